This is an optimization exercise on Yosys and OpenROAD, whose aim is small area, not a production implementation. RTL that was checked went through simulation tests only; none was proved equivalent to the original. The runs stand in the order in which they began. Some may have run side by side, so a run need not build on the results above it, and the first need not be the original design. Not every run is shown, and edits may drop behaviour that the tests do not exercise. The RTL of runs 5 to 9 was laid out without a check of its function. Power and IR drop assume default switching activity.

`design/flow/run.sh`:
```
#!/bin/bash
# synth_recipe.tcl (not shown) runs the flow's synth.tcl, then flattens the netlist and writes it again
# the make line also repeats each setting of config.mk as NAME=value (left out here)
make -C /OpenROAD-flow-scripts/flow DESIGN_CONFIG=/design/flow/config.mk WORK_HOME=/design/flow/orfs CLKGATE_MAP_FILE= SYNTH_SCRIPT=/design/flow/synth_recipe.tcl finish
```
`design/flow/config.mk`:
```
export PLATFORM = sky130hd
export DESIGN_NAME = pim_system
export DESIGN_NICKNAME = pim_system
export VERILOG_FILES = /design/flow/design.v
export SDC_FILE = /design/flow/constraint.sdc
export NUM_CORES = 4
export LEC_CHECK = 0
export CAP_MARGIN = 20
export CORE_MARGIN = 2
export CORE_UTILIZATION = 40
export SLEW_MARGIN = 20
```
`design/flow/constraint.sdc`:
```
create_clock -name core_clock -period 5.0 [get_ports {clk}]
set_input_delay 1.0000 -clock core_clock [delete_from_list [all_inputs] [get_ports {clk}]]
set_output_delay 1.0000 -clock core_clock [all_outputs]
set_load 0.01 [all_outputs]
```
`design/flow/design.v`:
```
localparam logic [7:0] OPC_NOP           = 8'h00;
localparam logic [7:0] OPC_FETCH_INPUT   = 8'h01;
localparam logic [7:0] OPC_FETCH_WEIGHTS = 8'h02;
localparam logic [7:0] OPC_COMPUTE       = 8'h03;
localparam logic [7:0] OPC_STORE_OUTPUT  = 8'h04;
localparam logic [7:0] OPC_HALT          = 8'hFF;  
typedef struct packed {
    logic [7:0]  opcode;
    logic [7:0]  flags;
    logic [31:0] addr;
    logic [15:0] mac_count;
} pim_cmd_t;
`timescale 1ns / 1ps
module priority_arbiter #(
    parameter int MASTERS = 2
) (
    input  logic [MASTERS-1:0] req,
    output logic [MASTERS-1:0] gnt
);
    always_comb begin
        gnt = '0;
        for (int i = 0; i < MASTERS; i++) begin
            if (req[i]) begin
                gnt = '0;
                gnt[i] = 1'b1;
            end
        end
    end
endmodule
`timescale 1ns / 1ps
module memory_model #(
    parameter int MEM_DEPTH_WORDS = 1024,  
    parameter int BUS_WIDTH_BITS     = 64,
    parameter int ADDR_WIDTH_BITS    = 64,
    parameter int READ_LATENCY   = 2
)(
    input  logic clk,
    input  logic rst_n,
    input  logic [ADDR_WIDTH_BITS-1:0] addr,
    input  logic [BUS_WIDTH_BITS-1:0]  wdata,
    input  logic                     wen,
    output logic [BUS_WIDTH_BITS-1:0] rdata,
    output logic                     rvalid
);
    logic rvalid_reg;
    assign rdata = '0;
    assign rvalid = rvalid_reg;
    always_ff @(posedge clk or negedge rst_n) begin
        if (!rst_n) begin
            rvalid_reg <= 1'b0;
        end else begin
            rvalid_reg <= !wen;
        end
    end
endmodule
`timescale 1ns / 1ps
module bus_interface #(
    parameter int BUS_WIDTH_BITS       = 64,
    parameter int CMD_SIZE_BITS        = 64,
    parameter int ADDR_WIDTH_BITS      = 64
)(
    input  logic clk,
    input  logic rst_n,
    input  logic              req_valid,
    output logic              req_ready,
    input  logic [1:0]        req_type,
    input  logic [ADDR_WIDTH_BITS-1:0] req_addr,
    input  logic [CMD_SIZE_BITS-1:0] req_data,
    input  logic [7:0]        req_len,
    output logic              bus_req,
    input  logic              bus_grant,
    output logic [ADDR_WIDTH_BITS-1:0] bus_addr,
    output logic [BUS_WIDTH_BITS-1:0] bus_write_data,
    output logic              bus_write_en,
    input  logic [BUS_WIDTH_BITS-1:0] bus_read_data,
    input  logic              bus_read_valid,
    output logic              bus_op_done
);
    typedef enum logic [1:0] { IDLE, ARBITRATING, TRANSFERRING } bus_state_e;
    bus_state_e bus_state_q, bus_state_d;
    logic [7:0] transfer_count_q, transfer_count_d;
    logic [7:0] current_req_len_q, current_req_len_d;
    logic [1:0] current_req_type_q, current_req_type_d;
    logic [ADDR_WIDTH_BITS-1:0] current_req_addr_q, current_req_addr_d;
    logic [CMD_SIZE_BITS-1:0] current_req_data_q, current_req_data_d;
    logic bus_op_done_r;
    localparam int CYCLES_PER_CMD_TRANSFER = (CMD_SIZE_BITS + BUS_WIDTH_BITS - 1) / BUS_WIDTH_BITS;
    assign req_ready      = (bus_state_q == IDLE);
    assign bus_req        = (bus_state_q == ARBITRATING);
    assign bus_write_en   = (bus_state_q == TRANSFERRING) && bus_grant && ((current_req_type_q == 2'b00) || (current_req_type_q == 2'b10));
    assign bus_write_data = current_req_data_q[BUS_WIDTH_BITS-1:0];
    assign bus_addr       = current_req_addr_q + (transfer_count_q * (BUS_WIDTH_BITS/8));
    assign bus_op_done    = bus_op_done_r;
    always_ff @(posedge clk or negedge rst_n) begin
        if (!rst_n) begin
            bus_state_q <= IDLE;
            transfer_count_q <= '0;
            current_req_len_q <= '0;
            bus_op_done_r <= 1'b0;
        end else begin
            bus_state_q <= bus_state_d;
            transfer_count_q <= transfer_count_d;
            current_req_len_q <= current_req_len_d;
            if (req_valid && req_ready) begin
                current_req_type_q <= req_type;
                current_req_addr_q <= req_addr;
                current_req_data_q <= req_data;
            end
            bus_op_done_r <= (bus_state_q == TRANSFERRING) && (bus_state_d == IDLE);
        end
    end
    always_comb begin
        bus_state_d = bus_state_q;
        transfer_count_d = transfer_count_q;
        current_req_len_d = current_req_len_q;
        case (bus_state_q)
            IDLE: begin
                if (req_valid) begin
                    bus_state_d = ARBITRATING;
                    current_req_len_d = (req_type == 2'b00) ? CYCLES_PER_CMD_TRANSFER : req_len;
                    transfer_count_d = '0;
                end
            end
            ARBITRATING: begin
                if (bus_grant) begin
                    bus_state_d = TRANSFERRING;
                end
            end
            TRANSFERRING: begin
                if (bus_grant) begin
                    if ((current_req_type_q == 2'b01) && !bus_read_valid) begin
                    end else begin
                        if (transfer_count_q == current_req_len_q - 1) begin
                            bus_state_d = IDLE;
                        end else begin
                            transfer_count_d = transfer_count_q + 1;
                        end
                    end
                end
            end
            default: bus_state_d = IDLE;
        endcase
    end
endmodule
`timescale 1ns / 1ps
module sequencer_fifo #(
    parameter int FIFO_DEPTH = 4,
    parameter int MICROPROG_LEN_WORDS = 4,
    parameter int CMD_SIZE_BITS = 64
) (
    input  logic clk,
    input  logic rst_n,
    input  logic write_en,    
    input  logic [CMD_SIZE_BITS*MICROPROG_LEN_WORDS-1:0] write_data,
    output logic write_ack,   
    input  logic read_en,     
    output logic [CMD_SIZE_BITS*MICROPROG_LEN_WORDS-1:0] read_data,  
    output logic empty,
    output logic full,
    output logic [$clog2(FIFO_DEPTH+1)-1:0] current_depth
);
    localparam int ENTRY_BITS = CMD_SIZE_BITS * MICROPROG_LEN_WORDS;
    localparam int PTR_W = (FIFO_DEPTH > 1) ? $clog2(FIFO_DEPTH) : 1;
    localparam int DEPTH_W = $clog2(FIFO_DEPTH + 1);  
    logic [ENTRY_BITS-1:0] mem [0:FIFO_DEPTH-1];
    logic [PTR_W-1:0] wr_ptr_q, wr_ptr_d;
    logic [PTR_W-1:0] rd_ptr_q, rd_ptr_d;
    logic [DEPTH_W-1:0] depth_count_q, depth_count_d;
    logic [ENTRY_BITS-1:0] read_data_r;
    logic do_write;
    logic do_read;
    assign read_data = read_data_r;
    assign empty = (depth_count_q == 0);
    assign full  = (depth_count_q == FIFO_DEPTH);
    assign current_depth = depth_count_q;
    always_ff @(posedge clk or negedge rst_n) begin
        if (!rst_n) begin
            wr_ptr_q     <= '0;
            rd_ptr_q     <= '0;
            depth_count_q<= '0;
            read_data_r  <= '0;  
            write_ack    <= 1'b0;  
        end else begin
            wr_ptr_q     <= wr_ptr_d;
            rd_ptr_q     <= rd_ptr_d;
            depth_count_q<= depth_count_d;
            write_ack    <= 1'b0;
            read_data_r  <= read_data_r;  
            if (do_write) begin  
                mem[wr_ptr_q] <= write_data;
                write_ack <= 1'b1;  
            end
            if (do_read) begin  
                read_data_r <= mem[rd_ptr_q];  
            end
        end
    end
    always_comb begin
        wr_ptr_d      = wr_ptr_q;
        rd_ptr_d      = rd_ptr_q;
        depth_count_d = depth_count_q;
        do_write = write_en && !full;
        do_read  = read_en  && !empty;
        if (do_write) begin
            wr_ptr_d = wr_ptr_q + 1;
        end
        if (do_read) begin
            rd_ptr_d = rd_ptr_q + 1;
        end
        if (do_write && !do_read) begin
            depth_count_d = depth_count_q + 1;
        end else if (!do_write && do_read) begin
            depth_count_d = depth_count_q - 1;
        end
    end
endmodule
`timescale 1ns / 1ps
module sequencer_fsm #(
    parameter int MICROPROG_LEN_WORDS      = 4,
    parameter int CMD_SIZE_BITS            = 64,
    parameter int SEQUENCER_EXECUTE_OVERHEAD = 8,
    parameter int SEQUENCER_PER_MICRO_CYCLES = 1
) (
    input  logic clk,
    input  logic rst_n,
    input  logic [CMD_SIZE_BITS*MICROPROG_LEN_WORDS-1:0] fifo_read_data,
    input  logic fifo_empty,
    output logic fifo_read_en,
    output logic cmd_to_pim_valid,
    output logic [CMD_SIZE_BITS-1:0] cmd_to_pim_data,
    input  logic cmd_to_pim_ready,
    input  logic pim_op_done,
    output logic sequencer_busy,
    output logic sequencer_done
);
    localparam int OP_IDX_W = (MICROPROG_LEN_WORDS > 1) ? $clog2(MICROPROG_LEN_WORDS) : 1;
    typedef enum logic [2:0] {
        S_IDLE, S_START_OVERHEAD, S_READ_FIFO_REQ, S_READ_FIFO_WAIT,
        S_ISSUE_MICRO_OP, S_WAIT_PIM_OP, S_CLEANUP
    } seq_state_e;
    seq_state_e state_q, state_d;
    logic [CMD_SIZE_BITS*MICROPROG_LEN_WORDS-1:0] microprog_q;
    logic [OP_IDX_W-1:0] micro_op_idx_q, micro_op_idx_d;
    logic [7:0] overhead_timer_q, overhead_timer_d;  
    logic sequencer_done_r;
    function automatic logic [CMD_SIZE_BITS-1:0] get_micro_op (
        input logic [CMD_SIZE_BITS*MICROPROG_LEN_WORDS-1:0] mp,
        input int index
    );
        get_micro_op = mp[(index*CMD_SIZE_BITS) +: CMD_SIZE_BITS];
    endfunction
    assign cmd_to_pim_data = get_micro_op(microprog_q, micro_op_idx_q);
    assign sequencer_busy = (state_q != S_IDLE);
    assign sequencer_done = sequencer_done_r;
    always_ff @(posedge clk or negedge rst_n) begin
        if (!rst_n) begin
            state_q <= S_IDLE;
            microprog_q <= '0;
            micro_op_idx_q <= '0;
            overhead_timer_q <= '0;
            sequencer_done_r <= 1'b0;
        end else begin
            state_q <= state_d;
            micro_op_idx_q <= micro_op_idx_d;
            overhead_timer_q <= overhead_timer_d;
            if (state_q == S_READ_FIFO_WAIT) begin
                microprog_q <= fifo_read_data;
            end else if (state_d == S_IDLE) begin
                microprog_q <= '0;  
            end
            sequencer_done_r <= (state_q == S_CLEANUP);  
        end
    end
    always_comb begin
        state_d = state_q;
        micro_op_idx_d = micro_op_idx_q;
        overhead_timer_d = overhead_timer_q;
        fifo_read_en = 1'b0;
        cmd_to_pim_valid = 1'b0;
        case (state_q)
            S_IDLE: begin
                if (!fifo_empty) begin
                    state_d = S_START_OVERHEAD;
                    overhead_timer_d = SEQUENCER_EXECUTE_OVERHEAD;
                end
            end
            S_START_OVERHEAD: begin
                if (overhead_timer_q <= 1) state_d = S_READ_FIFO_REQ;
                else overhead_timer_d = overhead_timer_q - 1;
            end
            S_READ_FIFO_REQ: begin
                fifo_read_en = 1'b1;
                state_d = S_READ_FIFO_WAIT;
            end
            S_READ_FIFO_WAIT: begin
                state_d = S_ISSUE_MICRO_OP;
                micro_op_idx_d = '0;
            end
            S_ISSUE_MICRO_OP: begin
                cmd_to_pim_valid = 1'b1;
                if (cmd_to_pim_ready) begin
                    state_d = S_WAIT_PIM_OP;
                    overhead_timer_d = SEQUENCER_PER_MICRO_CYCLES;
                end
            end
            S_WAIT_PIM_OP: begin
                if (overhead_timer_q > 1) overhead_timer_d = overhead_timer_q - 1;
                else overhead_timer_d = '0;
                if (pim_op_done) begin
                    if (micro_op_idx_q == MICROPROG_LEN_WORDS - 1) begin
                        state_d = S_CLEANUP;
                    end else begin
                        micro_op_idx_d = micro_op_idx_q + 1;
                        state_d = S_ISSUE_MICRO_OP;
                    end
                end
            end
            S_CLEANUP: begin
                state_d = S_IDLE;
            end
            default: state_d = S_IDLE;
        endcase
    end
endmodule
`timescale 1ns / 1ps
module pim_controller #(
    parameter int CMD_SIZE_BITS         = 64,
    parameter int MACS_PER_CYCLE        = 16,
    parameter int PIM_BASE_LATENCY_CYCLES = 20,
    parameter int FETCH_CYCLES          = 5,
    parameter int STORE_CYCLES          = 5,
    parameter int FETCH_BUS_TRANSFERS   = 128,  
    parameter int CONTROLLER_DECODE_CYCLES = 5,
    parameter int ADDR_WIDTH_BITS       = 64
)(
    input  logic                   clk,
    input  logic                   rst_n,
    input  logic                   cmd_valid,
    input  logic [CMD_SIZE_BITS-1:0] cmd_data,
    output logic                   cmd_ready,
    output logic                   bus_req_valid,
    output logic [1:0]             bus_req_type,
    output logic [ADDR_WIDTH_BITS-1:0] bus_req_addr,
    output logic [7:0]             bus_req_len,
    output logic [CMD_SIZE_BITS-1:0] bus_req_data,  
    input  logic                   bus_req_ready,
    input  logic                   bus_op_done,
    output logic                   pim_busy,
    output logic                   pim_op_done
);
    typedef enum logic [2:0] {
        S_IDLE, S_DECODE, S_ISSUE_BUS_REQ,
        S_WAIT_BUS_COMPLETE, S_LOCAL_MEM, S_PERFORM_COMPUTE
    } state_e;
    state_e state_q, state_d;
    pim_cmd_t current_cmd_q, current_cmd_d;
    logic [$clog2(CONTROLLER_DECODE_CYCLES+1):0] decode_timer_q, decode_timer_d;
    logic [15:0] op_timer_q, op_timer_d;
    logic [15:0] mac_ops_q, mac_ops_d;
    logic pim_op_done_r;
    assign cmd_ready = (state_q == S_IDLE);
    assign pim_busy = (state_q != S_IDLE);
    assign bus_req_type = (current_cmd_q.opcode == OPC_STORE_OUTPUT) ? 2'b10 : 2'b01;
    assign bus_req_addr = {{(ADDR_WIDTH_BITS-32){1'b0}}, current_cmd_q.addr};
    assign bus_req_len  = FETCH_BUS_TRANSFERS[7:0];
    assign bus_req_data = '0;  
    assign pim_op_done = pim_op_done_r;
    always_ff @(posedge clk or negedge rst_n) begin
        if (!rst_n) begin
            state_q <= S_IDLE;
            current_cmd_q <= '0;
            decode_timer_q <= '0;
            op_timer_q <= '0;
            mac_ops_q <= '0;
            pim_op_done_r <= 1'b0;
        end else begin
            state_q <= state_d;
            current_cmd_q <= current_cmd_d;
            decode_timer_q <= decode_timer_d;
            op_timer_q <= op_timer_d;
            mac_ops_q <= mac_ops_d;
            pim_op_done_r <= (state_q != S_IDLE) && (state_d == S_IDLE);
        end
    end
    always_comb begin
        state_d = state_q;
        current_cmd_d = current_cmd_q;
        decode_timer_d = decode_timer_q;
        op_timer_d = op_timer_q;
        mac_ops_d = mac_ops_q;
        bus_req_valid = 1'b0;
        case (state_q)
            S_IDLE: begin
                if (cmd_valid) begin
                    current_cmd_d = pim_cmd_t'(cmd_data);
                    mac_ops_d = current_cmd_d.mac_count;
                    decode_timer_d = CONTROLLER_DECODE_CYCLES;
                    state_d = S_DECODE;
                end
            end
            S_DECODE: begin
                if (decode_timer_q <= 1) begin
                    decode_timer_d = '0;
                    if ((current_cmd_q.opcode == OPC_FETCH_INPUT) ||
                        (current_cmd_q.opcode == OPC_FETCH_WEIGHTS) ||
                        (current_cmd_q.opcode == OPC_STORE_OUTPUT)) begin
                        state_d = S_ISSUE_BUS_REQ;
                    end else if (current_cmd_q.opcode == OPC_COMPUTE) begin
                        op_timer_d = PIM_BASE_LATENCY_CYCLES + ((mac_ops_q + MACS_PER_CYCLE - 1) / MACS_PER_CYCLE);
                        state_d = S_PERFORM_COMPUTE;
                    end else begin
                        state_d = S_IDLE;
                    end
                end else begin
                    decode_timer_d = decode_timer_q - 1;
                end
            end
            S_ISSUE_BUS_REQ: begin
                bus_req_valid = 1'b1;
                if (bus_req_ready) begin
                    state_d = S_WAIT_BUS_COMPLETE;
                end
            end
            S_WAIT_BUS_COMPLETE: begin
                if (bus_op_done) begin
                    op_timer_d = (current_cmd_q.opcode == OPC_STORE_OUTPUT) ? STORE_CYCLES : FETCH_CYCLES;
                    state_d = S_LOCAL_MEM;
                end
            end
            S_LOCAL_MEM: begin
                if (op_timer_q <= 1) begin
                    state_d = S_IDLE;
                end else begin
                    op_timer_d = op_timer_q - 1;
                end
            end
            S_PERFORM_COMPUTE: begin
                if (op_timer_q <= 1) begin
                    state_d = S_IDLE;
                end else begin
                    op_timer_d = op_timer_q - 1;
                end
            end
            default: begin
                state_d = S_IDLE;
            end
        endcase
    end
endmodule
`timescale 1ns / 1ps
module pim_system #(
    parameter int BUS_WIDTH_BITS           = 64,
    parameter int CMD_SIZE_BITS            = 64,
    parameter int FETCH_BUS_TRANSFERS      = 128,
    parameter int MACS_PER_CYCLE           = 16,
    parameter int PIM_BASE_LATENCY_CYCLES  = 20,
    parameter int FETCH_CYCLES             = 5,
    parameter int STORE_CYCLES             = 5,
    parameter int SEQUENCER_FIFO_DEPTH     = 4,
    parameter int MICROPROG_LEN_WORDS      = 4,
    parameter int ADDR_WIDTH_BITS          = 64,
    parameter int MEM_DEPTH_WORDS          = 1024
)(
    input  logic clk,
    input  logic rst_n,
    input  logic cpu_cmd_valid,
    input  logic [CMD_SIZE_BITS-1:0]  cpu_cmd_data,
    output logic cpu_cmd_ready,
    input  logic cpu_microprog_valid,
    input  logic [CMD_SIZE_BITS*MICROPROG_LEN_WORDS-1:0] cpu_microprog_data,
    output logic cpu_microprog_ack,
    input  logic cpu_execute_seq_valid,
    output logic cpu_execute_seq_ready,
    output logic pim_system_idle,
    output logic sequencer_busy_out
);
    logic       seq_cmd_valid, seq_cmd_ready;
    logic [CMD_SIZE_BITS-1:0] seq_cmd_data;
    logic [1:0] cmd_arb_req, cmd_arb_gnt;
    logic       seq_cmd_gnt, cpu_cmd_gnt;
    logic       pim_ctrl_cmd_valid;
    logic [CMD_SIZE_BITS-1:0] pim_ctrl_cmd_data;
    logic       pim_ctrl_cmd_ready, pim_ctrl_pim_busy, pim_ctrl_pim_op_done;
    logic       pim_bus_req_valid, pim_bus_req_ready;
    logic [1:0] pim_bus_req_type;
    logic [ADDR_WIDTH_BITS-1:0] pim_bus_req_addr;
    logic [7:0] pim_bus_req_len;
    logic [CMD_SIZE_BITS-1:0] pim_bus_req_data;
    logic       bus_if_op_done;
    logic       bus_grant;
    assign bus_grant = 1'b1;
    logic       fifo_empty, fifo_full, fifo_read_en;
    logic [CMD_SIZE_BITS*MICROPROG_LEN_WORDS-1:0] fifo_read_data;
    logic [ADDR_WIDTH_BITS-1:0]  mem_bus_addr;
    logic [BUS_WIDTH_BITS-1:0]   mem_bus_wdata;
    logic                        mem_bus_wen;
    logic [BUS_WIDTH_BITS-1:0]   mem_bus_rdata;
    logic                        mem_bus_rvalid;
    logic       bus_req_sink, sequencer_done_sink;
    priority_arbiter #(.MASTERS(2)) i_cmd_arb (  
        .req({seq_cmd_valid, cpu_cmd_valid}),
        .gnt({seq_cmd_gnt, cpu_cmd_gnt})
    );
    assign pim_ctrl_cmd_valid = (seq_cmd_gnt && seq_cmd_valid) || (cpu_cmd_gnt && cpu_cmd_valid);
    assign pim_ctrl_cmd_data  = seq_cmd_gnt ? seq_cmd_data : cpu_cmd_data;
    assign seq_cmd_ready = seq_cmd_gnt && pim_ctrl_cmd_ready;
    assign cpu_cmd_ready = cpu_cmd_gnt && pim_ctrl_cmd_ready;
    bus_interface #( .ADDR_WIDTH_BITS(ADDR_WIDTH_BITS) ) i_bus_if (
        .clk(clk), .rst_n(rst_n),
        .req_valid(pim_bus_req_valid), .req_ready(pim_bus_req_ready),
        .req_type(pim_bus_req_type), .req_addr(pim_bus_req_addr),
        .req_len(pim_bus_req_len), .req_data(pim_bus_req_data),
        .bus_grant(bus_grant),
        .bus_req(bus_req_sink),
        .bus_addr(mem_bus_addr), .bus_write_en(mem_bus_wen), .bus_write_data(mem_bus_wdata),
        .bus_read_data(mem_bus_rdata), .bus_read_valid(mem_bus_rvalid),
        .bus_op_done(bus_if_op_done)
    );
    sequencer_fifo #(.FIFO_DEPTH(SEQUENCER_FIFO_DEPTH)) i_fifo (
        .clk(clk), .rst_n(rst_n),
        .write_en(cpu_microprog_valid), .write_data(cpu_microprog_data),
        .write_ack(cpu_microprog_ack),
        .read_en(fifo_read_en), .read_data(fifo_read_data),
        .empty(fifo_empty), .full(fifo_full), .current_depth()
    );
    sequencer_fsm i_seq_fsm (
        .clk(clk), .rst_n(rst_n),
        .fifo_read_data(fifo_read_data), .fifo_empty(fifo_empty),
        .fifo_read_en(fifo_read_en),
        .cmd_to_pim_valid(seq_cmd_valid), .cmd_to_pim_data(seq_cmd_data),
        .cmd_to_pim_ready(seq_cmd_ready),
        .pim_op_done(pim_ctrl_pim_op_done),
        .sequencer_busy(sequencer_busy_out),
        .sequencer_done(sequencer_done_sink)
    );
    pim_controller #( .ADDR_WIDTH_BITS(ADDR_WIDTH_BITS) ) i_pim_ctrl (
        .clk(clk), .rst_n(rst_n),
        .cmd_valid(pim_ctrl_cmd_valid), .cmd_data(pim_ctrl_cmd_data),
        .cmd_ready(pim_ctrl_cmd_ready),
        .bus_req_valid(pim_bus_req_valid), .bus_req_ready(pim_bus_req_ready),
        .bus_req_type(pim_bus_req_type), .bus_req_addr(pim_bus_req_addr),
        .bus_req_len(pim_bus_req_len), .bus_req_data(pim_bus_req_data),
        .bus_op_done(bus_if_op_done),
        .pim_busy(pim_ctrl_pim_busy),
        .pim_op_done(pim_ctrl_pim_op_done)
    );
    memory_model #( .MEM_DEPTH_WORDS(MEM_DEPTH_WORDS), .ADDR_WIDTH_BITS(ADDR_WIDTH_BITS) ) i_mem (  
        .clk(clk), .rst_n(rst_n),
        .addr(mem_bus_addr), .wen(mem_bus_wen), .wdata(mem_bus_wdata),
        .rdata(mem_bus_rdata), .rvalid(mem_bus_rvalid)
    );
    assign pim_system_idle = !pim_ctrl_pim_busy && !sequencer_busy_out && fifo_empty;
    assign cpu_execute_seq_ready = !fifo_empty && !sequencer_busy_out;
endmodule
```
==> reports/metrics.cfg, run 1 <==
[run_status]
outcome = finished clean

[logic_synthesis]
ys_types = 70
synth_common_cells = edfxtp_1 (386), dfrtp_1 (274), nand2_1 (171), o21ai_0 (165), nor2_1 (140)
synthArstFlopShare_pct = 41.5
synth_edf_count = 386
synthFlopType = edfxtp_1
yosysTopAreaCell = edfxtp_1
ys_seq_elements = 660
synth.avg_cell_area_um2 = 13.8
syn_area_mm2 = 0.0262
yosysMostFrequentCell = edfxtp_1
synthesis.nets = 2249
syn_inst = 1903
ys_seq_area_share_pct = 70.3
synthTopCellsByArea = edfxtp_1 (44%), dfrtp_1 (26%), a222oi_1 (3.7%)
netlist.area_leader.share_pct = 44.2
yosys_warnings = 7

[die]
die_w_um = 260
ios = 330
die_y_um = 260
row_count = 93
core-area_mm2 = 0.0646
die-area_mm2 = 0.0676
start_util_pct = 40.6

[worst_setup_path]
cp-start-kind = flop
cp.arrival_ns = 2.62
crit_required_ns = 4.00
r2r_slack_ns = 1.48
crit_fanout = 27
path_class = reg -> out
crit_path_end_kind = output port

[clocking]
clk_root_buffer_cell = clkbuf_16
cts.path.max_buffers = 3
post_cts_buffers = 0
path_clk_slew_ns = 0.06
clock-sinks = 660
cts_hold_buf = 0
tritoncts = done
cts_resized = 0
cts_htree_levels = 3
clk_latency_ns = 0.60
cts-buffers-inserted = 71

[finish]
largest_reg_flops = 384
nets = 2348
largest_register = i_fifo.mem
fin_area_mm2 = 0.0308
fillers = 5597
postLayoutCoreUtil_pct = 47.6
drive_gt1_share_pct = 9.18
area_delta_synth_final_pct = 17.3
largestRegisters = i_fifo.mem (384), i_fifo.read_data_r (96), i_seq_fsm.microprog_q (96)
fin_cells = 2914
antenna_cells = 0

[power]
power.total_mw = 17.5
vdd_drop_max_mv = 0.361
powerDensity_mw_per_mm2 = 568
leakagePower_nw = 11.3

[placed_design]
port_buffers = 128
place.gp.congestion = 0.779
place_hpwl_mm = 39.0
pre_cts_slack_ns = 1.37
placed_area_mm2 = 0.0285
place_inst = 2784

[sta]
drv_slew = 0
fin_setup_tns_ns = 0
final_hold_viol_count = 0
layout_setup_ws_ns = 1.38
finalCritPeriodShare_pct = 72.3
setup_violations = 0
relSlewSlack_pct = 31.0
min_period_ns = 3.62
rsz0062_at_grt = false
fmax_ghz = 0.277
whs_ns = 0.342
tightest_slew_ns = 1.04
worst_clock_skew_ns = 0.0301

[global_route]
grt_max_degree = 182
grt_pass1_wl_mm = 96.0
grtUsageTotal_pct = 18.6
antenna_found_initial = 2
grt-ovfl-total = 0
first_global_vias = 15900

[worst_hold_path]
hold_path.class = in -> async

[routing]
drc = 0
routed_wl_mm = 62.4
wire_per_inst_um = 21.4
drtPass1Iterations = 8
dr_total_vias = 16100
viasPerCell = 5.54
ant_nets = 0
drt-initial-drc-count = 1829

[job]
cap_violations = 0

==> final cells by class <==
cell class | instances | area, um2 | share of cell area [%]
sequential | 660 | 18400 | 59.9
multi-input combinational | 1092 | 7290 | 23.7
clock buffer | 103 | 2030 | 6.60
timing repair buffer | 158 | 1590 | 5.16
tap | 855 | 1070 | 3.48
clock inverter | 27 | 277 | 0.899
inverter | 19 | 71.3 | 0.232
==> layer usage <==
layer	routed length (um)	GRT usage, %
met2	30000	29.7
met4	1400	5.06
met5	13	0
met3	3520	3.45
met1	27500	26.2
==> final timing paths <==
path | endpoint | start | depth (start not counted)
setup / recovery | cpu_cmd_ready | i_seq_fsm.state_q[2] | 6
hold reg to reg | i_bus_if.current_req_len_q[7] | i_bus_if.current_req_len_q[7] | 1
hold / removal | i_bus_if.transfer_count_q[4] | rst_n | 1
setup reg to reg | i_pim_ctrl.op_timer_q[13] | i_pim_ctrl.mac_ops_q[4] | 9
min in group core_clock | i_bus_if.current_req_len_q[7] | i_bus_if.current_req_len_q[7] | 1
max in group asynchronous | i_fifo.read_data_r[128] | rst_n | 2
==> power by group <==
part / switching [mW] / internal (mW) / total (mW)
registers: 0.877 / 6.96 / 7.84
clock network: 2.13 / 3.00 / 5.13
logic: 2.75 / 1.76 / 4.51
==> critical path, cell delays in order (launching register included) <==
cell and delay, ns:
dfrtp_1 0.49, inv_1 0.16, nor3_2 0.05, buf_4 0.28
nand2b_1 0.24, nor4_1 0.20, clkdlybuf4s50_1 0.59
==> cells by family (layout without fill, tap and decap cells) <==
logic type,count (synthesis),count (layout),share of synthesized area [%]
adder cells (fa/ha/maj),21,21,1.03
AO/OA/AOI/OAI,528,528,13.9
buffers and inverters,151,307,2.24
multiplexers,52,52,3.19
AND/OR/NAND/NOR,448,448,7.82
XOR/XNOR,43,43,1.46
flip-flops,660,660,70.3
==> cell usage in the layout, fill, tap and decap left out, types with 4 or more instances in the layout <==
| cell | count |
|---|---|
| o31ai_1 | 6 |
| clkbuf_16 | 73 |
| a21oi_1 | 119 |
| nor2b_1 | 6 |
| or4_1 | 4 |
| mux2i_1 | 25 |
| a222oi_1 | 96 |
| nor2_1 | 140 |
| or3_1 | 9 |
| buf_4 | 24 |
| ha_1 | 16 |
| xor2_1 | 16 |
| buf_12 | 6 |
| nand2_1 | 171 |
| mux4_2 | 24 |
| nor3_1 | 19 |
| and3_4 | 4 |
| clkbuf_1 | 21 |
| nor4_1 | 14 |
| nand2b_1 | 10 |
| o21ai_0 | 164 |
| nand3_1 | 26 |
| and2_1 | 6 |
| ha_4 | 4 |
| dfrtp_1 | 274 |
| inv_1 | 19 |
| clkdlybuf4s50_1 | 127 |
| edfxtp_1 | 386 |
| clkbuf_8 | 9 |
| xnor2_1 | 26 |
| or2_2 | 4 |
| clkinv_1 | 5 |
| a22o_1 | 101 |
| nand4_1 | 9 |
| clkinv_2 | 9 |
==> run 2: changes to the inputs <==
==> design/flow/design.v (replaced) <==
`timescale 1ns / 1ps
module pim_system #(
    parameter int BUS_WIDTH_BITS           = 64,
    parameter int CMD_SIZE_BITS            = 64,
    parameter int FETCH_BUS_TRANSFERS      = 128,
    parameter int MACS_PER_CYCLE           = 16,
    parameter int PIM_BASE_LATENCY_CYCLES  = 20,
    parameter int FETCH_CYCLES             = 5,
    parameter int STORE_CYCLES             = 5,
    parameter int SEQUENCER_FIFO_DEPTH     = 4,
    parameter int MICROPROG_LEN_WORDS      = 4,
    parameter int ADDR_WIDTH_BITS          = 64,
    parameter int MEM_DEPTH_WORDS          = 1024
)(
    input  logic clk,
    input  logic rst_n,
    input  logic cpu_cmd_valid,
    input  logic [CMD_SIZE_BITS-1:0]  cpu_cmd_data,
    output logic cpu_cmd_ready,
    input  logic cpu_microprog_valid,
    input  logic [CMD_SIZE_BITS*MICROPROG_LEN_WORDS-1:0] cpu_microprog_data,
    output logic cpu_microprog_ack,
    input  logic cpu_execute_seq_valid,
    output logic cpu_execute_seq_ready,
    output logic pim_system_idle,
    output logic sequencer_busy_out
);
    localparam int CW = 14;    
    localparam int EW = 4*CW;  
    function automatic logic [CW-1:0] encode(input logic [63:0] w);
        logic c, b;
        c = (w[63:56] == 8'h03);
        b = (w[63:56] == 8'h01) || (w[63:56] == 8'h02) || (w[63:56] == 8'h04);
        encode = {c, w[15:4], c ? (|w[3:0]) : b};
    endfunction
    logic [EW-1:0] mem [0:3];
    logic [1:0] wr_ptr_q, rd_ptr_q;
    logic [2:0] count_q;
    logic       ack_q;
    logic       empty, full, do_write, do_read;
    logic [EW-1:0] wdata;
    assign wdata = {encode(cpu_microprog_data[255:192]), encode(cpu_microprog_data[191:128]),
                    encode(cpu_microprog_data[127:64]),  encode(cpu_microprog_data[63:0])};
    assign empty    = (count_q == 3'd0);
    assign full     = count_q[2];
    assign do_write = cpu_microprog_valid && !full;
    always_ff @(posedge clk) begin
        if (do_write) mem[wr_ptr_q] <= wdata;
    end
    always_ff @(posedge clk or negedge rst_n) begin
        if (!rst_n) begin
            wr_ptr_q <= '0;
            rd_ptr_q <= '0;
            count_q  <= '0;
            ack_q    <= 1'b0;
        end else begin
            ack_q <= do_write;
            if (do_write) wr_ptr_q <= wr_ptr_q + 2'd1;
            if (do_read)  rd_ptr_q <= rd_ptr_q + 2'd1;
            if (do_write && !do_read)      count_q <= count_q + 3'd1;
            else if (!do_write && do_read) count_q <= count_q - 3'd1;
        end
    end
    logic       seq_busy_q, seq_pre_q;
    logic [3:0] seq_cnt_q;
    logic [EW-1:0] prog_q;
    logic       seq_issue, seq_wait, seq_cleanup;
    logic       ctrl_busy, accept;
    assign seq_issue   = seq_busy_q && !seq_pre_q && !seq_cnt_q[3] && !seq_cnt_q[2];
    assign seq_wait    = seq_busy_q && !seq_pre_q && seq_cnt_q[2];
    assign seq_cleanup = seq_busy_q && !seq_pre_q && seq_cnt_q[3];
    assign do_read     = seq_busy_q && seq_pre_q && (seq_cnt_q == 4'd8);
    always_ff @(posedge clk) begin
        if (do_read) prog_q <= mem[rd_ptr_q];
    end
    always_ff @(posedge clk or negedge rst_n) begin
        if (!rst_n) begin
            seq_busy_q <= 1'b0;
            seq_pre_q  <= 1'b0;
            seq_cnt_q  <= '0;
        end else if (!seq_busy_q) begin
            if (!empty) begin
                seq_busy_q <= 1'b1;
                seq_pre_q  <= 1'b1;
                seq_cnt_q  <= '0;
            end
        end else if (seq_pre_q) begin
            if (seq_cnt_q == 4'd9) begin
                seq_pre_q <= 1'b0;
                seq_cnt_q <= '0;
            end else begin
                seq_cnt_q <= seq_cnt_q + 4'd1;
            end
        end else if (seq_cleanup) begin
            seq_busy_q <= 1'b0;
            seq_cnt_q  <= '0;
        end else if (seq_issue) begin
            if (!ctrl_busy) seq_cnt_q[2] <= 1'b1;
        end else begin  
            if (!ctrl_busy) begin
                seq_cnt_q[2] <= 1'b0;
                if (seq_cnt_q[1:0] == 2'd3) seq_cnt_q[3] <= 1'b1;
                else seq_cnt_q[1:0] <= seq_cnt_q[1:0] + 2'd1;
            end
        end
    end
    logic [12:0] ctr_q;
    logic        rnd_q;
    logic [CW-1:0] code;
    logic [12:0]   start;
    assign code = seq_issue ? prog_q[seq_cnt_q[1:0]*CW +: CW] : encode(cpu_cmd_data);
    assign start = code[CW-1] ? {1'b1, ~code[CW-2:1]} :
                   code[0]    ? 13'd8075 : 13'd19;
    assign ctrl_busy = (ctr_q != {8'd0, 4'b1100, rnd_q});
    assign accept    = !ctrl_busy && (seq_issue || cpu_cmd_valid);
    always_ff @(posedge clk or negedge rst_n) begin
        if (!rst_n) begin
            ctr_q <= 13'd24;
            rnd_q <= 1'b0;
        end else if (accept) begin
            ctr_q <= start;
            rnd_q <= code[CW-1] & code[0];
        end else if (ctrl_busy) begin
            ctr_q <= ctr_q + 13'd1;
        end
    end
    assign cpu_cmd_ready         = cpu_cmd_valid && !seq_issue && !ctrl_busy;
    assign cpu_microprog_ack     = ack_q;
    assign cpu_execute_seq_ready = !empty && !seq_busy_q;
    assign pim_system_idle       = !ctrl_busy && !seq_busy_q && empty;
    assign sequencer_busy_out    = seq_busy_q;
endmodule
==> run 2 against run 1 <==
Net effect: still clean; synthesized area shrank 54%; total power fell by 58%; sequential power down 55%; worst hold slack improved by 0.18 ns; core utilization up 2.6 points; first-iteration DRC count decreased by 79%; routed wire length down 62%; clock skew down 0.022 ns; clock power shrank 55%; via count decreased by 62%; sequential share of layout area grew 1.1 points; critical path type unchanged; largest cell class unchanged; largest power group unchanged.
==> reports/metrics.cfg, run 2 <==
[clocking]
post_cts_buffers = 0  ; unchanged
cts_htree_levels = 1  ; -2
cts-buffers-inserted = 30  ; -58%
cts_hold_buf = 0  ; unchanged
clock-sinks = 308  ; -53%
path_clk_slew_ns = 0.06  ; about the same
clk_latency_ns = 0.54  ; -0.06 ns
tritoncts = done
cts_resized = 0  ; unchanged
cts.path.max_buffers = 3  ; unchanged
clk_root_buffer_cell = clkbuf_16

[worst_setup_path]
cp-start-kind = flop
crit_fanout = 14  ; -48%
rr_worst_depth = 5  ; -4
path_class = reg -> out
cp.arrival_ns = 2.90  ; +0.28 ns
crit_required_ns = 4.00  ; about the same
crit_path_end_kind = output port

[finish]
fin_area_mm2 = 0.0149  ; -51%
nets = 1095  ; -53%
final_common_cell = edfxtp_1
area_delta_synth_final_pct = 23.2
drive_gt1_share_pct = 17.3  ; +8.2 points
largest_reg_flops = 224  ; -42%
layout_common_cells = edfxtp_1 (280), clkdlybuf4s50_1 (128), mux4_2 (66)
largest_register = mem
largestRegisters = mem (224), prog_q (56), ctr_q (13)

[sta]
rsz0062_at_grt = false
final_hold_viol_count = 0  ; unchanged
fmax_ghz = 0.256  ; -7.3%
finalCritPeriodShare_pct = 78.0  ; +5.7 points
min_period_ns = 3.90  ; +0.285 ns
worst_clock_skew_ns = 0.00819  ; -0.0219 ns
setup_violations = 0  ; unchanged
tightest_slew_ns = 0.812  ; -0.223 ns
relSlewSlack_pct = 45.9  ; +15 points
layout_setup_ws_ns = 1.10  ; -0.285 ns
fin_setup_tns_ns = 0  ; unchanged
drv_slew = 0  ; unchanged

[logic_synthesis]
synth_common_cells = edfxtp_1 (280), mux4_2 (66), nand2_1 (37), dfrtp_1 (26), nor2_1 (23)
ys_seq_elements = 308  ; -53%
yosysMostFrequentCell = edfxtp_1
synth.avg_cell_area_um2 = 19.8  ; +44%
ys_types = 49  ; -30%
synthFlopType = edfxtp_1
syn_inst = 612  ; -68%
syn_area_mm2 = 0.0121  ; -54%
synth_edf_count = 280  ; -27%
netlist.area_leader.share_pct = 69.4  ; +25 points
synthArstFlopShare_pct = 9.09  ; -32 points
synthesis.nets = 947  ; -58%
yosys_warnings = 1  ; -6
ys_seq_area_share_pct = 75.2  ; +4.9 points
yosysTopAreaCell = edfxtp_1
synthTopCellsByArea = edfxtp_1 (69%), mux4_2 (12%), dfrtp_1 (5.4%)

[routing]
drc = 0  ; unchanged
ant_nets = 0  ; unchanged
routed_wl_mm = 23.6  ; -62%
dr_total_vias = 6182  ; -62%
wire_per_inst_um = 20.1  ; -6.3%
viasPerCell = 5.26  ; -5.1%
drtPass1Iterations = 5  ; -3
drt-initial-drc-count = 385  ; -79%

[job]
cap_violations = 0  ; unchanged

[placed_design]
port_buffers = 128  ; unchanged
pre_cts_slack_ns = 1.50  ; +0.133 ns
place_hpwl_mm = 14.6  ; -63%
placed_area_mm2 = 0.0139  ; -51%
place.gp.congestion = 0.839  ; +7.7%

[die]
die_w_um = 178  ; -32%
core-area_mm2 = 0.0297  ; -54%
die_y_um = 178  ; -32%
row_count = 63  ; -32%
ios = 330  ; unchanged
start_util_pct = 40.8  ; +0.15 points
die-area_mm2 = 0.0317  ; -53%

[worst_hold_path]
hold_path_depth = 2
hold_path.class = reg -> reg

[run_status]
outcome = finished clean

[power]
leakagePower_nw = 4.85  ; -57%
powerDensity_mw_per_mm2 = 494  ; -13%
vdd_drop_max_mv = 0.314  ; -13%

[global_route]
grt_pass1_wl_mm = 36.4  ; -62%
grtUsageTotal_pct = 15.2  ; -3.4 points
grt-ovfl-total = 0  ; unchanged
grt_max_degree = 59  ; -68%
first_global_vias = 6585  ; -59%
antenna_found_initial = 5  ; +3

==> run 2: final cells by class <==
type,count,area [um2]
diodes,2,5.00
clock buffers,35,791
clock inverters,21,228
fillers,2392,14800
inverters,10,37.5
multi-input cells,271,2870
flip-flops and latches,308,9120
well taps,390,488
repair buffers,139,1390
==> run 2: path summary, 6_finish.rpt <==
path / startpoint / to / slack [ns]
max: ctr_q[9] / pim_system_idle / 1.10
min in group asynchronous: rst_n / ack_q / 0.84
max in group asynchronous: rst_n / ctr_q[3] / 3.84
max reg2reg: ctr_q[9] / ctr_q[3] / 2.52
min: rnd_q / rnd_q / 0.52
min reg2reg: rnd_q / rnd_q / 0.52
==> run 2: power breakdown <==
part	switching [mW]	total, mW	internal, mW
clock	0.911	2.29	1.38
combinational	0.776	1.56	0.788
sequential	0.241	3.51	3.27
==> run 2: critical path, cell delays in order, from the launching register on <==
cell and delay (ns):
dfrtp_1 0.42, nor4_1 0.45, nand4_1 0.63, nor2_1 0.28, clkdlybuf4s50_1 0.57
==> run 2: cells by family (layout without fill, tap and decap cells) <==
logic type / after synthesis / in the layout / synth area share, %
buffers and inverters: 33 / 205 / 1.17
xor gates and xnor gates: 21 / 21 / 1.52
other: 0 / 2 / 0
muxes: 76 / 76 / 13.7
DFF: 308 / 308 / 75.2
AOI/OAI and AO/OA: 49 / 49 / 2.45
and+or+nand+nor: 115 / 115 / 4.82
adders and majority gates: 10 / 10 / 1.10
==> run 2: through the flow <==
stage	total power, mW	utilization [%]	hold slack [ns]	std cells
3_5_place_dp	5.18	46.8	0.506	1118
2_1_floorplan	4.61	-	0.483	612
4_1_cts	7.47	50.2	0.520	1174
6_report	7.37	50.2	0.518	1176
3_3_place_gp	5.09	46.8	0.499	1118
5_1_grt	7.72	50.2	0.545	1174
==> run 2: layer usage <==
layer	share of wire [%]	vias up	track usage [%]
met5	0.12	-	0
met4	1.4	4	3.35
met3	7.2	29	3.47
met2	50	193	26.0
met1	42	3176	19.9
li1	-	2780	-
==> run 3: changes to the inputs <==
==> design/flow/flow/run.sh (new file) <==
#!/bin/bash
# Standard layout, with two changes: the port buffers are the smallest
# buffer (buf_1), and clock tree synthesis uses smaller clock buffers and
# no dummy loads.
set -euo pipefail
export BUFFER_PORTS_ARGS="-buffer_cell sky130_fd_sc_hd__buf_1"
export CTS_ARGS="-sink_clustering_enable -repair_clock_nets -dont_use_dummy_load -buf_list {sky130_fd_sc_hd__clkbuf_4} -sink_clustering_size 12 -sink_clustering_max_diameter 50"
bash standard.sh > standard.log 2>&1
==> design/flow/standard.sh (new file) <==
#!/bin/bash
# synth_recipe.tcl (not shown) runs the flow's synth.tcl, then flattens the netlist and writes it again
# the make line also repeats each setting of config.mk as NAME=value (left out here)
make -C /OpenROAD-flow-scripts/flow DESIGN_CONFIG=/design/flow/config.mk WORK_HOME=/design/flow/orfs CLKGATE_MAP_FILE= SYNTH_SCRIPT=/design/flow/synth_recipe.tcl "${@:-finish}"
removed: design/flow/run.sh
==> run 3 against run 2 <==
Net effect: register-to-register slack worse by 0.31 ns; highest routed layer unchanged; setup slack better by 0.33 ns; via count is 0.27% lower; largest power group unchanged.
==> reports/metrics.cfg, run 3 <==
[sta]
relSlewSlack_pct = 37.1  ; -8.7 points
drv_slew = 0  ; unchanged
tightest_slew_ns = 0.943  ; +0.131 ns
min_period_ns = 3.57  ; -0.329 ns
fmax_ghz = 0.280  ; +9.2%
setup_violations = 0  ; unchanged
worst_clock_skew_ns = 0.0700  ; +0.0618 ns
fin_setup_tns_ns = 0  ; unchanged
final_hold_viol_count = 0  ; unchanged
finalCritPeriodShare_pct = 71.4  ; -6.6 points
rsz0062_at_grt = false

[finish]
nets = 1099  ; +0.37%
layout_common_cells = edfxtp_1 (280), buf_1 (128), mux4_2 (66)
largest_register = mem
final_common_cell = edfxtp_1
area_delta_synth_final_pct = 10.2
largestRegisters = mem (224), prog_q (56), ctr_q (13)
largest_reg_flops = 224  ; unchanged
drive_gt1_share_pct = 16.5  ; -0.81 points

[clocking]
clk_latency_ns = 0.66  ; +0.12 ns
cts_hold_buf = 0  ; unchanged
tritoncts = done
cts_resized = 0  ; unchanged
cts_htree_levels = 2  ; +1
clock-sinks = 308  ; unchanged
path_clk_slew_ns = 0.11  ; +0.05 ns
clk_root_buffer_cell = clkbuf_4
post_cts_buffers = 0  ; unchanged
cts-buffers-inserted = 34  ; +13%
cts.path.max_buffers = 3  ; unchanged

[global_route]
antenna_found_initial = 4  ; -1
grtUsageTotal_pct = 15.2  ; about the same
first_global_vias = 6529  ; -0.85%
grt-ovfl-total = 0  ; unchanged
grt_pass1_wl_mm = 36.1  ; -1.0%
grt_max_degree = 59  ; unchanged

[job]
cap_violations = 0  ; unchanged

[worst_setup_path]
crit_fanout = 14  ; unchanged
worstReg2RegStart = seq_cnt_q[0]
rr_endpoint = count_q[2]
r2r_slack_ns = 2.21  ; -0.31 ns
cp.arrival_ns = 2.57  ; -0.33 ns
crit_required_ns = 4.00  ; about the same
rr_worst_depth = 12  ; +7
cp-start-kind = flop
crit_path_end_kind = output port
path_class = reg -> out

[die]
die_w_um = 178  ; unchanged
ios = 330  ; unchanged
row_count = 63  ; unchanged
core-area_mm2 = 0.0297  ; unchanged
die-area_mm2 = 0.0317  ; unchanged
start_util_pct = 40.8  ; unchanged
die_y_um = 178  ; unchanged

[logic_synthesis]
ys_seq_area_share_pct = 75.2  ; unchanged
synthTopCellsByArea = edfxtp_1 (69%), mux4_2 (12%), dfrtp_1 (5.4%)
ys_seq_elements = 308  ; unchanged
synth_common_cells = edfxtp_1 (280), mux4_2 (66), nand2_1 (37), dfrtp_1 (26), nor2_1 (23)
yosys_warnings = 1  ; unchanged
ys_types = 49  ; unchanged
syn_area_mm2 = 0.0121  ; unchanged
synthArstFlopShare_pct = 9.09  ; unchanged
syn_inst = 612  ; unchanged
synth_edf_count = 280  ; unchanged
synthesis.nets = 947  ; unchanged
netlist.area_leader.share_pct = 69.4  ; unchanged
yosysMostFrequentCell = edfxtp_1
synthFlopType = edfxtp_1
synth.avg_cell_area_um2 = 19.8  ; unchanged
yosysTopAreaCell = edfxtp_1

[run_status]
outcome = finished clean

[routing]
routed_wl_mm = 23.4  ; -0.75%
dr_total_vias = 6165  ; -0.27%
wire_per_inst_um = 20.3  ; +1.1%
viasPerCell = 5.34  ; +1.5%
drtPass1Iterations = 5  ; unchanged
drt-initial-drc-count = 470  ; +22%
drc = 0  ; unchanged
ant_nets = 0  ; unchanged

[power]
leakagePower_nw = 4.16  ; -14%
powerDensity_mw_per_mm2 = 452  ; -8.5%
vdd_drop_max_mv = 0.184  ; -41%
power.total_mw = 6.02  ; -18%

[placed_design]
place.gp.congestion = 0.861  ; +2.6%
place_hpwl_mm = 14.8  ; +1.0%
port_buffers = 128  ; unchanged

[worst_hold_path]
hold_path.class = in -> async

-- run 3: how the worst max path moves through the flow --
stage                         from         endpoint
3_3_place_gp   cpu_microprog_valid       mem[3][10]
6_report                  ctr_q[3]  pim_system_idle
5_1_grt                   ctr_q[3]  pim_system_idle
3_5_place_dp   cpu_microprog_valid       mem[3][10]
2_1_floorplan         seq_cnt_q[0]       count_q[1]
4_1_cts                   ctr_q[3]  pim_system_idle
-- run 3: metal layers --
layer,up-vias,part of all wire [%],GRT usage (%)
li1,2771,-,-
met1,3138,43,20.5
met2,207,48,24.9
met3,47,6.4,3.22
met4,2,2.1,4.61
met5,-,0.056,0
-- run 3: stage by stage --
| step | std cells | area, um2 | hold slack, ns | setup slack, ns | util [%] |
|---|---|---|---|---|---|
| floorplan | 612 | 12100 | 0.483 | 0.160 | - |
| global placement | 1118 | 13100 | 0.499 | 1.79 | 44.0 |
| detailed placement | 1118 | 13100 | 0.505 | 1.71 | 44.0 |
| CTS | 1152 | 13300 | 0.348 | 1.47 | 44.9 |
| global route | 1153 | 13300 | 0.353 | 1.19 | 44.9 |
| finish | 1155 | 13300 | 0.379 | 1.43 | 44.9 |
-- run 3: final cells by class --
cell class	count	area [um2]
antenna	3	7.51
clock buffer	34	255
fill	2561	16400
inverter	10	37.5
multi-input combinational	271	2870
sequential	308	9120
tap	390	488
timing repair buffer	139	563
-- run 3: cells by family after synthesis --
logic type | synth area share, %
AO/OA/AOI/OAI | 2.45
XOR/XNOR | 1.52
adder cells (fa/ha/maj) | 1.10
buffers and inverters | 1.17
flip-flops | 75.2
multiplexers | 13.7
AND/OR/NAND/NOR | 4.82
-- run 3: report_power, final --
group / leakage [nW] / total, mW / internal [mW] / switching, mW
clock network: 0.156 / 1.04 / 0.316 / 0.719
logic: 1.15 / 1.43 / 0.710 / 0.724
registers: 2.86 / 3.55 / 3.27 / 0.289
total: 4.16 / 6.02 / 4.29 / 1.73
-- run 3: worst max-delay path: stages (launching register included) --
cell	delay, ns
dfstp_2	0.59
nor4bb_1	0.31
nand4_1	0.63
nor2_1	0.28
buf_1	0.18
==> run 4: changes to the inputs <==
==> design/flow/flow/run.sh (replaced) <==
#!/bin/bash
# Standard layout, with two changes: the port buffers are the smallest
# buffer (buf_1), and clock tree synthesis uses smaller clock buffers and
# no dummy loads.
set -euo pipefail
export BUFFER_PORTS_ARGS="-buffer_cell sky130_fd_sc_hd__buf_1"
export CTS_ARGS="-sink_clustering_enable -repair_clock_nets -dont_use_dummy_load -buf_list {sky130_fd_sc_hd__clkbuf_4 sky130_fd_sc_hd__clkbuf_8}"
bash standard.sh > standard.log 2>&1
==> run 4 against run 3 <==
Net effect: critical path type unchanged; largest cell class unchanged; combinational power about the same; sequential share of layout area decreased by 2.1 points; non-clock buffer count unchanged; synthesized area unchanged; largest power group unchanged; still clean; clock-buffer cell count increased by 16; total power increased by 11%.
==> reports/metrics.cfg, run 4 <==
[power]
p_int_mw = 4.86  ; +13%
pwr-share-seq_pct = 53.2  ; -5.8 points
clkPwrFrac_pct = 25.4  ; +8.2 points
vdd_drop_max_mv = 0.177  ; -4.3%
switchingPower_mw = 1.83  ; +5.7%
powerDensity_mw_per_mm2 = 486  ; +7.6%
pwr-share-comb_pct = 21.4  ; -2.4 points
p_sw_share_pct = 27.3  ; -1.4 points
leakagePower_nw = 4.37  ; +4.9%

[worst_setup_path]
cp.arrival_ns = 2.44  ; -0.13 ns
cp.buffers_inverters = 1  ; unchanged
crit_path_end_kind = output port
path_class = reg -> out
crit_fanout = 14  ; unchanged
rr_worst_depth = 12  ; unchanged
cp.depth = 4  ; unchanged
cp-start-kind = flop
slowest_delay_ns = 0.58  ; -0.05 ns
crit_chain = nor4bb_1, nand4_1, nor2_1, buf_1
crit_required_ns = 4.00  ; about the same
crit_family = simple AND/OR/NAND/NOR gates
cp_slowest_cell = dfstp_2

[job]
cap_violations = 0  ; unchanged

[clocking]
cts.path.max_buffers = 3  ; unchanged
path_clk_slew_ns = 0.06  ; -0.05 ns
cts_hold_buf = 0  ; unchanged
clk_latency_ns = 0.56  ; -0.10 ns
cts-buffers-inserted = 50  ; +47%
cts_htree_levels = 2  ; unchanged
clk_root_buffer_cell = clkbuf_8
tritoncts = done
post_cts_buffers = 0  ; unchanged
clock-sinks = 308  ; unchanged
cts_resized = 0  ; unchanged

[finish]
layout_common_cells = edfxtp_1 (280), buf_1 (128), mux4_2 (66)
largestRegisters = mem (224), prog_q (56), ctr_q (13)
nets = 1115  ; +1.5%
largest_reg_flops = 224  ; unchanged
fillers = 2510  ; -2.0%
ff_latch_area_mm2 = 0.00912  ; unchanged
largest_register = mem
final_common_cell = edfxtp_1
area_delta_synth_final_pct = 13.7
postLayoutCoreUtil_pct = 46.3  ; +1.4 points
multiInputGateArea_mm2 = 0.00287  ; unchanged
drive_gt1_share_pct = 18.3  ; +1.7 points

[run_status]
outcome = finished clean

[logic_synthesis]
yosysMostFrequentCell = edfxtp_1
synthesis.nets = 947  ; unchanged
synth_compound_area_share_pct = 2.45  ; unchanged
yosysTopAreaCell = edfxtp_1
netlist.area_leader.share_pct = 69.4  ; unchanged
ys_types = 49  ; unchanged
synthArstFlopShare_pct = 9.09  ; unchanged
synth_top_family_by_area = multiplexers
syn_area_mm2 = 0.0121  ; unchanged
ys_seq_elements = 308  ; unchanged
yosys.area_share.xor_xnor_pct = 1.52  ; unchanged
synth-simple-area-share_pct = 4.82  ; unchanged
synth_edf_count = 280  ; unchanged
synthFlopType = edfxtp_1
synth.avg_cell_area_um2 = 19.8  ; unchanged
yosys_warnings = 1  ; unchanged
synth_common_cells = edfxtp_1 (280), mux4_2 (66), nand2_1 (37), dfrtp_1 (26), nor2_1 (23)
synth.area.mux_share_pct = 13.7  ; unchanged
syn_inst = 612  ; unchanged
synth_adder_area_share_pct = 1.10  ; unchanged
ys_seq_area_share_pct = 75.2  ; unchanged
synthTopCellsByArea = edfxtp_1 (69%), mux4_2 (12%), dfrtp_1 (5.4%)

[sta]
final_hold_viol_count = 0  ; unchanged
fmax_ghz = 0.291  ; +4.0%
drv_slew = 0  ; unchanged
setup_violations = 0  ; unchanged
fin_setup_tns_ns = 0  ; unchanged
min_period_ns = 3.44  ; -0.137 ns
relSlewSlack_pct = 38.0  ; +0.83 points
tightest_slew_ns = 0.931  ; -0.0124 ns
worst_clock_skew_ns = 0.0509  ; -0.0191 ns
rsz0062_at_grt = false
finalCritPeriodShare_pct = 68.7  ; -2.7 points

[routing]
drt-initial-drc-count = 577  ; +23%
routed_wl_mm = 23.6  ; +0.60%
drtPass1Iterations = 5  ; unchanged
wire_per_inst_um = 20.1  ; -0.69%
dr_total_vias = 6195  ; +0.49%
ant_nets = 0  ; unchanged
drc = 0  ; unchanged
viasPerCell = 5.29  ; -0.80%

[die]
die-area_mm2 = 0.0317  ; unchanged
start_util_pct = 40.8  ; unchanged
die_y_um = 178  ; unchanged
die_w_um = 178  ; unchanged
row_count = 63  ; unchanged
ios = 330  ; unchanged
core-area_mm2 = 0.0297  ; unchanged

[global_route]
antenna_found_initial = 3  ; -1
grtUsageTotal_pct = 15.3  ; +0.15 points
grt_max_degree = 59  ; unchanged
grt_pass1_wl_mm = 36.5  ; +1.1%
first_global_vias = 6662  ; +2.0%
grt-ovfl-total = 0  ; unchanged

[worst_hold_path]
hold_path.class = in -> async

[placed_design]
place_hpwl_mm = 14.8  ; unchanged
port_buffers = 128  ; unchanged
place.gp.congestion = 0.861  ; unchanged

==> run 4: worst paths after layout <==
check                             start             to  slack (ns)
max in group asynchronous         rst_n       ctr_q[4]        4.21
min reg2reg                   ctr_q[12]      ctr_q[12]        0.52
max reg2reg                seq_cnt_q[0]     count_q[2]        2.21
max                            ctr_q[3]  cpu_cmd_ready        1.56
min                               rst_n   seq_cnt_q[0]        0.46
min in group core_clock       ctr_q[12]      ctr_q[12]        0.52
==> run 4: per-stage QoR <==
step	instance area (um2)	hold slack (ns)	setup WS, ns	power (mW)	std cells
after CTS	13800	0.442	1.55	6.80	1168
after floorplan	12100	0.483	0.160	4.61	612
after global routing	13800	0.460	1.26	7.05	1168
final	13800	0.459	1.56	6.69	1170
after detailed placement	13100	0.505	1.71	5.09	1118
after global placement	13100	0.499	1.79	5.02	1118
==> run 4: power groups by stage <==
| stage | Clock, mW | Sequential, mW | Combinational (mW) |
|---|---|---|---|
| after CTS | 1.75 | 3.58 | 1.47 |
| after global routing | 1.86 | 3.61 | 1.57 |
| final | 1.70 | 3.56 | 1.43 |
| after global placement | 0 | 3.60 | 1.42 |
| after floorplan | 0 | 3.43 | 1.19 |
| after detailed placement | 0 | 3.63 | 1.46 |
==> run 4: logic make-up after synthesis <==
logic type / Yosys count
fa+ha+maj: 10
mux: 76
compound gates: 49
simple gates: 115
xor+xnor: 21
flops: 308
buf+inv: 33
==> run 4: worst register-to-register path: stages, from the launching register on <==
cell     delay [ns]
dfrtp_1        0.70
buf_4          0.38
inv_1          0.13
ha_1           0.21
nand4_1        0.13
nor2_4         0.04
inv_1          0.06
ha_1           0.17
inv_1          0.06
fa_1           0.37
xor2_1         0.17
nor2_1         0.12
xor2_1         0.15
==> run 4: routing by layer <==
layer	track usage, %	vias to the layer above	wire length (um)
met5	0	-	13
met4	4.44	2	499
met3	4.01	47	1780
met2	25.0	234	11300
met1	20.4	3126	9950
li1	-	2786	-
==> run 4: cell type report <==
| cell class | instances | area share [%] |
|---|---|---|
| flip-flops and latches | 308 | 66.2 |
| multi-input cells | 271 | 20.9 |
| clock buffers | 50 | 5.00 |
| repair buffers | 139 | 4.09 |
| well taps | 390 | 3.54 |
| inverters | 10 | 0.273 |
| diodes | 2 | 0.0363 |
==> run 5: changes to the inputs <==
--- a/design/flow/design.v
+++ b/design/flow/design.v
@@ -27,9 +27,13 @@
 );
-    localparam int CW = 14;    
+    localparam int CW = 13;    
     localparam int EW = 4*CW;  
     function automatic logic [CW-1:0] encode(input logic [63:0] w);
-        logic c, b;
+        logic c, b, z, r;
         c = (w[63:56] == 8'h03);
         b = (w[63:56] == 8'h01) || (w[63:56] == 8'h02) || (w[63:56] == 8'h04);
-        encode = {c, w[15:4], c ? (|w[3:0]) : b};
+        z = (w[15:4] == 12'd0);
+        r = |w[3:0];
+        if (c) encode = (z && r) ? {1'b0, 12'd1} : {r, w[15:4]};
+        else if (b) encode = {1'b0, 12'd116};
+        else encode = {1'b1, 12'd0};
     endfunction
@@ -37,3 +41,3 @@
     logic [1:0] wr_ptr_q, rd_ptr_q;
-    logic [2:0] count_q;
+    logic       full_q;    
     logic       ack_q;
@@ -43,4 +47,4 @@
                     encode(cpu_microprog_data[127:64]),  encode(cpu_microprog_data[63:0])};
-    assign empty    = (count_q == 3'd0);
-    assign full     = count_q[2];
+    assign empty    = (wr_ptr_q == rd_ptr_q) && !full_q;
+    assign full     = full_q;
     assign do_write = cpu_microprog_valid && !full;
@@ -53,3 +57,3 @@
             rd_ptr_q <= '0;
-            count_q  <= '0;
+            full_q   <= 1'b0;
             ack_q    <= 1'b0;
@@ -59,4 +63,4 @@
             if (do_read)  rd_ptr_q <= rd_ptr_q + 2'd1;
-            if (do_write && !do_read)      count_q <= count_q + 3'd1;
-            else if (!do_write && do_read) count_q <= count_q - 3'd1;
+            if (do_read)       full_q <= 1'b0;
+            else if (do_write) full_q <= (wr_ptr_q + 2'd1 == rd_ptr_q);
         end
@@ -72,4 +76,10 @@
     assign do_read     = seq_busy_q && seq_pre_q && (seq_cnt_q == 4'd8);
+    logic [EW-1:0] head;
+    always_comb begin
+        head = '0;
+        for (int k = 0; k < 4; k++)
+            head = head | (mem[k] & {EW{rd_ptr_q == 2'(k)}});
+    end
     always_ff @(posedge clk) begin
-        if (do_read) prog_q <= mem[rd_ptr_q];
+        if (do_read) prog_q <= head;
     end
@@ -110,5 +120,10 @@
     logic [12:0]   start;
-    assign code = seq_issue ? prog_q[seq_cnt_q[1:0]*CW +: CW] : encode(cpu_cmd_data);
-    assign start = code[CW-1] ? {1'b1, ~code[CW-2:1]} :
-                   code[0]    ? 13'd8075 : 13'd19;
+    always_comb begin
+        code = encode(cpu_cmd_data) & {CW{!seq_issue}};
+        for (int k = 0; k < 4; k++)
+            code = code | (prog_q[k*CW +: CW] & {CW{seq_issue && seq_cnt_q[1:0] == 2'(k)}});
+    end
+    logic other;
+    assign other = code[12] && (code[11:0] == 12'd0);
+    assign start = other ? 13'd19 : {1'b1, ~code[11:0]};
     assign ctrl_busy = (ctr_q != {8'd0, 4'b1100, rnd_q});
@@ -121,3 +136,3 @@
             ctr_q <= start;
-            rnd_q <= code[CW-1] & code[0];
+            rnd_q <= code[12] && !other;
         end else if (ctrl_busy) begin
==> design/flow/flow/run.sh (replaced) <==
#!/bin/bash
# Standard layout, with two changes: the port buffers are the smallest
# buffer (buf_1), and clock tree synthesis uses smaller clock buffers and
# no dummy loads.
set -euo pipefail
export BUFFER_PORTS_ARGS="-buffer_cell sky130_fd_sc_hd__buf_1"
export CTS_ARGS="-sink_clustering_enable -repair_clock_nets -dont_use_dummy_load -buf_list {sky130_fd_sc_hd__clkbuf_4} -sink_clustering_size 12 -sink_clustering_max_diameter 40"
bash standard.sh > standard.log 2>&1
--- a/design/flow/config.mk
+++ b/design/flow/config.mk
@@ -9,3 +9,4 @@
 export CORE_MARGIN = 2
-export CORE_UTILIZATION = 40
+export CORE_UTILIZATION = 70
+export PLACE_DENSITY = 0.8
 export SLEW_MARGIN = 20
==> run 5 against run 4 <==
Net effect: clock-buffer cell count shrank 14; largest cell class unchanged; total power shrank 14%; first-iteration DRC count grew 12%; critical endpoint is now pim_system_idle; combinational power grew 12%; clock skew grew 0.0080 ns; core utilization grew 30 points; fmax shrank 16%; global-route usage grew 14 points; still clean; sequential share of layout area grew 0.90 points; register-to-register slack lost 0.26 ns; synthesized area shrank 4.0%.
==> reports/metrics.cfg, run 5 <==
[logic_synthesis]
synth.avg_cell_area_um2 = 14.6  ; -26%
synthFlopType = edfxtp_1
synthesis.nets = 1136  ; +20%
yosysMostFrequentCell = edfxtp_1
netlist.area_leader.share_pct = 67.2  ; -2.3 points
yosysTopAreaCell = edfxtp_1
ys_types = 46  ; -6.1%
synthTopCellsByArea = edfxtp_1 (67%), a22oi_1 (6.9%), dfrtp_1 (5.2%)
ys_seq_area_share_pct = 72.8  ; -2.5 points
syn_area_mm2 = 0.0116  ; -4.0%
synth_edf_count = 260  ; -7.1%
synth_common_cells = edfxtp_1 (260), a22oi_1 (107), nand2_1 (88), clkbuf_1 (36), and2_1 (32)
ys_seq_elements = 286  ; -7.1%
synthArstFlopShare_pct = 9.09  ; unchanged
yosys_warnings = 1  ; unchanged
syn_inst = 798  ; +30%

[global_route]
grtUsageTotal_pct = 29.2  ; +14 points
antenna_found_initial = 1  ; -2
grt-ovfl-total = 0  ; unchanged
grt_max_degree = 57  ; -3.4%
grt_pass1_wl_mm = 39.4  ; +8.1%
first_global_vias = 7554  ; +13%

[die]
die_w_um = 133  ; -25%
die_y_um = 133  ; -25%
core-area_mm2 = 0.0164  ; -45%
start_util_pct = 70.9  ; +30 points
die-area_mm2 = 0.0177  ; -44%
row_count = 47  ; -25%
ios = 330  ; unchanged

[routing]
met2_length_mm = 12.7  ; +13%
drc = 0  ; unchanged
drtPass1Iterations = 5  ; unchanged
drt-initial-drc-count = 644  ; +12%
top_layer_used = met4
wl_met3_mm = 2.22  ; +25%
ant_nets = 0  ; unchanged
routed_wl_mm = 25.4  ; +7.9%
dr_total_vias = 7556  ; +22%
met1_length_mm = 9.90  ; -0.47%
wire_per_inst_um = 22.0  ; +9.2%
viasPerCell = 6.54  ; +23%

[sta]
drv_slew = 0  ; unchanged
fmax_ghz = 0.244  ; -16%
setup_violations = 0  ; unchanged
worst_clock_skew_ns = 0.0589  ; +0.00799 ns
tightest_slew_ns = 0.815  ; -0.115 ns
finalCritPeriodShare_pct = 81.8  ; +13 points
min_period_ns = 4.09  ; +0.657 ns
relSlewSlack_pct = 45.6  ; +7.7 points
whs_ns = 0.373  ; -0.0857 ns
final_hold_viol_count = 0  ; unchanged
rsz0062_at_grt = false
fin_setup_tns_ns = 0  ; unchanged

[clocking]
post_cts_buffers = 0  ; unchanged
tritoncts = done
cts_htree_levels = 2  ; unchanged
cts-buffers-inserted = 36  ; -28%
cts_resized = 0  ; unchanged
clock-sinks = 286  ; -7.1%
clk_latency_ns = 0.63  ; +0.07 ns
clk_root_buffer_cell = clkbuf_4
path_clk_slew_ns = 0.09  ; +0.03 ns
cts.path.max_buffers = 3  ; unchanged
cts_hold_buf = 0  ; unchanged

[finish]
final_common_cell = edfxtp_1
largest_reg_flops = 208  ; -7.1%
largest_register = mem
largestRegisters = mem (208), prog_q (52), ctr_q (13)
area_delta_synth_final_pct = 8.44
layout_common_cells = edfxtp_1 (260), buf_1 (128), a22oi_1 (107)
drive_gt1_share_pct = 6.31  ; -12 points
nets = 1275  ; +14%

[power]
vdd_drop_max_mv = 0.358  ; +100%
clkPwrFrac_pct = 17.5  ; -7.9 points
p_sw_share_pct = 33.6  ; +6.3 points
leakagePower_nw = 4.46  ; +2.0%
pwr-share-seq_pct = 54.6  ; +1.4 points
switchingPower_mw = 1.94  ; +5.8%
powerDensity_mw_per_mm2 = 457  ; -6.0%
pwr-share-comb_pct = 27.9  ; +6.5 points
p_int_mw = 3.82  ; -21%

[worst_setup_path]
worstReg2RegStart = ctr_q[8]
cp.arrival_ns = 3.09  ; +0.65 ns
crit_fanout = 12  ; -2
worstSetupStartpoint = ctr_q[8]
path_class = reg -> out
r2r_slack_ns = 1.95  ; -0.26 ns
crit_required_ns = 4.00  ; about the same
cp-start-kind = flop
rr_endpoint = ctr_q[7]
rr_worst_depth = 6  ; -6
crit_path_end_kind = output port
cp-endpoint = pim_system_idle

[placed_design]
place_hpwl_mm = 15.9  ; +7.6%
place.gp.congestion = 0.893  ; +3.8%
port_buffers = 128  ; unchanged

[job]
cap_violations = 0  ; unchanged

[run_status]
outcome = finished clean

[worst_hold_path]
hold_path.class = in -> async

run 5: changes by cell type in the layout (fill, tap and decap cells not counted), sizes merged, moves of 14 or more:
cell | previous run | this run
nor4 | 10 | 24
a21o | 1 | 18
mux4 | 70 | 0
clkbuf | 50 | 36
nand2 | 37 | 88
edfxtp | 280 | 260
and2 | 5 | 32
a22oi | 0 | 107
run 5: power by group through the flow:
stage	sequential [mW]	combinational, mW	clock (mW)
floorplan	3.14	1.12	0
global placement	3.17	1.55	0
detailed placement	3.19	1.59	0
CTS	3.14	1.59	1.03
global route	3.17	1.76	1.11
finish	3.14	1.60	1.01
run 5: per-layer routing:
layer  GRT usage, %  vias up
met5              0        -
met4           9.32        0
met3           5.06       50
met2           48.5      424
met1           40.2     3666
li1               -     3416
run 5: area by class of cell:
type | instances | area (um2)
Antenna cell | 1 | 2.50
Clock buffer | 36 | 270
Fill cell | 956 | 3800
Inverter | 7 | 26.3
Multi-Input combinational cell | 463 | 2980
Sequential cell | 286 | 8460
Tap cell | 220 | 275
Timing Repair Buffer | 143 | 593
run 5: through the flow:
stage          power (mW)  worst slack [ns]  util [%]  instance area (um2)  cells
2_1_floorplan        4.25              1.32         -                11600    798
6_report             5.76             0.908      76.8                12600   1156
3_3_place_gp         4.72              1.50      75.2                12300   1119
4_1_cts              5.76             0.824      76.8                12600   1155
3_5_place_dp         4.78              1.53      75.2                12300   1119
5_1_grt              6.05             0.647      76.8                12600   1156
run 5: critical path: stages (launching register included):
cell and delay, ns:
dfrtp_1 0.44, or4_1 0.57, nor4_1 0.48, nand3_1 0.50
nor3_1 0.32, buf_1 0.18
run 5: how the worst min path moves through the flow:
| stage | startpoint | end | slack (ns) |
|---|---|---|---|
| finish | rst_n | rnd_q | 0.37 |
| global route | rst_n | rnd_q | 0.37 |
| CTS | rst_n | rnd_q | 0.34 |
| detailed placement | ctr_q[12] | ctr_q[12] | 0.50 |
| global placement | ctr_q[12] | ctr_q[12] | 0.49 |
| floorplan | ctr_q[12] | ctr_q[12] | 0.47 |
run 5: cells by family after synthesis:
group / Yosys count / synth area share (%)
xor gates and xnor gates: 21 / 1.58
adders and majority gates: 13 / 1.40
and+or+nand+nor: 217 / 9.27
AOI/OAI and AO/OA: 212 / 13.2
DFF: 286 / 72.8
buffers and inverters: 49 / 1.74
==> run 6: changes to the inputs <==
==> design/flow/flow/run.sh (replaced) <==
#!/bin/bash
# Standard layout, with two changes: the port buffers are the smallest
# buffer (buf_1), and clock tree synthesis uses smaller clock buffers and
# no dummy loads.
set -euo pipefail
export BUFFER_PORTS_ARGS="-buffer_cell sky130_fd_sc_hd__buf_1"
export CTS_ARGS="-sink_clustering_enable -repair_clock_nets -dont_use_dummy_load -buf_list {sky130_fd_sc_hd__clkbuf_16} -sink_clustering_size 40 -sink_clustering_max_diameter 60"
bash standard.sh > standard.log 2>&1
==> run 6 against run 5 <==
Net effect: critical path depth stayed put; fmax grew 4.6%; still clean on timing, DRC and antenna; largest cell class unchanged; largest power group unchanged; worst hold slack gained 0.13 ns.
==> reports/metrics.cfg, run 6 <==
[logic_synthesis]
yosys_warnings = 1  ; unchanged
ys_types = 46  ; unchanged
synthFlopType = edfxtp_1
synthTopCellsByArea = edfxtp_1 (67%), a22oi_1 (6.9%), dfrtp_1 (5.2%)
synth_common_cells = edfxtp_1 (260), a22oi_1 (107), nand2_1 (88), clkbuf_1 (36), and2_1 (32)
yosysTopAreaCell = edfxtp_1
synth.avg_cell_area_um2 = 14.6  ; unchanged
ys_seq_elements = 286  ; unchanged
netlist.area_leader.share_pct = 67.2  ; unchanged
ys_seq_area_share_pct = 72.8  ; unchanged
syn_inst = 798  ; unchanged
synthesis.nets = 1136  ; unchanged
syn_area_mm2 = 0.0116  ; unchanged
synthArstFlopShare_pct = 9.09  ; unchanged
synth_edf_count = 260  ; unchanged
yosysMostFrequentCell = edfxtp_1

[worst_setup_path]
crit_required_ns = 4.00  ; about the same
crit_path_end_kind = output port
crit_chain = or4_1, nor4_1, nand3_1, nor3_1, buf_1
cp-start-kind = flop
cp_slowest_cell = or4_1
path_class = reg -> out
crit_fanout = 12  ; unchanged
slowest_delay_ns = 0.57  ; about the same
cp.buffers_inverters = 1  ; unchanged
crit_family = simple AND/OR/NAND/NOR gates
cp.arrival_ns = 2.91  ; -0.18 ns

[sta]
finalCritPeriodShare_pct = 78.2  ; -3.6 points
min_period_ns = 3.91  ; -0.180 ns
layout_setup_ws_ns = 1.09  ; +0.180 ns
relSlewSlack_pct = 45.5  ; -0.19 points
fmax_ghz = 0.256  ; +4.6%
fin_setup_tns_ns = 0  ; unchanged
final_hold_viol_count = 0  ; unchanged
setup_violations = 0  ; unchanged
drv_slew = 0  ; unchanged
tightest_slew_ns = 0.818  ; +0.00285 ns
worst_clock_skew_ns = 0.0933  ; +0.0344 ns
rsz0062_at_grt = false

[finish]
nets = 1255  ; -1.6%
layout_common_cells = edfxtp_1 (260), buf_1 (128), a22oi_1 (107)
antenna_cells = 0  ; -1
fillers = 916  ; -4.2%
final_common_cell = edfxtp_1
largest_reg_flops = 208  ; unchanged
largestRegisters = mem (208), prog_q (52), ctr_q (13)
drive_gt1_share_pct = 4.26  ; -2.0 points
largest_register = mem
area_delta_synth_final_pct = 9.53

[routing]
drt-initial-drc-count = 661  ; +2.6%
drtPass1Iterations = 5  ; unchanged
ant_nets = 0  ; unchanged
viasPerCell = 6.64  ; +1.5%
wire_per_inst_um = 22.4  ; +1.9%
dr_total_vias = 7532  ; -0.32%
drc = 0  ; unchanged
routed_wl_mm = 25.4  ; about the same

[power]
leakagePower_nw = 4.49  ; +0.71%
pwr-share-seq_pct = 52.5  ; -2.1 points
pwr-share-comb_pct = 26.7  ; -1.2 points
p_int_mw = 4.06  ; +6.3%
clkPwrFrac_pct = 20.8  ; +3.3 points
switchingPower_mw = 1.93  ; -0.22%
vdd_drop_max_mv = 0.358  ; about the same
powerDensity_mw_per_mm2 = 471  ; +3.1%
p_sw_share_pct = 32.2  ; -1.4 points

[clocking]
cts.path.max_buffers = 3  ; unchanged
cts_resized = 0  ; unchanged
cts-buffers-inserted = 16  ; -56%
tritoncts = done
clk_latency_ns = 0.53  ; -0.10 ns
cts_htree_levels = 1  ; -1
post_cts_buffers = 0  ; unchanged
clk_root_buffer_cell = clkbuf_16
clock-sinks = 286  ; unchanged
path_clk_slew_ns = 0.11  ; +0.02 ns
cts_hold_buf = 0  ; unchanged

[die]
core-area_mm2 = 0.0164  ; unchanged
die-area_mm2 = 0.0177  ; unchanged
die_w_um = 133  ; unchanged
die_y_um = 133  ; unchanged
row_count = 47  ; unchanged
ios = 330  ; unchanged
start_util_pct = 70.9  ; unchanged

[placed_design]
place_hpwl_mm = 15.9  ; unchanged
pre_cts_slack_ns = 1.53  ; unchanged
place.gp.congestion = 0.893  ; unchanged
port_buffers = 128  ; unchanged

[global_route]
grt-ovfl-total = 0  ; unchanged
grt_max_degree = 57  ; unchanged
grtUsageTotal_pct = 29.1  ; -0.092 points
first_global_vias = 7450  ; -1.4%
grt_pass1_wl_mm = 39.6  ; +0.47%
antenna_found_initial = 0  ; -1

[job]
cap_violations = 0  ; unchanged

[run_status]
outcome = finished clean

[worst_hold_path]
hold_path.class = in -> async

## run 6: cell counts after synthesis
Identical to the previous run, type by type.
## run 6: worst paths after layout
| kind | startpoint | depth (start not counted) | endpoint | slack, ns |
|---|---|---|---|---|
| hold reg to reg | mem[2][13] | 2 | prog_q[13] | 0.51 |
| hold / removal | rst_n | 2 | ctr_q[5] | 0.50 |
| min in group core_clock | mem[2][13] | 2 | prog_q[13] | 0.51 |
| max in group asynchronous | rst_n | 2 | ctr_q[4] | 4.14 |
| setup reg to reg | ctr_q[8] | 6 | ctr_q[7] | 1.98 |
| setup / recovery | ctr_q[8] | 5 | pim_system_idle | 1.09 |
## run 6: kinds of logic (layout without fill, tap and decap cells)
kind of cell | count (synthesis) | in the layout | synth area share [%]
adder cells (fa/ha/maj) | 13 | 13 | 1.40
buffers and inverters | 49 | 166 | 1.74
AND/OR/NAND/NOR | 217 | 217 | 9.27
XOR/XNOR | 21 | 21 | 1.58
AO/OA/AOI/OAI | 212 | 212 | 13.2
flip-flops | 286 | 286 | 72.8
## run 6: final cells by class
class / count / area, um2 / area share (%)
Sequential cell: 286 / 8460 / 66.4
Clock buffer: 16 / 400 / 3.14
Inverter: 7 / 26.3 / 0.206
Tap cell: 220 / 275 / 2.16
Multi-Input combinational cell: 463 / 2980 / 23.4
Timing Repair Buffer: 143 / 593 / 4.66
## run 6: power groups by stage
stage               clock (mW)  combinational [mW]  sequential, mW
finish                    1.25                1.60            3.15
global route              1.33                1.77            3.17
CTS                       1.26                1.60            3.14
detailed placement           0                1.59            3.19
floorplan                    0                1.12            3.14
global placement             0                1.55            3.17
## run 6: metrics by stage
stage	util, %	cells	power (mW)	hold slack [ns]	cell area [um2]
after global placement	75.2	1119	4.72	0.492	12300
after floorplan	-	798	4.25	0.474	11600
after detailed placement	75.2	1119	4.78	0.505	12300
after CTS	77.6	1135	6.00	0.508	12700
final	77.6	1135	5.99	0.503	12700
after global routing	77.6	1135	6.27	0.525	12700
## run 6: per-layer routing
metal,up-vias,track usage (%),wire [um]
met5,-,0,0
met4,0,8.66,622
met3,43,3.68,2160
met2,432,48.8,12800
met1,3687,40.9,9900
li1,3370,-,-
## run 6: worst reg2reg max path: cells and delay by family (launching register included)
family             cells  cell delay (ns)
DFF                    1             0.42
AOI/OAI and AO/OA      2             0.42
and+or+nand+nor        4             2.10
==> run 7: changes to the inputs <==
==> design/flow/flow/run.sh (replaced) <==
#!/bin/bash
# Standard layout, with two changes: the port buffers are the smallest
# buffer (buf_1), and clock tree synthesis uses smaller clock buffers and
# no dummy loads.
set -euo pipefail
export BUFFER_PORTS_ARGS="-buffer_cell sky130_fd_sc_hd__buf_1"
export CTS_ARGS="-sink_clustering_enable -repair_clock_nets -dont_use_dummy_load -buf_list {sky130_fd_sc_hd__clkbuf_8} -sink_clustering_size 20 -sink_clustering_max_diameter 50"
bash standard.sh > standard.log 2>&1
==> run 7 against run 6 <==
Net effect: synthesized cell count unchanged; register-to-register slack about the same; critical path depth unchanged; still clean; critical endpoint unchanged.
==> reports/metrics.cfg, run 7 <==
[clocking]
post_cts_buffers = 0  ; unchanged
tritoncts = done
clock-sinks = 286  ; unchanged
path_clk_slew_ns = 0.07  ; -0.04 ns
cts.path.max_buffers = 3  ; unchanged
cts-buffers-inserted = 23  ; +7
cts_resized = 0  ; unchanged
cts_hold_buf = 0  ; unchanged
clk_latency_ns = 0.56  ; +0.03 ns
cts_htree_levels = 1  ; unchanged
clk_root_buffer_cell = clkbuf_8

[logic_synthesis]
yosysMostFrequentCell = edfxtp_1
synthesis.nets = 1136  ; unchanged
synthArstFlopShare_pct = 9.09  ; unchanged
ys_seq_elements = 286  ; unchanged
yosysTopAreaCell = edfxtp_1
yosys_warnings = 1  ; unchanged
synthTopCellsByArea = edfxtp_1 (67%), a22oi_1 (6.9%), dfrtp_1 (5.2%)
ys_seq_area_share_pct = 72.8  ; unchanged
synth_common_cells = edfxtp_1 (260), a22oi_1 (107), nand2_1 (88), clkbuf_1 (36), and2_1 (32)
syn_area_mm2 = 0.0116  ; unchanged
synth.avg_cell_area_um2 = 14.6  ; unchanged
ys_types = 46  ; unchanged
synth_edf_count = 260  ; unchanged
synthFlopType = edfxtp_1
syn_inst = 798  ; unchanged
netlist.area_leader.share_pct = 67.2  ; unchanged

[power]
switchingPower_mw = 1.92  ; -0.88%
pwr-share-comb_pct = 27.5  ; +0.8 points
p_int_mw = 3.90  ; -4.0%
p_sw_share_pct = 32.9  ; +0.70 points
leakagePower_nw = 4.46  ; -0.71%
clkPwrFrac_pct = 18.5  ; -2.3 points
vdd_drop_max_mv = 0.388  ; +8.5%
pwr-share-seq_pct = 54.0  ; +1.5 points
powerDensity_mw_per_mm2 = 460  ; -2.3%

[global_route]
grt-ovfl-total = 0  ; unchanged
antenna_found_initial = 0  ; unchanged
grt_pass1_wl_mm = 39.0  ; -1.6%
grtUsageTotal_pct = 28.5  ; -0.58 points
grt_max_degree = 57  ; unchanged
first_global_vias = 7471  ; +0.28%

[worst_setup_path]
crit_path_end_kind = output port
r2r_slack_ns = 1.98  ; about the same
cp.arrival_ns = 3.00  ; +0.09 ns
crit_required_ns = 4.00  ; about the same
crit_fanout = 12  ; unchanged
rr_worst_depth = 6  ; unchanged
cp-start-kind = flop
path_class = reg -> out

[sta]
worst_clock_skew_ns = 0.0705  ; -0.0228 ns
fin_setup_tns_ns = 0  ; unchanged
drv_slew = 0  ; unchanged
min_period_ns = 4.00  ; +0.0904 ns
tightest_slew_ns = 0.835  ; +0.0166 ns
final_hold_viol_count = 0  ; unchanged
relSlewSlack_pct = 44.3  ; -1.1 points
fmax_ghz = 0.250  ; -2.3%
finalCritPeriodShare_pct = 80.0  ; +1.8 points
rsz0062_at_grt = false
setup_violations = 0  ; unchanged

[finish]
area_delta_synth_final_pct = 8.81
final_common_cell = edfxtp_1
fillers = 941  ; +2.7%
largestRegisters = mem (208), prog_q (52), ctr_q (13)
nets = 1262  ; +0.56%
layout_common_cells = edfxtp_1 (260), buf_1 (128), a22oi_1 (107)
largest_register = mem
fin_area_mm2 = 0.0127  ; -0.66%
largest_reg_flops = 208  ; unchanged
drive_gt1_share_pct = 4.99  ; +0.73 points
antenna_cells = 0  ; unchanged

[die]
start_util_pct = 70.9  ; unchanged
die-area_mm2 = 0.0177  ; unchanged
die_w_um = 133  ; unchanged
row_count = 47  ; unchanged
core-area_mm2 = 0.0164  ; unchanged
die_y_um = 133  ; unchanged
ios = 330  ; unchanged

[placed_design]
port_buffers = 128  ; unchanged
place.gp.congestion = 0.893  ; unchanged
placed_area_mm2 = 0.0123  ; unchanged
place_hpwl_mm = 15.9  ; unchanged

[routing]
drc = 0  ; unchanged
viasPerCell = 6.57  ; -0.93%
ant_nets = 0  ; unchanged
drtPass1Iterations = 5  ; unchanged
routed_wl_mm = 25.1  ; -1.4%
drt-initial-drc-count = 729  ; +10%
wire_per_inst_um = 22.0  ; -2.0%
dr_total_vias = 7508  ; -0.32%

[job]
cap_violations = 0  ; unchanged

[worst_hold_path]
hold_path.class = in -> async

[run_status]
outcome = finished clean

run 7: layer usage:
| metal | GRT usage [%] | vias up | share of wire, % |
|---|---|---|---|
| met1 | 39.9 | 3689 | 39 |
| met3 | 2.95 | 44 | 8.4 |
| met5 | 0 | - | 0 |
| li1 | - | 3381 | - |
| met2 | 48.2 | 394 | 50 |
| met4 | 9.08 | 0 | 2.4 |
run 7: worst max-delay path, stage by stage, from the launching register on:
cell     delay, ns
dfrtp_1       0.43
or4_1         0.57
nor4_1        0.48
nand3_1       0.50
nor3_1        0.31
buf_1         0.18
run 7: cell type report:
cell class / instances / area [um2] / share of cell area (%)
Multi-Input combinational cell: 463 / 2980 / 23.5
Inverter: 7 / 26.3 / 0.208
Clock buffer: 23 / 317 / 2.50
Timing Repair Buffer: 143 / 593 / 4.69
Tap cell: 220 / 275 / 2.18
Sequential cell: 286 / 8460 / 66.9
run 7: power by group through the flow:
stage	Combinational [mW]	Clock [mW]	Sequential, mW
after global placement	1.55	0	3.17
after detailed placement	1.59	0	3.19
final	1.60	1.07	3.14
after CTS	1.60	1.08	3.14
after global routing	1.76	1.16	3.17
after floorplan	1.12	0	3.14
run 7: path summary, 6_finish.rpt:
kind / start / endpoint
max: ctr_q[8] / pim_system_idle
min: rst_n / ctr_q[5]
max reg2reg: ctr_q[8] / ctr_q[3]
min reg2reg: mem[1][37] / prog_q[37]
max in group asynchronous: rst_n / ctr_q[4]
min in group core_clock: mem[1][37] / prog_q[37]
run 7: logic make-up (layout without fill, tap and decap cells):
kind of cell | count (synthesis) | in the layout | synth area share, %
fa+ha+maj | 13 | 13 | 1.40
xor+xnor | 21 | 21 | 1.58
buf+inv | 49 | 173 | 1.74
flops | 286 | 286 | 72.8
simple gates | 217 | 217 | 9.27
compound gates | 212 | 212 | 13.2
run 7: per-stage QoR:
step	utilization, %	total power, mW	hold slack (ns)	setup WS [ns]	cells
2_1_floorplan	-	4.25	0.474	1.32	798
3_3_place_gp	75.2	4.72	0.492	1.50	1119
3_5_place_dp	75.2	4.78	0.505	1.53	1119
4_1_cts	77.1	5.82	0.452	0.933	1142
5_1_grt	77.1	6.09	0.479	0.755	1142
6_report	77.1	5.82	0.467	0.998	1142
==> run 8: changes to the inputs <==
--- a/design/flow/design.v
+++ b/design/flow/design.v
@@ -30,10 +30,7 @@
     function automatic logic [CW-1:0] encode(input logic [63:0] w);
-        logic c, b, z, r;
+        logic c, b, r;
         c = (w[63:56] == 8'h03);
         b = (w[63:56] == 8'h01) || (w[63:56] == 8'h02) || (w[63:56] == 8'h04);
-        z = (w[15:4] == 12'd0);
         r = |w[3:0];
-        if (c) encode = (z && r) ? {1'b0, 12'd1} : {r, w[15:4]};
-        else if (b) encode = {1'b0, 12'd116};
-        else encode = {1'b1, 12'd0};
+        encode = {!c || (w[4] && r), w[15:6], c ? w[5] : b, c && (w[4] || r)};
     endfunction
@@ -67,11 +64,9 @@
     end
-    logic       seq_busy_q, seq_pre_q;
-    logic [3:0] seq_cnt_q;
+    logic [4:0] seq_q;
     logic [EW-1:0] prog_q;
-    logic       seq_issue, seq_wait, seq_cleanup;
+    logic       seq_busy, seq_issue;
     logic       ctrl_busy, accept;
-    assign seq_issue   = seq_busy_q && !seq_pre_q && !seq_cnt_q[3] && !seq_cnt_q[2];
-    assign seq_wait    = seq_busy_q && !seq_pre_q && seq_cnt_q[2];
-    assign seq_cleanup = seq_busy_q && !seq_pre_q && seq_cnt_q[3];
-    assign do_read     = seq_busy_q && seq_pre_q && (seq_cnt_q == 4'd8);
+    assign seq_busy  = (seq_q != 5'd0);
+    assign seq_issue = seq_q[4] && !seq_q[3] && !seq_q[0];
+    assign do_read   = (seq_q == 5'd14);
     logic [EW-1:0] head;
@@ -86,31 +81,10 @@
     always_ff @(posedge clk or negedge rst_n) begin
-        if (!rst_n) begin
-            seq_busy_q <= 1'b0;
-            seq_pre_q  <= 1'b0;
-            seq_cnt_q  <= '0;
-        end else if (!seq_busy_q) begin
-            if (!empty) begin
-                seq_busy_q <= 1'b1;
-                seq_pre_q  <= 1'b1;
-                seq_cnt_q  <= '0;
-            end
-        end else if (seq_pre_q) begin
-            if (seq_cnt_q == 4'd9) begin
-                seq_pre_q <= 1'b0;
-                seq_cnt_q <= '0;
-            end else begin
-                seq_cnt_q <= seq_cnt_q + 4'd1;
-            end
-        end else if (seq_cleanup) begin
-            seq_busy_q <= 1'b0;
-            seq_cnt_q  <= '0;
-        end else if (seq_issue) begin
-            if (!ctrl_busy) seq_cnt_q[2] <= 1'b1;
-        end else begin  
-            if (!ctrl_busy) begin
-                seq_cnt_q[2] <= 1'b0;
-                if (seq_cnt_q[1:0] == 2'd3) seq_cnt_q[3] <= 1'b1;
-                else seq_cnt_q[1:0] <= seq_cnt_q[1:0] + 2'd1;
-            end
-        end
+        if (!rst_n)
+            seq_q <= 5'd0;
+        else if (!seq_busy)
+            seq_q <= empty ? 5'd0 : 5'd6;
+        else if (seq_q[4] && seq_q[3])
+            seq_q <= 5'd0;
+        else if (!seq_q[4] || !ctrl_busy)
+            seq_q <= seq_q + 5'd1;
     end
@@ -123,7 +97,7 @@
         for (int k = 0; k < 4; k++)
-            code = code | (prog_q[k*CW +: CW] & {CW{seq_issue && seq_cnt_q[1:0] == 2'(k)}});
+            code = code | (prog_q[k*CW +: CW] & {CW{seq_issue && seq_q[2:1] == 2'(k)}});
     end
-    logic other;
-    assign other = code[12] && (code[11:0] == 12'd0);
-    assign start = other ? 13'd19 : {1'b1, ~code[11:0]};
+    logic special;
+    assign special = code[12] && !code[0];
+    assign start = !special ? {1'b1, ~code[11:0]} : code[1] ? 13'd8075 : 13'd19;
     assign ctrl_busy = (ctr_q != {8'd0, 4'b1100, rnd_q});
@@ -136,3 +110,3 @@
             ctr_q <= start;
-            rnd_q <= code[12] && !other;
+            rnd_q <= code[12] && code[0];
         end else if (ctrl_busy) begin
@@ -143,5 +117,5 @@
     assign cpu_microprog_ack     = ack_q;
-    assign cpu_execute_seq_ready = !empty && !seq_busy_q;
-    assign pim_system_idle       = !ctrl_busy && !seq_busy_q && empty;
-    assign sequencer_busy_out    = seq_busy_q;
+    assign cpu_execute_seq_ready = !empty && !seq_busy;
+    assign pim_system_idle       = !ctrl_busy && !seq_busy && empty;
+    assign sequencer_busy_out    = seq_busy;
 endmodule
==> design/flow/flow/run.sh (replaced) <==
#!/bin/bash
# Standard layout, with two changes: the port buffers are the smallest
# buffer (buf_1), and clock tree synthesis uses smaller clock buffers and
# no dummy loads.
set -euo pipefail
export BUFFER_PORTS_ARGS="-buffer_cell sky130_fd_sc_hd__buf_1"
export CTS_ARGS="-sink_clustering_enable -repair_clock_nets -dont_use_dummy_load -buf_list {sky130_fd_sc_hd__clkbuf_2} -sink_clustering_size 6 -sink_clustering_max_diameter 30"
bash standard.sh > standard.log 2>&1
==> run 8 against run 7 <==
Net effect: global-route usage increased by 0.24 points; via count decreased by 8.6%; register-to-register slack improved by 0.48 ns; clock skew increased by 0.032 ns; setup slack improved by 0.27 ns; first-iteration DRC count decreased by 4.9%; cell area decreased by 3.4%; largest cell class unchanged; largest power group unchanged; highest routed layer unchanged.
==> reports/metrics.cfg, run 8 <==
[sta]
tightest_slew_ns = 1.02  ; +0.188 ns
worst_clock_skew_ns = 0.103  ; +0.0324 ns
fmax_ghz = 0.268  ; +7.3%
fin_setup_tns_ns = 0  ; unchanged
final_hold_viol_count = 0  ; unchanged
drv_slew = 0  ; unchanged
layout_setup_ws_ns = 1.27  ; +0.273 ns
relSlewSlack_pct = 31.8  ; -13 points
rsz0062_at_grt = false
min_period_ns = 3.73  ; -0.273 ns
finalCritPeriodShare_pct = 74.6  ; -5.5 points
setup_violations = 0  ; unchanged

[clocking]
cts_resized = 0  ; unchanged
cts-buffers-inserted = 56  ; +140%
clk_latency_ns = 0.81  ; +0.25 ns
cts.path.max_buffers = 3  ; unchanged
cts_htree_levels = 2  ; +1
post_cts_buffers = 0  ; unchanged
clock-sinks = 285  ; -0.35%
clk_root_buffer_cell = clkbuf_2
path_clk_slew_ns = 0.12  ; +0.05 ns
cts_hold_buf = 0  ; unchanged
tritoncts = done

[global_route]
antenna_found_initial = 4  ; +4
grt_pass1_wl_mm = 35.7  ; -8.4%
grt_max_degree = 53  ; -7.0%
first_global_vias = 6830  ; -8.6%
grtUsageTotal_pct = 28.8  ; +0.24 points
grt-ovfl-total = 0  ; unchanged

[worst_setup_path]
crit_fanout = 18  ; +6
cp_common_cell = inv_1
cp.buffers_inverters = 4  ; +3
crit_chain = buf_4, inv_1, ha_1, nor4b_1, inv_1, nor2_1, buf_1
cp_slowest_cell = nor4b_1
cp.arrival_ns = 2.73  ; -0.27 ns
slowest_delay_ns = 0.50  ; -0.07 ns
crit_required_ns = 4.00  ; about the same
crit_family = simple AND/OR/NAND/NOR gates
crit_path_end_kind = output port
cp-start-kind = flop
path_class = reg -> out

[logic_synthesis]
synth_edf_count = 260  ; unchanged
synth_adder_area_share_pct = 1.34  ; -0.058 points
ys_seq_area_share_pct = 75.3  ; +2.6 points
ys_seq_elements = 285  ; -0.35%
synth_top_family_by_area = compound AO/OA/AOI/OAI gates
synth-simple-area-share_pct = 7.09  ; -2.2 points
netlist.area_leader.share_pct = 69.7  ; +2.6 points
syn_inst = 691  ; -13%
yosys.area_share.xor_xnor_pct = 1.33  ; -0.25 points
synth_compound_area_share_pct = 10.0  ; -3.2 points
synthesis.nets = 1028  ; -9.5%
synth.area.mux_share_pct = 3.41  ; +3.4 points
synthTopCellsByArea = edfxtp_1 (70%), a22oi_1 (7.0%), dfrtp_1 (5.1%)
synth.avg_cell_area_um2 = 16.2  ; +11%
synthArstFlopShare_pct = 8.77  ; -0.32 points
syn_area_mm2 = 0.0112  ; -3.7%
ys_types = 52  ; +13%
yosys_warnings = 1  ; unchanged
yosysMostFrequentCell = edfxtp_1
synth_common_cells = edfxtp_1 (260), a22oi_1 (104), nand2_1 (85), clkbuf_1 (27), dfrtp_1 (23)
yosysTopAreaCell = edfxtp_1
synthFlopType = edfxtp_1

[finish]
final_common_cell = edfxtp_1
area_delta_synth_final_pct = 9.19
layout_common_cells = edfxtp_1 (260), buf_1 (128), a22oi_1 (104)
largestRegisters = mem (208), prog_q (52), ctr_q (13)
largest_register = mem
nets = 1195  ; -5.3%
fillers = 957  ; +1.7%
drive_gt1_share_pct = 12.7  ; +7.7 points
largest_reg_flops = 208  ; unchanged

[placed_design]
place_hpwl_mm = 14.6  ; -7.8%
pre_cts_slack_ns = 1.72  ; +0.194 ns
place.gp.congestion = 0.840  ; -6.0%
port_buffers = 128  ; unchanged

[die]
core-area_mm2 = 0.0158  ; -3.9%
row_count = 46  ; -2.1%
die_w_um = 130  ; -1.8%
die-area_mm2 = 0.0170  ; -3.6%
ios = 330  ; unchanged
start_util_pct = 71.0  ; +0.13 points
die_y_um = 130  ; -1.8%

[routing]
dr_total_vias = 6861  ; -8.6%
drc = 0  ; unchanged
wire_per_inst_um = 22.4  ; +2.2%
routed_wl_mm = 24.1  ; -3.7%
viasPerCell = 6.38  ; -3.0%
drtPass1Iterations = 7  ; +2
ant_nets = 0  ; unchanged
drt-initial-drc-count = 693  ; -4.9%

[worst_hold_path]
hold_path.class = in -> async

[power]
vdd_drop_max_mv = 0.369  ; -5.0%
power.total_mw = 5.69  ; -2.2%
powerDensity_mw_per_mm2 = 465  ; +1.2%
leakagePower_nw = 4.06  ; -8.9%

[job]
cap_violations = 0  ; unchanged

[run_status]
outcome = finished clean

-- run 8: worst register-to-register path, cell delays in order (launching register included) --
cell	delay (ns)
dfrtp_1	0.41
nor2b_1	0.40
and2_2	0.91
buf_4	0.49
-- run 8: kinds of logic after synthesis --
group / Yosys count
and+or+nand+nor: 160
adders and majority gates: 12
DFF: 285
AOI/OAI and AO/OA: 153
muxes: 21
buffers and inverters: 43
xor gates and xnor gates: 17
-- run 8: routing by layer --
layer,global-route usage [%],routed length (um)
met1,37.0,9160
met2,47.3,12100
met3,8.14,2330
met4,11.8,578
met5,0,0
-- run 8: final cells by class --
type                    count  area (um2)  share of cell area (%)
multi-input cells         363        2610                    21.3
repair buffers            141         578                    4.73
inverters                  11        41.3                   0.338
well taps                 216         270                    2.21
flip-flops and latches    285        8440                    69.0
clock buffers              56         280                    2.29
diodes                      4        10.0                  0.0819
-- run 8: worst paths after layout --
check                                             from                     to  slack, ns  cells after the start
worst max-delay path                          seq_q[1]  cpu_execute_seq_ready       1.27                      7
worst min-delay path                             rst_n               ctr_q[5]       0.16                      2
worst max register to register                  full_q             mem[1][46]       2.46                      3
worst min register to register              mem[1][44]             prog_q[44]       0.49                      2
max in group asynchronous                        rst_n              ctr_q[11]       4.48                      2
min in group core_clock         cpu_microprog_data[78]             mem[2][23]       0.43                      1
-- run 8: stage by stage --
step | instance area, um2 | hold slack (ns) | utilization (%) | std cells
floorplan | 11200 | 0.476 | - | 691
global placement | 11900 | 0.502 | 75.7 | 1016
detailed placement | 11900 | 0.506 | 75.7 | 1016
CTS | 12200 | 0.120 | 77.5 | 1072
global route | 12200 | 0.0997 | 77.5 | 1075
finish | 12200 | 0.157 | 77.5 | 1076
-- run 8: power by group --
part	total (mW)	internal (mW)	switching [mW]
registers	3.09	2.94	0.147
clock network	1.02	0.290	0.731
logic	1.58	0.580	1.00
==> run 9: changes to the inputs <==
==> design/flow/flow/run.sh (replaced) <==
#!/bin/bash
# Standard layout, with two changes: the port buffers are the smallest
# buffer (buf_1), and clock tree synthesis uses smaller clock buffers and
# no dummy loads.
set -euo pipefail
export BUFFER_PORTS_ARGS="-buffer_cell sky130_fd_sc_hd__buf_1"
export CTS_ARGS="-sink_clustering_enable -repair_clock_nets -dont_use_dummy_load -buf_list {sky130_fd_sc_hd__clkbuf_4} -sink_clustering_size 10 -sink_clustering_max_diameter 35"
bash standard.sh > standard.log 2>&1
==> run 9 against run 8 <==
Net effect: global-route usage down 0.23 points; flip-flop and latch count is the same; routed wire length decreased by 2.1%; fmax increased by 4.3%; clock power is essentially flat; highest routed layer unchanged; clock-buffer cell count decreased by 16; via count shrank 1.4%; setup slack improved by 0.15 ns; largest power group unchanged; non-clock buffer count unchanged; critical path depth is the same; synthesized cell count did not move.
==> reports/metrics.cfg, run 9 <==
[worst_setup_path]
cp-start-kind = flop
path_class = reg -> out
rr_endpoint = mem[1][24]
worstReg2RegStart = full_q
crit_path_end_kind = output port
cp-endpoint = cpu_execute_seq_ready
crit_fanout = 18  ; unchanged
cp.arrival_ns = 2.58  ; -0.15 ns
rr_worst_depth = 3  ; unchanged
r2r_slack_ns = 2.48  ; +0.02 ns
crit_required_ns = 4.00  ; about the same
worstSetupStartpoint = seq_q[1]

[logic_synthesis]
synth_adder_area_share_pct = 1.34  ; unchanged
ys_types = 52  ; unchanged
yosysTopAreaCell = edfxtp_1
synthFlopType = edfxtp_1
synthesis.nets = 1028  ; unchanged
ys_seq_elements = 285  ; unchanged
yosys.area_share.xor_xnor_pct = 1.33  ; unchanged
syn_area_mm2 = 0.0112  ; unchanged
yosys_warnings = 1  ; unchanged
yosysMostFrequentCell = edfxtp_1
synth.avg_cell_area_um2 = 16.2  ; unchanged
ys_seq_area_share_pct = 75.3  ; unchanged
synth_compound_area_share_pct = 10.0  ; unchanged
synth_common_cells = edfxtp_1 (260), a22oi_1 (104), nand2_1 (85), clkbuf_1 (27), dfrtp_1 (23)
synth-simple-area-share_pct = 7.09  ; unchanged
synth_edf_count = 260  ; unchanged
syn_inst = 691  ; unchanged
synthTopCellsByArea = edfxtp_1 (70%), a22oi_1 (7.0%), dfrtp_1 (5.1%)
netlist.area_leader.share_pct = 69.7  ; unchanged
synth_top_family_by_area = compound AO/OA/AOI/OAI gates
synthArstFlopShare_pct = 8.77  ; unchanged
synth.area.mux_share_pct = 3.41  ; unchanged

[sta]
relSlewSlack_pct = 32.9  ; +1.1 points
drv_slew = 0  ; unchanged
tightest_slew_ns = 1.01  ; -0.0168 ns
fin_setup_tns_ns = 0  ; unchanged
finalCritPeriodShare_pct = 71.5  ; -3.1 points
whs_ns = 0.373  ; +0.216 ns
final_hold_viol_count = 0  ; unchanged
setup_violations = 0  ; unchanged
rsz0062_at_grt = false
min_period_ns = 3.58  ; -0.155 ns
fmax_ghz = 0.280  ; +4.3%
worst_clock_skew_ns = 0.0630  ; -0.0399 ns

[clocking]
clk_root_buffer_cell = clkbuf_4
cts_hold_buf = 0  ; unchanged
cts_resized = 0  ; unchanged
clk_latency_ns = 0.64  ; -0.17 ns
cts_htree_levels = 2  ; unchanged
clock-sinks = 285  ; unchanged
path_clk_slew_ns = 0.08  ; -0.04 ns
tritoncts = done
cts-buffers-inserted = 40  ; -29%
cts.path.max_buffers = 3  ; unchanged
post_cts_buffers = 0  ; unchanged

[run_status]
outcome = finished clean

[finish]
final_common_cell = edfxtp_1
layout_common_cells = edfxtp_1 (260), buf_1 (128), a22oi_1 (104)
largest_reg_flops = 208  ; unchanged
fillers = 969  ; +1.3%
drive_gt1_share_pct = 11.1  ; -1.7 points
largestRegisters = mem (208), prog_q (52), ctr_q (13)
area_delta_synth_final_pct = 9.34
largest_register = mem
nets = 1179  ; -1.3%

[routing]
drc = 0  ; unchanged
wire_per_inst_um = 22.3  ; -0.49%
viasPerCell = 6.39  ; +0.23%
dr_total_vias = 6768  ; -1.4%
ant_nets = 0  ; unchanged
drtPass1Iterations = 5  ; -2
routed_wl_mm = 23.6  ; -2.1%
drt-initial-drc-count = 611  ; -12%

[placed_design]
port_buffers = 128  ; unchanged
place_hpwl_mm = 14.6  ; unchanged
place.gp.congestion = 0.840  ; unchanged

[global_route]
grt_pass1_wl_mm = 35.4  ; -0.95%
grt-ovfl-total = 0  ; unchanged
grtUsageTotal_pct = 28.5  ; -0.23 points
grt_max_degree = 53  ; unchanged
antenna_found_initial = 4  ; unchanged
first_global_vias = 6758  ; -1.1%

[die]
die_y_um = 130  ; unchanged
die_w_um = 130  ; unchanged
core-area_mm2 = 0.0158  ; unchanged
die-area_mm2 = 0.0170  ; unchanged
row_count = 46  ; unchanged
start_util_pct = 71.0  ; unchanged
ios = 330  ; unchanged

[worst_hold_path]
hold_path.class = in -> async

[job]
cap_violations = 0  ; unchanged

[power]
vdd_drop_max_mv = 0.281  ; -24%
power.total_mw = 5.70  ; +0.23%
leakagePower_nw = 4.01  ; -1.2%
powerDensity_mw_per_mm2 = 466  ; about the same

## run 9: cell counts after synthesis
No cell type changed its count.
## run 9: worst min path at each step
stage	to	slack [ns]
5_1_grt	ctr_q[7]	0.34
4_1_cts	ctr_q[5]	0.34
3_3_place_gp	rnd_q	0.50
6_report	ctr_q[7]	0.37
3_5_place_dp	ctr_q[12]	0.51
2_1_floorplan	ctr_q[12]	0.48
## run 9: cell families (layout without fill, tap and decap cells)
group,after synthesis,count (layout)
DFF,285,285
and+or+nand+nor,160,160
AOI/OAI and AO/OA,153,153
buffers and inverters,43,192
muxes,21,21
xor gates and xnor gates,17,17
adders and majority gates,12,12
other,0,3
## run 9: worst max-delay path, cell delays in order, from the launching register on
cell and delay [ns]:
dfrtp_1 0.35, buf_4 0.25, inv_1 0.10, ha_1 0.13
nor4b_1 0.50, inv_1 0.13, nor2_1 0.29, buf_1 0.23
## run 9: metrics by stage
stage / area, um2 / std cells / worst slack [ns] / util (%)
5_1_grt: 12200 / 1058 / 1.27 / 77.6
6_report: 12200 / 1059 / 1.42 / 77.6
2_1_floorplan: 11200 / 691 / 1.98 / -
4_1_cts: 12200 / 1056 / 1.37 / 77.6
3_3_place_gp: 11900 / 1016 / 1.84 / 75.7
3_5_place_dp: 11900 / 1016 / 1.72 / 75.7
## run 9: routing by layer
| layer | share of wire, % | track usage, % | vias up |
|---|---|---|---|
| met1 | 38 | 36.4 | 3341 |
| met2 | 50 | 46.9 | 352 |
| li1 | - | - | 3032 |
| met5 | 0 | 0 | - |
| met4 | 2.6 | 12.1 | 0 |
| met3 | 9.4 | 8.22 | 43 |
## run 9: final cells by class
cell class                 count  area [um2]  area share, %
clock buffer                  40         300           2.45
sequential                   285        8440           68.9
inverter                      11        41.3          0.337
multi-input combinational    363        2610           21.3
antenna                        3        7.51         0.0613
tap                          216         270           2.21
timing repair buffer         141         578           4.72
## run 9: power by group
group / switching [mW] / total (mW) / internal (mW) / leakage, nW
clock network: 0.679 / 1.05 / 0.368 / 0.184
logic: 0.988 / 1.57 / 0.579 / 1.21
registers: 0.145 / 3.08 / 2.94 / 2.62
total: 1.81 / 5.70 / 3.89 / 4.01
==> run 10: changes to the inputs <==
--- a/design/flow/design.v
+++ b/design/flow/design.v
@@ -79,2 +79,3 @@
         if (do_read) prog_q <= head;
+        else if (seq_issue && !ctrl_busy) prog_q[EW-CW-1:0] <= prog_q[EW-1:CW];
     end
@@ -96,4 +97,3 @@
         code = encode(cpu_cmd_data) & {CW{!seq_issue}};
-        for (int k = 0; k < 4; k++)
-            code = code | (prog_q[k*CW +: CW] & {CW{seq_issue && seq_q[2:1] == 2'(k)}});
+        code = code | (prog_q[CW-1:0] & {CW{seq_issue}});
     end
==> run 10 against run 9 <==
Net effect: synthesized cell count grew 5.8%; via count grew 2.0%; critical path depth shrank 1; largest cell class unchanged; register-to-register slack lost 0.04 ns; critical endpoint unchanged; non-clock buffer count shrank 2; cell count grew 3.2%; routed wire length shrank 1.8%; highest routed layer unchanged.
==> reports/metrics.cfg, run 10 <==
[clocking]
cts-buffers-inserted = 41  ; +2.5%
cts.path.max_buffers = 3  ; unchanged
path_clk_slew_ns = 0.10  ; +0.02 ns
clock-sinks = 285  ; unchanged
tritoncts = done
cts_htree_levels = 2  ; unchanged
clk_root_buffer_cell = clkbuf_4
cts_resized = 0  ; unchanged
cts_hold_buf = 0  ; unchanged
post_cts_buffers = 0  ; unchanged
clk_latency_ns = 0.65  ; about the same

[worst_setup_path]
cp.arrival_ns = 2.48  ; -0.10 ns
path_class = reg -> out
crit_path_end_kind = output port
cp-start-kind = flop
crit_fanout = 5  ; -13
crit_required_ns = 4.00  ; about the same

[logic_synthesis]
synth_common_cells = edfxtp_1 (260), nand2_1 (86), o21ai_0 (58), a22o_1 (45), a221oi_1 (39)
yosysTopAreaCell = edfxtp_1
synth-simple-area-share_pct = 7.28  ; +0.20 points
yosysMostFrequentCell = edfxtp_1
ys_seq_elements = 285  ; unchanged
synth_compound_area_share_pct = 12.8  ; +2.8 points
synth.area.mux_share_pct = 0  ; -3.4 points
yosys_warnings = 1  ; unchanged
synth_edf_count = 260  ; unchanged
netlist.area_leader.share_pct = 69.9  ; +0.16 points
yosys.area_share.xor_xnor_pct = 1.41  ; +0.081 points
synthArstFlopShare_pct = 8.77  ; unchanged
syn_inst = 731  ; +5.8%
synth_adder_area_share_pct = 1.34  ; +0.0030 points
ys_seq_area_share_pct = 75.5  ; +0.17 points
synthesis.nets = 1068  ; +3.9%
synthFlopType = edfxtp_1
synthTopCellsByArea = edfxtp_1 (70%), dfrtp_1 (5.2%), a22o_1 (3.5%)
synth.avg_cell_area_um2 = 15.3  ; -5.7%
syn_area_mm2 = 0.0112  ; -0.22%
synth_top_family_by_area = compound AO/OA/AOI/OAI gates
ys_types = 42  ; -19%

[finish]
drive_gt1_share_pct = 8.24  ; -2.8 points
final_common_cell = edfxtp_1
fillers = 935  ; -3.5%
area_delta_synth_final_pct = 9.22
largest_reg_flops = 208  ; unchanged
nets = 1213  ; +2.9%
layout_common_cells = edfxtp_1 (260), buf_1 (128), nand2_1 (85)
largestRegisters = mem (208), prog_q (52), ctr_q (13)
fin_area_mm2 = 0.0122  ; -0.34%
largest_register = mem

[sta]
drv_slew = 0  ; unchanged
rsz0062_at_grt = false
finalCritPeriodShare_pct = 69.6  ; -1.9 points
whs_ns = 0.343  ; -0.0297 ns
setup_violations = 0  ; unchanged
layout_setup_ws_ns = 1.52  ; +0.0935 ns
relSlewSlack_pct = 39.6  ; +6.6 points
min_period_ns = 3.48  ; -0.0935 ns
tightest_slew_ns = 0.906  ; -0.0996 ns
fin_setup_tns_ns = 0  ; unchanged
worst_clock_skew_ns = 0.0943  ; +0.0313 ns
final_hold_viol_count = 0  ; unchanged
fmax_ghz = 0.287  ; +2.7%

[placed_design]
place_hpwl_mm = 14.5  ; -0.84%
place.gp.congestion = 0.854  ; +1.6%
port_buffers = 128  ; unchanged
placed_area_mm2 = 0.0119  ; -0.41%
pre_cts_slack_ns = 1.86  ; +0.136 ns

[routing]
ant_nets = 0  ; unchanged
wire_per_inst_um = 21.3  ; -4.8%
routed_wl_mm = 23.2  ; -1.8%
dr_total_vias = 6902  ; +2.0%
viasPerCell = 6.31  ; -1.2%
drc = 0  ; unchanged
drtPass1Iterations = 5  ; unchanged
drt-initial-drc-count = 703  ; +15%

[power]
vdd_drop_max_mv = 0.351  ; +25%
powerDensity_mw_per_mm2 = 451  ; -3.2%
power.total_mw = 5.50  ; -3.5%
leakagePower_nw = 4.03  ; +0.44%

[die]
core-area_mm2 = 0.0157  ; -0.36%
die_w_um = 130  ; -0.11%
start_util_pct = 71.1  ; +0.10 points
row_count = 46  ; unchanged
die_y_um = 130  ; -0.11%
ios = 330  ; unchanged
die-area_mm2 = 0.0170  ; -0.21%

[job]
cap_violations = 0  ; unchanged

[worst_hold_path]
hold_path.class = in -> async

[global_route]
grt-ovfl-total = 0  ; unchanged
grt_max_degree = 74  ; +40%
antenna_found_initial = 2  ; -2
first_global_vias = 7014  ; +3.8%
grtUsageTotal_pct = 28.3  ; -0.19 points
grt_pass1_wl_mm = 35.8  ; +1.2%

[run_status]
outcome = finished clean

-- run 10: cell families after synthesis --
kind of cell,after synthesis
AOI/OAI and AO/OA,195
xor gates and xnor gates,18
adders and majority gates,12
buffers and inverters,48
DFF,285
and+or+nand+nor,173
-- run 10: through the flow --
step                instances  utilization (%)
detailed placement       1049             75.6
floorplan                 731                -
global route             1092             77.6
finish                   1093             77.6
global placement         1049             75.6
CTS                      1090             77.6
-- run 10: path summary, 6_finish.rpt --
path | depth (start not counted) | start | end | slack [ns]
worst max-delay path | 6 | seq_q[0] | cpu_execute_seq_ready | 1.52
worst min-delay path | 2 | rst_n | ctr_q[12] | 0.34
worst max register to register | 5 | ctr_q[3] | prog_q[25] | 2.44
worst min register to register | 2 | mem[1][40] | prog_q[40] | 0.52
max in group asynchronous | 2 | rst_n | ctr_q[4] | 4.29
min in group core_clock | 2 | mem[1][40] | prog_q[40] | 0.52
-- run 10: cell type report --
type	instances	area, um2	area share [%]
clock buffers	41	308	2.52
well taps	216	270	2.22
multi-input cells	398	2570	21.1
flip-flops and latches	285	8440	69.1
repair buffers	139	563	4.61
diodes	3	7.51	0.0615
inverters	11	41.3	0.338
-- run 10: critical path, cell delays in order, from the launching register on --
cell and delay [ns]:
dfrtp_1 0.43, inv_1 0.19, ha_1 0.17, nor4b_1 0.50, inv_1 0.14, nor2_1 0.25, buf_1 0.19
-- run 10: per-layer routing --
layer | global-route usage [%] | share of wire [%] | wire [um]
met1 | 37.1 | 39 | 8950
met2 | 46.0 | 50 | 11600
met3 | 5.99 | 8.1 | 1880
met4 | 14.1 | 3.3 | 777
met5 | 0 | 0 | 0
-- run 10: power by group --
part	leakage (nW)	total, mW	internal [mW]	switching, mW
Combinational	1.22	1.41	0.527	0.883
Sequential	2.62	3.04	2.89	0.148
Clock	0.189	1.05	0.377	0.672
Total	4.03	5.50	3.80	1.70
==> run 11: changes to the inputs <==
--- a/design/flow/config.mk
+++ b/design/flow/config.mk
@@ -7,6 +7,7 @@
 export LEC_CHECK = 0
-export CAP_MARGIN = 20
+export CAP_MARGIN = 0
 export CORE_MARGIN = 2
 export CORE_UTILIZATION = 70
+export GPL_TIMING_DRIVEN = 0
 export PLACE_DENSITY = 0.8
-export SLEW_MARGIN = 20
+export SLEW_MARGIN = 0
==> run 11 against run 10 <==
Net effect: clock skew is 0.012 ns higher; highest routed layer unchanged; sequential share of layout area fell by 0.42 points; setup slack lost 0.031 ns; clock power about the same; largest power group unchanged; flip-flop and latch count is the same; first-iteration DRC count decreased by 13%; fmax is 0.87% lower; total power grew 2.0%; core utilization rose by 0.47 points; synthesized cell count is the same; global-route usage barely moved.
==> reports/metrics.cfg, run 11 <==
[run_status]
outcome = finished clean

[sta]
relSlewSlack_pct = 42.3  ; +2.7 points
worst_clock_skew_ns = 0.107  ; +0.0125 ns
drv_slew = 0  ; unchanged
tightest_slew_ns = 0.865  ; -0.0410 ns
finalCritPeriodShare_pct = 70.2  ; +0.61 points
final_hold_viol_count = 0  ; unchanged
layout_setup_ws_ns = 1.49  ; -0.0307 ns
setup_violations = 0  ; unchanged
whs_ns = 0.365  ; +0.0214 ns
rsz0062_at_grt = false
fmax_ghz = 0.285  ; -0.87%
min_period_ns = 3.51  ; +0.0307 ns

[die]
row_count = 46  ; unchanged
ios = 330  ; unchanged
start_util_pct = 71.1  ; unchanged
die_w_um = 130  ; unchanged
die_y_um = 130  ; unchanged
die-area_mm2 = 0.0170  ; unchanged
core-area_mm2 = 0.0157  ; unchanged

[clocking]
cts.path.max_buffers = 3  ; unchanged
path_clk_slew_ns = 0.10  ; about the same
cts-buffers-inserted = 41  ; unchanged
clock-sinks = 285  ; unchanged
cts_hold_buf = 0  ; unchanged
post_cts_buffers = 0  ; unchanged
tritoncts = done
cts_resized = 0  ; unchanged
clk_root_buffer_cell = clkbuf_4
clk_latency_ns = 0.66  ; about the same
cts_htree_levels = 2  ; unchanged

[finish]
drive_gt1_share_pct = 6.66  ; -1.6 points
final_common_cell = edfxtp_1
area_delta_synth_final_pct = 9.88
ff_latch_area_mm2 = 0.00844  ; unchanged
largest_reg_flops = 208  ; unchanged
layout_common_cells = edfxtp_1 (260), buf_1 (127), nand2_1 (86)
nets = 1240  ; +2.2%
fin_area_mm2 = 0.0123  ; +0.60%
multiInputGateArea_mm2 = 0.00257  ; -0.29%
largest_register = mem
largestRegisters = mem (208), prog_q (52), ctr_q (13)
fillers = 981  ; +4.9%

[power]
power.total_mw = 5.61  ; +2.0%
leakagePower_nw = 4.04  ; +0.36%
vdd_drop_max_mv = 0.314  ; -10%
powerDensity_mw_per_mm2 = 457  ; +1.4%

[logic_synthesis]
synthArstFlopShare_pct = 8.77  ; unchanged
syn_inst = 731  ; unchanged
ys_seq_area_share_pct = 75.5  ; unchanged
synthFlopType = edfxtp_1
synth_edf_count = 260  ; unchanged
yosys_warnings = 1  ; unchanged
synthesis.nets = 1068  ; unchanged
yosysTopAreaCell = edfxtp_1
netlist.area_leader.share_pct = 69.9  ; unchanged
syn_area_mm2 = 0.0112  ; unchanged
ys_seq_elements = 285  ; unchanged
yosysMostFrequentCell = edfxtp_1
synth_common_cells = edfxtp_1 (260), nand2_1 (86), o21ai_0 (58), a22o_1 (45), a221oi_1 (39)
ys_types = 42  ; unchanged
synth.avg_cell_area_um2 = 15.3  ; unchanged
synthTopCellsByArea = edfxtp_1 (70%), dfrtp_1 (5.2%), a22o_1 (3.5%)

[placed_design]
pre_cts_slack_ns = 2.13  ; +0.276 ns
port_buffers = 128  ; unchanged
place.gp.congestion = 0.917  ; +7.4%
placed_area_mm2 = 0.0120  ; +0.65%
place_hpwl_mm = 15.8  ; +8.9%

[routing]
drc = 0  ; unchanged
dr_total_vias = 7062  ; +2.3%
wire_per_inst_um = 21.4  ; +0.63%
routed_wl_mm = 23.9  ; +2.9%
ant_nets = 0  ; unchanged
drt-initial-drc-count = 610  ; -13%
viasPerCell = 6.32  ; about the same
drtPass1Iterations = 6  ; +1

[global_route]
grtUsageTotal_pct = 28.4  ; +0.029 points
grt-ovfl-total = 0  ; unchanged
busiest_layer = met2
use_met2_pct = 47.7  ; +1.8 points
grt.met3_usage_pct = 5.58  ; -0.41 points
grt_use_met1_pct = 36.5  ; -0.66 points
grt_max_degree = 53  ; -28%
first_global_vias = 6745  ; -3.8%
antenna_found_initial = 1  ; -1
grt_pass1_wl_mm = 35.3  ; -1.3%

[worst_setup_path]
slowest_delay_ns = 0.57  ; +0.07 ns
path_class = reg -> out
crit_path_end_kind = output port
crit_fanout = 10  ; +5
crit_chain = nand2_1, nor3_1, nand4_1, clkbuf_1, nor2_1, buf_1
cp.arrival_ns = 2.51  ; +0.03 ns
cp-start-kind = flop
crit_required_ns = 4.00  ; about the same
crit_family = simple AND/OR/NAND/NOR gates
cp_slowest_cell = dfstp_2
cp.buffers_inverters = 2  ; -1

[worst_hold_path]
hold_path.class = in -> async

[job]
cap_violations = 0  ; unchanged

## run 11: path summary, 6_finish.rpt
| kind | start | end | slack, ns | cells after the start |
|---|---|---|---|---|
| setup / recovery | ctr_q[3] | pim_system_idle | 1.49 | 6 |
| setup reg to reg | rd_ptr_q[0] | prog_q[1] | 2.33 | 7 |
| hold reg to reg | prog_q[43] | prog_q[30] | 0.51 | 2 |
| min in group core_clock | prog_q[43] | prog_q[30] | 0.51 | 2 |
| max in group asynchronous | rst_n | ctr_q[8] | 4.12 | 1 |
| hold / removal | rst_n | rd_ptr_q[1] | 0.36 | 1 |
## run 11: layout make-up
class | instances | area share, %
Antenna cell | 1 | 0.0204
Tap cell | 216 | 2.20
Sequential cell | 285 | 68.7
Clock buffer | 41 | 2.51
Buffer | 37 | 1.20
Inverter | 11 | 0.336
Timing Repair Buffer | 129 | 4.09
Multi-Input combinational cell | 398 | 20.9
## run 11: kinds of logic after synthesis
logic type | synth area share [%]
AO/OA/AOI/OAI | 12.8
XOR/XNOR | 1.41
adder cells (fa/ha/maj) | 1.34
flip-flops | 75.5
AND/OR/NAND/NOR | 7.28
buffers and inverters | 1.69
## run 11: metrics by stage
step	utilization, %	cells	TNS, ns
after detailed placement	76.1	1076	0
after floorplan	-	731	0
final	78.1	1118	0
after global routing	78.1	1118	0
after CTS	78.1	1117	0
after global placement	75.9	1075	-37.58
## run 11: per-layer routing
metal / routed length [um] / share of wire, %
met1: 9170 / 38
met3: 1980 / 8.3
met2: 11900 / 50
met5: 0 / 0
met4: 837 / 3.5
## run 11: worst register-to-register path: stages, from the launching register on
cell and delay, ns:
dfrtp_1 0.46, inv_1 0.12, ha_1 0.22, clkbuf_1 0.23, clkbuf_1 0.40, a22o_1 0.34
a221oi_1 0.43, o21ai_0 0.15
## run 11: power by group
| part | internal [mW] | total (mW) | switching, mW |
|---|---|---|---|
| registers | 2.89 | 3.04 | 0.152 |
| clock network | 0.378 | 1.06 | 0.685 |
| logic | 0.546 | 1.50 | 0.955 |
==> run 12: changes to the inputs <==
--- a/design/flow/design.v
+++ b/design/flow/design.v
@@ -37,4 +37,4 @@
     logic [EW-1:0] mem [0:3];
-    logic [1:0] wr_ptr_q, rd_ptr_q;
-    logic       full_q;    
+    logic [3:0] valid_q;
+    logic [3:0] move;
     logic       ack_q;
@@ -44,7 +44,13 @@
                     encode(cpu_microprog_data[127:64]),  encode(cpu_microprog_data[63:0])};
-    assign empty    = (wr_ptr_q == rd_ptr_q) && !full_q;
-    assign full     = full_q;
+    assign empty    = (valid_q == 4'b0000);
+    assign full     = (valid_q == 4'b1111);
     assign do_write = cpu_microprog_valid && !full;
+    assign move[3] = do_read;
+    assign move[2] = valid_q[2] && (!valid_q[3] || move[3]);
+    assign move[1] = valid_q[1] && (!valid_q[2] || move[2]);
+    assign move[0] = valid_q[0] && (!valid_q[1] || move[1]);
     always_ff @(posedge clk) begin
-        if (do_write) mem[wr_ptr_q] <= wdata;
+        if (do_write) mem[0] <= wdata;
+        for (int k = 1; k < 4; k++)
+            if (move[k-1]) mem[k] <= mem[k-1];
     end
@@ -52,12 +58,9 @@
         if (!rst_n) begin
-            wr_ptr_q <= '0;
-            rd_ptr_q <= '0;
-            full_q   <= 1'b0;
-            ack_q    <= 1'b0;
+            valid_q <= '0;
+            ack_q   <= 1'b0;
         end else begin
             ack_q <= do_write;
-            if (do_write) wr_ptr_q <= wr_ptr_q + 2'd1;
-            if (do_read)  rd_ptr_q <= rd_ptr_q + 2'd1;
-            if (do_read)       full_q <= 1'b0;
-            else if (do_write) full_q <= (wr_ptr_q + 2'd1 == rd_ptr_q);
+            valid_q[0] <= do_write || (valid_q[0] && !move[0]);
+            for (int k = 1; k < 4; k++)
+                valid_q[k] <= move[k-1] || (valid_q[k] && !move[k]);
         end
@@ -71,11 +74,4 @@
     assign do_read   = (seq_q == 5'd14);
-    logic [EW-1:0] head;
-    always_comb begin
-        head = '0;
-        for (int k = 0; k < 4; k++)
-            head = head | (mem[k] & {EW{rd_ptr_q == 2'(k)}});
-    end
     always_ff @(posedge clk) begin
-        if (do_read) prog_q <= head;
-        else if (seq_issue && !ctrl_busy) prog_q[EW-CW-1:0] <= prog_q[EW-1:CW];
+        if (do_read) prog_q <= mem[3];
     end
@@ -97,3 +93,4 @@
         code = encode(cpu_cmd_data) & {CW{!seq_issue}};
-        code = code | (prog_q[CW-1:0] & {CW{seq_issue}});
+        for (int k = 0; k < 4; k++)
+            code = code | (prog_q[k*CW +: CW] & {CW{seq_issue && seq_q[2:1] == 2'(k)}});
     end
--- a/design/flow/config.mk
+++ b/design/flow/config.mk
@@ -7,7 +7,6 @@
 export LEC_CHECK = 0
-export CAP_MARGIN = 0
+export CAP_MARGIN = 20
 export CORE_MARGIN = 2
 export CORE_UTILIZATION = 70
-export GPL_TIMING_DRIVEN = 0
 export PLACE_DENSITY = 0.8
-export SLEW_MARGIN = 0
+export SLEW_MARGIN = 20
==> run 12 against run 11 <==
Net effect: fmax increased by 2.4%; cell area decreased by 11%; highest routed layer unchanged; sequential share of layout area increased by 8.0 points; first-iteration DRC count decreased by 43%; largest power group unchanged; still clean; clock power decreased by 7%; sequential power decreased by 9.5%; critical endpoint unchanged; flip-flop and latch count decreased by 1; via count decreased by 31%.
==> reports/metrics.cfg, run 12 <==
[run_status]
outcome = finished clean

[die]
row_count = 43  ; -6.5%
ios = 330  ; unchanged
die-area_mm2 = 0.0152  ; -10%
start_util_pct = 71.8  ; +0.75 points
die_y_um = 123  ; -5.3%
die_w_um = 123  ; -5.3%
core-area_mm2 = 0.0139  ; -12%

[placed_design]
pre_cts_slack_ns = 1.86  ; -0.269 ns
port_buffers = 128  ; unchanged
place.gp.congestion = 0.861  ; -6.2%
place_inst = 814  ; -24%
place_hpwl_mm = 9.92  ; -37%

[finish]
fillers = 730  ; -26%
antenna_cells = 0  ; -1
area_delta_synth_final_pct = 9.94  ; about the same
fin_cells = 853  ; -24%
postLayoutCoreUtil_pct = 79.0  ; +0.86 points
largestRegisters = mem (208), prog_q (52), ctr_q (13)
final_common_cell = edfxtp_1
nets = 1004  ; -19%
multiInputGateArea_mm2 = 0.00149  ; -42%
largest_reg_flops = 208  ; unchanged
drive_gt1_share_pct = 10.7  ; +4.0 points
ff_latch_area_mm2 = 0.00841  ; -0.30%
largest_register = mem
layout_common_cells = edfxtp_1 (260), buf_1 (128), nand2_1 (40)

[routing]
drc = 0  ; unchanged
routed_wl_mm = 14.6  ; -39%
dr_total_vias = 4907  ; -31%
wire_per_inst_um = 17.1  ; -20%
drt-initial-drc-count = 345  ; -43%
ant_nets = 0  ; unchanged
drtPass1Iterations = 5  ; -1
viasPerCell = 5.75  ; -8.9%

[worst_setup_path]
crit_required_ns = 4.00  ; about the same
cp.arrival_ns = 2.43  ; -0.08 ns
cp_slowest_cell = dfrtp_1
worstReg2RegStart = seq_q[2]
crit_fanout = 17  ; +7
crit_family = simple AND/OR/NAND/NOR gates
worstSetupStartpoint = seq_q[2]
path_class = reg -> out
crit_path_end_kind = output port
cp.depth = 4  ; -2
r2r_slack_ns = 2.50  ; +0.17 ns
crit_chain = nor3_1, inv_1, nor3b_1, buf_1
rr_endpoint = mem[1][18]
slowest_delay_ns = 0.71  ; +0.14 ns
cp-endpoint = pim_system_idle
cp.buffers_inverters = 2  ; unchanged
rr_worst_depth = 4  ; -3
cp-start-kind = flop

[logic_synthesis]
synth_common_cells = edfxtp_1 (260), nand2_1 (40), dfrtp_1 (22), nor2_1 (16), mux4_2 (13)
yosysMostFrequentCell = edfxtp_1
synthArstFlopShare_pct = 8.45  ; -0.32 points
synthTopCellsByArea = edfxtp_1 (78%), dfrtp_1 (5.5%), mux4_2 (2.9%)
netlist.area_leader.share_pct = 78.3  ; +8.4 points
syn_inst = 513  ; -30%
syn_area_mm2 = 0.00997  ; -11%
yosys_warnings = 2  ; +1
ys_types = 47  ; +12%
synthesis.nets = 842  ; -21%
ys_seq_elements = 284  ; -0.35%
synth.avg_cell_area_um2 = 19.4  ; +27%
yosysTopAreaCell = edfxtp_1
ys_seq_area_share_pct = 84.3  ; +8.8 points
synthFlopType = edfxtp_1
synth_edf_count = 260  ; unchanged

[clocking]
clock-sinks = 284  ; -0.35%
clk_latency_ns = 0.62  ; -0.04 ns
cts-buffers-inserted = 39  ; -4.9%
clk_root_buffer_cell = clkbuf_4
cts_htree_levels = 2  ; unchanged
path_clk_slew_ns = 0.09  ; about the same
post_cts_buffers = 0  ; unchanged
cts_resized = 0  ; unchanged
tritoncts = done
cts.path.max_buffers = 3  ; unchanged
cts_hold_buf = 0  ; unchanged

[global_route]
grt-ovfl-total = 0  ; unchanged
antenna_found_initial = 0  ; -1
first_global_vias = 4874  ; -28%
grt_max_degree = 54  ; +1.9%
grtUsageTotal_pct = 20.3  ; -8.1 points
grt_pass1_wl_mm = 22.6  ; -36%

[power]
p_sw_share_pct = 20.7  ; -11 points
p_int_mw = 3.14  ; -18%
clkPwrFrac_pct = 24.8  ; +5.8 points
switchingPower_mw = 0.818  ; -54%
vdd_drop_max_mv = 0.227  ; -28%
powerDensity_mw_per_mm2 = 361  ; -21%
leakagePower_nw = 3.48  ; -14%
pwr-share-comb_pct = 5.6  ; -21 points
pwr-share-seq_pct = 69.5  ; +15 points

[sta]
setup_violations = 0  ; unchanged
rsz0062_at_grt = false
drv_slew = 0  ; unchanged
layout_setup_ws_ns = 1.57  ; +0.0809 ns
final_hold_viol_count = 0  ; unchanged
tightest_slew_ns = 0.872  ; +0.00670 ns
worst_clock_skew_ns = 0.0696  ; -0.0372 ns
min_period_ns = 3.43  ; -0.0809 ns
relSlewSlack_pct = 41.9  ; -0.38 points
fin_setup_tns_ns = 0  ; unchanged
fmax_ghz = 0.291  ; +2.4%
finalCritPeriodShare_pct = 68.6  ; -1.6 points

[worst_hold_path]
hold_path.class = reg -> reg
hold_path_depth = 0

[job]
cap_violations = 0  ; unchanged

run 12: cell types whose count changed in the layout (fill, tap and decap cells not counted), sizes merged, moves of 7 or more:
cell	before	now
ha	12	4
a22oi	26	0
a22o	45	2
nand4	4	11
a221oi	39	2
o21ai	58	12
nand2	86	40
nor2	23	16
mux4	0	13
clkbuf	78	39
run 12: logic make-up after synthesis:
kind of cell             synth area share [%]
buffers and inverters                   0.853
adder cells (fa/ha/maj)                 0.502
XOR/XNOR                                 1.14
AO/OA/AOI/OAI                            2.67
AND/OR/NAND/NOR                          7.04
flip-flops                               84.3
multiplexers                             3.45
run 12: final cells by class:
class                           instances  share of cell area [%]
Sequential cell                       284                    76.7
Clock buffer                           39                    2.67
Tap cell                              180                    2.05
Timing Repair Buffer                  133                    4.72
Inverter                                8                   0.285
Multi-Input combinational cell        209                    13.5
run 12: power groups by stage:
stage	clock, mW	sequential [mW]	combinational, mW
2_1_floorplan	0	2.78	0.142
3_3_place_gp	0	2.80	0.206
3_5_place_dp	0	2.80	0.221
4_1_cts	1.03	2.75	0.223
5_1_grt	1.11	2.76	0.249
6_report	0.983	2.75	0.223
run 12: routing by layer:
layer	global-route usage (%)	share of wire [%]
met5	0	0
met4	9.38	2.6
met1	24.0	38
met3	5.03	7.7
met2	35.3	52
run 12: through the flow:
| stage | power (mW) | instance area [um2] | hold slack [ns] |
|---|---|---|---|
| final | 3.96 | 11000 | 0.394 |
| after global routing | 4.12 | 11000 | 0.402 |
| after CTS | 4.00 | 11000 | 0.395 |
| after detailed placement | 3.03 | 10700 | 0.405 |
| after global placement | 3.00 | 10700 | 0.402 |
| after floorplan | 2.93 | 9970 | 0.400 |
run 12: worst min-delay path by stage:
| stage | startpoint | end | slack, ns |
|---|---|---|---|
| after global routing | mem[3][21] | prog_q[21] | 0.40 |
| after CTS | mem[3][19] | prog_q[19] | 0.39 |
| after global placement | mem[2][5] | mem[3][5] | 0.40 |
| after detailed placement | mem[0][17] | mem[1][17] | 0.40 |
| final | mem[3][23] | prog_q[23] | 0.39 |
| after floorplan | mem[0][0] | mem[1][0] | 0.40 |
==> run 13: changes to the inputs <==
==> design/flow/flow/run.sh (replaced) <==
#!/bin/bash
# Standard layout, with two changes: the port buffers are the smallest
# buffer (buf_1), and clock tree synthesis uses smaller clock buffers and
# no dummy loads.
set -euo pipefail
export BUFFER_PORTS_ARGS="-buffer_cell sky130_fd_sc_hd__buf_1"
export CTS_ARGS="-sink_clustering_enable -repair_clock_nets -dont_use_dummy_load -buf_list {sky130_fd_sc_hd__clkbuf_4} -sink_clustering_size 12 -sink_clustering_max_diameter 40"
bash standard.sh > standard.log 2>&1
==> run 13 against run 12 <==
Net effect: still clean on timing, DRC and antenna; combinational power hardly changed; first-iteration DRC count is 7.8% higher; synthesized area stayed put; via count is 1.4% lower; sequential share of layout area is 0.51 points higher; worst hold slack worse by 0.044 ns; clock skew is 0.0035 ns lower; total power is 3.1% lower; cell area is 0.66% lower; flip-flop and latch count stayed put; sequential power hardly changed; critical path type unchanged; critical endpoint is now cpu_execute_seq_ready; largest cell class unchanged; largest power group unchanged.
==> reports/metrics.cfg, run 13 <==
[run_status]
outcome = finished clean

[worst_setup_path]
cp.buffers_inverters = 2  ; unchanged
worstReg2RegStart = seq_q[2]
crit_chain = nor3_1, inv_1, nor2_1, buf_1
rr_worst_depth = 4  ; unchanged
crit_path_end_kind = output port
r2r_slack_ns = 2.45  ; -0.05 ns
crit_fanout = 17  ; unchanged
cp.arrival_ns = 2.49  ; +0.06 ns
cp-start-kind = flop
path_class = reg -> out
crit_family = simple AND/OR/NAND/NOR gates
slowest_delay_ns = 0.72  ; about the same
rr_endpoint = mem[1][23]
crit_required_ns = 4.00  ; about the same
cp_slowest_cell = dfrtp_1

[clocking]
cts_htree_levels = 1  ; -1
cts_hold_buf = 0  ; unchanged
clk_root_buffer_cell = clkbuf_4
clk_latency_ns = 0.64  ; +0.02 ns
cts_resized = 0  ; unchanged
tritoncts = done
path_clk_slew_ns = 0.12  ; +0.03 ns
cts.path.max_buffers = 3  ; unchanged
post_cts_buffers = 0  ; unchanged
clock-sinks = 284  ; unchanged
cts-buffers-inserted = 29  ; -26%

[sta]
finalCritPeriodShare_pct = 69.8  ; +1.1 points
relSlewSlack_pct = 43.3  ; +1.5 points
drv_slew = 0  ; unchanged
tightest_slew_ns = 0.850  ; -0.0220 ns
setup_violations = 0  ; unchanged
rsz0062_at_grt = false
fin_setup_tns_ns = 0  ; unchanged
final_hold_viol_count = 0  ; unchanged
worst_clock_skew_ns = 0.0661  ; -0.00353 ns
min_period_ns = 3.49  ; +0.0572 ns
fmax_ghz = 0.287  ; -1.6%

[finish]
multiInputGateArea_mm2 = 0.00149  ; unchanged
final_common_cell = edfxtp_1
fin_cells = 844  ; -1.1%
ff_latch_area_mm2 = 0.00841  ; unchanged
layout_common_cells = edfxtp_1 (260), buf_1 (128), nand2_1 (40)
drive_gt1_share_pct = 9.35  ; -1.3 points
fillers = 745  ; +2.1%
largest_register = mem
postLayoutCoreUtil_pct = 78.5  ; -0.52 points
fin_area_mm2 = 0.0109  ; -0.66%
nets = 994  ; -1.0%
largest_reg_flops = 208  ; unchanged
area_delta_synth_final_pct = 9.21
largestRegisters = mem (208), prog_q (52), ctr_q (13)

[routing]
drc = 0  ; unchanged
routed_wl_mm = 14.5  ; -0.62%
ant_nets = 0  ; unchanged
viasPerCell = 5.73  ; -0.38%
drt-initial-drc-count = 372  ; +7.8%
drtPass1Iterations = 5  ; unchanged
wire_per_inst_um = 17.2  ; +0.44%
dr_total_vias = 4837  ; -1.4%

[placed_design]
placed_area_mm2 = 0.0107  ; unchanged
place.gp.congestion = 0.861  ; unchanged
place_hpwl_mm = 9.92  ; unchanged
place_inst = 814  ; unchanged
port_buffers = 128  ; unchanged

[logic_synthesis]
synth_common_cells = edfxtp_1 (260), nand2_1 (40), dfrtp_1 (22), nor2_1 (16), mux4_2 (13)
synthFlopType = edfxtp_1
synthTopCellsByArea = edfxtp_1 (78%), dfrtp_1 (5.5%), mux4_2 (2.9%)
ys_seq_area_share_pct = 84.3  ; unchanged
yosysMostFrequentCell = edfxtp_1
synth_edf_count = 260  ; unchanged
synthArstFlopShare_pct = 8.45  ; unchanged
netlist.area_leader.share_pct = 78.3  ; unchanged
ys_types = 47  ; unchanged
yosys_warnings = 2  ; unchanged
synth.avg_cell_area_um2 = 19.4  ; unchanged
ys_seq_elements = 284  ; unchanged
synthesis.nets = 842  ; unchanged
syn_area_mm2 = 0.00997  ; unchanged
syn_inst = 513  ; unchanged
yosysTopAreaCell = edfxtp_1

[global_route]
grt_max_degree = 54  ; unchanged
grt-ovfl-total = 0  ; unchanged
grt_pass1_wl_mm = 22.4  ; -0.91%
antenna_found_initial = 1  ; +1
grtUsageTotal_pct = 19.9  ; -0.45 points
first_global_vias = 4798  ; -1.6%

[die]
row_count = 43  ; unchanged
die_y_um = 123  ; unchanged
die_w_um = 123  ; unchanged
ios = 330  ; unchanged
start_util_pct = 71.8  ; unchanged
die-area_mm2 = 0.0152  ; unchanged
core-area_mm2 = 0.0139  ; unchanged

[power]
pwr-share-comb_pct = 5.8  ; +0.2 points
power.total_mw = 3.84  ; -3.1%
vdd_drop_max_mv = 0.229  ; +0.80%
leakagePower_nw = 3.43  ; -1.3%
clkPwrFrac_pct = 22.4  ; -2.4 points
p_sw_share_pct = 20.6  ; -0.097 points
p_int_mw = 3.05  ; -3.0%
powerDensity_mw_per_mm2 = 352  ; -2.5%
switchingPower_mw = 0.789  ; -3.6%
pwr-share-seq_pct = 71.8  ; +2.3 points

[job]
cap_violations = 0  ; unchanged

[worst_hold_path]
hold_path.class = in -> async

[run 13: cell counts after synthesis]
No cell type changed its count.
[run 13: area by class of cell]
class,instances,area share (%)
timing repair buffer,133,4.76
multi-input combinational,209,13.6
clock buffer,29,2.00
inverter,8,0.287
tap,180,2.07
antenna,1,0.0230
sequential,284,77.2
[run 13: per-layer routing]
layer	vias up	share of wire (%)	routed length (um)	track usage (%)
li1	2315	-	-	-
met1	2271	39	5590	24.4
met2	225	52	7560	35.2
met3	26	7.4	1070	3.55
met4	0	1.9	281	7.95
met5	-	0	0	0
[run 13: how the worst max path moves through the flow]
stage                           startpoint                    end  slack, ns  depth (start not counted)
after floorplan                   seq_q[1]        pim_system_idle       2.21                          8
after CTS                         seq_q[2]        pim_system_idle       1.42                          4
after global placement    cpu_cmd_data[60]               ctr_q[4]       1.89                          6
final                             seq_q[2]  cpu_execute_seq_ready       1.51                          4
after detailed placement  cpu_cmd_data[60]               ctr_q[4]       1.86                          6
after global routing              seq_q[2]        pim_system_idle       1.35                          4
[run 13: cell families (layout without fill, tap and decap cells)]
logic type                 count (synthesis)  in the layout  synth area share (%)
buffers and inverters                     20            170                 0.853
and+or+nand+nor                          133            133                  7.04
other                                      0              1                     0
AOI/OAI and AO/OA                         41             41                  2.67
xor gates and xnor gates                  13             13                  1.14
adders and majority gates                  4              4                 0.502
muxes                                     18             18                  3.45
DFF                                      284            284                  84.3
[run 13: power groups by stage]
stage | clock network (mW) | logic, mW | registers, mW
floorplan | 0 | 0.142 | 2.78
CTS | 0.898 | 0.223 | 2.75
global route | 0.986 | 0.249 | 2.76
finish | 0.859 | 0.223 | 2.75
global placement | 0 | 0.206 | 2.80
detailed placement | 0 | 0.221 | 2.80
[run 13: per-stage QoR]
stage | hold slack (ns) | worst slack (ns)
2_1_floorplan | 0.400 | 2.21
3_3_place_gp | 0.402 | 1.89
3_5_place_dp | 0.405 | 1.86
4_1_cts | 0.315 | 1.42
5_1_grt | 0.331 | 1.35
6_report | 0.350 | 1.51
==> run 14: changes to the inputs <==
==> design/flow/flow/run.sh (replaced) <==
#!/bin/bash
# Standard layout, with two changes: the port buffers are the smallest
# buffer (buf_1), and clock tree synthesis uses smaller clock buffers and
# no dummy loads.
set -euo pipefail
export BUFFER_PORTS_ARGS="-buffer_cell sky130_fd_sc_hd__buf_1"
export CTS_ARGS="-sink_clustering_enable -repair_clock_nets -dont_use_dummy_load -buf_list {sky130_fd_sc_hd__clkbuf_4 sky130_fd_sc_hd__clkbuf_8} -root_buf sky130_fd_sc_hd__clkbuf_8 -tree_buf sky130_fd_sc_hd__clkbuf_8 -sink_clustering_buffer sky130_fd_sc_hd__clkbuf_4 -sink_clustering_size 11 -sink_clustering_max_diameter 35"
bash standard.sh > standard.log 2>&1
==> run 14 against run 13 <==
Net effect: setup slack improved by 0.13 ns; die area unchanged; critical path type unchanged; clock power grew 16%; critical path depth is the same; clock-buffer cell count increased by 7; register-to-register slack about the same; synthesized area stayed put; largest power group unchanged.
==> reports/metrics.cfg, run 14 <==
[routing]
wire_per_inst_um = 17.1  ; -0.44%
drtPass1Iterations = 4  ; -1
drt-initial-drc-count = 320  ; -14%
drc = 0  ; unchanged
ant_nets = 0  ; unchanged
viasPerCell = 5.73  ; about the same
dr_total_vias = 4869  ; +0.66%
routed_wl_mm = 14.5  ; +0.27%

[worst_setup_path]
cp.arrival_ns = 2.36  ; -0.13 ns
crit_required_ns = 4.00  ; about the same
rr_endpoint = mem[1][5]
crit_fanout = 17  ; unchanged
r2r_slack_ns = 2.45  ; about the same
cp-start-kind = flop
crit_path_end_kind = output port
worstReg2RegStart = seq_q[2]
rr_worst_depth = 4  ; unchanged
path_class = reg -> out

[clocking]
clock-sinks = 284  ; unchanged
cts_resized = 0  ; unchanged
clk_latency_ns = 0.51  ; -0.13 ns
tritoncts = done
cts-buffers-inserted = 36  ; +24%
cts_htree_levels = 2  ; +1
clk_root_buffer_cell = clkbuf_8
post_cts_buffers = 0  ; unchanged
cts_hold_buf = 0  ; unchanged
cts.path.max_buffers = 3  ; unchanged
path_clk_slew_ns = 0.11  ; about the same

[sta]
min_period_ns = 3.36  ; -0.127 ns
fmax_ghz = 0.297  ; +3.8%
rsz0062_at_grt = false
worst_clock_skew_ns = 0.0585  ; -0.00755 ns
whs_ns = 0.374  ; +0.0232 ns
tightest_slew_ns = 0.853  ; +0.00342 ns
fin_setup_tns_ns = 0  ; unchanged
finalCritPeriodShare_pct = 67.2  ; -2.5 points
final_hold_viol_count = 0  ; unchanged
drv_slew = 0  ; unchanged
setup_violations = 0  ; unchanged
relSlewSlack_pct = 43.1  ; -0.23 points

[die]
start_util_pct = 71.8  ; unchanged
die_y_um = 123  ; unchanged
die-area_mm2 = 0.0152  ; unchanged
die_w_um = 123  ; unchanged
row_count = 43  ; unchanged
core-area_mm2 = 0.0139  ; unchanged
ios = 330  ; unchanged

[worst_hold_path]
holdPathEnd = mem[2][19]
hold_path.class = reg -> reg
hp-start = mem[1][19]
hold_path_depth = 0

[finish]
final_common_cell = edfxtp_1
fin_cells = 850  ; +0.71%
largest_reg_flops = 208  ; unchanged
largestRegisters = mem (208), prog_q (52), ctr_q (13)
antenna_cells = 0  ; -1
largest_register = mem
fin_area_mm2 = 0.0110  ; +0.75%
area_delta_synth_final_pct = 10.0
layout_common_cells = edfxtp_1 (260), buf_1 (128), nand2_1 (40)
nets = 1001  ; +0.70%
drive_gt1_share_pct = 10.3  ; +0.95 points

[logic_synthesis]
synthesis.nets = 842  ; unchanged
yosys_warnings = 2  ; unchanged
netlist.area_leader.share_pct = 78.3  ; unchanged
ys_seq_elements = 284  ; unchanged
syn_area_mm2 = 0.00997  ; unchanged
synth.avg_cell_area_um2 = 19.4  ; unchanged
syn_inst = 513  ; unchanged
ys_types = 47  ; unchanged
yosysTopAreaCell = edfxtp_1
yosysMostFrequentCell = edfxtp_1
synthArstFlopShare_pct = 8.45  ; unchanged
synth_edf_count = 260  ; unchanged
synthFlopType = edfxtp_1
synthTopCellsByArea = edfxtp_1 (78%), dfrtp_1 (5.5%), mux4_2 (2.9%)
ys_seq_area_share_pct = 84.3  ; unchanged
synth_common_cells = edfxtp_1 (260), nand2_1 (40), dfrtp_1 (22), nor2_1 (16), mux4_2 (13)

[placed_design]
place_inst = 814  ; unchanged
place_hpwl_mm = 9.92  ; unchanged
placed_area_mm2 = 0.0107  ; unchanged
port_buffers = 128  ; unchanged
place.gp.congestion = 0.861  ; unchanged

[job]
cap_violations = 0  ; unchanged

[global_route]
antenna_found_initial = 0  ; -1
first_global_vias = 4858  ; +1.3%
grtUsageTotal_pct = 20.3  ; +0.48 points
grt-ovfl-total = 0  ; unchanged
grt_max_degree = 54  ; unchanged
grt_pass1_wl_mm = 22.6  ; +0.77%

[power]
powerDensity_mw_per_mm2 = 362  ; +2.8%
vdd_drop_max_mv = 0.220  ; -4.0%
leakagePower_nw = 3.48  ; +1.3%

[run_status]
outcome = finished clean

run 14: cell counts after synthesis:
No cell type changed its count.
run 14: stage by stage:
step / total power, mW / worst slack [ns] / util [%]
after floorplan: 2.93 / 2.21 / -
after global placement: 3.00 / 1.89 / 76.8
after detailed placement: 3.03 / 1.86 / 76.8
after CTS: 4.01 / 1.59 / 79.0
after global routing: 4.14 / 1.52 / 79.0
final: 3.98 / 1.64 / 79.0
run 14: where the power goes:
group / internal, mW / switching, mW / total (mW)
clock network: 0.379 / 0.619 / 0.998
registers: 2.68 / 0.0733 / 2.75
logic: 0.100 / 0.122 / 0.223
total: 3.16 / 0.814 / 3.98
run 14: routing by layer:
| layer | vias up | GRT usage (%) | share of wire, % |
|---|---|---|---|
| met4 | 0 | 10.2 | 2.4 |
| met1 | 2274 | 24.4 | 38 |
| met3 | 32 | 4.11 | 8.2 |
| li1 | 2324 | - | - |
| met2 | 239 | 35.4 | 52 |
| met5 | - | 0 | 0 |
run 14: worst max-delay path by stage:
stage / cells after the start / end / slack, ns / from
after floorplan: 8 / pim_system_idle / 2.21 / seq_q[1]
after global placement: 6 / ctr_q[4] / 1.89 / cpu_cmd_data[60]
after detailed placement: 6 / ctr_q[4] / 1.86 / cpu_cmd_data[60]
after CTS: 4 / pim_system_idle / 1.59 / seq_q[2]
after global routing: 4 / pim_system_idle / 1.52 / seq_q[2]
final: 4 / pim_system_idle / 1.64 / seq_q[2]
run 14: worst max-delay path, stage by stage (launching register included):
cell and delay (ns):
dfrtp_1 0.72, nor3_1 0.48, inv_1 0.17, nor3b_1 0.29, buf_1 0.19
run 14: final cells by class:
class	instances	area, um2
Multi-Input combinational cell	209	1490
Sequential cell	284	8410
Timing Repair Buffer	133	518
Tap cell	180	225
Clock buffer	36	302
Fill cell	724	2910
Inverter	8	31.3
run 14: kinds of logic (layout without fill, tap and decap cells):
| group | count (synthesis) | count (layout) | synth area share (%) |
|---|---|---|---|
| compound gates | 41 | 41 | 2.67 |
| xor+xnor | 13 | 13 | 1.14 |
| fa+ha+maj | 4 | 4 | 0.502 |
| buf+inv | 20 | 177 | 0.853 |
| flops | 284 | 284 | 84.3 |
| mux | 18 | 18 | 3.45 |
| simple gates | 133 | 133 | 7.04 |
==> run 15: changes to the inputs <==
==> design/flow/flow/run.sh (replaced) <==
#!/bin/bash
# Standard layout, with two changes: the port buffers are the smallest
# buffer (buf_1), and clock tree synthesis uses smaller clock buffers and
# no dummy loads.
set -euo pipefail
export BUFFER_PORTS_ARGS="-buffer_cell sky130_fd_sc_hd__buf_1"
export CTS_ARGS="-sink_clustering_enable -repair_clock_nets -dont_use_dummy_load -buf_list {sky130_fd_sc_hd__clkbuf_4 sky130_fd_sc_hd__clkbuf_8} -root_buf sky130_fd_sc_hd__clkbuf_8 -tree_buf sky130_fd_sc_hd__clkbuf_8 -sink_clustering_buffer sky130_fd_sc_hd__clkbuf_4 -sink_clustering_size 12 -sink_clustering_max_diameter 40"
bash standard.sh > standard.log 2>&1
==> run 15 against run 14 <==
Net effect: still clean on timing, DRC and antenna; clock skew decreased by 0.0027 ns; total power decreased by 2.6%; synthesized cell count unchanged; core utilization decreased by 0.47 points; combinational power about the same; clock power decreased by about 10%; fmax decreased by 1.0%; cell count decreased by 0.82%; critical endpoint unchanged; largest cell class unchanged; largest power group unchanged; highest routed layer unchanged.
==> reports/metrics.cfg, run 15 <==
[run_status]
outcome = finished clean

[logic_synthesis]
synthArstFlopShare_pct = 8.45  ; unchanged
synth.avg_cell_area_um2 = 19.4  ; unchanged
ys_seq_elements = 284  ; unchanged
synth_common_cells = edfxtp_1 (260), nand2_1 (40), dfrtp_1 (22), nor2_1 (16), mux4_2 (13)
synth_edf_count = 260  ; unchanged
synthFlopType = edfxtp_1
ys_seq_area_share_pct = 84.3  ; unchanged
syn_area_mm2 = 0.00997  ; unchanged
yosysMostFrequentCell = edfxtp_1
yosysTopAreaCell = edfxtp_1
netlist.area_leader.share_pct = 78.3  ; unchanged
ys_types = 47  ; unchanged
synthTopCellsByArea = edfxtp_1 (78%), dfrtp_1 (5.5%), mux4_2 (2.9%)
synthesis.nets = 842  ; unchanged
yosys_warnings = 2  ; unchanged
syn_inst = 513  ; unchanged

[routing]
dr_total_vias = 4805  ; -1.3%
drtPass1Iterations = 5  ; +1
wire_per_inst_um = 17.2  ; +0.21%
routed_wl_mm = 14.5  ; -0.61%
drt-initial-drc-count = 432  ; +35%
ant_nets = 0  ; unchanged
viasPerCell = 5.70  ; -0.49%
drc = 0  ; unchanged

[clocking]
cts_resized = 0  ; unchanged
post_cts_buffers = 0  ; unchanged
clk_root_buffer_cell = clkbuf_8
cts_hold_buf = 0  ; unchanged
clk_latency_ns = 0.54  ; +0.03 ns
cts_htree_levels = 1  ; -1
clock-sinks = 284  ; unchanged
tritoncts = done
path_clk_slew_ns = 0.12  ; about the same
cts-buffers-inserted = 29  ; -19%
cts.path.max_buffers = 3  ; unchanged

[sta]
whs_ns = 0.393  ; +0.0193 ns
relSlewSlack_pct = 43.4  ; +0.28 points
rsz0062_at_grt = false
fmax_ghz = 0.294  ; -1.0%
min_period_ns = 3.40  ; +0.0349 ns
worst_clock_skew_ns = 0.0558  ; -0.00272 ns
setup_violations = 0  ; unchanged
final_hold_viol_count = 0  ; unchanged
fin_setup_tns_ns = 0  ; unchanged
finalCritPeriodShare_pct = 67.9  ; +0.70 points
tightest_slew_ns = 0.848  ; -0.00516 ns
drv_slew = 0  ; unchanged

[worst_hold_path]
hold_path.class = reg -> reg

[placed_design]
place.gp.congestion = 0.861  ; unchanged
placed_area_mm2 = 0.0107  ; unchanged
port_buffers = 128  ; unchanged
place_hpwl_mm = 9.92  ; unchanged

[global_route]
busiest_layer = met2
grt-ovfl-total = 0  ; unchanged
grt.met3_usage_pct = 3.60  ; -0.51 points
grtUsageTotal_pct = 19.9  ; -0.45 points
antenna_found_initial = 0  ; unchanged
use_met2_pct = 35.2  ; -0.17 points
first_global_vias = 4806  ; -1.1%
grt_max_degree = 54  ; unchanged
grt_use_met1_pct = 24.4  ; +0.043 points
grt_pass1_wl_mm = 22.4  ; -0.70%

[finish]
largestRegisters = mem (208), prog_q (52), ctr_q (13)
fin_area_mm2 = 0.0109  ; -0.59%
largest_register = mem
drive_gt1_share_pct = 9.35  ; -0.95 points
nets = 994  ; -0.70%
layout_common_cells = edfxtp_1 (260), buf_1 (128), nand2_1 (40)
area_delta_synth_final_pct = 9.37
antenna_cells = 0  ; unchanged
largest_reg_flops = 208  ; unchanged
final_common_cell = edfxtp_1

[worst_setup_path]
cp.buffers_inverters = 2  ; unchanged
crit_family = simple AND/OR/NAND/NOR gates
crit_fanout = 17  ; unchanged
path_class = reg -> out
crit_path_end_kind = output port
slowest_delay_ns = 0.72  ; about the same
cp_slowest_cell = dfrtp_1
crit_chain = nor3_1, inv_1, nor3b_1, buf_1
crit_required_ns = 4.00  ; about the same
cp-start-kind = flop
cp.arrival_ns = 2.40  ; +0.04 ns

[die]
core-area_mm2 = 0.0139  ; unchanged
die-area_mm2 = 0.0152  ; unchanged
row_count = 43  ; unchanged
die_w_um = 123  ; unchanged
ios = 330  ; unchanged
start_util_pct = 71.8  ; unchanged
die_y_um = 123  ; unchanged

[power]
power.total_mw = 3.87  ; -2.6%
leakagePower_nw = 3.44  ; -1.1%
vdd_drop_max_mv = 0.231  ; +4.8%
powerDensity_mw_per_mm2 = 355  ; -2.1%

[job]
cap_violations = 0  ; unchanged

[run 15: cells by family after synthesis]
group                      Yosys count  share of synthesized area (%)
AOI/OAI and AO/OA                   41                           2.67
and+or+nand+nor                    133                           7.04
adders and majority gates            4                          0.502
DFF                                284                           84.3
buffers and inverters               20                          0.853
muxes                               18                           3.45
xor gates and xnor gates            13                           1.14
[run 15: cell type report]
| type | count | area [um2] |
|---|---|---|
| Multi-Input combinational cell | 209 | 1490 |
| Inverter | 8 | 31.3 |
| Timing Repair Buffer | 133 | 518 |
| Clock buffer | 29 | 236 |
| Sequential cell | 284 | 8410 |
| Tap cell | 180 | 225 |
| Fill cell | 739 | 2970 |
[run 15: worst reg2reg max path, cell delays in order, from the launching register on]
cell and delay, ns:
dfrtp_1 0.92, and3_1 0.29, nand2_1 0.13, nand4_1 0.14, and2_4 0.58
[run 15: through the flow]
step	utilization [%]	cells	setup slack, ns
6_report	78.6	843	1.60
5_1_grt	78.6	843	1.47
4_1_cts	78.5	843	1.55
3_5_place_dp	76.8	814	1.86
3_3_place_gp	76.8	814	1.89
2_1_floorplan	-	513	2.21
[run 15: per-layer routing]
layer | up-vias | part of all wire, %
li1 | 2310 | -
met1 | 2253 | 38
met4 | 0 | 1.9
met5 | - | 0
met2 | 217 | 52
met3 | 25 | 7.6
[run 15: path summary, 6_finish.rpt]
kind / startpoint / to / slack, ns / cells after the start
setup / recovery: seq_q[2] / pim_system_idle / 1.60 / 4
max in group asynchronous: rst_n / ctr_q[4] / 4.21 / 2
setup reg to reg: seq_q[2] / mem[1][23] / 2.47 / 4
hold / removal: mem[0][36] / mem[1][36] / 0.39 / 0
hold reg to reg: mem[0][36] / mem[1][36] / 0.39 / 0
min in group asynchronous: rst_n / seq_q[2] / 0.46 / 2
[run 15: where the power goes]
part           switching [mW]  internal, mW
Combinational           0.124         0.100
Clock                   0.597         0.297
Sequential             0.0718          2.68
==> run 16: changes to the inputs <==
==> design/flow/flow/run.sh (replaced) <==
#!/bin/bash
# Standard layout, with two changes: the port buffers are the smallest
# buffer (buf_1), and clock tree synthesis uses smaller clock buffers and
# no dummy loads.
set -euo pipefail
export BUFFER_PORTS_ARGS="-buffer_cell sky130_fd_sc_hd__buf_1"
export CTS_ARGS="-sink_clustering_enable -repair_clock_nets -dont_use_dummy_load -buf_list {sky130_fd_sc_hd__clkbuf_4 sky130_fd_sc_hd__clkbuf_8} -root_buf sky130_fd_sc_hd__clkbuf_8 -tree_buf sky130_fd_sc_hd__clkbuf_8 -sink_clustering_buffer sky130_fd_sc_hd__clkbuf_4 -sink_clustering_size 11 -sink_clustering_max_diameter 40"
bash standard.sh > standard.log 2>&1
==> run 16 against run 15 <==
Net effect: via count hardly changed; cell count is 0.12% higher; critical path type unchanged; fmax is 0.20% higher; setup slack better by 0.0068 ns; still clean on timing, DRC and antenna; clock power is 1% higher; die area stayed put; critical path depth stayed put; critical endpoint unchanged; global-route usage hardly changed; synthesized cell count stayed put; sequential share of layout area is 0.053 points lower; total power is 0.22% higher.
==> reports/metrics.cfg, run 16 <==
[routing]
routed_wl_mm = 14.5  ; about the same
dr_total_vias = 4804  ; -0.021%
ant_nets = 0  ; unchanged
drc = 0  ; unchanged
viasPerCell = 5.69  ; -0.14%
wire_per_inst_um = 17.1  ; about the same
drt-initial-drc-count = 349  ; -19%
drtPass1Iterations = 4  ; -1

[power]
switchingPower_mw = 0.792  ; about the same
p_int_mw = 3.09  ; +0.29%
pwr-share-seq_pct = 71.0  ; about the same
clkPwrFrac_pct = 23.3  ; +0.2 points
leakagePower_nw = 3.45  ; +0.13%
vdd_drop_max_mv = 0.225  ; -2.5%
pwr-share-comb_pct = 5.7  ; about the same
powerDensity_mw_per_mm2 = 355  ; +0.15%
p_sw_share_pct = 20.4  ; -0.056 points

[logic_synthesis]
yosysTopAreaCell = edfxtp_1
synthesis.nets = 842  ; unchanged
ys_seq_elements = 284  ; unchanged
ys_types = 47  ; unchanged
yosysMostFrequentCell = edfxtp_1
synthArstFlopShare_pct = 8.45  ; unchanged
synthTopCellsByArea = edfxtp_1 (78%), dfrtp_1 (5.5%), mux4_2 (2.9%)
synth_edf_count = 260  ; unchanged
synth.avg_cell_area_um2 = 19.4  ; unchanged
syn_area_mm2 = 0.00997  ; unchanged
syn_inst = 513  ; unchanged
yosys_warnings = 2  ; unchanged
synth_common_cells = edfxtp_1 (260), nand2_1 (40), dfrtp_1 (22), nor2_1 (16), mux4_2 (13)
synthFlopType = edfxtp_1
netlist.area_leader.share_pct = 78.3  ; unchanged
ys_seq_area_share_pct = 84.3  ; unchanged

[sta]
final_hold_viol_count = 0  ; unchanged
fmax_ghz = 0.295  ; +0.20%
worst_clock_skew_ns = 0.0424  ; -0.0134 ns
finalCritPeriodShare_pct = 67.8  ; -0.14 points
tightest_slew_ns = 0.841  ; -0.00704 ns
setup_violations = 0  ; unchanged
drv_slew = 0  ; unchanged
fin_setup_tns_ns = 0  ; unchanged
min_period_ns = 3.39  ; -0.00680 ns
layout_setup_ws_ns = 1.61  ; +0.00680 ns
rsz0062_at_grt = false
relSlewSlack_pct = 43.9  ; +0.53 points

[global_route]
grt-ovfl-total = 0  ; unchanged
first_global_vias = 4784  ; -0.46%
antenna_found_initial = 0  ; unchanged
grt_max_degree = 54  ; unchanged
grtUsageTotal_pct = 19.9  ; +0.039 points
grt_pass1_wl_mm = 22.5  ; about the same

[job]
cap_violations = 0  ; unchanged

[die]
die-area_mm2 = 0.0152  ; unchanged
core-area_mm2 = 0.0139  ; unchanged
ios = 330  ; unchanged
start_util_pct = 71.8  ; unchanged
die_y_um = 123  ; unchanged
die_w_um = 123  ; unchanged
row_count = 43  ; unchanged

[finish]
largestRegisters = mem (208), prog_q (52), ctr_q (13)
final_common_cell = edfxtp_1
postLayoutCoreUtil_pct = 78.6  ; about the same
layout_common_cells = edfxtp_1 (260), buf_1 (128), nand2_1 (40)
largest_register = mem
area_delta_synth_final_pct = 9.45  ; about the same
largest_reg_flops = 208  ; unchanged
antenna_cells = 0  ; unchanged
drive_gt1_share_pct = 9.49  ; +0.14 points
nets = 995  ; +0.10%

[clocking]
tritoncts = done
cts_hold_buf = 0  ; unchanged
cts.path.max_buffers = 3  ; unchanged
cts_resized = 0  ; unchanged
clk_latency_ns = 0.54  ; about the same
cts-buffers-inserted = 30  ; +3.4%
cts_htree_levels = 1  ; unchanged
post_cts_buffers = 0  ; unchanged
clk_root_buffer_cell = clkbuf_8
path_clk_slew_ns = 0.11  ; about the same
clock-sinks = 284  ; unchanged

[placed_design]
place.gp.congestion = 0.861  ; unchanged
place_hpwl_mm = 9.92  ; unchanged
pre_cts_slack_ns = 1.86  ; unchanged
port_buffers = 128  ; unchanged

[worst_setup_path]
path_class = reg -> out
cp-start-kind = flop
crit_fanout = 17  ; unchanged
cp.arrival_ns = 2.39  ; about the same
crit_required_ns = 4.00  ; about the same
crit_path_end_kind = output port

[run_status]
outcome = finished clean

[worst_hold_path]
hold_path.class = reg -> reg

## run 16: changes by cell type in the layout (fill, tap and decap cells not counted), sizes merged
cell and change:
clkbuf +1
## run 16: path summary, 6_finish.rpt
check	from	endpoint	slack, ns	cells past startpoint
min in group asynchronous	rst_n	seq_q[2]	0.46	2
max in group asynchronous	rst_n	ctr_q[3]	4.22	2
setup reg to reg	seq_q[2]	mem[1][6]	2.49	4
hold / removal	mem[0][17]	mem[1][17]	0.41	0
hold reg to reg	mem[0][17]	mem[1][17]	0.41	0
setup / recovery	seq_q[2]	pim_system_idle	1.61	4
## run 16: critical path, stage by stage, from the launching register on
cell	delay (ns)
dfrtp_1	0.72
nor3_1	0.48
inv_1	0.17
nor3b_1	0.29
buf_1	0.19
## run 16: cell type report
cell class | instances | area [um2]
repair buffers | 133 | 518
inverters | 8 | 31.3
well taps | 180 | 225
clock buffers | 30 | 244
multi-input cells | 209 | 1490
flip-flops and latches | 284 | 8410
fillers | 740 | 2970
## run 16: kinds of logic after synthesis
| group | Yosys count | synth area share [%] |
|---|---|---|
| AOI/OAI and AO/OA | 41 | 2.67 |
| xor gates and xnor gates | 13 | 1.14 |
| adders and majority gates | 4 | 0.502 |
| buffers and inverters | 20 | 0.853 |
| DFF | 284 | 84.3 |
| muxes | 18 | 3.45 |
| and+or+nand+nor | 133 | 7.04 |
## run 16: per-stage QoR
stage / power (mW) / area, um2 / hold slack (ns) / cells
global placement: 3.00 / 10700 / 0.402 / 814
CTS: 3.91 / 10900 / 0.411 / 844
floorplan: 2.93 / 9970 / 0.400 / 513
detailed placement: 3.03 / 10700 / 0.405 / 814
finish: 3.88 / 10900 / 0.408 / 844
global route: 4.04 / 10900 / 0.419 / 844
## run 16: layer usage
| metal | global-route usage, % | part of all wire [%] | vias up |
|---|---|---|---|
| met5 | 0 | 0 | - |
| met4 | 8.10 | 2.1 | 0 |
| met3 | 3.69 | 7.0 | 32 |
| met2 | 35.0 | 52 | 199 |
| met1 | 24.7 | 39 | 2258 |
| li1 | - | - | 2315 |
## run 16: power by group through the flow
stage | logic [mW] | clock network [mW] | registers, mW
floorplan | 0.142 | 0 | 2.78
global placement | 0.206 | 0 | 2.80
detailed placement | 0.221 | 0 | 2.80
CTS | 0.223 | 0.940 | 2.75
global route | 0.249 | 1.03 | 2.76
finish | 0.223 | 0.903 | 2.75
==> run 17: changes to the inputs <==
==> design/flow/flow/run.sh (replaced) <==
#!/bin/bash
# Standard layout, with two changes: the port buffers are the smallest
# buffer (buf_1), and clock tree synthesis uses smaller clock buffers and
# no dummy loads.
set -euo pipefail
export BUFFER_PORTS_ARGS="-buffer_cell sky130_fd_sc_hd__buf_1"
export CTS_ARGS="-sink_clustering_enable -repair_clock_nets -dont_use_dummy_load -buf_list {sky130_fd_sc_hd__clkbuf_4} -sink_clustering_size 11 -sink_clustering_max_diameter 38"
bash standard.sh > standard.log 2>&1
==> run 17 against run 16 <==
Net effect: sequential power hardly changed; setup slack worse by 0.060 ns; core utilization is 0.15 points higher; total power is 0.87% higher; routed wire length is 1.0% higher; combinational power hardly changed; register-to-register slack worse by 0.03 ns; clock skew is 0.015 ns higher; cell count is 0.71% higher; flip-flop and latch count stayed put; worst hold slack worse by 0.021 ns; clock-buffer cell count is 5 higher; critical endpoint unchanged; largest cell class unchanged.
==> reports/metrics.cfg, run 17 <==
[run_status]
outcome = finished clean

[sta]
min_period_ns = 3.45  ; +0.0601 ns
worst_clock_skew_ns = 0.0570  ; +0.0146 ns
finalCritPeriodShare_pct = 69.0  ; +1.2 points
drv_slew = 0  ; unchanged
setup_violations = 0  ; unchanged
layout_setup_ws_ns = 1.55  ; -0.0601 ns
final_hold_viol_count = 0  ; unchanged
tightest_slew_ns = 0.865  ; +0.0237 ns
fin_setup_tns_ns = 0  ; unchanged
rsz0062_at_grt = false
relSlewSlack_pct = 42.3  ; -1.6 points
fmax_ghz = 0.290  ; -1.7%

[power]
leakagePower_nw = 3.46  ; +0.44%
power.total_mw = 3.91  ; +0.87%
powerDensity_mw_per_mm2 = 358  ; +0.68%
vdd_drop_max_mv = 0.220  ; -2.1%

[logic_synthesis]
yosysMostFrequentCell = edfxtp_1
synth_edf_count = 260  ; unchanged
synthArstFlopShare_pct = 8.45  ; unchanged
synthFlopType = edfxtp_1
netlist.area_leader.share_pct = 78.3  ; unchanged
syn_inst = 513  ; unchanged
yosys_warnings = 2  ; unchanged
ys_types = 47  ; unchanged
ys_seq_area_share_pct = 84.3  ; unchanged
synth.avg_cell_area_um2 = 19.4  ; unchanged
syn_area_mm2 = 0.00997  ; unchanged
synth_common_cells = edfxtp_1 (260), nand2_1 (40), dfrtp_1 (22), nor2_1 (16), mux4_2 (13)
synthesis.nets = 842  ; unchanged
ys_seq_elements = 284  ; unchanged
yosysTopAreaCell = edfxtp_1
synthTopCellsByArea = edfxtp_1 (78%), dfrtp_1 (5.5%), mux4_2 (2.9%)

[finish]
fillers = 736  ; -0.54%
ff_latch_area_mm2 = 0.00841  ; unchanged
area_delta_synth_final_pct = 9.66
largest_reg_flops = 208  ; unchanged
multiInputGateArea_mm2 = 0.00149  ; unchanged
drive_gt1_share_pct = 10.2  ; +0.68 points
layout_common_cells = edfxtp_1 (260), buf_1 (128), nand2_1 (40)
nets = 1000  ; +0.50%
final_common_cell = edfxtp_1
largestRegisters = mem (208), prog_q (52), ctr_q (13)
largest_register = mem

[worst_setup_path]
slowest_delay_ns = 0.73  ; about the same
rr_worst_depth = 4  ; unchanged
cp.depth = 4  ; unchanged
cp.arrival_ns = 2.45  ; +0.06 ns
worstSetupStartpoint = seq_q[2]
cp.buffers_inverters = 2  ; unchanged
r2r_slack_ns = 2.46  ; -0.03 ns
crit_required_ns = 4.00  ; about the same
crit_chain = nor3_1, inv_1, nor3b_1, buf_1
rr_endpoint = mem[1][23]
crit_fanout = 17  ; unchanged
crit_path_end_kind = output port
cp-start-kind = flop
crit_family = simple AND/OR/NAND/NOR gates
worstReg2RegStart = seq_q[2]
path_class = reg -> out
cp_slowest_cell = dfrtp_1

[clocking]
clock-sinks = 284  ; unchanged
clk_latency_ns = 0.61  ; +0.07 ns
cts_resized = 0  ; unchanged
cts.path.max_buffers = 3  ; unchanged
cts_hold_buf = 0  ; unchanged
cts-buffers-inserted = 35  ; +17%
path_clk_slew_ns = 0.11  ; about the same
tritoncts = done
cts_htree_levels = 2  ; +1
clk_root_buffer_cell = clkbuf_4
post_cts_buffers = 0  ; unchanged

[routing]
drtPass1Iterations = 5  ; +1
wire_per_inst_um = 17.2  ; +0.32%
viasPerCell = 5.73  ; +0.66%
routed_wl_mm = 14.6  ; +1.0%
ant_nets = 0  ; unchanged
drc = 0  ; unchanged
dr_total_vias = 4870  ; +1.4%
drt-initial-drc-count = 351  ; +0.57%

[job]
cap_violations = 0  ; unchanged

[worst_hold_path]
hp-start = mem[1][23]
holdPathEnd = mem[2][23]
hold_path_depth = 0  ; unchanged
hold_path.class = reg -> reg

[placed_design]
pre_cts_slack_ns = 1.86  ; unchanged
place.gp.congestion = 0.861  ; unchanged
place_hpwl_mm = 9.92  ; unchanged
port_buffers = 128  ; unchanged

[global_route]
grt_max_degree = 54  ; unchanged
grt-ovfl-total = 0  ; unchanged
antenna_found_initial = 1  ; +1
grt_pass1_wl_mm = 22.6  ; +0.80%
first_global_vias = 4819  ; +0.73%
grtUsageTotal_pct = 20.4  ; +0.47 points

[die]
die-area_mm2 = 0.0152  ; unchanged
die_y_um = 123  ; unchanged
die_w_um = 123  ; unchanged
start_util_pct = 71.8  ; unchanged
ios = 330  ; unchanged
row_count = 43  ; unchanged
core-area_mm2 = 0.0139  ; unchanged

==> run 17: cell counts after synthesis <==
No cell type changed its count.
==> run 17: worst max-delay path by stage <==
stage / end / slack (ns)
after floorplan: pim_system_idle / 2.21
after global placement: ctr_q[4] / 1.89
after detailed placement: ctr_q[4] / 1.86
after CTS: pim_system_idle / 1.48
after global routing: pim_system_idle / 1.41
final: pim_system_idle / 1.55
==> run 17: final cells by class <==
cell class | instances | share of cell area, %
Clock buffer | 35 | 2.40
Timing Repair Buffer | 133 | 4.74
Tap cell | 180 | 2.06
Sequential cell | 284 | 76.9
Inverter | 8 | 0.286
Antenna cell | 1 | 0.0229
Multi-Input combinational cell | 209 | 13.6
==> run 17: power by group <==
part / leakage (nW) / total, mW / internal [mW] / switching, mW
logic: 0.704 / 0.223 / 0.100 / 0.123
clock network: 0.161 / 0.936 / 0.325 / 0.612
registers: 2.60 / 2.75 / 2.68 / 0.0718
total: 3.46 / 3.91 / 3.11 / 0.806
==> run 17: logic make-up (layout without fill, tap and decap cells) <==
kind of cell	count (synthesis)	after routing	synth area share, %
fa+ha+maj	4	4	0.502
flops	284	284	84.3
mux	18	18	3.45
compound gates	41	41	2.67
simple gates	133	133	7.04
xor+xnor	13	13	1.14
buf+inv	20	176	0.853
other cells	0	1	0
==> run 17: layer usage <==
layer / vias up / wire (um) / track usage (%)
met2: 221 / 7560 / 35.2
met3: 34 / 1100 / 5.26
li1: 2322 / - / -
met5: - / 0 / 0
met4: 0 / 319 / 8.52
met1: 2293 / 5640 / 24.6
==> run 17: metrics by stage <==
step | util (%) | instances | hold WS [ns] | area, um2
2_1_floorplan | - | 513 | 0.400 | 9970
3_3_place_gp | 76.8 | 814 | 0.402 | 10700
3_5_place_dp | 76.8 | 814 | 0.405 | 10700
4_1_cts | 78.7 | 849 | 0.377 | 10900
5_1_grt | 78.8 | 850 | 0.386 | 10900
6_report | 78.8 | 850 | 0.387 | 10900
==> run 18: changes to the inputs <==
==> design/flow/flow/run.sh (replaced) <==
#!/bin/bash
# The standard layout (standard.sh: standard synthesis, floorplan,
# placement, CTS, routing), with two changes passed through the ORFS
# variables it reads:
#  - port buffers are the smallest buffer, buf_1 (every port still gets one);
#  - clock tree synthesis builds its tree from clkbuf_8 and its leaves from
#    clkbuf_4 in clusters of at most 11 sinks, without dummy loads.
# The whole make run's output goes to standard.log; ORFS keeps each
# tool's own log under orfs/logs/.
set -euo pipefail
export BUFFER_PORTS_ARGS="-buffer_cell sky130_fd_sc_hd__buf_1"
export CTS_ARGS="-sink_clustering_enable -repair_clock_nets -dont_use_dummy_load -buf_list {sky130_fd_sc_hd__clkbuf_4 sky130_fd_sc_hd__clkbuf_8} -root_buf sky130_fd_sc_hd__clkbuf_8 -tree_buf sky130_fd_sc_hd__clkbuf_8 -sink_clustering_buffer sky130_fd_sc_hd__clkbuf_4 -sink_clustering_size 11 -sink_clustering_max_diameter 40"
bash standard.sh > standard.log 2>&1
==> run 18 against run 17 <==
Net effect: still clean; clock-buffer cell count is 5 lower; via count is 1.4% lower; synthesized area stayed put; fmax is 1.8% higher; first-iteration DRC count is 0.57% lower.
==> reports/metrics.cfg, run 18 <==
[run_status]
outcome = finished clean

[routing]
ant_nets = 0  ; unchanged
routed_wl_mm = 14.5  ; -1.0%
wire_per_inst_um = 17.1  ; -0.32%
drt-initial-drc-count = 349  ; -0.57%
viasPerCell = 5.69  ; -0.65%
drc = 0  ; unchanged
dr_total_vias = 4804  ; -1.4%
drtPass1Iterations = 4  ; -1

[sta]
min_period_ns = 3.39  ; -0.0601 ns
relSlewSlack_pct = 43.9  ; +1.6 points
fin_setup_tns_ns = 0  ; unchanged
final_hold_viol_count = 0  ; unchanged
fmax_ghz = 0.295  ; +1.8%
rsz0062_at_grt = false
worst_clock_skew_ns = 0.0424  ; -0.0146 ns
tightest_slew_ns = 0.841  ; -0.0237 ns
setup_violations = 0  ; unchanged
finalCritPeriodShare_pct = 67.8  ; -1.2 points
drv_slew = 0  ; unchanged

[clocking]
clk_latency_ns = 0.54  ; -0.07 ns
cts_hold_buf = 0  ; unchanged
tritoncts = done
cts_htree_levels = 1  ; -1
clk_root_buffer_cell = clkbuf_8
cts-buffers-inserted = 30  ; -14%
cts.path.max_buffers = 3  ; unchanged
clock-sinks = 284  ; unchanged
path_clk_slew_ns = 0.11  ; about the same
cts_resized = 0  ; unchanged
post_cts_buffers = 0  ; unchanged

[logic_synthesis]
synth_edf_count = 260  ; unchanged
yosys_warnings = 2  ; unchanged
ys_seq_area_share_pct = 84.3  ; unchanged
syn_inst = 513  ; unchanged
ys_seq_elements = 284  ; unchanged
syn_area_mm2 = 0.00997  ; unchanged
yosysTopAreaCell = edfxtp_1
synthesis.nets = 842  ; unchanged
yosysMostFrequentCell = edfxtp_1
synth.avg_cell_area_um2 = 19.4  ; unchanged
ys_types = 47  ; unchanged
synthFlopType = edfxtp_1
synthTopCellsByArea = edfxtp_1 (78%), dfrtp_1 (5.5%), mux4_2 (2.9%)
synth_common_cells = edfxtp_1 (260), nand2_1 (40), dfrtp_1 (22), nor2_1 (16), mux4_2 (13)
synthArstFlopShare_pct = 8.45  ; unchanged
netlist.area_leader.share_pct = 78.3  ; unchanged

[power]
vdd_drop_max_mv = 0.225  ; +2.1%
pwr-share-comb_pct = 5.7  ; about the same
p_int_mw = 3.09  ; -0.64%
switchingPower_mw = 0.792  ; -1.7%
p_sw_share_pct = 20.4  ; -0.18 points
powerDensity_mw_per_mm2 = 355  ; -0.67%
leakagePower_nw = 3.45  ; -0.44%
pwr-share-seq_pct = 71.0  ; +0.6 points
clkPwrFrac_pct = 23.3  ; -0.6 points

[worst_hold_path]
hold_path.class = reg -> reg
hp-start = mem[0][17]
holdPathEnd = mem[1][17]
hold_path_depth = 0  ; unchanged

[global_route]
antenna_found_initial = 0  ; -1
grt_max_degree = 54  ; unchanged
grtUsageTotal_pct = 19.9  ; -0.47 points
grt-ovfl-total = 0  ; unchanged
first_global_vias = 4784  ; -0.73%
grt_pass1_wl_mm = 22.5  ; -0.79%

[worst_setup_path]
rr_endpoint = mem[1][6]
path_class = reg -> out
cp.arrival_ns = 2.39  ; -0.06 ns
crit_chain = nor3_1, inv_1, nor3b_1, buf_1
worstReg2RegStart = seq_q[2]
cp-start-kind = flop
crit_fanout = 17  ; unchanged
slowest_delay_ns = 0.72  ; about the same
crit_required_ns = 4.00  ; about the same
cp_slowest_cell = dfrtp_1
rr_worst_depth = 4  ; unchanged
r2r_slack_ns = 2.49  ; +0.03 ns
crit_path_end_kind = output port

[finish]
largest_register = mem
nets = 995  ; -0.50%
largestRegisters = mem (208), prog_q (52), ctr_q (13)
multiInputGateArea_mm2 = 0.00149  ; unchanged
largest_reg_flops = 208  ; unchanged
area_delta_synth_final_pct = 9.45
antenna_cells = 0  ; -1
final_common_cell = edfxtp_1
fin_area_mm2 = 0.0109  ; -0.19%
layout_common_cells = edfxtp_1 (260), buf_1 (128), nand2_1 (40)
fillers = 740  ; +0.54%
ff_latch_area_mm2 = 0.00841  ; unchanged
postLayoutCoreUtil_pct = 78.6  ; -0.15 points
drive_gt1_share_pct = 9.49  ; -0.68 points

[placed_design]
placed_area_mm2 = 0.0107  ; unchanged
port_buffers = 128  ; unchanged
place.gp.congestion = 0.861  ; unchanged
place_hpwl_mm = 9.92  ; unchanged

[die]
row_count = 43  ; unchanged
die-area_mm2 = 0.0152  ; unchanged
die_y_um = 123  ; unchanged
ios = 330  ; unchanged
core-area_mm2 = 0.0139  ; unchanged
die_w_um = 123  ; unchanged
start_util_pct = 71.8  ; unchanged

[job]
cap_violations = 0  ; unchanged

-- run 18: cell counts after synthesis --
No cell type changed its count.
-- run 18: kinds of logic after synthesis --
group,after synthesis,share of synthesized area (%)
flops,284,84.3
simple gates,133,7.04
compound gates,41,2.67
buf+inv,20,0.853
mux,18,3.45
xor+xnor,13,1.14
fa+ha+maj,4,0.502
-- run 18: power groups by stage --
| stage | Clock (mW) | Sequential [mW] | Combinational (mW) |
|---|---|---|---|
| floorplan | 0 | 2.78 | 0.142 |
| global placement | 0 | 2.80 | 0.206 |
| detailed placement | 0 | 2.80 | 0.221 |
| CTS | 0.940 | 2.75 | 0.223 |
| global route | 1.03 | 2.76 | 0.249 |
| finish | 0.903 | 2.75 | 0.223 |
-- run 18: layout make-up --
type	count	area share (%)
well taps	180	2.06
repair buffers	133	4.75
inverters	8	0.287
multi-input cells	209	13.6
flip-flops and latches	284	77.1
clock buffers	30	2.24
-- run 18: per-layer routing --
layer | share of wire (%) | global-route usage, % | up-vias
li1 | - | - | 2315
met1 | 39 | 24.7 | 2258
met2 | 52 | 35.0 | 199
met3 | 7.0 | 3.69 | 32
met4 | 2.1 | 8.10 | 0
met5 | 0 | 0 | -
-- run 18: through the flow --
stage	cells	hold WS (ns)	setup WS (ns)	total power, mW
floorplan	513	0.400	2.21	2.93
global placement	814	0.402	1.89	3.00
detailed placement	814	0.405	1.86	3.03
CTS	844	0.411	1.55	3.91
global route	844	0.419	1.47	4.04
finish	844	0.408	1.61	3.88
-- run 18: how the worst max path moves through the flow --
| stage | slack, ns | from | endpoint |
|---|---|---|---|
| final | 1.61 | seq_q[2] | pim_system_idle |
| after floorplan | 2.21 | seq_q[1] | pim_system_idle |
| after CTS | 1.55 | seq_q[2] | pim_system_idle |
| after detailed placement | 1.86 | cpu_cmd_data[60] | ctr_q[4] |
| after global routing | 1.47 | seq_q[2] | pim_system_idle |
| after global placement | 1.89 | cpu_cmd_data[60] | ctr_q[4] |
-- run 18: worst max-delay path, delay by kind of cell (launching register included) --
family	cells	cell delay [ns]
buffers and inverters	2	0.36
DFF	1	0.72
and+or+nand+nor	2	0.77
==> run 19: changes to the inputs <==
==> design/flow/flow/run.sh (replaced) <==
#!/bin/bash
# Standard layout, with two changes: the port buffers are the smallest
# buffer (buf_1), and clock tree synthesis uses smaller clock buffers and
# no dummy loads.
set -euo pipefail
export BUFFER_PORTS_ARGS="-buffer_cell sky130_fd_sc_hd__buf_1"
export CTS_ARGS="-sink_clustering_enable -repair_clock_nets -dont_use_dummy_load -buf_list {sky130_fd_sc_hd__clkbuf_2 sky130_fd_sc_hd__clkbuf_8} -root_buf sky130_fd_sc_hd__clkbuf_8 -tree_buf sky130_fd_sc_hd__clkbuf_8 -sink_clustering_buffer sky130_fd_sc_hd__clkbuf_2 -sink_clustering_size 7 -sink_clustering_max_diameter 30"
bash standard.sh > standard.log 2>&1
==> run 19 against run 18 <==
Net effect: cell area up 0.50%; still clean; highest routed layer unchanged; via count increased by 3.9%; clock-buffer cell count is 21 higher; flip-flop and latch count did not move; synthesized cell count unchanged.
==> reports/metrics.cfg, run 19 <==
[finish]
largestRegisters = mem (208), prog_q (52), ctr_q (13)
final_common_cell = edfxtp_1
drive_gt1_share_pct = 12.3  ; +2.8 points
fin_area_mm2 = 0.0110  ; +0.50%
largest_register = mem
area_delta_synth_final_pct = 10.0
nets = 1016  ; +2.1%
layout_common_cells = edfxtp_1 (260), buf_1 (128), clkbuf_2 (46)
fillers = 743  ; +0.41%
ff_latch_area_mm2 = 0.00841  ; unchanged
multiInputGateArea_mm2 = 0.00149  ; unchanged
largest_reg_flops = 208  ; unchanged
antenna_cells = 0  ; unchanged

[clocking]
clk_latency_ns = 0.53  ; about the same
cts.path.max_buffers = 3  ; unchanged
cts_htree_levels = 2  ; +1
cts_hold_buf = 0  ; unchanged
post_cts_buffers = 0  ; unchanged
cts_resized = 0  ; unchanged
path_clk_slew_ns = 0.10  ; about the same
cts-buffers-inserted = 51  ; +70%
clk_root_buffer_cell = clkbuf_8
tritoncts = done
clock-sinks = 284  ; unchanged

[global_route]
grt-ovfl-total = 0  ; unchanged
grtUsageTotal_pct = 20.5  ; +0.61 points
grt_max_degree = 54  ; unchanged
antenna_found_initial = 0  ; unchanged
first_global_vias = 4953  ; +3.5%
grt_pass1_wl_mm = 22.8  ; +1.7%

[placed_design]
port_buffers = 128  ; unchanged
pre_cts_slack_ns = 1.86  ; unchanged
place.gp.congestion = 0.861  ; unchanged
place_hpwl_mm = 9.92  ; unchanged
placed_area_mm2 = 0.0107  ; unchanged

[routing]
drtPass1Iterations = 7  ; +3
viasPerCell = 5.77  ; +1.4%
dr_total_vias = 4990  ; +3.9%
drc = 0  ; unchanged
wire_per_inst_um = 17.1  ; -0.11%
ant_nets = 0  ; unchanged
routed_wl_mm = 14.8  ; +2.4%
drt-initial-drc-count = 367  ; +5.2%

[logic_synthesis]
synth_top_family_by_area = simple AND/OR/NAND/NOR gates
synthFlopType = edfxtp_1
synth.avg_cell_area_um2 = 19.4  ; unchanged
synthArstFlopShare_pct = 8.45  ; unchanged
ys_seq_area_share_pct = 84.3  ; unchanged
synthTopCellsByArea = edfxtp_1 (78%), dfrtp_1 (5.5%), mux4_2 (2.9%)
netlist.area_leader.share_pct = 78.3  ; unchanged
synth_compound_area_share_pct = 2.67  ; unchanged
ys_seq_elements = 284  ; unchanged
yosys_warnings = 2  ; unchanged
syn_area_mm2 = 0.00997  ; unchanged
synthesis.nets = 842  ; unchanged
yosysMostFrequentCell = edfxtp_1
ys_types = 47  ; unchanged
synth_adder_area_share_pct = 0.502  ; unchanged
synth-simple-area-share_pct = 7.04  ; unchanged
yosys.area_share.xor_xnor_pct = 1.14  ; unchanged
syn_inst = 513  ; unchanged
synth.area.mux_share_pct = 3.45  ; unchanged
yosysTopAreaCell = edfxtp_1
synth_edf_count = 260  ; unchanged
synth_common_cells = edfxtp_1 (260), nand2_1 (40), dfrtp_1 (22), nor2_1 (16), mux4_2 (13)

[worst_setup_path]
crit_fanout = 17  ; unchanged
crit_path_end_kind = output port
path_class = reg -> out
cp-start-kind = flop
crit_required_ns = 4.00  ; about the same
cp.arrival_ns = 2.32  ; -0.07 ns

[die]
ios = 330  ; unchanged
die-area_mm2 = 0.0152  ; unchanged
die_w_um = 123  ; unchanged
row_count = 43  ; unchanged
start_util_pct = 71.8  ; unchanged
die_y_um = 123  ; unchanged
core-area_mm2 = 0.0139  ; unchanged

[worst_hold_path]
hold_path.class = reg -> reg

[power]
leakagePower_nw = 3.53  ; +2.4%
powerDensity_mw_per_mm2 = 362  ; +2.0%
vdd_drop_max_mv = 0.209  ; -6.8%

[job]
cap_violations = 0  ; unchanged

[sta]
whs_ns = 0.392  ; -0.0157 ns
worst_clock_skew_ns = 0.0595  ; +0.0171 ns
tightest_slew_ns = 0.860  ; +0.0191 ns
layout_setup_ws_ns = 1.68  ; +0.0675 ns
fin_setup_tns_ns = 0  ; unchanged
finalCritPeriodShare_pct = 66.4  ; -1.4 points
setup_violations = 0  ; unchanged
relSlewSlack_pct = 42.6  ; -1.3 points
final_hold_viol_count = 0  ; unchanged
fmax_ghz = 0.301  ; +2.0%
rsz0062_at_grt = false
drv_slew = 0  ; unchanged
min_period_ns = 3.32  ; -0.0675 ns

[run_status]
outcome = finished clean

-- run 19: area by class of cell --
type,count,share of cell area [%]
repair buffers,133,4.72
flip-flops and latches,284,76.7
well taps,180,2.05
multi-input cells,209,13.5
clock buffers,51,2.73
inverters,8,0.285
-- run 19: report_power, final --
group / total [mW] / switching (mW) / internal, mW
clock: 0.999 / 0.664 / 0.336
sequential: 2.75 / 0.0723 / 2.68
combinational: 0.223 / 0.123 / 0.100
-- run 19: metal layers --
layer	share of wire, %	track usage [%]	vias up
met2	52	35.9	267
li1	-	-	2353
met1	38	24.2	2331
met3	8.2	5.35	39
met5	0	0	-
met4	2.3	8.81	0
-- run 19: path summary, 6_finish.rpt --
kind	startpoint	endpoint	slack, ns	depth (start not counted)
worst max register to register	ctr_q[4]	ctr_q[4]	2.52	6
worst min-delay path	mem[2][13]	mem[3][13]	0.39	0
min in group asynchronous	rst_n	seq_q[1]	0.44	2
worst min register to register	mem[2][13]	mem[3][13]	0.39	0
max in group asynchronous	rst_n	ctr_q[4]	4.21	2
worst max-delay path	seq_q[2]	pim_system_idle	1.68	4
-- run 19: critical path, cell delays in order (launching register included) --
cell,delay [ns]
dfrtp_1,0.71
nor3_1,0.49
inv_1,0.17
nor3b_1,0.28
buf_1,0.19
-- run 19: cells by family after synthesis --
kind of cell / count (synthesis)
XOR/XNOR: 13
adder cells (fa/ha/maj): 4
AO/OA/AOI/OAI: 41
flip-flops: 284
AND/OR/NAND/NOR: 133
multiplexers: 18
buffers and inverters: 20
-- run 19: stage by stage --
stage	utilization [%]	total power, mW	std cells
finish	79.0	3.98	865
global route	79.0	4.14	865
CTS	79.0	4.02	865
detailed placement	76.8	3.03	814
global placement	76.8	3.00	814
floorplan	-	2.93	513
==> run 20: changes to the inputs <==
--- a/design/flow/design.v
+++ b/design/flow/design.v
@@ -84,4 +84,4 @@
             seq_q <= 5'd0;
-        else if (!seq_q[4] || !ctrl_busy)
-            seq_q <= seq_q + 5'd1;
+        else
+            seq_q <= seq_q + {4'd0, !seq_q[4] || !ctrl_busy};
     end
@@ -105,7 +105,5 @@
             rnd_q <= 1'b0;
-        end else if (accept) begin
-            ctr_q <= start;
-            rnd_q <= code[12] && code[0];
-        end else if (ctrl_busy) begin
-            ctr_q <= ctr_q + 13'd1;
+        end else begin
+            ctr_q <= accept ? start : ctr_q + {12'd0, ctrl_busy};
+            if (accept) rnd_q <= code[12] && code[0];
         end
==> design/flow/flow/run.sh (replaced) <==
#!/bin/bash
# The standard layout (standard.sh: standard synthesis, floorplan,
# placement, CTS, routing), with two changes passed through the ORFS
# variables it reads:
#  - port buffers are the smallest buffer, buf_1 (every port still gets one);
#  - clock tree synthesis builds its tree from clkbuf_8 and its leaves from
#    clkbuf_4 in clusters of at most 11 sinks, without dummy loads.
# The whole make run's output goes to standard.log; ORFS keeps each
# tool's own log under orfs/logs/.
set -euo pipefail
export BUFFER_PORTS_ARGS="-buffer_cell sky130_fd_sc_hd__buf_1"
export CTS_ARGS="-sink_clustering_enable -repair_clock_nets -dont_use_dummy_load -buf_list {sky130_fd_sc_hd__clkbuf_4 sky130_fd_sc_hd__clkbuf_8} -root_buf sky130_fd_sc_hd__clkbuf_8 -tree_buf sky130_fd_sc_hd__clkbuf_8 -sink_clustering_buffer sky130_fd_sc_hd__clkbuf_4 -sink_clustering_size 11 -sink_clustering_max_diameter 40"
bash standard.sh > standard.log 2>&1
==> run 20 against run 19 <==
Net effect: first-iteration DRC count is 6.0% higher; sequential share of layout area hardly changed; cell area hardly changed; critical path depth stayed put; global-route usage is 1.4 points higher; clock-buffer cell count is 16 lower; critical endpoint unchanged; highest routed layer unchanged.
==> reports/metrics.cfg, run 20 <==
[worst_setup_path]
crit_fanout = 5  ; -12
r2r_slack_ns = 2.24  ; -0.28 ns
cp.arrival_ns = 2.26  ; -0.06 ns
crit_path_end_kind = output port
path_class = reg -> out
cp-start-kind = flop
crit_required_ns = 4.00  ; about the same

[worst_hold_path]
hold_path.class = reg -> reg

[routing]
dr_total_vias = 4877  ; -2.3%
wire_per_inst_um = 18.2  ; +6.4%
viasPerCell = 5.74  ; -0.54%
routed_wl_mm = 15.5  ; +4.6%
drc = 0  ; unchanged
drt-initial-drc-count = 389  ; +6.0%
ant_nets = 0  ; unchanged
drtPass1Iterations = 5  ; -2

[die]
die_y_um = 123  ; -0.24%
ios = 330  ; unchanged
start_util_pct = 71.5  ; -0.36 points
row_count = 43  ; unchanged
die-area_mm2 = 0.0151  ; -0.49%
core-area_mm2 = 0.0139  ; unchanged
die_w_um = 123  ; -0.24%

[power]
pwr-share-seq_pct = 69.8  ; +0.6 points
leakagePower_nw = 3.50  ; -0.90%
p_sw_share_pct = 20.6  ; -1.0 points
switchingPower_mw = 0.815  ; -5.1%
p_int_mw = 3.15  ; +0.92%
pwr-share-comb_pct = 5.0  ; -0.6 points
vdd_drop_max_mv = 0.325  ; +55%
clkPwrFrac_pct = 25.2  ; about the same
powerDensity_mw_per_mm2 = 361  ; -0.35%

[global_route]
grt_pass1_wl_mm = 24.0  ; +5.2%
grtUsageTotal_pct = 21.9  ; +1.4 points
first_global_vias = 4859  ; -1.9%
antenna_found_initial = 2  ; +2
grt_max_degree = 55  ; +1.9%
grt-ovfl-total = 0  ; unchanged

[finish]
largest_reg_flops = 208  ; unchanged
postLayoutCoreUtil_pct = 79.0  ; about the same
largest_register = mem
drive_gt1_share_pct = 10.2  ; -2.1 points
layout_common_cells = edfxtp_1 (260), buf_1 (128), nand2_1 (43)
final_common_cell = edfxtp_1
largestRegisters = mem (208), prog_q (52), ctr_q (13)
fillers = 735  ; -1.1%
area_delta_synth_final_pct = 10.5
nets = 999  ; -1.7%
fin_cells = 850  ; -1.7%

[logic_synthesis]
yosysMostFrequentCell = edfxtp_1
ys_seq_area_share_pct = 84.8  ; +0.43 points
yosys.area_share.xor_xnor_pct = 1.15  ; +0.0058 points
yosysTopAreaCell = edfxtp_1
netlist.area_leader.share_pct = 78.7  ; +0.39 points
synth_adder_area_share_pct = 0.504  ; +0.0025 points
synth_edf_count = 260  ; unchanged
synth.avg_cell_area_um2 = 19.6  ; +0.87%
synth_common_cells = edfxtp_1 (260), nand2_1 (43), nor2_1 (28), dfrtp_1 (22), mux4_2 (13)
synth.area.mux_share_pct = 3.05  ; -0.40 points
synth_compound_area_share_pct = 2.62  ; -0.050 points
synthesis.nets = 835  ; -0.83%
yosys_warnings = 2  ; unchanged
ys_seq_elements = 284  ; unchanged
synth_top_family_by_area = simple AND/OR/NAND/NOR gates
synth-simple-area-share_pct = 7.47  ; +0.43 points
ys_types = 46  ; -2.1%
synthArstFlopShare_pct = 8.45  ; unchanged
syn_inst = 506  ; -1.4%
syn_area_mm2 = 0.00992  ; -0.50%
synthTopCellsByArea = edfxtp_1 (79%), dfrtp_1 (5.5%), mux4_2 (3.0%)
synthFlopType = edfxtp_1

[sta]
fmax_ghz = 0.307  ; +1.9%
finalCritPeriodShare_pct = 65.2  ; -1.2 points
whs_ns = 0.400  ; +0.00824 ns
min_period_ns = 3.26  ; -0.0606 ns
setup_violations = 0  ; unchanged
drv_slew = 0  ; unchanged
relSlewSlack_pct = 27.7  ; -15 points
tightest_slew_ns = 1.07  ; +0.210 ns
fin_setup_tns_ns = 0  ; unchanged
rsz0062_at_grt = false
final_hold_viol_count = 0  ; unchanged
worst_clock_skew_ns = 0.0457  ; -0.0138 ns
layout_setup_ws_ns = 1.74  ; +0.0606 ns

[placed_design]
pre_cts_slack_ns = 1.97  ; +0.103 ns
place_inst = 812  ; -0.25%
place.gp.congestion = 0.904  ; +5.0%
place_hpwl_mm = 10.8  ; +8.4%
port_buffers = 128  ; unchanged

[clocking]
clk_latency_ns = 0.51  ; -0.02 ns
path_clk_slew_ns = 0.10  ; about the same
cts_hold_buf = 0  ; unchanged
post_cts_buffers = 0  ; unchanged
clock-sinks = 284  ; unchanged
cts_resized = 0  ; unchanged
clk_root_buffer_cell = clkbuf_8
cts.path.max_buffers = 3  ; unchanged
cts-buffers-inserted = 35  ; -31%
cts_htree_levels = 2  ; unchanged
tritoncts = done

[job]
cap_violations = 0  ; unchanged

[run_status]
outcome = finished clean

## run 20: critical path: stages, from the launching register on
cell	delay [ns]
dfstp_2	0.58
nor4bb_1	0.34
nand4_1	0.32
nor3_1	0.35
buf_1	0.19
## run 20: final cells by class
type	instances	area [um2]	share of cell area, %
repair buffers	135	546	4.97
flip-flops and latches	284	8410	76.7
inverters	3	11.3	0.103
diodes	2	5.00	0.0456
multi-input cells	211	1480	13.5
well taps	180	225	2.05
clock buffers	35	294	2.68
## run 20: path summary, 6_finish.rpt
| check | startpoint | to | cells after the start |
|---|---|---|---|
| max | ctr_q[4] | pim_system_idle | 4 |
| min | mem[1][1] | mem[2][1] | 0 |
| max reg2reg | seq_q[1] | mem[3][27] | 6 |
| min reg2reg | mem[1][1] | mem[2][1] | 0 |
| max in group asynchronous | rst_n | ctr_q[3] | 2 |
| min in group asynchronous | rst_n | seq_q[1] | 2 |
## run 20: routing by layer
layer	routed length (um)	part of all wire [%]	GRT usage (%)
met1	5890	38	27.7
met2	8000	52	36.5
met5	0	0	0
met4	361	2.3	10.9
met3	1240	8.0	4.94
## run 20: cell families after synthesis
family / after synthesis
flip-flops: 284
AND/OR/NAND/NOR: 143
AO/OA/AOI/OAI: 37
multiplexers: 14
XOR/XNOR: 13
buffers and inverters: 11
adder cells (fa/ha/maj): 4
## run 20: per-stage QoR
stage / total power [mW] / area, um2
6_report: 3.96 / 11000
5_1_grt: 4.13 / 11000
4_1_cts: 4.00 / 10900
3_5_place_dp: 3.01 / 10600
3_3_place_gp: 2.98 / 10600
2_1_floorplan: 2.92 / 9920
## run 20: power groups by stage
stage               Clock, mW  Sequential [mW]  Combinational (mW)
finish                  0.997             2.76               0.199
global route             1.13             2.77               0.223
CTS                      1.04             2.76               0.199
detailed placement          0             2.81               0.198
global placement            0             2.80               0.183
floorplan                   0             2.79               0.130
==> run 21: changes to the inputs <==
--- a/design/flow/design.v
+++ b/design/flow/design.v
@@ -84,4 +84,4 @@
             seq_q <= 5'd0;
-        else
-            seq_q <= seq_q + {4'd0, !seq_q[4] || !ctrl_busy};
+        else if (!seq_q[4] || !ctrl_busy)
+            seq_q <= seq_q + 5'd1;
     end
@@ -105,5 +105,7 @@
             rnd_q <= 1'b0;
-        end else begin
-            ctr_q <= accept ? start : ctr_q + {12'd0, ctrl_busy};
-            if (accept) rnd_q <= code[12] && code[0];
+        end else if (accept) begin
+            ctr_q <= start;
+            rnd_q <= code[12] && code[0];
+        end else if (ctrl_busy) begin
+            ctr_q <= ctr_q + 13'd1;
         end
==> design/flow/run.sh (new file) <==
#!/bin/bash
# synth_recipe.tcl (not shown) runs the flow's synth.tcl, then flattens the netlist and writes it again
# the make line also repeats each setting of config.mk as NAME=value (left out here)
make -C /OpenROAD-flow-scripts/flow DESIGN_CONFIG=/design/flow/config.mk WORK_HOME=/design/flow/orfs CLKGATE_MAP_FILE= SYNTH_SCRIPT=/design/flow/synth_recipe.tcl finish
--- a/design/flow/config.mk
+++ b/design/flow/config.mk
@@ -10,2 +10,5 @@
 export CORE_UTILIZATION = 70
+export CTS_BUF_LIST = sky130_fd_sc_hd__clkbuf_4 sky130_fd_sc_hd__clkbuf_8
+export CTS_CLUSTER_DIAMETER = 40
+export CTS_CLUSTER_SIZE = 11
 export PLACE_DENSITY = 0.8
removed: design/flow/flow/run.sh
removed: design/flow/standard.sh
==> run 21 against run 20 <==
Net effect: critical path type unchanged; flip-flop and latch count is the same; cell count up 2.2%; global-route usage up 3.3 points; cell area up 10%; still clean on timing, DRC and antenna; synthesized area rose by 0.50%; critical endpoint unchanged; via count grew 6.3%; largest cell class unchanged.
==> reports/metrics.cfg, run 21 <==
[finish]
layout_common_cells = edfxtp_1 (260), clkdlybuf4s50_1 (127), nand2_1 (40)
nets = 994  ; -0.50%
final_common_cell = edfxtp_1
largest_register = mem
drive_gt1_share_pct = 12.9  ; +2.7 points
antenna_cells = 0  ; -2
postLayoutCoreUtil_pct = 87.2  ; +8.2 points
fin_area_mm2 = 0.0121  ; +10%
largest_reg_flops = 208  ; unchanged
fillers = 524  ; -29%
area_delta_synth_final_pct = 21.4
largestRegisters = mem (208), prog_q (52), ctr_q (13)

[die]
die-area_mm2 = 0.0152  ; +0.49%
die_y_um = 123  ; +0.24%
row_count = 43  ; unchanged
start_util_pct = 71.8  ; +0.36 points
core-area_mm2 = 0.0139  ; unchanged
die_w_um = 123  ; +0.24%
ios = 330  ; unchanged

[clocking]
clk_latency_ns = 0.55  ; +0.04 ns
path_clk_slew_ns = 0.08  ; -0.02 ns
cts_htree_levels = 1  ; -1
clock-sinks = 284  ; unchanged
clk_root_buffer_cell = clkbuf_8
post_cts_buffers = 0  ; unchanged
cts_resized = 0  ; unchanged
cts-buffers-inserted = 30  ; -14%
cts_hold_buf = 0  ; unchanged
cts.path.max_buffers = 3  ; unchanged
tritoncts = done

[logic_synthesis]
synth_edf_count = 260  ; unchanged
yosysTopAreaCell = edfxtp_1
syn_area_mm2 = 0.00997  ; +0.50%
ys_types = 47  ; +2.2%
synthTopCellsByArea = edfxtp_1 (78%), dfrtp_1 (5.5%), mux4_2 (2.9%)
ys_seq_area_share_pct = 84.3  ; -0.43 points
ys_seq_elements = 284  ; unchanged
synth.avg_cell_area_um2 = 19.4  ; -0.87%
yosysMostFrequentCell = edfxtp_1
synthFlopType = edfxtp_1
synth_common_cells = edfxtp_1 (260), nand2_1 (40), dfrtp_1 (22), nor2_1 (16), mux4_2 (13)
synthesis.nets = 842  ; +0.84%
syn_inst = 513  ; +1.4%
yosys_warnings = 2  ; unchanged
synthArstFlopShare_pct = 8.45  ; unchanged
netlist.area_leader.share_pct = 78.3  ; -0.39 points

[routing]
drc = 0  ; unchanged
wire_per_inst_um = 21.2  ; +17%
drt-initial-drc-count = 459  ; +18%
ant_nets = 0  ; unchanged
routed_wl_mm = 18.5  ; +19%
dr_total_vias = 5182  ; +6.3%
viasPerCell = 5.96  ; +3.9%
drtPass1Iterations = 5  ; unchanged

[worst_setup_path]
rr_worst_depth = 5  ; -1
path_class = reg -> out
cp.arrival_ns = 2.99  ; +0.73 ns
cp_slowest_cell = clkdlybuf4s50_1
crit_family = buffers and inverters
crit_path_end_kind = output port
slowest_delay_ns = 0.60  ; +0.02 ns
cp.buffers_inverters = 3  ; +2
crit_chain = inv_1, ha_1, nand2b_1, nor3_1, inv_1, nor3b_1, clkdlybuf4s50_1
r2r_slack_ns = 2.29  ; +0.05 ns
crit_required_ns = 4.00  ; about the same
cp-start-kind = flop
cp_common_cell = inv_1
crit_fanout = 8  ; +3
cp.depth = 7  ; +3

[power]
clkPwrFrac_pct = 33.2  ; +8.0 points
leakagePower_nw = 4.00  ; +14%
pwr-share-seq_pct = 60.2  ; -9.6 points
p_int_mw = 3.65  ; +16%
pwr-share-comb_pct = 6.5  ; +1.5 points
p_sw_share_pct = 20.4  ; -0.18 points
switchingPower_mw = 0.936  ; +15%
powerDensity_mw_per_mm2 = 379  ; +4.9%
vdd_drop_max_mv = 0.287  ; -12%

[global_route]
grt_use_met1_pct = 31.3  ; +3.6 points
use_met2_pct = 44.9  ; +8.4 points
antenna_found_initial = 0  ; -2
grt.met3_usage_pct = 4.98  ; +0.046 points
grt_max_degree = 54  ; -1.8%
busiest_layer = met2
first_global_vias = 5487  ; +13%
grt-ovfl-total = 0  ; unchanged
grt_pass1_wl_mm = 28.2  ; +17%
grtUsageTotal_pct = 25.2  ; +3.3 points

[sta]
rsz0062_at_grt = false
tightest_slew_ns = 0.903  ; -0.168 ns
fmax_ghz = 0.251  ; -18%
final_hold_viol_count = 0  ; unchanged
relSlewSlack_pct = 39.8  ; +12 points
drv_slew = 0  ; unchanged
finalCritPeriodShare_pct = 79.8  ; +15 points
setup_violations = 0  ; unchanged
worst_clock_skew_ns = 0.0113  ; -0.0344 ns
fin_setup_tns_ns = 0  ; unchanged
min_period_ns = 3.99  ; +0.727 ns
layout_setup_ws_ns = 1.01  ; -0.727 ns

[job]
cap_violations = 0  ; unchanged

[run_status]
outcome = finished clean

[worst_hold_path]
hold_path.class = reg -> reg
hold_path_depth = 0  ; unchanged

[placed_design]
placed_area_mm2 = 0.0115  ; +7.7%
pre_cts_slack_ns = 1.47  ; -0.499 ns
place_hpwl_mm = 11.5  ; +7.1%
place.gp.congestion = 0.866  ; -4.2%
port_buffers = 128  ; unchanged

-- run 21: cells by family (layout without fill, tap and decap cells) --
kind of cell	count (synthesis)	after routing	share of synthesized area [%]
DFF	284	284	84.3
and+or+nand+nor	133	133	7.04
AOI/OAI and AO/OA	41	41	2.67
buffers and inverters	20	196	0.853
muxes	18	18	3.45
xor gates and xnor gates	13	13	1.14
adders and majority gates	4	4	0.502
-- run 21: path summary, 6_finish.rpt --
path / start / to
max: seq_q[0] / pim_system_idle
min: mem[1][5] / mem[2][5]
max reg2reg: seq_q[4] / ctr_q[4]
min reg2reg: mem[1][5] / mem[2][5]
max in group asynchronous: rst_n / seq_q[1]
min in group asynchronous: rst_n / seq_q[0]
-- run 21: power by group through the flow --
stage | logic, mW | clock network, mW | registers [mW]
after global routing | 0.322 | 1.65 | 2.77
after detailed placement | 0.290 | 0 | 2.81
final | 0.299 | 1.53 | 2.76
after floorplan | 0.142 | 0 | 2.78
after global placement | 0.271 | 0 | 2.79
after CTS | 0.299 | 1.56 | 2.76
-- run 21: layout make-up --
type	instances	area (um2)	area share (%)
inverter	8	31.3	0.258
sequential	284	8410	69.5
clock inverter	2	35.0	0.289
clock buffer	54	606	5.00
timing repair buffer	132	1310	10.8
tap	180	225	1.86
multi-input combinational	209	1490	12.3
-- run 21: per-stage QoR --
stage	cells	hold slack [ns]	total power [mW]
after floorplan	513	0.400	2.93
after global placement	813	0.401	3.06
after detailed placement	813	0.405	3.10
after CTS	869	0.418	4.62
after global routing	869	0.425	4.74
final	869	0.415	4.59
-- run 21: per-layer routing --
layer  vias up  part of all wire [%]
li1       2325                     -
met1      2523                    36
met2       293                    53
met3        41                   7.9
met4         0                   2.5
met5         -                     0
==> run 22: changes to the inputs <==
==> design/flow/flow/run.sh (new file) <==
#!/bin/bash
# The standard layout (standard.sh: standard synthesis, floorplan,
# placement, CTS, routing), with two changes passed through the ORFS
# variables it reads:
#  - port buffers are the smallest buffer, buf_1 (every port still gets one);
#  - clock tree synthesis builds its tree from clkbuf_8 and its leaves from
#    clkbuf_4 in clusters of at most 11 sinks, without dummy loads.
# The whole make run's output goes to standard.log; ORFS keeps each
# tool's own log under orfs/logs/.
set -euo pipefail
export BUFFER_PORTS_ARGS="-buffer_cell sky130_fd_sc_hd__buf_1"
export CTS_ARGS="-sink_clustering_enable -repair_clock_nets -dont_use_dummy_load -buf_list {sky130_fd_sc_hd__clkbuf_4 sky130_fd_sc_hd__clkbuf_8} -root_buf sky130_fd_sc_hd__clkbuf_8 -tree_buf sky130_fd_sc_hd__clkbuf_8 -sink_clustering_buffer sky130_fd_sc_hd__clkbuf_4 -sink_clustering_size 11 -sink_clustering_max_diameter 40"
bash standard.sh > standard.log 2>&1
==> design/flow/standard.sh (new file) <==
#!/bin/bash
# synth_recipe.tcl (not shown) runs the flow's synth.tcl, then flattens the netlist and writes it again
# the make line also repeats each setting of config.mk as NAME=value (left out here)
make -C /OpenROAD-flow-scripts/flow DESIGN_CONFIG=/design/flow/config.mk WORK_HOME=/design/flow/orfs CLKGATE_MAP_FILE= SYNTH_SCRIPT=/design/flow/synth_recipe.tcl "${@:-finish}"
==> design/flow/config.mk (replaced) <==
export PLATFORM = sky130hd
export DESIGN_NAME = pim_system
export DESIGN_NICKNAME = pim_system
export VERILOG_FILES = /design/flow/design.v
export SDC_FILE = /design/flow/constraint.sdc
export NUM_CORES = 4
export LEC_CHECK = 0
export CAP_MARGIN = 20
export CORE_MARGIN = 2
export CORE_UTILIZATION = 60
export PLACE_DENSITY = 0.7
export SLEW_MARGIN = 20
removed: design/flow/run.sh
==> run 22 against run 21 <==
Net effect: still clean; total power decreased by 14%; first-iteration DRC count decreased by 25%; flip-flop and latch count unchanged; fmax increased by 16%; largest power group unchanged; highest routed layer unchanged; cell area decreased by 9.1%; clock-buffer cell count decreased by 20; sequential power about the same; critical path type unchanged.
==> reports/metrics.cfg, run 22 <==
[die]
row_count = 47  ; +9.3%
die-area_mm2 = 0.0177  ; +16%
core-area_mm2 = 0.0164  ; +18%
die_w_um = 133  ; +7.8%
start_util_pct = 60.8  ; -11 points
ios = 330  ; unchanged
die_y_um = 133  ; +7.8%

[finish]
fillers = 1105  ; +110%
final_common_cell = edfxtp_1
largest_reg_flops = 208  ; unchanged
antenna_cells = 0  ; unchanged
nets = 999  ; +0.50%
largest_register = mem
drive_gt1_share_pct = 10.2  ; -2.7 points
postLayoutCoreUtil_pct = 67.1  ; -20 points
fin_cells = 888  ; +2.2%
largestRegisters = mem (208), prog_q (52), ctr_q (13)
fin_area_mm2 = 0.0110  ; -9.1%
area_delta_synth_final_pct = 10.4
layout_common_cells = edfxtp_1 (260), buf_1 (128), nand2_1 (40)

[logic_synthesis]
synth.avg_cell_area_um2 = 19.4  ; unchanged
synthTopCellsByArea = edfxtp_1 (78%), dfrtp_1 (5.5%), mux4_2 (2.9%)
synthFlopType = edfxtp_1
netlist.area_leader.share_pct = 78.3  ; unchanged
synthArstFlopShare_pct = 8.45  ; unchanged
yosys_warnings = 2  ; unchanged
synth_common_cells = edfxtp_1 (260), nand2_1 (40), dfrtp_1 (22), nor2_1 (16), mux4_2 (13)
yosysMostFrequentCell = edfxtp_1
ys_seq_area_share_pct = 84.3  ; unchanged
ys_types = 47  ; unchanged
yosysTopAreaCell = edfxtp_1
synthesis.nets = 842  ; unchanged
synth_edf_count = 260  ; unchanged
syn_inst = 513  ; unchanged
syn_area_mm2 = 0.00997  ; unchanged
ys_seq_elements = 284  ; unchanged

[clocking]
cts_htree_levels = 2  ; +1
post_cts_buffers = 0  ; unchanged
clk_latency_ns = 0.51  ; -0.04 ns
cts-buffers-inserted = 34  ; +13%
cts.path.max_buffers = 3  ; unchanged
clock-sinks = 284  ; unchanged
path_clk_slew_ns = 0.10  ; +0.02 ns
tritoncts = done
cts_resized = 0  ; unchanged
clk_root_buffer_cell = clkbuf_8
cts_hold_buf = 0  ; unchanged

[sta]
drv_slew = 0  ; unchanged
finalCritPeriodShare_pct = 69.0  ; -11 points
rsz0062_at_grt = false
setup_violations = 0  ; unchanged
worst_clock_skew_ns = 0.0567  ; +0.0454 ns
min_period_ns = 3.45  ; -0.538 ns
tightest_slew_ns = 0.839  ; -0.0636 ns
whs_ns = 0.372  ; -0.0432 ns
final_hold_viol_count = 0  ; unchanged
fmax_ghz = 0.290  ; +16%
relSlewSlack_pct = 44.0  ; +4.2 points
fin_setup_tns_ns = 0  ; unchanged
layout_setup_ws_ns = 1.55  ; +0.538 ns

[worst_setup_path]
crit_required_ns = 4.00  ; about the same
r2r_slack_ns = 2.18  ; -0.11 ns
worstReg2RegStart = seq_q[2]
cp-start-kind = flop
crit_fanout = 17  ; +9
path_class = reg -> out
rr_worst_depth = 5  ; unchanged
crit_path_end_kind = output port
rr_endpoint = mem[1][39]
cp.arrival_ns = 2.45  ; -0.54 ns

[routing]
ant_nets = 0  ; unchanged
viasPerCell = 5.42  ; -9.1%
drc = 0  ; unchanged
drt-initial-drc-count = 342  ; -25%
dr_total_vias = 4815  ; -7.1%
drtPass1Iterations = 4  ; -1
wire_per_inst_um = 16.1  ; -24%
routed_wl_mm = 14.3  ; -23%

[worst_hold_path]
hp-start = mem[2][18]
hold_path_depth = 0  ; unchanged
hold_path.class = reg -> reg
holdPathEnd = mem[3][18]

[global_route]
grt_pass1_wl_mm = 23.1  ; -18%
grt_max_degree = 55  ; +1.9%
grt-ovfl-total = 0  ; unchanged
grtUsageTotal_pct = 16.9  ; -8.3 points
first_global_vias = 4798  ; -13%
antenna_found_initial = 0  ; unchanged

[power]
power.total_mw = 3.97  ; -14%
powerDensity_mw_per_mm2 = 360  ; -4.9%
vdd_drop_max_mv = 0.214  ; -25%
leakagePower_nw = 3.47  ; -13%

[placed_design]
placed_area_mm2 = 0.0107  ; -6.5%
pre_cts_slack_ns = 1.76  ; +0.292 ns
place_inst = 854  ; +5.0%
port_buffers = 128  ; unchanged
place.gp.congestion = 0.924  ; +6.7%
place_hpwl_mm = 9.34  ; -19%

[run_status]
outcome = finished clean

[job]
cap_violations = 0  ; unchanged

-- run 22: worst max path at each step --
stage / cells past startpoint / end / slack, ns / from
6_report: 7 / pim_system_idle / 1.55 / seq_q[1]
5_1_grt: 7 / pim_system_idle / 1.32 / seq_q[1]
4_1_cts: 7 / pim_system_idle / 1.21 / seq_q[1]
3_5_place_dp: 7 / pim_system_idle / 1.76 / seq_q[1]
3_3_place_gp: 6 / ctr_q[4] / 1.86 / cpu_cmd_data[60]
2_1_floorplan: 8 / pim_system_idle / 2.21 / seq_q[1]
-- run 22: cell families after synthesis --
logic type | share of synthesized area [%]
AO/OA/AOI/OAI | 2.67
XOR/XNOR | 1.14
adder cells (fa/ha/maj) | 0.502
buffers and inverters | 0.853
flip-flops | 84.3
multiplexers | 3.45
AND/OR/NAND/NOR | 7.04
-- run 22: layout make-up --
cell class	count	area, um2	area share (%)
flip-flops and latches	284	8410	76.4
repair buffers	133	518	4.71
well taps	220	275	2.50
multi-input cells	209	1480	13.5
inverters	8	31.3	0.284
clock buffers	34	287	2.60
-- run 22: worst max-delay path, stage by stage (launching register included) --
cell and delay, ns:
dfrtp_2 0.62, inv_1 0.18, ha_1 0.17, nand2b_1 0.09
nor3_1 0.28, inv_1 0.16, nor3b_1 0.28, buf_1 0.18
-- run 22: routing by layer --
layer  track usage, %  vias to the layer above  part of all wire (%)
li1                 -                     2315                     -
met5                0                        -                     0
met1             21.1                     2285                    40
met2             28.2                      186                    51
met3             4.37                       29                   6.7
met4             7.77                        0                   2.2
-- run 22: power breakdown --
| group | internal, mW | total [mW] | switching (mW) |
|---|---|---|---|
| Combinational | 0.101 | 0.223 | 0.122 |
| Sequential | 2.68 | 2.75 | 0.0718 |
| Clock | 0.361 | 0.990 | 0.628 |
==> run 23: changes to the inputs <==
--- a/design/flow/config.mk
+++ b/design/flow/config.mk
@@ -9,4 +9,4 @@
 export CORE_MARGIN = 2
-export CORE_UTILIZATION = 60
-export PLACE_DENSITY = 0.7
+export CORE_UTILIZATION = 75
+export PLACE_DENSITY = 0.85
 export SLEW_MARGIN = 20
==> run 23 against run 22 <==
Net effect: synthesized area stayed put; routed wire length grew 22%; global-route usage rose by 9.1 points; clock skew decreased by 0.0098 ns; register-to-register slack got worse by 0.26 ns; core utilization rose by 16 points; largest cell class unchanged; worst hold slack gained 0.031 ns; sequential share of layout area rose by 0.43 points; clock-buffer cell count stayed put; cell area decreased by 0.57%; cell count fell by 5.1%; first-iteration DRC count is 73% higher.
==> reports/metrics.cfg, run 23 <==
[routing]
dr_total_vias = 5127  ; +6.5%
drc = 0  ; unchanged
routed_wl_mm = 17.5  ; +22%
drt-initial-drc-count = 592  ; +73%
ant_nets = 0  ; unchanged
viasPerCell = 6.08  ; +12%
drtPass1Iterations = 5  ; +1
wire_per_inst_um = 20.7  ; +29%

[clocking]
clk_root_buffer_cell = clkbuf_8
path_clk_slew_ns = 0.10  ; about the same
clock-sinks = 284  ; unchanged
cts_hold_buf = 0  ; unchanged
cts_htree_levels = 2  ; unchanged
cts.path.max_buffers = 3  ; unchanged
cts-buffers-inserted = 34  ; unchanged
cts_resized = 0  ; unchanged
post_cts_buffers = 0  ; unchanged
clk_latency_ns = 0.52  ; about the same
tritoncts = done

[sta]
fin_setup_tns_ns = 0  ; unchanged
relSlewSlack_pct = 40.6  ; -3.4 points
worst_clock_skew_ns = 0.0469  ; -0.00981 ns
finalCritPeriodShare_pct = 72.3  ; +3.3 points
tightest_slew_ns = 0.888  ; +0.0489 ns
rsz0062_at_grt = false
fmax_ghz = 0.277  ; -4.6%
final_hold_viol_count = 0  ; unchanged
setup_violations = 0  ; unchanged
drv_slew = 0  ; unchanged
min_period_ns = 3.61  ; +0.165 ns

[worst_setup_path]
cp-start-kind = flop
cp_slowest_cell = nand4_1
cp.arrival_ns = 2.61  ; +0.16 ns
crit_path_end_kind = output port
crit_required_ns = 4.00  ; about the same
cp.buffers_inverters = 1  ; -2
path_class = reg -> out
crit_fanout = 15  ; -2
slowest_delay_ns = 0.62  ; about the same
crit_family = simple AND/OR/NAND/NOR gates
crit_chain = nor4bb_1, nand4_1, nor3b_1, buf_1

[global_route]
first_global_vias = 5262  ; +9.7%
grt_pass1_wl_mm = 27.1  ; +17%
antenna_found_initial = 0  ; unchanged
grt-ovfl-total = 0  ; unchanged
grtUsageTotal_pct = 26.0  ; +9.1 points
grt_max_degree = 54  ; -1.8%

[logic_synthesis]
syn_inst = 513  ; unchanged
ys_seq_area_share_pct = 84.3  ; unchanged
ys_seq_elements = 284  ; unchanged
syn_area_mm2 = 0.00997  ; unchanged
synth_common_cells = edfxtp_1 (260), nand2_1 (40), dfrtp_1 (22), nor2_1 (16), mux4_2 (13)
synth_edf_count = 260  ; unchanged
ys_types = 47  ; unchanged
synthArstFlopShare_pct = 8.45  ; unchanged
netlist.area_leader.share_pct = 78.3  ; unchanged
synth.avg_cell_area_um2 = 19.4  ; unchanged
yosysTopAreaCell = edfxtp_1
synthFlopType = edfxtp_1
synthesis.nets = 842  ; unchanged
synthTopCellsByArea = edfxtp_1 (78%), dfrtp_1 (5.5%), mux4_2 (2.9%)
yosysMostFrequentCell = edfxtp_1
yosys_warnings = 2  ; unchanged

[finish]
final_common_cell = edfxtp_1
layout_common_cells = edfxtp_1 (260), buf_1 (128), nand2_1 (40)
largest_register = mem
nets = 998  ; -0.10%
largest_reg_flops = 208  ; unchanged
largestRegisters = mem (208), prog_q (52), ctr_q (13)
antenna_cells = 0  ; unchanged
postLayoutCoreUtil_pct = 83.3  ; +16 points
fin_area_mm2 = 0.0109  ; -0.57%
drive_gt1_share_pct = 9.90  ; -0.28 points
area_delta_synth_final_pct = 9.75

[power]
vdd_drop_max_mv = 0.301  ; +41%
powerDensity_mw_per_mm2 = 363  ; +0.83%
leakagePower_nw = 3.47  ; about the same

[die]
core-area_mm2 = 0.0131  ; -20%
die_w_um = 119  ; -10%
die-area_mm2 = 0.0142  ; -19%
row_count = 42  ; -11%
start_util_pct = 75.9  ; +15 points
die_y_um = 119  ; -10%
ios = 330  ; unchanged

[worst_hold_path]
hold_path.class = reg -> reg

[job]
cap_violations = 0  ; unchanged

[run_status]
outcome = finished clean

[placed_design]
placed_area_mm2 = 0.0107  ; -0.58%
place.gp.congestion = 0.820  ; -11%
port_buffers = 128  ; unchanged
place_hpwl_mm = 12.2  ; +31%

==> run 23: cell count changes in the layout (fill, tap and decap cells not counted) <==
cell     delta
buf_4       -1
and2_2      -1
and2_4      +1
dfrtp_1     +1
dfrtp_2     -1
==> run 23: worst paths after layout <==
| path | slack, ns | start | endpoint | cells after the start |
|---|---|---|---|---|
| min in group asynchronous | 0.48 | rst_n | valid_q[0] | 2 |
| max in group asynchronous | 4.18 | rst_n | ctr_q[4] | 2 |
| worst min register to register | 0.40 | mem[0][3] | mem[1][3] | 0 |
| worst max register to register | 1.92 | ctr_q[4] | ctr_q[4] | 5 |
| worst max-delay path | 1.39 | ctr_q[4] | pim_system_idle | 4 |
| worst min-delay path | 0.40 | mem[0][3] | mem[1][3] | 0 |
==> run 23: cells by family after synthesis <==
family | count (synthesis) | synth area share [%]
flops | 284 | 84.3
simple gates | 133 | 7.04
compound gates | 41 | 2.67
buf+inv | 20 | 0.853
mux | 18 | 3.45
xor+xnor | 13 | 1.14
fa+ha+maj | 4 | 0.502
==> run 23: power breakdown <==
part | total (mW) | switching (mW) | internal (mW) | leakage [nW]
Combinational | 0.229 | 0.129 | 0.100 | 0.700
Clock | 0.991 | 0.629 | 0.362 | 0.169
Sequential | 2.76 | 0.0742 | 2.68 | 2.60
Total | 3.98 | 0.832 | 3.14 | 3.47
==> run 23: per-stage QoR <==
stage / cells / hold WS [ns] / power, mW / setup WS (ns)
finish: 843 / 0.403 / 3.98 / 1.39
global route: 843 / 0.410 / 4.14 / 1.18
CTS: 843 / 0.394 / 4.01 / 1.35
detailed placement: 809 / 0.405 / 3.04 / 1.78
global placement: 809 / 0.401 / 3.01 / 1.78
floorplan: 513 / 0.400 / 2.93 / 2.21
==> run 23: cell type report <==
| type | instances | area (um2) |
|---|---|---|
| sequential | 284 | 8410 |
| fill | 589 | 2190 |
| multi-input combinational | 209 | 1490 |
| timing repair buffer | 132 | 510 |
| clock buffer | 34 | 287 |
| tap | 176 | 220 |
| inverter | 8 | 31.3 |
==> run 23: layer usage <==
| layer | global-route usage (%) | vias to the layer above | wire, um |
|---|---|---|---|
| met5 | 0 | - | 0 |
| met4 | 9.85 | 0 | 578 |
| met3 | 5.80 | 63 | 1400 |
| met2 | 43.1 | 313 | 8860 |
| met1 | 34.6 | 2439 | 6620 |
| li1 | - | 2312 | - |
==> run 24: changes to the inputs <==
--- a/design/flow/design.v
+++ b/design/flow/design.v
@@ -84,4 +84,4 @@
             seq_q <= 5'd0;
-        else if (!seq_q[4] || !ctrl_busy)
-            seq_q <= seq_q + 5'd1;
+        else
+            seq_q <= seq_q + {4'd0, !seq_q[4] || !ctrl_busy};
     end
@@ -105,7 +105,5 @@
             rnd_q <= 1'b0;
-        end else if (accept) begin
-            ctr_q <= start;
-            rnd_q <= code[12] && code[0];
-        end else if (ctrl_busy) begin
-            ctr_q <= ctr_q + 13'd1;
+        end else begin
+            ctr_q <= accept ? start : ctr_q + {12'd0, ctrl_busy};
+            if (accept) rnd_q <= code[12] && code[0];
         end
==> design/flow/flow/run.sh (replaced) <==
#!/bin/bash
# The standard layout (standard.sh) with three changes:
#  - synthesis is the standard flow's synthesis script (synth_recipe.tcl, ORFS synth.tcl)
#    with only the ABC mapping script replaced by flow/abc_area.script
#    (area-oriented mapping plus don't-care optimisation, mfs2); the Yosys
#    passes, and so the registers and their names, are unchanged;
#  - port buffers are the smallest buffer, buf_1 (every port still gets one);
#  - clock tree synthesis builds its tree from clkbuf_8 and its leaves from
#    clkbuf_4 in clusters of at most 11 sinks, without dummy loads.
# The make run's output goes to standard.log; ORFS keeps each tool's own
# log under orfs/logs/.
set -euo pipefail
here=$(pwd)
sed "s#^source \$::env(SCRIPTS_DIR)/synth_preamble.tcl\$#&\nset abc_args [lreplace \$abc_args 1 1 $here/flow/abc_area.script]\nputs \"ABC script: [lindex \$abc_args 1]\"#" \
  "$FLOW_HOME/scripts/synth.tcl" > synth_abc.tcl
grep -q "flow/abc_area.script" synth_abc.tcl
sed "s#^source \$::env(SCRIPTS_DIR)/synth.tcl\$#source $here/synth_abc.tcl#" synth_recipe.tcl > own_synth.tcl
grep -q "source $here/synth_abc.tcl" own_synth.tcl
export BUFFER_PORTS_ARGS="-buffer_cell sky130_fd_sc_hd__buf_1"
export CTS_ARGS="-sink_clustering_enable -repair_clock_nets -dont_use_dummy_load -buf_list {sky130_fd_sc_hd__clkbuf_4 sky130_fd_sc_hd__clkbuf_8} -root_buf sky130_fd_sc_hd__clkbuf_8 -tree_buf sky130_fd_sc_hd__clkbuf_8 -sink_clustering_buffer sky130_fd_sc_hd__clkbuf_4 -sink_clustering_size 11 -sink_clustering_max_diameter 40"
bash standard.sh SYNTH_SCRIPT="$here/own_synth.tcl" finish > standard.log 2>&1
==> design/flow/flow/abc_area.script (new file) <==
&get -n
&st
&dch -f
&nf -R 1000 -p
&put
mfs2 -W 10
&get -n
&st
&dch -f
&nf -R 1000 -p
&put
mfs2 -W 10
&get -n
&st
&dch -f
&nf -R 1000 -p
&put
mfs2 -W 10
strash
&get -n
&st
&dch -f
&nf -R 1000 -p
&put
buffer -c
topo
stime -c
upsize -c
dnsize -c
--- a/design/flow/config.mk
+++ b/design/flow/config.mk
@@ -9,4 +9,4 @@
 export CORE_MARGIN = 2
-export CORE_UTILIZATION = 75
-export PLACE_DENSITY = 0.85
+export CORE_UTILIZATION = 70
+export PLACE_DENSITY = 0.8
 export SLEW_MARGIN = 20
==> run 24 against run 23 <==
Net effect: combinational power increased to 2.5 times the previous value; clock skew increased by 0.011 ns; synthesized cell count decreased by 4.1%; total power increased by 19%; synthesized area decreased by 2.5%; clock power decreased by 2%; largest cell class unchanged; largest power group unchanged.
==> reports/metrics.cfg, run 24 <==
[routing]
routed_wl_mm = 15.7  ; -10%
dr_total_vias = 4871  ; -5.0%
ant_nets = 0  ; unchanged
drc = 0  ; unchanged
wire_per_inst_um = 18.7  ; -9.7%
drtPass1Iterations = 5  ; unchanged
viasPerCell = 5.82  ; -4.3%
drt-initial-drc-count = 436  ; -26%

[logic_synthesis]
ys_seq_elements = 284  ; unchanged
synthFlopType = edfxtp_1
synth.avg_cell_area_um2 = 19.8  ; +1.7%
syn_inst = 492  ; -4.1%
synth_edf_count = 260  ; unchanged
ys_seq_area_share_pct = 86.5  ; +2.2 points
synthArstFlopShare_pct = 8.45  ; unchanged
synthTopCellsByArea = edfxtp_1 (80%), dfrtp_1 (5.7%), a222oi_1 (1.1%)
yosysTopAreaCell = edfxtp_1
syn_area_mm2 = 0.00972  ; -2.5%
synthesis.nets = 821  ; -2.5%
synth_common_cells = edfxtp_1 (260), nor2_1 (25), dfrtp_1 (22), nand2_1 (21), a21oi_1 (17)
ys_types = 46  ; -2.1%
yosys_warnings = 2  ; unchanged
yosysMostFrequentCell = edfxtp_1
netlist.area_leader.share_pct = 80.3  ; +2.0 points

[worst_setup_path]
crit_required_ns = 4.00  ; about the same
crit_fanout = 5  ; -10
cp-start-kind = flop
cp.arrival_ns = 2.28  ; -0.33 ns
crit_path_end_kind = output port
path_class = reg -> out

[die]
ios = 330  ; unchanged
die_y_um = 122  ; +2.1%
die-area_mm2 = 0.0148  ; +4.3%
die_w_um = 122  ; +2.1%
start_util_pct = 70.9  ; -5.0 points
core-area_mm2 = 0.0137  ; +4.4%
row_count = 43  ; +2.4%

[global_route]
grt-ovfl-total = 0  ; unchanged
grt_pass1_wl_mm = 24.0  ; -11%
antenna_found_initial = 0  ; unchanged
grtUsageTotal_pct = 21.9  ; -4.1 points
first_global_vias = 4875  ; -7.4%
grt_max_degree = 53  ; -1.9%

[power]
powerDensity_mw_per_mm2 = 437  ; +20%
leakagePower_nw = 3.44  ; -0.66%
power.total_mw = 4.73  ; +19%
vdd_drop_max_mv = 0.310  ; +3.0%

[finish]
final_common_cell = edfxtp_1
fin_cells = 837  ; -0.71%
largest_register = mem
largest_reg_flops = 208  ; unchanged
layout_common_cells = edfxtp_1 (260), buf_1 (128), clkbuf_4 (29)
postLayoutCoreUtil_pct = 78.9  ; -4.4 points
largestRegisters = mem (208), prog_q (52), ctr_q (13)
fin_area_mm2 = 0.0108  ; -1.1%
antenna_cells = 0  ; unchanged
area_delta_synth_final_pct = 11.4
nets = 988  ; -1.0%
drive_gt1_share_pct = 9.44  ; -0.46 points

[placed_design]
place_hpwl_mm = 10.7  ; -13%
place.gp.congestion = 0.867  ; +5.7%
place_inst = 802  ; -0.87%
placed_area_mm2 = 0.0105  ; -1.3%
pre_cts_slack_ns = 1.63  ; -0.154 ns
port_buffers = 128  ; unchanged

[sta]
worst_clock_skew_ns = 0.0583  ; +0.0114 ns
rsz0062_at_grt = false
setup_violations = 0  ; unchanged
tightest_slew_ns = 0.919  ; +0.0307 ns
finalCritPeriodShare_pct = 65.7  ; -6.6 points
fmax_ghz = 0.305  ; +10%
layout_setup_ws_ns = 1.72  ; +0.331 ns
whs_ns = 0.378  ; -0.0252 ns
fin_setup_tns_ns = 0  ; unchanged
relSlewSlack_pct = 38.6  ; -2.0 points
final_hold_viol_count = 0  ; unchanged
drv_slew = 0  ; unchanged
min_period_ns = 3.28  ; -0.331 ns

[run_status]
outcome = finished clean

[worst_hold_path]
hold_path.class = reg -> reg

[clocking]
post_cts_buffers = 0  ; unchanged
cts-buffers-inserted = 34  ; unchanged
cts.path.max_buffers = 3  ; unchanged
cts_htree_levels = 2  ; unchanged
cts_hold_buf = 0  ; unchanged
path_clk_slew_ns = 0.10  ; about the same
clk_latency_ns = 0.50  ; -0.02 ns
cts_resized = 0  ; unchanged
clock-sinks = 284  ; unchanged
clk_root_buffer_cell = clkbuf_8
tritoncts = done

[job]
cap_violations = 0  ; unchanged

## run 24: cell families (layout without fill, tap and decap cells)
family	count (synthesis)	after routing	share of synthesized area (%)
buffers and inverters	14	179	0.644
adder cells (fa/ha/maj)	4	4	0.515
AO/OA/AOI/OAI	75	75	5.41
XOR/XNOR	14	14	1.26
flip-flops	284	284	86.5
multiplexers	1	1	0.116
AND/OR/NAND/NOR	100	100	5.55
## run 24: layout make-up
| cell class | count | area (um2) |
|---|---|---|
| sequential | 284 | 8410 |
| multi-input combinational | 194 | 1300 |
| timing repair buffer | 138 | 576 |
| inverter | 7 | 28.8 |
| fill | 742 | 2890 |
| clock buffer | 34 | 287 |
| tap | 180 | 225 |
## run 24: routing by layer
layer / up-vias / GRT usage, % / wire, um / share of wire [%]
li1: 2290 / - / - / -
met1: 2323 / 26.3 / 5720 / 37
met2: 216 / 38.0 / 8280 / 53
met3: 42 / 4.07 / 1010 / 6.4
met4: 0 / 11.9 / 642 / 4.1
met5: - / 0 / 0 / 0
## run 24: final timing paths
kind,startpoint,end,slack [ns],cells past startpoint
worst max register to register,seq_q[3],ctr_q[12],1.80,11
max in group asynchronous,rst_n,ctr_q[3],4.22,2
min in group asynchronous,rst_n,ctr_q[10],0.48,2
worst min-delay path,mem[2][12],mem[3][12],0.38,0
worst max-delay path,ctr_q[3],pim_system_idle,1.72,4
worst min register to register,mem[2][12],mem[3][12],0.38,0
## run 24: critical path, stage by stage, from the launching register on
cell and delay (ns):
dfstp_2 0.56, nor4b_1 0.31, nand4_1 0.32, nor3b_1 0.42
buf_1 0.20
## run 24: power breakdown
group,switching [mW],leakage (nW),internal [mW]
Clock,0.613,0.169,0.361
Sequential,0.168,2.61,3.00
Combinational,0.382,0.667,0.201
Total,1.16,3.44,3.57
==> run 25: changes to the inputs <==
--- a/design/flow/flow/abc_area.script
+++ b/design/flow/flow/abc_area.script
@@ -24,6 +24,2 @@
 &put
-buffer -c
 topo
-stime -c
-upsize -c
-dnsize -c
==> run 25 against run 24 <==
Net effect: still clean on timing, DRC and antenna; via count rose by 2.3%; clock power is 3.4% lower; register-to-register slack got worse by 0.09 ns; clock-buffer cell count decreased by 3.
==> reports/metrics.cfg, run 25 <==
[clocking]
post_cts_buffers = 0  ; unchanged
clock-sinks = 284  ; unchanged
clk_latency_ns = 0.53  ; +0.03 ns
cts.path.max_buffers = 3  ; unchanged
tritoncts = done
cts_hold_buf = 0  ; unchanged
path_clk_slew_ns = 0.11  ; about the same
cts_htree_levels = 1  ; -1
cts_resized = 0  ; unchanged
cts-buffers-inserted = 31  ; -8.8%
clk_root_buffer_cell = clkbuf_8

[power]
switchingPower_mw = 1.17  ; +1.0%
leakagePower_nw = 3.38  ; -1.7%
pwr-share-comb_pct = 12.2  ; about the same
clkPwrFrac_pct = 20.1  ; -0.5 points
vdd_drop_max_mv = 0.373  ; +20%
p_sw_share_pct = 25.1  ; +0.48 points
powerDensity_mw_per_mm2 = 437  ; about the same
p_int_mw = 3.51  ; -1.5%
pwr-share-seq_pct = 67.8  ; +0.7 points

[logic_synthesis]
synth_edf_count = 260  ; unchanged
syn_area_mm2 = 0.00966  ; -0.67%
ys_types = 36  ; -22%
synthArstFlopShare_pct = 8.45  ; unchanged
synthTopCellsByArea = edfxtp_1 (81%), dfrtp_1 (5.7%), a222oi_1 (1.1%)
ys_seq_area_share_pct = 87.1  ; +0.58 points
synth.avg_cell_area_um2 = 19.9  ; +0.76%
synthesis.nets = 814  ; -0.85%
yosys_warnings = 2  ; unchanged
yosysMostFrequentCell = edfxtp_1
netlist.area_leader.share_pct = 80.8  ; +0.54 points
yosysTopAreaCell = edfxtp_1
syn_inst = 485  ; -1.4%
ys_seq_elements = 284  ; unchanged
synth_common_cells = edfxtp_1 (260), nor2_1 (26), dfrtp_1 (22), nand2_1 (21), a21oi_1 (17)
synthFlopType = edfxtp_1

[finish]
largest_reg_flops = 208  ; unchanged
area_delta_synth_final_pct = 11.2
multiInputGateArea_mm2 = 0.00127  ; -2.2%
largestRegisters = mem (208), prog_q (52), ctr_q (13)
nets = 985  ; -0.30%
ff_latch_area_mm2 = 0.00841  ; unchanged
antenna_cells = 0  ; unchanged
fin_area_mm2 = 0.0107  ; -0.84%
largest_register = mem
layout_common_cells = edfxtp_1 (260), buf_1 (128), clkbuf_4 (28)
fillers = 707  ; -4.7%
drive_gt1_share_pct = 7.34  ; -2.1 points
final_common_cell = edfxtp_1
fin_cells = 830  ; -0.84%

[sta]
tightest_slew_ns = 0.819  ; -0.100 ns
rsz0062_at_grt = false
min_period_ns = 3.29  ; +0.00932 ns
setup_violations = 0  ; unchanged
worst_clock_skew_ns = 0.0362  ; -0.0221 ns
relSlewSlack_pct = 45.2  ; +6.6 points
finalCritPeriodShare_pct = 65.9  ; +0.19 points
fmax_ghz = 0.304  ; -0.28%
drv_slew = 0  ; unchanged
final_hold_viol_count = 0  ; unchanged
layout_setup_ws_ns = 1.71  ; -0.00932 ns
fin_setup_tns_ns = 0  ; unchanged

[die]
row_count = 42  ; -2.3%
die-area_mm2 = 0.0148  ; -0.65%
ios = 330  ; unchanged
core-area_mm2 = 0.0133  ; -2.7%
start_util_pct = 72.3  ; +1.5 points
die_w_um = 121  ; -0.32%
die_y_um = 121  ; -0.32%

[routing]
ant_nets = 0  ; unchanged
viasPerCell = 6.00  ; +3.2%
drt-initial-drc-count = 430  ; -1.4%
drtPass1Iterations = 8  ; +3
dr_total_vias = 4983  ; +2.3%
drc = 0  ; unchanged
routed_wl_mm = 16.3  ; +4.4%
wire_per_inst_um = 19.7  ; +5.3%

[global_route]
grt_max_degree = 54  ; +1.9%
first_global_vias = 5050  ; +3.6%
grt-ovfl-total = 0  ; unchanged
grt_pass1_wl_mm = 25.2  ; +5.0%
grtUsageTotal_pct = 23.2  ; +1.3 points
antenna_found_initial = 0  ; unchanged

[worst_setup_path]
crit_chain = nor2_1, nand2_1, nor3b_1, buf_4, a22oi_1, o21ai_0, a221oi_1, nor2b_1, buf_4, clkinv_1, o21bai_1, o21ai_0
rr_endpoint = ctr_q[11]
crit_path_end_kind = flop
cp-start-kind = flop
r2r_slack_ns = 1.71  ; -0.09 ns
cp_slowest_cell = o21bai_1
path_class = reg -> reg
worstSetupStartpoint = seq_q[3]
cp.arrival_ns = 3.68  ; +1.40 ns
crit_fanout = 15  ; +10
worstReg2RegStart = seq_q[3]
rr_worst_depth = 12  ; +1
cp-endpoint = ctr_q[11]
slowest_delay_ns = 0.48  ; -0.08 ns
crit_required_ns = 5.39  ; +1.39 ns

[worst_hold_path]
hold_path.class = reg -> reg

[placed_design]
pre_cts_slack_ns = 1.33  ; -0.304 ns
port_buffers = 128  ; unchanged
place.gp.congestion = 0.866  ; -0.14%
place_inst = 799  ; -0.37%
place_hpwl_mm = 11.0  ; +3.5%
placed_area_mm2 = 0.0105  ; -0.27%

[job]
cap_violations = 0  ; unchanged

[run_status]
outcome = finished clean

run 25: area by class of cell:
class,instances,share of cell area (%)
Timing Repair Buffer,138,5.17
Multi-Input combinational cell,194,11.8
Tap cell,176,2.05
Inverter,7,0.245
Sequential cell,284,78.3
Clock buffer,31,2.34
run 25: worst max-delay path: cells and delay by family, from the launching register on:
family	cells	cell delay, ns
buf+inv	3	0.59
flops	1	0.46
compound gates	5	0.97
simple gates	4	1.11
run 25: cells by family (layout without fill, tap and decap cells):
logic type | after synthesis | after routing | synth area share [%]
flops | 284 | 284 | 87.1
compound gates | 75 | 75 | 5.26
xor+xnor | 14 | 14 | 1.27
fa+ha+maj | 4 | 4 | 0.518
buf+inv | 7 | 176 | 0.272
mux | 1 | 1 | 0.117
simple gates | 100 | 100 | 5.47
run 25: metal layers:
layer | wire (um) | vias up | track usage [%] | part of all wire [%]
li1 | - | 2279 | - | -
met1 | 5990 | 2382 | 28.3 | 37
met2 | 8520 | 280 | 41.3 | 52
met3 | 1350 | 42 | 4.46 | 8.3
met4 | 476 | 0 | 8.91 | 2.9
met5 | 0 | - | 0 | 0
run 25: worst min path at each step:
stage | slack, ns | end | from | cells past startpoint
after floorplan | 0.40 | mem[1][0] | mem[0][0] | 0
after global routing | 0.38 | mem[1][39] | mem[0][39] | 0
after CTS | 0.37 | mem[1][15] | mem[0][15] | 0
after detailed placement | 0.40 | mem[1][12] | mem[0][12] | 0
final | 0.38 | mem[1][15] | mem[0][15] | 0
after global placement | 0.40 | mem[1][11] | mem[0][11] | 0
run 25: per-stage QoR:
step                      total power [mW]  hold slack, ns  utilization (%)
after floorplan                       3.54           0.400                -
after global placement                3.71           0.401             78.5
after detailed placement              3.80           0.405             78.5
after CTS                             4.72           0.367             80.4
after global routing                  4.88           0.375             80.4
final                                 4.69           0.375             80.4
run 25: power by group through the flow:
stage / Clock (mW) / Combinational (mW) / Sequential, mW
detailed placement: 0 / 0.571 / 3.23
floorplan: 0 / 0.360 / 3.18
finish: 0.941 / 0.570 / 3.18
global placement: 0 / 0.520 / 3.19
CTS: 0.970 / 0.574 / 3.17
global route: 1.05 / 0.631 / 3.20
==> run 26: changes to the inputs <==
--- a/design/flow/flow/abc_area.script
+++ b/design/flow/flow/abc_area.script
@@ -1 +1,5 @@
+&get -n
+&st
+&dc2
+&put
 &get -n
@@ -24,2 +28,9 @@
 &put
+mfs2 -W 10
+strash
+&get -n
+&st
+&dch -f
+&nf -R 1000 -p
+&put
 topo
==> run 26 against run 25 <==
Net effect: still clean; fmax shrank 14%; sequential share of layout area rose by 0.33 points; cell count down 0.24%; via count is 3.4% lower; global-route usage down 1.1 points; critical endpoint is now ctr_q[7]; largest cell class unchanged; highest routed layer unchanged.
==> reports/metrics.cfg, run 26 <==
[finish]
largestRegisters = mem (208), prog_q (52), ctr_q (13)
antenna_cells = 0  ; unchanged
drive_gt1_share_pct = 7.21  ; -0.13 points
fillers = 684  ; -3.3%
nets = 983  ; -0.20%
multiInputGateArea_mm2 = 0.00125  ; -1.5%
final_common_cell = edfxtp_1
area_delta_synth_final_pct = 10.9
layout_common_cells = edfxtp_1 (260), buf_1 (128), nand2_1 (34)
largest_reg_flops = 208  ; unchanged
largest_register = mem
postLayoutCoreUtil_pct = 80.1  ; -0.34 points
ff_latch_area_mm2 = 0.00841  ; unchanged
fin_area_mm2 = 0.0107  ; -0.42%

[worst_setup_path]
crit_required_ns = 5.34  ; -0.05 ns
rr_worst_depth = 11  ; -1
crit_path_end_kind = flop
worstSetupStartpoint = seq_q[0]
cp-endpoint = ctr_q[7]
cp.depth = 11  ; -1
crit_chain = nor2_1, nand2_1, nor3b_1, buf_4, a221o_1, a221oi_1, nor2b_1, buf_4, or2_0, nor2b_1, o21ai_0
cp_slowest_cell = nor3b_1
cp.buffers_inverters = 2  ; -1
worstReg2RegStart = seq_q[0]
cp.arrival_ns = 4.15  ; +0.47 ns
r2r_slack_ns = 1.19  ; -0.52 ns
path_class = reg -> reg
crit_fanout = 16  ; +1
cp-start-kind = flop
crit_family = simple AND/OR/NAND/NOR gates
slowest_delay_ns = 0.68  ; +0.20 ns
rr_endpoint = ctr_q[7]

[clocking]
cts_hold_buf = 0  ; unchanged
cts.path.max_buffers = 3  ; unchanged
path_clk_slew_ns = 0.11  ; about the same
cts-buffers-inserted = 31  ; unchanged
clk_latency_ns = 0.54  ; about the same
clk_root_buffer_cell = clkbuf_8
tritoncts = done
cts_htree_levels = 1  ; unchanged
post_cts_buffers = 0  ; unchanged
clock-sinks = 284  ; unchanged
cts_resized = 0  ; unchanged

[routing]
wl_met3_mm = 1.08  ; -20%
met1_length_mm = 5.85  ; -2.4%
ant_nets = 0  ; unchanged
wire_per_inst_um = 18.8  ; -4.5%
drtPass1Iterations = 5  ; -3
met2_length_mm = 8.17  ; -4.1%
top_layer_used = met4
viasPerCell = 5.81  ; -3.2%
dr_total_vias = 4812  ; -3.4%
drc = 0  ; unchanged
routed_wl_mm = 15.6  ; -4.8%
drt-initial-drc-count = 381  ; -11%

[logic_synthesis]
synth_edf_count = 260  ; unchanged
syn_area_mm2 = 0.00964  ; -0.19%
ys_seq_elements = 284  ; unchanged
synthArstFlopShare_pct = 8.45  ; unchanged
yosysTopAreaCell = edfxtp_1
yosys_warnings = 2  ; unchanged
synth_adder_area_share_pct = 0.519  ; +0.0010 points
synth-simple-area-share_pct = 5.80  ; +0.34 points
synth.area.mux_share_pct = 0.221  ; +0.10 points
yosys.area_share.xor_xnor_pct = 1.45  ; +0.18 points
syn_inst = 484  ; -0.21%
yosysMostFrequentCell = edfxtp_1
synthFlopType = edfxtp_1
ys_types = 37  ; +2.8%
synth_top_family_by_area = simple AND/OR/NAND/NOR gates
synthTopCellsByArea = edfxtp_1 (81%), dfrtp_1 (5.7%), nand2_1 (1.3%)
synthesis.nets = 813  ; -0.12%
netlist.area_leader.share_pct = 81.0  ; +0.16 points
synth_common_cells = edfxtp_1 (260), nand2_1 (34), dfrtp_1 (22), nor2_1 (21), nor3_1 (20)
synth_compound_area_share_pct = 4.66  ; -0.60 points
synth.avg_cell_area_um2 = 19.9  ; about the same
ys_seq_area_share_pct = 87.3  ; +0.17 points

[die]
die-area_mm2 = 0.0147  ; -0.19%
ios = 330  ; unchanged
row_count = 42  ; unchanged
start_util_pct = 72.2  ; -0.14 points
die_w_um = 121  ; about the same
die_y_um = 121  ; about the same
core-area_mm2 = 0.0133  ; unchanged

[sta]
relSlewSlack_pct = 53.4  ; +8.1 points
fin_setup_tns_ns = 0  ; unchanged
tightest_slew_ns = 0.700  ; -0.119 ns
fmax_ghz = 0.262  ; -14%
final_hold_viol_count = 0  ; unchanged
min_period_ns = 3.81  ; +0.520 ns
setup_violations = 0  ; unchanged
drv_slew = 0  ; unchanged
rsz0062_at_grt = false
worst_clock_skew_ns = 0.0523  ; +0.0161 ns
finalCritPeriodShare_pct = 76.3  ; +10 points

[global_route]
grt_max_degree = 55  ; +1.9%
grt-ovfl-total = 0  ; unchanged
grt_pass1_wl_mm = 24.1  ; -4.4%
first_global_vias = 4872  ; -3.5%
grtUsageTotal_pct = 22.1  ; -1.1 points
antenna_found_initial = 0  ; unchanged

[placed_design]
placed_area_mm2 = 0.0104  ; -0.44%
place_hpwl_mm = 10.8  ; -1.8%
place.gp.congestion = 0.887  ; +2.5%
port_buffers = 128  ; unchanged

[power]
leakagePower_nw = 3.42  ; +1.0%
powerDensity_mw_per_mm2 = 363  ; -17%
vdd_drop_max_mv = 0.279  ; -25%

[worst_hold_path]
hold_path.class = reg -> reg

[run_status]
outcome = finished clean

[job]
cap_violations = 0  ; unchanged

## run 26: changes by cell type after synthesis, sizes merged, moves of 4 or more
cell,previous run,this run
or4,9,5
nor3,9,20
o21a,0,5
clkinv,7,2
xor2,7,11
a21oi,17,9
nand2,21,34
nor2,26,21
nand3,3,7
o22ai,5,0
nand4b,4,0
o21ai,15,9
## run 26: power by group
group          switching (mW)  internal [mW]
sequential             0.0673           2.68
combinational           0.120         0.0806
clock                   0.611          0.315
total                   0.798           3.08
## run 26: cells by family (layout without fill, tap and decap cells)
kind of cell | Yosys count | in the layout
flip-flops | 284 | 284
AND/OR/NAND/NOR | 114 | 114
AO/OA/AOI/OAI | 62 | 62
XOR/XNOR | 16 | 16
adder cells (fa/ha/maj) | 4 | 4
multiplexers | 2 | 2
buffers and inverters | 2 | 170
## run 26: worst min path at each step
stage,start,endpoint,slack [ns],depth (start not counted)
3_3_place_gp,mem[1][22],mem[2][22],0.40,0
5_1_grt,mem[1][7],mem[2][7],0.40,0
3_5_place_dp,mem[0][17],mem[1][17],0.40,0
4_1_cts,mem[1][7],mem[2][7],0.40,0
6_report,mem[1][7],mem[2][7],0.39,0
2_1_floorplan,mem[0][0],mem[1][0],0.40,0
## run 26: cell type report
cell class,instances,area share (%)
Clock buffer,31,2.35
Sequential cell,284,78.7
Tap cell,176,2.06
Multi-Input combinational cell,198,11.7
Inverter,2,0.0702
Timing Repair Buffer,137,5.13
## run 26: per-layer routing
metal / vias up / global-route usage, %
met2: 236 / 38.3
met1: 2287 / 27.8
met4: 0 / 9.05
li1: 2251 / -
met3: 38 / 4.18
met5: - / 0
## run 26: per-stage QoR
step / cells / total power [mW] / hold slack [ns] / setup slack (ns)
after floorplan: 484 / 2.90 / 0.400 / 0.518
after global placement: 797 / 2.97 / 0.401 / 1.47
after detailed placement: 797 / 3.00 / 0.405 / 1.29
after CTS: 828 / 3.91 / 0.398 / 1.21
after global routing: 828 / 4.04 / 0.400 / 0.884
final: 828 / 3.88 / 0.391 / 1.19
==> run 27: changes to the inputs <==
--- a/design/flow/design.v
+++ b/design/flow/design.v
@@ -99,12 +99,12 @@
     assign start = !special ? {1'b1, ~code[11:0]} : code[1] ? 13'd8075 : 13'd19;
-    assign ctrl_busy = (ctr_q != {8'd0, 4'b1100, rnd_q});
+    logic ctrl_on_q;
+    assign ctrl_busy = ctrl_on_q && (ctr_q != {8'd0, 4'b1100, rnd_q});
     assign accept    = !ctrl_busy && (seq_issue || cpu_cmd_valid);
     always_ff @(posedge clk or negedge rst_n) begin
-        if (!rst_n) begin
-            ctr_q <= 13'd24;
-            rnd_q <= 1'b0;
-        end else begin
-            ctr_q <= accept ? start : ctr_q + {12'd0, ctrl_busy};
-            if (accept) rnd_q <= code[12] && code[0];
-        end
+        if (!rst_n)      ctrl_on_q <= 1'b0;
+        else if (accept) ctrl_on_q <= 1'b1;
+    end
+    always_ff @(posedge clk) begin
+        ctr_q <= accept ? start : ctr_q + {12'd0, ctrl_busy};
+        if (accept) rnd_q <= code[12] && code[0];
     end
--- a/design/flow/flow/run.sh
+++ b/design/flow/flow/run.sh
@@ -8,3 +8,3 @@
 #  - clock tree synthesis builds its tree from clkbuf_8 and its leaves from
-#    clkbuf_4 in clusters of at most 11 sinks, without dummy loads.
+#    clkbuf_4 in clusters of at most 10 sinks, without dummy loads.
 # The make run's output goes to standard.log; ORFS keeps each tool's own
@@ -19,3 +19,3 @@
 export BUFFER_PORTS_ARGS="-buffer_cell sky130_fd_sc_hd__buf_1"
-export CTS_ARGS="-sink_clustering_enable -repair_clock_nets -dont_use_dummy_load -buf_list {sky130_fd_sc_hd__clkbuf_4 sky130_fd_sc_hd__clkbuf_8} -root_buf sky130_fd_sc_hd__clkbuf_8 -tree_buf sky130_fd_sc_hd__clkbuf_8 -sink_clustering_buffer sky130_fd_sc_hd__clkbuf_4 -sink_clustering_size 11 -sink_clustering_max_diameter 40"
+export CTS_ARGS="-sink_clustering_enable -repair_clock_nets -dont_use_dummy_load -buf_list {sky130_fd_sc_hd__clkbuf_4 sky130_fd_sc_hd__clkbuf_8} -root_buf sky130_fd_sc_hd__clkbuf_8 -tree_buf sky130_fd_sc_hd__clkbuf_8 -sink_clustering_buffer sky130_fd_sc_hd__clkbuf_4 -sink_clustering_size 10 -sink_clustering_max_diameter 40"
 bash standard.sh SYNTH_SCRIPT="$here/own_synth.tcl" finish > standard.log 2>&1
==> run 27 against run 26 <==
Net effect: total power grew 6.4%; register-to-register slack gained 0.37 ns; flip-flop and latch count grew 1; highest routed layer unchanged; routed wire length grew 1.9%; clock skew shrank 0.012 ns; via count grew 1.0%; largest power group unchanged; core utilization grew 0.16 points; critical endpoint is now ctr_q[2]; fmax grew 11%.
==> reports/metrics.cfg, run 27 <==
[clocking]
cts_resized = 0  ; unchanged
cts_hold_buf = 0  ; unchanged
clock-sinks = 285  ; +0.35%
cts_htree_levels = 2  ; +1
tritoncts = done
cts.path.max_buffers = 3  ; unchanged
clk_root_buffer_cell = clkbuf_8
post_cts_buffers = 0  ; unchanged
cts-buffers-inserted = 35  ; +13%
clk_latency_ns = 0.51  ; -0.03 ns
path_clk_slew_ns = 0.11  ; about the same

[placed_design]
place_hpwl_mm = 10.7  ; -1.4%
port_buffers = 128  ; unchanged
pre_cts_slack_ns = 1.33  ; +0.0475 ns
placed_area_mm2 = 0.0104  ; -0.61%
place.gp.congestion = 0.820  ; -7.5%

[finish]
largest_reg_flops = 208  ; unchanged
nets = 985  ; +0.20%
largest_register = mem
final_common_cell = edfxtp_1
fillers = 665  ; -2.8%
antenna_cells = 0  ; unchanged
drive_gt1_share_pct = 7.19  ; -0.022 points
area_delta_synth_final_pct = 11.3
fin_area_mm2 = 0.0107  ; -0.20%
largestRegisters = mem (208), prog_q (52), ctr_q (13)
layout_common_cells = edfxtp_1 (261), buf_1 (128), nand2_1 (33)

[logic_synthesis]
synthTopCellsByArea = edfxtp_1 (82%), dfrtp_1 (2.9%), dfxtp_1 (2.7%)
ys_types = 36  ; -2.7%
yosysTopAreaCell = edfxtp_1
synthesis.nets = 813  ; unchanged
ys_seq_area_share_pct = 87.3  ; about the same
yosys_warnings = 2  ; unchanged
netlist.area_leader.share_pct = 81.7  ; +0.73 points
synth.avg_cell_area_um2 = 19.8  ; -0.51%
synthArstFlopShare_pct = 3.86  ; -4.6 points
synth_common_cells = edfxtp_1 (261), nand2_1 (33), nor2_1 (26), nor3_1 (15), dfxtp_1 (13)
syn_area_mm2 = 0.00959  ; -0.51%
synthFlopType = edfxtp_1
ys_seq_elements = 285  ; +0.35%
syn_inst = 484  ; unchanged
yosysMostFrequentCell = edfxtp_1
synth_edf_count = 261  ; +0.38%

[global_route]
grtUsageTotal_pct = 22.9  ; +0.76 points
grt-ovfl-total = 0  ; unchanged
first_global_vias = 4932  ; +1.2%
grt_pass1_wl_mm = 24.5  ; +1.9%
grt_max_degree = 55  ; unchanged
antenna_found_initial = 0  ; unchanged

[routing]
drt-initial-drc-count = 459  ; +20%
drtPass1Iterations = 6  ; +1
ant_nets = 0  ; unchanged
routed_wl_mm = 15.9  ; +1.9%
drc = 0  ; unchanged
dr_total_vias = 4861  ; +1.0%
viasPerCell = 5.86  ; +0.77%
wire_per_inst_um = 19.1  ; +1.7%

[die]
start_util_pct = 72.1  ; -0.082 points
die_y_um = 121  ; -0.25%
ios = 330  ; unchanged
die_w_um = 121  ; -0.25%
core-area_mm2 = 0.0133  ; -0.39%
row_count = 42  ; unchanged
die-area_mm2 = 0.0147  ; -0.49%

[worst_setup_path]
crit_fanout = 15  ; -1
rr_worst_depth = 12  ; +1
cp.arrival_ns = 3.77  ; -0.38 ns
r2r_slack_ns = 1.56  ; +0.37 ns
worstReg2RegStart = seq_q[3]
crit_required_ns = 5.33  ; about the same
path_class = reg -> reg
cp-start-kind = flop
rr_endpoint = ctr_q[2]
crit_path_end_kind = flop

[run_status]
outcome = finished clean

[sta]
setup_violations = 0  ; unchanged
finalCritPeriodShare_pct = 68.9  ; -7.4 points
fin_setup_tns_ns = 0  ; unchanged
layout_setup_ws_ns = 1.56  ; +0.369 ns
worst_clock_skew_ns = 0.0406  ; -0.0117 ns
min_period_ns = 3.44  ; -0.369 ns
rsz0062_at_grt = false
whs_ns = 0.395  ; +0.00445 ns
final_hold_viol_count = 0  ; unchanged
relSlewSlack_pct = 30.0  ; -23 points
drv_slew = 0  ; unchanged
tightest_slew_ns = 1.05  ; +0.346 ns
fmax_ghz = 0.290  ; +11%

[power]
vdd_drop_max_mv = 0.290  ; +3.9%
power.total_mw = 4.13  ; +6.4%
leakagePower_nw = 3.40  ; -0.50%
powerDensity_mw_per_mm2 = 387  ; +6.6%

[worst_hold_path]
holdPathEnd = mem[3][35]
hold_path.class = reg -> reg
hold_path_depth = 0  ; unchanged
hp-start = mem[2][35]

[job]
cap_violations = 0  ; unchanged

[run 27: cell type report]
cell class	count	area, um2	share of cell area [%]
well taps	176	220	2.06
clock buffers	35	294	2.76
multi-input cells	196	1240	11.6
repair buffers	135	533	5.00
flip-flops and latches	285	8370	78.5
inverters	3	11.3	0.106
[run 27: stage by stage]
stage,utilization (%),cells
floorplan,-,484
global placement,78.0,795
detailed placement,78.0,795
CTS,80.2,830
global route,80.2,830
finish,80.2,830
[run 27: worst max-delay path by stage]
| stage | startpoint | end | slack [ns] | cells after the start |
|---|---|---|---|---|
| after floorplan | seq_q[2] | mem[2][0] | 0.51 | 5 |
| after global placement | cpu_cmd_data[1] | ctr_q[5] | 1.37 | 10 |
| final | seq_q[3] | ctr_q[2] | 1.56 | 12 |
| after detailed placement | cpu_cmd_data[1] | ctr_q[12] | 1.33 | 8 |
| after global routing | seq_q[3] | ctr_q[2] | 1.29 | 12 |
| after CTS | seq_q[3] | ctr_q[2] | 1.58 | 12 |
[run 27: worst max-delay path, stage by stage, from the launching register on]
cell and delay [ns]:
dfrtp_1 0.43, nor2_1 0.09, nand2_1 0.46, nor2_1 0.13, buf_4 0.23, a22oi_1 0.18, o21ai_0 0.13, a221oi_1 0.32
nor2b_1 0.73, nand2b_1 0.31, a221oi_1 0.08, nand2_1 0.10, o21ai_0 0.08
[run 27: power breakdown]
part / switching [mW] / internal (mW) / leakage, nW / total (mW)
logic: 0.202 / 0.147 / 0.662 / 0.349
clock network: 0.628 / 0.371 / 0.174 / 0.999
registers: 0.0766 / 2.70 / 2.57 / 2.78
total: 0.906 / 3.22 / 3.40 / 4.13
[run 27: logic make-up (layout without fill, tap and decap cells)]
group           after synthesis  count (layout)  synth area share (%)
compound gates               64              64                  4.93
mux                           2               2                 0.222
buf+inv                       3             173                 0.117
fa+ha+maj                     4               4                 0.522
flops                       285             285                  87.3
simple gates                112             112                  5.61
xor+xnor                     14              14                  1.28
[run 27: layer usage]
metal	share of wire [%]	GRT usage (%)
met4	3.4	11.0
met3	6.5	4.04
met2	52	39.6
met5	0	0
met1	38	28.2
==> run 28: changes to the inputs <==
--- a/design/flow/config.mk
+++ b/design/flow/config.mk
@@ -7,3 +7,3 @@
 export LEC_CHECK = 0
-export CAP_MARGIN = 20
+export CAP_MARGIN = 0
 export CORE_MARGIN = 2
@@ -11,2 +11,2 @@
 export PLACE_DENSITY = 0.8
-export SLEW_MARGIN = 20
+export SLEW_MARGIN = 0
==> run 28 against run 27 <==
Net effect: still clean; flip-flop and latch count unchanged; sequential share of layout area is essentially flat; critical path depth did not move; cell count unchanged; fmax down 0.69%; cell area about the same; first-iteration DRC count is the same; synthesized cell count did not move; clock power hardly changed; worst hold slack worse by 0.0021 ns.
==> reports/metrics.cfg, run 28 <==
[clocking]
clk_latency_ns = 0.51  ; about the same
post_cts_buffers = 0  ; unchanged
cts.path.max_buffers = 3  ; unchanged
clock-sinks = 285  ; unchanged
path_clk_slew_ns = 0.11  ; about the same
clk_root_buffer_cell = clkbuf_8
cts_hold_buf = 0  ; unchanged
cts-buffers-inserted = 35  ; unchanged
cts_htree_levels = 2  ; unchanged
tritoncts = done
cts_resized = 0  ; unchanged

[routing]
met1_length_mm = 5.90  ; -0.97%
wl_met3_mm = 1.08  ; +5.1%
drc = 0  ; unchanged
ant_nets = 0  ; unchanged
met2_length_mm = 8.37  ; +0.58%
drtPass1Iterations = 7  ; +1
wire_per_inst_um = 19.1  ; +0.12%
dr_total_vias = 4845  ; -0.33%
drt-initial-drc-count = 459  ; unchanged
routed_wl_mm = 15.9  ; +0.12%
top_layer_used = met4
viasPerCell = 5.84  ; -0.33%

[placed_design]
place.gp.congestion = 0.820  ; unchanged
place_hpwl_mm = 10.7  ; unchanged
port_buffers = 128  ; unchanged

[finish]
layout_common_cells = edfxtp_1 (261), buf_1 (128), nand2_1 (33)
fillers = 666  ; +0.15%
largest_reg_flops = 208  ; unchanged
drive_gt1_share_pct = 7.19  ; unchanged
area_delta_synth_final_pct = 11.2  ; about the same
antenna_cells = 0  ; unchanged
nets = 985  ; unchanged
largest_register = mem
final_common_cell = edfxtp_1
largestRegisters = mem (208), prog_q (52), ctr_q (13)

[logic_synthesis]
yosysMostFrequentCell = edfxtp_1
syn_inst = 484  ; unchanged
ys_seq_elements = 285  ; unchanged
synth.avg_cell_area_um2 = 19.8  ; unchanged
yosysTopAreaCell = edfxtp_1
synth_common_cells = edfxtp_1 (261), nand2_1 (33), nor2_1 (26), nor3_1 (15), dfxtp_1 (13)
synth_edf_count = 261  ; unchanged
synthArstFlopShare_pct = 3.86  ; unchanged
synthesis.nets = 813  ; unchanged
synthFlopType = edfxtp_1
synthTopCellsByArea = edfxtp_1 (82%), dfrtp_1 (2.9%), dfxtp_1 (2.7%)
ys_types = 36  ; unchanged
yosys_warnings = 2  ; unchanged
syn_area_mm2 = 0.00959  ; unchanged
netlist.area_leader.share_pct = 81.7  ; unchanged
ys_seq_area_share_pct = 87.3  ; unchanged

[sta]
drv_slew = 0  ; unchanged
fin_setup_tns_ns = 0  ; unchanged
min_period_ns = 3.47  ; +0.0239 ns
relSlewSlack_pct = 17.0  ; -13 points
final_hold_viol_count = 0  ; unchanged
finalCritPeriodShare_pct = 69.3  ; +0.48 points
fmax_ghz = 0.288  ; -0.69%
tightest_slew_ns = 1.25  ; +0.200 ns
worst_clock_skew_ns = 0.0424  ; +0.00185 ns
whs_ns = 0.393  ; -0.00209 ns
rsz0062_at_grt = false
setup_violations = 0  ; unchanged

[power]
vdd_drop_max_mv = 0.290  ; about the same
powerDensity_mw_per_mm2 = 387  ; about the same
leakagePower_nw = 3.40  ; about the same

[job]
cap_violations = 0  ; unchanged

[worst_setup_path]
worstReg2RegStart = seq_q[3]
crit_path_end_kind = flop
cp.arrival_ns = 3.79  ; +0.02 ns
worstSetupStartpoint = seq_q[3]
crit_required_ns = 5.32  ; about the same
crit_fanout = 15  ; unchanged
cp-start-kind = flop
path_class = reg -> reg

[die]
start_util_pct = 72.1  ; unchanged
ios = 330  ; unchanged
die-area_mm2 = 0.0147  ; unchanged
die_y_um = 121  ; unchanged
die_w_um = 121  ; unchanged
row_count = 42  ; unchanged
core-area_mm2 = 0.0133  ; unchanged

[worst_hold_path]
hold_path.class = reg -> reg
hp-start = mem[2][35]

[global_route]
grtUsageTotal_pct = 22.9  ; unchanged
first_global_vias = 4932  ; unchanged
antenna_found_initial = 0  ; unchanged
grt_pass1_wl_mm = 24.5  ; unchanged
grt_max_degree = 55  ; unchanged
grt-ovfl-total = 0  ; unchanged

[run_status]
outcome = finished clean

## run 28: cell counts after synthesis
Identical to the previous run, type by type.
## run 28: kinds of logic (layout without fill, tap and decap cells)
family	Yosys count	in the layout	share of synthesized area, %
DFF	285	285	87.3
and+or+nand+nor	112	112	5.61
AOI/OAI and AO/OA	64	64	4.93
xor gates and xnor gates	14	14	1.28
adders and majority gates	4	4	0.522
buffers and inverters	3	173	0.117
muxes	2	2	0.222
## run 28: path summary, 6_finish.rpt
check / endpoint / slack, ns / cells after the start
worst max-delay path: ctr_q[2] / 1.53 / 12
min in group asynchronous: seq_q[2] / 0.46 / 1
worst max register to register: ctr_q[2] / 1.53 / 12
worst min-delay path: mem[3][35] / 0.39 / 0
worst min register to register: mem[3][35] / 0.39 / 0
max in group asynchronous: seq_q[3] / 4.11 / 1
## run 28: critical path: stages, from the launching register on
cell and delay, ns:
dfrtp_1 0.43, nor2_1 0.09, nand2_1 0.46, nor2_1 0.13, buf_4 0.23, a22oi_1 0.18, o21ai_0 0.13, a221oi_1 0.32
nor2b_1 0.74, nand2b_1 0.31, a221oi_1 0.08, nand2_1 0.10, o21ai_0 0.09
## run 28: area by class of cell
class	instances	area (um2)	share of cell area [%]
clock buffers	35	294	2.76
inverters	3	11.3	0.106
multi-input cells	196	1230	11.6
flip-flops and latches	285	8370	78.5
well taps	176	220	2.06
repair buffers	135	533	5.00
## run 28: where the power goes
| part | total, mW | switching (mW) | internal (mW) |
|---|---|---|---|
| Combinational | 0.350 | 0.203 | 0.147 |
| Clock | 0.999 | 0.628 | 0.371 |
| Sequential | 2.78 | 0.0772 | 2.70 |
| Total | 4.13 | 0.908 | 3.22 |
## run 28: stage by stage
step	utilization (%)	std cells	power, mW	setup WS [ns]	instance area, um2
final	80.2	830	4.13	1.53	10700
after global routing	80.2	830	4.31	1.29	10700
after CTS	80.2	830	4.16	1.58	10700
after detailed placement	78.0	795	3.17	1.33	10400
after global placement	78.0	795	3.14	1.37	10400
after floorplan	-	484	3.03	0.511	9610
## run 28: routing by layer
layer	vias to the layer above	track usage (%)
met2	253	39.6
met4	0	11.0
met5	-	0
li1	2274	-
met3	37	4.04
met1	2281	28.2
==> run 29: changes to the inputs <==
--- a/design/flow/flow/run.sh
+++ b/design/flow/flow/run.sh
@@ -19,3 +19,3 @@
 export BUFFER_PORTS_ARGS="-buffer_cell sky130_fd_sc_hd__buf_1"
-export CTS_ARGS="-sink_clustering_enable -repair_clock_nets -dont_use_dummy_load -buf_list {sky130_fd_sc_hd__clkbuf_4 sky130_fd_sc_hd__clkbuf_8} -root_buf sky130_fd_sc_hd__clkbuf_8 -tree_buf sky130_fd_sc_hd__clkbuf_8 -sink_clustering_buffer sky130_fd_sc_hd__clkbuf_4 -sink_clustering_size 10 -sink_clustering_max_diameter 40"
+export CTS_ARGS="-sink_clustering_enable -repair_clock_nets -dont_use_dummy_load -buf_list {sky130_fd_sc_hd__clkbuf_4 sky130_fd_sc_hd__clkbuf_8} -root_buf sky130_fd_sc_hd__clkbuf_8 -tree_buf sky130_fd_sc_hd__clkbuf_8 -sink_clustering_buffer sky130_fd_sc_hd__clkbuf_8 -sink_clustering_size 22 -sink_clustering_max_diameter 40"
 bash standard.sh SYNTH_SCRIPT="$here/own_synth.tcl" finish > standard.log 2>&1
--- a/design/flow/config.mk
+++ b/design/flow/config.mk
@@ -7,3 +7,3 @@
 export LEC_CHECK = 0
-export CAP_MARGIN = 0
+export CAP_MARGIN = 20
 export CORE_MARGIN = 2
@@ -11,2 +11,2 @@
 export PLACE_DENSITY = 0.8
-export SLEW_MARGIN = 0
+export SLEW_MARGIN = 20
==> run 29 against run 28 <==
Net effect: sequential power hardly changed; worst hold slack worse by 0.029 ns; flip-flop and latch count stayed put; setup slack better by 0.044 ns; synthesized area stayed put; routed wire length is 1.2% lower.
==> reports/metrics.cfg, run 29 <==
[routing]
ant_nets = 0  ; unchanged
viasPerCell = 5.80  ; -0.59%
drt-initial-drc-count = 448  ; -2.4%
wire_per_inst_um = 19.1  ; -0.24%
dr_total_vias = 4770  ; -1.5%
routed_wl_mm = 15.7  ; -1.2%
drtPass1Iterations = 7  ; unchanged
drc = 0  ; unchanged

[finish]
final_common_cell = edfxtp_1
fillers = 632  ; -5.1%
area_delta_synth_final_pct = 12.1
largest_register = mem
multiInputGateArea_mm2 = 0.00124  ; +0.20%
drive_gt1_share_pct = 6.04  ; -1.1 points
antenna_cells = 0  ; unchanged
ff_latch_area_mm2 = 0.00837  ; unchanged
nets = 977  ; -0.81%
largestRegisters = mem (208), prog_q (52), ctr_q (13)
largest_reg_flops = 208  ; unchanged
layout_common_cells = edfxtp_1 (261), buf_1 (128), nand2_1 (33)
fin_area_mm2 = 0.0107  ; +0.75%

[worst_setup_path]
cp.buffers_inverters = 1  ; unchanged
path_class = reg -> reg
crit_path_end_kind = flop
cp.arrival_ns = 3.77  ; -0.02 ns
crit_chain = nor2_1, nand2_1, nor2_1, buf_4, a22oi_1, o21ai_0, a221oi_1, nor2b_1, a211o_1, o21ai_0
cp_slowest_cell = nor2b_1
rr_worst_depth = 10  ; -2
r2r_slack_ns = 1.58  ; +0.04 ns
crit_family = simple AND/OR/NAND/NOR gates
rr_endpoint = ctr_q[12]
crit_fanout = 15  ; unchanged
slowest_delay_ns = 0.73  ; about the same
cp-start-kind = flop
crit_required_ns = 5.35  ; +0.03 ns
worstReg2RegStart = seq_q[3]

[logic_synthesis]
synth.avg_cell_area_um2 = 19.8  ; unchanged
syn_area_mm2 = 0.00959  ; unchanged
synthFlopType = edfxtp_1
yosysMostFrequentCell = edfxtp_1
synthArstFlopShare_pct = 3.86  ; unchanged
synthesis.nets = 813  ; unchanged
synthTopCellsByArea = edfxtp_1 (82%), dfrtp_1 (2.9%), dfxtp_1 (2.7%)
netlist.area_leader.share_pct = 81.7  ; unchanged
ys_seq_area_share_pct = 87.3  ; unchanged
synth_common_cells = edfxtp_1 (261), nand2_1 (33), nor2_1 (26), nor3_1 (15), dfxtp_1 (13)
yosysTopAreaCell = edfxtp_1
ys_seq_elements = 285  ; unchanged
synth_edf_count = 261  ; unchanged
syn_inst = 484  ; unchanged
yosys_warnings = 2  ; unchanged
ys_types = 36  ; unchanged

[global_route]
antenna_found_initial = 0  ; unchanged
grt_max_degree = 55  ; unchanged
grtUsageTotal_pct = 22.3  ; -0.57 points
grt_pass1_wl_mm = 24.3  ; -0.82%
first_global_vias = 4852  ; -1.6%
grt-ovfl-total = 0  ; unchanged

[clocking]
clock-sinks = 285  ; unchanged
clk_root_buffer_cell = clkbuf_8
clk_latency_ns = 0.56  ; +0.05 ns
cts.path.max_buffers = 3  ; unchanged
cts_htree_levels = 1  ; -1
cts_hold_buf = 0  ; unchanged
cts_resized = 0  ; unchanged
post_cts_buffers = 0  ; unchanged
tritoncts = done
cts-buffers-inserted = 27  ; -23%
path_clk_slew_ns = 0.11  ; about the same

[job]
cap_violations = 0  ; unchanged

[die]
ios = 330  ; unchanged
die_w_um = 121  ; unchanged
start_util_pct = 72.1  ; unchanged
row_count = 42  ; unchanged
core-area_mm2 = 0.0133  ; unchanged
die_y_um = 121  ; unchanged
die-area_mm2 = 0.0147  ; unchanged

[placed_design]
place.gp.congestion = 0.820  ; unchanged
port_buffers = 128  ; unchanged
placed_area_mm2 = 0.0104  ; unchanged
place_hpwl_mm = 10.7  ; unchanged

[power]
p_sw_share_pct = 21.5  ; -0.51 points
pwr-share-seq_pct = 65.5  ; -1.8 points
powerDensity_mw_per_mm2 = 395  ; +2.0%
leakagePower_nw = 3.42  ; +0.62%
switchingPower_mw = 0.912  ; +0.39%
pwr-share-comb_pct = 8.1  ; -0.4 points
vdd_drop_max_mv = 0.267  ; -8.2%
clkPwrFrac_pct = 26.3  ; +2.1 points
p_int_mw = 3.33  ; +3.4%

[sta]
fin_setup_tns_ns = 0  ; unchanged
setup_violations = 0  ; unchanged
finalCritPeriodShare_pct = 68.5  ; -0.89 points
worst_clock_skew_ns = 0.0529  ; +0.0105 ns
drv_slew = 0  ; unchanged
final_hold_viol_count = 0  ; unchanged
min_period_ns = 3.42  ; -0.0444 ns
tightest_slew_ns = 1.05  ; -0.195 ns
rsz0062_at_grt = false
relSlewSlack_pct = 29.7  ; +13 points
fmax_ghz = 0.292  ; +1.3%

[worst_hold_path]
hold_path.class = reg -> reg
holdPathEnd = mem[2][9]
hold_path_depth = 0  ; unchanged
hp-start = mem[1][9]

[run_status]
outcome = finished clean

## run 29: cell counts after synthesis
No cell type changed its count.
## run 29: worst max path at each step
stage	startpoint	to	slack, ns	cells past startpoint
global route	seq_q[3]	ctr_q[2]	1.30	12
global placement	cpu_cmd_data[1]	ctr_q[5]	1.37	10
CTS	seq_q[3]	ctr_q[3]	1.59	10
detailed placement	cpu_cmd_data[1]	ctr_q[12]	1.33	8
finish	seq_q[3]	ctr_q[12]	1.58	10
floorplan	seq_q[2]	mem[2][0]	0.51	5
## run 29: worst register-to-register path: stages, from the launching register on
cell and delay [ns]:
dfrtp_1 0.42, nor2_1 0.09, nand2_1 0.46, nor2_1 0.13, buf_4 0.23, a22oi_1 0.18, o21ai_0 0.13, a221oi_1 0.32
nor2b_1 0.73, a211o_1 0.41, o21ai_0 0.15
## run 29: cells by family (layout without fill, tap and decap cells)
logic type      Yosys count  in the layout  share of synthesized area (%)
simple gates            112            112                           5.61
compound gates           64             64                           4.93
buf+inv                   3            165                          0.117
fa+ha+maj                 4              4                          0.522
mux                       2              2                          0.222
flops                   285            285                           87.3
xor+xnor                 14             14                           1.28
## run 29: layer usage
metal / GRT usage (%) / vias up / share of wire, %
met3: 3.34 / 42 / 6.6
met2: 39.2 / 234 / 52
li1: - / 2238 / -
met1: 28.2 / 2256 / 38
met5: 0 / - / 0
met4: 8.87 / 0 / 3.3
## run 29: stage by stage
stage / setup slack (ns) / power [mW] / instances / hold WS, ns / util [%]
2_1_floorplan: 0.511 / 3.03 / 484 / 0.400 / -
3_3_place_gp: 1.37 / 3.14 / 795 / 0.401 / 78.0
3_5_place_dp: 1.33 / 3.17 / 795 / 0.405 / 78.0
4_1_cts: 1.59 / 4.27 / 822 / 0.365 / 80.8
5_1_grt: 1.30 / 4.41 / 822 / 0.363 / 80.8
6_report: 1.58 / 4.24 / 822 / 0.364 / 80.8
## run 29: area by class of cell
type,instances,area share (%)
clock buffers,27,3.46
inverters,3,0.105
multi-input cells,196,11.5
flip-flops and latches,285,77.9
well taps,176,2.05
repair buffers,135,4.96
## run 29: power groups by stage
| stage | Combinational (mW) | Clock (mW) | Sequential (mW) |
|---|---|---|---|
| detailed placement | 0.344 | 0 | 2.83 |
| global route | 0.384 | 1.23 | 2.79 |
| global placement | 0.325 | 0 | 2.82 |
| finish | 0.346 | 1.12 | 2.78 |
| CTS | 0.347 | 1.15 | 2.78 |
| floorplan | 0.221 | 0 | 2.81 |
==> run 30: changes to the inputs <==
--- a/design/flow/flow/run.sh
+++ b/design/flow/flow/run.sh
@@ -19,3 +19,3 @@
 export BUFFER_PORTS_ARGS="-buffer_cell sky130_fd_sc_hd__buf_1"
-export CTS_ARGS="-sink_clustering_enable -repair_clock_nets -dont_use_dummy_load -buf_list {sky130_fd_sc_hd__clkbuf_4 sky130_fd_sc_hd__clkbuf_8} -root_buf sky130_fd_sc_hd__clkbuf_8 -tree_buf sky130_fd_sc_hd__clkbuf_8 -sink_clustering_buffer sky130_fd_sc_hd__clkbuf_8 -sink_clustering_size 22 -sink_clustering_max_diameter 40"
+export CTS_ARGS="-sink_clustering_enable -repair_clock_nets -dont_use_dummy_load -buf_list {sky130_fd_sc_hd__clkbuf_4 sky130_fd_sc_hd__clkbuf_8} -root_buf sky130_fd_sc_hd__clkbuf_8 -tree_buf sky130_fd_sc_hd__clkbuf_8 -sink_clustering_buffer sky130_fd_sc_hd__clkbuf_4 -sink_clustering_size 12 -sink_clustering_max_diameter 30"
 bash standard.sh SYNTH_SCRIPT="$here/own_synth.tcl" finish > standard.log 2>&1
==> run 30 against run 29 <==
Net effect: routed wire length up 1.5%; cell area down 0.30%; worst hold slack better by 0.016 ns; global-route usage increased by 0.82 points; total power decreased by 1.0%; synthesized cell count unchanged; clock power shrank 4%; clock-buffer cell count grew 14; critical path type unchanged; critical endpoint is now ctr_q[7]; largest cell class unchanged.
==> reports/metrics.cfg, run 30 <==
[run_status]
outcome = finished clean

[logic_synthesis]
yosys_warnings = 2  ; unchanged
ys_types = 36  ; unchanged
synthArstFlopShare_pct = 3.86  ; unchanged
synthFlopType = edfxtp_1
ys_seq_area_share_pct = 87.3  ; unchanged
syn_inst = 484  ; unchanged
ys_seq_elements = 285  ; unchanged
synthesis.nets = 813  ; unchanged
netlist.area_leader.share_pct = 81.7  ; unchanged
synth_edf_count = 261  ; unchanged
synth_common_cells = edfxtp_1 (261), nand2_1 (33), nor2_1 (26), nor3_1 (15), dfxtp_1 (13)
yosysTopAreaCell = edfxtp_1
synthTopCellsByArea = edfxtp_1 (82%), dfrtp_1 (2.9%), dfxtp_1 (2.7%)
yosysMostFrequentCell = edfxtp_1
syn_area_mm2 = 0.00959  ; unchanged
synth.avg_cell_area_um2 = 19.8  ; unchanged

[routing]
dr_total_vias = 4909  ; +2.9%
drc = 0  ; unchanged
drt-initial-drc-count = 484  ; +8.0%
routed_wl_mm = 15.9  ; +1.5%
wire_per_inst_um = 19.1  ; -0.15%
drtPass1Iterations = 5  ; -2
viasPerCell = 5.87  ; +1.2%
ant_nets = 0  ; unchanged

[global_route]
grt-ovfl-total = 0  ; unchanged
antenna_found_initial = 0  ; unchanged
grt_max_degree = 55  ; unchanged
grt_pass1_wl_mm = 24.7  ; +1.6%
first_global_vias = 4988  ; +2.8%
grtUsageTotal_pct = 23.1  ; +0.82 points

[clocking]
cts_resized = 0  ; unchanged
tritoncts = done
cts.path.max_buffers = 3  ; unchanged
cts_hold_buf = 0  ; unchanged
clk_latency_ns = 0.53  ; -0.03 ns
clk_root_buffer_cell = clkbuf_8
cts_htree_levels = 2  ; +1
post_cts_buffers = 0  ; unchanged
cts-buffers-inserted = 41  ; +52%
clock-sinks = 285  ; unchanged
path_clk_slew_ns = 0.11  ; about the same

[sta]
final_hold_viol_count = 0  ; unchanged
setup_violations = 0  ; unchanged
drv_slew = 0  ; unchanged
worst_clock_skew_ns = 0.0594  ; +0.00649 ns
fin_setup_tns_ns = 0  ; unchanged
fmax_ghz = 0.287  ; -1.7%
min_period_ns = 3.48  ; +0.0592 ns
relSlewSlack_pct = 28.8  ; -0.90 points
tightest_slew_ns = 1.06  ; +0.0135 ns
rsz0062_at_grt = false
finalCritPeriodShare_pct = 69.6  ; +1.2 points

[finish]
area_delta_synth_final_pct = 11.7
drive_gt1_share_pct = 8.03  ; +2.0 points
antenna_cells = 0  ; unchanged
largestRegisters = mem (208), prog_q (52), ctr_q (13)
largest_register = mem
nets = 991  ; +1.4%
layout_common_cells = edfxtp_1 (261), buf_1 (128), clkbuf_4 (36)
final_common_cell = edfxtp_1
fillers = 655  ; +3.6%
largest_reg_flops = 208  ; unchanged

[die]
core-area_mm2 = 0.0133  ; unchanged
row_count = 42  ; unchanged
start_util_pct = 72.1  ; unchanged
ios = 330  ; unchanged
die-area_mm2 = 0.0147  ; unchanged
die_w_um = 121  ; unchanged
die_y_um = 121  ; unchanged

[power]
vdd_drop_max_mv = 0.292  ; +9.3%
power.total_mw = 4.20  ; -1.0%
leakagePower_nw = 3.43  ; +0.22%
powerDensity_mw_per_mm2 = 392  ; -0.73%

[worst_setup_path]
crit_required_ns = 5.32  ; -0.03 ns
cp-start-kind = flop
path_class = reg -> reg
crit_path_end_kind = flop
r2r_slack_ns = 1.52  ; -0.06 ns
cp.arrival_ns = 3.80  ; +0.03 ns
crit_fanout = 15  ; unchanged

[placed_design]
place.gp.congestion = 0.820  ; unchanged
place_hpwl_mm = 10.7  ; unchanged
port_buffers = 128  ; unchanged

[worst_hold_path]
hold_path.class = reg -> reg

[job]
cap_violations = 0  ; unchanged

run 30: cell type report:
| cell class | instances | area, um2 | share of cell area [%] |
|---|---|---|---|
| well taps | 176 | 220 | 2.06 |
| repair buffers | 135 | 533 | 4.97 |
| multi-input cells | 196 | 1240 | 11.5 |
| flip-flops and latches | 285 | 8370 | 78.2 |
| inverters | 3 | 11.3 | 0.105 |
| clock buffers | 41 | 339 | 3.16 |
run 30: path summary, 6_finish.rpt:
check | from | end | cells past startpoint
setup / recovery | seq_q[3] | ctr_q[7] | 10
hold / removal | mem[3][27] | prog_q[27] | 0
setup reg to reg | seq_q[3] | ctr_q[7] | 10
hold reg to reg | mem[3][27] | prog_q[27] | 0
max in group asynchronous | rst_n | seq_q[4] | 1
min in group asynchronous | rst_n | ctrl_on_q | 1
run 30: cells by family after synthesis:
kind of cell	after synthesis	share of synthesized area [%]
AOI/OAI and AO/OA	64	4.93
xor gates and xnor gates	14	1.28
adders and majority gates	4	0.522
buffers and inverters	3	0.117
DFF	285	87.3
muxes	2	0.222
and+or+nand+nor	112	5.61
run 30: layer usage:
layer | GRT usage, % | share of wire (%)
met4 | 12.1 | 3.5
met1 | 28.6 | 38
met5 | 0 | 0
met3 | 4.51 | 6.5
met2 | 39.2 | 52
run 30: worst max-delay path, cell delays in order (launching register included):
cell and delay (ns):
dfrtp_1 0.42, nor2_1 0.09, nand2_1 0.48, nor2_1 0.13
buf_4 0.23, a22oi_1 0.18, o21ai_0 0.13, a221oi_1 0.33
nor2b_1 0.74, a211o_1 0.42, o22ai_1 0.15
run 30: metrics by stage:
step / hold slack, ns / area (um2) / cells / worst slack, ns / util, %
floorplan: 0.400 / 9610 / 484 / 0.511 / -
global placement: 0.401 / 10400 / 795 / 1.37 / 78.0
detailed placement: 0.405 / 10400 / 795 / 1.33 / 78.0
CTS: 0.380 / 10700 / 836 / 1.56 / 80.6
global route: 0.388 / 10700 / 836 / 1.25 / 80.6
finish: 0.380 / 10700 / 836 / 1.52 / 80.6
run 30: where the power goes:
part / switching, mW / internal, mW / leakage [nW] / total [mW]
clock: 0.643 / 0.425 / 0.202 / 1.07
sequential: 0.0796 / 2.70 / 2.57 / 2.78
combinational: 0.201 / 0.147 / 0.662 / 0.348
==> run 31: changes to the inputs <==
--- a/design/flow/flow/run.sh
+++ b/design/flow/flow/run.sh
@@ -8,3 +8,3 @@
 #  - clock tree synthesis builds its tree from clkbuf_8 and its leaves from
-#    clkbuf_4 in clusters of at most 10 sinks, without dummy loads.
+#    clkbuf_4 in clusters of at most 11 sinks, without dummy loads.
 # The make run's output goes to standard.log; ORFS keeps each tool's own
@@ -19,3 +19,3 @@
 export BUFFER_PORTS_ARGS="-buffer_cell sky130_fd_sc_hd__buf_1"
-export CTS_ARGS="-sink_clustering_enable -repair_clock_nets -dont_use_dummy_load -buf_list {sky130_fd_sc_hd__clkbuf_4 sky130_fd_sc_hd__clkbuf_8} -root_buf sky130_fd_sc_hd__clkbuf_8 -tree_buf sky130_fd_sc_hd__clkbuf_8 -sink_clustering_buffer sky130_fd_sc_hd__clkbuf_4 -sink_clustering_size 12 -sink_clustering_max_diameter 30"
+export CTS_ARGS="-sink_clustering_enable -repair_clock_nets -dont_use_dummy_load -buf_list {sky130_fd_sc_hd__clkbuf_4 sky130_fd_sc_hd__clkbuf_8} -root_buf sky130_fd_sc_hd__clkbuf_8 -tree_buf sky130_fd_sc_hd__clkbuf_8 -sink_clustering_buffer sky130_fd_sc_hd__clkbuf_4 -sink_clustering_size 11 -sink_clustering_max_diameter 40"
 bash standard.sh SYNTH_SCRIPT="$here/own_synth.tcl" finish > standard.log 2>&1
==> run 31 against run 30 <==
Net effect: sequential power about the same; die area unchanged; worst hold slack improved by 0.014 ns; still clean on timing, DRC and antenna; routed wire length decreased by 1.8%; clock power decreased by 14%; via count decreased by 2.0%; core utilization decreased by 0.66 points; combinational power about the same.
==> reports/metrics.cfg, run 31 <==
[worst_setup_path]
r2r_slack_ns = 1.54  ; +0.02 ns
cp.arrival_ns = 3.80  ; about the same
rr_endpoint = ctr_q[12]
cp_slowest_cell = nor2b_1
cp.buffers_inverters = 1  ; unchanged
slowest_delay_ns = 0.74  ; about the same
cp_common_cell = o21ai_0
crit_chain = nand2_1, nor2_1, buf_4, a22oi_1, o21ai_0, a221oi_1, nor2b_1, a211o_1, o21ai_0
cp-start-kind = flop
crit_path_end_kind = flop
path_class = reg -> reg
crit_fanout = 15  ; unchanged
crit_required_ns = 5.33  ; about the same
crit_family = simple AND/OR/NAND/NOR gates
worstReg2RegStart = seq_q[4]
rr_worst_depth = 9  ; -1

[placed_design]
port_buffers = 128  ; unchanged
place.gp.congestion = 0.820  ; unchanged
place_hpwl_mm = 10.7  ; unchanged

[logic_synthesis]
yosysMostFrequentCell = edfxtp_1
synth_top_family_by_area = simple AND/OR/NAND/NOR gates
synth_compound_area_share_pct = 4.93  ; unchanged
yosys.area_share.xor_xnor_pct = 1.28  ; unchanged
yosys_warnings = 2  ; unchanged
syn_inst = 484  ; unchanged
synth_edf_count = 261  ; unchanged
ys_seq_area_share_pct = 87.3  ; unchanged
ys_seq_elements = 285  ; unchanged
synth.avg_cell_area_um2 = 19.8  ; unchanged
synth_adder_area_share_pct = 0.522  ; unchanged
synth_common_cells = edfxtp_1 (261), nand2_1 (33), nor2_1 (26), nor3_1 (15), dfxtp_1 (13)
netlist.area_leader.share_pct = 81.7  ; unchanged
syn_area_mm2 = 0.00959  ; unchanged
synth.area.mux_share_pct = 0.222  ; unchanged
synth-simple-area-share_pct = 5.61  ; unchanged
synthFlopType = edfxtp_1
synthTopCellsByArea = edfxtp_1 (82%), dfrtp_1 (2.9%), dfxtp_1 (2.7%)
synthArstFlopShare_pct = 3.86  ; unchanged
synthesis.nets = 813  ; unchanged
ys_types = 36  ; unchanged
yosysTopAreaCell = edfxtp_1

[clocking]
post_cts_buffers = 0  ; unchanged
cts_hold_buf = 0  ; unchanged
cts_htree_levels = 1  ; -1
tritoncts = done
path_clk_slew_ns = 0.12  ; about the same
cts-buffers-inserted = 31  ; -24%
clock-sinks = 285  ; unchanged
clk_root_buffer_cell = clkbuf_8
clk_latency_ns = 0.52  ; about the same
cts_resized = 0  ; unchanged
cts.path.max_buffers = 3  ; unchanged

[power]
p_int_mw = 3.16  ; -3.4%
powerDensity_mw_per_mm2 = 380  ; -2.9%
p_sw_share_pct = 21.8  ; -0.25 points
pwr-share-comb_pct = 8.6  ; +0.3 points
leakagePower_nw = 3.38  ; -1.5%
pwr-share-seq_pct = 68.7  ; +2.4 points
switchingPower_mw = 0.880  ; -4.8%
clkPwrFrac_pct = 22.7  ; -2.7 points
vdd_drop_max_mv = 0.265  ; -9.3%

[routing]
viasPerCell = 5.83  ; -0.77%
drc = 0  ; unchanged
wire_per_inst_um = 18.9  ; -0.62%
drtPass1Iterations = 8  ; +3
dr_total_vias = 4813  ; -2.0%
ant_nets = 0  ; unchanged
drt-initial-drc-count = 543  ; +12%
top_layer_used = met4
met1_length_mm = 5.95  ; -0.80%
met2_length_mm = 8.28  ; -0.89%
routed_wl_mm = 15.6  ; -1.8%
wl_met3_um = 931  ; -9.6%

[die]
die_y_um = 121  ; unchanged
core-area_mm2 = 0.0133  ; unchanged
die_w_um = 121  ; unchanged
die-area_mm2 = 0.0147  ; unchanged
row_count = 42  ; unchanged
ios = 330  ; unchanged
start_util_pct = 72.1  ; unchanged

[sta]
fin_setup_tns_ns = 0  ; unchanged
setup_violations = 0  ; unchanged
rsz0062_at_grt = false
min_period_ns = 3.46  ; -0.0202 ns
worst_clock_skew_ns = 0.0403  ; -0.0191 ns
whs_ns = 0.395  ; +0.0145 ns
tightest_slew_ns = 1.04  ; -0.0275 ns
drv_slew = 0  ; unchanged
relSlewSlack_pct = 30.6  ; +1.8 points
fmax_ghz = 0.289  ; +0.58%
finalCritPeriodShare_pct = 69.2  ; -0.40 points
final_hold_viol_count = 0  ; unchanged

[finish]
largest_reg_flops = 208  ; unchanged
nets = 981  ; -1.0%
final_common_cell = edfxtp_1
postLayoutCoreUtil_pct = 79.9  ; -0.66 points
drive_gt1_share_pct = 6.62  ; -1.4 points
area_delta_synth_final_pct = 10.8
layout_common_cells = edfxtp_1 (261), buf_1 (128), nand2_1 (33)
antenna_cells = 0  ; unchanged
largest_register = mem
fillers = 675  ; +3.1%
largestRegisters = mem (208), prog_q (52), ctr_q (13)

[worst_hold_path]
hold_path.class = reg -> reg
hp-start = mem[2][48]
hold_path_depth = 0  ; unchanged
holdPathEnd = mem[3][48]

[global_route]
grtUsageTotal_pct = 22.3  ; -0.82 points
first_global_vias = 4903  ; -1.7%
grt-ovfl-total = 0  ; unchanged
antenna_found_initial = 0  ; unchanged
grt_pass1_wl_mm = 24.3  ; -1.7%
grt_max_degree = 55  ; unchanged

[job]
cap_violations = 0  ; unchanged

[run_status]
outcome = finished clean

run 31: cell counts after synthesis:
No cell type changed its count.
run 31: cells by family after synthesis:
group	Yosys count
buf+inv	3
mux	2
xor+xnor	14
flops	285
simple gates	112
fa+ha+maj	4
compound gates	64
run 31: through the flow:
step | setup WS, ns | power (mW) | std cells | area, um2
finish | 1.54 | 4.04 | 826 | 10600
global route | 1.30 | 4.23 | 826 | 10600
CTS | 1.57 | 4.08 | 826 | 10600
detailed placement | 1.33 | 3.17 | 795 | 10400
global placement | 1.37 | 3.14 | 795 | 10400
floorplan | 0.511 | 3.03 | 484 | 9610
run 31: power by group through the flow:
stage	Combinational (mW)	Clock [mW]	Sequential, mW
floorplan	0.221	0	2.81
global placement	0.325	0	2.82
detailed placement	0.344	0	2.83
CTS	0.347	0.961	2.78
global route	0.385	1.05	2.79
finish	0.346	0.919	2.78
run 31: layout make-up:
class,instances,area [um2],area share (%)
multi-input combinational,196,1240,11.6
tap,176,220,2.07
sequential,285,8370,78.8
timing repair buffer,135,533,5.02
inverter,3,11.3,0.106
clock buffer,31,251,2.37
run 31: routing by layer:
layer	track usage, %	up-vias
met5	0	-
met4	9.59	0
met3	3.24	37
met2	38.8	226
met1	28.4	2293
li1	-	2257
run 31: worst max path at each step:
stage,startpoint,endpoint,slack (ns),cells after the start
2_1_floorplan,seq_q[2],mem[2][0],0.51,5
3_3_place_gp,cpu_cmd_data[1],ctr_q[5],1.37,10
3_5_place_dp,cpu_cmd_data[1],ctr_q[12],1.33,8
4_1_cts,seq_q[3],ctr_q[12],1.57,10
5_1_grt,seq_q[3],ctr_q[2],1.30,12
6_report,seq_q[4],ctr_q[12],1.54,9
run 31: worst reg2reg max path, delay by kind of cell (launching register included):
family / cells / cell delay (ns)
compound gates: 5 / 1.20
simple gates: 3 / 1.37
flops: 1 / 0.46
buf+inv: 1 / 0.23
==> run 32: changes to the inputs <==
--- a/design/flow/config.mk
+++ b/design/flow/config.mk
@@ -10,3 +10,3 @@
 export CORE_UTILIZATION = 70
-export PLACE_DENSITY = 0.8
+export PLACE_DENSITY = 0.9
 export SLEW_MARGIN = 20
==> run 32 against run 31 <==
Net effect: still clean; die area stayed put; combinational power is 3% higher; clock-buffer cell count stayed put; non-clock buffer count stayed put; routed wire length is 9.7% higher; sequential share of layout area is 0.056 points lower; critical path type unchanged.
==> reports/metrics.cfg, run 32 <==
[logic_synthesis]
netlist.area_leader.share_pct = 81.7  ; unchanged
yosysTopAreaCell = edfxtp_1
synthFlopType = edfxtp_1
synth.avg_cell_area_um2 = 19.8  ; unchanged
syn_inst = 484  ; unchanged
synth_common_cells = edfxtp_1 (261), nand2_1 (33), nor2_1 (26), nor3_1 (15), dfxtp_1 (13)
ys_types = 36  ; unchanged
synthArstFlopShare_pct = 3.86  ; unchanged
yosys_warnings = 2  ; unchanged
ys_seq_elements = 285  ; unchanged
synthTopCellsByArea = edfxtp_1 (82%), dfrtp_1 (2.9%), dfxtp_1 (2.7%)
yosysMostFrequentCell = edfxtp_1
ys_seq_area_share_pct = 87.3  ; unchanged
synth_edf_count = 261  ; unchanged
synthesis.nets = 813  ; unchanged
syn_area_mm2 = 0.00959  ; unchanged

[worst_setup_path]
cp_slowest_cell = nor2b_1
cp.arrival_ns = 3.96  ; +0.16 ns
crit_path_end_kind = flop
crit_family = simple AND/OR/NAND/NOR gates
slowest_delay_ns = 0.73  ; about the same
cp.buffers_inverters = 1  ; unchanged
crit_fanout = 9  ; -6
path_class = reg -> reg
cp_common_cell = nor2_1
crit_chain = nor2_1, and2_0, nand2_1, nor2_1, buf_4, a22oi_1, o21ai_0, a221oi_1, nor2b_1, a211o_1, o22ai_1
cp-start-kind = flop
crit_required_ns = 5.35  ; +0.02 ns

[worst_hold_path]
hold_path.class = reg -> reg

[clocking]
cts.path.max_buffers = 3  ; unchanged
clk_root_buffer_cell = clkbuf_8
tritoncts = done
path_clk_slew_ns = 0.11  ; about the same
post_cts_buffers = 0  ; unchanged
cts_hold_buf = 0  ; unchanged
cts-buffers-inserted = 31  ; unchanged
cts_resized = 0  ; unchanged
cts_htree_levels = 1  ; unchanged
clock-sinks = 285  ; unchanged
clk_latency_ns = 0.54  ; +0.02 ns

[sta]
drv_slew = 0  ; unchanged
rsz0062_at_grt = false
min_period_ns = 3.60  ; +0.142 ns
relSlewSlack_pct = 29.3  ; -1.4 points
finalCritPeriodShare_pct = 72.1  ; +2.8 points
whs_ns = 0.388  ; -0.00637 ns
tightest_slew_ns = 1.06  ; +0.0210 ns
fmax_ghz = 0.277  ; -3.9%
setup_violations = 0  ; unchanged
final_hold_viol_count = 0  ; unchanged
worst_clock_skew_ns = 0.0356  ; -0.00473 ns
fin_setup_tns_ns = 0  ; unchanged

[placed_design]
place.gp.congestion = 0.854  ; +4.1%
placed_area_mm2 = 0.0104  ; unchanged
port_buffers = 128  ; unchanged
place_hpwl_mm = 11.6  ; +9.0%

[finish]
layout_common_cells = edfxtp_1 (261), buf_1 (128), nand2_1 (33)
postLayoutCoreUtil_pct = 80.0  ; about the same
largestRegisters = mem (208), prog_q (52), ctr_q (13)
ff_latch_area_mm2 = 0.00837  ; unchanged
area_delta_synth_final_pct = 10.9  ; about the same
largest_reg_flops = 208  ; unchanged
final_common_cell = edfxtp_1
fin_area_mm2 = 0.0106  ; about the same
nets = 981  ; unchanged
fillers = 645  ; -4.4%
multiInputGateArea_mm2 = 0.00124  ; unchanged
drive_gt1_share_pct = 6.62  ; unchanged
largest_register = mem

[routing]
drc = 0  ; unchanged
wire_per_inst_um = 20.7  ; +9.3%
routed_wl_mm = 17.2  ; +9.7%
viasPerCell = 6.02  ; +3.2%
drt-initial-drc-count = 422  ; -22%
drtPass1Iterations = 6  ; -2
dr_total_vias = 4987  ; +3.6%
ant_nets = 0  ; unchanged

[die]
die-area_mm2 = 0.0147  ; unchanged
die_y_um = 121  ; unchanged
core-area_mm2 = 0.0133  ; unchanged
row_count = 42  ; unchanged
die_w_um = 121  ; unchanged
start_util_pct = 72.1  ; unchanged
ios = 330  ; unchanged

[global_route]
antenna_found_initial = 3  ; +3
grt_max_degree = 53  ; -3.6%
grt.met3_usage_pct = 3.48  ; +0.23 points
grtUsageTotal_pct = 23.8  ; +1.5 points
busiest_layer = met2
grt_pass1_wl_mm = 25.4  ; +4.7%
use_met2_pct = 42.1  ; +3.3 points
grt_use_met1_pct = 27.9  ; -0.52 points
first_global_vias = 5034  ; +2.7%
grt-ovfl-total = 0  ; unchanged

[power]
powerDensity_mw_per_mm2 = 383  ; +0.60%
leakagePower_nw = 3.38  ; about the same
vdd_drop_max_mv = 0.288  ; +8.7%

[job]
cap_violations = 0  ; unchanged

[run_status]
outcome = finished clean

run 32: cell counts after synthesis:
Identical to the previous run, type by type.
run 32: worst reg2reg max path: cells and delay by family (launching register included):
kind | cells | cell delay [ns]
DFF | 1 | 0.45
AOI/OAI and AO/OA | 5 | 0.82
and+or+nand+nor | 5 | 1.85
buffers and inverters | 1 | 0.29
run 32: cell families after synthesis:
family / synth area share, %
flip-flops: 87.3
AND/OR/NAND/NOR: 5.61
AO/OA/AOI/OAI: 4.93
XOR/XNOR: 1.28
adder cells (fa/ha/maj): 0.522
buffers and inverters: 0.117
multiplexers: 0.222
run 32: area by class of cell:
type	count	area share [%]
diodes	3	0.0706
inverters	3	0.106
clock buffers	31	2.36
well taps	176	2.07
repair buffers	135	5.01
multi-input cells	196	11.6
flip-flops and latches	285	78.7
run 32: per-stage QoR:
step | instances | power, mW | setup WS (ns)
floorplan | 484 | 3.03 | 0.511
global placement | 795 | 3.15 | 1.40
detailed placement | 795 | 3.18 | 1.29
CTS | 826 | 4.09 | 1.46
global route | 829 | 4.24 | 1.16
finish | 829 | 4.07 | 1.40
run 32: layer usage:
metal | wire length [um] | up-vias
li1 | - | 2261
met1 | 5840 | 2361
met2 | 9060 | 303
met3 | 1310 | 62
met4 | 954 | 0
met5 | 0 | -
run 32: where the power goes:
part | internal, mW | total (mW) | switching [mW]
registers | 2.70 | 2.78 | 0.0773
clock network | 0.315 | 0.935 | 0.620
logic | 0.146 | 0.356 | 0.210
total | 3.16 | 4.07 | 0.908
run 32: worst paths after layout:
path / startpoint / end / slack (ns) / cells past startpoint
max: seq_q[3] / ctr_q[11] / 1.40 / 11
min reg2reg: mem[0][39] / mem[1][39] / 0.39 / 0
max reg2reg: seq_q[3] / ctr_q[11] / 1.40 / 11
min in group asynchronous: rst_n / seq_q[3] / 0.43 / 1
max in group asynchronous: rst_n / ack_q / 4.17 / 1
min: mem[0][39] / mem[1][39] / 0.39 / 0
==> run 33: changes to the inputs <==
--- a/design/flow/flow/run.sh
+++ b/design/flow/flow/run.sh
@@ -19,3 +19,3 @@
 export BUFFER_PORTS_ARGS="-buffer_cell sky130_fd_sc_hd__buf_1"
-export CTS_ARGS="-sink_clustering_enable -repair_clock_nets -dont_use_dummy_load -buf_list {sky130_fd_sc_hd__clkbuf_4 sky130_fd_sc_hd__clkbuf_8} -root_buf sky130_fd_sc_hd__clkbuf_8 -tree_buf sky130_fd_sc_hd__clkbuf_8 -sink_clustering_buffer sky130_fd_sc_hd__clkbuf_4 -sink_clustering_size 11 -sink_clustering_max_diameter 40"
+export CTS_ARGS="-sink_clustering_enable -repair_clock_nets -dont_use_dummy_load -buf_list {sky130_fd_sc_hd__clkbuf_4 sky130_fd_sc_hd__clkbuf_8} -root_buf sky130_fd_sc_hd__clkbuf_8 -tree_buf sky130_fd_sc_hd__clkbuf_8 -sink_clustering_buffer sky130_fd_sc_hd__clkbuf_4 -sink_clustering_size 12 -sink_clustering_max_diameter 40"
 bash standard.sh SYNTH_SCRIPT="$here/own_synth.tcl" finish > standard.log 2>&1
==> run 33 against run 32 <==
Net effect: still clean on timing, DRC and antenna; cell count fell by 0.12%; routed wire length down 2.5%; flip-flop and latch count unchanged; core utilization fell by 0.056 points; critical path type unchanged; largest power group unchanged; highest routed layer unchanged.
==> reports/metrics.cfg, run 33 <==
[routing]
routed_wl_mm = 16.7  ; -2.5%
drtPass1Iterations = 5  ; -1
drc = 0  ; unchanged
viasPerCell = 5.98  ; -0.64%
wire_per_inst_um = 20.2  ; -2.4%
dr_total_vias = 4949  ; -0.76%
ant_nets = 0  ; unchanged
drt-initial-drc-count = 448  ; +6.2%

[global_route]
grtUsageTotal_pct = 23.3  ; -0.51 points
antenna_found_initial = 3  ; unchanged
grt_max_degree = 53  ; unchanged
grt_pass1_wl_mm = 25.0  ; -1.8%
first_global_vias = 4948  ; -1.7%
grt-ovfl-total = 0  ; unchanged

[power]
leakagePower_nw = 3.37  ; -0.14%
powerDensity_mw_per_mm2 = 381  ; -0.32%
vdd_drop_max_mv = 0.262  ; -8.8%

[logic_synthesis]
synth_common_cells = edfxtp_1 (261), nand2_1 (33), nor2_1 (26), nor3_1 (15), dfxtp_1 (13)
synthTopCellsByArea = edfxtp_1 (82%), dfrtp_1 (2.9%), dfxtp_1 (2.7%)
ys_types = 36  ; unchanged
yosysTopAreaCell = edfxtp_1
synthesis.nets = 813  ; unchanged
yosysMostFrequentCell = edfxtp_1
synthArstFlopShare_pct = 3.86  ; unchanged
yosys_warnings = 2  ; unchanged
syn_inst = 484  ; unchanged
synthFlopType = edfxtp_1
synth.avg_cell_area_um2 = 19.8  ; unchanged
ys_seq_area_share_pct = 87.3  ; unchanged
ys_seq_elements = 285  ; unchanged
netlist.area_leader.share_pct = 81.7  ; unchanged
syn_area_mm2 = 0.00959  ; unchanged
synth_edf_count = 261  ; unchanged

[placed_design]
place_hpwl_mm = 11.6  ; unchanged
place.gp.congestion = 0.854  ; unchanged
port_buffers = 128  ; unchanged
placed_area_mm2 = 0.0104  ; unchanged

[clocking]
tritoncts = done
cts_htree_levels = 1  ; unchanged
cts_hold_buf = 0  ; unchanged
cts.path.max_buffers = 3  ; unchanged
path_clk_slew_ns = 0.11  ; about the same
clock-sinks = 285  ; unchanged
clk_latency_ns = 0.55  ; about the same
cts-buffers-inserted = 30  ; -3.2%
cts_resized = 0  ; unchanged
post_cts_buffers = 0  ; unchanged
clk_root_buffer_cell = clkbuf_8

[die]
ios = 330  ; unchanged
die-area_mm2 = 0.0147  ; unchanged
row_count = 42  ; unchanged
start_util_pct = 72.1  ; unchanged
core-area_mm2 = 0.0133  ; unchanged
die_w_um = 121  ; unchanged
die_y_um = 121  ; unchanged

[sta]
min_period_ns = 3.63  ; +0.0286 ns
fin_setup_tns_ns = 0  ; unchanged
final_hold_viol_count = 0  ; unchanged
drv_slew = 0  ; unchanged
setup_violations = 0  ; unchanged
rsz0062_at_grt = false
fmax_ghz = 0.275  ; -0.79%
worst_clock_skew_ns = 0.0546  ; +0.0190 ns
relSlewSlack_pct = 27.6  ; -1.6 points
tightest_slew_ns = 1.08  ; +0.0235 ns
finalCritPeriodShare_pct = 72.7  ; +0.57 points

[worst_setup_path]
cp-start-kind = flop
crit_fanout = 9  ; unchanged
cp_common_cell = nor2_1
slowest_delay_ns = 0.73  ; about the same
crit_required_ns = 5.34  ; about the same
path_class = reg -> reg
crit_family = simple AND/OR/NAND/NOR gates
cp_slowest_cell = nor2b_1
crit_path_end_kind = flop
crit_chain = nor2_1, and2_0, nand2_1, nor2_1, buf_4, a22oi_1, o21ai_0, a221oi_1, nor2b_1, a211o_1, o32ai_1
cp.arrival_ns = 3.97  ; about the same
worstSetupStartpoint = seq_q[3]
cp.buffers_inverters = 1  ; unchanged
worstReg2RegStart = seq_q[3]

[worst_hold_path]
hp-start = mem[1][42]
hold_path.class = reg -> reg

[finish]
nets = 980  ; -0.10%
fin_area_mm2 = 0.0106  ; about the same
largest_register = mem
drive_gt1_share_pct = 6.47  ; -0.14 points
layout_common_cells = edfxtp_1 (261), buf_1 (128), nand2_1 (33)
largest_reg_flops = 208  ; unchanged
final_common_cell = edfxtp_1
area_delta_synth_final_pct = 10.8  ; about the same
largestRegisters = mem (208), prog_q (52), ctr_q (13)

[run_status]
outcome = finished clean

[job]
cap_violations = 0  ; unchanged

## run 33: changes by cell type in the layout (fill, tap and decap cells not counted)
| cell | delta |
|---|---|
| clkbuf_4 | -1 |
## run 33: where the power goes
part / leakage [nW] / switching, mW / internal, mW
Combinational: 0.662 / 0.210 / 0.146
Clock: 0.146 / 0.614 / 0.305
Sequential: 2.57 / 0.0767 / 2.70
## run 33: kinds of logic (layout without fill, tap and decap cells)
logic type | after synthesis | in the layout | share of synthesized area (%)
flops | 285 | 285 | 87.3
mux | 2 | 2 | 0.222
fa+ha+maj | 4 | 4 | 0.522
compound gates | 64 | 64 | 4.93
xor+xnor | 14 | 14 | 1.28
simple gates | 112 | 112 | 5.61
buf+inv | 3 | 168 | 0.117
other cells | 0 | 3 | 0
## run 33: final timing paths
| check | cells after the start | endpoint | slack [ns] |
|---|---|---|---|
| max | 11 | ctr_q[8] | 1.37 |
| min | 0 | mem[2][42] | 0.39 |
| max reg2reg | 11 | ctr_q[8] | 1.37 |
| min reg2reg | 0 | mem[2][42] | 0.39 |
| max in group asynchronous | 1 | seq_q[3] | 4.18 |
| min in group asynchronous | 1 | valid_q[2] | 0.42 |
## run 33: worst reg2reg max path: stages (launching register included)
cell and delay, ns:
dfrtp_1 0.45, nor2_1 0.18, and2_0 0.37, nand2_1 0.09, nor2_1 0.53, buf_4 0.29
a22oi_1 0.08, o21ai_0 0.08, a221oi_1 0.09, nor2b_1 0.73, a211o_1 0.43, o32ai_1 0.12
## run 33: stage by stage
stage                     util, %  hold slack, ns  worst slack (ns)  cells  power [mW]
after CTS                    79.9           0.378              1.46    825        4.08
after detailed placement     78.0           0.405              1.29    795        3.18
final                        79.9           0.388              1.37    828        4.05
after global routing         79.9           0.386              1.15    828        4.22
after global placement       78.0           0.402              1.40    795        3.15
after floorplan                 -           0.400             0.511    484        3.03
## run 33: area by class of cell
cell class | instances | area (um2)
sequential | 285 | 8370
tap | 176 | 220
multi-input combinational | 196 | 1240
antenna | 3 | 7.51
inverter | 3 | 11.3
timing repair buffer | 135 | 533
fill | 669 | 2670
clock buffer | 30 | 244
## run 33: per-layer routing
metal,wire length (um),part of all wire (%),up-vias,global-route usage (%)
li1,-,-,2262,-
met1,5620,34,2347,27.3
met2,9020,54,289,42.0
met3,1320,7.9,51,3.34
met4,777,4.6,0,11.8
met5,0,0,-,0
==> run 34: changes to the inputs <==
--- a/design/flow/flow/run.sh
+++ b/design/flow/flow/run.sh
@@ -8,3 +8,3 @@
 #  - clock tree synthesis builds its tree from clkbuf_8 and its leaves from
-#    clkbuf_4 in clusters of at most 11 sinks, without dummy loads.
+#    clkbuf_4 in clusters of at most 12 sinks, without dummy loads.
 # The make run's output goes to standard.log; ORFS keeps each tool's own
==> run 34 against run 33 <==
Net effect: die area unchanged; synthesized cell count unchanged; setup slack unchanged; global-route usage unchanged; critical path depth did not move; first-iteration DRC count unchanged; cell count did not move.
==> reports/metrics.cfg, run 34 <==
[run_status]
outcome = finished clean

[logic_synthesis]
synth_top_family_by_area = simple AND/OR/NAND/NOR gates
syn_inst = 484  ; unchanged
ys_seq_elements = 285  ; unchanged
synthFlopType = edfxtp_1
yosys_warnings = 2  ; unchanged
synthesis.nets = 813  ; unchanged
yosysMostFrequentCell = edfxtp_1
yosysTopAreaCell = edfxtp_1
netlist.area_leader.share_pct = 81.7  ; unchanged
synth_adder_area_share_pct = 0.522  ; unchanged
synth_edf_count = 261  ; unchanged
synth.avg_cell_area_um2 = 19.8  ; unchanged
synthArstFlopShare_pct = 3.86  ; unchanged
synth_compound_area_share_pct = 4.93  ; unchanged
synth-simple-area-share_pct = 5.61  ; unchanged
synth.area.mux_share_pct = 0.222  ; unchanged
synthTopCellsByArea = edfxtp_1 (82%), dfrtp_1 (2.9%), dfxtp_1 (2.7%)
syn_area_mm2 = 0.00959  ; unchanged
synth_common_cells = edfxtp_1 (261), nand2_1 (33), nor2_1 (26), nor3_1 (15), dfxtp_1 (13)
ys_seq_area_share_pct = 87.3  ; unchanged
yosys.area_share.xor_xnor_pct = 1.28  ; unchanged
ys_types = 36  ; unchanged

[die]
die-area_mm2 = 0.0147  ; unchanged
start_util_pct = 72.1  ; unchanged
die_y_um = 121  ; unchanged
row_count = 42  ; unchanged
ios = 330  ; unchanged
core-area_mm2 = 0.0133  ; unchanged
die_w_um = 121  ; unchanged

[sta]
layout_setup_ws_ns = 1.37  ; unchanged
finalCritPeriodShare_pct = 72.7  ; unchanged
setup_violations = 0  ; unchanged
min_period_ns = 3.63  ; unchanged
worst_clock_skew_ns = 0.0546  ; unchanged
rsz0062_at_grt = false
final_hold_viol_count = 0  ; unchanged
drv_slew = 0  ; unchanged
fmax_ghz = 0.275  ; unchanged
relSlewSlack_pct = 27.6  ; unchanged
tightest_slew_ns = 1.08  ; unchanged
fin_setup_tns_ns = 0  ; unchanged

[worst_setup_path]
path_class = reg -> reg
crit_path_end_kind = flop
crit_required_ns = 5.34  ; about the same
worstSetupStartpoint = seq_q[3]
worstReg2RegStart = seq_q[3]
slowest_delay_ns = 0.73  ; about the same
crit_chain = nor2_1, and2_0, nand2_1, nor2_1, buf_4, a22oi_1, o21ai_0, a221oi_1, nor2b_1, a211o_1, o32ai_1
cp.arrival_ns = 3.97  ; about the same
cp_slowest_cell = nor2b_1
cp_common_cell = nor2_1
cp-start-kind = flop
crit_fanout = 9  ; unchanged

[finish]
largest_register = mem
postLayoutCoreUtil_pct = 79.9  ; unchanged
largest_reg_flops = 208  ; unchanged
largestRegisters = mem (208), prog_q (52), ctr_q (13)
drive_gt1_share_pct = 6.47  ; unchanged
final_common_cell = edfxtp_1
nets = 980  ; unchanged
layout_common_cells = edfxtp_1 (261), buf_1 (128), nand2_1 (33)
area_delta_synth_final_pct = 10.8  ; unchanged
fin_area_mm2 = 0.0106  ; unchanged

[global_route]
grt_use_met1_pct = 27.3  ; unchanged
busiest_layer = met2
grt.met3_usage_pct = 3.34  ; unchanged
antenna_found_initial = 3  ; unchanged
grt_pass1_wl_mm = 25.0  ; unchanged
use_met2_pct = 42.0  ; unchanged
first_global_vias = 4948  ; unchanged
grt-ovfl-total = 0  ; unchanged
grt_max_degree = 53  ; unchanged
grtUsageTotal_pct = 23.3  ; unchanged

[clocking]
cts.path.max_buffers = 3  ; unchanged
tritoncts = done
cts_hold_buf = 0  ; unchanged
path_clk_slew_ns = 0.11  ; about the same
cts_htree_levels = 1  ; unchanged
cts-buffers-inserted = 30  ; unchanged
clk_root_buffer_cell = clkbuf_8
post_cts_buffers = 0  ; unchanged
clk_latency_ns = 0.55  ; about the same
cts_resized = 0  ; unchanged
clock-sinks = 285  ; unchanged

[power]
pwr-share-comb_pct = 8.8  ; about the same
powerDensity_mw_per_mm2 = 381  ; unchanged
clkPwrFrac_pct = 22.7  ; about the same
p_int_mw = 3.15  ; unchanged
leakagePower_nw = 3.37  ; unchanged
pwr-share-seq_pct = 68.5  ; about the same
p_sw_share_pct = 22.2  ; unchanged
switchingPower_mw = 0.901  ; unchanged
power.total_mw = 4.05  ; unchanged
vdd_drop_max_mv = 0.262  ; unchanged

[worst_hold_path]
hold_path.class = reg -> reg
hp-start = mem[1][42]

[placed_design]
place.gp.congestion = 0.854  ; unchanged
place_hpwl_mm = 11.6  ; unchanged
pre_cts_slack_ns = 1.29  ; unchanged
placed_area_mm2 = 0.0104  ; unchanged
port_buffers = 128  ; unchanged

[routing]
ant_nets = 0  ; unchanged
drt-initial-drc-count = 448  ; unchanged
dr_total_vias = 4949  ; unchanged
drtPass1Iterations = 5  ; unchanged
wire_per_inst_um = 20.2  ; unchanged
viasPerCell = 5.98  ; unchanged
drc = 0  ; unchanged
routed_wl_mm = 16.7  ; unchanged

[job]
cap_violations = 0  ; unchanged

==> run 34: cell counts after synthesis <==
Identical to the previous run, type by type.
==> run 34: final cells by class <==
class	instances	area, um2
tap	176	220
antenna	3	7.51
fill	669	2670
sequential	285	8370
clock buffer	30	244
multi-input combinational	196	1240
inverter	3	11.3
timing repair buffer	135	533
==> run 34: worst paths after layout <==
check | end | slack, ns | cells past startpoint
max | ctr_q[8] | 1.37 | 11
min | mem[2][42] | 0.39 | 0
max reg2reg | ctr_q[8] | 1.37 | 11
min reg2reg | mem[2][42] | 0.39 | 0
max in group asynchronous | seq_q[3] | 4.18 | 1
min in group asynchronous | valid_q[2] | 0.42 | 1
==> run 34: logic make-up after synthesis <==
group / count (synthesis)
AO/OA/AOI/OAI: 64
XOR/XNOR: 14
adder cells (fa/ha/maj): 4
buffers and inverters: 3
flip-flops: 285
multiplexers: 2
AND/OR/NAND/NOR: 112
==> run 34: routing by layer <==
layer / up-vias / wire [um]
met4: 0 / 777
li1: 2262 / -
met2: 289 / 9020
met5: - / 0
met3: 51 / 1320
met1: 2347 / 5620
==> run 34: through the flow <==
step / cells / hold WS, ns
2_1_floorplan: 484 / 0.400
3_3_place_gp: 795 / 0.402
3_5_place_dp: 795 / 0.405
4_1_cts: 825 / 0.378
5_1_grt: 828 / 0.386
6_report: 828 / 0.388
==> run 34: power by group through the flow <==
| stage | Combinational (mW) | Clock, mW | Sequential, mW |
|---|---|---|---|
| floorplan | 0.221 | 0 | 2.81 |
| global placement | 0.329 | 0 | 2.82 |
| detailed placement | 0.352 | 0 | 2.83 |
| CTS | 0.353 | 0.954 | 2.78 |
| global route | 0.390 | 1.04 | 2.79 |
| finish | 0.356 | 0.920 | 2.78 |
==> run 34: critical path, delay by kind of cell (launching register included) <==
family,cells,cell delay (ns)
buf+inv,1,0.29
flops,1,0.45
simple gates,5,1.90
compound gates,5,0.80
==> run 35: changes to the inputs <==
--- a/design/flow/config.mk
+++ b/design/flow/config.mk
@@ -9,3 +9,3 @@
 export CORE_MARGIN = 2
-export CORE_UTILIZATION = 70
+export CORE_UTILIZATION = 65
 export PLACE_DENSITY = 0.9
==> run 35 against run 34 <==
Net effect: flip-flop and latch count unchanged; clock power decreased by 1%; synthesized area unchanged; via count decreased by 0.71%; die area increased by 7.4%; fmax increased by 9.5%; total power decreased by 0.39%; routed wire length decreased by 4.2%; non-clock buffer count increased by 3; core utilization decreased by 6.3 points; critical path depth decreased by 3; largest cell class unchanged.
==> reports/metrics.cfg, run 35 <==
[global_route]
grt-ovfl-total = 0  ; unchanged
grtUsageTotal_pct = 20.5  ; -2.8 points
first_global_vias = 4985  ; +0.75%
antenna_found_initial = 0  ; -3
grt_max_degree = 54  ; +1.9%
grt_pass1_wl_mm = 24.9  ; -0.14%

[worst_setup_path]
slowest_delay_ns = 0.75  ; +0.02 ns
cp.buffers_inverters = 1  ; unchanged
path_class = reg -> reg
cp_slowest_cell = nor2b_1
crit_required_ns = 5.37  ; +0.03 ns
crit_path_end_kind = flop
crit_fanout = 15  ; +6
rr_worst_depth = 8  ; -3
worstReg2RegStart = seq_q[3]
crit_family = simple AND/OR/NAND/NOR gates
crit_chain = nor2_1, nand2_1, nor3_1, buf_4, a221oi_1, nor2b_1, a211o_1, o22ai_1
r2r_slack_ns = 1.68  ; +0.32 ns
cp-start-kind = flop
cp.arrival_ns = 3.68  ; -0.29 ns
rr_endpoint = ctr_q[9]

[logic_synthesis]
yosysTopAreaCell = edfxtp_1
ys_seq_area_share_pct = 87.3  ; unchanged
yosysMostFrequentCell = edfxtp_1
netlist.area_leader.share_pct = 81.7  ; unchanged
ys_types = 36  ; unchanged
synthTopCellsByArea = edfxtp_1 (82%), dfrtp_1 (2.9%), dfxtp_1 (2.7%)
synthesis.nets = 813  ; unchanged
yosys_warnings = 2  ; unchanged
synth_common_cells = edfxtp_1 (261), nand2_1 (33), nor2_1 (26), nor3_1 (15), dfxtp_1 (13)
synthArstFlopShare_pct = 3.86  ; unchanged
syn_area_mm2 = 0.00959  ; unchanged
synthFlopType = edfxtp_1
ys_seq_elements = 285  ; unchanged
synth_edf_count = 261  ; unchanged
syn_inst = 484  ; unchanged
synth.avg_cell_area_um2 = 19.8  ; unchanged

[clocking]
clk_root_buffer_cell = clkbuf_8
cts_htree_levels = 1  ; unchanged
cts_hold_buf = 0  ; unchanged
cts-buffers-inserted = 29  ; -3.3%
path_clk_slew_ns = 0.12  ; about the same
tritoncts = done
clock-sinks = 285  ; unchanged
cts.path.max_buffers = 3  ; unchanged
post_cts_buffers = 0  ; unchanged
clk_latency_ns = 0.52  ; -0.03 ns
cts_resized = 0  ; unchanged

[finish]
antenna_cells = 0  ; -3
fillers = 822  ; +23%
area_delta_synth_final_pct = 11.2
largestRegisters = mem (208), prog_q (52), ctr_q (13)
layout_common_cells = edfxtp_1 (261), buf_1 (128), nand2_1 (33)
ff_latch_area_mm2 = 0.00837  ; unchanged
nets = 982  ; +0.20%
postLayoutCoreUtil_pct = 73.6  ; -6.3 points
largest_register = mem
final_common_cell = edfxtp_1
largest_reg_flops = 208  ; unchanged
drive_gt1_share_pct = 6.76  ; +0.29 points
multiInputGateArea_mm2 = 0.00124  ; -0.10%

[routing]
met1_length_mm = 5.98  ; +6.4%
wire_per_inst_um = 19.2  ; -5.0%
top_layer_used = met4
wl_met3_mm = 1.31  ; -0.30%
met2_length_mm = 8.08  ; -10%
routed_wl_mm = 16.0  ; -4.2%
drtPass1Iterations = 5  ; unchanged
ant_nets = 0  ; unchanged
viasPerCell = 5.89  ; -1.5%
drc = 0  ; unchanged
dr_total_vias = 4914  ; -0.71%
drt-initial-drc-count = 429  ; -4.2%

[die]
die_w_um = 125  ; +3.7%
core-area_mm2 = 0.0145  ; +8.9%
die-area_mm2 = 0.0157  ; +7.4%
start_util_pct = 66.2  ; -5.9 points
ios = 330  ; unchanged
die_y_um = 125  ; +3.7%
row_count = 44  ; +4.8%

[placed_design]
place.gp.congestion = 0.882  ; +3.3%
place_hpwl_mm = 10.7  ; -8.5%
port_buffers = 128  ; unchanged

[sta]
relSlewSlack_pct = 32.9  ; +5.2 points
worst_clock_skew_ns = 0.0454  ; -0.00922 ns
min_period_ns = 3.32  ; -0.316 ns
drv_slew = 0  ; unchanged
fmax_ghz = 0.301  ; +9.5%
finalCritPeriodShare_pct = 66.3  ; -6.3 points
fin_setup_tns_ns = 0  ; unchanged
whs_ns = 0.395  ; +0.00727 ns
rsz0062_at_grt = false
tightest_slew_ns = 1.00  ; -0.0783 ns
setup_violations = 0  ; unchanged
final_hold_viol_count = 0  ; unchanged

[worst_hold_path]
hp-start = mem[2][1]
hold_path.class = reg -> reg
holdPathEnd = mem[3][1]
hold_path_depth = 0  ; unchanged

[power]
leakagePower_nw = 3.39  ; +0.51%
power.total_mw = 4.04  ; -0.39%
vdd_drop_max_mv = 0.249  ; -5.1%
powerDensity_mw_per_mm2 = 379  ; -0.73%

[run_status]
outcome = finished clean

[job]
cap_violations = 0  ; unchanged

run 35: changes by cell type in the layout (fill, tap and decap cells not counted):
cell,change
buf_16,+1
clkbuf_4,-1
and2_4,-1
diode_2,-3
buf_4,+2
and2_2,+1
run 35: kinds of logic (layout without fill, tap and decap cells):
| group | after synthesis | in the layout | share of synthesized area (%) |
|---|---|---|---|
| DFF | 285 | 285 | 87.3 |
| and+or+nand+nor | 112 | 112 | 5.61 |
| AOI/OAI and AO/OA | 64 | 64 | 4.93 |
| xor gates and xnor gates | 14 | 14 | 1.28 |
| adders and majority gates | 4 | 4 | 0.522 |
| buffers and inverters | 3 | 170 | 0.117 |
| muxes | 2 | 2 | 0.222 |
run 35: stage by stage:
| step | cells | setup slack [ns] | area (um2) |
|---|---|---|---|
| after detailed placement | 805 | 1.28 | 10400 |
| after floorplan | 484 | 0.511 | 9610 |
| after CTS | 834 | 1.67 | 10600 |
| after global routing | 835 | 1.31 | 10700 |
| after global placement | 805 | 1.40 | 10400 |
| final | 835 | 1.68 | 10700 |
run 35: layout make-up:
type                       count  share of cell area [%]
inverter                       3                   0.106
sequential                   285                    78.5
tap                          184                    2.16
multi-input combinational    196                    11.6
clock buffer                  29                    2.22
timing repair buffer         138                    5.40
run 35: report_power, final:
part           internal [mW]  leakage (nW)  switching, mW
Combinational          0.147         0.683          0.205
Clock                  0.297         0.141          0.612
Sequential              2.70          2.57         0.0754
run 35: worst max path at each step:
stage / depth (start not counted) / from / slack, ns / endpoint
finish: 8 / seq_q[3] / 1.68 / ctr_q[9]
CTS: 6 / ctr_q[9] / 1.67 / pim_system_idle
global route: 12 / seq_q[3] / 1.31 / ctr_q[5]
floorplan: 5 / seq_q[2] / 0.51 / mem[2][0]
detailed placement: 8 / cpu_cmd_data[1] / 1.28 / ctr_q[12]
global placement: 8 / cpu_cmd_data[1] / 1.40 / ctr_q[9]
run 35: metal layers:
metal	vias up	GRT usage, %
li1	2260	-
met3	52	3.21
met1	2315	26.8
met5	-	0
met2	287	34.5
met4	0	9.35
==> run 36: changes to the inputs <==
--- a/design/flow/flow/run.sh
+++ b/design/flow/flow/run.sh
@@ -19,3 +19,3 @@
 export BUFFER_PORTS_ARGS="-buffer_cell sky130_fd_sc_hd__buf_1"
-export CTS_ARGS="-sink_clustering_enable -repair_clock_nets -dont_use_dummy_load -buf_list {sky130_fd_sc_hd__clkbuf_4 sky130_fd_sc_hd__clkbuf_8} -root_buf sky130_fd_sc_hd__clkbuf_8 -tree_buf sky130_fd_sc_hd__clkbuf_8 -sink_clustering_buffer sky130_fd_sc_hd__clkbuf_4 -sink_clustering_size 12 -sink_clustering_max_diameter 40"
+export CTS_ARGS="-sink_clustering_enable -repair_clock_nets -dont_use_dummy_load -buf_list {sky130_fd_sc_hd__clkbuf_4 sky130_fd_sc_hd__clkbuf_16} -root_buf sky130_fd_sc_hd__clkbuf_16 -tree_buf sky130_fd_sc_hd__clkbuf_16 -sink_clustering_buffer sky130_fd_sc_hd__clkbuf_4 -sink_clustering_size 12 -sink_clustering_max_diameter 40"
 bash standard.sh SYNTH_SCRIPT="$here/own_synth.tcl" finish > standard.log 2>&1
--- a/design/flow/config.mk
+++ b/design/flow/config.mk
@@ -9,3 +9,3 @@
 export CORE_MARGIN = 2
-export CORE_UTILIZATION = 65
+export CORE_UTILIZATION = 70
 export PLACE_DENSITY = 0.9
==> run 36 against run 35 <==
Net effect: die area fell by 6.9%; still clean on timing, DRC and antenna; via count rose by 1.9%; clock power rose by 7.7%; critical endpoint unchanged.
==> reports/metrics.cfg, run 36 <==
[run_status]
outcome = finished clean

[global_route]
busiest_layer = met2
grt_use_met1_pct = 27.8  ; +0.96 points
use_met2_pct = 43.4  ; +8.8 points
grtUsageTotal_pct = 24.2  ; +3.7 points
grt_max_degree = 53  ; -1.9%
grt-ovfl-total = 0  ; unchanged
antenna_found_initial = 2  ; +2
first_global_vias = 5094  ; +2.2%
grt.met3_usage_pct = 3.43  ; +0.22 points
grt_pass1_wl_mm = 25.9  ; +3.8%

[sta]
layout_setup_ws_ns = 1.33  ; -0.357 ns
fin_setup_tns_ns = 0  ; unchanged
fmax_ghz = 0.272  ; -9.7%
setup_violations = 0  ; unchanged
rsz0062_at_grt = false
drv_slew = 0  ; unchanged
final_hold_viol_count = 0  ; unchanged
min_period_ns = 3.67  ; +0.357 ns
relSlewSlack_pct = 29.5  ; -3.4 points
worst_clock_skew_ns = 0.0405  ; -0.00487 ns
tightest_slew_ns = 1.05  ; +0.0507 ns
finalCritPeriodShare_pct = 73.5  ; +7.1 points

[worst_setup_path]
cp-start-kind = flop
path_class = reg -> reg
rr_worst_depth = 11  ; +3
cp.arrival_ns = 3.99  ; +0.31 ns
rr_endpoint = ctr_q[9]
crit_fanout = 9  ; -6
worstReg2RegStart = seq_q[3]
crit_path_end_kind = flop
crit_required_ns = 5.32  ; -0.05 ns
r2r_slack_ns = 1.33  ; -0.36 ns

[clocking]
cts.path.max_buffers = 3  ; unchanged
path_clk_slew_ns = 0.11  ; about the same
clk_root_buffer_cell = clkbuf_16
post_cts_buffers = 0  ; unchanged
cts-buffers-inserted = 30  ; +3.4%
clock-sinks = 285  ; unchanged
tritoncts = done
cts_hold_buf = 0  ; unchanged
cts_htree_levels = 1  ; unchanged
cts_resized = 0  ; unchanged
clk_latency_ns = 0.49  ; -0.03 ns

[die]
start_util_pct = 72.1  ; +5.9 points
ios = 330  ; unchanged
die_y_um = 121  ; -3.5%
die-area_mm2 = 0.0147  ; -6.9%
core-area_mm2 = 0.0133  ; -8.2%
die_w_um = 121  ; -3.5%
row_count = 42  ; -4.5%

[finish]
postLayoutCoreUtil_pct = 80.2  ; +6.5 points
drive_gt1_share_pct = 6.47  ; -0.29 points
largestRegisters = mem (208), prog_q (52), ctr_q (13)
largest_register = mem
nets = 980  ; -0.20%
area_delta_synth_final_pct = 11.2  ; about the same
layout_common_cells = edfxtp_1 (261), buf_1 (128), nand2_1 (33)
final_common_cell = edfxtp_1
largest_reg_flops = 208  ; unchanged

[power]
powerDensity_mw_per_mm2 = 386  ; +1.9%
leakagePower_nw = 3.39  ; about the same
vdd_drop_max_mv = 0.273  ; +9.8%

[logic_synthesis]
synth_common_cells = edfxtp_1 (261), nand2_1 (33), nor2_1 (26), nor3_1 (15), dfxtp_1 (13)
synth.area.mux_share_pct = 0.222  ; unchanged
synth_edf_count = 261  ; unchanged
synth-simple-area-share_pct = 5.61  ; unchanged
ys_seq_elements = 285  ; unchanged
yosysMostFrequentCell = edfxtp_1
synthArstFlopShare_pct = 3.86  ; unchanged
synthTopCellsByArea = edfxtp_1 (82%), dfrtp_1 (2.9%), dfxtp_1 (2.7%)
syn_inst = 484  ; unchanged
syn_area_mm2 = 0.00959  ; unchanged
yosysTopAreaCell = edfxtp_1
ys_seq_area_share_pct = 87.3  ; unchanged
synth_adder_area_share_pct = 0.522  ; unchanged
ys_types = 36  ; unchanged
synth_compound_area_share_pct = 4.93  ; unchanged
netlist.area_leader.share_pct = 81.7  ; unchanged
yosys.area_share.xor_xnor_pct = 1.28  ; unchanged
yosys_warnings = 2  ; unchanged
synthesis.nets = 813  ; unchanged
synth.avg_cell_area_um2 = 19.8  ; unchanged
synth_top_family_by_area = simple AND/OR/NAND/NOR gates
synthFlopType = edfxtp_1

[routing]
drc = 0  ; unchanged
wire_per_inst_um = 20.9  ; +9.1%
dr_total_vias = 5006  ; +1.9%
ant_nets = 0  ; unchanged
drtPass1Iterations = 7  ; +2
routed_wl_mm = 17.3  ; +8.2%
drt-initial-drc-count = 403  ; -6.1%
viasPerCell = 6.05  ; +2.7%

[worst_hold_path]
hold_path.class = reg -> reg
hold_path_depth = 0  ; unchanged
holdPathEnd = mem[2][42]
hp-start = mem[1][42]

[placed_design]
place.gp.congestion = 0.854  ; -3.2%
port_buffers = 128  ; unchanged
pre_cts_slack_ns = 1.29  ; +0.00855 ns
place_hpwl_mm = 11.6  ; +9.3%

[job]
cap_violations = 0  ; unchanged

==> run 36: power by group <==
| part | internal, mW | switching, mW | leakage (nW) |
|---|---|---|---|
| clock network | 0.360 | 0.618 | 0.161 |
| registers | 2.70 | 0.0777 | 2.57 |
| logic | 0.146 | 0.210 | 0.662 |
==> run 36: area by class of cell <==
cell class | count | area (um2)
antenna | 3 | 7.51
clock buffer | 30 | 278
fill | 660 | 2640
inverter | 3 | 11.3
multi-input combinational | 196 | 1240
sequential | 285 | 8370
tap | 176 | 220
timing repair buffer | 135 | 533
==> run 36: cell families after synthesis <==
family                   after synthesis
AO/OA/AOI/OAI                         64
XOR/XNOR                              14
adder cells (fa/ha/maj)                4
buffers and inverters                  3
flip-flops                           285
multiplexers                           2
AND/OR/NAND/NOR                      112
==> run 36: worst max-delay path: stages, from the launching register on <==
cell and delay [ns]:
dfrtp_1 0.45, nor2_1 0.19, and2_0 0.37, nand2_1 0.09, nor2_1 0.53, buf_4 0.29, a22oi_1 0.08, o21ai_0 0.09
a221oi_1 0.09, nor2b_1 0.74, a211o_1 0.43, o22ai_1 0.14
==> run 36: worst max path at each step <==
stage	start	end	slack [ns]	cells after the start
finish	seq_q[3]	ctr_q[9]	1.33	11
global route	seq_q[3]	ctr_q[2]	1.14	13
CTS	seq_q[3]	ctr_q[9]	1.45	11
detailed placement	cpu_cmd_data[1]	ctr_q[9]	1.29	8
global placement	cpu_cmd_data[1]	ctr_q[7]	1.40	8
floorplan	seq_q[2]	mem[2][0]	0.51	5
==> run 36: stage by stage <==
| stage | area, um2 | hold WS (ns) | power [mW] | instances |
|---|---|---|---|---|
| after floorplan | 9610 | 0.400 | 3.03 | 484 |
| after global placement | 10400 | 0.402 | 3.15 | 795 |
| after detailed placement | 10400 | 0.405 | 3.18 | 795 |
| after CTS | 10700 | 0.378 | 4.15 | 825 |
| after global routing | 10700 | 0.388 | 4.28 | 828 |
| final | 10700 | 0.388 | 4.11 | 828 |
==> run 36: metal layers <==
layer / vias to the layer above / part of all wire (%)
li1: 2258 / -
met1: 2382 / 34
met3: 62 / 7.5
met4: 0 / 5.9
met2: 304 / 53
met5: - / 0
==> run 37: changes to the inputs <==
--- a/design/flow/flow/run.sh
+++ b/design/flow/flow/run.sh
@@ -19,3 +19,3 @@
 export BUFFER_PORTS_ARGS="-buffer_cell sky130_fd_sc_hd__buf_1"
-export CTS_ARGS="-sink_clustering_enable -repair_clock_nets -dont_use_dummy_load -buf_list {sky130_fd_sc_hd__clkbuf_4 sky130_fd_sc_hd__clkbuf_16} -root_buf sky130_fd_sc_hd__clkbuf_16 -tree_buf sky130_fd_sc_hd__clkbuf_16 -sink_clustering_buffer sky130_fd_sc_hd__clkbuf_4 -sink_clustering_size 12 -sink_clustering_max_diameter 40"
+export CTS_ARGS="-sink_clustering_enable -repair_clock_nets -dont_use_dummy_load -buf_list {sky130_fd_sc_hd__clkbuf_4 sky130_fd_sc_hd__clkbuf_8} -root_buf sky130_fd_sc_hd__clkbuf_8 -tree_buf sky130_fd_sc_hd__clkbuf_8 -sink_clustering_buffer sky130_fd_sc_hd__clkbuf_4 -sink_clustering_size 12 -sink_clustering_max_diameter 40 -distance_between_buffers 200"
 bash standard.sh SYNTH_SCRIPT="$here/own_synth.tcl" finish > standard.log 2>&1
==> run 37 against run 36 <==
Net effect: fmax up 1.1%; clock skew rose by 0.014 ns; still clean on timing, DRC and antenna; cell count is the same; routed wire length down 3.5%; combinational power barely moved; core utilization shrank 0.25 points; critical path depth unchanged; die area did not move.
==> reports/metrics.cfg, run 37 <==
[run_status]
outcome = finished clean

[clocking]
cts.path.max_buffers = 3  ; unchanged
post_cts_buffers = 0  ; unchanged
tritoncts = done
cts_hold_buf = 0  ; unchanged
cts_resized = 0  ; unchanged
path_clk_slew_ns = 0.11  ; about the same
clk_latency_ns = 0.55  ; +0.06 ns
clk_root_buffer_cell = clkbuf_8
clock-sinks = 285  ; unchanged
cts_htree_levels = 1  ; unchanged
cts-buffers-inserted = 30  ; unchanged

[sta]
relSlewSlack_pct = 27.6  ; -1.9 points
tightest_slew_ns = 1.08  ; +0.0276 ns
setup_violations = 0  ; unchanged
layout_setup_ws_ns = 1.37  ; +0.0408 ns
drv_slew = 0  ; unchanged
fin_setup_tns_ns = 0  ; unchanged
finalCritPeriodShare_pct = 72.7  ; -0.82 points
fmax_ghz = 0.275  ; +1.1%
worst_clock_skew_ns = 0.0546  ; +0.0141 ns
rsz0062_at_grt = false
min_period_ns = 3.63  ; -0.0408 ns
final_hold_viol_count = 0  ; unchanged

[global_route]
grt_pass1_wl_mm = 25.0  ; -3.5%
grt-ovfl-total = 0  ; unchanged
grtUsageTotal_pct = 23.3  ; -0.93 points
grt_max_degree = 53  ; unchanged
antenna_found_initial = 3  ; +1
first_global_vias = 4948  ; -2.9%

[logic_synthesis]
yosysTopAreaCell = edfxtp_1
synthFlopType = edfxtp_1
synth_compound_area_share_pct = 4.93  ; unchanged
netlist.area_leader.share_pct = 81.7  ; unchanged
synthArstFlopShare_pct = 3.86  ; unchanged
synth_edf_count = 261  ; unchanged
yosys.area_share.xor_xnor_pct = 1.28  ; unchanged
synth_top_family_by_area = simple AND/OR/NAND/NOR gates
synthesis.nets = 813  ; unchanged
synth-simple-area-share_pct = 5.61  ; unchanged
synth.area.mux_share_pct = 0.222  ; unchanged
syn_inst = 484  ; unchanged
ys_types = 36  ; unchanged
synth_adder_area_share_pct = 0.522  ; unchanged
ys_seq_area_share_pct = 87.3  ; unchanged
synth_common_cells = edfxtp_1 (261), nand2_1 (33), nor2_1 (26), nor3_1 (15), dfxtp_1 (13)
synthTopCellsByArea = edfxtp_1 (82%), dfrtp_1 (2.9%), dfxtp_1 (2.7%)
yosysMostFrequentCell = edfxtp_1
ys_seq_elements = 285  ; unchanged
synth.avg_cell_area_um2 = 19.8  ; unchanged
syn_area_mm2 = 0.00959  ; unchanged
yosys_warnings = 2  ; unchanged

[power]
vdd_drop_max_mv = 0.262  ; -4.0%
pwr-share-comb_pct = 8.8  ; about the same
switchingPower_mw = 0.901  ; -0.60%
p_sw_share_pct = 22.2  ; +0.19 points
leakagePower_nw = 3.37  ; -0.45%
powerDensity_mw_per_mm2 = 381  ; -1.2%
clkPwrFrac_pct = 22.7  ; -1.1 points
p_int_mw = 3.15  ; -1.7%
pwr-share-seq_pct = 68.5  ; +0.9 points

[die]
ios = 330  ; unchanged
core-area_mm2 = 0.0133  ; unchanged
die-area_mm2 = 0.0147  ; unchanged
die_w_um = 121  ; unchanged
start_util_pct = 72.1  ; unchanged
die_y_um = 121  ; unchanged
row_count = 42  ; unchanged

[routing]
wire_per_inst_um = 20.2  ; -3.5%
drtPass1Iterations = 5  ; -2
ant_nets = 0  ; unchanged
viasPerCell = 5.98  ; -1.1%
routed_wl_mm = 16.7  ; -3.5%
dr_total_vias = 4949  ; -1.1%
drc = 0  ; unchanged
drt-initial-drc-count = 448  ; +11%

[worst_setup_path]
cp-start-kind = flop
crit_chain = nor2_1, and2_0, nand2_1, nor2_1, buf_4, a22oi_1, o21ai_0, a221oi_1, nor2b_1, a211o_1, o32ai_1
cp_slowest_cell = nor2b_1
crit_path_end_kind = flop
crit_fanout = 9  ; unchanged
cp.arrival_ns = 3.97  ; -0.02 ns
cp_common_cell = nor2_1
path_class = reg -> reg
slowest_delay_ns = 0.73  ; about the same
crit_required_ns = 5.34  ; +0.02 ns

[finish]
drive_gt1_share_pct = 6.47  ; unchanged
final_common_cell = edfxtp_1
area_delta_synth_final_pct = 10.8
layout_common_cells = edfxtp_1 (261), buf_1 (128), nand2_1 (33)
ff_latch_area_mm2 = 0.00837  ; unchanged
multiInputGateArea_mm2 = 0.00124  ; unchanged
nets = 980  ; unchanged
fillers = 669  ; +1.4%
largest_reg_flops = 208  ; unchanged
largestRegisters = mem (208), prog_q (52), ctr_q (13)
largest_register = mem

[placed_design]
port_buffers = 128  ; unchanged
place_hpwl_mm = 11.6  ; unchanged
place.gp.congestion = 0.854  ; unchanged
pre_cts_slack_ns = 1.29  ; unchanged

[job]
cap_violations = 0  ; unchanged

[worst_hold_path]
hold_path.class = reg -> reg

[run 37: cell types whose count changed in the layout (fill, tap and decap cells not counted)]
| cell | before | now |
|---|---|---|
| clkbuf_16 | 3 | 0 |
| clkbuf_8 | 0 | 3 |
[run 37: metrics by stage]
stage	util, %	cells	cell area (um2)	hold slack [ns]	total power, mW
5_1_grt	79.9	828	10600	0.386	4.22
4_1_cts	79.9	825	10600	0.378	4.08
3_5_place_dp	78.0	795	10400	0.405	3.18
3_3_place_gp	78.0	795	10400	0.402	3.15
6_report	79.9	828	10600	0.388	4.05
2_1_floorplan	-	484	9610	0.400	3.03
[run 37: worst paths after layout]
kind,startpoint,end,slack [ns],cells after the start
min,mem[1][42],mem[2][42],0.39,0
min in group asynchronous,rst_n,valid_q[2],0.42,1
max in group asynchronous,rst_n,seq_q[3],4.18,1
max,seq_q[3],ctr_q[8],1.37,11
min reg2reg,mem[1][42],mem[2][42],0.39,0
max reg2reg,seq_q[3],ctr_q[8],1.37,11
[run 37: area by class of cell]
class / count / share of cell area (%)
Clock buffer: 30 / 2.30
Antenna cell: 3 / 0.0706
Multi-Input combinational cell: 196 / 11.6
Timing Repair Buffer: 135 / 5.02
Tap cell: 176 / 2.07
Sequential cell: 285 / 78.8
Inverter: 3 / 0.106
[run 37: metal layers]
metal	global-route usage, %	up-vias	share of wire (%)
li1	-	2262	-
met1	27.3	2347	34
met2	42.0	289	54
met3	3.34	51	7.9
met4	11.8	0	4.6
met5	0	-	0
[run 37: cell families (layout without fill, tap and decap cells)]
| group | count (synthesis) | after routing |
|---|---|---|
| buffers and inverters | 3 | 168 |
| flip-flops | 285 | 285 |
| AO/OA/AOI/OAI | 64 | 64 |
| adder cells (fa/ha/maj) | 4 | 4 |
| AND/OR/NAND/NOR | 112 | 112 |
| XOR/XNOR | 14 | 14 |
| other | 0 | 3 |
| multiplexers | 2 | 2 |
[run 37: critical path, delay by kind of cell, from the launching register on]
| family | cells | cell delay (ns) |
|---|---|---|
| compound gates | 5 | 0.80 |
| buf+inv | 1 | 0.29 |
| flops | 1 | 0.45 |
| simple gates | 5 | 1.90 |
[run 37: power by group through the flow]
stage	Combinational, mW	Clock [mW]	Sequential (mW)
2_1_floorplan	0.221	0	2.81
3_3_place_gp	0.329	0	2.82
3_5_place_dp	0.352	0	2.83
4_1_cts	0.353	0.954	2.78
5_1_grt	0.390	1.04	2.79
6_report	0.356	0.920	2.78

separate check: timing with driven ports:
The results above use ideal ports. As a check the final layouts listed here were re-extracted and re-timed, cells and wires unchanged. Step 1, drivers: a clkbuf_16 drives clk and a buf_2 each remaining input, both assumed. Step 2 also shifts input and output timing later by t, the mid clock arrival at the registers, as if the neighbouring blocks saw the same clock. Three values: ideal ports, drivers, drivers and shift; two values: the first two.
| run | shift t [ns] | setup slack, ns | worst setup path at the end | clock arrival spread, ns | worst register clock-pin slew, ns |
|---|---|---|---|---|---|
| run 1 | 0.646 | 1.384 / 1.327 / 1.389 | input to register | 0.035 / 0.036 | 0.06 / 0.06 |
| run 2 | 0.585 | 1.099 / 1.054 / 1.529 | input to register | 0.009 / 0.009 | 0.07 / 0.07 |
| run 3 | 0.648 | 1.428 / 1.386 / 1.700 | input to register | 0.100 / 0.101 | 0.12 / 0.12 |
| run 4 | 0.582 | 1.565 / 1.523 / 1.700 | input to register | 0.064 / 0.065 | 0.06 / 0.06 |
| run 5 | 0.643 | 0.908 / 0.867 / 1.510 | register to output | 0.060 / 0.059 | 0.12 / 0.12 |
| run 6 | 0.530 | 1.088 / 1.042 / 1.572 | register to output | 0.094 / 0.095 | 0.12 / 0.12 |
| run 7 | 0.568 | 0.998 / 0.956 / 1.523 | register to output | 0.070 / 0.071 | 0.11 / 0.11 |
| run 8 | 0.800 | 1.270 / 1.232 / 1.726 | input to register | 0.103 / 0.103 | 0.12 / 0.12 |
| run 9 | 0.649 | 1.425 / 1.384 / 1.741 | input to register | 0.063 / 0.063 | 0.10 / 0.10 |
| run 10 | 0.649 | 1.518 / 1.477 / 1.845 | input to register | 0.094 / 0.094 | 0.10 / 0.10 |
| run 11 | 0.648 | 1.488 / 1.446 / 2.094 | register to output | 0.112 / 0.113 | 0.10 / 0.10 |
| run 12 | 0.621 | 1.569 / 1.535 / 1.803 | input to register | 0.077 / 0.077 | 0.10 / 0.10 |
| run 13 | 0.646 | 1.511 / 1.476 / 1.835 | input to register | 0.066 / 0.066 | 0.12 / 0.12 |
| run 14 | 0.520 | 1.638 / 1.600 / 1.814 | input to register | 0.059 / 0.058 | 0.11 / 0.11 |
| run 15 | 0.545 | 1.603 / 1.567 / 1.825 | input to register | 0.056 / 0.056 | 0.12 / 0.12 |
| run 16 | 0.551 | 1.610 / 1.574 / 1.843 | input to register | 0.042 / 0.042 | 0.11 / 0.11 |
| run 17 | 0.613 | 1.550 / 1.514 / 1.799 | input to register | 0.067 / 0.067 | 0.11 / 0.11 |
| run 18 | 0.551 | 1.610 / 1.574 / 1.843 | input to register | 0.042 / 0.042 | 0.11 / 0.11 |
| run 19 | 0.533 | 1.678 / 1.642 / 1.808 | input to register | 0.059 / 0.060 | 0.12 / 0.12 |
| run 20 | 0.522 | 1.738 / 1.704 / 1.870 | input to register | 0.051 / 0.051 | 0.10 / 0.10 |
| run 21 | 0.574 | 1.012 / 0.978 / 1.417 | input to register | 0.012 / 0.012 | 0.08 / 0.08 |
| run 22 | 0.518 | 1.550 / 1.513 / 1.742 | input to register | 0.058 / 0.058 | 0.10 / 0.10 |
| run 23 | 0.530 | 1.385 / 1.348 / 1.755 | input to register | 0.047 / 0.047 | 0.10 / 0.10 |
| run 24 | 0.504 | 1.717 / 1.683 / 1.582 | input to register | 0.061 / 0.061 | 0.11 / 0.11 |
| run 25 | 0.554 | 1.707 / 1.707 / 1.318 | input to register | 0.042 / 0.042 | 0.11 / 0.11 |
| run 26 | 0.547 | 1.187 / 1.187 / 1.187 | register to register | 0.053 / 0.052 | 0.12 / 0.12 |
| run 27 | 0.528 | 1.557 / 1.557 / 1.308 | input to register | 0.041 / 0.041 | 0.11 / 0.11 |
| run 28 | 0.526 | 1.533 / 1.533 / 1.280 | input to register | 0.043 / 0.043 | 0.11 / 0.11 |
| run 29 | 0.565 | 1.577 / 1.577 / 1.303 | input to register | 0.054 / 0.054 | 0.11 / 0.11 |
| run 30 | 0.542 | 1.518 / 1.518 / 1.283 | input to register | 0.063 / 0.063 | 0.11 / 0.11 |
| run 31 | 0.538 | 1.538 / 1.538 / 1.306 | input to register | 0.041 / 0.041 | 0.12 / 0.12 |
| run 32 | 0.551 | 1.396 / 1.396 / 1.267 | input to register | 0.038 / 0.038 | 0.11 / 0.11 |
| run 33 | 0.549 | 1.367 / 1.367 / 1.278 | input to register | 0.055 / 0.056 | 0.11 / 0.11 |
| run 34 | 0.549 | 1.367 / 1.367 / 1.278 | input to register | 0.055 / 0.056 | 0.11 / 0.11 |
| run 35 | 0.538 | 1.683 / 1.664 / 1.288 | input to register | 0.045 / 0.046 | 0.12 / 0.12 |
| run 36 | 0.502 | 1.326 / 1.326 / 1.263 | input to register | 0.042 / 0.042 | 0.11 / 0.11 |
| run 37 | 0.549 | 1.367 / 1.367 / 1.278 | input to register | 0.055 / 0.056 | 0.11 / 0.11 |
After both steps setup and hold are still met in every run listed. The setup slack of run 35, which loses most, moves by -0.019 ns with the drivers and by -0.395 ns with both steps.
